Background: an optimization exercise with open tools, aiming at small area, a short achievable clock period and few clock cycles. Do not read the settings as production practice.
Only simulation tests tie the RTL to the original design; equivalence was not proved.
The runs stand in the order in which they began. Some may have run side by side, so a run need not build on the results above it, and the first need not be the original design.
Some runs may be left out. An edit can pass the tests and still lose a function that they never use.
Power is estimated from default activity; no workload was simulated.

==> design.v <==
module Reg 
#(
  parameter WIDTH = 1, 
  parameter RESET_VAL = 0
)
(
  input clk,
  input rst,
  input [WIDTH-1:0] din,
  output reg [WIDTH-1:0] dout,
  input wen
);
  always @(posedge clk) begin
    if (!rst) begin
      dout <= RESET_VAL;
    end else if (wen) begin
      dout <= din;
    end
  end
endmodule
module CLA_4Bits(PP,GP,S,A,B,CI);
  output          PP,GP;                   
  output [3:0]    S;                       
  input  [3:0]    A,B;                     
  input           CI;                      
  wire [3:0] P =  A | B;
  wire [3:0] G =  A & B;
  wire  C1 =  G[0] | P[0]&CI;
  wire  C2 =  G[1] | P[1]&C1;
  wire  C3 =  G[2] | P[2]&C2;
  wire [3:0] C = { C3, C2, C1, CI };
  assign PP = & P[3:0];
  assign GP = G[3] | P[3]&G[2] | P[3]&P[2]&G[1] | P[3]&P[2]&P[1]&G[0];
  assign S  =  A ^ B ^ C ;
endmodule
module CLA_Gen_2Bits(PPP,GPP,C4,PP,GP,CI);
  output          PPP, GPP, C4;
  input  [1:0]    PP, GP;
  input           CI;
  assign C4=GP[0] | PP[0]&CI,
         GPP=GP[1] | PP[1]&GP[0],
         PPP=PP[1]&PP[0];
endmodule
module CLA_Gen_4Bits(PPP,GPP,C4,C8,C12,PP,GP,CI);
  output          PPP, GPP, C4, C8, C12;
  input  [3:0]    PP, GP;
  input           CI;
      assign C4=GP[0] | PP[0]&CI,
             C8=GP[1] | PP[1]&GP[0] | PP[1]&PP[0]&CI,
             C12=GP[2] | PP[2]&GP[1] | PP[2]&PP[1]&GP[0] | PP[2]&PP[1]&PP[0]&CI,
             GPP=GP[3] | PP[3]&GP[2] | PP[3]&PP[2]&GP[1] | PP[3]&PP[2]&PP[1]&GP[0],
             PPP = & PP[3:0];
endmodule
module CLA_16Bits(PPP,GPP,S,A,B,CI);
  output          GPP, PPP;
  output [15:0]   S;
  input  [15:0]   A,B;
  input           CI;
  wire   [3:0]    PP, GP;
  wire            C4, C8, C12;
  CLA_4Bits  BITS30(PP[0],GP[0],S[3:0],A[3:0],B[3:0],CI),
             BITS74(PP[1],GP[1],S[7:4],A[7:4],B[7:4],C4),
             BITS118(PP[2],GP[2],S[11:8],A[11:8],B[11:8],C8),
             BITS1512(PP[3],GP[3],S[15:12],A[15:12],B[15:12],C12);
  CLA_Gen_4Bits GEN150(PPP,GPP,C4,C8,C12,PP[3:0],GP[3:0],CI);
endmodule
module CLA_64Bits(PPP,GPP,S,A,B,CI);
  output          GPP, PPP;
  output [63:0]   S;
  input  [63:0]   A,B;
  input           CI;
  wire   [3:0]    PP, GP;
  wire            C16, C32, C48;
  CLA_16Bits     BITS15_0(PP[0],GP[0],S[15:0],A[15:0],B[15:0],CI),
                 BITS31_16(PP[1],GP[1],S[31:16],A[31:16],B[31:16],C16),
                 BITS47_32(PP[2],GP[2],S[47:32],A[47:32],B[47:32],C32),
                 BITS63_48(PP[3],GP[3],S[63:48],A[63:48],B[63:48],C48);
  CLA_Gen_4Bits  GEN63_0(PPP,GPP,C16,C32,C48,PP[3:0],GP[3:0],1'b0);
endmodule
module CLA_32Bit_Adder(CO,S,A,B,CI);
  output          CO;
  output [31:0]   S;
  input  [31:0]   A,B;
  input           CI;
  wire            GPP, PPP;
  wire   [1:0]    PP, GP;
  wire            C16, C32, C48;
  CLA_16Bits     BITS15_0(PP[0],GP[0],S[15:0],A[15:0],B[15:0],CI),
                 BITS31_16(PP[1],GP[1],S[31:16],A[31:16],B[31:16],C16);
  CLA_Gen_2Bits  GEN31_0(PPP,GPP,C16,PP[1:0],GP[1:0],CI);
  assign         CO =  GPP | PPP&CI;
endmodule
module CLA_64Bit_Adder(CO,S,A,B,CI);
  output          CO;
  output [63:0]   S;
  input  [63:0]   A,B;
  input           CI;
  wire            GPP, PPP;
  wire   [3:0]    PP, GP;
  wire            C16, C32, C48;
  CLA_16Bits     BITS15_0(PP[0],GP[0],S[15:0],A[15:0],B[15:0],CI),
                 BITS31_16(PP[1],GP[1],S[31:16],A[31:16],B[31:16],C16),
                 BITS47_32(PP[2],GP[2],S[47:32],A[47:32],B[47:32],C32),
                 BITS63_48(PP[3],GP[3],S[63:48],A[63:48],B[63:48],C48);
  CLA_Gen_4Bits  GEN63_0(PPP,GPP,C16,C32,C48,PP[3:0],GP[3:0],CI);
  assign         CO =  GPP | PPP&CI;
endmodule
module CLA_128Bit_Adder_CLK(Clk, Rst, S, A, B);
  input Clk;
  input Rst;
  output reg [127:0]   S;
  input  [127:0]   A,B;
  wire            GPP, PPP;
  wire   [1:0]    PP, GP;
  wire            C64;
  reg [127:0] SInside;
  CLA_64Bits     BITS63_0(PP[0],GP[0],SInside[63:0],A[63:0],B[63:0],1'b0),
                 BITS128_64(PP[1],GP[1],SInside[127:64],A[127:64],B[127:64],C64);
  CLA_Gen_2Bits  GEN63_0(PPP,GPP,C64,PP[1:0],GP[1:0],1'b0);
  always @ (posedge Clk) begin
    if(!Rst) begin
      S <= 128'h0;
    end else begin
      S <= SInside;
    end
  end
endmodule
module CLA_128Bit_Adder(S, A, B);
  output reg [127:0]   S;
  input  [127:0]   A,B;
  wire            GPP, PPP;
  wire   [1:0]    PP, GP;
  wire            C64;
  CLA_64Bits     BITS63_0(PP[0],GP[0],S[63:0],A[63:0],B[63:0],1'b0),
                 BITS128_64(PP[1],GP[1],S[127:64],A[127:64],B[127:64],C64);
  CLA_Gen_2Bits  GEN63_0(PPP,GPP,C64,PP[1:0],GP[1:0],1'b0);
endmodule
module CasAdder3_2
#(parameter DataWidth = 128)
(
  input [DataWidth - 1 : 0] Addend0,
  input [DataWidth - 1 : 0] Addend1,
  input [DataWidth - 1 : 0] Addend2,
  output [DataWidth - 1 : 0] Sum,
  output [DataWidth - 1 : 0] Carry 
);
  assign Sum = Addend0 ^ Addend1 ^ Addend2;
  wire [DataWidth : 0] CarryMore = {(Addend0 & Addend2) | (Addend1 & Addend2) | (Addend0 & Addend1), 1'b0};
  assign Carry = CarryMore[DataWidth - 1 : 0];
  wire [DataWidth - 1 : 0] testsum0 = Addend0 + Addend1 + Addend2;
  wire [DataWidth - 1 : 0] testsum1 = Sum + Carry;
endmodule
module CasAdder4_2
#(parameter DataWidth = 128)
(
  input [DataWidth - 1 : 0] Addend0,
  input [DataWidth - 1 : 0] Addend1,
  input [DataWidth - 1 : 0] Addend2,
  input [DataWidth - 1 : 0] Addend3,
  output [DataWidth - 1 : 0] Sum,
  output [DataWidth - 1 : 0] Carry 
);
  wire [DataWidth - 1 : 0] Addend1AndAddend0 = Addend1 & Addend0;
  wire [DataWidth - 1 : 0] Addend2AndAddend0 = Addend2 & Addend0;
  wire [DataWidth - 1 : 0] Addend2AndAddend1 = Addend2 & Addend1;
  wire [DataWidth - 1 : 0] Sum1 = Addend0 ^ Addend1 ^ Addend2;
  wire [DataWidth : 0] Carry1 = {(Addend1AndAddend0 | Addend2AndAddend0 | Addend2AndAddend1), 1'b0};
  wire [DataWidth - 1 : 0] Carry2 = Carry1[DataWidth - 1 : 0];
  assign Sum = Sum1 ^ Addend3 ^ Carry2;
  wire [DataWidth : 0] Carry3 = {((Sum1 & Addend3) | (Sum1 & Carry2) | (Addend3 & Carry2)), 1'b0};
  assign Carry[DataWidth - 1 : 0] = Carry3[DataWidth - 1 : 0];
endmodule
module GenPP(
  input [63:0] Mulitiplicand,
  input [63:0] Mulitiplier,
  output [64 : 0] PartialProduct0,
  output [64 : 0] PartialProduct1,
  output [64 : 0] PartialProduct2,
  output [64 : 0] PartialProduct3,
  output [64 : 0] PartialProduct4,
  output [64 : 0] PartialProduct5,
  output [64 : 0] PartialProduct6,
  output [64 : 0] PartialProduct7,
  output [64 : 0] PartialProduct8,
  output [64 : 0] PartialProduct9,
  output [64 : 0] PartialProduct10,
  output [64 : 0] PartialProduct11,
  output [64 : 0] PartialProduct12,
  output [64 : 0] PartialProduct13,
  output [64 : 0] PartialProduct14,
  output [64 : 0] PartialProduct15,
  output [64 : 0] PartialProduct16,
  output [64 : 0] PartialProduct17,
  output [64 : 0] PartialProduct18,
  output [64 : 0] PartialProduct19,
  output [64 : 0] PartialProduct20,
  output [64 : 0] PartialProduct21,
  output [64 : 0] PartialProduct22,
  output [64 : 0] PartialProduct23,
  output [64 : 0] PartialProduct24,
  output [64 : 0] PartialProduct25,
  output [64 : 0] PartialProduct26,
  output [64 : 0] PartialProduct27,
  output [64 : 0] PartialProduct28,
  output [64 : 0] PartialProduct29,
  output [64 : 0] PartialProduct30,
  output [64 : 0] PartialProduct31
);
  wire [2:0] Segment0 = {Mulitiplier[1:0], 1'b0};
  wire [2:0] Segment1 = Mulitiplier[3:1];
  wire [2:0] Segment2 = Mulitiplier[5:3];
  wire [2:0] Segment3 = Mulitiplier[7:5];
  wire [2:0] Segment4 = Mulitiplier[9:7];
  wire [2:0] Segment5 = Mulitiplier[11:9];
  wire [2:0] Segment6 = Mulitiplier[13:11];
  wire [2:0] Segment7 = Mulitiplier[15:13];
  wire [2:0] Segment8 = Mulitiplier[17:15];
  wire [2:0] Segment9 = Mulitiplier[19:17];
  wire [2:0] Segment10 = Mulitiplier[21:19];
  wire [2:0] Segment11 = Mulitiplier[23:21];
  wire [2:0] Segment12 = Mulitiplier[25:23];
  wire [2:0] Segment13 = Mulitiplier[27:25];
  wire [2:0] Segment14 = Mulitiplier[29:27];
  wire [2:0] Segment15 = Mulitiplier[31:29];
  wire [2:0] Segment16 = Mulitiplier[33:31];
  wire [2:0] Segment17 = Mulitiplier[35:33];
  wire [2:0] Segment18 = Mulitiplier[37:35];
  wire [2:0] Segment19 = Mulitiplier[39:37];
  wire [2:0] Segment20 = Mulitiplier[41:39];
  wire [2:0] Segment21 = Mulitiplier[43:41];
  wire [2:0] Segment22 = Mulitiplier[45:43];
  wire [2:0] Segment23 = Mulitiplier[47:45];
  wire [2:0] Segment24 = Mulitiplier[49:47];
  wire [2:0] Segment25 = Mulitiplier[51:49];
  wire [2:0] Segment26 = Mulitiplier[53:51];
  wire [2:0] Segment27 = Mulitiplier[55:53];
  wire [2:0] Segment28 = Mulitiplier[57:55];
  wire [2:0] Segment29 = Mulitiplier[59:57];
  wire [2:0] Segment30 = Mulitiplier[61:59];
  wire [2:0] Segment31 = Mulitiplier[63:61];
  assign PartialProduct0 = BoothDecode(Segment0, Mulitiplicand);
  assign PartialProduct1 = BoothDecode(Segment1, Mulitiplicand);
  assign PartialProduct2 = BoothDecode(Segment2, Mulitiplicand);
  assign PartialProduct3 = BoothDecode(Segment3, Mulitiplicand);
  assign PartialProduct4 = BoothDecode(Segment4, Mulitiplicand);
  assign PartialProduct5 = BoothDecode(Segment5, Mulitiplicand);
  assign PartialProduct6 = BoothDecode(Segment6, Mulitiplicand);
  assign PartialProduct7 = BoothDecode(Segment7, Mulitiplicand);
  assign PartialProduct8 = BoothDecode(Segment8, Mulitiplicand);
  assign PartialProduct9 = BoothDecode(Segment9, Mulitiplicand);
  assign PartialProduct10 = BoothDecode(Segment10, Mulitiplicand);
  assign PartialProduct11 = BoothDecode(Segment11, Mulitiplicand);
  assign PartialProduct12 = BoothDecode(Segment12, Mulitiplicand);
  assign PartialProduct13 = BoothDecode(Segment13, Mulitiplicand);
  assign PartialProduct14 = BoothDecode(Segment14, Mulitiplicand);
  assign PartialProduct15 = BoothDecode(Segment15, Mulitiplicand);
  assign PartialProduct16 = BoothDecode(Segment16, Mulitiplicand);
  assign PartialProduct17 = BoothDecode(Segment17, Mulitiplicand);
  assign PartialProduct18 = BoothDecode(Segment18, Mulitiplicand);
  assign PartialProduct19 = BoothDecode(Segment19, Mulitiplicand);
  assign PartialProduct20 = BoothDecode(Segment20, Mulitiplicand);
  assign PartialProduct21 = BoothDecode(Segment21, Mulitiplicand);
  assign PartialProduct22 = BoothDecode(Segment22, Mulitiplicand);
  assign PartialProduct23 = BoothDecode(Segment23, Mulitiplicand);
  assign PartialProduct24 = BoothDecode(Segment24, Mulitiplicand);
  assign PartialProduct25 = BoothDecode(Segment25, Mulitiplicand);
  assign PartialProduct26 = BoothDecode(Segment26, Mulitiplicand);
  assign PartialProduct27 = BoothDecode(Segment27, Mulitiplicand);
  assign PartialProduct28 = BoothDecode(Segment28, Mulitiplicand);
  assign PartialProduct29 = BoothDecode(Segment29, Mulitiplicand);
  assign PartialProduct30 = BoothDecode(Segment30, Mulitiplicand);
  assign PartialProduct31 = BoothDecode(Segment31, Mulitiplicand);
  function [64 : 0] BoothDecode;
    input [2:0] Segment;
    input [64 - 1 : 0] Mulitiplicand;
    case ( Segment[2:0] )
         3'b000  :  BoothDecode = 65'h0_0000_0000_0000_0000;                                          
         3'b001,
         3'b010  :  BoothDecode = { Mulitiplicand[64-1], Mulitiplicand[64-1:0] }  ;  
         3'b011  :  BoothDecode = { Mulitiplicand[64-1:0], 1'b0 }  ;                        
         3'b100  :  BoothDecode = { ~Mulitiplicand[64-1:0], 1'b1 }  ;                       
         3'b101,
         3'b110  :  BoothDecode = { ~Mulitiplicand[64-1], ~Mulitiplicand[64-1:0] } ; 
         3'b111  :  BoothDecode = 65'h1FFFFFFFF_FFFFFFFF;                                            
    endcase
  endfunction
endmodule
module AddPP_FinL(
  input Clk,
  input Rst,
  input [1:0] MulHoldFlagFromEx,
  input [128 - 1 : 0] SumPP_CSA50,
  input [128 - 1 : 0] CarryPP_CSA50,
  output reg [(64 * 2) - 1 : 0] Sum,
  output reg MulHoldEndToEx
);
  wire [(64 * 2) - 1 : 0] SumInside;
  CLA_128Bit_Adder_CLK CLA(Clk, Rst, Sum, SumPP_CSA50, CarryPP_CSA50);
  always @ (posedge Clk) begin
    if(!Rst) begin
      MulHoldEndToEx <= 1'b0;
    end else if(MulHoldFlagFromEx == 2'b01) begin
      MulHoldEndToEx <= 1'b1;
    end else begin
      MulHoldEndToEx <= 1'b0;
    end
  end
endmodule
module AddPP_FivL(
  input Clk,
  input Rst,
  input [1:0] MulHoldFlagFromEx,
  input [126 - 1 : 0] SumPP_CSA40,
  input [126 - 1 : 0] CarryPP_CSA40,
  input Mulitiplier_63,
  output [(64 * 2) - 1 : 0] Sum,
  output reg MulHoldEndToEx
);
  reg [128 - 1 : 0] SumPP_CSA50Inside;
  reg [128 - 1 : 0] CarryPP_CSA50Inside;  
  reg [1:0] MulHoldFlagFromExInside;
  wire [128 - 1 : 0] SumPP_CSA50;
  wire [128 - 1 : 0] CarryPP_CSA50;
  CasAdder3_2 #(128) CSA_50({2'h0, SumPP_CSA40}, {2'h0, CarryPP_CSA40}, {65'h0_0000_0000_0000_0000, Mulitiplier_63, 62'h0000_0000_0000_0000}, SumPP_CSA50, CarryPP_CSA50);
  AddPP_FinL u_AddPP_FinL(Clk, Rst, MulHoldFlagFromExInside, SumPP_CSA50Inside, CarryPP_CSA50Inside, Sum, MulHoldEndToEx);
  Reg #(2, 2'b0) Reg_MulHoldFlagFromExInside (Clk, Rst, MulHoldFlagFromEx, MulHoldFlagFromExInside, 1'b1);
  always @ (posedge Clk) begin
    if(!Rst) begin
      SumPP_CSA50Inside <= 128'h0;
      CarryPP_CSA50Inside <= 128'h0;
    end else begin
      SumPP_CSA50Inside <= SumPP_CSA50;
      CarryPP_CSA50Inside <= CarryPP_CSA50;
    end
  end
endmodule
module AddPP_ForL(
  input Clk,
  input Rst,
  input [1:0] MulHoldFlagFromEx,
  input [94 - 1 : 0] SumPP_CSA30,
  input [96 - 1 : 0] SumPP_CSA31,
  input [94 - 1 : 0] CarryPP_CSA30,
  input [96 - 1 : 0] CarryPP_CSA31,
  input Mulitiplier_63,
  output [(64 * 2) - 1 : 0] Sum,
  output reg MulHoldEndToEx
);
  reg [126 - 1 : 0] SumPP_CSA40Inside;
  reg [126 - 1 : 0] CarryPP_CSA40Inside;
  reg Mulitiplier_63Inside;
  reg [1:0] MulHoldFlagFromExInside;
  wire [126 - 1 : 0] SumPP_CSA40;
  wire [126 - 1 : 0] CarryPP_CSA40;
  CasAdder4_2 #(.DataWidth(126)) CSA_40({32'h0000_0000, SumPP_CSA30}, {SumPP_CSA31, 30'h0000_0000}, {32'h0000_0000, CarryPP_CSA30}, {CarryPP_CSA31, 30'h0000_0000}, SumPP_CSA40, CarryPP_CSA40);
  AddPP_FivL u_AddPP_FivL(Clk, Rst, MulHoldFlagFromExInside, SumPP_CSA40Inside, CarryPP_CSA40Inside, Mulitiplier_63Inside, Sum, MulHoldEndToEx);
  Reg #(2, 2'b0) Reg_MulHoldFlagFromExInside (Clk, Rst, MulHoldFlagFromEx, MulHoldFlagFromExInside, 1'b1);
  always @ (posedge Clk) begin
    if(!Rst) begin
      SumPP_CSA40Inside <= 126'h0;
      CarryPP_CSA40Inside <= 126'h0;
    end else begin
      SumPP_CSA40Inside <= SumPP_CSA40;
      CarryPP_CSA40Inside <= CarryPP_CSA40;
    end
  end
  Reg #(1, 1'b0) Reg_Mulitiplier_63Inside (Clk, Rst, Mulitiplier_63, Mulitiplier_63Inside, 1'b1);
endmodule
module AddPP_ThiL(
  input Clk,
  input Rst,
  input [1:0] MulHoldFlagFromEx,
  input [78 - 1 : 0] SumPP_CSA20,
  input [80 - 1 : 0] SumPP_CSA21,
  input [80 - 1 : 0] SumPP_CSA22,
  input [80 - 1 : 0] SumPP_CSA23,
  input [78 - 1 : 0] CarryPP_CSA20,
  input [80 - 1 : 0] CarryPP_CSA21,
  input [80 - 1 : 0] CarryPP_CSA22,
  input [80 - 1 : 0] CarryPP_CSA23,
  input Mulitiplier_63,
  output [(64 * 2) - 1 : 0] Sum,
  output MulHoldEndToEx
);
  reg [94 - 1 : 0] SumPP_CSA30Inside;
  reg [96 - 1 : 0] SumPP_CSA31Inside;
  reg [94 - 1 : 0] CarryPP_CSA30Inside;
  reg [96 - 1 : 0] CarryPP_CSA31Inside;
  reg Mulitiplier_63Inside;
  reg [1:0] MulHoldFlagFromExInside;
  wire [94 - 1 : 0] SumPP_CSA30;
  wire [94 - 1 : 0] CarryPP_CSA30;
  CasAdder4_2 #(.DataWidth(94)) CSA_30({16'h0000, SumPP_CSA20}, {SumPP_CSA21, 14'h0000}, {16'h0000, CarryPP_CSA20}, {CarryPP_CSA21, 14'h0000}, SumPP_CSA30, CarryPP_CSA30);
  wire [96 - 1 : 0] SumPP_CSA31;
  wire [96 - 1 : 0] CarryPP_CSA31;
  CasAdder4_2 #(.DataWidth(96)) CSA_31({16'h0000, SumPP_CSA22}, {SumPP_CSA23, 16'h0000}, {16'h0000, CarryPP_CSA22}, {CarryPP_CSA23, 16'h0000}, SumPP_CSA31, CarryPP_CSA31);  
  AddPP_ForL u_AddPP_ForL(Clk, Rst, MulHoldFlagFromExInside, SumPP_CSA30Inside, SumPP_CSA31Inside, CarryPP_CSA30Inside, CarryPP_CSA31Inside, Mulitiplier_63Inside, Sum, MulHoldEndToEx);
  Reg #(2, 2'b0) Reg_MulHoldFlagFromExInside (Clk, Rst, MulHoldFlagFromEx, MulHoldFlagFromExInside, 1'b1);
  always @ (posedge Clk) begin
    if(!Rst) begin
      SumPP_CSA30Inside <= 94'h0;
      SumPP_CSA31Inside <= 96'h0;
      CarryPP_CSA30Inside <= 94'h0;
      CarryPP_CSA31Inside <= 96'h0;
    end else begin
      SumPP_CSA30Inside <= SumPP_CSA30;
      SumPP_CSA31Inside <= SumPP_CSA31;
      CarryPP_CSA30Inside <= CarryPP_CSA30;
      CarryPP_CSA31Inside <= CarryPP_CSA31;
    end
  end
  Reg #(1, 1'b0) Reg_Mulitiplier_63Inside (Clk, Rst, Mulitiplier_63, Mulitiplier_63Inside, 1'b1);
endmodule
module AddPP_SecL(
  input Clk,
  input Rst,
  input [1:0] MulHoldFlagFromEx,
  input [70 - 1 : 0] SumPP_CSA10,
  input [72 - 1 : 0] SumPP_CSA11,
  input [72 - 1 : 0] SumPP_CSA12,
  input [72 - 1 : 0] SumPP_CSA13,
  input [72 - 1 : 0] SumPP_CSA14,
  input [72 - 1 : 0] SumPP_CSA15,
  input [72 - 1 : 0] SumPP_CSA16,
  input [72 - 1 : 0] SumPP_CSA17,
  input [70 - 1 : 0] CarryPP_CSA10,
  input [72 - 1 : 0] CarryPP_CSA11,
  input [72 - 1 : 0] CarryPP_CSA12,
  input [72 - 1 : 0] CarryPP_CSA13,
  input [72 - 1 : 0] CarryPP_CSA14,
  input [72 - 1 : 0] CarryPP_CSA15,
  input [72 - 1 : 0] CarryPP_CSA16,
  input [72 - 1 : 0] CarryPP_CSA17,
  input Mulitiplier_63,
  output [(64 * 2) - 1 : 0] Sum,
  output MulHoldEndToEx
);
  reg [78 - 1 : 0] SumPP_CSA20Inside;
  reg [80 - 1 : 0] SumPP_CSA21Inside;
  reg [80 - 1 : 0] SumPP_CSA22Inside;
  reg [80 - 1 : 0] SumPP_CSA23Inside;
  reg [78 - 1 : 0] CarryPP_CSA20Inside;
  reg [80 - 1 : 0] CarryPP_CSA21Inside;
  reg [80 - 1 : 0] CarryPP_CSA22Inside;
  reg [80 - 1 : 0] CarryPP_CSA23Inside;
  reg Mulitiplier_63Inside;
  reg [1:0] MulHoldFlagFromExInside;
  wire [78 - 1 : 0] SumPP_CSA20;
  wire [78 - 1 : 0] CarryPP_CSA20;
  CasAdder4_2 #(.DataWidth(78)) CSA_20({8'h00, SumPP_CSA10}, {SumPP_CSA11, 6'h00}, {8'h00, CarryPP_CSA10}, {CarryPP_CSA11, 6'h00}, SumPP_CSA20, CarryPP_CSA20);
  wire [80 - 1 : 0] SumPP_CSA21;
  wire [80 - 1 : 0] CarryPP_CSA21;
  CasAdder4_2 #(.DataWidth(80)) CSA_21({8'h00, SumPP_CSA12}, {SumPP_CSA13, 8'h00}, {8'h00, CarryPP_CSA12}, {CarryPP_CSA13, 8'h00}, SumPP_CSA21, CarryPP_CSA21);
  wire [80 - 1 : 0] SumPP_CSA22;
  wire [80 - 1 : 0] CarryPP_CSA22;
  CasAdder4_2 #(.DataWidth(80)) CSA_22({8'h00, SumPP_CSA14}, {SumPP_CSA15, 8'h00}, {8'h00, CarryPP_CSA14}, {CarryPP_CSA15, 8'h00}, SumPP_CSA22, CarryPP_CSA22);
  wire [80 - 1 : 0] SumPP_CSA23;
  wire [80 - 1 : 0] CarryPP_CSA23;
  CasAdder4_2 #(.DataWidth(80)) CSA_23({8'h00, SumPP_CSA16}, {SumPP_CSA17, 8'h00}, {8'h00, CarryPP_CSA16}, {CarryPP_CSA17, 8'h00}, SumPP_CSA23, CarryPP_CSA23);
  AddPP_ThiL u_AddPP_ThiL(Clk, Rst, MulHoldFlagFromExInside, SumPP_CSA20Inside, SumPP_CSA21Inside, SumPP_CSA22Inside, SumPP_CSA23Inside, CarryPP_CSA20Inside, CarryPP_CSA21Inside, CarryPP_CSA22Inside, CarryPP_CSA23Inside, Mulitiplier_63Inside, Sum, MulHoldEndToEx);
  Reg #(2, 2'b0) Reg_MulHoldFlagFromExInside (Clk, Rst, MulHoldFlagFromEx, MulHoldFlagFromExInside, 1'b1);
  always @ (posedge Clk) begin
    if(!Rst) begin
      SumPP_CSA20Inside <= 78'h0;
      SumPP_CSA21Inside <= 80'h0;
      SumPP_CSA22Inside <= 80'h0;
      SumPP_CSA23Inside <= 80'h0;
      CarryPP_CSA20Inside <= 78'h0;
      CarryPP_CSA21Inside <= 80'h0;
      CarryPP_CSA22Inside <= 80'h0;
      CarryPP_CSA23Inside <= 80'h0;
    end else begin
      SumPP_CSA20Inside <= SumPP_CSA20;
      SumPP_CSA21Inside <= SumPP_CSA21;
      SumPP_CSA22Inside <= SumPP_CSA22;
      SumPP_CSA23Inside <= SumPP_CSA23;
      CarryPP_CSA20Inside <= CarryPP_CSA20;
      CarryPP_CSA21Inside <= CarryPP_CSA21;
      CarryPP_CSA22Inside <= CarryPP_CSA22;
      CarryPP_CSA23Inside <= CarryPP_CSA23;
    end
  end
  Reg #(1, 1'b0) Reg_Mulitiplier_63Inside (Clk, Rst, Mulitiplier_63, Mulitiplier_63Inside, 1'b1);
endmodule
module AddPP(
  input Clk,
  input Rst,
  input [63:0] Mulitiplier,
  input [1:0] MulHoldFlagFromEx,
  input [64 : 0] PartialProduct0,
  input [64 : 0] PartialProduct1,
  input [64 : 0] PartialProduct2,
  input [64 : 0] PartialProduct3,
  input [64 : 0] PartialProduct4,
  input [64 : 0] PartialProduct5,
  input [64 : 0] PartialProduct6,
  input [64 : 0] PartialProduct7,
  input [64 : 0] PartialProduct8,
  input [64 : 0] PartialProduct9,
  input [64 : 0] PartialProduct10,
  input [64 : 0] PartialProduct11,
  input [64 : 0] PartialProduct12,
  input [64 : 0] PartialProduct13,
  input [64 : 0] PartialProduct14,
  input [64 : 0] PartialProduct15,
  input [64 : 0] PartialProduct16,
  input [64 : 0] PartialProduct17,
  input [64 : 0] PartialProduct18,
  input [64 : 0] PartialProduct19,
  input [64 : 0] PartialProduct20,
  input [64 : 0] PartialProduct21,
  input [64 : 0] PartialProduct22,
  input [64 : 0] PartialProduct23,
  input [64 : 0] PartialProduct24,
  input [64 : 0] PartialProduct25,
  input [64 : 0] PartialProduct26,
  input [64 : 0] PartialProduct27,
  input [64 : 0] PartialProduct28,
  input [64 : 0] PartialProduct29,
  input [64 : 0] PartialProduct30,
  input [64 : 0] PartialProduct31,
  output [(64 * 2) - 1 : 0] Sum,
  output MulHoldEndToEx
);
  reg [70 - 1 : 0] SumPP_CSA10Inside;
  reg [72 - 1 : 0] SumPP_CSA11Inside;
  reg [72 - 1 : 0] SumPP_CSA12Inside;
  reg [72 - 1 : 0] SumPP_CSA13Inside;
  reg [72 - 1 : 0] SumPP_CSA14Inside;
  reg [72 - 1 : 0] SumPP_CSA15Inside;
  reg [72 - 1 : 0] SumPP_CSA16Inside;
  reg [72 - 1 : 0] SumPP_CSA17Inside;
  reg [70 - 1 : 0] CarryPP_CSA10Inside;
  reg [72 - 1 : 0] CarryPP_CSA11Inside;
  reg [72 - 1 : 0] CarryPP_CSA12Inside;
  reg [72 - 1 : 0] CarryPP_CSA13Inside;
  reg [72 - 1 : 0] CarryPP_CSA14Inside;
  reg [72 - 1 : 0] CarryPP_CSA15Inside;
  reg [72 - 1 : 0] CarryPP_CSA16Inside;
  reg [72 - 1 : 0] CarryPP_CSA17Inside;
  reg Mulitiplier_63Inside;
  reg [1:0] MulHoldFlagFromExInside;
  wire [70 - 1 : 0] AddPP0_CSA10 = {{6{1'b0}}, PartialProduct0[64 - 1 : 0]};
  wire [70 - 1 : 0] AddPP1_CSA10 = {{4{1'b0}}, PartialProduct1[64 - 1 : 0], 1'b0, Mulitiplier[1]};
  wire [70 - 1 : 0] AddPP2_CSA10 = {{2{1'b0}}, PartialProduct2[64 - 1 : 0], 1'b0, Mulitiplier[3], 2'h0};
  wire [70 - 1 : 0] AddPP3_CSA10 = {PartialProduct3[64 - 1 : 0], 1'b0, Mulitiplier[5], 4'h0};
  wire [70 - 1 : 0] SumPP_CSA10;
  wire [70 - 1 : 0] CarryPP_CSA10;
  CasAdder4_2 #(.DataWidth(70 )) CSA_10(AddPP0_CSA10, AddPP1_CSA10, AddPP2_CSA10, AddPP3_CSA10, SumPP_CSA10, CarryPP_CSA10);
  wire [72 - 1 : 0] AddPP0_CSA11 = {{6{1'b0}}, PartialProduct4[64 - 1 : 0], 1'b0, Mulitiplier[7]};
  wire [72 - 1 : 0] AddPP1_CSA11 = {{4{1'b0}}, PartialProduct5[64 - 1 : 0], 1'b0, Mulitiplier[9], 2'h0};
  wire [72 - 1 : 0] AddPP2_CSA11 = {{2{1'b0}}, PartialProduct6[64 - 1 : 0], 1'b0, Mulitiplier[11], 4'h0};
  wire [72 - 1 : 0] AddPP3_CSA11 = {PartialProduct7[64 - 1 : 0], 1'b0, Mulitiplier[13], 6'h00};
  wire [72 - 1 : 0] SumPP_CSA11;
  wire [72 - 1 : 0] CarryPP_CSA11;
  CasAdder4_2 #(.DataWidth(72)) CSA_11(AddPP0_CSA11, AddPP1_CSA11, AddPP2_CSA11, AddPP3_CSA11, SumPP_CSA11, CarryPP_CSA11);
  wire [72 - 1 : 0] AddPP0_CSA12 = {{6{1'b0}}, PartialProduct8[64 - 1 : 0], 1'b0, Mulitiplier[15]};
  wire [72 - 1 : 0] AddPP1_CSA12 = {{4{1'b0}}, PartialProduct9[64 - 1 : 0], 1'b0, Mulitiplier[17], 2'h0};
  wire [72 - 1 : 0] AddPP2_CSA12 = {{2{1'b0}}, PartialProduct10[64 - 1 : 0], 1'b0, Mulitiplier[19], 4'h0};
  wire [72 - 1 : 0] AddPP3_CSA12 = {PartialProduct11[64 - 1 : 0], 1'b0, Mulitiplier[21], 6'h00};
  wire [72 - 1 : 0] SumPP_CSA12;
  wire [72 - 1 : 0] CarryPP_CSA12;
  CasAdder4_2 #(.DataWidth(72)) CSA_12(AddPP0_CSA12, AddPP1_CSA12, AddPP2_CSA12, AddPP3_CSA12, SumPP_CSA12, CarryPP_CSA12);
  wire [72 - 1 : 0] AddPP0_CSA13 = {{6{1'b0}}, PartialProduct12[64 - 1 : 0], 1'b0, Mulitiplier[23]};
  wire [72 - 1 : 0] AddPP1_CSA13 = {{4{1'b0}}, PartialProduct13[64 - 1 : 0], 1'b0, Mulitiplier[25], 2'h0};
  wire [72 - 1 : 0] AddPP2_CSA13 = {{2{1'b0}}, PartialProduct14[64 - 1 : 0], 1'b0, Mulitiplier[27], 4'h0};
  wire [72 - 1 : 0] AddPP3_CSA13 = {PartialProduct15[64 - 1 : 0], 1'b0, Mulitiplier[29], 6'h00};
  wire [72 - 1 : 0] SumPP_CSA13;
  wire [72 - 1 : 0] CarryPP_CSA13;
  CasAdder4_2 #(.DataWidth(72)) CSA_13(AddPP0_CSA13, AddPP1_CSA13, AddPP2_CSA13, AddPP3_CSA13, SumPP_CSA13, CarryPP_CSA13);
  wire [72 - 1 : 0] AddPP0_CSA14 = {{6{1'b0}}, PartialProduct16[64 - 1 : 0], 1'b0, Mulitiplier[31]};
  wire [72 - 1 : 0] AddPP1_CSA14 = {{4{1'b0}}, PartialProduct17[64 - 1 : 0], 1'b0, Mulitiplier[33], 2'h0};
  wire [72 - 1 : 0] AddPP2_CSA14 = {{2{1'b0}}, PartialProduct18[64 - 1 : 0], 1'b0, Mulitiplier[35], 4'h0};
  wire [72 - 1 : 0] AddPP3_CSA14 = {PartialProduct19[64 - 1 : 0], 1'b0, Mulitiplier[37], 6'h00};
  wire [72 - 1 : 0] SumPP_CSA14;
  wire [72 - 1 : 0] CarryPP_CSA14;
  CasAdder4_2 #(.DataWidth(72)) CSA_14(AddPP0_CSA14, AddPP1_CSA14, AddPP2_CSA14, AddPP3_CSA14, SumPP_CSA14, CarryPP_CSA14);
  wire [72 - 1 : 0] AddPP0_CSA15 = {{6{1'b0}}, PartialProduct20[64 - 1 : 0], 1'b0, Mulitiplier[39]};
  wire [72 - 1 : 0] AddPP1_CSA15 = {{4{1'b0}}, PartialProduct21[64 - 1 : 0], 1'b0, Mulitiplier[41], 2'h0};
  wire [72 - 1 : 0] AddPP2_CSA15 = {{2{1'b0}}, PartialProduct22[64 - 1 : 0], 1'b0, Mulitiplier[43], 4'h0};
  wire [72 - 1 : 0] AddPP3_CSA15 = {PartialProduct23[64 - 1 : 0], 1'b0, Mulitiplier[45], 6'h00};
  wire [72 - 1 : 0] SumPP_CSA15;
  wire [72 - 1 : 0] CarryPP_CSA15;
  CasAdder4_2 #(.DataWidth(72)) CSA_15(AddPP0_CSA15, AddPP1_CSA15, AddPP2_CSA15, AddPP3_CSA15, SumPP_CSA15, CarryPP_CSA15);
  wire [72 - 1 : 0] AddPP0_CSA16 = {{6{1'b0}}, PartialProduct24[64 - 1 : 0], 1'b0, Mulitiplier[47]};
  wire [72 - 1 : 0] AddPP1_CSA16 = {{4{1'b0}}, PartialProduct25[64 - 1 : 0], 1'b0, Mulitiplier[49], 2'h0};
  wire [72 - 1 : 0] AddPP2_CSA16 = {{2{1'b0}}, PartialProduct26[64 - 1 : 0], 1'b0, Mulitiplier[51], 4'h0};
  wire [72 - 1 : 0] AddPP3_CSA16 = {PartialProduct27[64 - 1 : 0], 1'b0, Mulitiplier[53], 6'h00};
  wire [72 - 1 : 0] SumPP_CSA16;
  wire [72 - 1 : 0] CarryPP_CSA16;
  CasAdder4_2 #(.DataWidth(72)) CSA_16(AddPP0_CSA16, AddPP1_CSA16, AddPP2_CSA16, AddPP3_CSA16, SumPP_CSA16, CarryPP_CSA16);
  wire [72 - 1 : 0] AddPP0_CSA17 = {{6{1'b0}}, PartialProduct28[64 - 1 : 0], 1'b0, Mulitiplier[55]};
  wire [72 - 1 : 0] AddPP1_CSA17 = {{4{1'b0}}, PartialProduct29[64 - 1 : 0], 1'b0, Mulitiplier[57], 2'h0};
  wire [72 - 1 : 0] AddPP2_CSA17 = {{2{1'b0}}, PartialProduct30[64 - 1 : 0], 1'b0, Mulitiplier[59], 4'h0};
  wire [72 - 1 : 0] AddPP3_CSA17 = {PartialProduct31[64 - 1 : 0], 1'b0, Mulitiplier[61], 6'h00};
  wire [72 - 1 : 0] SumPP_CSA17;
  wire [72 - 1 : 0] CarryPP_CSA17;
  CasAdder4_2 #(.DataWidth(72)) CSA_17(AddPP0_CSA17, AddPP1_CSA17, AddPP2_CSA17, AddPP3_CSA17, SumPP_CSA17, CarryPP_CSA17);
  AddPP_SecL u_AddPP_SecL(Clk, Rst, MulHoldFlagFromExInside, SumPP_CSA10Inside, SumPP_CSA11Inside, SumPP_CSA12Inside, SumPP_CSA13Inside, SumPP_CSA14Inside, SumPP_CSA15Inside, SumPP_CSA16Inside, SumPP_CSA17Inside, CarryPP_CSA10Inside, CarryPP_CSA11Inside, CarryPP_CSA12Inside, CarryPP_CSA13Inside, CarryPP_CSA14Inside, CarryPP_CSA15Inside, CarryPP_CSA16Inside, CarryPP_CSA17Inside, Mulitiplier_63Inside, Sum, MulHoldEndToEx);
  always @ (posedge Clk) begin
    if(!Rst) begin
      MulHoldFlagFromExInside <= 2'b0;
    end else begin
      MulHoldFlagFromExInside <= MulHoldFlagFromEx;
    end
  end
  always @ (posedge Clk) begin
    if(!Rst) begin
      SumPP_CSA10Inside <= 70'h0;
      SumPP_CSA11Inside <= 72'h0;
      SumPP_CSA12Inside <= 72'h0;
      SumPP_CSA13Inside <= 72'h0;
      SumPP_CSA14Inside <= 72'h0;
      SumPP_CSA15Inside <= 72'h0;
      SumPP_CSA16Inside <= 72'h0;
      SumPP_CSA17Inside <= 72'h0;
      CarryPP_CSA10Inside <= 70'h0;
      CarryPP_CSA11Inside <= 72'h0;
      CarryPP_CSA12Inside <= 72'h0;
      CarryPP_CSA13Inside <= 72'h0;
      CarryPP_CSA14Inside <= 72'h0;
      CarryPP_CSA15Inside <= 72'h0;
      CarryPP_CSA16Inside <= 72'h0;
      CarryPP_CSA17Inside <= 72'h0;
    end else begin
      SumPP_CSA10Inside <= SumPP_CSA10;
      SumPP_CSA11Inside <= SumPP_CSA11;
      SumPP_CSA12Inside <= SumPP_CSA12;
      SumPP_CSA13Inside <= SumPP_CSA13;
      SumPP_CSA14Inside <= SumPP_CSA14;
      SumPP_CSA15Inside <= SumPP_CSA15;
      SumPP_CSA16Inside <= SumPP_CSA16;
      SumPP_CSA17Inside <= SumPP_CSA17;
      CarryPP_CSA10Inside <= CarryPP_CSA10;
      CarryPP_CSA11Inside <= CarryPP_CSA11;
      CarryPP_CSA12Inside <= CarryPP_CSA12;
      CarryPP_CSA13Inside <= CarryPP_CSA13;
      CarryPP_CSA14Inside <= CarryPP_CSA14;
      CarryPP_CSA15Inside <= CarryPP_CSA15;
      CarryPP_CSA16Inside <= CarryPP_CSA16;
      CarryPP_CSA17Inside <= CarryPP_CSA17;
    end
  end
  Reg #(1, 1'b0) Reg_Mulitiplier_63Inside (Clk, Rst, Mulitiplier[63], Mulitiplier_63Inside, 1'b1);
endmodule
module DivCore (
  input Clk,
  input Rst,
  input [63:0] Divisor,
  input [63:0] Dividend, 
  input [1:0] DivHoldFlagFromEx,
  input [4:0] DivWriteAddrToDiv,
  input [6:0] DivOpCodeFromEx,
  input [2:0] DivFunct3FromEx,
  input [6:0] DivFunct7FromEx,
  output reg [63:0] Quotient,
  output reg [63:0] Remainder,
  output reg DivHoldEndToEx,                                           
  output [6:0] DivOpCodeToEx,
  output [2:0] DivFunct3ToEx,
  output [6:0] DivFunct7ToEx,
  output [4:0] DivWriteAddrToEx
);
  parameter DivIdel = 4'b0001;
  parameter DivStart = 4'b0010;
  parameter DivRun = 4'b0100;
  parameter DivEnd = 4'b1000;
  reg [3:0] CurrentState;
  reg [3:0] NextState;
  reg [6:0] DivCounter;
  reg [128:0] RemainderInside;
  reg [63:0] DivisorInside;
  reg [63:0] DividendInside;
  reg [6:0] DivOpocdeInside;
  reg [2:0] DivFunct3Inside;
  reg [6:0] DivFunct7Inside;
  reg [4:0] DivWriteAddrInside;
  always @ (posedge Clk) begin
    if(!Rst) begin
      DivisorInside <= 64'h0;
      DividendInside <= 64'h0;
      DivOpocdeInside <= 7'h00;
      DivFunct3Inside <= 3'h0;
      DivFunct7Inside <= 7'h00;
      DivWriteAddrInside <= 5'h00;
    end else if(DivHoldFlagFromEx == 2'b10) begin
      DivisorInside <= Divisor;
      DividendInside <= Dividend;
      DivOpocdeInside <= DivOpCodeFromEx;
      DivFunct3Inside <= DivFunct3FromEx;
      DivFunct7Inside <= DivFunct7FromEx;
      DivWriteAddrInside <= DivWriteAddrToDiv;
    end
  end
  assign DivOpCodeToEx = DivHoldEndToEx ? DivOpocdeInside : 7'h00;
  assign DivFunct3ToEx = DivHoldEndToEx ? DivFunct3Inside : 3'h0;
  assign DivFunct7ToEx = DivHoldEndToEx ? DivFunct7Inside : 7'h00;
  assign DivWriteAddrToEx = DivHoldEndToEx ? DivWriteAddrInside : 5'h00;
  wire [63:0] ans;
  wire [63:0] InvDivisorInside = ~DivisorInside + 1;
  wire CarryOut;
  CLA_64Bit_Adder CLA_64Bit_Adder_Div(CarryOut, ans, RemainderInside[127:64], InvDivisorInside, 1'b0);
  always @ (posedge Clk) begin
    if(!Rst) begin
      CurrentState <= DivIdel;
    end else begin
      CurrentState <= NextState;
    end
  end
  always @ ( * ) begin
    case (CurrentState) 
      DivIdel : begin
        if(DivHoldFlagFromEx == 2'b10) begin
          NextState = DivStart;
        end else begin
          NextState = DivIdel;
        end
      end
      DivStart : begin
        NextState = DivRun;
      end
      DivRun : begin
        if(DivCounter == 7'h40) begin
          NextState = DivEnd;
        end else begin
          NextState = DivRun;
        end
      end
      DivEnd : begin
        NextState = DivIdel;
      end
      default : begin
        NextState = DivIdel;
      end
    endcase
  end
  always @ ( * ) begin
    case (CurrentState)
      DivIdel : begin
        Remainder = 64'b0;
        DivHoldEndToEx = 1'b0;
        Quotient = 64'b0;
      end
      DivStart : begin
        Remainder = 64'b0;
        DivHoldEndToEx = 1'b0;
        Quotient = 64'b0;
      end
      DivEnd : begin
        DivHoldEndToEx = 1'b1;
        Remainder = RemainderInside[128:65];
        Quotient = RemainderInside[63:0];
      end
      default : begin
        Remainder = 64'b0;
        DivHoldEndToEx = 1'b0;
        Quotient = 64'b0;
      end
    endcase
  end
  always @ (posedge Clk) begin
    if(!Rst) begin
      DivCounter <= 7'h00;
      RemainderInside <= 129'h0;
    end else begin
      case (CurrentState)
        DivStart : begin
          DivCounter <= 7'h00;
          RemainderInside <= {65'h0, DividendInside};
        end
        DivRun : begin
          RemainderInside <= (CarryOut | RemainderInside[128]) ? {ans[63:0], RemainderInside[63:0], 1'b1} : {RemainderInside[127:0], 1'b0};
          if(DivCounter == 7'h40) begin
            DivCounter <= 7'h00;
          end else begin
            DivCounter <= DivCounter + 1;
          end
        end
        default : begin
          DivCounter <= 7'h00;
          RemainderInside <= 129'h0;
        end
      endcase
    end
  end
endmodule
module BalotelliMulDiv (
  input Clk,
  input Rst,
  input InValid,
  input [3:0] InOp,
  input [63:0] InA,
  input [63:0] InB,
  output InReady,
  output OutValid,
  output [63:0] OutResult
);
  reg Busy;
  wire Fire = InValid & ~Busy;
  assign InReady = ~Busy;
  wire Word = InOp[3];
  wire IsDiv = InOp[2];
  wire DivSigned = IsDiv & ~InOp[0];
  wire [63:0] ExtA = Word ? (DivSigned ? {{32{InA[31]}}, InA[31:0]} : {32'h0, InA[31:0]}) : InA;
  wire [63:0] ExtB = Word ? (DivSigned ? {{32{InB[31]}}, InB[31:0]} : {32'h0, InB[31:0]}) : InB;
  wire NegA = DivSigned & ExtA[63];
  wire NegB = DivSigned & ExtB[63];
  wire [63:0] AbsA = NegA ? (~ExtA + 64'h1) : ExtA;
  wire [63:0] AbsB = NegB ? (~ExtB + 64'h1) : ExtB;
  reg [3:0] OpR;
  reg [63:0] AR;
  reg [63:0] BR;
  reg NegAR;
  reg NegBR;
  wire MulDone;
  wire DivDone;
  wire Done = MulDone | DivDone;
  always @(posedge Clk) begin
    if (!Rst) begin
      Busy <= 1'b0;
      OpR <= 4'h0;
      AR <= 64'h0;
      BR <= 64'h0;
      NegAR <= 1'b0;
      NegBR <= 1'b0;
    end else begin
      if (Fire) begin
        Busy <= 1'b1;
        OpR <= InOp;
        AR <= ExtA;
        BR <= ExtB;
        NegAR <= NegA;
        NegBR <= NegB;
      end else if (Done) begin
        Busy <= 1'b0;
      end
    end
  end
  wire [1:0] MulHoldFlag = (Fire & ~IsDiv) ? 2'b01 : 2'b00;
  wire [127:0] Product;
  wire [64 : 0] PartialProduct0;
  wire [64 : 0] PartialProduct1;
  wire [64 : 0] PartialProduct2;
  wire [64 : 0] PartialProduct3;
  wire [64 : 0] PartialProduct4;
  wire [64 : 0] PartialProduct5;
  wire [64 : 0] PartialProduct6;
  wire [64 : 0] PartialProduct7;
  wire [64 : 0] PartialProduct8;
  wire [64 : 0] PartialProduct9;
  wire [64 : 0] PartialProduct10;
  wire [64 : 0] PartialProduct11;
  wire [64 : 0] PartialProduct12;
  wire [64 : 0] PartialProduct13;
  wire [64 : 0] PartialProduct14;
  wire [64 : 0] PartialProduct15;
  wire [64 : 0] PartialProduct16;
  wire [64 : 0] PartialProduct17;
  wire [64 : 0] PartialProduct18;
  wire [64 : 0] PartialProduct19;
  wire [64 : 0] PartialProduct20;
  wire [64 : 0] PartialProduct21;
  wire [64 : 0] PartialProduct22;
  wire [64 : 0] PartialProduct23;
  wire [64 : 0] PartialProduct24;
  wire [64 : 0] PartialProduct25;
  wire [64 : 0] PartialProduct26;
  wire [64 : 0] PartialProduct27;
  wire [64 : 0] PartialProduct28;
  wire [64 : 0] PartialProduct29;
  wire [64 : 0] PartialProduct30;
  wire [64 : 0] PartialProduct31;
  GenPP GenPP_64(InA, InB, PartialProduct0, PartialProduct1, PartialProduct2,
                PartialProduct3, PartialProduct4, PartialProduct5, PartialProduct6, PartialProduct7, PartialProduct8,
                PartialProduct9, PartialProduct10, PartialProduct11, PartialProduct12, PartialProduct13, PartialProduct14,
                PartialProduct15, PartialProduct16, PartialProduct17, PartialProduct18, PartialProduct19, PartialProduct20,
                PartialProduct21, PartialProduct22, PartialProduct23, PartialProduct24, PartialProduct25, PartialProduct26,
                PartialProduct27, PartialProduct28, PartialProduct29, PartialProduct30, PartialProduct31);
  AddPP AddPP_64(Clk, Rst, InB, MulHoldFlag, PartialProduct0, PartialProduct1, PartialProduct2,
                PartialProduct3, PartialProduct4, PartialProduct5, PartialProduct6, PartialProduct7, PartialProduct8,
                PartialProduct9, PartialProduct10, PartialProduct11, PartialProduct12, PartialProduct13, PartialProduct14,
                PartialProduct15, PartialProduct16, PartialProduct17, PartialProduct18, PartialProduct19, PartialProduct20,
                PartialProduct21, PartialProduct22, PartialProduct23, PartialProduct24, PartialProduct25, PartialProduct26,
                PartialProduct27, PartialProduct28, PartialProduct29, PartialProduct30, PartialProduct31, Product, MulDone);
  wire [63:0] MulResult = OpR[3] ? {{32{Product[31]}}, Product[31:0]} : Product[63:0];
  wire [1:0] DivHoldFlag = (Fire & IsDiv) ? 2'b10 : 2'b00;
  wire [63:0] Quotient;
  wire [63:0] Remainder;
  DivCore DivCore_RISCV (Clk, Rst, AbsB, AbsA, DivHoldFlag,
                         5'h00, 7'h00, 3'h0, 7'h00,
                         Quotient, Remainder, DivDone,
                         , , , );
  wire DivByZero = (BR == 64'h0);
  wire [63:0] SQuotient = (NegAR ^ NegBR) ? (~Quotient + 64'h1) : Quotient;
  wire [63:0] SRemainder = NegAR ? (~Remainder + 64'h1) : Remainder;
  wire [63:0] DivFull = OpR[1] ? (DivByZero ? AR : SRemainder)
                                   : (DivByZero ? 64'hffff_ffff_ffff_ffff : SQuotient);
  wire [63:0] DivResult = OpR[3] ? {{32{DivFull[31]}}, DivFull[31:0]} : DivFull;
  assign OutValid = Done;
  assign OutResult = DivDone ? DivResult : (MulDone ? MulResult : 64'h0);
endmodule
==> run.sh <==
#!/bin/bash
# synth_recipe.tcl (not shown) runs the flow's synth.tcl, then flattens the netlist and writes it again
# the make line also repeats each setting of config.mk as NAME=value (left out here)
make -C /OpenROAD-flow-scripts/flow DESIGN_CONFIG=/design/flow/config.mk WORK_HOME=/design/flow/orfs CLKGATE_MAP_FILE= SYNTH_SCRIPT=/design/flow/synth_recipe.tcl finish
==> config.mk <==
export PLATFORM = sky130hd
export DESIGN_NAME = BalotelliMulDiv
export DESIGN_NICKNAME = BalotelliMulDiv
export VERILOG_FILES = /design/flow/design.v
export SDC_FILE = /design/flow/constraint.sdc
export NUM_CORES = 4
export LEC_CHECK = 0
export CAP_MARGIN = 20
export CORE_MARGIN = 2
export CORE_UTILIZATION = 40
export SLEW_MARGIN = 20
==> constraint.sdc <==
create_clock -name core_clock -period 8.0 [get_ports {Clk}]
set_input_delay 1.6000 -clock core_clock [delete_from_list [all_inputs] [get_ports {Clk}]]
set_output_delay 1.6000 -clock core_clock [all_outputs]
set_load 0.01 [all_outputs]
==> results of run 1 <==
==> how the worst min path moves through the flow <==
stage                                         from                                    endpoint  slack [ns]
3_3_place_gp         AddPP_64.SumPP_CSA14Inside[2]  AddPP_64.u_AddPP_SecL.SumPP_CSA22Inside[2]        0.41
4_1_cts                                  flip-flop                                   flip-flop        0.43
5_1_grt                                  flip-flop                                   flip-flop        0.43
2_1_floorplan  AddPP_64.MulHoldFlagFromExInside[0]                                   flip-flop        0.41
3_5_place_dp         AddPP_64.SumPP_CSA16Inside[2]  AddPP_64.u_AddPP_SecL.SumPP_CSA23Inside[2]        0.42
6_report                                 flip-flop                                   flip-flop        0.42
==> through the flow <==
step	worst slack [ns]	area, um^2	hold slack (ns)	cells
after CTS	0.7674	134800	0.4252	18930
after global routing	0.5162	134900	0.4308	18941
after detailed placement	1.444	128000	0.4169	18577
after global placement	1.330	128000	0.4137	18576
after floorplan	2.228	124800	0.4119	15651
final	0.6901	134900	0.4221	18957
==> power by group <==
group	internal, mW	switching [mW]
combinational	4.17	6.01
sequential	10.4	1.10
clock	5.71	3.96
total	20.3	11.1
==> cell type report <==
cell class                 instances  share of cell area (%)
clock buffer                     269                   4.224
tap                             4140                   3.840
inverter                         429                   1.201
antenna                           27                 0.05009
multi-input combinational      11771                   60.81
sequential                      1753                   26.02
clock inverter                    84                  0.8376
timing repair buffer             484                   3.016
==> worst max-delay path, stage by stage (launching register included) <==
cell and delay, ns:
dfxtp_1 0.32, nor4_1 0.42, nand4_1 0.29, nor4_2 1.02
buf_4 0.36, nor2_2 0.04, buf_4 0.27, o21ai_0 0.21
nand4_1 0.37, o21ai_1 0.66, a221o_1 0.28, clkdlybuf4s50_1 0.55
==> cell usage after synthesis, drive strengths merged, types with 38 or more instances <==
cell type and n:
a211oi 330, a21o 79, a21oi 1275, a221oi 103, a22o 64, a22oi 642, a31oi 38, and2 919
buf 261, clkbuf 1437, dfxtp 1753, fa 995, ha 479, inv 426, maj3 55, mux2i 65
nand2 1811, nand2b 74, nand3 94, nor2 1893, nor3 128, nor4 89, o211ai 266, o21ai 1444
o31ai 69, or3 51, or4 53, xnor2 267, xor2 152
==> routing by layer <==
layer | GRT usage (%) | wire (um)
met4 | 16.32 | 30190
met3 | 7.198 | 50540
met5 | 0 | 145
met1 | 39.29 | 196700
met2 | 43.58 | 201900
==> kinds of logic after synthesis <==
logic type / synth area share [%]
compound gates: 21.90
xor+xnor: 2.940
fa+ha+maj: 21.20
buf+inv: 6.400
flops: 28.12
mux: 0.5483
simple gates: 18.90
==> results by group, run 1 <==
Drt
  – Wire per inst: 25.29 um
  – Routed wire length: 479500 um
  – Drt via density: a little under 6
  – DRC viols: 0
  – DRT iter0 DRCs: 13885
  – Routed Antenna Nets: 0
  – 1st-pass router iterations: 10
  – Vias: 111450

Timing
  – F_max: 0.1368 GHz
  – Tmin final: 7.310 ns
  – # setup viols final: 0
  – Final worst-path cycle share: 91.37%
  – TNS Setup: 0 ns
  – Slew Limit Fails: 0
  – Max-Slew Margin vs Limit: between 10% and 20%
  – Least-Margin Pin Slew: 1.279 ns
  – Setup Skew: 0.06880 ns
  – Final hold vios: 0
  – RSZ-0062 raised after global routing: false

Clock tree
  – Total CTS buffers: 200
  – Setup repair bufs after CTS: 0
  – Clk Latency, worst-skew pair: 0.91 ns
  – Worst-path clk slew: approximately 0.070 ns
  – Post-CTS Resized: 0
  – H-tree depth: 4
  – CTS tree: built
  – CTS root buf: clkbuf_16
  – Max Buffers Root-to-Sink: 4
  – TritonCTS Sinks: 1753
  – CTS Hold Buffers Added: 0

Flow run
  – Max Cap Viol: 0

Finish
  – Storage cell area: 35090 um^2
  – Share of cells above drive strength 1: approximately 5.5%
  – Most frequent cells in the layout: 1866 x nor2_1, 1807 x nand2_1, 1752 x dfxtp_1
  – Fillers: 30831
  – Fin nets: around 16000
  – Commonest non-fill, non-tap cell in the layout: nor2_1
  – Area occupied by multi-input gates: 82040 um^2
  – Area Growth Syn to Fin: 8.076%
  – Util after Layout: 43.36%

Worst setup path
  – Data required time of the worst path: 6.40 ns
  – Crit path capture: OutResult[38]
  – Worst r2r src: DivCore_RISCV.DivisorInside[12]
  – CP startpoint kind: flip-flop
  – Setup CP Type: flip-flop to primary output
  – Peak fanout along the critical path: 32
  – CP endpoint kind: primary output
  – Worst Setup SP: BR[58]
  – R2R setup slack: 1.41 ns
  – WP data arrival: around 5.7 ns
  – R2R Path End: DivCore_RISCV.RemainderInside[127]
  – Worst r2r path cells: 22

Synthesis
  – Post-synth EDFFs: 0
  – Main synth FF type: dfxtp_1
  – Synthesized area: 124800 um^2
  – Synth area leaders: dfxtp_1 28%, fa_1 16%, o21ai_0 5.8%
  – Seq/Total Area, Yosys: approximately 28%
  – Syn Area/Cell: 7.975 um^2
  – Asr flop ratio synth: 0%
  – Count of different cell masters after synthesis: between 80 and 90
  – Post-synthesis net count: 17260
  – Synth Register Bits: 1753
  – Synth Warn #: 12
  – Share of the synthesized area in the top cell type: about 28%
  – Synth Instances: 15651
  – Largest area contributor in the netlist: dfxtp_1

Power and ir drop
  – Total leakage power: 53.63 nW
  – VDD IR-drop max: between 200 and 250 uV
  – Power density over cell area: approximately 230 nW/um^2
  – Pwr Total: 31.33 mW

Global route
  – Total Routing Usage GR: 29.46%
  – GRT overflow: 0
  – Antenna violations before repair: between 50 and 60
  – Vias in the first global route: roughly 100k
  – Pin count of the biggest net entering global routing: 241
  – First-pass GRT wire length: roughly 700000 um

Placed design
  – Gpl congestion: between 1 and 1.5
  – Port Buffers: 200
  – DP HPWL: 336400 um

Floorplan
  – IO Count: about 200
  – Core Region: between 300000 and 400000 um^2
  – DIE HEIGHT: approximately 560 um
  – Placement row count: 205
  – DIE AREA: approximately 320000 um^2
  – Starting Density: about two fifths
  – Die X: 562.6 um

Outcome
  – Outcome: no timing/DRC/antenna violations

Worst hold path
  – Hold Path Depth: 1
  – Worst hold-check path type: flip-flop to flip-flop
==> inputs of run 2 (changes only) <==
==> design.v (replaced) <==
module BalotelliMulDiv (
  input Clk,
  input Rst,
  input InValid,
  input [3:0] InOp,
  input [63:0] InA,
  input [63:0] InB,
  output InReady,
  output OutValid,
  output [63:0] OutResult
);
  localparam IDLE = 2'd0, MUL = 2'd1, DPRE = 2'd2, DDIV = 2'd3;
  reg [1:0] Mode;
  reg DShift;        
  reg Rdy;           
  reg First;         
  reg QPrev;         
  reg OpW, OpSg, OpRem;
  reg NegA, NegB, Dz;
  reg [6:0] Cnt;
  reg TV;            
  reg TMul, TW, TNeg, TQ, TOnes;
  reg OV;
  reg [63:0] X1, X2, S, C, Out;
  assign InReady = Rdy;
  assign OutValid = OV;
  assign OutResult = Out;
  function [6:0] clz64(input [63:0] v);
    reg [1:0] c1 [0:31];
    reg z1 [0:31];
    reg [2:0] c2 [0:15];
    reg z2 [0:15];
    reg [3:0] c3 [0:7];
    reg z3 [0:7];
    reg [4:0] c4 [0:3];
    reg z4 [0:3];
    reg [5:0] c5 [0:1];
    reg z5 [0:1];
    integer i;
    begin
      for (i = 0; i < 32; i = i + 1) begin
        z1[i] = ~(v[2*i+1] | v[2*i]);
        c1[i] = {1'b0, ~v[2*i+1]};
      end
      for (i = 0; i < 16; i = i + 1) begin
        z2[i] = z1[2*i+1] & z1[2*i];
        c2[i] = z1[2*i+1] ? {1'b1, c1[2*i][0]} : {1'b0, c1[2*i+1][0]};
      end
      for (i = 0; i < 8; i = i + 1) begin
        z3[i] = z2[2*i+1] & z2[2*i];
        c3[i] = z2[2*i+1] ? {1'b1, c2[2*i][1:0]} : {1'b0, c2[2*i+1][1:0]};
      end
      for (i = 0; i < 4; i = i + 1) begin
        z4[i] = z3[2*i+1] & z3[2*i];
        c4[i] = z3[2*i+1] ? {1'b1, c3[2*i][2:0]} : {1'b0, c3[2*i+1][2:0]};
      end
      for (i = 0; i < 2; i = i + 1) begin
        z5[i] = z4[2*i+1] & z4[2*i];
        c5[i] = z4[2*i+1] ? {1'b1, c4[2*i][3:0]} : {1'b0, c4[2*i+1][3:0]};
      end
      if (z5[1] & z5[0]) clz64 = 7'd64;
      else clz64 = z5[1] ? {2'b01, c5[0][4:0]} : {2'b00, c5[1][4:0]};
    end
  endfunction
  reg [63:0] AddA, AddB;
  reg AddCin;
  wire [64:0] AddSum = {1'b0, AddA} + {1'b0, AddB} + {64'h0, AddCin};
  wire Cond = AddSum[64];
  wire Busy = Mode != IDLE;
  wire InMul = Mode == MUL;
  wire InDPre = Mode == DPRE;
  wire InDShift = (Mode == DDIV) & DShift;
  wire InDIter = (Mode == DDIV) & ~DShift;
  always @(*) begin
    if (TV) begin
      if (TMul) begin
        AddA = S;
        AddB = C;
        AddCin = 1'b0;
      end else begin
        AddA = (TQ ? C : S) ^ {64{TNeg}};
        AddB = 64'h0;
        AddCin = TNeg;
      end
    end else if (InDShift) begin
      AddA = X1;
      AddB = 64'h0;
      AddCin = NegA;
    end else begin
      AddA = S;
      AddB = ~X2;
      AddCin = ~NegB;
    end
  end
  wire [63:0] Qm = (First & OpW) ? {{32{X2[31]}}, X2[31:0]} : X2;
  function [63:0] booth_pp(input [2:0] b, input [63:0] m);
    reg neg, one, two;
    begin
      neg = b[2] & ~(b[1] & b[0]);
      one = b[1] ^ b[0];
      two = (b[2] & ~b[1] & ~b[0]) | (~b[2] & b[1] & b[0]);
      booth_pp = (({64{one}} & m) | ({64{two}} & {m[62:0], 1'b0})) ^ {64{neg}};
    end
  endfunction
  wire [2:0] Bd0 = {Qm[1], Qm[0], QPrev};
  wire [2:0] Bd1 = {Qm[3], Qm[2], Qm[1]};
  wire Neg0 = Bd0[2] & ~(Bd0[1] & Bd0[0]);
  wire Neg1 = Bd1[2] & ~(Bd1[1] & Bd1[0]);
  wire [63:0] PP0 = booth_pp(Bd0, X1);
  wire [63:0] PP1 = booth_pp(Bd1, {X1[61:0], 2'b00});
  wire [63:0] S0 = First ? 64'h0 : S;
  wire [63:0] C0 = First ? 64'h0 : C;
  wire [63:0] S1 = S0 ^ C0 ^ PP0;
  wire [63:0] M1 = (S0 & C0) | (S0 & PP0) | (C0 & PP0);
  wire [63:0] C1 = {M1[62:0], Neg0};
  wire [63:0] S2 = S1 ^ C1 ^ PP1;
  wire [63:0] M2 = (S1 & C1) | (S1 & PP1) | (C1 & PP1);
  wire [63:0] C2 = {M2[62:0], Neg1};
  wire MulLastNext = (&Qm[63:7]) | ~(|Qm[63:7]);
  wire [63:0] QmNext = {{4{Qm[63]}}, Qm[63:4]};
  wire MulLastIn = (&InB[63:3]) | ~(|InB[63:3]) |
                   (InOp[3] & ((&InB[31:3]) | ~(|InB[31:3])));
  wire [63:0] AExt = OpW ? {{32{OpSg & X1[31]}}, X1[31:0]} : X1;
  wire [63:0] BExt = OpW ? {{32{OpSg & X2[31]}}, X2[31:0]} : X2;
  wire PNegA = OpSg & AExt[63];
  wire PNegB = OpSg & BExt[63];
  wire [63:0] PV = AExt ^ {64{PNegA}};
  wire [63:0] PVLen = PNegA ? {PV[62:0], 1'b1} : PV;
  wire [63:0] PY = BExt ^ {64{PNegB}};
  wire PDz = ~(|BExt);
  wire [7:0] PJ = {1'b0, clz64(PY)} - {1'b0, clz64(PVLen)};
  wire PSkip = PJ[7] | PDz;
  reg [63:0] Sh;
  always @(*) begin
    Sh = X2;
    if (Cnt[0]) Sh = {Sh[62:0], NegB};
    if (Cnt[1]) Sh = {Sh[61:0], {2{NegB}}};
    if (Cnt[2]) Sh = {Sh[59:0], {4{NegB}}};
    if (Cnt[3]) Sh = {Sh[55:0], {8{NegB}}};
    if (Cnt[4]) Sh = {Sh[47:0], {16{NegB}}};
    if (Cnt[5]) Sh = {Sh[31:0], {32{NegB}}};
    if (Cnt[6]) Sh = {64{NegB}};
  end
  wire [63:0] Res = TW ? {{32{AddSum[31]}}, AddSum[31:0]} : AddSum[63:0];
  always @(posedge Clk) begin
    if (Rdy) begin
      X1 <= InA;
      X2 <= InB;
      OpW <= InOp[3];
      OpSg <= ~InOp[0];
      OpRem <= InOp[1];
    end else if (InMul) begin
      X1 <= {X1[59:0], 4'h0};
      X2 <= QmNext;
    end else if (InDPre) begin
      X1 <= PV;
      X2 <= PY;
    end else if (InDShift) begin
      X2 <= Sh;
    end else begin
      X2 <= {1'b0, X2[63:1]};
    end
    if (InMul) begin
      S <= S2;
      C <= C2;
    end else begin
      if (InDShift | Cond) S <= AddSum[63:0];
      C <= InDShift ? 64'h0 : {C[62:0], Cond};
    end
    Out <= TOnes ? 64'hffff_ffff_ffff_ffff : Res;
    QPrev <= Rdy ? 1'b0 : Qm[3];
    First <= Rdy;
    if (InDPre) begin
      NegA <= PNegA;
      NegB <= PNegB;
      Dz <= PDz;
      Cnt <= PJ[6:0];
    end else if (InDIter) begin
      Cnt <= Cnt - 7'd1;
    end
    TMul <= InMul;
    TW <= OpW;
    TQ <= ~OpRem;
    TNeg <= OpRem ? NegA : (NegA ^ NegB);
    TOnes <= ~InMul & ~OpRem & Dz;
    if (!Rst) begin
      Mode <= IDLE;
      DShift <= 1'b0;
      Rdy <= 1'b1;
      TV <= 1'b0;
      OV <= 1'b0;
    end else begin
      TV <= Rdy & Busy;
      OV <= TV;
      if (Rdy) begin
        if (InValid) begin
          Mode <= InOp[2] ? DPRE : MUL;
          Rdy <= ~InOp[2] & MulLastIn;
        end else begin
          Mode <= IDLE;
          Rdy <= 1'b1;
        end
      end else begin
        case (Mode)
          MUL: Rdy <= MulLastNext;
          DPRE: begin
            Mode <= DDIV;
            DShift <= 1'b1;
            Rdy <= PSkip;
          end
          default: begin
            DShift <= 1'b0;
            Rdy <= DShift ? (Cnt == 7'd0) : (Cnt == 7'd1);
          end
        endcase
      end
    end
  end
endmodule
==> run 2 against run 1 <==
- synthesized cell count is 69% lower
- non-clock buffer count is 166 lower
- flip-flop and latch count is 1407 lower
- sequential power is 68% lower
- register-to-register slack better by 0.41 ns
- routed wire length is 68% lower
- critical path type is now flip-flop to flip-flop
==> results by group, run 2 <==
Finish
  – Commonest non-fill, non-tap cell in the layout: nand2_1
  – Fillers: about 9200
  – Fin nets: roughly 5000
  – Util after Layout: 44.92%
  – Area Growth Syn to Fin: 11.22%
  – Share of cells above drive strength 1: 7.643%
  – Most frequent cells in the layout: 668 x nand2_1, 449 x o21ai_0, 417 x a21oi_1

Power and ir drop
  – Sw Ratio: between 40% and 50%
  – Internal: between 7 and 8 mW
  – Switching pwr: 6.933 mW
  – Logic gate share of total power: ~59%
  – Clock share of power: 15.8%
  – Power density over cell area: 350.1 nW/um^2
  – VDD IR-drop max: 221.4 uV
  – Flop pwr share: 25.3%
  – Total leakage power: roughly 15 nW

Timing
  – F_max: between 0.15 and 0.2 GHz
  – Max-Slew Margin vs Limit: around 24%
  – Least-Margin Pin Slew: 1.138 ns
  – TNS Setup: 0 ns
  – Final hold vios: 0
  – Setup Skew: roughly 0.024 ns
  – Tmin final: a little over 6 ns
  – # setup viols final: 0
  – Slew Limit Fails: 0
  – Final worst-path cycle share: 77.24%
  – RSZ-0062 raised after global routing: false
  – Post-route setup slack: 1.821 ns

Global route
  – Antenna violations before repair: 11
  – First-pass GRT wire length: 226300 um
  – Pin count of the biggest net entering global routing: 109
  – Total Routing Usage GR: a little under a third
  – GRT overflow: 0
  – Vias in the first global route: 35628

Synthesis
  – Synth top cells by count: 669 x nand2_1, 449 x o21ai_0, 429 x clkbuf_1
  – Synth Instances: roughly 4800
  – Main synth FF type: dfxtp_1
  – Top-count cell post-synth: nand2_1
  – Post-synth EDFFs: 143
  – Synth Warn #: 21
  – Seq/Total Area, Yosys: 22.58%
  – Synthesized area: between 30000 and 40000 um^2
  – Synth Register Bits: around 350
  – Count of different cell masters after synthesis: 91
  – Synth area leaders: edfxtp_1 12%, dfxtp_1 11%, fa_1 7.0%
  – Asr flop ratio synth: 0%
  – Share of the synthesized area in the top cell type: 11.60%
  – Syn Area/Cell: 7.678 um^2
  – Post-synthesis net count: 5165
  – Largest area contributor in the netlist: edfxtp_1

Worst setup path
  – Worst r2r src: TMul
  – R2R Path End: S[52]
  – Setup CP Type: flip-flop to flip-flop
  – R2R setup slack: 1.82 ns
  – Peak fanout along the critical path: 41
  – Worst r2r path cells: 14
  – WP data arrival: 6.52 ns
  – Data required time of the worst path: 8.34 ns
  – CP endpoint kind: flip-flop
  – CP startpoint kind: flip-flop

Drt
  – Vias: 37377
  – Drt via density: 6.337
  – Wire per inst: 25.80 um
  – DRC viols: 0
  – DRT iter0 DRCs: around 4000
  – 1st-pass router iterations: 6
  – Routed wire length: 152200 um
  – Routed Antenna Nets: 0

Placed design
  – Pre-CTS setup slack: 1.946 ns
  – Gpl congestion: 1.001
  – Port Buffers: 200
  – DP HPWL: 107700 um

Worst hold path
  – Hold Path Depth: 1
  – Worst hold-check path type: flip-flop to flip-flop
  – Hold path endpoint: TQ
  – Min-Delay Startpoint: OpRem

Clock tree
  – CTS tree: built
  – CTS Hold Buffers Added: 0
  – H-tree depth: 2
  – TritonCTS Sinks: 346
  – CTS root buf: clkbuf_16
  – Max Buffers Root-to-Sink: 3
  – Clk Latency, worst-skew pair: 0.65 ns
  – Worst-path clk slew: 0.07 ns
  – Setup repair bufs after CTS: 0
  – Post-CTS Resized: 0
  – Total CTS buffers: 47

Floorplan
  – DIE HEIGHT: about 300 um
  – Die X: between 300 and 400 um
  – Placement row count: roughly 110
  – IO Count: 201
  – Core Region: about 90000 um^2
  – DIE AREA: 95000 um^2
  – Starting Density: 40.39%

Outcome
  – Outcome: no timing/DRC/antenna violations

Flow run
  – Max Cap Viol: 0
==> run 2: cell types whose count changed in the layout (fill, tap and decap cells not counted), sizes merged, moves of 866 or more <==
cell / before / now
nand2: 1811 / 669
dfxtp: 1753 / 203
nor2: 1893 / 260
and2: 919 / 14
o21ai: 1444 / 455
fa: 995 / 129
==> run 2: power by group through the flow <==
stage               Sequential, mW  Combinational [mW]  Clock (mW)
detailed placement            3.64                8.36           0
floorplan                     3.19                5.93           0
global route                  3.73                9.32        2.37
global placement              3.65                8.30           0
finish                        3.65                8.49        2.28
CTS                           3.62                8.39        2.31
==> run 2: area by class of cell <==
| type | count | area [um^2] | share of cell area [%] |
|---|---|---|---|
| flip-flops and latches | 346 | 8378 | 20.35 |
| clock inverters | 25 | 282.8 | 0.6867 |
| clock buffers | 63 | 1319 | 3.203 |
| diodes | 2 | 5.005 | 0.01215 |
| multi-input cells | 3838 | 26360 | 64.01 |
| inverters | 120 | 451.7 | 1.097 |
| well taps | 1186 | 1484 | 3.604 |
| repair buffers | 318 | 2900 | 7.044 |
==> run 2: layer usage <==
layer | GRT usage [%] | routed length (um) | vias up
met5 | 0 | 11 | -
met4 | 16.23 | 8577 | 2
li1 | - | - | 16984
met1 | 41.48 | 62800 | 18053
met3 | 6.315 | 14300 | 385
met2 | 47.81 | 66470 | 1953
==> run 2: metrics by stage <==
stage	std cells	hold slack [ns]	cell area, um^2	power [mW]
after global placement	5808	0.4066	39570	11.95
after detailed placement	5808	0.4060	39570	11.99
after floorplan	4822	0.3706	37020	9.122
after CTS	5896	0.4165	41170	14.32
final	5898	0.4167	41180	14.41
after global routing	5896	0.4334	41170	15.41
==> run 2: how the worst max path moves through the flow <==
| stage | slack [ns] | to | startpoint |
|---|---|---|---|
| finish | 1.82 | S[52] | TMul |
| global route | 1.54 | S[52] | TMul |
| CTS | 1.90 | S[52] | TMul |
| detailed placement | 1.95 | S[52] | TMul |
| global placement | 2.01 | S[52] | TMul |
| floorplan | 1.76 | S[0] | Mode[0] |
==> run 2: logic make-up (layout without fill, tap and decap cells) <==
| kind of cell | after synthesis | count (layout) | synth area share (%) |
|---|---|---|---|
| AOI/OAI and AO/OA | 1569 | 1569 | 26.27 |
| adders and majority gates | 208 | 208 | 9.645 |
| muxes | 176 | 176 | 7.063 |
| xor gates and xnor gates | 374 | 374 | 8.848 |
| DFF | 346 | 346 | 22.58 |
| buffers and inverters | 638 | 526 | 6.570 |
| and+or+nand+nor | 1511 | 1511 | 19.02 |
| other | 0 | 2 | 0 |
==> run 2: critical path: stages, from the launching register on <==
cell and delay [ns]:
dfxtp_1 0.84, and2_2 0.93, a21oi_1 0.22, fa_1 0.50, fa_1 0.48, nor2b_1 0.19, o2111ai_1 0.19, a211oi_2 0.30
o21ai_1 0.13, a2111oi_0 0.76, a211oi_1 0.16, buf_4 0.22, a2111o_1 0.40, a2111oi_0 0.45, a311oi_1 0.09
Testbench counts for the RTL of run 2, summed over its fixed seeds: cycles 30,454.
==> inputs of run 3 (changes only) <==
--- a/config.mk
+++ b/config.mk
@@ -5,7 +5,9 @@
 export SDC_FILE = /design/flow/constraint.sdc
 export NUM_CORES = 4
 export LEC_CHECK = 0
+export ABC_CLOCK_PERIOD_IN_PS = 2500
 export CAP_MARGIN = 20
 export CORE_MARGIN = 2
 export CORE_UTILIZATION = 40
+export SETUP_SLACK_MARGIN = 5
 export SLEW_MARGIN = 20
==> run 3 against run 2 <==
- count of clock-buffer cells in the layout up 7
- sequential share of layout area down 3.0 points
- fmax up 32%
- hold slack worse by 0.0039 ns
- setup slack better by 1.5 ns
- critical path type unchanged
- largest power group unchanged
==> results by group, run 3 <==
Outcome
  – Outcome: no timing/DRC/antenna violations

Synthesis
  – Synth top cells by count: 669 x nand2_1, 449 x o21ai_0, 429 x clkbuf_1
  – Share of the synthesized area in the top cell type: 11.60%
  – Count of different cell masters after synthesis: approximately 90
  – Seq/Total Area, Yosys: 22.58%
  – Synth Warn #: 21
  – Syn Area/Cell: about 7.7 um^2
  – Synth Register Bits: roughly 350
  – Post-synthesis net count: about 5200
  – Synth area leaders: edfxtp_1 12%, dfxtp_1 11%, fa_1 7.0%
  – Asr flop ratio synth: 0%
  – Post-synth EDFFs: ~140
  – Largest area contributor in the netlist: edfxtp_1
  – Synthesized area: 37020 um^2
  – Main synth FF type: dfxtp_1
  – Top-count cell post-synth: nand2_1
  – Synth Instances: 4822

Power and ir drop
  – Flop pwr share: between 10% and 20%
  – Internal: 9.813 mW
  – Sw Ratio: 46.83%
  – VDD IR-drop max: 185.4 uV
  – Power density over cell area: 381.9 nW/um^2
  – Pwr Total: about 18 mW
  – Switching pwr: 8.642 mW
  – Logic gate share of total power: 68.6%
  – Total leakage power: 18.24 nW
  – Clock share of power: 11.7%

Placed design
  – Placed Area: 39760 um^2
  – Gpl congestion: 0.9807
  – DP HPWL: 106300 um
  – Pre-CTS setup slack: 1.657 ns
  – Port Buffers: 200

Clock tree
  – TritonCTS Sinks: approximately 350
  – Clk Latency, worst-skew pair: 0.66 ns
  – Max Buffers Root-to-Sink: 3
  – CTS tree: built
  – Total CTS buffers: 47
  – Worst-path clk slew: approximately 0.070 ns
  – H-tree depth: 2
  – CTS root buf: clkbuf_16

Worst hold path
  – Worst hold-check path type: flip-flop to flip-flop

Finish
  – Commonest non-fill, non-tap cell in the layout: nand2_1
  – Area Growth Syn to Fin: 30.54%
  – Fin nets: 5355
  – Fillers: ~8500
  – Share of cells above drive strength 1: 21.87%
  – Most frequent cells in the layout: 647 x nand2_1, 370 x a21oi_1, 322 x o21ai_0
  – Post-route cell area: ~48000 um^2

Floorplan
  – Die X: 308.2 um
  – IO Count: 201
  – Starting Density: approximately two fifths
  – DIE AREA: between 90000 and 100000 um^2
  – Core Region: 91660 um^2
  – Placement row count: 111
  – DIE HEIGHT: about 300 um

Flow run
  – Max Cap Viol: 0

Drt
  – DRT iter0 DRCs: 5065
  – Routed Antenna Nets: 0
  – Routed wire length: 173500 um
  – Wire per inst: 27.81 um
  – Drt via density: 6.502
  – DRC viols: 0
  – Vias: 40571
  – 1st-pass router iterations: 8

Global route
  – Met3 usage: under 10%
  – First-pass GRT wire length: 248400 um
  – GRT overflow: 0
  – Met2 Use GR: approximately 53%
  – GR peak layer: met2
  – Vias in the first global route: 37918
  – Pin count of the biggest net entering global routing: 176
  – Met1 Use GR: 44.65%
  – Antenna violations before repair: 13
  – Total Routing Usage GR: 34.71%

Timing
  – TNS Setup: 0 ns
  – Least-Margin Pin Slew: 1.062 ns
  – F_max: around 0.21 GHz
  – Slew Limit Fails: 0
  – Post-route setup slack: 3.303 ns
  – Final worst-path cycle share: between 50% and 60%
  – Tmin final: 4.697 ns
  – Final hold vios: 0
  – RSZ-0062 raised after global routing: true
  – Setup Skew: slightly above 0.03 ns
  – # setup viols final: 0
  – Max-Slew Margin vs Limit: 29.16%

Worst setup path
  – Data required time of the worst path: between 8 and 9 ns
  – Peak fanout along the critical path: 6
  – CP endpoint kind: flip-flop
  – Setup CP Type: flip-flop to flip-flop
  – WP data arrival: 5.10 ns
  – R2R setup slack: roughly 3.3 ns
  – CP startpoint kind: flip-flop
[run 3: cell counts after synthesis]
Identical to the previous run, type by type.
[run 3: final timing paths]
kind / cells past startpoint / end / start
worst min-delay path: 1 / TQ / OpRem
worst min register to register: 1 / TQ / OpRem
worst max-delay path: 18 / S[25] / X1[0]
worst max register to register: 18 / S[25] / X1[0]
[run 3: power by group through the flow]
stage          logic, mW  registers (mW)  clock network (mW)
2_1_floorplan       6.14            3.18                   0
3_3_place_gp        8.46            3.65                   0
3_5_place_dp        8.52            3.64                   0
4_1_cts             11.2            3.58                2.17
5_1_grt             13.5            3.69                2.24
6_report            12.7            3.62                2.17
[run 3: final cells by class]
type                       count  area, um^2  share of cell area, %
inverter                     120       485.5                  1.005
antenna                        5       12.51                0.02589
multi-input combinational   3849       29400                  60.84
timing repair buffer         648        7042                  14.57
tap                         1186        1484                  3.071
sequential                   346        8402                  17.39
clock inverter                16       87.58                 0.1812
clock buffer                  70        1410                  2.918
[run 3: kinds of logic (layout without fill, tap and decap cells)]
group | after synthesis | count (layout) | synth area share (%)
other | 0 | 5 | 0
adder cells (fa/ha/maj) | 208 | 208 | 9.645
buffers and inverters | 638 | 854 | 6.570
AO/OA/AOI/OAI | 1569 | 1570 | 26.27
flip-flops | 346 | 346 | 22.58
multiplexers | 176 | 176 | 7.063
AND/OR/NAND/NOR | 1511 | 1521 | 19.02
XOR/XNOR | 374 | 374 | 8.848
[run 3: timing repair]
item                                   4_1_cts  5_1_grt
pin swaps                                  157      132
hold buffers                                 0        0
setup endpoints to repair                  455      336
cloned                                      39        8
buffers inserted                           217       88
endpoints found under the hold margin        0        0
resized for setup                          564      286
[run 3: routing by layer]
layer / vias to the layer above / wire length, um
li1: 17697 / -
met1: 19624 / 66150
met2: 2618 / 76940
met3: 624 / 19390
met4: 8 / 10970
met5: - / 57
[run 3: critical path, stage by stage (launching register included)]
cell and delay [ns]:
edfxtp_1 0.56, inv_1 0.28, o21ai_0 0.16, o21ai_1 0.24, fa_2 0.29, fa_2 0.25
nor2b_4 0.06, o2111ai_4 0.22, buf_6 0.14, a21oi_4 0.05, or4b_4 0.60, a311oi_4 0.43
nor2_2 0.08, a41oi_2 0.28, o2bb2ai_4 0.17, nand3_4 0.12, buf_12 0.20, buf_8 0.14
buf_16 0.15
[run 3: metrics by stage]
stage | cells | hold WS (ns) | utilization, %
after global routing | 6235 | 0.4360 | 52.71
after detailed placement | 5797 | 0.4010 | 43.38
final | 6240 | 0.4128 | 52.72
after floorplan | 4822 | 0.3706 | -
after CTS | 6139 | 0.4089 | 50.50
after global placement | 5797 | 0.4085 | 43.38
==> inputs of run 4 (changes only) <==
--- a/design.v
+++ b/design.v
@@ -104,22 +104,34 @@
   endfunction
   wire [2:0] Bd0 = {Qm[1], Qm[0], QPrev};
   wire [2:0] Bd1 = {Qm[3], Qm[2], Qm[1]};
+  wire [2:0] Bd2 = {Qm[5], Qm[4], Qm[3]};
+  wire [2:0] Bd3 = {Qm[7], Qm[6], Qm[5]};
   wire Neg0 = Bd0[2] & ~(Bd0[1] & Bd0[0]);
   wire Neg1 = Bd1[2] & ~(Bd1[1] & Bd1[0]);
+  wire Neg2 = Bd2[2] & ~(Bd2[1] & Bd2[0]);
+  wire Neg3 = Bd3[2] & ~(Bd3[1] & Bd3[0]);
   wire [63:0] PP0 = booth_pp(Bd0, X1);
   wire [63:0] PP1 = booth_pp(Bd1, {X1[61:0], 2'b00});
+  wire [63:0] PP2 = booth_pp(Bd2, {X1[59:0], 4'b0000});
+  wire [63:0] PP3 = booth_pp(Bd3, {X1[57:0], 6'b000000});
   wire [63:0] S0 = First ? 64'h0 : S;
   wire [63:0] C0 = First ? 64'h0 : C;
-  wire [63:0] S1 = S0 ^ C0 ^ PP0;
-  wire [63:0] M1 = (S0 & C0) | (S0 & PP0) | (C0 & PP0);
-  wire [63:0] C1 = {M1[62:0], Neg0};
-  wire [63:0] S2 = S1 ^ C1 ^ PP1;
-  wire [63:0] M2 = (S1 & C1) | (S1 & PP1) | (C1 & PP1);
-  wire [63:0] C2 = {M2[62:0], Neg1};
-  wire MulLastNext = (&Qm[63:7]) | ~(|Qm[63:7]);
-  wire [63:0] QmNext = {{4{Qm[63]}}, Qm[63:4]};
-  wire MulLastIn = (&InB[63:3]) | ~(|InB[63:3]) |
-                   (InOp[3] & ((&InB[31:3]) | ~(|InB[31:3])));
+  wire [63:0] Sa = S0 ^ C0 ^ PP0;
+  wire [63:0] Ma = (S0 & C0) | (S0 & PP0) | (C0 & PP0);
+  wire [63:0] Ca = {Ma[62:0], Neg0};
+  wire [63:0] Sb = PP1 ^ PP2 ^ PP3;
+  wire [63:0] Mb = (PP1 & PP2) | (PP1 & PP3) | (PP2 & PP3);
+  wire [63:0] Cb = {Mb[62:0], Neg1};
+  wire [63:0] Sc = Sa ^ Ca ^ Sb;
+  wire [63:0] Mc = (Sa & Ca) | (Sa & Sb) | (Ca & Sb);
+  wire [63:0] Cc = {Mc[62:0], Neg2};
+  wire [63:0] S2 = Sc ^ Cc ^ Cb;
+  wire [63:0] M2 = (Sc & Cc) | (Sc & Cb) | (Cc & Cb);
+  wire [63:0] C2 = {M2[62:0], Neg3};
+  wire MulLastNext = (&Qm[63:15]) | ~(|Qm[63:15]);
+  wire [63:0] QmNext = {{8{Qm[63]}}, Qm[63:8]};
+  wire MulLastIn = (&InB[63:7]) | ~(|InB[63:7]) |
+                   (InOp[3] & ((&InB[31:7]) | ~(|InB[31:7])));
   wire [63:0] AExt = OpW ? {{32{OpSg & X1[31]}}, X1[31:0]} : X1;
   wire [63:0] BExt = OpW ? {{32{OpSg & X2[31]}}, X2[31:0]} : X2;
   wire PNegA = OpSg & AExt[63];
@@ -150,7 +162,7 @@
       OpSg <= ~InOp[0];
       OpRem <= InOp[1];
     end else if (InMul) begin
-      X1 <= {X1[59:0], 4'h0};
+      X1 <= {X1[55:0], 8'h00};
       X2 <= QmNext;
     end else if (InDPre) begin
       X1 <= PV;
@@ -168,7 +180,7 @@
       C <= InDShift ? 64'h0 : {C[62:0], Cond};
     end
     Out <= TOnes ? 64'hffff_ffff_ffff_ffff : Res;
-    QPrev <= Rdy ? 1'b0 : Qm[3];
+    QPrev <= Rdy ? 1'b0 : Qm[7];
     First <= Rdy;
     if (InDPre) begin
       NegA <= PNegA;
==> run 4 against run 3 <==
- still clean
- final cell count grew 18%
- via count rose by 21%
- first-iteration DRC count grew 40%
- critical path depth increased by 2
- final area up 25%
- routed wire length is 36% higher
- sequential power increased by 4%
- sequential share of layout area decreased by 3.4 points
- count of clock-buffer cells in the layout decreased by 9
- core utilization grew 3.9 points
==> results by group, run 4 <==
Power and ir drop
  – Total leakage power: 23.79 nW
  – Power density over cell area: 469.1 nW/um^2
  – VDD IR-drop max: 247.8 uV

Synthesis
  – Main synth FF type: dfxtp_1
  – Count of different cell masters after synthesis: 92
  – Synth Register Bits: 346
  – Synth Warn #: 21
  – Synth top cells by count: 574 x nand2_1, 472 x o21ai_0, 433 x inv_1
  – Syn Area/Cell: between 7 and 8 um^2
  – Post-synth EDFFs: 143
  – Post-synthesis net count: 5928
  – Share of the synthesized area in the top cell type: 11.85%
  – Largest area contributor in the netlist: fa_1
  – Synthesized area: 42900 um^2
  – Seq/Total Area, Yosys: 19.48%
  – Synth Instances: between 5000 and 6000
  – Asr flop ratio synth: 0%
  – Synth area leaders: fa_1 12%, edfxtp_1 10%, dfxtp_1 9.5%
  – Top-count cell post-synth: nand2_1

Drt
  – Vias: 49074
  – 1st-pass router iterations: 9
  – Wire per inst: 32.24 um
  – Routed wire length: 236600 um
  – Drt via density: around 6.7
  – DRC viols: 0
  – DRT iter0 DRCs: 7100
  – Routed Antenna Nets: 0

Finish
  – Storage cell area: 8462 um^2
  – Commonest non-fill, non-tap cell in the layout: nand2_1
  – Area Growth Syn to Fin: 40.82%
  – Most frequent cells in the layout: 512 x nand2_1, 393 x buf_4, 370 x inv_1
  – Fin nets: between 6000 and 7000
  – Area occupied by multi-input gates: 35860 um^2
  – Share of cells above drive strength 1: 31.66%
  – Fillers: 9290
  – Util after Layout: 56.59%

Clock tree
  – CTS root buf: clkbuf_16
  – CTS Hold Buffers Added: 0
  – H-tree depth: 2
  – CTS tree: built
  – Max Buffers Root-to-Sink: 3
  – Total CTS buffers: 49
  – Clk Latency, worst-skew pair: 0.68 ns
  – TritonCTS Sinks: 346
  – Worst-path clk slew: 0.07 ns

Worst setup path
  – CP bufs+invs: 4
  – Worst Setup SP: Mode[0]
  – CP startpoint kind: flip-flop
  – WP data arrival: 4.78 ns
  – CP delay by family, top: compound AO/OA/AOI/OAI gates
  – Worst r2r src: Mode[0]
  – Peak fanout along the critical path: 8
  – Data required time of the worst path: approximately 8.4 ns
  – CP endpoint kind: flip-flop
  – Setup CP Type: flip-flop to flip-flop
  – CP peak stage delay: 0.47 ns
  – Slowest CP cell: fa_2
  – CP cell instances: ha_4, nand2_8, buf_16, nor2_4, a211oi_4, a31oi_2, fa_2, fa_2, nor2b_4, o31a_1, a21oi_2, a21oi_2, o21ai_4, nor4b_4, o2111ai_1, a31oi_1, nand2b_4, buf_12, buf_12, buf_16

Global route
  – Antenna violations before repair: 24
  – GRT overflow: 0
  – Vias in the first global route: about 46000
  – First-pass GRT wire length: approximately 330000 um
  – Total Routing Usage GR: ~40%
  – Pin count of the biggest net entering global routing: between 100 and 150

Timing
  – Final worst-path cycle share: 54.95%
  – Setup Skew: 0.04104 ns
  – # setup viols final: 0
  – F_max: 0.2275 GHz
  – Slew Limit Fails: 0
  – Post-route setup slack: 3.604 ns
  – TNS Setup: 0 ns
  – Hold_ws: just under 0.5 ns
  – Final hold vios: 0
  – Max-Slew Margin vs Limit: between 30 and 40%
  – Least-Margin Pin Slew: 1.036 ns
  – Tmin final: 4.396 ns
  – RSZ-0062 raised after global routing: true

Floorplan
  – Die X: 331.5 um
  – Core Region: 106800 um^2
  – DIE AREA: 109900 um^2
  – DIE HEIGHT: between 300 and 400 um
  – Placement row count: between 100 and 150
  – IO Count: around 200
  – Starting Density: 40.19%

Placed design
  – Port Buffers: 200
  – DP HPWL: 128500 um
  – Gpl congestion: roughly 1
  – Pre-CTS setup slack: 2.312 ns

Worst hold path
  – Min-Delay Startpoint: C[61]
  – Worst hold-check path type: flip-flop to flip-flop

Flow run
  – Max Cap Viol: 0

Outcome
  – Outcome: no timing/DRC/antenna violations
==> run 4: path summary, 6_finish.rpt <==
| check | to | slack [ns] | depth (start not counted) |
|---|---|---|---|
| min | C[62] | 0.49 | 2 |
| max | S[2] | 3.60 | 20 |
| max reg2reg | S[2] | 3.60 | 20 |
| min reg2reg | C[62] | 0.49 | 2 |
==> run 4: worst register-to-register path, cell delays in order (launching register included) <==
cell,delay [ns]
dfxtp_4,0.35
ha_4,0.19
nand2_8,0.16
buf_16,0.17
nor2_4,0.05
a211oi_4,0.17
a31oi_2,0.07
fa_2,0.47
fa_2,0.42
nor2b_4,0.12
o31a_1,0.15
a21oi_2,0.09
a21oi_2,0.24
o21ai_4,0.14
nor4b_4,0.29
o2111ai_1,0.14
a31oi_1,0.26
nand2b_4,0.20
buf_12,0.16
buf_12,0.12
buf_16,0.15
==> run 4: per-stage QoR <==
| step | area [um^2] | total power [mW] | std cells |
|---|---|---|---|
| floorplan | 44250 | 14.16 | 5458 |
| global placement | 46180 | 18.68 | 6622 |
| detailed placement | 46200 | 18.80 | 6623 |
| CTS | 56490 | 25.47 | 7146 |
| global route | 60400 | 29.78 | 7333 |
| finish | 60410 | 28.34 | 7339 |
==> run 4: per-layer routing <==
metal	GRT usage (%)	vias up	share of wire (%)
met5	0	-	0.063
met4	30.24	16	10
met3	13.80	1249	14
met2	59.92	4065	42
met1	48.19	23643	34
li1	-	20101	-
==> run 4: power by group <==
| group | switching, mW | leakage, nW | internal (mW) |
|---|---|---|---|
| combinational | 12.3 | 19.8 | 9.92 |
| clock | 1.03 | 0.807 | 1.36 |
| sequential | 0.972 | 3.15 | 2.80 |
| total | 14.3 | 23.8 | 14.1 |
==> run 4: cell families (layout without fill, tap and decap cells) <==
family	after synthesis	count (layout)	synth area share (%)
other	0	8	0
buffers and inverters	1001	1451	9.120
AOI/OAI and AO/OA	1693	1695	25.10
muxes	207	207	6.895
xor gates and xnor gates	492	492	10.04
adders and majority gates	335	335	14.22
and+or+nand+nor	1384	1402	15.14
DFF	346	346	19.48
==> run 4: cell type report <==
| type | instances | area share, % |
|---|---|---|
| timing repair buffer | 914 | 17.99 |
| multi-input combinational | 4131 | 59.36 |
| sequential | 346 | 14.01 |
| antenna | 8 | 0.03314 |
| clock buffer | 61 | 2.224 |
| inverter | 440 | 2.873 |
| timing repair inverter | 5 | 0.08284 |
| tap | 1403 | 2.906 |
| clock inverter | 31 | 0.5281 |
==> run 4: timing repair <==
action / CTS / global route
cloned: 79 / 17
setup endpoints to repair: 459 / 306
gates resized for setup: 975 / 522
setup buffers: 352 / 168
pin swaps: 493 / 358
Testbench counts for the RTL of run 4, summed over its fixed seeds: cycles 24,179.
==> inputs of run 5 (changes only) <==
--- a/design.v
+++ b/design.v
@@ -9,9 +9,10 @@
   output OutValid,
   output [63:0] OutResult
 );
-  localparam IDLE = 2'd0, MUL = 2'd1, DPRE = 2'd2, DDIV = 2'd3;
-  reg [1:0] Mode;
-  reg DShift;        
+  reg SMul;          
+  reg SPre;          
+  reg SShift;        
+  reg SIter;         
   reg Rdy;           
   reg First;         
   reg QPrev;         
@@ -19,8 +20,9 @@
   reg NegA, NegB, Dz;
   reg [6:0] Cnt;
   reg TV;            
-  reg TMul, TW, TNeg, TQ, TOnes;
+  reg TW, TOnes;
   reg OV;
+  reg ASelS, ASelC, ASelX1, AInv, BSelC, BSelD, ACin;
   reg [63:0] X1, X2, S, C, Out;
   assign InReady = Rdy;
   assign OutValid = OV;
@@ -62,36 +64,11 @@
       else clz64 = z5[1] ? {2'b01, c5[0][4:0]} : {2'b00, c5[1][4:0]};
     end
   endfunction
-  reg [63:0] AddA, AddB;
-  reg AddCin;
-  wire [64:0] AddSum = {1'b0, AddA} + {1'b0, AddB} + {64'h0, AddCin};
+  wire [63:0] AddA = ((S & {64{ASelS}}) | (C & {64{ASelC}}) | (X1 & {64{ASelX1}})) ^ {64{AInv}};
+  wire [63:0] AddB = (C & {64{BSelC}}) | (~X2 & {64{BSelD}});
+  wire [65:0] AddWide = {1'b0, AddA, ACin} + {1'b0, AddB, ACin};
+  wire [64:0] AddSum = AddWide[65:1];
   wire Cond = AddSum[64];
-  wire Busy = Mode != IDLE;
-  wire InMul = Mode == MUL;
-  wire InDPre = Mode == DPRE;
-  wire InDShift = (Mode == DDIV) & DShift;
-  wire InDIter = (Mode == DDIV) & ~DShift;
-  always @(*) begin
-    if (TV) begin
-      if (TMul) begin
-        AddA = S;
-        AddB = C;
-        AddCin = 1'b0;
-      end else begin
-        AddA = (TQ ? C : S) ^ {64{TNeg}};
-        AddB = 64'h0;
-        AddCin = TNeg;
-      end
-    end else if (InDShift) begin
-      AddA = X1;
-      AddB = 64'h0;
-      AddCin = NegA;
-    end else begin
-      AddA = S;
-      AddB = ~X2;
-      AddCin = ~NegB;
-    end
-  end
   wire [63:0] Qm = (First & OpW) ? {{32{X2[31]}}, X2[31:0]} : X2;
   function [63:0] booth_pp(input [2:0] b, input [63:0] m);
     reg neg, one, two;
@@ -154,6 +131,10 @@
     if (Cnt[6]) Sh = {64{NegB}};
   end
   wire [63:0] Res = TW ? {{32{AddSum[31]}}, AddSum[31:0]} : AddSum[63:0];
+  wire Busy = SMul | SShift | SIter;
+  wire TVNext = Rst & Rdy & Busy;
+  wire ShNext = ~Rdy & SPre;
+  wire TNegNext = OpRem ? NegA : (NegA ^ NegB);
   always @(posedge Clk) begin
     if (Rdy) begin
       X1 <= InA;
@@ -161,70 +142,69 @@
       OpW <= InOp[3];
       OpSg <= ~InOp[0];
       OpRem <= InOp[1];
-    end else if (InMul) begin
+    end else if (SMul) begin
       X1 <= {X1[55:0], 8'h00};
       X2 <= QmNext;
-    end else if (InDPre) begin
+    end else if (SPre) begin
       X1 <= PV;
       X2 <= PY;
-    end else if (InDShift) begin
+    end else if (SShift) begin
       X2 <= Sh;
     end else begin
       X2 <= {1'b0, X2[63:1]};
     end
-    if (InMul) begin
+    if (SMul) begin
       S <= S2;
       C <= C2;
     end else begin
-      if (InDShift | Cond) S <= AddSum[63:0];
-      C <= InDShift ? 64'h0 : {C[62:0], Cond};
+      if (SShift | Cond) S <= AddSum[63:0];
+      C <= SShift ? 64'h0 : {C[62:0], Cond};
     end
     Out <= TOnes ? 64'hffff_ffff_ffff_ffff : Res;
     QPrev <= Rdy ? 1'b0 : Qm[7];
     First <= Rdy;
-    if (InDPre) begin
+    if (SPre) begin
       NegA <= PNegA;
       NegB <= PNegB;
       Dz <= PDz;
       Cnt <= PJ[6:0];
-    end else if (InDIter) begin
+    end else if (SIter) begin
       Cnt <= Cnt - 7'd1;
     end
-    TMul <= InMul;
     TW <= OpW;
-    TQ <= ~OpRem;
-    TNeg <= OpRem ? NegA : (NegA ^ NegB);
-    TOnes <= ~InMul & ~OpRem & Dz;
+    TOnes <= ~SMul & ~OpRem & Dz;
+    ASelS <= TVNext ? (SMul | OpRem) : ~ShNext;
+    ASelC <= TVNext & ~SMul & ~OpRem;
+    ASelX1 <= ShNext;
+    AInv <= TVNext & ~SMul & TNegNext;
+    BSelC <= TVNext & SMul;
+    BSelD <= ~TVNext & ~ShNext;
+    ACin <= TVNext ? (~SMul & TNegNext) : (SPre ? PNegA : ~NegB);
     if (!Rst) begin
-      Mode <= IDLE;
-      DShift <= 1'b0;
+      SMul <= 1'b0;
+      SPre <= 1'b0;
+      SShift <= 1'b0;
+      SIter <= 1'b0;
       Rdy <= 1'b1;
       TV <= 1'b0;
       OV <= 1'b0;
     end else begin
-      TV <= Rdy & Busy;
+      TV <= TVNext;
       OV <= TV;
       if (Rdy) begin
-        if (InValid) begin
-          Mode <= InOp[2] ? DPRE : MUL;
-          Rdy <= ~InOp[2] & MulLastIn;
-        end else begin
-          Mode <= IDLE;
-          Rdy <= 1'b1;
-        end
+        SMul <= InValid & ~InOp[2];
+        SPre <= InValid & InOp[2];
+        SShift <= 1'b0;
+        SIter <= 1'b0;
+        Rdy <= ~InValid | (~InOp[2] & MulLastIn);
       end else begin
-        case (Mode)
-          MUL: Rdy <= MulLastNext;
-          DPRE: begin
-            Mode <= DDIV;
-            DShift <= 1'b1;
-            Rdy <= PSkip;
-          end
-          default: begin
-            DShift <= 1'b0;
-            Rdy <= DShift ? (Cnt == 7'd0) : (Cnt == 7'd1);
-          end
-        endcase
+        SPre <= 1'b0;
+        SShift <= SPre;
+        SIter <= SShift | SIter;
+        if (SMul) Rdy <= MulLastNext;
+        else if (SPre) Rdy <= PSkip;
+        else if (SShift) Rdy <= Cnt == 7'd0;
+        else Rdy <= Cnt == 7'd1;
       end
     end
   end
==> run 5 against run 4 <==
- fmax decreased by 1.0%
- highest routed layer unchanged
- hold slack improved by 0.015 ns
- global-route usage decreased by 1.6 points
- sequential share of layout area increased by 0.73 points
- still clean
- flip-flop and latch count increased by 5
==> results by group, run 5 <==
Timing
  – Max-Slew Margin vs Limit: 17.12%
  – RSZ-0062 raised after global routing: true
  – Setup Skew: 0.02158 ns
  – F_max: 0.2252 GHz
  – Least-Margin Pin Slew: 1.239 ns
  – Post-route setup slack: 3.559 ns
  – Final hold vios: 0
  – Tmin final: between 4 and 5 ns
  – TNS Setup: 0 ns
  – Final worst-path cycle share: about 56%
  – Slew Limit Fails: 0
  – # setup viols final: 0

Worst setup path
  – Setup CP Type: flip-flop to flip-flop
  – R2R Path End: S[6]
  – CP peak stage delay: 0.54 ns
  – Data required time of the worst path: 8.39 ns
  – CP delay by family, top: compound AO/OA/AOI/OAI gates
  – CP bufs+invs: 5
  – WP data arrival: 4.83 ns
  – Worst r2r path cells: 17
  – Slowest CP cell: o32ai_4
  – R2R setup slack: roughly 3.6 ns
  – Peak fanout along the critical path: 7
  – CP startpoint kind: flip-flop
  – Worst r2r src: ASelS
  – CP endpoint kind: flip-flop
  – CP cell instances: buf_6, a222oi_1, xnor2_1, ha_2, buf_6, buf_4, nand2_1, o21ai_0, a21oi_1, o32ai_4, o211ai_2, nand2_2, a41oi_4, o221a_4, o21bai_4, buf_12, buf_12

Global route
  – Antenna violations before repair: 18
  – Total Routing Usage GR: 38.77%
  – GRT overflow: 0
  – Vias in the first global route: ~43000
  – First-pass GRT wire length: approximately 300000 um
  – Pin count of the biggest net entering global routing: 170

Synthesis
  – Top-count cell post-synth: nand2_1
  – Main synth FF type: dfxtp_1
  – Post-Synth Simple-Gate Area: 14.95%
  – Count of different cell masters after synthesis: 93
  – Multiplexer share of the synthesized area: 6.681%
  – Share of the synthesized area in the top cell type: approximately an eighth
  – Synth area leaders: fa_1 12%, edfxtp_1 10%, dfxtp_1 10%
  – Synthesized area: 41000 um^2
  – Adder-Cell Fraction of Synth Area: approximately 15%
  – Synth Instances: between 5000 and 6000
  – Synth Warn #: 21
  – Post-synth EDFFs: about 140
  – Syn Area/Cell: slightly above 8 um^2
  – Synth Area in Compound Gates: around a quarter
  – Seq/Total Area, Yosys: between 20% and 30%
  – Post-Synth XOR/XNOR Area: 10.70%
  – Post-synthesis net count: roughly 5500
  – Asr flop ratio synth: 0%
  – Largest family of logic cells by synthesized area: compound AO/OA/AOI/OAI gates
  – Synth Register Bits: roughly 350
  – Largest area contributor in the netlist: fa_1
  – Synth top cells by count: 515 x nand2_1, 466 x xnor2_1, 428 x o21ai_0

Finish
  – Fin nets: 6002
  – Share of cells above drive strength 1: 31.79%
  – Area Growth Syn to Fin: 41.68%
  – Most frequent cells in the layout: 485 x nand2_1, 399 x buf_4, 375 x inv_1
  – Commonest non-fill, non-tap cell in the layout: nand2_1
  – Non-Filler Instances: 6951

Floorplan
  – IO Count: 201
  – DIE AREA: 105100 um^2
  – DIE HEIGHT: 324.1 um
  – Core Region: roughly 100000 um^2
  – Die X: between 300 and 400 um
  – Starting Density: between 40% and 50%
  – Placement row count: 117

Drt
  – Wire per inst: between 30 and 40 um
  – Routed wire length: roughly 220000 um
  – Drt via density: 6.671
  – DRC viols: 0
  – DRT iter0 DRCs: 7493
  – 1st-pass router iterations: 14
  – Vias: 46371
  – Routed Antenna Nets: 0

Placed design
  – Gpl congestion: 0.9919
  – Port Buffers: 200
  – DP HPWL: 121000 um
  – Pre-CTS setup slack: 2.391 ns
  – Dpl cells: about 6200

Clock tree
  – TritonCTS Sinks: 351
  – Clk Latency, worst-skew pair: roughly 0.69 ns
  – CTS root buf: clkbuf_16
  – Worst-path clk slew: about 0.060 ns
  – Total CTS buffers: 49
  – H-tree depth: 2
  – Max Buffers Root-to-Sink: 3
  – CTS tree: built

Worst hold path
  – Hold Path Depth: 2
  – Hold path endpoint: C[44]
  – Worst hold-check path type: flip-flop to flip-flop
  – Min-Delay Startpoint: C[43]

Flow run
  – Max Cap Viol: 0

Outcome
  – Outcome: no timing/DRC/antenna violations
run 5: cell types whose count changed after synthesis, sizes merged, moves of 38 or more:
cell and delta:
a211oi -59, a21oi -104, xnor2 +64, a222oi +70, o21ai -38, and3 -41
a22oi -63, xor2 -55, nand2 -58
run 5: cell type report:
class | instances | area (um^2)
Sequential cell | 351 | 8561
Fill cell | 8568 | 43660
Antenna cell | 9 | 22.52
Inverter | 428 | 1652
Tap cell | 1368 | 1712
Clock buffer | 72 | 1465
Timing Repair inverter | 1 | 8.758
Clock inverter | 18 | 148.9
Timing Repair Buffer | 920 | 10840
Multi-Input combinational cell | 3784 | 33680
run 5: worst register-to-register path: cells and delay by family, from the launching register on:
kind	cells	cell delay, ns
buf+inv	5	0.76
flops	1	0.43
fa+ha+maj	1	0.37
compound gates	8	2.26
simple gates	2	0.16
xor+xnor	1	0.15
run 5: routing by layer:
layer | vias to the layer above | routed length [um] | global-route usage (%)
li1 | 18798 | - | -
met1 | 22246 | 73170 | 46.72
met2 | 4034 | 90530 | 57.59
met3 | 1281 | 32350 | 11.58
met4 | 12 | 23090 | 30.63
met5 | - | 78 | 0.09259
run 5: through the flow:
stage / util [%] / instance area, um^2 / hold slack (ns)
floorplan: - / 42400 / 0.3493
global placement: 43.65 / 44410 / 0.4922
detailed placement: 43.65 / 44410 / 0.4995
CTS: 53.65 / 54580 / 0.4964
global route: 57.07 / 58060 / 0.5253
finish: 57.09 / 58080 / 0.5063
run 5: kinds of logic after synthesis:
kind of cell / count (synthesis)
AOI/OAI and AO/OA: 1465
xor gates and xnor gates: 501
adders and majority gates: 332
buffers and inverters: 952
DFF: 351
muxes: 186
and+or+nand+nor: 1293
run 5: worst max-delay path by stage:
| stage | startpoint | end | slack, ns | depth (start not counted) |
|---|---|---|---|---|
| 2_1_floorplan | ASelC | S[0] | 3.41 | 15 |
| 3_3_place_gp | ASelX1 | S[16] | 2.50 | 14 |
| 3_5_place_dp | ASelX1 | S[16] | 2.39 | 14 |
| 4_1_cts | ASelC | S[4] | 3.91 | 17 |
| 5_1_grt | ASelC | S[38] | 3.54 | 17 |
| 6_report | ASelS | S[6] | 3.56 | 17 |
run 5: repair_timing:
item                       4_1_cts  5_1_grt
setup buffers                  351      176
cloned                          67       13
pin swaps                      405      293
hold buffers                     0        0
setup endpoints to repair      424      302
gates resized for setup        952      419
Testbench counts for the RTL of run 5, summed over its fixed seeds: cycles 24,179.
Power of run 5 is not shown: the default activity estimate is doubtful for this run.
==> inputs of run 6 (changes only) <==
--- a/config.mk
+++ b/config.mk
@@ -5,7 +5,7 @@
 export SDC_FILE = /design/flow/constraint.sdc
 export NUM_CORES = 4
 export LEC_CHECK = 0
-export ABC_CLOCK_PERIOD_IN_PS = 2500
+export ABC_CLOCK_PERIOD_IN_PS = 1500
 export CAP_MARGIN = 20
 export CORE_MARGIN = 2
 export CORE_UTILIZATION = 40
==> run 6 against run 5 <==
- still clean on timing, DRC and antenna
- synthesized area did not move
- count of clock-buffer cells in the layout did not move
- final area unchanged
- routed wire length unchanged
- setup slack did not move
- global-route usage unchanged
- non-clock buffer count unchanged
- via count unchanged
- flip-flop and latch count stayed put
- synthesized cell count did not move
- final cell count is the same
- critical endpoint unchanged
==> results by group, run 6 <==
Global route
  – Vias in the first global route: 43318
  – Antenna violations before repair: 18
  – First-pass GRT wire length: 297600 um
  – Pin count of the biggest net entering global routing: 170
  – Total Routing Usage GR: 38.77%
  – GRT overflow: 0

Synthesis
  – Post-Synth XOR/XNOR Area: 10.70%
  – Seq/Total Area, Yosys: 20.63%
  – Synthesized area: 41000 um^2
  – Synth Warn #: 21
  – Synth Instances: 5080
  – Asr flop ratio synth: 0%
  – Synth Register Bits: 351
  – Main synth FF type: dfxtp_1
  – Post-Synth Simple-Gate Area: 14.95%
  – Synth Area in Compound Gates: 23.38%
  – Largest family of logic cells by synthesized area: compound AO/OA/AOI/OAI gates
  – Share of the synthesized area in the top cell type: 12.35%
  – Post-synth EDFFs: 143
  – Multiplexer share of the synthesized area: 6.681%
  – Count of different cell masters after synthesis: 93
  – Largest area contributor in the netlist: fa_1
  – Top-count cell post-synth: nand2_1
  – Synth top cells by count: 515 x nand2_1, 466 x xnor2_1, 428 x o21ai_0
  – Post-synthesis net count: 5547
  – Synth area leaders: fa_1 12%, edfxtp_1 10%, dfxtp_1 10%
  – Adder-Cell Fraction of Synth Area: approximately 15%
  – Syn Area/Cell: 8.070 um^2

Timing
  – Post-route setup slack: 3.559 ns
  – Least-Margin Pin Slew: 1.239 ns
  – Setup Skew: about 0.022 ns
  – Final hold vios: 0
  – Tmin final: 4.441 ns
  – Max-Slew Margin vs Limit: 17.12%
  – TNS Setup: 0 ns
  – # setup viols final: 0
  – RSZ-0062 raised after global routing: true
  – Slew Limit Fails: 0
  – F_max: 0.2252 GHz
  – Final worst-path cycle share: between 50% and 60%

Clock tree
  – CTS Hold Buffers Added: 0
  – CTS tree: built
  – H-tree depth: 2
  – Worst-path clk slew: about 0.060 ns
  – Clk Latency, worst-skew pair: 0.69 ns
  – TritonCTS Sinks: 351
  – CTS root buf: clkbuf_16
  – Total CTS buffers: 49
  – Max Buffers Root-to-Sink: 3

Floorplan
  – IO Count: ~200
  – Die X: 324.1 um
  – Placement row count: 117
  – DIE HEIGHT: between 300 and 400 um
  – Starting Density: 40.29%
  – DIE AREA: 105100 um^2
  – Core Region: 101700 um^2

Worst setup path
  – Worst r2r path cells: 17
  – Peak fanout along the critical path: 7
  – Slowest CP cell: o32ai_4
  – R2R setup slack: 3.56 ns
  – CP startpoint kind: flip-flop
  – CP bufs+invs: 5
  – CP peak stage delay: 0.54 ns
  – R2R Path End: S[6]
  – Worst r2r src: ASelS
  – Setup CP Type: flip-flop to flip-flop
  – Data required time of the worst path: 8.39 ns
  – CP endpoint kind: flip-flop
  – CP delay by family, top: compound AO/OA/AOI/OAI gates
  – WP data arrival: between 4 and 5 ns
  – CP cell instances: buf_6, a222oi_1, xnor2_1, ha_2, buf_6, buf_4, nand2_1, o21ai_0, a21oi_1, o32ai_4, o211ai_2, nand2_2, a41oi_4, o221a_4, o21bai_4, buf_12, buf_12

Placed design
  – DP HPWL: roughly 120000 um
  – Pre-CTS setup slack: about 2.4 ns
  – Gpl congestion: 0.9919
  – Port Buffers: 200

Worst hold path
  – Hold path endpoint: C[44]
  – Worst hold-check path type: flip-flop to flip-flop
  – Hold Path Depth: 2
  – Min-Delay Startpoint: C[43]

Finish
  – Commonest non-fill, non-tap cell in the layout: nand2_1
  – Area Growth Syn to Fin: 41.68%
  – Fin nets: 6002
  – Util after Layout: around 57%
  – Most frequent cells in the layout: 485 x nand2_1, 399 x buf_4, 375 x inv_1
  – Share of cells above drive strength 1: 31.79%

Drt
  – Routed wire length: 219200 um
  – Drt via density: 6.671
  – 1st-pass router iterations: 14
  – Routed Antenna Nets: 0
  – DRC viols: 0
  – DRT iter0 DRCs: 7493
  – Vias: 46371
  – Wire per inst: 31.54 um

Flow run
  – Max Cap Viol: 0

Outcome
  – Outcome: no timing/DRC/antenna violations
run 6: cell counts after synthesis:
No cell type changed its count.
run 6: metal layers:
| metal | track usage [%] | wire (um) | up-vias |
|---|---|---|---|
| li1 | - | - | 18798 |
| met1 | 46.72 | 73170 | 22246 |
| met2 | 57.59 | 90530 | 4034 |
| met3 | 11.58 | 32350 | 1281 |
| met4 | 30.63 | 23090 | 12 |
| met5 | 0.09259 | 78 | - |
run 6: worst max path at each step:
stage                start     to  slack [ns]  depth (start not counted)
detailed placement  ASelX1  S[16]        2.39                         14
global placement    ASelX1  S[16]        2.50                         14
global route         ASelC  S[38]        3.54                         17
finish               ASelS   S[6]        3.56                         17
CTS                  ASelC   S[4]        3.91                         17
floorplan            ASelC   S[0]        3.41                         15
run 6: kinds of logic (layout without fill, tap and decap cells):
group,after synthesis,in the layout
adder cells (fa/ha/maj),332,332
AND/OR/NAND/NOR,1293,1298
XOR/XNOR,501,501
AO/OA/AOI/OAI,1465,1467
buffers and inverters,952,1439
flip-flops,351,351
other,0,9
multiplexers,186,186
run 6: layout make-up:
cell class	count	area [um^2]
fill	8568	43660
multi-input combinational	3784	33680
timing repair buffer	920	10840
sequential	351	8561
tap	1368	1712
inverter	428	1652
clock buffer	72	1465
clock inverter	18	148.9
antenna	9	22.52
timing repair inverter	1	8.758
run 6: metrics by stage:
step / instances / cell area (um^2) / hold WS [ns]
finish: 6951 / 58080 / 0.5063
global route: 6943 / 58060 / 0.5253
CTS: 6753 / 54580 / 0.4964
detailed placement: 6245 / 44410 / 0.4995
global placement: 6245 / 44410 / 0.4922
floorplan: 5080 / 42400 / 0.3493
run 6: what timing repair did:
item                                    CTS  global route
buffers inserted                        351           176
endpoints found under the setup margin  424           302
resized for setup                       952           419
cloned                                   67            13
endpoints found under the hold margin     0             0
pin swaps                               405           293
run 6: worst register-to-register path, stage by stage (launching register included):
cell,delay [ns]
dfxtp_4,0.43
buf_6,0.17
a222oi_1,0.39
xnor2_1,0.15
ha_2,0.37
buf_6,0.13
buf_4,0.10
nand2_1,0.04
o21ai_0,0.37
a21oi_1,0.22
o32ai_4,0.54
o211ai_2,0.16
nand2_2,0.12
a41oi_4,0.11
o221a_4,0.27
o21bai_4,0.20
buf_12,0.20
buf_12,0.16
Power of run 6 is not shown: the default activity estimate is doubtful for this run.
==> inputs of run 7 (changes only) <==
--- a/design.v
+++ b/design.v
@@ -12,18 +12,20 @@
   reg SMul;          
   reg SPre;          
   reg SShift;        
-  reg SIter;         
+  reg SStep1;        
+  reg SStep4;        
   reg Rdy;           
   reg First;         
   reg QPrev;         
   reg OpW, OpSg, OpRem;
   reg NegA, NegB, Dz;
-  reg [6:0] Cnt;
+  reg [5:0] Cnt;     
   reg TV;            
   reg TW, TOnes;
   reg OV;
   reg ASelS, ASelC, ASelX1, AInv, BSelC, BSelD, ACin;
-  reg [63:0] X1, X2, S, C, Out;
+  reg [63:0] X1, S, C, Out;
+  reg [64:0] X2, X3;
   assign InReady = Rdy;
   assign OutValid = OV;
   assign OutResult = Out;
@@ -65,11 +67,22 @@
     end
   endfunction
   wire [63:0] AddA = ((S & {64{ASelS}}) | (C & {64{ASelC}}) | (X1 & {64{ASelX1}})) ^ {64{AInv}};
-  wire [63:0] AddB = (C & {64{BSelC}}) | (~X2 & {64{BSelD}});
+  wire [63:0] AddB = (C & {64{BSelC}}) | (~X2[63:0] & {64{BSelD}});
   wire [65:0] AddWide = {1'b0, AddA, ACin} + {1'b0, AddB, ACin};
   wire [64:0] AddSum = AddWide[65:1];
-  wire Cond = AddSum[64];
-  wire [63:0] Qm = (First & OpW) ? {{32{X2[31]}}, X2[31:0]} : X2;
+  wire [66:0] Sub2Wide = {2'b00, S, ~NegB} + {1'b0, ~{X2[63:0], NegB}, ~NegB};
+  wire [65:0] Sub2 = Sub2Wide[66:1];
+  wire [64:0] A3 = SStep1 ? {2'b00, X2[64:2]} : {1'b0, S};
+  wire [64:0] B3 = SStep1 ? {1'b0, X2[64:2], NegB} : ~X3;
+  wire C3In = SStep1 ? NegB : ~NegB;
+  wire [66:0] Add3Wide = {1'b0, A3, C3In} + {1'b0, B3, C3In};
+  wire [65:0] Add3 = Add3Wide[66:1];
+  wire Ge1 = AddSum[64] & ~X2[64];
+  wire Ge2 = Sub2[65];
+  wire Ge3 = Add3[65];
+  wire Q1 = SStep4 & (Ge3 | Ge2);
+  wire Q0 = SStep4 ? (Ge3 | (Ge1 & ~Ge2)) : Ge1;
+  wire [63:0] Qm = (First & OpW) ? {{32{X2[31]}}, X2[31:0]} : X2[63:0];
   function [63:0] booth_pp(input [2:0] b, input [63:0] m);
     reg neg, one, two;
     begin
@@ -110,7 +123,7 @@
   wire MulLastIn = (&InB[63:7]) | ~(|InB[63:7]) |
                    (InOp[3] & ((&InB[31:7]) | ~(|InB[31:7])));
   wire [63:0] AExt = OpW ? {{32{OpSg & X1[31]}}, X1[31:0]} : X1;
-  wire [63:0] BExt = OpW ? {{32{OpSg & X2[31]}}, X2[31:0]} : X2;
+  wire [63:0] BExt = OpW ? {{32{OpSg & X2[31]}}, X2[31:0]} : X2[63:0];
   wire PNegA = OpSg & AExt[63];
   wire PNegB = OpSg & BExt[63];
   wire [63:0] PV = AExt ^ {64{PNegA}};
@@ -118,47 +131,52 @@
   wire [63:0] PY = BExt ^ {64{PNegB}};
   wire PDz = ~(|BExt);
   wire [7:0] PJ = {1'b0, clz64(PY)} - {1'b0, clz64(PVLen)};
+  wire [5:0] PHalf = PJ[6:1] + {5'b0, PJ[0]};
   wire PSkip = PJ[7] | PDz;
-  reg [63:0] Sh;
+  reg [64:0] Sh;
   always @(*) begin
     Sh = X2;
-    if (Cnt[0]) Sh = {Sh[62:0], NegB};
-    if (Cnt[1]) Sh = {Sh[61:0], {2{NegB}}};
-    if (Cnt[2]) Sh = {Sh[59:0], {4{NegB}}};
-    if (Cnt[3]) Sh = {Sh[55:0], {8{NegB}}};
-    if (Cnt[4]) Sh = {Sh[47:0], {16{NegB}}};
-    if (Cnt[5]) Sh = {Sh[31:0], {32{NegB}}};
-    if (Cnt[6]) Sh = {64{NegB}};
+    if (Cnt[0]) Sh = {Sh[62:0], {2{NegB}}};
+    if (Cnt[1]) Sh = {Sh[60:0], {4{NegB}}};
+    if (Cnt[2]) Sh = {Sh[56:0], {8{NegB}}};
+    if (Cnt[3]) Sh = {Sh[48:0], {16{NegB}}};
+    if (Cnt[4]) Sh = {Sh[32:0], {32{NegB}}};
+    if (Cnt[5]) Sh = {Sh[0], {64{NegB}}};
   end
   wire [63:0] Res = TW ? {{32{AddSum[31]}}, AddSum[31:0]} : AddSum[63:0];
-  wire Busy = SMul | SShift | SIter;
+  wire Busy = SMul | SShift | SStep1 | SStep4;
   wire TVNext = Rst & Rdy & Busy;
   wire ShNext = ~Rdy & SPre;
   wire TNegNext = OpRem ? NegA : (NegA ^ NegB);
   always @(posedge Clk) begin
     if (Rdy) begin
       X1 <= InA;
-      X2 <= InB;
+      X2 <= {1'b0, InB};
       OpW <= InOp[3];
       OpSg <= ~InOp[0];
       OpRem <= InOp[1];
     end else if (SMul) begin
       X1 <= {X1[55:0], 8'h00};
-      X2 <= QmNext;
+      X2 <= {1'b0, QmNext};
     end else if (SPre) begin
       X1 <= PV;
-      X2 <= PY;
+      X2 <= {1'b0, PY};
     end else if (SShift) begin
       X2 <= Sh;
     end else begin
-      X2 <= {1'b0, X2[63:1]};
-    end
+      X2 <= {2'b00, X2[64:2]};
+    end
+    X3 <= SStep1 ? Add3[64:0] : {2'b00, X3[64:2]};
     if (SMul) begin
       S <= S2;
       C <= C2;
     end else begin
-      if (SShift | Cond) S <= AddSum[63:0];
-      C <= SShift ? 64'h0 : {C[62:0], Cond};
+      if (SShift | (Q1 & Q0)) S <= SShift ? AddSum[63:0] : Add3[63:0];
+      else if (Q1) S <= Sub2[63:0];
+      else if (Q0) S <= AddSum[63:0];
+      if (SShift) C <= 64'h0;
+      else if (SStep4) C <= {C[61:0], Q1, Q0};
+      else C <= {C[62:0], Q0};
     end
     Out <= TOnes ? 64'hffff_ffff_ffff_ffff : Res;
     QPrev <= Rdy ? 1'b0 : Qm[7];
@@ -167,9 +185,9 @@
       NegA <= PNegA;
       NegB <= PNegB;
       Dz <= PDz;
-      Cnt <= PJ[6:0];
-    end else if (SIter) begin
-      Cnt <= Cnt - 7'd1;
+      Cnt <= PHalf;
+    end else if (SStep4) begin
+      Cnt <= Cnt - 6'd1;
     end
     TW <= OpW;
     TOnes <= ~SMul & ~OpRem & Dz;
@@ -184,7 +202,8 @@
       SMul <= 1'b0;
       SPre <= 1'b0;
       SShift <= 1'b0;
-      SIter <= 1'b0;
+      SStep1 <= 1'b0;
+      SStep4 <= 1'b0;
       Rdy <= 1'b1;
       TV <= 1'b0;
       OV <= 1'b0;
@@ -195,16 +214,19 @@
         SMul <= InValid & ~InOp[2];
         SPre <= InValid & InOp[2];
         SShift <= 1'b0;
-        SIter <= 1'b0;
+        SStep1 <= 1'b0;
+        SStep4 <= 1'b0;
         Rdy <= ~InValid | (~InOp[2] & MulLastIn);
       end else begin
         SPre <= 1'b0;
         SShift <= SPre;
-        SIter <= SShift | SIter;
+        SStep1 <= SShift;
+        SStep4 <= SStep1 | SStep4;
         if (SMul) Rdy <= MulLastNext;
         else if (SPre) Rdy <= PSkip;
-        else if (SShift) Rdy <= Cnt == 7'd0;
-        else Rdy <= Cnt == 7'd1;
+        else if (SShift) Rdy <= Cnt == 6'd0;
+        else if (SStep1) Rdy <= Cnt == 6'd1;
+        else Rdy <= Cnt == 6'd2;
       end
     end
   end
--- a/config.mk
+++ b/config.mk
@@ -5,7 +5,6 @@
 export SDC_FILE = /design/flow/constraint.sdc
 export NUM_CORES = 4
 export LEC_CHECK = 0
-export ABC_CLOCK_PERIOD_IN_PS = 1500
 export CAP_MARGIN = 20
 export CORE_MARGIN = 2
 export CORE_UTILIZATION = 40
==> run 7 against run 6 <==
- non-clock buffer count rose by 203
- critical path type unchanged
- via count rose by 37%
- core utilization rose by 1.0 points
- synthesized cell count rose by 35%
- final cell count rose by 33%
- die area rose by 29%
- routed wire length rose by 47%
==> results by group, run 7 <==
Synthesis
  – Synth Register Bits: 417
  – Syn Area/Cell: 7.732 um^2
  – Synthesized area: 53100 um^2
  – Synth Warn #: 21
  – Count of different cell masters after synthesis: 92
  – Share of the synthesized area in the top cell type: 10.33%
  – Multiplexer share of the synthesized area: under 10%
  – Post-Synth XOR/XNOR Area: approximately a tenth
  – Post-Synth Simple-Gate Area: 15.05%
  – Post-synthesis net count: between 7000 and 8000
  – Seq/Total Area, Yosys: 18.42%
  – Synth area leaders: dfxtp_1 10%, fa_1 9.6%, xnor2_1 8.8%
  – Asr flop ratio synth: 0%
  – Main synth FF type: dfxtp_1
  – Synth Instances: 6868
  – Adder-Cell Fraction of Synth Area: approximately 15%
  – Synth Area in Compound Gates: 27.01%
  – Largest area contributor in the netlist: dfxtp_1
  – Synth top cells by count: 636 x nand2_1, 560 x clkbuf_1, 536 x a21oi_1
  – Top-count cell post-synth: nand2_1
  – Largest family of logic cells by synthesized area: compound AO/OA/AOI/OAI gates
  – Post-synth EDFFs: 143

Finish
  – Fin nets: around 8000
  – Area Growth Syn to Fin: 44.09%
  – Most frequent cells in the layout: 571 x nand2_1, 567 x buf_4, 449 x inv_1
  – Commonest non-fill, non-tap cell in the layout: nand2_1
  – Regs by FF count: X2 (65), X3 (65)
  – Share of cells above drive strength 1: 32.97%

Timing
  – # setup viols final: 0
  – Final worst-path cycle share: 60.83%
  – TNS Setup: 0 ns
  – Final hold vios: 0
  – F_max: 0.2055 GHz
  – Max-Slew Margin vs Limit: around a fifth
  – Least-Margin Pin Slew: roughly 1.2 ns
  – Setup Skew: 0.04715 ns
  – Tmin final: 4.866 ns
  – RSZ-0062 raised after global routing: true
  – Slew Limit Fails: 0

Worst setup path
  – CP peak stage delay: 0.54 ns
  – Worst r2r src: X2[10]
  – Most used cell, CP: a21o_1
  – R2R Path End: Rdy
  – Peak fanout along the critical path: 7
  – R2R setup slack: 3.13 ns
  – WP data arrival: 5.48 ns
  – CP endpoint kind: flip-flop
  – CP cell instances: inv_1, nand3_1, or3_1, o31a_1, nor2_1, nand2b_1, or2_2, nand2b_4, nor2_2, a31o_2, ha_1, nor2b_1, o21ai_1, nand2b_1, a21o_1, a21o_1, a21o_1, a21oi_2, o21ai_2, o21ai_1, o21ai_2, a311oi_1
  – CP startpoint kind: flip-flop
  – Slowest CP cell: inv_1
  – Setup CP Type: flip-flop to flip-flop
  – Data required time of the worst path: 8.61 ns
  – Worst r2r path cells: 22

Clock tree
  – TritonCTS Sinks: 417
  – Max Buffers Root-to-Sink: 3
  – CTS tree: built
  – CTS root buf: clkbuf_16
  – H-tree depth: 2
  – Worst-path clk slew: 0.06 ns
  – Total CTS buffers: 57
  – Clk Latency, worst-skew pair: 0.74 ns

Drt
  – Drt via density: 6.877
  – DRC viols: 0
  – Routed wire length: 322800 um
  – Routed Antenna Nets: 0
  – Wire per inst: 34.89 um
  – Vias: 63637
  – DRT iter0 DRCs: slightly above 10000
  – 1st-pass router iterations: 10

Floorplan
  – Core Region: 131600 um^2
  – DIE AREA: 135700 um^2
  – Die X: around 370 um
  – IO Count: 201
  – Starting Density: 40.34%
  – Placement row count: about 130
  – DIE HEIGHT: between 300 and 400 um

Global route
  – Vias in the first global route: 58694
  – First-pass GRT wire length: 439000 um
  – GRT overflow: 0
  – Pin count of the biggest net entering global routing: 106
  – Total Routing Usage GR: between 40% and 50%
  – Antenna violations before repair: 36

Placed design
  – DP HPWL: 202700 um
  – Gpl congestion: 1.026
  – Port Buffers: 200

Worst hold path
  – Min-Delay Startpoint: X3[60]
  – Worst hold-check path type: flip-flop to flip-flop
  – Hold path endpoint: X3[58]
  – Hold Path Depth: 2

Outcome
  – Outcome: no timing/DRC/antenna violations

Flow run
  – Max Cap Viol: 0
-- run 7: cells by family (layout without fill, tap and decap cells) --
logic type,Yosys count,in the layout
xor+xnor,623,623
buf+inv,1171,1752
fa+ha+maj,465,465
other cells,0,21
compound gates,2200,2203
mux,267,267
simple gates,1725,1750
flops,417,417
-- run 7: per-stage QoR --
stage	setup slack, ns	cell area, um^2	cells	utilization [%]	hold WS, ns
2_1_floorplan	4.008	55330	6868	-	0.3642
3_3_place_gp	1.548	57550	8348	43.72	0.4627
3_5_place_dp	1.536	57550	8348	43.72	0.4671
4_1_cts	3.386	71900	9006	54.62	0.4762
5_1_grt	3.108	76460	9233	58.09	0.4902
6_report	3.134	76510	9253	58.13	0.4633
-- run 7: critical path, delay by kind of cell, from the launching register on --
kind	cells	cell delay [ns]
flip-flops	1	0.31
buffers and inverters	1	0.54
AO/OA/AOI/OAI	11	1.91
AND/OR/NAND/NOR	9	1.72
adder cells (fa/ha/maj)	1	0.27
-- run 7: worst max-delay path by stage --
stage | end | start | cells past startpoint | slack, ns
3_3_place_gp | Rdy | X1[31] | 19 | 1.55
6_report | Rdy | X2[10] | 22 | 3.13
4_1_cts | Rdy | OpW | 25 | 3.39
5_1_grt | Rdy | X2[63] | 22 | 3.11
2_1_floorplan | S[62] | ASelS | 18 | 4.01
3_5_place_dp | Rdy | X1[31] | 19 | 1.54
-- run 7: area by class of cell --
| cell class | instances | area, um^2 |
|---|---|---|
| repair buffers | 1123 | 12520 |
| fillers | 11174 | 55120 |
| well taps | 1755 | 2196 |
| multi-input cells | 5308 | 47700 |
| clock inverters | 26 | 391.6 |
| diodes | 21 | 52.55 |
| clock buffers | 81 | 1703 |
| flip-flops and latches | 417 | 9857 |
| inverters | 521 | 2083 |
| repair inverters | 1 | 8.758 |
-- run 7: metal layers --
layer | track usage (%) | routed length, um | vias to the layer above
met2 | 61.60 | 125900 | 5763
met4 | 31.90 | 30760 | 25
met5 | 0 | 227 | -
met1 | 56.08 | 114600 | 30582
met3 | 17.65 | 51250 | 1592
li1 | - | - | 25675
-- run 7: repair_timing --
item / CTS / global route
pin swaps: 635 / 508
hold buffers: 0 / 0
buffers inserted: 465 / 218
endpoints found under the setup margin: 556 / 430
gates resized for setup: 1403 / 599
cloned: 86 / 8
Testbench counts for the RTL of run 7, summed over its fixed seeds: cycles 17,360.
Power of run 7 is not shown: the default activity estimate is doubtful for this run.
==> inputs of run 8 (changes only) <==
--- a/config.mk
+++ b/config.mk
@@ -8,5 +8,5 @@
 export CAP_MARGIN = 20
 export CORE_MARGIN = 2
 export CORE_UTILIZATION = 40
-export SETUP_SLACK_MARGIN = 5
+export SETUP_SLACK_MARGIN = 3
 export SLEW_MARGIN = 20
==> run 8 against run 7 <==
- hold slack worse by 0.0038 ns
- synthesized area did not move
- setup slack worse by 0.16 ns
- flip-flop and latch count stayed put
- first-iteration DRC count shrank 21%
- routed wire length fell by 22%
- synthesized cell count did not move
- count of clock-buffer cells in the layout is 4 higher
- critical path type unchanged
- die area stayed put
- clock skew rose by 0.013 ns
==> results by group, run 8 <==
Outcome
  – Outcome: no timing/DRC/antenna violations

Worst setup path
  – CP peak stage delay: 0.45 ns
  – Slowest CP cell: nor3b_2
  – CP cell instances: buf_4, inv_1, ha_1, a21oi_1, nor3b_1, a211oi_2, nor3b_2, a31oi_1, a21oi_2, o41a_1, o21ai_1, a2111oi_0, nor2_1, xnor2_1, o31ai_1
  – CP startpoint kind: flip-flop
  – Data required time of the worst path: 8.44 ns
  – CP endpoint kind: flip-flop
  – WP data arrival: 5.47 ns
  – Setup CP Type: flip-flop to flip-flop
  – Peak fanout along the critical path: 13

Clock tree
  – Worst-path clk slew: around 0.06 ns
  – Max Buffers Root-to-Sink: 3
  – CTS root buf: clkbuf_16
  – TritonCTS Sinks: 417
  – CTS tree: built
  – H-tree depth: 2
  – Clk Latency, worst-skew pair: 0.75 ns
  – Total CTS buffers: ~60

Global route
  – Vias in the first global route: just over 50000
  – Antenna violations before repair: 34
  – GRT overflow: 0
  – Pin count of the biggest net entering global routing: between 100 and 150
  – Total Routing Usage GR: 35.58%
  – First-pass GRT wire length: around 360000 um

Synthesis
  – Synthesized area: 53100 um^2
  – Share of the synthesized area in the top cell type: 10.33%
  – Syn Area/Cell: between 7 and 8 um^2
  – Largest area contributor in the netlist: dfxtp_1
  – Post-synthesis net count: 7468
  – Synth top cells by count: 636 x nand2_1, 560 x clkbuf_1, 536 x a21oi_1
  – Top-count cell post-synth: nand2_1
  – Synth Register Bits: 417
  – Synth Instances: 6868
  – Asr flop ratio synth: 0%
  – Seq/Total Area, Yosys: 18.42%
  – Synth area leaders: dfxtp_1 10%, fa_1 9.6%, xnor2_1 8.8%
  – Synth Warn #: 21
  – Main synth FF type: dfxtp_1
  – Post-synth EDFFs: 143
  – Count of different cell masters after synthesis: 92

Drt
  – Routed wire length: 253200 um
  – 1st-pass router iterations: 12
  – DRC viols: 0
  – DRT iter0 DRCs: approximately 8000
  – Vias: 55131
  – Wire per inst: 29.68 um
  – Drt via density: around 6.5
  – Routed Antenna Nets: 0

Timing
  – TNS Setup: 0 ns
  – Setup Skew: 0.06024 ns
  – Tmin final: approximately 5 ns
  – RSZ-0062 raised after global routing: true
  – Slew Limit Fails: 0
  – Least-Margin Pin Slew: 1.139 ns
  – Final worst-path cycle share: 62.82%
  – Max-Slew Margin vs Limit: a little under a quarter
  – F_max: ~0.20 GHz
  – # setup viols final: 0
  – Final hold vios: 0
  – Post-route setup slack: 2.974 ns

Floorplan
  – Core Region: 131600 um^2
  – DIE AREA: approximately 140000 um^2
  – Starting Density: 40.34%
  – Placement row count: 133
  – Die X: 368.4 um
  – IO Count: about 200
  – DIE HEIGHT: 368.4 um

Placed design
  – Placed Area: 56200 um^2
  – DP HPWL: approximately 190000 um
  – Port Buffers: 200
  – Gpl congestion: a little over 1
  – Pre-CTS setup slack: 1.702 ns

Worst hold path
  – Worst hold-check path type: flip-flop to flip-flop

Finish
  – Most frequent cells in the layout: 623 x nand2_1, 534 x xnor2_1, 524 x a21oi_1
  – Share of cells above drive strength 1: between 10% and 20%
  – Fillers: 13102
  – Storage cell area: 9879 um^2
  – Post-route cell area: 60050 um^2
  – Fin nets: 7323
  – Regs by FF count: X2 (65), X3 (65)
  – Commonest non-fill, non-tap cell in the layout: nand2_1
  – Area Growth Syn to Fin: 13.08%
  – Area occupied by multi-input gates: 39740 um^2

Flow run
  – Max Cap Viol: 0
## run 8: cell counts after synthesis
No cell type changed its count.
## run 8: final timing paths
path | from | to | slack (ns) | cells past startpoint
worst min register to register | X3[45] | X3[43] | 0.46 | 2
worst max register to register | X2[2] | S[60] | 2.97 | 15
worst max-delay path | X2[2] | S[60] | 2.97 | 15
worst min-delay path | X3[45] | X3[43] | 0.46 | 2
## run 8: per-layer routing
layer / vias to the layer above / share of wire [%] / global-route usage [%]
met2: 3531 / 41 / 50.72
met3: 545 / 12 / 8.212
li1: 24146 / - / -
met5: - / 0.0087 / 0
met1: 26905 / 43 / 51.22
met4: 4 / 4.7 / 14.42
## run 8: repair_timing
action | CTS | global route
endpoints found under the setup margin | 185 | 136
setup buffers | 37 | 30
pin swaps | 15 | 27
hold buffers | 0 | 0
cloned | 9 | 7
gates resized for setup | 145 | 102
## run 8: logic make-up after synthesis
kind of cell / count (synthesis) / share of synthesized area [%]
compound gates: 2200 / 27.01
xor+xnor: 623 / 10.29
mux: 267 / 6.305
simple gates: 1725 / 15.05
flops: 417 / 18.42
fa+ha+maj: 465 / 14.55
buf+inv: 1171 / 8.381
## run 8: per-stage QoR
step                hold WS [ns]  util, %  std cells
finish                    0.4596    45.62       8531
global route              0.5050    45.61       8528
CTS                       0.4630    44.99       8491
detailed placement        0.4413    42.69       8334
global placement          0.4450    42.69       8334
floorplan                 0.3462        -       6868
## run 8: critical path, delay by kind of cell (launching register included)
kind	cells	cell delay (ns)
flops	1	0.31
simple gates	3	0.98
xor+xnor	1	0.28
buf+inv	2	0.56
compound gates	8	2.17
fa+ha+maj	1	0.42
## run 8: cell type report
| type | instances | share of cell area, % |
|---|---|---|
| Antenna cell | 3 | 0.01250 |
| Clock buffer | 85 | 2.826 |
| Clock inverter | 26 | 0.5209 |
| Inverter | 521 | 3.290 |
| Multi-Input combinational cell | 5284 | 66.17 |
| Sequential cell | 417 | 16.45 |
| Tap cell | 1755 | 3.657 |
| Timing Repair Buffer | 439 | 7.053 |
| Timing Repair inverter | 1 | 0.01250 |
Power of run 8 is not shown: the default activity estimate is doubtful for this run.
==> inputs of run 9 (changes only) <==
--- a/design.v
+++ b/design.v
@@ -19,11 +19,11 @@
   reg QPrev;         
   reg OpW, OpSg, OpRem;
   reg NegA, NegB, Dz;
-  reg [5:0] Cnt;     
+  reg [6:0] Cnt;     
   reg TV;            
-  reg TW, TOnes;
+  reg TW, TQ, TNeg;
   reg OV;
-  reg ASelS, ASelC, ASelX1, AInv, BSelC, BSelD, ACin;
+  reg ASelAlt, ASelX1, BSelC, BSelD, ACin;
   reg [63:0] X1, S, C, Out;
   reg [64:0] X2, X3;
   assign InReady = Rdy;
@@ -66,7 +66,8 @@
       else clz64 = z5[1] ? {2'b01, c5[0][4:0]} : {2'b00, c5[1][4:0]};
     end
   endfunction
-  wire [63:0] AddA = ((S & {64{ASelS}}) | (C & {64{ASelC}}) | (X1 & {64{ASelX1}})) ^ {64{AInv}};
+  wire [63:0] AddAlt = ASelX1 ? X1 : ((TQ ? C : S) ^ {64{TNeg}});
+  wire [63:0] AddA = ASelAlt ? AddAlt : S;
   wire [63:0] AddB = (C & {64{BSelC}}) | (~X2[63:0] & {64{BSelD}});
   wire [65:0] AddWide = {1'b0, AddA, ACin} + {1'b0, AddB, ACin};
   wire [64:0] AddSum = AddWide[65:1];
@@ -131,17 +132,17 @@
   wire [63:0] PY = BExt ^ {64{PNegB}};
   wire PDz = ~(|BExt);
   wire [7:0] PJ = {1'b0, clz64(PY)} - {1'b0, clz64(PVLen)};
-  wire [5:0] PHalf = PJ[6:1] + {5'b0, PJ[0]};
   wire PSkip = PJ[7] | PDz;
+  wire [5:0] Half = Cnt[6:1] + {5'b0, Cnt[0]};
   reg [64:0] Sh;
   always @(*) begin
     Sh = X2;
-    if (Cnt[0]) Sh = {Sh[62:0], {2{NegB}}};
-    if (Cnt[1]) Sh = {Sh[60:0], {4{NegB}}};
-    if (Cnt[2]) Sh = {Sh[56:0], {8{NegB}}};
-    if (Cnt[3]) Sh = {Sh[48:0], {16{NegB}}};
-    if (Cnt[4]) Sh = {Sh[32:0], {32{NegB}}};
-    if (Cnt[5]) Sh = {Sh[0], {64{NegB}}};
+    if (Half[0]) Sh = {Sh[62:0], {2{NegB}}};
+    if (Half[1]) Sh = {Sh[60:0], {4{NegB}}};
+    if (Half[2]) Sh = {Sh[56:0], {8{NegB}}};
+    if (Half[3]) Sh = {Sh[48:0], {16{NegB}}};
+    if (Half[4]) Sh = {Sh[32:0], {32{NegB}}};
+    if (Half[5]) Sh = {Sh[0], {64{NegB}}};
   end
   wire [63:0] Res = TW ? {{32{AddSum[31]}}, AddSum[31:0]} : AddSum[63:0];
   wire Busy = SMul | SShift | SStep1 | SStep4;
@@ -178,26 +179,27 @@
       else if (SStep4) C <= {C[61:0], Q1, Q0};
       else C <= {C[62:0], Q0};
     end
-    Out <= TOnes ? 64'hffff_ffff_ffff_ffff : Res;
+    Out <= Res;
     QPrev <= Rdy ? 1'b0 : Qm[7];
     First <= Rdy;
     if (SPre) begin
       NegA <= PNegA;
       NegB <= PNegB;
       Dz <= PDz;
-      Cnt <= PHalf;
+      Cnt <= PJ[6:0];
+    end else if (SShift) begin
+      Cnt <= {1'b0, Half};
     end else if (SStep4) begin
-      Cnt <= Cnt - 6'd1;
+      Cnt <= Cnt - 7'd1;
     end
     TW <= OpW;
-    TOnes <= ~SMul & ~OpRem & Dz;
-    ASelS <= TVNext ? (SMul | OpRem) : ~ShNext;
-    ASelC <= TVNext & ~SMul & ~OpRem;
+    TQ <= ~OpRem;
+    TNeg <= TNegNext | (~OpRem & Dz);
+    ASelAlt <= (TVNext & ~SMul) | ShNext;
     ASelX1 <= ShNext;
-    AInv <= TVNext & ~SMul & TNegNext;
     BSelC <= TVNext & SMul;
     BSelD <= ~TVNext & ~ShNext;
-    ACin <= TVNext ? (~SMul & TNegNext) : (SPre ? PNegA : ~NegB);
+    ACin <= TVNext ? (~SMul & TNegNext & ~(~OpRem & Dz)) : (SPre ? PNegA : ~NegB);
     if (!Rst) begin
       SMul <= 1'b0;
       SPre <= 1'b0;
@@ -224,9 +226,9 @@
         SStep4 <= SStep1 | SStep4;
         if (SMul) Rdy <= MulLastNext;
         else if (SPre) Rdy <= PSkip;
-        else if (SShift) Rdy <= Cnt == 6'd0;
-        else if (SStep1) Rdy <= Cnt == 6'd1;
-        else Rdy <= Cnt == 6'd2;
+        else if (SShift) Rdy <= Cnt == 7'd0;
+        else if (SStep1) Rdy <= Cnt == 7'd1;
+        else Rdy <= Cnt == 7'd2;
       end
     end
   end
--- a/config.mk
+++ b/config.mk
@@ -8,5 +8,5 @@
 export CAP_MARGIN = 20
 export CORE_MARGIN = 2
 export CORE_UTILIZATION = 40
-export SETUP_SLACK_MARGIN = 3
+export SETUP_SLACK_MARGIN = 2
 export SLEW_MARGIN = 20
==> run 9 against run 8 <==
- flip-flop and latch count did not move
- die area rose by 1.8%
- hold slack got worse by 0.024 ns
- highest routed layer unchanged
- critical path type unchanged
- final cell count rose by 2.3%
- via count rose by 0.29%
- still clean
- count of clock-buffer cells in the layout fell by 6
- register-to-register slack got worse by 0.79 ns
==> results by group, run 9 <==
Timing
  – Final hold vios: 0
  – Final worst-path cycle share: 72.68%
  – Tmin final: 5.814 ns
  – Slew Limit Fails: 0
  – F_max: roughly 0.17 GHz
  – TNS Setup: 0 ns
  – # setup viols final: 0
  – Setup Skew: 0.04593 ns
  – Least-Margin Pin Slew: 1.151 ns
  – Max-Slew Margin vs Limit: 23.29%
  – RSZ-0062 raised after global routing: false

Drt
  – DRT iter0 DRCs: 7635
  – Routed Antenna Nets: 0
  – Vias: 55291
  – Wire per inst: 28.55 um
  – DRC viols: 0
  – 1st-pass router iterations: 8
  – Routed wire length: 249200 um
  – Drt via density: between 6 and 7

Synthesis
  – Top-count cell post-synth: nand2_1
  – Synthesized area: 54060 um^2
  – Synth Instances: about 7000
  – Asr flop ratio synth: 0%
  – Seq/Total Area, Yosys: a little under a fifth
  – Count of different cell masters after synthesis: 104
  – Share of the synthesized area in the top cell type: approximately a tenth
  – Synth Warn #: 21
  – Post-synth EDFFs: 144
  – Synth top cells by count: 736 x nand2_1, 624 x o21ai_0, 595 x a21oi_1
  – Largest area contributor in the netlist: dfxtp_1
  – Post-synthesis net count: 7723
  – Main synth FF type: dfxtp_1
  – Synth area leaders: dfxtp_1 10%, fa_1 9.4%, edfxtp_1 8.0%
  – Syn Area/Cell: 7.590 um^2
  – Synth Register Bits: 417

Floorplan
  – Placement row count: roughly 130
  – Starting Density: 40.41%
  – Die X: 371.6 um
  – DIE HEIGHT: ~370 um
  – Core Region: 133800 um^2
  – IO Count: between 200 and 250
  – DIE AREA: 138100 um^2

Worst setup path
  – R2R setup slack: 2.19 ns
  – CP delay by family, top: compound AO/OA/AOI/OAI gates
  – Setup CP Type: flip-flop to flip-flop
  – Slowest CP cell: o32a_2
  – CP endpoint kind: flip-flop
  – Peak fanout along the critical path: 64
  – CP cell instances: clkbuf_8, inv_1, o221ai_1, a21bo_2, or2_2, nor2_1, nand3_1, inv_1, nand2b_4, o32a_2, ha_1, nor2b_1, o21ai_0, nand2b_1, and2_1, o21ai_0, nand2b_1, a21o_1, a21oi_1, o21ai_0, a2111oi_0
  – CP bufs+invs: 3
  – Worst r2r src: OpW
  – Worst r2r path cells: 21
  – Data required time of the worst path: 8.55 ns
  – R2R Path End: Rdy
  – WP data arrival: 6.36 ns
  – CP startpoint kind: flip-flop
  – Most used cell, CP: o21ai_0
  – CP peak stage delay: 0.53 ns

Clock tree
  – CTS tree: built
  – Worst-path clk slew: 0.07 ns
  – CTS root buf: clkbuf_16
  – TritonCTS Sinks: 417
  – Max Buffers Root-to-Sink: 3
  – Total CTS buffers: 60
  – Clk Latency, worst-skew pair: approximately 0.73 ns
  – H-tree depth: 2
  – Setup repair bufs after CTS: 0
  – CTS Hold Buffers Added: 0

Worst hold path
  – Worst hold-check path type: flip-flop to flip-flop
  – Hold path endpoint: OV
  – Min-Delay Startpoint: TV
  – Hold Path Depth: 1

Finish
  – Area Growth Syn to Fin: 10.40%
  – Share of cells above drive strength 1: a little over 7%
  – Fin nets: approximately 7500
  – Most frequent cells in the layout: 736 x nand2_1, 622 x o21ai_0, 592 x a21oi_1
  – Regs by FF count: X2 (65), X3 (65)
  – Commonest non-fill, non-tap cell in the layout: nand2_1

Global route
  – GRT overflow: 0
  – Vias in the first global route: 52011
  – Pin count of the biggest net entering global routing: 145
  – Total Routing Usage GR: 34.82%
  – Antenna violations before repair: 24
  – First-pass GRT wire length: about 360000 um

Outcome
  – Outcome: no timing/DRC/antenna violations

Placed design
  – Gpl congestion: 1.043
  – DP HPWL: 190100 um
  – Port Buffers: 200

Flow run
  – Max Cap Viol: 0
## run 9: changes by cell type in the layout (fill, tap and decap cells not counted), moves of 43 or more
cell / previous run / this run
a21oi_1: 524 / 592
nand2_1: 623 / 736
buf_4: 206 / 157
xor2_1: 86 / 139
a211oi_1: 115 / 47
o21ai_0: 498 / 622
xnor2_1: 534 / 491
mux2i_1: 123 / 201
a222oi_1: 70 / 6
## run 9: worst max path at each step
stage / cells past startpoint / startpoint / slack (ns) / endpoint
after floorplan: 19 / TQ / 2.64 / S[0]
after global placement: 18 / OpW / 2.12 / Cnt[6]
after detailed placement: 21 / X1[63] / 1.97 / Rdy
after CTS: 23 / X1[63] / 2.03 / Rdy
after global routing: 21 / OpW / 1.96 / Rdy
final: 21 / OpW / 2.19 / Rdy
## run 9: area by class of cell
cell class	instances	area [um^2]
clock inverters	35	508.0
clock buffers	79	1759
repair buffers	367	3359
multi-input cells	5514	39960
fillers	13665	74110
flip-flops and latches	417	9832
well taps	1768	2212
diodes	6	15.01
inverters	545	2046
## run 9: per-layer routing
metal	wire length, um	up-vias	track usage, %	share of wire, %
li1	-	24676	-	-
met1	109500	27045	50.48	44
met2	103100	3116	50.65	41
met3	27070	450	7.168	11
met4	9580	4	12.29	3.8
met5	27	-	0	0.011
## run 9: repair_timing
action,4_1_cts,5_1_grt
gates resized for setup,3,10
setup endpoints to repair,1,1
hold endpoints to repair,0,0
## run 9: cells by family (layout without fill, tap and decap cells)
family / Yosys count / after routing / synth area share, %
DFF: 417 / 417 / 18.11
adders and majority gates: 465 / 465 / 14.29
xor gates and xnor gates: 635 / 635 / 10.30
and+or+nand+nor: 1834 / 1834 / 15.56
muxes: 313 / 313 / 6.790
buffers and inverters: 1192 / 1026 / 8.440
AOI/OAI and AO/OA: 2267 / 2267 / 26.52
other: 0 / 6 / 0
## run 9: metrics by stage
stage / instance area, um^2 / hold slack (ns) / instances / util, % / setup slack (ns)
2_1_floorplan: 54070 / 0.3427 / 7123 / - / 2.638
3_3_place_gp: 57350 / 0.4236 / 8611 / 42.86 / 2.123
4_1_cts: 59630 / 0.4356 / 8725 / 44.57 / 2.032
6_report: 59690 / 0.4356 / 8731 / 44.61 / 2.186
5_1_grt: 59670 / 0.4665 / 8725 / 44.60 / 1.964
3_5_place_dp: 57350 / 0.4215 / 8611 / 42.87 / 1.970
Testbench counts for the RTL of run 9, summed over its fixed seeds: cycles 17,360.
Power of run 9 is left out: the tool's default activity adds up to more than one toggle a clock period on the data nets, which glitch-free logic cannot reach.
==> inputs of run 10 (changes only) <==
--- a/config.mk
+++ b/config.mk
@@ -8,5 +8,5 @@
 export CAP_MARGIN = 20
 export CORE_MARGIN = 2
 export CORE_UTILIZATION = 40
-export SETUP_SLACK_MARGIN = 2
+export SETUP_SLACK_MARGIN = 3
 export SLEW_MARGIN = 20
==> run 10 against run 9 <==
- clock skew up 0.0030 ns
- critical endpoint is now Cnt[6]
- routed wire length up 1.9%
- core utilization up 0.79 points
==> results by group, run 10 <==
Outcome
  – Outcome: no timing/DRC/antenna violations

Floorplan
  – IO Count: 201
  – Core Region: ~130000 um^2
  – DIE AREA: 138100 um^2
  – Placement row count: 134
  – Die X: 371.6 um
  – DIE HEIGHT: 371.6 um
  – Starting Density: about two fifths

Worst setup path
  – Worst r2r src: OpSg
  – CP bufs+invs: 3
  – CP peak stage delay: 0.75 ns
  – CP cell instances: buf_6, and2_4, or3_1, o31ai_1, a21oi_1, or2_2, nor2_2, nand3_2, inv_4, nand2b_4, buf_4, o32ai_2, fa_1, nor2b_1, o21ai_0, nand2b_1, a21o_1, a21oi_1, xnor2_1, nand2_1, o21ai_0
  – R2R Path End: Cnt[6]
  – Worst r2r path cells: 21
  – Data required time of the worst path: approximately 8.4 ns
  – CP startpoint kind: flip-flop
  – Peak fanout along the critical path: 19
  – R2R setup slack: 2.97 ns
  – CP delay by family, top: compound AO/OA/AOI/OAI gates
  – Setup CP Type: flip-flop to flip-flop
  – WP data arrival: 5.42 ns
  – CP endpoint kind: flip-flop
  – Slowest CP cell: o32ai_2

Clock tree
  – CTS tree: built
  – Worst-path clk slew: 0.07 ns
  – Total CTS buffers: 58
  – Max Buffers Root-to-Sink: 3
  – CTS Hold Buffers Added: 0
  – Clk Latency, worst-skew pair: 0.71 ns
  – H-tree depth: 2
  – CTS root buf: clkbuf_16
  – TritonCTS Sinks: 417

Finish
  – Commonest non-fill, non-tap cell in the layout: nand2_1
  – Post-route cell area: 60750 um^2
  – Share of cells above drive strength 1: 9.230%
  – Area Growth Syn to Fin: 12.37%
  – Util after Layout: 45.41%
  – Regs by FF count: X2 (65), X3 (65)
  – Fillers: 13569
  – Fin nets: 7594
  – Most frequent cells in the layout: 732 x nand2_1, 616 x o21ai_0, 586 x a21oi_1

Worst hold path
  – Hold path endpoint: X3[33]
  – Hold Path Depth: 1
  – Worst hold-check path type: flip-flop to flip-flop
  – Min-Delay Startpoint: X3[35]

Synthesis
  – Synthesized area: 54060 um^2
  – Syn Area/Cell: 7.590 um^2
  – Synth top cells by count: 736 x nand2_1, 624 x o21ai_0, 595 x a21oi_1
  – Seq/Total Area, Yosys: 18.11%
  – Top-count cell post-synth: nand2_1
  – Synth Instances: roughly 7100
  – Synth Register Bits: 417
  – Post-synthesis net count: 7723
  – Main synth FF type: dfxtp_1
  – Synth area leaders: dfxtp_1 10%, fa_1 9.4%, edfxtp_1 8.0%
  – Synth Warn #: 21
  – Largest area contributor in the netlist: dfxtp_1
  – Count of different cell masters after synthesis: 104
  – Post-synth EDFFs: 144
  – Asr flop ratio synth: 0%
  – Share of the synthesized area in the top cell type: between 10% and 20%

Drt
  – Wire per inst: 28.80 um
  – DRC viols: 0
  – Drt via density: 6.380
  – 1st-pass router iterations: 7
  – Routed wire length: 253900 um
  – Vias: 56239
  – Routed Antenna Nets: 0
  – DRT iter0 DRCs: 7813

Timing
  – Setup Skew: between 0.04 and 0.05 ns
  – Least-Margin Pin Slew: 1.188 ns
  – Final hold vios: 0
  – RSZ-0062 raised after global routing: true
  – Tmin final: 5.025 ns
  – F_max: 0.1990 GHz
  – Slew Limit Fails: 0
  – TNS Setup: 0 ns
  – Final worst-path cycle share: 62.82%
  – Max-Slew Margin vs Limit: approximately a fifth
  – Post-route setup slack: 2.975 ns
  – # setup viols final: 0

Flow run
  – Max Cap Viol: 0

Placed design
  – Placed Area: 57410 um^2
  – DP HPWL: about 190000 um
  – Pre-CTS setup slack: 1.470 ns
  – Gpl congestion: 1.016
  – Port Buffers: 200

Global route
  – Pin count of the biggest net entering global routing: 82
  – Antenna violations before repair: 29
  – First-pass GRT wire length: 360600 um
  – Total Routing Usage GR: 35.08%
  – Vias in the first global route: 52443
  – GRT overflow: 0
==> run 10: final cells by class <==
class                      instances  area (um^2)  area share (%)
clock inverter                    42        440.4          0.7250
tap                             1768         2212           3.641
clock buffer                      66         1513           2.490
timing repair buffer             451         4245           6.988
antenna                            5        12.51         0.02060
inverter                         545         2074           3.415
multi-input combinational       5521        40410           66.51
sequential                       417         9846           16.21
==> run 10: kinds of logic after synthesis <==
logic type / Yosys count / synth area share [%]
AO/OA/AOI/OAI: 2267 / 26.52
AND/OR/NAND/NOR: 1834 / 15.56
buffers and inverters: 1192 / 8.440
XOR/XNOR: 635 / 10.30
adder cells (fa/ha/maj): 465 / 14.29
flip-flops: 417 / 18.11
multiplexers: 313 / 6.790
==> run 10: what timing repair did <==
action / CTS / global route
gates cloned: 4 / 7
endpoints found under the setup margin: 182 / 110
pin swaps: 4 / 16
buffers inserted: 21 / 44
resized for setup: 54 / 92
==> run 10: worst max-delay path by stage <==
stage / start / to / depth (start not counted)
3_3_place_gp: X1[63] / Rdy / 23
5_1_grt: OpW / Rdy / 22
6_report: OpSg / Cnt[6] / 21
4_1_cts: X1[31] / Rdy / 24
2_1_floorplan: TQ / S[0] / 19
3_5_place_dp: X1[63] / Rdy / 23
==> run 10: per-layer routing <==
layer	routed length, um	global-route usage, %
met4	11210	13.51
met3	30630	7.985
met1	107600	50.37
met2	104200	50.53
met5	253	0
==> run 10: metrics by stage <==
step / hold WS (ns) / instances
2_1_floorplan: 0.3427 / 7123
3_3_place_gp: 0.4448 / 8626
3_5_place_dp: 0.4491 / 8626
4_1_cts: 0.4650 / 8759
5_1_grt: 0.4765 / 8810
6_report: 0.4563 / 8815
Power of run 10 is not shown: the default activity estimate is doubtful for this run.
==> inputs of run 11 (changes only) <==
--- a/design.v
+++ b/design.v
@@ -17,7 +17,7 @@
   reg Rdy;           
   reg First;         
   reg QPrev;         
-  reg OpW, OpSg, OpRem;
+  reg OpW, OpRem;
   reg NegA, NegB, Dz;
   reg [6:0] Cnt;     
   reg TV;            
@@ -83,7 +83,7 @@
   wire Ge3 = Add3[65];
   wire Q1 = SStep4 & (Ge3 | Ge2);
   wire Q0 = SStep4 ? (Ge3 | (Ge1 & ~Ge2)) : Ge1;
-  wire [63:0] Qm = (First & OpW) ? {{32{X2[31]}}, X2[31:0]} : X2[63:0];
+  wire [63:0] Qm = X2[63:0];
   function [63:0] booth_pp(input [2:0] b, input [63:0] m);
     reg neg, one, two;
     begin
@@ -123,14 +123,14 @@
   wire [63:0] QmNext = {{8{Qm[63]}}, Qm[63:8]};
   wire MulLastIn = (&InB[63:7]) | ~(|InB[63:7]) |
                    (InOp[3] & ((&InB[31:7]) | ~(|InB[31:7])));
-  wire [63:0] AExt = OpW ? {{32{OpSg & X1[31]}}, X1[31:0]} : X1;
-  wire [63:0] BExt = OpW ? {{32{OpSg & X2[31]}}, X2[31:0]} : X2[63:0];
-  wire PNegA = OpSg & AExt[63];
-  wire PNegB = OpSg & BExt[63];
-  wire [63:0] PV = AExt ^ {64{PNegA}};
-  wire [63:0] PVLen = PNegA ? {PV[62:0], 1'b1} : PV;
-  wire [63:0] PY = BExt ^ {64{PNegB}};
-  wire PDz = ~(|BExt);
+  wire InSg = ~InOp[0] | ~InOp[2];
+  wire [63:0] InAExt = InOp[3] ? {{32{InSg & InA[31]}}, InA[31:0]} : InA;
+  wire [63:0] InBExt = InOp[3] ? {{32{InSg & InB[31]}}, InB[31:0]} : InB;
+  wire InNegA = InOp[2] & ~InOp[0] & (InOp[3] ? InA[31] : InA[63]);
+  wire InNegB = InOp[2] & ~InOp[0] & (InOp[3] ? InB[31] : InB[63]);
+  wire [63:0] PVLen = NegA ? {X1[62:0], 1'b1} : X1;
+  wire [63:0] PY = X2[63:0];
+  wire PDz = ~(|X2[63:0]) & ~NegB;
   wire [7:0] PJ = {1'b0, clz64(PY)} - {1'b0, clz64(PVLen)};
   wire PSkip = PJ[7] | PDz;
   wire [5:0] Half = Cnt[6:1] + {5'b0, Cnt[0]};
@@ -151,17 +151,17 @@
   wire TNegNext = OpRem ? NegA : (NegA ^ NegB);
   always @(posedge Clk) begin
     if (Rdy) begin
-      X1 <= InA;
-      X2 <= {1'b0, InB};
+      X1 <= InAExt ^ {64{InNegA}};
+      X2 <= {1'b0, InBExt ^ {64{InNegB}}};
+      NegA <= InNegA;
+      NegB <= InNegB;
       OpW <= InOp[3];
-      OpSg <= ~InOp[0];
       OpRem <= InOp[1];
     end else if (SMul) begin
       X1 <= {X1[55:0], 8'h00};
       X2 <= {1'b0, QmNext};
     end else if (SPre) begin
-      X1 <= PV;
-      X2 <= {1'b0, PY};
+      X2 <= X2;
     end else if (SShift) begin
       X2 <= Sh;
     end else begin
@@ -183,8 +183,6 @@
     QPrev <= Rdy ? 1'b0 : Qm[7];
     First <= Rdy;
     if (SPre) begin
-      NegA <= PNegA;
-      NegB <= PNegB;
       Dz <= PDz;
       Cnt <= PJ[6:0];
     end else if (SShift) begin
@@ -199,7 +197,7 @@
     ASelX1 <= ShNext;
     BSelC <= TVNext & SMul;
     BSelD <= ~TVNext & ~ShNext;
-    ACin <= TVNext ? (~SMul & TNegNext & ~(~OpRem & Dz)) : (SPre ? PNegA : ~NegB);
+    ACin <= TVNext ? (~SMul & TNegNext & ~(~OpRem & Dz)) : (SPre ? NegA : ~NegB);
     if (!Rst) begin
       SMul <= 1'b0;
       SPre <= 1'b0;
--- a/config.mk
+++ b/config.mk
@@ -8,5 +8,5 @@
 export CAP_MARGIN = 20
 export CORE_MARGIN = 2
 export CORE_UTILIZATION = 40
-export SETUP_SLACK_MARGIN = 3
+export SETUP_SLACK_MARGIN = 3.5
 export SLEW_MARGIN = 20
==> run 11 against run 10 <==
- synthesized area fell by 1.7%
- hold slack got worse by 0.12 ns
- routed wire length rose by 3.9%
- clock skew fell by 0.017 ns
- final cell count fell by 0.83%
- highest routed layer unchanged
- final area rose by 3.5%
- flip-flop and latch count fell by 1
- die area fell by 1.7%
==> results by group, run 11 <==
Floorplan
  – Core Region: approximately 130000 um^2
  – Placement row count: 133
  – IO Count: 201
  – Die X: 368.4 um
  – DIE AREA: 135700 um^2
  – Starting Density: 40.36%
  – DIE HEIGHT: about 370 um

Worst hold path
  – Min-Delay Startpoint: OpW
  – Hold Path Depth: 0
  – Worst hold-check path type: flip-flop to flip-flop

Worst setup path
  – Worst r2r path cells: 21
  – Setup CP Type: flip-flop to flip-flop
  – Worst r2r src: TQ
  – CP startpoint kind: flip-flop
  – Peak fanout along the critical path: 12
  – CP endpoint kind: flip-flop
  – Data required time of the worst path: 8.44 ns
  – WP data arrival: 5.13 ns
  – Worst Setup SP: TQ

Clock tree
  – CTS root buf: clkbuf_16
  – CTS tree: built
  – Clk Latency, worst-skew pair: 0.70 ns
  – H-tree depth: 2
  – Total CTS buffers: between 50 and 60
  – Max Buffers Root-to-Sink: 3
  – Worst-path clk slew: ~0.06 ns
  – CTS Hold Buffers Added: 0
  – TritonCTS Sinks: 416

Timing
  – Final hold vios: 0
  – RSZ-0062 raised after global routing: true
  – TNS Setup: 0 ns
  – F_max: 0.2131 GHz
  – Setup Skew: 0.03200 ns
  – Post-route setup slack: 3.307 ns
  – Slew Limit Fails: 0
  – Max-Slew Margin vs Limit: 5.294%
  – # setup viols final: 0
  – Final worst-path cycle share: 58.66%
  – Least-Margin Pin Slew: 1.411 ns
  – Hold_ws: around 0.34 ns
  – Tmin final: about 4.7 ns

Finish
  – Most frequent cells in the layout: 599 x nand2_1, 584 x a21oi_1, 526 x o21ai_0
  – Fin nets: 7525
  – Area Growth Syn to Fin: 18.42%
  – Fillers: ~13000
  – Commonest non-fill, non-tap cell in the layout: nand2_1
  – Regs by FF count: X2 (65), X3 (65)
  – Share of cells above drive strength 1: 13.38%
  – Util after Layout: a little under half

Global route
  – GRT overflow: 0
  – Antenna violations before repair: 20
  – Vias in the first global route: 50355
  – First-pass GRT wire length: 362900 um
  – Pin count of the biggest net entering global routing: 136
  – Total Routing Usage GR: a little over a third

Outcome
  – Outcome: no timing/DRC/antenna violations

Synthesis
  – Count of different cell masters after synthesis: 114
  – Largest area contributor in the netlist: edfxtp_1
  – Post-synth EDFFs: 204
  – Syn Area/Cell: 7.767 um^2
  – Synth Warn #: 21
  – Main synth FF type: dfxtp_1
  – Post-synthesis net count: ~7400
  – Share of the synthesized area in the top cell type: 11.53%
  – Synth top cells by count: 615 x nand2_1, 606 x a21oi_1, 559 x o21ai_0
  – Top-count cell post-synth: nand2_1
  – Synth Register Bits: approximately 420
  – Synth area leaders: edfxtp_1 12%, fa_1 9.6%, dfxtp_1 8.0%
  – Synthesized area: 53120 um^2
  – Synth Instances: 6839
  – Seq/Total Area, Yosys: roughly a fifth
  – Asr flop ratio synth: 0%

Drt
  – DRT iter0 DRCs: 8712
  – Vias: 55964
  – Routed Antenna Nets: 0
  – DRC viols: 0
  – 1st-pass router iterations: 10
  – Drt via density: 6.402
  – Routed wire length: 263800 um
  – Wire per inst: 30.18 um

Placed design
  – Pre-CTS setup slack: 1.767 ns
  – Gpl congestion: 1.111
  – Port Buffers: 200
  – DP HPWL: 188100 um

Flow run
  – Max Cap Viol: 0
## run 11: path summary, 6_finish.rpt
| kind | endpoint | slack [ns] |
|---|---|---|
| setup / recovery | S[33] | 3.31 |
| hold / removal | TW | 0.34 |
| setup reg to reg | S[33] | 3.31 |
| hold reg to reg | TW | 0.34 |
## run 11: layout make-up
| type | instances | area (um^2) | share of cell area [%] |
|---|---|---|---|
| diodes | 15 | 37.54 | 0.05967 |
| clock buffers | 67 | 1535 | 2.441 |
| clock inverters | 37 | 405.4 | 0.6445 |
| inverters | 519 | 2003 | 3.184 |
| multi-input cells | 5326 | 40140 | 63.82 |
| flip-flops and latches | 416 | 10410 | 16.55 |
| well taps | 1755 | 2196 | 3.491 |
| repair buffers | 607 | 6175 | 9.816 |
## run 11: cells by family after synthesis
kind of cell / after synthesis / share of synthesized area [%]
simple gates: 1699 / 14.74
mux: 323 / 6.614
buf+inv: 1104 / 7.999
flops: 416 / 19.52
fa+ha+maj: 464 / 14.52
compound gates: 2200 / 26.17
xor+xnor: 633 / 10.44
## run 11: routing by layer
layer  vias up  routed length, um  GRT usage (%)
met5         -                348         0.7479
met4        12              16150          17.69
met3       650              41320          15.73
met2      4047              99590          47.53
met1     27017             106400          50.51
li1      24238                  -              -
## run 11: worst max-delay path: stages (launching register included)
cell and delay [ns]:
dfxtp_4 0.36, buf_12 0.13, buf_12 0.13, mux2i_1 0.21
xor2_1 0.16, o21ai_0 0.09, nand2_1 0.10, o21ai_1 0.08
ha_1 0.38, and4_4 0.23, a21o_4 0.22, a311oi_4 0.29
o31a_4 0.20, a31o_4 0.19, o211ai_4 0.12, a221oi_4 0.34
nor4_2 0.08, o31ai_2 0.38, nand4_1 0.19, buf_6 0.23
buf_4 0.17, buf_16 0.15
## run 11: timing repair
action | CTS | global route
resized for setup | 158 | 243
pin swaps | 38 | 72
gates cloned | 9 | 15
endpoints found under the setup margin | 214 | 190
buffers inserted | 112 | 108
## run 11: per-stage QoR
step | area (um^2) | instances
6_report | 62900 | 8742
5_1_grt | 62870 | 8727
4_1_cts | 60600 | 8604
3_5_place_dp | 56640 | 8379
3_3_place_gp | 56630 | 8379
2_1_floorplan | 53200 | 6839
Testbench counts for the RTL of run 11, summed over its fixed seeds: cycles 17,360.
Power of run 11 is not shown: the default activity estimate is doubtful for this run.
==> inputs of run 12 (changes only) <==
--- a/config.mk
+++ b/config.mk
@@ -8,5 +8,5 @@
 export CAP_MARGIN = 20
 export CORE_MARGIN = 2
 export CORE_UTILIZATION = 40
-export SETUP_SLACK_MARGIN = 3.5
+export SETUP_SLACK_MARGIN = 4
 export SLEW_MARGIN = 20
==> run 12 against run 11 <==
- flip-flop and latch count unchanged
- global-route usage increased by 4.0 points
- register-to-register slack improved by 0.03 ns
- core utilization increased by 4.8 points
- count of clock-buffer cells in the layout increased by 6
- non-clock buffer count increased by 309
- hold slack improved by 0.012 ns
- routed wire length increased by 11%
- synthesized area unchanged
- still clean
- critical endpoint is now S[57]
- fmax increased by 0.61%
==> results by group, run 12 <==
Synthesis
  – Adder-Cell Fraction of Synth Area: between 10% and 20%
  – Synthesized area: 53120 um^2
  – Top-count cell post-synth: nand2_1
  – Synth area leaders: edfxtp_1 12%, fa_1 9.6%, dfxtp_1 8.0%
  – Share of the synthesized area in the top cell type: ~12%
  – Main synth FF type: dfxtp_1
  – Largest area contributor in the netlist: edfxtp_1
  – Seq/Total Area, Yosys: ~20%
  – Syn Area/Cell: just under 8 um^2
  – Synth Instances: 6839
  – Synth Warn #: 21
  – Multiplexer share of the synthesized area: 6.614%
  – Largest family of logic cells by synthesized area: compound AO/OA/AOI/OAI gates
  – Post-synth EDFFs: 204
  – Count of different cell masters after synthesis: between 100 and 150
  – Post-synthesis net count: 7438
  – Synth top cells by count: 615 x nand2_1, 606 x a21oi_1, 559 x o21ai_0
  – Asr flop ratio synth: 0%
  – Synth Register Bits: 416
  – Post-Synth XOR/XNOR Area: 10.44%
  – Post-Synth Simple-Gate Area: 14.74%
  – Synth Area in Compound Gates: 26.17%

Drt
  – 1st-pass router iterations: 13
  – Top routing layer in use: met5
  – Drt via density: roughly 6.6
  – Routed Antenna Nets: 0
  – DR WL met2: 109100 um
  – Wire per inst: 32.18 um
  – DRC viols: 0
  – DRT iter0 DRCs: 10824
  – Met1 Wirelength: 112000 um
  – Vias: 59501
  – Routed wire length: about 300000 um
  – Met3 wire len: 48090 um

Worst setup path
  – CP bufs+invs: 5
  – Worst r2r path cells: 22
  – CP delay by family, top: compound AO/OA/AOI/OAI gates
  – Slowest CP cell: dfxtp_4
  – CP endpoint kind: flip-flop
  – R2R setup slack: 3.34 ns
  – Setup CP Type: flip-flop to flip-flop
  – Peak fanout along the critical path: 6
  – CP startpoint kind: flip-flop
  – CP peak stage delay: 0.41 ns
  – Worst r2r src: TQ
  – Data required time of the worst path: 8.45 ns
  – CP cell instances: buf_12, buf_12, mux2i_4, xor2_1, o21ai_1, nand2_1, o21ai_1, ha_1, buf_4, nand3_1, a21boi_2, buf_4, buf_4, and4bb_2, o21ai_4, o311a_4, o21a_4, o21ai_4, a21oi_2, xor2_2, a222oi_1, a21oi_1
  – Most used cell, CP: buf_4
  – WP data arrival: about 5.1 ns
  – R2R Path End: S[57]

Worst hold path
  – Min-Delay Startpoint: OpW
  – Hold path endpoint: TW
  – Hold Path Depth: 0
  – Worst hold-check path type: flip-flop to flip-flop

Global route
  – Antenna violations before repair: 16
  – Pin count of the biggest net entering global routing: 102
  – GRT overflow: 0
  – First-pass GRT wire length: 399700 um
  – Total Routing Usage GR: between 40% and 50%
  – Vias in the first global route: roughly 54000

Finish
  – Fillers: 12181
  – Most frequent cells in the layout: 569 x nand2_1, 548 x a21oi_1, 484 x buf_4
  – Regs by FF count: X2 (65), X3 (65)
  – Share of cells above drive strength 1: 22.10%
  – Fin nets: 7840
  – Area Growth Syn to Fin: 30.32%
  – Commonest non-fill, non-tap cell in the layout: nand2_1

Timing
  – F_max: 0.2144 GHz
  – TNS Setup: 0 ns
  – Final worst-path cycle share: 58.31%
  – RSZ-0062 raised after global routing: true
  – Tmin final: 4.665 ns
  – Final hold vios: 0
  – # setup viols final: 0
  – Slew Limit Fails: 0
  – Least-Margin Pin Slew: 1.398 ns
  – Max-Slew Margin vs Limit: 5.833%
  – Setup Skew: 0.05153 ns

Floorplan
  – IO Count: 201
  – Core Region: 131600 um^2
  – DIE AREA: 135700 um^2
  – Placement row count: around 130
  – Die X: 368.4 um
  – DIE HEIGHT: 368.4 um
  – Starting Density: about 40%

Clock tree
  – CTS root buf: clkbuf_16
  – TritonCTS Sinks: 416
  – CTS tree: built
  – Total CTS buffers: 56
  – Worst-path clk slew: 0.07 ns
  – Clk Latency, worst-skew pair: 0.72 ns
  – Max Buffers Root-to-Sink: 3
  – H-tree depth: 2

Outcome
  – Outcome: no timing/DRC/antenna violations

Placed design
  – DP HPWL: 195800 um
  – Port Buffers: 200
  – Gpl congestion: 1.139

Flow run
  – Max Cap Viol: 0
[run 12: repair_timing]
action	4_1_cts	5_1_grt
hold buffers	0	0
setup buffers	375	153
setup endpoints to repair	326	245
resized for setup	678	421
cloned	43	17
pin swaps	214	197
[run 12: metrics by stage]
stage	instances	hold slack [ns]	util (%)	cell area, um^2	worst slack (ns)
final	9067	0.3505	52.59	69230	3.335
after detailed placement	8350	0.3357	42.86	56410	1.898
after global placement	8350	0.3330	42.86	56410	1.884
after floorplan	6839	0.3233	-	53240	1.834
after global routing	9045	0.3715	52.55	69170	3.293
after CTS	8874	0.3523	49.97	65770	3.594
[run 12: worst max path at each step]
| stage | cells after the start | to | from | slack [ns] |
|---|---|---|---|---|
| floorplan | 18 | S[0] | TQ | 1.83 |
| finish | 22 | S[57] | TQ | 3.34 |
| global placement | 18 | S[3] | TQ | 1.88 |
| CTS | 21 | S[30] | TQ | 3.59 |
| detailed placement | 18 | S[3] | TQ | 1.90 |
| global route | 21 | S[15] | TQ | 3.29 |
[run 12: kinds of logic after synthesis]
| family | Yosys count |
|---|---|
| XOR/XNOR | 633 |
| AND/OR/NAND/NOR | 1699 |
| adder cells (fa/ha/maj) | 464 |
| multiplexers | 323 |
| flip-flops | 416 |
| buffers and inverters | 1104 |
| AO/OA/AOI/OAI | 2200 |
[run 12: final cells by class]
class / count / area [um^2] / share of cell area (%)
multi-input cells: 5330 / 42530 / 61.44
diodes: 23 / 57.56 / 0.08314
repair buffers: 916 / 10040 / 14.51
clock buffers: 73 / 1568 / 2.265
flip-flops and latches: 416 / 10410 / 15.04
repair inverters: 2 / 17.52 / 0.02530
clock inverters: 33 / 350.3 / 0.5061
inverters: 519 / 2048 / 2.959
well taps: 1755 / 2196 / 3.172
[run 12: per-layer routing]
metal | track usage (%) | vias up
met5 | 0.9972 | -
met4 | 22.16 | 30
met2 | 52.88 | 4722
met3 | 18.76 | 993
met1 | 54.16 | 28856
li1 | - | 24900
Power of run 12 is not shown: the default activity estimate is doubtful for this run.
==> inputs of run 13 (changes only) <==
==> design.v (replaced) <==
module BalotelliMulDiv (
  input Clk,
  input Rst,
  input InValid,
  input [3:0] InOp,
  input [63:0] InA,
  input [63:0] InB,
  output InReady,
  output OutValid,
  output [63:0] OutResult
);
  reg SMul;          
  reg SShift;        
  reg SStep1;        
  reg SStep4;        
  reg Rdy;           
  reg First;         
  reg QPrev;         
  reg OpW, OpRem;
  reg NegA, NegB, Dz;
  reg [6:0] Cnt;     
  reg TV;            
  reg TW, TQ, TNeg;
  reg OV;
  reg ASelAlt, BSelC, BSelD, ACin;
  reg A3SelAlt;
  reg [63:0] X1, S, C, Out;
  reg [64:0] X2, X3;
  assign InReady = Rdy;
  assign OutValid = OV;
  assign OutResult = Out;
  function [6:0] clz64(input [63:0] v);
    reg [1:0] c1 [0:31];
    reg z1 [0:31];
    reg [2:0] c2 [0:15];
    reg z2 [0:15];
    reg [3:0] c3 [0:7];
    reg z3 [0:7];
    reg [4:0] c4 [0:3];
    reg z4 [0:3];
    reg [5:0] c5 [0:1];
    reg z5 [0:1];
    integer i;
    begin
      for (i = 0; i < 32; i = i + 1) begin
        z1[i] = ~(v[2*i+1] | v[2*i]);
        c1[i] = {1'b0, ~v[2*i+1]};
      end
      for (i = 0; i < 16; i = i + 1) begin
        z2[i] = z1[2*i+1] & z1[2*i];
        c2[i] = z1[2*i+1] ? {1'b1, c1[2*i][0]} : {1'b0, c1[2*i+1][0]};
      end
      for (i = 0; i < 8; i = i + 1) begin
        z3[i] = z2[2*i+1] & z2[2*i];
        c3[i] = z2[2*i+1] ? {1'b1, c2[2*i][1:0]} : {1'b0, c2[2*i+1][1:0]};
      end
      for (i = 0; i < 4; i = i + 1) begin
        z4[i] = z3[2*i+1] & z3[2*i];
        c4[i] = z3[2*i+1] ? {1'b1, c3[2*i][2:0]} : {1'b0, c3[2*i+1][2:0]};
      end
      for (i = 0; i < 2; i = i + 1) begin
        z5[i] = z4[2*i+1] & z4[2*i];
        c5[i] = z4[2*i+1] ? {1'b1, c4[2*i][3:0]} : {1'b0, c4[2*i+1][3:0]};
      end
      if (z5[1] & z5[0]) clz64 = 7'd64;
      else clz64 = z5[1] ? {2'b01, c5[0][4:0]} : {2'b00, c5[1][4:0]};
    end
  endfunction
  wire [63:0] AddAlt = (TQ ? C : S) ^ {64{TNeg}};
  wire [63:0] AddA = ASelAlt ? AddAlt : S;
  wire [63:0] AddB = (C & {64{BSelC}}) | (~X2[63:0] & {64{BSelD}});
  wire [65:0] AddWide = {1'b0, AddA, ACin} + {1'b0, AddB, ACin};
  wire [64:0] AddSum = AddWide[65:1];
  wire [66:0] Sub2Wide = {2'b00, S, ~NegB} + {1'b0, ~{X2[63:0], NegB}, ~NegB};
  wire [65:0] Sub2 = Sub2Wide[66:1];
  wire [64:0] A3 = A3SelAlt ? (SStep1 ? {2'b00, X2[64:2]} : {1'b0, X1}) : {1'b0, S};
  wire [64:0] B3 = SStep1 ? {1'b0, X2[64:2], NegB} : (~X3 & {65{~SShift}});
  wire C3In = SStep1 ? NegB : (SShift ? NegA : ~NegB);
  wire [66:0] Add3Wide = {1'b0, A3, C3In} + {1'b0, B3, C3In};
  wire [65:0] Add3 = Add3Wide[66:1];
  wire Ge1 = AddSum[64] & ~X2[64];
  wire Ge2 = Sub2[65];
  wire Ge3 = Add3[65];
  wire Q1 = SStep4 & (Ge3 | Ge2);
  wire Q0 = SStep4 ? (Ge3 | (Ge1 & ~Ge2)) : Ge1;
  wire [63:0] Qm = X2[63:0];
  function [63:0] booth_pp(input [2:0] b, input [63:0] m);
    reg neg, one, two;
    begin
      neg = b[2] & ~(b[1] & b[0]);
      one = b[1] ^ b[0];
      two = (b[2] & ~b[1] & ~b[0]) | (~b[2] & b[1] & b[0]);
      booth_pp = (({64{one}} & m) | ({64{two}} & {m[62:0], 1'b0})) ^ {64{neg}};
    end
  endfunction
  wire [16:0] Qx = {Qm[15:0], QPrev};
  wire [7:0] Ng;
  wire [63:0] PP [0:7];
  genvar k;
  generate
    for (k = 0; k < 8; k = k + 1) begin : g_pp
      wire [2:0] bd = Qx[2*k+2:2*k];
      assign Ng[k] = bd[2] & ~(bd[1] & bd[0]);
      assign PP[k] = booth_pp(bd, X1 << (2*k));
    end
  endgenerate
  wire [63:0] S0 = First ? 64'h0 : S;
  wire [63:0] C0 = First ? 64'h0 : C;
  function [127:0] csa(input [63:0] x, input [63:0] y, input [63:0] z, input n);
    reg [63:0] m;
    begin
      m = (x & y) | (x & z) | (y & z);
      csa = {x ^ y ^ z, m[62:0], n};
    end
  endfunction
  wire [127:0] Ra = csa(PP[0], PP[1], PP[2], Ng[0]);
  wire [127:0] Rb = csa(PP[3], PP[4], PP[5], Ng[1]);
  wire [127:0] Rc = csa(PP[6], PP[7], S0, Ng[2]);
  wire [127:0] Rd = csa(Ra[127:64], Ra[63:0], Rb[127:64], Ng[3]);
  wire [127:0] Re = csa(Rb[63:0], Rc[127:64], Rc[63:0], Ng[4]);
  wire [127:0] Rf = csa(Rd[127:64], Rd[63:0], Re[127:64], Ng[5]);
  wire [127:0] Rg = csa(Rf[127:64], Rf[63:0], Re[63:0], Ng[6]);
  wire [127:0] Rh = csa(Rg[127:64], Rg[63:0], C0, Ng[7]);
  wire [63:0] S2 = Rh[127:64];
  wire [63:0] C2 = Rh[63:0];
  wire MulLastNext = (&Qm[63:31]) | ~(|Qm[63:31]);
  wire [63:0] QmNext = {{16{Qm[63]}}, Qm[63:16]};
  wire MulLastIn = (&InB[63:15]) | ~(|InB[63:15]) |
                   (InOp[3] & ((&InB[31:15]) | ~(|InB[31:15])));
  wire InSg = ~InOp[0] | ~InOp[2];
  wire [63:0] InAExt = InOp[3] ? {{32{InSg & InA[31]}}, InA[31:0]} : InA;
  wire [63:0] InBExt = InOp[3] ? {{32{InSg & InB[31]}}, InB[31:0]} : InB;
  wire InNegA = InOp[2] & ~InOp[0] & (InOp[3] ? InA[31] : InA[63]);
  wire InNegB = InOp[2] & ~InOp[0] & (InOp[3] ? InB[31] : InB[63]);
  wire [63:0] InV = InAExt ^ {64{InNegA}};
  wire [63:0] InY = InBExt ^ {64{InNegB}};
  wire [63:0] PVLen = InNegA ? {InV[62:0], 1'b1} : InV;
  wire [63:0] PY = InY;
  wire PDz = ~(|InY) & ~InNegB;
  wire [7:0] PJ = {1'b0, clz64(PY)} - {1'b0, clz64(PVLen)};
  wire PSkip = PJ[7] | PDz;
  wire [5:0] Half = Cnt[6:1] + {5'b0, Cnt[0]};
  reg [64:0] Sh;
  always @(*) begin
    Sh = X2;
    if (Half[0]) Sh = {Sh[62:0], {2{NegB}}};
    if (Half[1]) Sh = {Sh[60:0], {4{NegB}}};
    if (Half[2]) Sh = {Sh[56:0], {8{NegB}}};
    if (Half[3]) Sh = {Sh[48:0], {16{NegB}}};
    if (Half[4]) Sh = {Sh[32:0], {32{NegB}}};
    if (Half[5]) Sh = {Sh[0], {64{NegB}}};
  end
  wire [63:0] Res = TW ? {{32{AddSum[31]}}, AddSum[31:0]} : AddSum[63:0];
  wire Busy = SMul | SShift | SStep1 | SStep4;
  wire TVNext = Rst & Rdy & Busy;
  wire ShNext = Rdy & InValid & InOp[2];
  wire TNegNext = OpRem ? NegA : (NegA ^ NegB);
  always @(posedge Clk) begin
    if (Rdy) begin
      X1 <= InV;
      X2 <= {1'b0, InY};
      NegA <= InNegA;
      NegB <= InNegB;
      Dz <= PDz;
      OpW <= InOp[3];
      OpRem <= InOp[1];
    end else if (SMul) begin
      X1 <= {X1[47:0], 16'h0000};
      X2 <= {1'b0, QmNext};
    end else if (SShift) begin
      X2 <= Sh;
    end else begin
      X2 <= {2'b00, X2[64:2]};
    end
    X3 <= SStep1 ? Add3[64:0] : {2'b00, X3[64:2]};
    if (SMul) begin
      S <= S2;
      C <= C2;
    end else begin
      if (SShift | (Q1 & Q0)) S <= Add3[63:0];
      else if (Q1) S <= Sub2[63:0];
      else if (Q0) S <= AddSum[63:0];
      if (SShift) C <= 64'h0;
      else if (SStep4) C <= {C[61:0], Q1, Q0};
      else C <= {C[62:0], Q0};
    end
    Out <= Res;
    QPrev <= Rdy ? 1'b0 : Qm[15];
    First <= Rdy;
    if (Rdy) begin
      Cnt <= PJ[6:0];
    end else if (SShift) begin
      Cnt <= {1'b0, Half};
    end else if (SStep4) begin
      Cnt <= Cnt - 7'd1;
    end
    TW <= OpW;
    TQ <= ~OpRem;
    TNeg <= TNegNext | (~OpRem & Dz);
    ASelAlt <= TVNext & ~SMul;
    BSelC <= TVNext & SMul;
    BSelD <= ~TVNext;
    ACin <= TVNext ? (~SMul & TNegNext & ~(~OpRem & Dz)) : ~NegB;
    A3SelAlt <= ShNext | (~Rdy & SShift);
    if (!Rst) begin
      SMul <= 1'b0;
      SShift <= 1'b0;
      SStep1 <= 1'b0;
      SStep4 <= 1'b0;
      Rdy <= 1'b1;
      TV <= 1'b0;
      OV <= 1'b0;
    end else begin
      TV <= TVNext;
      OV <= TV;
      if (Rdy) begin
        SMul <= InValid & ~InOp[2];
        SShift <= InValid & InOp[2];
        SStep1 <= 1'b0;
        SStep4 <= 1'b0;
        Rdy <= ~InValid | (InOp[2] ? PSkip : MulLastIn);
      end else begin
        SShift <= 1'b0;
        SStep1 <= SShift;
        SStep4 <= SStep1 | SStep4;
        if (SMul) Rdy <= MulLastNext;
        else if (SShift) Rdy <= Cnt == 7'd0;
        else if (SStep1) Rdy <= Cnt == 7'd1;
        else Rdy <= Cnt == 7'd2;
      end
    end
  end
endmodule
--- a/config.mk
+++ b/config.mk
@@ -8,5 +8,5 @@
 export CAP_MARGIN = 20
 export CORE_MARGIN = 2
 export CORE_UTILIZATION = 40
-export SETUP_SLACK_MARGIN = 4
+export SETUP_SLACK_MARGIN = 3.5
 export SLEW_MARGIN = 20
==> run 13 against run 12 <==
- still clean on timing, DRC and antenna
- core utilization shrank 1.8 points
- clock skew down 0.011 ns
- register-to-register slack got worse by 0.40 ns
- setup slack lost 0.40 ns
- final area is 15% higher
- routed wire length up 22%
- final cell count grew 14%
- flip-flop and latch count decreased by 1
- count of clock-buffer cells in the layout decreased by 5
- critical path depth fell by 4
==> results by group, run 13 <==
Outcome
  – Outcome: no timing/DRC/antenna violations

Global route
  – GRT overflow: 0
  – Total Routing Usage GR: 42.14%
  – Antenna violations before repair: 26
  – First-pass GRT wire length: 490900 um
  – Vias in the first global route: 66230
  – Pin count of the biggest net entering global routing: 91

Floorplan
  – DIE HEIGHT: 401.3 um
  – Placement row count: ~150
  – DIE AREA: 161000 um^2
  – Core Region: 156400 um^2
  – Starting Density: 40.36%
  – Die X: 401.3 um
  – IO Count: 201

Worst setup path
  – Setup CP Type: flip-flop to flip-flop
  – WP data arrival: 5.52 ns
  – Worst Setup SP: X2[10]
  – CP peak stage delay: roughly 0.56 ns
  – CP startpoint kind: flip-flop
  – CP cell instances: clkinvlp_4, nand2_2, o22ai_4, buf_12, buf_4, buf_16, buf_12, a22oi_2, xnor2_2, fa_2, inv_1, fa_2, fa_2, fa_2, fa_1, inv_2, a222oi_1, o21ai_1
  – CP endpoint kind: flip-flop
  – Peak fanout along the critical path: 13
  – Worst r2r src: X2[10]
  – Most used cell, CP: fa_2
  – Data required time of the worst path: 8.46 ns
  – Slowest CP cell: fa_2

Finish
  – Fillers: 14640
  – Most frequent cells in the layout: 671 x xnor2_1, 594 x nand2_1, 563 x a21oi_1
  – Share of cells above drive strength 1: 20.72%
  – Regs by FF count: X2 (65), X3 (65)
  – Area Growth Syn to Fin: 25.89%
  – Fin nets: ~9100
  – Commonest non-fill, non-tap cell in the layout: xnor2_1

Timing
  – Final worst-path cycle share: 63.31%
  – RSZ-0062 raised after global routing: true
  – Final hold vios: 0
  – F_max: 0.1975 GHz
  – # setup viols final: 0
  – TNS Setup: 0 ns
  – Least-Margin Pin Slew: 1.254 ns
  – Tmin final: approximately 5.1 ns
  – Setup Skew: approximately 0.041 ns
  – Max-Slew Margin vs Limit: 15.92%
  – Slew Limit Fails: 0

Drt
  – DRT iter0 DRCs: 10028
  – Wire per inst: 34.55 um
  – Drt via density: 6.692
  – 1st-pass router iterations: 10
  – DRC viols: 0
  – Routed wire length: around 360000 um
  – Vias: between 60000 and 70000
  – Routed Antenna Nets: 0

Clock tree
  – H-tree depth: 2
  – Worst-path clk slew: 0.06 ns
  – CTS root buf: clkbuf_16
  – Clk Latency, worst-skew pair: 0.74 ns
  – CTS tree: built
  – TritonCTS Sinks: 415
  – Total CTS buffers: 55
  – Max Buffers Root-to-Sink: 3

Flow run
  – Max Cap Viol: 0

Worst hold path
  – Min-Delay Startpoint: OpW
  – Worst hold-check path type: flip-flop to flip-flop

Synthesis
  – Seq/Total Area, Yosys: between 15 and 20%
  – Synth Warn #: 21
  – Post-synthesis net count: 8798
  – Count of different cell masters after synthesis: about 100
  – Syn Area/Cell: 7.944 um^2
  – Synth top cells by count: 711 x xnor2_1, 613 x a21oi_1, 613 x nand2_1
  – Largest area contributor in the netlist: fa_1
  – Synth area leaders: fa_1 16%, xnor2_1 9.9%, dfxtp_1 8.6%
  – Post-synth EDFFs: 143
  – Synthesized area: 63120 um^2
  – Main synth FF type: dfxtp_1
  – Top-count cell post-synth: xnor2_1
  – Share of the synthesized area in the top cell type: between 10% and 20%
  – Synth Instances: 7946
  – Asr flop ratio synth: 0%
  – Synth Register Bits: approximately 420

Placed design
  – Gpl congestion: roughly 1.1
  – Port Buffers: 200
  – DP HPWL: 244300 um
## run 13: cell types whose count changed in the layout (fill, tap and decap cells not counted), moves of 71 or more
| cell | change |
|---|---|
| nor2b_1 | -86 |
| o22ai_1 | +127 |
| fa_1 | +128 |
| o21ai_0 | -71 |
| a22oi_2 | +92 |
| fa_2 | +120 |
| nand2b_1 | +87 |
| inv_1 | +77 |
| a22oi_1 | +120 |
| xnor2_1 | +288 |
## run 13: final cells by class
class	count	area [um^2]	area share, %
diodes	17	42.54	0.05353
clock buffers	68	1506	1.896
clock inverters	35	478.0	0.6015
inverters	603	2431	3.059
multi-input cells	6206	51960	65.38
flip-flops and latches	415	9841	12.38
well taps	2058	2575	3.240
repair buffers	912	10550	13.27
repair inverters	9	88.84	0.1118
## run 13: metrics by stage
stage	std cells	instance area (um^2)	setup slack, ns	utilization, %	hold slack (ns)
after detailed placement	9697	67070	1.111	42.89	0.3741
final	10323	79470	2.935	50.81	0.4067
after global routing	10311	79440	2.862	50.80	0.4000
after floorplan	7946	63880	2.693	-	0.3233
after CTS	10204	76730	3.062	49.06	0.3879
after global placement	9697	67070	1.000	42.89	0.3862
## run 13: cells by family (layout without fill, tap and decap cells)
group           count (synthesis)  count (layout)  synth area share, %
compound gates               2458            2463                25.08
xor+xnor                      846             846                11.74
fa+ha+maj                     717             717                20.18
buf+inv                      1338            1627                8.113
flops                         415             415                15.43
mux                           328             328                5.929
other cells                     0              17                    0
simple gates                 1844            1852                13.53
## run 13: critical path, delay by kind of cell, from the launching register on
kind | cells | cell delay (ns)
buffers and inverters | 7 | 0.92
flip-flops | 1 | 0.45
AND/OR/NAND/NOR | 1 | 0.12
XOR/XNOR | 1 | 0.11
AO/OA/AOI/OAI | 4 | 0.72
adder cells (fa/ha/maj) | 5 | 2.47
## run 13: worst paths after layout
path	to	slack [ns]	cells after the start
max reg2reg	S[56]	2.94	18
min reg2reg	TW	0.41	0
min	TW	0.41	0
max	S[56]	2.94	18
## run 13: what timing repair did
action	4_1_cts	5_1_grt
hold buffers	0	0
setup buffers	347	92
resized for setup	766	437
cloned	57	10
setup endpoints to repair	267	206
pin swaps	234	264
## run 13: per-layer routing
metal | up-vias | part of all wire (%) | GRT usage (%)
met2 | 5243 | 42 | 63.33
met5 | - | 0.26 | 3.598
met4 | 32 | 10 | 33.55
li1 | 28540 | - | -
met1 | 33503 | 34 | 48.03
met3 | 1763 | 13 | 15.33
Testbench counts for the RTL of run 13, summed over its fixed seeds: cycles 12,975.
Power of run 13 is left out: the tool's default activity adds up to more than one toggle a clock period on the data nets, which glitch-free logic cannot reach.
==> inputs of run 14 (changes only) <==
--- a/design.v
+++ b/design.v
@@ -18,11 +18,12 @@
   reg QPrev;         
   reg OpW, OpRem;
   reg NegA, NegB, Dz;
-  reg [6:0] Cnt;     
+  reg [5:0] Cnt;     
+  reg [6:0] LzA, LzB;  
   reg TV;            
-  reg TW, TQ, TNeg;
+  reg TW;
   reg OV;
-  reg ASelAlt, BSelC, BSelD, ACin;
+  reg AInv, AZero, BInv, BSelC, BSelD, ACin;
   reg A3SelAlt;
   reg [63:0] X1, S, C, Out;
   reg [64:0] X2, X3;
@@ -66,9 +67,8 @@
       else clz64 = z5[1] ? {2'b01, c5[0][4:0]} : {2'b00, c5[1][4:0]};
     end
   endfunction
-  wire [63:0] AddAlt = (TQ ? C : S) ^ {64{TNeg}};
-  wire [63:0] AddA = ASelAlt ? AddAlt : S;
-  wire [63:0] AddB = (C & {64{BSelC}}) | (~X2[63:0] & {64{BSelD}});
+  wire [63:0] AddA = (S ^ {64{AInv}}) & {64{~AZero}};
+  wire [63:0] AddB = ((C ^ {64{BInv}}) & {64{BSelC}}) | (~X2[63:0] & {64{BSelD}});
   wire [65:0] AddWide = {1'b0, AddA, ACin} + {1'b0, AddB, ACin};
   wire [64:0] AddSum = AddWide[65:1];
   wire [66:0] Sub2Wide = {2'b00, S, ~NegB} + {1'b0, ~{X2[63:0], NegB}, ~NegB};
@@ -93,12 +93,12 @@
       booth_pp = (({64{one}} & m) | ({64{two}} & {m[62:0], 1'b0})) ^ {64{neg}};
     end
   endfunction
-  wire [16:0] Qx = {Qm[15:0], QPrev};
-  wire [7:0] Ng;
-  wire [63:0] PP [0:7];
+  wire [12:0] Qx = {Qm[11:0], QPrev};
+  wire [5:0] Ng;
+  wire [63:0] PP [0:5];
   genvar k;
   generate
-    for (k = 0; k < 8; k = k + 1) begin : g_pp
+    for (k = 0; k < 6; k = k + 1) begin : g_pp
       wire [2:0] bd = Qx[2*k+2:2*k];
       assign Ng[k] = bd[2] & ~(bd[1] & bd[0]);
       assign PP[k] = booth_pp(bd, X1 << (2*k));
@@ -115,18 +115,16 @@
   endfunction
   wire [127:0] Ra = csa(PP[0], PP[1], PP[2], Ng[0]);
   wire [127:0] Rb = csa(PP[3], PP[4], PP[5], Ng[1]);
-  wire [127:0] Rc = csa(PP[6], PP[7], S0, Ng[2]);
-  wire [127:0] Rd = csa(Ra[127:64], Ra[63:0], Rb[127:64], Ng[3]);
-  wire [127:0] Re = csa(Rb[63:0], Rc[127:64], Rc[63:0], Ng[4]);
-  wire [127:0] Rf = csa(Rd[127:64], Rd[63:0], Re[127:64], Ng[5]);
-  wire [127:0] Rg = csa(Rf[127:64], Rf[63:0], Re[63:0], Ng[6]);
-  wire [127:0] Rh = csa(Rg[127:64], Rg[63:0], C0, Ng[7]);
+  wire [127:0] Rd = csa(Ra[127:64], Ra[63:0], Rb[127:64], Ng[2]);
+  wire [127:0] Re = csa(Rb[63:0], S0, C0, Ng[3]);
+  wire [127:0] Rf = csa(Rd[127:64], Rd[63:0], Re[127:64], Ng[4]);
+  wire [127:0] Rh = csa(Rf[127:64], Rf[63:0], Re[63:0], Ng[5]);
   wire [63:0] S2 = Rh[127:64];
   wire [63:0] C2 = Rh[63:0];
-  wire MulLastNext = (&Qm[63:31]) | ~(|Qm[63:31]);
-  wire [63:0] QmNext = {{16{Qm[63]}}, Qm[63:16]};
-  wire MulLastIn = (&InB[63:15]) | ~(|InB[63:15]) |
-                   (InOp[3] & ((&InB[31:15]) | ~(|InB[31:15])));
+  wire MulLastNext = (&Qm[63:23]) | ~(|Qm[63:23]);
+  wire [63:0] QmNext = {{12{Qm[63]}}, Qm[63:12]};
+  wire MulLastIn = (&InB[63:11]) | ~(|InB[63:11]) |
+                   (InOp[3] & ((&InB[31:11]) | ~(|InB[31:11])));
   wire InSg = ~InOp[0] | ~InOp[2];
   wire [63:0] InAExt = InOp[3] ? {{32{InSg & InA[31]}}, InA[31:0]} : InA;
   wire [63:0] InBExt = InOp[3] ? {{32{InSg & InB[31]}}, InB[31:0]} : InB;
@@ -137,18 +135,20 @@
   wire [63:0] PVLen = InNegA ? {InV[62:0], 1'b1} : InV;
   wire [63:0] PY = InY;
   wire PDz = ~(|InY) & ~InNegB;
-  wire [7:0] PJ = {1'b0, clz64(PY)} - {1'b0, clz64(PVLen)};
-  wire PSkip = PJ[7] | PDz;
-  wire [5:0] Half = Cnt[6:1] + {5'b0, Cnt[0]};
+  wire [7:0] PJ = {1'b0, LzB} - {1'b0, LzA};
+  wire PSkip = PJ[7] | Dz;
+  wire [5:0] Half = PJ[6:1] + {5'b0, PJ[0]};
   reg [64:0] Sh;
   always @(*) begin
     Sh = X2;
-    if (Half[0]) Sh = {Sh[62:0], {2{NegB}}};
-    if (Half[1]) Sh = {Sh[60:0], {4{NegB}}};
-    if (Half[2]) Sh = {Sh[56:0], {8{NegB}}};
-    if (Half[3]) Sh = {Sh[48:0], {16{NegB}}};
-    if (Half[4]) Sh = {Sh[32:0], {32{NegB}}};
-    if (Half[5]) Sh = {Sh[0], {64{NegB}}};
+    if (PJ[0]) Sh = {Sh[62:0], {2{NegB}}};
+    if (PJ[1]) Sh = {Sh[62:0], {2{NegB}}};
+    if (PJ[2]) Sh = {Sh[60:0], {4{NegB}}};
+    if (PJ[3]) Sh = {Sh[56:0], {8{NegB}}};
+    if (PJ[4]) Sh = {Sh[48:0], {16{NegB}}};
+    if (PJ[5]) Sh = {Sh[32:0], {32{NegB}}};
+    if (PJ[6]) Sh = {Sh[0], {64{NegB}}};
+    if (PSkip) Sh = {65{1'b1}};
   end
   wire [63:0] Res = TW ? {{32{AddSum[31]}}, AddSum[31:0]} : AddSum[63:0];
   wire Busy = SMul | SShift | SStep1 | SStep4;
@@ -165,7 +165,7 @@
       OpW <= InOp[3];
       OpRem <= InOp[1];
     end else if (SMul) begin
-      X1 <= {X1[47:0], 16'h0000};
+      X1 <= {X1[51:0], 12'h0};
       X2 <= {1'b0, QmNext};
     end else if (SShift) begin
       X2 <= Sh;
@@ -185,20 +185,22 @@
       else C <= {C[62:0], Q0};
     end
     Out <= Res;
-    QPrev <= Rdy ? 1'b0 : Qm[15];
+    QPrev <= Rdy ? 1'b0 : Qm[11];
     First <= Rdy;
     if (Rdy) begin
-      Cnt <= PJ[6:0];
-    end else if (SShift) begin
-      Cnt <= {1'b0, Half};
+      LzA <= clz64(PVLen);
+      LzB <= clz64(PY);
+    end
+    if (SShift) begin
+      Cnt <= Half;
     end else if (SStep4) begin
-      Cnt <= Cnt - 7'd1;
+      Cnt <= Cnt - 6'd1;
     end
     TW <= OpW;
-    TQ <= ~OpRem;
-    TNeg <= TNegNext | (~OpRem & Dz);
-    ASelAlt <= TVNext & ~SMul;
-    BSelC <= TVNext & SMul;
+    AInv <= TVNext & ~SMul & OpRem & TNegNext;
+    AZero <= TVNext & ~SMul & ~OpRem;
+    BInv <= TVNext & ~SMul & (TNegNext | Dz);
+    BSelC <= TVNext & (SMul | ~OpRem);
     BSelD <= ~TVNext;
     ACin <= TVNext ? (~SMul & TNegNext & ~(~OpRem & Dz)) : ~NegB;
     A3SelAlt <= ShNext | (~Rdy & SShift);
@@ -218,15 +220,15 @@
         SShift <= InValid & InOp[2];
         SStep1 <= 1'b0;
         SStep4 <= 1'b0;
-        Rdy <= ~InValid | (InOp[2] ? PSkip : MulLastIn);
+        Rdy <= ~InValid | (~InOp[2] & MulLastIn);
       end else begin
         SShift <= 1'b0;
         SStep1 <= SShift;
         SStep4 <= SStep1 | SStep4;
         if (SMul) Rdy <= MulLastNext;
-        else if (SShift) Rdy <= Cnt == 7'd0;
-        else if (SStep1) Rdy <= Cnt == 7'd1;
-        else Rdy <= Cnt == 7'd2;
+        else if (SShift) Rdy <= PSkip | (Half == 6'd0);
+        else if (SStep1) Rdy <= Cnt == 6'd1;
+        else Rdy <= Cnt == 6'd2;
       end
     end
   end
==> run 14 against run 13 <==
- hold slack gained 0.034 ns
- register-to-register slack gained 0.11 ns
- non-clock buffer count shrank 329
- fmax grew 2.3%
- first-iteration DRC count shrank 9.2%
- setup slack gained 0.11 ns
- critical path type unchanged
==> results by group, run 14 <==
Clock tree
  – Worst-path clk slew: approximately 0.07 ns
  – CTS root buf: clkbuf_16
  – CTS tree: built
  – CTS Hold Buffers Added: 0
  – H-tree depth: 2
  – Clk Latency, worst-skew pair: 0.71 ns
  – Total CTS buffers: 56
  – Max Buffers Root-to-Sink: 3
  – TritonCTS Sinks: 428

Floorplan
  – Starting Density: between 40% and 50%
  – DIE HEIGHT: roughly 380 um
  – Core Region: 141900 um^2
  – Die X: 382.6 um
  – DIE AREA: 146400 um^2
  – Placement row count: 138
  – IO Count: 201

Timing
  – # setup viols final: 0
  – Slew Limit Fails: 0
  – Max-Slew Margin vs Limit: approximately 26%
  – TNS Setup: 0 ns
  – F_max: 0.2020 GHz
  – Final worst-path cycle share: 61.88%
  – RSZ-0062 raised after global routing: true
  – Final hold vios: 0
  – Setup Skew: 0.03912 ns
  – Tmin final: 4.951 ns
  – Least-Margin Pin Slew: 1.113 ns

Outcome
  – Outcome: no timing/DRC/antenna violations

Finish
  – Regs by FF count: X2 (65), X3 (65)
  – Share of cells above drive strength 1: 12.81%
  – Area Growth Syn to Fin: 18.05%
  – Most frequent cells in the layout: 654 x xnor2_1, 580 x nand2_1, 567 x nor2_1
  – Fillers: 13889
  – Fin nets: 8110
  – Commonest non-fill, non-tap cell in the layout: xnor2_1

Placed design
  – DP HPWL: just over 200000 um
  – Gpl congestion: 1.060
  – Port Buffers: 200

Synthesis
  – Post-synth EDFFs: 154
  – Top-count cell post-synth: xnor2_1
  – Share of the synthesized area in the top cell type: between 10% and 20%
  – Post-synthesis net count: roughly 8100
  – Synth top cells by count: 668 x xnor2_1, 603 x nand2_1, 584 x nor2_1
  – Synth Register Bits: approximately 430
  – Main synth FF type: dfxtp_1
  – Synthesized area: 57330 um^2
  – Syn Area/Cell: 7.766 um^2
  – Largest area contributor in the netlist: fa_1
  – Synth area leaders: fa_1 13%, xnor2_1 10%, dfxtp_1 9.6%
  – Seq/Total Area, Yosys: around 18%
  – Count of different cell masters after synthesis: 89
  – Synth Warn #: 21
  – Asr flop ratio synth: 0%
  – Synth Instances: 7382

Worst setup path
  – CP startpoint kind: flip-flop
  – Setup CP Type: flip-flop to flip-flop
  – WP data arrival: 5.40 ns
  – CP peak stage delay: 0.61 ns
  – CP endpoint kind: flip-flop
  – CP bufs+invs: 5
  – CP delay by family, top: adder cells
  – CP cell instances: clkinvlp_4, buf_6, nand3_2, o21ai_4, clkbuf_16, a22oi_2, xnor2_2, fa_1, inv_1, fa_2, fa_1, inv_2, fa_2, o21ai_4, nor2_1, a222oi_1, nand2_1
  – Worst r2r src: X2[1]
  – Slowest CP cell: fa_2
  – Peak fanout along the critical path: 61
  – Worst Setup SP: X2[1]
  – Data required time of the worst path: between 8 and 9 ns

Drt
  – Routed Antenna Nets: 0
  – 1st-pass router iterations: 7
  – DRC viols: 0
  – Drt via density: between 6 and 7
  – Vias: roughly 60000
  – DRT iter0 DRCs: 9106
  – Wire per inst: 30.61 um
  – Routed wire length: 285600 um

Global route
  – GRT overflow: 0
  – Vias in the first global route: 55965
  – First-pass GRT wire length: 400500 um
  – Total Routing Usage GR: between 30 and 40%
  – Pin count of the biggest net entering global routing: 172
  – Antenna violations before repair: 15

Flow run
  – Max Cap Viol: 0

Worst hold path
  – Worst hold-check path type: flip-flop to flip-flop
  – Min-Delay Startpoint: TV
-- run 14: final timing paths --
check / depth (start not counted) / endpoint / slack [ns]
setup / recovery: 17 / S[61] / 3.05
hold / removal: 1 / OV / 0.44
setup reg to reg: 17 / S[61] / 3.05
hold reg to reg: 1 / OV / 0.44
-- run 14: cell families after synthesis --
group / Yosys count / synth area share, %
xor+xnor: 813 / 12.42
flops: 428 / 17.63
simple gates: 1900 / 15.31
fa+ha+maj: 589 / 17.78
compound gates: 2300 / 25.35
buf+inv: 1142 / 7.619
mux: 210 / 3.883
-- run 14: per-stage QoR --
stage               hold slack, ns  util [%]  area (um^2)  cells  worst slack (ns)
floorplan                   0.3233         -        57440   7382             3.504
global placement            0.4234     42.80        60740   8982             1.513
detailed placement          0.4229     42.80        60750   8982             1.450
CTS                         0.4451     46.60        66140   9259             3.221
global route                0.4709     47.67        67650   9324             3.067
finish                      0.4407     47.68        67670   9333             3.049
-- run 14: what timing repair did --
action                                  in CTS  in global routing
buffers inserted                           143                 50
endpoints found under the setup margin     351                222
pin swaps                                   70                 74
cloned                                      28                 15
gates resized for setup                    406                216
-- run 14: final cells by class --
| cell class | instances | area, um^2 | area share, % |
|---|---|---|---|
| antenna | 9 | 22.52 | 0.03328 |
| clock buffer | 71 | 1556 | 2.300 |
| clock inverter | 35 | 414.1 | 0.6120 |
| inverter | 491 | 1947 | 2.877 |
| multi-input combinational | 5825 | 44800 | 66.20 |
| sequential | 428 | 10200 | 15.07 |
| tap | 1890 | 2365 | 3.494 |
| timing repair buffer | 583 | 6365 | 9.405 |
| timing repair inverter | 1 | 8.758 | 0.01294 |
-- run 14: metal layers --
layer  vias to the layer above  part of all wire, %  GRT usage [%]
met5                         -                0.049              0
met4                        22                  6.1          17.95
met3                       806                   15          13.61
met2                      4469                   39          49.90
met1                     29137                   40          51.14
li1                      25854                    -              -
Testbench counts for the RTL of run 14, summed over its fixed seeds: cycles 14,539.
Power of run 14 is left out for the same reason.
==> inputs of run 15 (changes only) <==
--- a/design.v
+++ b/design.v
@@ -93,12 +93,12 @@
       booth_pp = (({64{one}} & m) | ({64{two}} & {m[62:0], 1'b0})) ^ {64{neg}};
     end
   endfunction
-  wire [12:0] Qx = {Qm[11:0], QPrev};
-  wire [5:0] Ng;
-  wire [63:0] PP [0:5];
+  wire [8:0] Qx = {Qm[7:0], QPrev};
+  wire [3:0] Ng;
+  wire [63:0] PP [0:3];
   genvar k;
   generate
-    for (k = 0; k < 6; k = k + 1) begin : g_pp
+    for (k = 0; k < 4; k = k + 1) begin : g_pp
       wire [2:0] bd = Qx[2*k+2:2*k];
       assign Ng[k] = bd[2] & ~(bd[1] & bd[0]);
       assign PP[k] = booth_pp(bd, X1 << (2*k));
@@ -114,17 +114,15 @@
     end
   endfunction
   wire [127:0] Ra = csa(PP[0], PP[1], PP[2], Ng[0]);
-  wire [127:0] Rb = csa(PP[3], PP[4], PP[5], Ng[1]);
+  wire [127:0] Rb = csa(PP[3], S0, C0, Ng[1]);
   wire [127:0] Rd = csa(Ra[127:64], Ra[63:0], Rb[127:64], Ng[2]);
-  wire [127:0] Re = csa(Rb[63:0], S0, C0, Ng[3]);
-  wire [127:0] Rf = csa(Rd[127:64], Rd[63:0], Re[127:64], Ng[4]);
-  wire [127:0] Rh = csa(Rf[127:64], Rf[63:0], Re[63:0], Ng[5]);
+  wire [127:0] Rh = csa(Rd[127:64], Rd[63:0], Rb[63:0], Ng[3]);
   wire [63:0] S2 = Rh[127:64];
   wire [63:0] C2 = Rh[63:0];
-  wire MulLastNext = (&Qm[63:23]) | ~(|Qm[63:23]);
-  wire [63:0] QmNext = {{12{Qm[63]}}, Qm[63:12]};
-  wire MulLastIn = (&InB[63:11]) | ~(|InB[63:11]) |
-                   (InOp[3] & ((&InB[31:11]) | ~(|InB[31:11])));
+  wire MulLastNext = (&Qm[63:15]) | ~(|Qm[63:15]);
+  wire [63:0] QmNext = {{8{Qm[63]}}, Qm[63:8]};
+  wire MulLastIn = (&InB[63:7]) | ~(|InB[63:7]) |
+                   (InOp[3] & ((&InB[31:7]) | ~(|InB[31:7])));
   wire InSg = ~InOp[0] | ~InOp[2];
   wire [63:0] InAExt = InOp[3] ? {{32{InSg & InA[31]}}, InA[31:0]} : InA;
   wire [63:0] InBExt = InOp[3] ? {{32{InSg & InB[31]}}, InB[31:0]} : InB;
@@ -165,7 +163,7 @@
       OpW <= InOp[3];
       OpRem <= InOp[1];
     end else if (SMul) begin
-      X1 <= {X1[51:0], 12'h0};
+      X1 <= {X1[55:0], 8'h0};
       X2 <= {1'b0, QmNext};
     end else if (SShift) begin
       X2 <= Sh;
@@ -185,7 +183,7 @@
       else C <= {C[62:0], Q0};
     end
     Out <= Res;
-    QPrev <= Rdy ? 1'b0 : Qm[11];
+    QPrev <= Rdy ? 1'b0 : Qm[7];
     First <= Rdy;
     if (Rdy) begin
       LzA <= clz64(PVLen);
==> run 15 against run 14 <==
- global-route usage fell by 0.79 points
- hold slack got worse by 0.010 ns
- critical path depth fell by 2
- critical endpoint is now S[4]
- core utilization decreased by 0.84 points
- non-clock buffer count is 92 lower
- routed wire length down 10%
- die area down 6.9%
- clock skew rose by 0.0067 ns
- register-to-register slack improved by 0.45 ns
- highest routed layer unchanged
- synthesized cell count is 5.3% lower
- still clean
- final cell count shrank 6.0%
==> results by group, run 15 <==
Finish
  – Share of cells above drive strength 1: 11.46%
  – Area Growth Syn to Fin: 15.88%
  – Regs by FF count: X2 (65), X3 (65)
  – Non-Filler Instances: 8773
  – Most frequent cells in the layout: 579 x nor2_1, 573 x nand2_1, 479 x a21oi_1
  – Commonest non-fill, non-tap cell in the layout: nor2_1
  – Fin nets: approximately 7600

Drt
  – DRC viols: 0
  – Wire per inst: 29.32 um
  – DRT iter0 DRCs: 7508
  – Routed wire length: 257200 um
  – Drt via density: roughly 6.3
  – Vias: 55701
  – Routed Antenna Nets: 0
  – 1st-pass router iterations: 8

Clock tree
  – Total CTS buffers: 57
  – CTS root buf: clkbuf_16
  – TritonCTS Sinks: 428
  – Clk Latency, worst-skew pair: 0.71 ns
  – Worst-path clk slew: 0.07 ns
  – H-tree depth: 2
  – CTS tree: built
  – Max Buffers Root-to-Sink: 3
  – CTS Hold Buffers Added: 0

Worst setup path
  – R2R Path End: S[4]
  – Crit path capture: S[4]
  – Worst Setup SP: X2[43]
  – CP startpoint kind: flip-flop
  – Data required time of the worst path: 8.43 ns
  – Worst r2r path cells: 15
  – Worst r2r src: X2[43]
  – CP endpoint kind: flip-flop
  – WP data arrival: between 4 and 5 ns
  – Peak fanout along the critical path: 8
  – Setup CP Type: flip-flop to flip-flop
  – R2R setup slack: ~3.5 ns

Floorplan
  – Core Region: 132000 um^2
  – Starting Density: 40.42%
  – DIE AREA: 136300 um^2
  – Placement row count: 133
  – DIE HEIGHT: 369.2 um
  – Die X: 369.2 um
  – IO Count: 201

Synthesis
  – Synth area leaders: dfxtp_1 10%, fa_1 9.6%, edfxtp_1 8.7%
  – Synth Warn #: 21
  – Synth Register Bits: ~430
  – Share of the synthesized area in the top cell type: 10.28%
  – Syn Area/Cell: 7.633 um^2
  – Largest area contributor in the netlist: dfxtp_1
  – Seq/Total Area, Yosys: a little under a fifth
  – Post-synth EDFFs: 154
  – Post-synthesis net count: ~7600
  – Asr flop ratio synth: 0%
  – Synth Instances: 6989
  – Synthesized area: 53340 um^2
  – Top-count cell post-synth: nor2_1
  – Synth top cells by count: 590 x nor2_1, 583 x nand2_1, 514 x o21ai_0
  – Count of different cell masters after synthesis: 92
  – Main synth FF type: dfxtp_1

Timing
  – # setup viols final: 0
  – Final worst-path cycle share: 56.29%
  – Setup Skew: 0.04579 ns
  – Max-Slew Margin vs Limit: 15.72%
  – F_max: 0.2220 GHz
  – Final hold vios: 0
  – RSZ-0062 raised after global routing: true
  – Slew Limit Fails: 0
  – Hold_ws: 0.4305 ns
  – TNS Setup: 0 ns
  – Least-Margin Pin Slew: 1.251 ns
  – Tmin final: about 4.5 ns

Placed design
  – Gpl congestion: approximately 1.0
  – Dpl cells: 8508
  – DP HPWL: 192300 um
  – Port Buffers: 200

Global route
  – Met3 usage: 12.14%
  – GR peak layer: met1
  – Met2 Use GR: 49.87%
  – Pin count of the biggest net entering global routing: 118
  – First-pass GRT wire length: 368100 um
  – Antenna violations before repair: 9
  – GRT overflow: 0
  – Met1 Use GR: 50.57%
  – Vias in the first global route: 52702
  – Total Routing Usage GR: between 30% and 40%

Flow run
  – Max Cap Viol: 0

Outcome
  – Outcome: no timing/DRC/antenna violations

Worst hold path
  – Worst hold-check path type: flip-flop to flip-flop
run 15: changes by cell type after synthesis, moves of 28 or more:
cell	before	now
o211ai_1	63	35
o21ai_0	555	514
xnor2_1	668	473
clkbuf_1	536	467
mux2i_1	120	171
fa_1	376	255
a22oi_1	359	263
xor2_1	145	210
run 15: area by class of cell:
class / instances / area [um^2]
Timing Repair Buffer: 491 / 4916
Sequential cell: 428 / 10180
Clock inverter: 34 / 342.8
Fill cell: 13206 / 70150
Antenna cell: 11 / 27.53
Clock buffer: 73 / 1580
Inverter: 477 / 1821
Tap cell: 1755 / 2196
Multi-Input combinational cell: 5504 / 40750
run 15: routing by layer:
| layer | up-vias | wire, um |
|---|---|---|
| met5 | - | 68 |
| met4 | 10 | 13270 |
| met3 | 604 | 33930 |
| met2 | 3514 | 102500 |
| met1 | 27042 | 107400 |
| li1 | 24531 | - |
run 15: through the flow:
stage | area (um^2) | worst slack [ns] | utilization, %
after global routing | 61790 | 3.411 | 46.82
after CTS | 60190 | 3.395 | 45.61
after global placement | 56730 | 1.752 | 42.99
final | 61810 | 3.497 | 46.84
after floorplan | 53370 | 3.582 | -
after detailed placement | 56730 | 1.688 | 42.99
run 15: cells by family after synthesis:
kind of cell | count (synthesis) | share of synthesized area, %
mux | 272 | 5.383
compound gates | 2138 | 25.36
xor+xnor | 683 | 11.21
buf+inv | 1067 | 7.686
simple gates | 1935 | 16.89
fa+ha+maj | 466 | 14.52
flops | 428 | 18.95
run 15: worst max-delay path: stages, from the launching register on:
cell and delay, ns:
dfxtp_1 0.69, buf_4 0.33, inv_1 0.25, ha_1 0.47
a21boi_1 0.32, nor2_1 0.09, a21boi_0 0.41, nor2_1 0.10
o21ai_0 0.35, a21oi_4 0.13, nor2_4 0.14, buf_12 0.17
buf_4 0.16, mux2_2 0.33, a21oi_1 0.17, o21ai_0 0.10
run 15: timing repair:
action                     CTS  global route
buffers inserted            55            71
gates resized for setup    209           207
gates cloned                10            11
pin swaps                   24            55
setup endpoints to repair  273           202
run 15: how the worst min path moves through the flow:
stage               from  endpoint  slack, ns  depth (start not counted)
floorplan            OpW        TW       0.32                          0
global placement      TV        OV       0.42                          1
detailed placement    TV        OV       0.42                          1
CTS                   TV        OV       0.43                          1
global route          TV        OV       0.46                          1
finish                TV        OV       0.43                          1
Testbench counts for the RTL of run 15, summed over its fixed seeds: cycles 16,307.
Power of run 15 is not shown: the default activity estimate is doubtful for this run.
==> inputs of run 16 (changes only) <==
--- a/design.v
+++ b/design.v
@@ -15,7 +15,7 @@
   reg SStep4;        
   reg Rdy;           
   reg First;         
-  reg QPrev;         
+  reg [5:0] BNeg, BOne, BTwo;  
   reg OpW, OpRem;
   reg NegA, NegB, Dz;
   reg [5:0] Cnt;     
@@ -84,24 +84,20 @@
   wire Q1 = SStep4 & (Ge3 | Ge2);
   wire Q0 = SStep4 ? (Ge3 | (Ge1 & ~Ge2)) : Ge1;
   wire [63:0] Qm = X2[63:0];
-  function [63:0] booth_pp(input [2:0] b, input [63:0] m);
-    reg neg, one, two;
-    begin
-      neg = b[2] & ~(b[1] & b[0]);
-      one = b[1] ^ b[0];
-      two = (b[2] & ~b[1] & ~b[0]) | (~b[2] & b[1] & b[0]);
-      booth_pp = (({64{one}} & m) | ({64{two}} & {m[62:0], 1'b0})) ^ {64{neg}};
-    end
-  endfunction
-  wire [8:0] Qx = {Qm[7:0], QPrev};
-  wire [3:0] Ng;
-  wire [63:0] PP [0:3];
+  wire [12:0] BNextBits = Rdy ? {InBExt[11:0], 1'b0} : {Qm[23:11]};
+  wire [5:0] Ng = BNeg;
+  wire [63:0] PP [0:5];
   genvar k;
   generate
-    for (k = 0; k < 4; k = k + 1) begin : g_pp
-      wire [2:0] bd = Qx[2*k+2:2*k];
-      assign Ng[k] = bd[2] & ~(bd[1] & bd[0]);
-      assign PP[k] = booth_pp(bd, X1 << (2*k));
+    for (k = 0; k < 6; k = k + 1) begin : g_pp
+      wire [2:0] bd = BNextBits[2*k+2:2*k];
+      wire [63:0] m = X1 << (2*k);
+      always @(posedge Clk) begin
+        BNeg[k] <= bd[2] & ~(bd[1] & bd[0]);
+        BOne[k] <= bd[1] ^ bd[0];
+        BTwo[k] <= (bd[2] & ~bd[1] & ~bd[0]) | (~bd[2] & bd[1] & bd[0]);
+      end
+      assign PP[k] = (({64{BOne[k]}} & m) | ({64{BTwo[k]}} & {m[62:0], 1'b0})) ^ {64{BNeg[k]}};
     end
   endgenerate
   wire [63:0] S0 = First ? 64'h0 : S;
@@ -114,15 +110,17 @@
     end
   endfunction
   wire [127:0] Ra = csa(PP[0], PP[1], PP[2], Ng[0]);
-  wire [127:0] Rb = csa(PP[3], S0, C0, Ng[1]);
+  wire [127:0] Rb = csa(PP[3], PP[4], PP[5], Ng[1]);
   wire [127:0] Rd = csa(Ra[127:64], Ra[63:0], Rb[127:64], Ng[2]);
-  wire [127:0] Rh = csa(Rd[127:64], Rd[63:0], Rb[63:0], Ng[3]);
+  wire [127:0] Re = csa(Rb[63:0], S0, C0, Ng[3]);
+  wire [127:0] Rf = csa(Rd[127:64], Rd[63:0], Re[127:64], Ng[4]);
+  wire [127:0] Rh = csa(Rf[127:64], Rf[63:0], Re[63:0], Ng[5]);
   wire [63:0] S2 = Rh[127:64];
   wire [63:0] C2 = Rh[63:0];
-  wire MulLastNext = (&Qm[63:15]) | ~(|Qm[63:15]);
-  wire [63:0] QmNext = {{8{Qm[63]}}, Qm[63:8]};
-  wire MulLastIn = (&InB[63:7]) | ~(|InB[63:7]) |
-                   (InOp[3] & ((&InB[31:7]) | ~(|InB[31:7])));
+  wire MulLastNext = (&Qm[63:23]) | ~(|Qm[63:23]);
+  wire [63:0] QmNext = {{12{Qm[63]}}, Qm[63:12]};
+  wire MulLastIn = (&InB[63:11]) | ~(|InB[63:11]) |
+                   (InOp[3] & ((&InB[31:11]) | ~(|InB[31:11])));
   wire InSg = ~InOp[0] | ~InOp[2];
   wire [63:0] InAExt = InOp[3] ? {{32{InSg & InA[31]}}, InA[31:0]} : InA;
   wire [63:0] InBExt = InOp[3] ? {{32{InSg & InB[31]}}, InB[31:0]} : InB;
@@ -163,7 +161,7 @@
       OpW <= InOp[3];
       OpRem <= InOp[1];
     end else if (SMul) begin
-      X1 <= {X1[55:0], 8'h0};
+      X1 <= {X1[51:0], 12'h0};
       X2 <= {1'b0, QmNext};
     end else if (SShift) begin
       X2 <= Sh;
@@ -183,7 +181,6 @@
       else C <= {C[62:0], Q0};
     end
     Out <= Res;
-    QPrev <= Rdy ? 1'b0 : Qm[7];
     First <= Rdy;
     if (Rdy) begin
       LzA <= clz64(PVLen);
==> run 16 against run 15 <==
- still clean
- global-route usage up 1.2 points
- critical path depth stayed put
- sequential share of layout area down 0.81 points
- setup slack worse by 0.057 ns
- largest cell class unchanged
==> results by group, run 16 <==
Outcome
  – Outcome: no timing/DRC/antenna violations

Clock tree
  – Clk Latency, worst-skew pair: between 0.7 and 0.8 ns
  – H-tree depth: 2
  – CTS tree: built
  – Worst-path clk slew: 0.07 ns
  – Total CTS buffers: 59
  – Max Buffers Root-to-Sink: 3
  – TritonCTS Sinks: 445
  – CTS root buf: clkbuf_16

Worst setup path
  – Worst r2r path cells: 15
  – CP endpoint kind: flip-flop
  – Data required time of the worst path: 8.44 ns
  – Setup CP Type: flip-flop to flip-flop
  – CP startpoint kind: flip-flop
  – WP data arrival: 5.00 ns
  – Peak fanout along the critical path: 11

Global route
  – First-pass GRT wire length: 406000 um
  – Pin count of the biggest net entering global routing: 117
  – Total Routing Usage GR: 37.39%
  – Antenna violations before repair: 11
  – GRT overflow: 0
  – Vias in the first global route: ~56000

Flow run
  – Max Cap Viol: 0

Floorplan
  – Placement row count: 140
  – IO Count: about 200
  – Starting Density: about two fifths
  – Die X: approximately 390 um
  – Core Region: around 150000 um^2
  – DIE AREA: 148700 um^2
  – DIE HEIGHT: around 390 um

Synthesis
  – Top-count cell post-synth: xnor2_1
  – Synthesized area: 58270 um^2
  – Largest area contributor in the netlist: fa_1
  – Syn Area/Cell: 7.891 um^2
  – Count of different cell masters after synthesis: 96
  – Seq/Total Area, Yosys: approximately 18%
  – Synth top cells by count: 658 x xnor2_1, 623 x nand2_1, 556 x a21oi_1
  – Synth Instances: 7384
  – Share of the synthesized area in the top cell type: 12.92%
  – Post-synthesis net count: ~8100
  – Synth Register Bits: 445
  – Synth Warn #: 21
  – Asr flop ratio synth: 0%
  – Synth area leaders: fa_1 13%, dfxtp_1 10%, xnor2_1 9.9%
  – Post-synth EDFFs: 154
  – Main synth FF type: dfxtp_1

Drt
  – Routed wire length: 294100 um
  – Routed Antenna Nets: 0
  – DRT iter0 DRCs: 9462
  – Drt via density: ~6.5
  – 1st-pass router iterations: 10
  – Vias: 60745
  – DRC viols: 0
  – Wire per inst: 31.56 um

Worst hold path
  – Worst hold-check path type: flip-flop to flip-flop
  – Hold Path Depth: 0

Placed design
  – Gpl congestion: 1.084
  – Port Buffers: 200
  – DP HPWL: ~220000 um

Timing
  – Final worst-path cycle share: 57.00%
  – Setup Skew: 0.03749 ns
  – Final hold vios: 0
  – Max-Slew Margin vs Limit: 14.00%
  – Least-Margin Pin Slew: 1.282 ns
  – RSZ-0062 raised after global routing: true
  – TNS Setup: 0 ns
  – Slew Limit Fails: 0
  – F_max: roughly 0.22 GHz
  – Tmin final: 4.560 ns
  – Hold_ws: ~0.36 ns
  – # setup viols final: 0

Finish
  – Fillers: ~14000
  – Regs by FF count: X2 (65), X3 (65)
  – Fin nets: around 8100
  – Most frequent cells in the layout: 643 x xnor2_1, 606 x nand2_1, 534 x a21oi_1
  – Share of cells above drive strength 1: a little under an eighth
  – Area Growth Syn to Fin: 15.87%
  – Commonest non-fill, non-tap cell in the layout: xnor2_1
## run 16: kinds of logic after synthesis
logic type / Yosys count / synth area share (%)
XOR/XNOR: 805 / 12.11
flip-flops: 445 / 17.93
AND/OR/NAND/NOR: 1805 / 14.49
AO/OA/AOI/OAI: 2321 / 25.44
buffers and inverters: 1149 / 7.638
multiplexers: 270 / 4.898
adder cells (fa/ha/maj): 589 / 17.49
## run 16: final timing paths
path	from	to	slack, ns
worst max register to register	X2[44]	S[26]	3.44
worst min register to register	OpW	TW	0.36
worst max-delay path	X2[44]	S[26]	3.44
worst min-delay path	OpW	TW	0.36
## run 16: layout make-up
cell class / instances / area [um^2] / share of cell area [%]
antenna: 9 / 22.52 / 0.03336
timing repair inverter: 1 / 8.758 / 0.01297
sequential: 445 / 10570 / 15.66
inverter: 509 / 2006 / 2.971
timing repair buffer: 522 / 5495 / 8.139
clock inverter: 31 / 340.3 / 0.5041
clock buffer: 79 / 1702 / 2.520
multi-input combinational: 5805 / 44970 / 66.61
tap: 1917 / 2399 / 3.553
## run 16: per-stage QoR
stage	std cells	utilization, %	area (um^2)	worst slack [ns]
floorplan	7384	-	58290	3.503
global placement	9020	42.38	61550	1.750
detailed placement	9020	42.38	61550	1.721
CTS	9203	44.89	65180	3.465
global route	9309	46.48	67490	3.394
finish	9318	46.49	67510	3.440
## run 16: critical path, cell delays in order, from the launching register on
cell and delay, ns:
dfxtp_1 0.32, buf_4 0.25, clkinvlp_4 0.38, ha_2 0.46, nand4_1 0.17, nor2_1 0.12, a32o_1 0.22, a211o_1 0.35
nor4_4 0.48, nor2_1 0.20, a31oi_4 0.25, buf_12 0.18, and2_4 0.32, nor2_1 0.08, a211oi_1 0.32, o21ai_0 0.15
## run 16: per-layer routing
| metal | up-vias | global-route usage [%] | wire length, um |
|---|---|---|---|
| li1 | 25918 | - | - |
| met1 | 29622 | 53.45 | 121500 |
| met2 | 4489 | 49.38 | 111800 |
| met3 | 704 | 14.84 | 44830 |
| met4 | 12 | 14.58 | 15590 |
| met5 | - | 0 | 274 |
## run 16: repair_timing
item / in CTS / in global routing
gates cloned: 16 / 15
resized for setup: 209 / 279
pin swaps: 22 / 78
setup buffers: 57 / 91
hold buffers: 0 / 0
endpoints found under the setup margin: 273 / 208
Testbench counts for the RTL of run 16, summed over its fixed seeds: cycles 14,539.
Power of run 16 is left out: the tool's default activity adds up to more than one toggle a clock period on the data nets, which glitch-free logic cannot reach.
==> inputs of run 17 (changes only) <==
--- a/design.v
+++ b/design.v
@@ -15,7 +15,7 @@
   reg SStep4;        
   reg Rdy;           
   reg First;         
-  reg [5:0] BNeg, BOne, BTwo;  
+  reg QPrev;         
   reg OpW, OpRem;
   reg NegA, NegB, Dz;
   reg [5:0] Cnt;     
@@ -81,23 +81,30 @@
   wire Ge1 = AddSum[64] & ~X2[64];
   wire Ge2 = Sub2[65];
   wire Ge3 = Add3[65];
-  wire Q1 = SStep4 & (Ge3 | Ge2);
+  wire Q1 = SStep4 & Ge2;
   wire Q0 = SStep4 ? (Ge3 | (Ge1 & ~Ge2)) : Ge1;
+  wire T3 = SShift | (SStep4 & Ge3);
+  wire T2 = SStep4 & Ge2;
+  wire [63:0] DivS = T3 ? Add3[63:0] : T2 ? Sub2[63:0] : Ge1 ? AddSum[63:0] : S;
   wire [63:0] Qm = X2[63:0];
-  wire [12:0] BNextBits = Rdy ? {InBExt[11:0], 1'b0} : {Qm[23:11]};
-  wire [5:0] Ng = BNeg;
-  wire [63:0] PP [0:5];
+  function [63:0] booth_pp(input [2:0] b, input [63:0] m);
+    reg neg, one, two;
+    begin
+      neg = b[2] & ~(b[1] & b[0]);
+      one = b[1] ^ b[0];
+      two = (b[2] & ~b[1] & ~b[0]) | (~b[2] & b[1] & b[0]);
+      booth_pp = (({64{one}} & m) | ({64{two}} & {m[62:0], 1'b0})) ^ {64{neg}};
+    end
+  endfunction
+  wire [8:0] Qx = {Qm[7:0], QPrev};
+  wire [3:0] Ng;
+  wire [63:0] PP [0:3];
   genvar k;
   generate
-    for (k = 0; k < 6; k = k + 1) begin : g_pp
-      wire [2:0] bd = BNextBits[2*k+2:2*k];
-      wire [63:0] m = X1 << (2*k);
-      always @(posedge Clk) begin
-        BNeg[k] <= bd[2] & ~(bd[1] & bd[0]);
-        BOne[k] <= bd[1] ^ bd[0];
-        BTwo[k] <= (bd[2] & ~bd[1] & ~bd[0]) | (~bd[2] & bd[1] & bd[0]);
-      end
-      assign PP[k] = (({64{BOne[k]}} & m) | ({64{BTwo[k]}} & {m[62:0], 1'b0})) ^ {64{BNeg[k]}};
+    for (k = 0; k < 4; k = k + 1) begin : g_pp
+      wire [2:0] bd = Qx[2*k+2:2*k];
+      assign Ng[k] = bd[2] & ~(bd[1] & bd[0]);
+      assign PP[k] = booth_pp(bd, X1 << (2*k));
     end
   endgenerate
   wire [63:0] S0 = First ? 64'h0 : S;
@@ -110,17 +117,15 @@
     end
   endfunction
   wire [127:0] Ra = csa(PP[0], PP[1], PP[2], Ng[0]);
-  wire [127:0] Rb = csa(PP[3], PP[4], PP[5], Ng[1]);
+  wire [127:0] Rb = csa(PP[3], S0, C0, Ng[1]);
   wire [127:0] Rd = csa(Ra[127:64], Ra[63:0], Rb[127:64], Ng[2]);
-  wire [127:0] Re = csa(Rb[63:0], S0, C0, Ng[3]);
-  wire [127:0] Rf = csa(Rd[127:64], Rd[63:0], Re[127:64], Ng[4]);
-  wire [127:0] Rh = csa(Rf[127:64], Rf[63:0], Re[63:0], Ng[5]);
+  wire [127:0] Rh = csa(Rd[127:64], Rd[63:0], Rb[63:0], Ng[3]);
   wire [63:0] S2 = Rh[127:64];
   wire [63:0] C2 = Rh[63:0];
-  wire MulLastNext = (&Qm[63:23]) | ~(|Qm[63:23]);
-  wire [63:0] QmNext = {{12{Qm[63]}}, Qm[63:12]};
-  wire MulLastIn = (&InB[63:11]) | ~(|InB[63:11]) |
-                   (InOp[3] & ((&InB[31:11]) | ~(|InB[31:11])));
+  wire MulLastNext = (&Qm[63:15]) | ~(|Qm[63:15]);
+  wire [63:0] QmNext = {{8{Qm[63]}}, Qm[63:8]};
+  wire MulLastIn = (&InB[63:7]) | ~(|InB[63:7]) |
+                   (InOp[3] & ((&InB[31:7]) | ~(|InB[31:7])));
   wire InSg = ~InOp[0] | ~InOp[2];
   wire [63:0] InAExt = InOp[3] ? {{32{InSg & InA[31]}}, InA[31:0]} : InA;
   wire [63:0] InBExt = InOp[3] ? {{32{InSg & InB[31]}}, InB[31:0]} : InB;
@@ -161,7 +166,7 @@
       OpW <= InOp[3];
       OpRem <= InOp[1];
     end else if (SMul) begin
-      X1 <= {X1[51:0], 12'h0};
+      X1 <= {X1[55:0], 8'h0};
       X2 <= {1'b0, QmNext};
     end else if (SShift) begin
       X2 <= Sh;
@@ -169,18 +174,16 @@
       X2 <= {2'b00, X2[64:2]};
     end
     X3 <= SStep1 ? Add3[64:0] : {2'b00, X3[64:2]};
+    S <= SMul ? S2 : DivS;
     if (SMul) begin
-      S <= S2;
       C <= C2;
     end else begin
-      if (SShift | (Q1 & Q0)) S <= Add3[63:0];
-      else if (Q1) S <= Sub2[63:0];
-      else if (Q0) S <= AddSum[63:0];
       if (SShift) C <= 64'h0;
       else if (SStep4) C <= {C[61:0], Q1, Q0};
       else C <= {C[62:0], Q0};
     end
     Out <= Res;
+    QPrev <= Rdy ? 1'b0 : Qm[7];
     First <= Rdy;
     if (Rdy) begin
       LzA <= clz64(PVLen);
==> run 17 against run 16 <==
- fmax decreased by 2.0%
- die area shrank 5.9%
- flip-flop and latch count fell by 17
- core utilization fell by 0.33 points
- non-clock buffer count fell by 51
- register-to-register slack worse by 0.09 ns
- clock skew rose by 0.019 ns
- critical path depth shrank 2
- routed wire length decreased by 11%
- setup slack lost 0.094 ns
==> results by group, run 17 <==
Timing
  – Final hold vios: 0
  – Setup Skew: 0.05668 ns
  – Post-route setup slack: 3.345 ns
  – # setup viols final: 0
  – F_max: 0.2148 GHz
  – TNS Setup: 0 ns
  – Final worst-path cycle share: between 50% and 60%
  – Slew Limit Fails: 0
  – Max-Slew Margin vs Limit: between 10 and 15%
  – Least-Margin Pin Slew: 1.290 ns
  – RSZ-0062 raised after global routing: true
  – Tmin final: between 4 and 5 ns

Worst setup path
  – Setup CP Type: flip-flop to flip-flop
  – Peak fanout along the critical path: 8
  – R2R Path End: S[60]
  – Worst r2r path cells: 13
  – R2R setup slack: 3.35 ns
  – Data required time of the worst path: between 8 and 9 ns
  – WP data arrival: 5.06 ns
  – CP startpoint kind: flip-flop
  – CP endpoint kind: flip-flop
  – Worst r2r src: X2[20]

Drt
  – 1st-pass router iterations: 8
  – Routed Antenna Nets: 0
  – Wire per inst: 29.64 um
  – Vias: 57442
  – Routed wire length: 262400 um
  – DRC viols: 0
  – Drt via density: 6.490
  – DRT iter0 DRCs: 7910

Synthesis
  – Post-synth EDFFs: 154
  – Synth area leaders: dfxtp_1 10%, fa_1 9.3%, edfxtp_1 8.4%
  – Synth Register Bits: around 430
  – Multiplexer share of the synthesized area: between 7 and 8%
  – Synth Area in Compound Gates: 25.61%
  – Largest family of logic cells by synthesized area: compound AO/OA/AOI/OAI gates
  – Post-Synth Simple-Gate Area: 15.71%
  – Post-Synth XOR/XNOR Area: between 10% and 20%
  – Synth Instances: 7082
  – Share of the synthesized area in the top cell type: 10.01%
  – Seq/Total Area, Yosys: between 10% and 20%
  – Synth top cells by count: 593 x nand2_1, 589 x a21oi_1, 549 x nor2_1
  – Synth Warn #: 21
  – Count of different cell masters after synthesis: a little over 100
  – Largest area contributor in the netlist: dfxtp_1
  – Syn Area/Cell: a little under 8 um^2
  – Post-synthesis net count: 7683
  – Asr flop ratio synth: 0%
  – Main synth FF type: dfxtp_1
  – Top-count cell post-synth: nand2_1
  – Synthesized area: 54770 um^2
  – Adder-Cell Fraction of Synth Area: 14.14%

Global route
  – Antenna violations before repair: 16
  – Vias in the first global route: 53338
  – Total Routing Usage GR: 35.28%
  – Pin count of the biggest net entering global routing: 93
  – GRT overflow: 0
  – First-pass GRT wire length: 370500 um

Placed design
  – DP HPWL: just under 200000 um
  – Gpl congestion: 1.035
  – Pre-CTS setup slack: 1.681 ns
  – Port Buffers: 200
  – Placed Area: ~58000 um^2

Floorplan
  – Core Region: 135600 um^2
  – DIE HEIGHT: around 370 um
  – Placement row count: 135
  – Die X: 374.0 um
  – IO Count: 201
  – Starting Density: about two fifths
  – DIE AREA: about 140000 um^2

Clock tree
  – CTS tree: built
  – H-tree depth: 2
  – Clk Latency, worst-skew pair: 0.73 ns
  – Max Buffers Root-to-Sink: 3
  – CTS Hold Buffers Added: 0
  – CTS root buf: clkbuf_16
  – Worst-path clk slew: 0.07 ns
  – TritonCTS Sinks: 428
  – Total CTS buffers: 58

Worst hold path
  – Min-Delay Startpoint: TV
  – Worst hold-check path type: flip-flop to flip-flop
  – Hold path endpoint: OV
  – Hold Path Depth: 1

Flow run
  – Max Cap Viol: 0

Finish
  – Fin nets: 7608
  – Post-route cell area: 62620 um^2
  – Util after Layout: about 46%
  – Commonest non-fill, non-tap cell in the layout: nand2_1
  – Most frequent cells in the layout: 583 x nand2_1, 570 x a21oi_1, 537 x nor2_1
  – Area Growth Syn to Fin: 14.32%
  – Regs by FF count: X2 (65), X3 (65)
  – Fillers: between 10000 and 15000
  – Share of cells above drive strength 1: 11.25%

Outcome
  – Outcome: no timing/DRC/antenna violations
-- run 17: cell count changes in the layout (fill, tap and decap cells not counted), moves of 50 or more --
cell,delta
a22oi_1,-75
xor2_1,+62
a31oi_1,-50
fa_1,-120
nor2_1,+80
mux2i_1,+67
xnor2_1,-199
-- run 17: cell families (layout without fill, tap and decap cells) --
family,Yosys count,count (layout)
DFF,428,428
and+or+nand+nor,1850,1852
other,0,13
adders and majority gates,466,466
muxes,399,399
xor gates and xnor gates,653,653
buffers and inverters,1093,1065
AOI/OAI and AO/OA,2193,2194
-- run 17: layer usage --
layer,vias to the layer above,global-route usage (%),share of wire (%)
li1,25002,-,-
met1,27842,47.69,40
met2,3883,50.17,41
met3,695,11.36,13
met4,20,17.39,5.9
met5,-,0,0.055
-- run 17: through the flow --
stage	hold slack, ns	instances
final	0.4214	8851
after global routing	0.4615	8838
after CTS	0.4458	8767
after detailed placement	0.4296	8609
after global placement	0.4274	8609
after floorplan	0.3233	7082
-- run 17: worst max-delay path by stage --
stage,end,cells past startpoint,start
global route,S[63],19,BInv
floorplan,S[0],16,SStep1
global placement,S[61],14,SStep1
CTS,LzA[2],12,InOp[2]
detailed placement,S[61],14,SStep1
finish,S[60],13,X2[20]
-- run 17: final cells by class --
| class | instances | area, um^2 | area share, % |
|---|---|---|---|
| Multi-Input combinational cell | 5564 | 41580 | 66.40 |
| Sequential cell | 428 | 10200 | 16.29 |
| Timing Repair Buffer | 471 | 4768 | 7.615 |
| Tap cell | 1781 | 2228 | 3.559 |
| Inverter | 482 | 1866 | 2.979 |
| Clock buffer | 76 | 1592 | 2.542 |
| Clock inverter | 34 | 337.8 | 0.5395 |
| Antenna cell | 13 | 32.53 | 0.05195 |
| Timing Repair inverter | 2 | 13.76 | 0.02198 |
-- run 17: critical path, stage by stage (launching register included) --
cell	delay, ns
dfxtp_2	0.48
buf_4	0.27
inv_1	0.26
ha_1	0.55
nand2_1	0.20
nor4_4	0.49
o2111ai_2	0.35
o2111ai_1	0.21
o21ai_1	0.23
o211ai_1	0.43
nand2_1	0.17
or2_2	0.31
a41oi_1	0.24
o211ai_1	0.14
-- run 17: what timing repair did --
| item | 4_1_cts | 5_1_grt |
|---|---|---|
| setup endpoints to repair | 262 | 200 |
| cloned | 4 | 11 |
| pin swaps | 18 | 27 |
| setup buffers | 44 | 60 |
| resized for setup | 167 | 179 |
Testbench counts for the RTL of run 17, summed over its fixed seeds: cycles 16,307.
Power of run 17 is not shown: the default activity estimate is doubtful for this run.
==> inputs of run 18 (changes only) <==
--- a/design.v
+++ b/design.v
@@ -15,7 +15,7 @@
   reg SStep4;        
   reg Rdy;           
   reg First;         
-  reg QPrev;         
+  reg [5:0] BNeg, BOne, BTwo;  
   reg OpW, OpRem;
   reg NegA, NegB, Dz;
   reg [5:0] Cnt;     
@@ -87,24 +87,20 @@
   wire T2 = SStep4 & Ge2;
   wire [63:0] DivS = T3 ? Add3[63:0] : T2 ? Sub2[63:0] : Ge1 ? AddSum[63:0] : S;
   wire [63:0] Qm = X2[63:0];
-  function [63:0] booth_pp(input [2:0] b, input [63:0] m);
-    reg neg, one, two;
-    begin
-      neg = b[2] & ~(b[1] & b[0]);
-      one = b[1] ^ b[0];
-      two = (b[2] & ~b[1] & ~b[0]) | (~b[2] & b[1] & b[0]);
-      booth_pp = (({64{one}} & m) | ({64{two}} & {m[62:0], 1'b0})) ^ {64{neg}};
-    end
-  endfunction
-  wire [8:0] Qx = {Qm[7:0], QPrev};
-  wire [3:0] Ng;
-  wire [63:0] PP [0:3];
+  wire [12:0] BNextBits = Rdy ? {InBExt[11:0], 1'b0} : {Qm[23:11]};
+  wire [5:0] Ng = BNeg;
+  wire [63:0] PP [0:5];
   genvar k;
   generate
-    for (k = 0; k < 4; k = k + 1) begin : g_pp
-      wire [2:0] bd = Qx[2*k+2:2*k];
-      assign Ng[k] = bd[2] & ~(bd[1] & bd[0]);
-      assign PP[k] = booth_pp(bd, X1 << (2*k));
+    for (k = 0; k < 6; k = k + 1) begin : g_pp
+      wire [2:0] bd = BNextBits[2*k+2:2*k];
+      wire [63:0] m = X1 << (2*k);
+      always @(posedge Clk) begin
+        BNeg[k] <= bd[2] & ~(bd[1] & bd[0]);
+        BOne[k] <= bd[1] ^ bd[0];
+        BTwo[k] <= (bd[2] & ~bd[1] & ~bd[0]) | (~bd[2] & bd[1] & bd[0]);
+      end
+      assign PP[k] = (({64{BOne[k]}} & m) | ({64{BTwo[k]}} & {m[62:0], 1'b0})) ^ {64{BNeg[k]}};
     end
   endgenerate
   wire [63:0] S0 = First ? 64'h0 : S;
@@ -117,15 +113,17 @@
     end
   endfunction
   wire [127:0] Ra = csa(PP[0], PP[1], PP[2], Ng[0]);
-  wire [127:0] Rb = csa(PP[3], S0, C0, Ng[1]);
+  wire [127:0] Rb = csa(PP[3], PP[4], PP[5], Ng[1]);
   wire [127:0] Rd = csa(Ra[127:64], Ra[63:0], Rb[127:64], Ng[2]);
-  wire [127:0] Rh = csa(Rd[127:64], Rd[63:0], Rb[63:0], Ng[3]);
+  wire [127:0] Re = csa(Rb[63:0], S0, C0, Ng[3]);
+  wire [127:0] Rf = csa(Rd[127:64], Rd[63:0], Re[127:64], Ng[4]);
+  wire [127:0] Rh = csa(Rf[127:64], Rf[63:0], Re[63:0], Ng[5]);
   wire [63:0] S2 = Rh[127:64];
   wire [63:0] C2 = Rh[63:0];
-  wire MulLastNext = (&Qm[63:15]) | ~(|Qm[63:15]);
-  wire [63:0] QmNext = {{8{Qm[63]}}, Qm[63:8]};
-  wire MulLastIn = (&InB[63:7]) | ~(|InB[63:7]) |
-                   (InOp[3] & ((&InB[31:7]) | ~(|InB[31:7])));
+  wire MulLastNext = (&Qm[63:23]) | ~(|Qm[63:23]);
+  wire [63:0] QmNext = {{12{Qm[63]}}, Qm[63:12]};
+  wire MulLastIn = (&InB[63:11]) | ~(|InB[63:11]) |
+                   (InOp[3] & ((&InB[31:11]) | ~(|InB[31:11])));
   wire InSg = ~InOp[0] | ~InOp[2];
   wire [63:0] InAExt = InOp[3] ? {{32{InSg & InA[31]}}, InA[31:0]} : InA;
   wire [63:0] InBExt = InOp[3] ? {{32{InSg & InB[31]}}, InB[31:0]} : InB;
@@ -166,7 +164,7 @@
       OpW <= InOp[3];
       OpRem <= InOp[1];
     end else if (SMul) begin
-      X1 <= {X1[55:0], 8'h0};
+      X1 <= {X1[51:0], 12'h0};
       X2 <= {1'b0, QmNext};
     end else if (SShift) begin
       X2 <= Sh;
@@ -183,7 +181,6 @@
       else C <= {C[62:0], Q0};
     end
     Out <= Res;
-    QPrev <= Rdy ? 1'b0 : Qm[7];
     First <= Rdy;
     if (Rdy) begin
       LzA <= clz64(PVLen);
==> run 18 against run 17 <==
- core utilization decreased by 0.33 points
- die area up 6.8%
- synthesized area up 6.9%
- global-route usage grew 2.2 points
- hold slack got worse by 0.066 ns
- count of clock-buffer cells in the layout increased by 1
- critical endpoint is now S[43]
- via count grew 5.1%
- routed wire length is 12% higher
- first-iteration DRC count rose by 16%
==> results by group, run 18 <==
Floorplan
  – Core Region: 145400 um^2
  – DIE HEIGHT: 386.5 um
  – IO Count: 201
  – Placement row count: 140
  – Starting Density: between 40 and 50%
  – Die X: 386.5 um
  – DIE AREA: 149400 um^2

Global route
  – Vias in the first global route: 55212
  – GRT overflow: 0
  – Pin count of the biggest net entering global routing: 88
  – Antenna violations before repair: 21
  – First-pass GRT wire length: 412400 um
  – Total Routing Usage GR: 37.53%

Worst setup path
  – CP endpoint kind: flip-flop
  – Worst r2r path cells: 16
  – Slowest CP cell: o21ai_1
  – R2R setup slack: about 3.4 ns
  – CP peak stage delay: 0.57 ns
  – Setup CP Type: flip-flop to flip-flop
  – CP bufs+invs: 4
  – CP cell instances: clkinv_1, buf_12, o21ai_1, ha_1, a21oi_1, o21ai_0, nor2_1, nand3_1, o21ai_4, o21ai_2, a41oi_1, o21bai_1, a21oi_4, o21ai_4, buf_12, buf_16
  – CP delay by family, top: compound AO/OA/AOI/OAI gates
  – Data required time of the worst path: around 8.5 ns
  – WP data arrival: 5.05 ns
  – CP startpoint kind: flip-flop
  – Worst Setup SP: BSelD
  – R2R Path End: S[43]
  – Worst r2r src: BSelD
  – Peak fanout along the critical path: 43

Timing
  – RSZ-0062 raised after global routing: true
  – # setup viols final: 0
  – F_max: 0.2172 GHz
  – Post-route setup slack: 3.397 ns
  – Final hold vios: 0
  – Final worst-path cycle share: 57.54%
  – Setup Skew: 0.05466 ns
  – Max-Slew Margin vs Limit: 18.55%
  – Tmin final: 4.603 ns
  – Least-Margin Pin Slew: roughly 1.2 ns
  – Slew Limit Fails: 0
  – TNS Setup: 0 ns

Synthesis
  – Synth Register Bits: 445
  – Synth area leaders: fa_1 13%, xnor2_1 10%, dfxtp_1 10%
  – Share of the synthesized area in the top cell type: 12.86%
  – Asr flop ratio synth: 0%
  – Largest area contributor in the netlist: fa_1
  – Synthesized area: between 50000 and 60000 um^2
  – Post-synthesis net count: approximately 8200
  – Synth Area in Compound Gates: 24.92%
  – Post-Synth Simple-Gate Area: 15.08%
  – Multiplexer share of the synthesized area: under 10%
  – Synth Warn #: 21
  – Count of different cell masters after synthesis: slightly above 100
  – Main synth FF type: dfxtp_1
  – Synth top cells by count: 667 x xnor2_1, 617 x nand2_1, 577 x nor2_1
  – Post-Synth XOR/XNOR Area: roughly 12%
  – Top-count cell post-synth: xnor2_1
  – Adder-Cell Fraction of Synth Area: 17.41%
  – Seq/Total Area, Yosys: 17.85%
  – Largest family of logic cells by synthesized area: compound AO/OA/AOI/OAI gates
  – Syn Area/Cell: 7.865 um^2
  – Post-synth EDFFs: 154
  – Synth Instances: roughly 7400

Clock tree
  – Worst-path clk slew: 0.06 ns
  – Clk Latency, worst-skew pair: about 0.74 ns
  – H-tree depth: 2
  – TritonCTS Sinks: 445
  – CTS root buf: clkbuf_16
  – CTS tree: built
  – Total CTS buffers: about 60
  – CTS Hold Buffers Added: 0
  – Max Buffers Root-to-Sink: 3

Finish
  – Fin nets: roughly 8100
  – Most frequent cells in the layout: 656 x xnor2_1, 601 x nand2_1, 567 x nor2_1
  – Regs by FF count: X2 (65), X3 (65)
  – Commonest non-fill, non-tap cell in the layout: xnor2_1
  – Util after Layout: 45.83%
  – Share of cells above drive strength 1: a little over a tenth
  – Area Growth Syn to Fin: 13.85%

Placed design
  – Pre-CTS setup slack: 1.880 ns
  – DP HPWL: 221600 um
  – Port Buffers: 200
  – Gpl congestion: 1.055

Worst hold path
  – Worst hold-check path type: flip-flop to flip-flop
  – Hold Path Depth: 0
  – Min-Delay Startpoint: OpW
  – Hold path endpoint: TW

Drt
  – DRC viols: 0
  – Wire per inst: 31.60 um
  – Vias: ~60000
  – Routed Antenna Nets: 0
  – Drt via density: 6.469
  – Routed wire length: roughly 290000 um
  – 1st-pass router iterations: 8
  – DRT iter0 DRCs: 9154

Flow run
  – Max Cap Viol: 0

Outcome
  – Outcome: no timing/DRC/antenna violations
-- run 18: cell count changes after synthesis, sizes merged, moves of 63 or more --
cell	before	now
a21oi	590	507
a22oi	291	373
fa	255	376
mux2i	245	166
nand2b	161	224
o21ai	467	549
xnor2	449	667
-- run 18: layer usage --
| metal | share of wire [%] | global-route usage [%] | wire [um] |
|---|---|---|---|
| met1 | 43 | 54.72 | 126100 |
| met5 | 0.037 | 0 | 108 |
| met3 | 15 | 14.27 | 44300 |
| met4 | 4.6 | 12.43 | 13430 |
| met2 | 38 | 49.67 | 111000 |
-- run 18: through the flow --
step	instance area (um^2)	instances	hold slack, ns
6_report	66630	9333	0.3556
5_1_grt	66620	9327	0.3855
3_5_place_dp	61950	9088	0.3428
2_1_floorplan	58610	7442	0.3233
4_1_cts	65170	9255	0.3551
3_3_place_gp	61940	9088	0.3255
-- run 18: worst max path at each step --
stage | end | slack, ns | depth (start not counted)
finish | S[43] | 3.40 | 16
global route | S[63] | 3.36 | 16
CTS | X2[31] | 3.41 | 14
detailed placement | LzB[2] | 1.88 | 11
global placement | LzB[2] | 2.05 | 11
floorplan | S[0] | 3.50 | 18
-- run 18: kinds of logic (layout without fill, tap and decap cells) --
family / Yosys count / count (layout)
AO/OA/AOI/OAI: 2257 / 2257
AND/OR/NAND/NOR: 1908 / 1912
buffers and inverters: 1158 / 1122
XOR/XNOR: 811 / 811
adder cells (fa/ha/maj): 589 / 589
flip-flops: 445 / 445
multiplexers: 274 / 274
other: 0 / 6
-- run 18: cell type report --
| type | count | area (um^2) |
|---|---|---|
| antenna | 6 | 15.01 |
| clock buffer | 77 | 1709 |
| clock inverter | 35 | 340.3 |
| fill | 14697 | 78760 |
| inverter | 521 | 1988 |
| multi-input combinational | 5843 | 44810 |
| sequential | 445 | 10560 |
| tap | 1917 | 2399 |
| timing repair buffer | 488 | 4801 |
| timing repair inverter | 1 | 8.758 |
-- run 18: repair_timing --
action / in CTS / in global routing
pin swaps: 23 / 20
gates cloned: 7 / 6
resized for setup: 161 / 195
endpoints found under the setup margin: 226 / 211
setup buffers: 48 / 66
Testbench counts for the RTL of run 18, summed over its fixed seeds: cycles 14,539.
Power of run 18 is not shown: default switching activity piles up to over one toggle a cycle in this logic, so the estimate is an artifact.
==> inputs of run 19 (changes only) <==
--- a/design.v
+++ b/design.v
@@ -81,11 +81,8 @@
   wire Ge1 = AddSum[64] & ~X2[64];
   wire Ge2 = Sub2[65];
   wire Ge3 = Add3[65];
-  wire Q1 = SStep4 & Ge2;
+  wire Q1 = SStep4 & (Ge3 | Ge2);
   wire Q0 = SStep4 ? (Ge3 | (Ge1 & ~Ge2)) : Ge1;
-  wire T3 = SShift | (SStep4 & Ge3);
-  wire T2 = SStep4 & Ge2;
-  wire [63:0] DivS = T3 ? Add3[63:0] : T2 ? Sub2[63:0] : Ge1 ? AddSum[63:0] : S;
   wire [63:0] Qm = X2[63:0];
   wire [12:0] BNextBits = Rdy ? {InBExt[11:0], 1'b0} : {Qm[23:11]};
   wire [5:0] Ng = BNeg;
@@ -172,10 +169,13 @@
       X2 <= {2'b00, X2[64:2]};
     end
     X3 <= SStep1 ? Add3[64:0] : {2'b00, X3[64:2]};
-    S <= SMul ? S2 : DivS;
     if (SMul) begin
+      S <= S2;
       C <= C2;
     end else begin
+      if (SShift | (Q1 & Q0)) S <= Add3[63:0];
+      else if (Q1) S <= Sub2[63:0];
+      else if (Q0) S <= AddSum[63:0];
       if (SShift) C <= 64'h0;
       else if (SStep4) C <= {C[61:0], Q1, Q0};
       else C <= {C[62:0], Q0};
--- a/config.mk
+++ b/config.mk
@@ -7,6 +7,7 @@
 export LEC_CHECK = 0
 export CAP_MARGIN = 20
 export CORE_MARGIN = 2
-export CORE_UTILIZATION = 40
+export CORE_UTILIZATION = 55
+export PLACE_DENSITY = 0.72
 export SETUP_SLACK_MARGIN = 3.5
 export SLEW_MARGIN = 20
==> run 19 against run 18 <==
- largest cell class unchanged
- non-clock buffer count up 34
- hold slack better by 0.099 ns
- first-iteration DRC count up 23%
- still clean on timing, DRC and antenna
- die area down 27%
- flip-flop and latch count unchanged
- synthesized cell count down 0.78%
- highest routed layer unchanged
==> results by group, run 19 <==
Synthesis
  – Asr flop ratio synth: 0%
  – Top-count cell post-synth: xnor2_1
  – Post-synthesis net count: ~8000
  – Count of different cell masters after synthesis: 96
  – Main synth FF type: dfxtp_1
  – Synth Instances: 7384
  – Share of the synthesized area in the top cell type: 12.92%
  – Synth Register Bits: roughly 450
  – Synth Warn #: 21
  – Syn Area/Cell: 7.891 um^2
  – Largest area contributor in the netlist: fa_1
  – Post-synth EDFFs: 154
  – Synth area leaders: fa_1 13%, dfxtp_1 10%, xnor2_1 9.9%
  – Synthesized area: 58270 um^2
  – Synth top cells by count: 658 x xnor2_1, 623 x nand2_1, 556 x a21oi_1
  – Seq/Total Area, Yosys: 17.93%

Drt
  – Wire per inst: ~35 um
  – DRT iter0 DRCs: ~11000
  – DRC viols: 0
  – 1st-pass router iterations: 10
  – Drt via density: 7.321
  – Vias: 64597
  – Routed Antenna Nets: 0
  – Routed wire length: 309600 um

Global route
  – Total Routing Usage GR: approximately 54%
  – First-pass GRT wire length: 421600 um
  – GRT overflow: 0
  – Vias in the first global route: 58817
  – Pin count of the biggest net entering global routing: 128
  – Antenna violations before repair: between 40 and 50

Worst setup path
  – CP peak stage delay: between 0.4 and 0.5 ns
  – CP startpoint kind: flip-flop
  – CP bufs+invs: 1
  – Setup CP Type: flip-flop to flip-flop
  – WP data arrival: 5.12 ns
  – CP delay by family, top: compound AO/OA/AOI/OAI gates
  – Peak fanout along the critical path: 13
  – CP endpoint kind: flip-flop
  – CP cell instances: buf_8, xor2_1, nand2_1, o21ai_0, ha_1, a211o_1, a21oi_1, o21ai_0, a21oi_1, a21boi_2, nor2_1, o21ai_0, xnor2_2, nor2_1, a211oi_1, o31ai_1
  – Slowest CP cell: xnor2_2
  – Most used cell, CP: o21ai_0
  – Data required time of the worst path: between 8 and 9 ns

Timing
  – RSZ-0062 raised after global routing: true
  – TNS Setup: 0 ns
  – Setup Skew: 0.03393 ns
  – Least-Margin Pin Slew: 1.205 ns
  – Slew Limit Fails: 0
  – Max-Slew Margin vs Limit: 19.08%
  – Final worst-path cycle share: between 50% and 60%
  – Final hold vios: 0
  – Hold_ws: 0.4543 ns
  – F_max: 0.2136 GHz
  – Tmin final: 4.681 ns
  – # setup viols final: 0

Placed design
  – Port Buffers: 200
  – Placed Area: about 61000 um^2
  – DP HPWL: 219500 um
  – Gpl congestion: 1.166

Outcome
  – Outcome: no timing/DRC/antenna violations

Finish
  – Most frequent cells in the layout: 633 x xnor2_1, 599 x nand2_1, 538 x a21oi_1
  – Area Growth Syn to Fin: 14.33%
  – Fillers: 9245
  – Util after Layout: 63.38%
  – Share of cells above drive strength 1: 11.33%
  – Post-route cell area: approximately 67000 um^2
  – Fin nets: 8062
  – Regs by FF count: X2 (65), X3 (65)
  – Commonest non-fill, non-tap cell in the layout: xnor2_1

Floorplan
  – Starting Density: 55.43%
  – DIE HEIGHT: 329.5 um
  – Placement row count: 119
  – IO Count: ~200
  – Die X: 329.5 um
  – DIE AREA: 108600 um^2
  – Core Region: ~110000 um^2

Worst hold path
  – Worst hold-check path type: flip-flop to flip-flop

Clock tree
  – Worst-path clk slew: 0.06 ns
  – Clk Latency, worst-skew pair: around 0.73 ns
  – Max Buffers Root-to-Sink: 3
  – Total CTS buffers: 56
  – H-tree depth: 2
  – CTS tree: built
  – CTS root buf: clkbuf_16
  – CTS Hold Buffers Added: 0
  – TritonCTS Sinks: between 400 and 500

Flow run
  – Max Cap Viol: 0
[run 19: per-stage QoR]
step | setup WS, ns | std cells
2_1_floorplan | 3.503 | 7384
3_3_place_gp | 1.933 | 8499
3_5_place_dp | 1.888 | 8500
4_1_cts | 3.441 | 8671
5_1_grt | 3.392 | 8778
6_report | 3.319 | 8824
[run 19: layout make-up]
cell class | count | area (um^2) | area share [%]
Clock inverter | 31 | 359.1 | 0.5390
Timing Repair inverter | 1 | 8.758 | 0.01315
Multi-Input combinational cell | 5803 | 44810 | 67.26
Sequential cell | 445 | 10580 | 15.88
Timing Repair Buffer | 522 | 5559 | 8.345
Antenna cell | 48 | 120.1 | 0.1803
Inverter | 509 | 1938 | 2.909
Clock buffer | 74 | 1510 | 2.267
Tap cell | 1391 | 1740 | 2.613
[run 19: worst register-to-register path, cell delays in order (launching register included)]
cell,delay [ns]
dfxtp_4,0.41
buf_8,0.20
xor2_1,0.28
nand2_1,0.27
o21ai_0,0.26
ha_1,0.40
a211o_1,0.29
a21oi_1,0.21
o21ai_0,0.15
a21oi_1,0.21
a21boi_2,0.14
nor2_1,0.39
o21ai_0,0.25
xnor2_2,0.43
nor2_1,0.08
a211oi_1,0.29
o31ai_1,0.12
[run 19: path summary, 6_finish.rpt]
check	start	end	slack, ns	cells past startpoint
max	BInv	S[41]	3.32	16
min reg2reg	TV	OV	0.45	1
max reg2reg	BInv	S[41]	3.32	16
min	TV	OV	0.45	1
[run 19: routing by layer]
layer	wire [um]	share of wire [%]	track usage [%]	vias to the layer above
li1	-	-	-	25937
met1	100300	32	61.51	30505
met2	124500	40	76.36	6235
met3	47840	15	22.07	1896
met4	36770	12	48.69	24
met5	175	0.057	0	-
[run 19: logic make-up after synthesis]
kind of cell	count (synthesis)	share of synthesized area (%)
fa+ha+maj	589	17.49
simple gates	1805	14.49
flops	445	17.93
buf+inv	1149	7.638
compound gates	2321	25.44
xor+xnor	805	12.11
mux	270	4.898
[run 19: repair_timing]
item	4_1_cts	5_1_grt
gates resized for setup	204	251
setup endpoints to repair	226	211
buffers inserted	48	84
cloned	18	20
pin swaps	23	33
Testbench counts for the RTL of run 19, summed over its fixed seeds: cycles 14,539.
Power of run 19 is left out for the same reason.
==> inputs of run 20 (changes only) <==
--- a/design.v
+++ b/design.v
@@ -68,17 +68,17 @@
     end
   endfunction
   wire [63:0] AddA = (S ^ {64{AInv}}) & {64{~AZero}};
-  wire [63:0] AddB = ((C ^ {64{BInv}}) & {64{BSelC}}) | (~X2[63:0] & {64{BSelD}});
+  wire [63:0] AddB = ((C ^ {64{BInv}}) & {64{BSelC}}) | (X2[63:0] & {64{BSelD}});
   wire [65:0] AddWide = {1'b0, AddA, ACin} + {1'b0, AddB, ACin};
   wire [64:0] AddSum = AddWide[65:1];
-  wire [66:0] Sub2Wide = {2'b00, S, ~NegB} + {1'b0, ~{X2[63:0], NegB}, ~NegB};
+  wire [66:0] Sub2Wide = {2'b00, S, ~NegB} + {1'b0, X2[63:0], ~NegB, ~NegB};
   wire [65:0] Sub2 = Sub2Wide[66:1];
-  wire [64:0] A3 = A3SelAlt ? (SStep1 ? {2'b00, X2[64:2]} : {1'b0, X1}) : {1'b0, S};
-  wire [64:0] B3 = SStep1 ? {1'b0, X2[64:2], NegB} : (~X3 & {65{~SShift}});
-  wire C3In = SStep1 ? NegB : (SShift ? NegA : ~NegB);
+  wire [64:0] A3 = A3SelAlt ? (SStep1 ? {2'b11, X2[64:2]} : {1'b0, X1}) : {1'b0, S};
+  wire [64:0] B3 = SStep1 ? {1'b1, X2[64:2], ~NegB} : (X3 & {65{~SShift}});
+  wire C3In = SShift ? NegA : ~NegB;
   wire [66:0] Add3Wide = {1'b0, A3, C3In} + {1'b0, B3, C3In};
   wire [65:0] Add3 = Add3Wide[66:1];
-  wire Ge1 = AddSum[64] & ~X2[64];
+  wire Ge1 = AddSum[64] & X2[64];
   wire Ge2 = Sub2[65];
   wire Ge3 = Add3[65];
   wire Q1 = SStep4 & (Ge3 | Ge2);
@@ -127,24 +127,25 @@
   wire InNegA = InOp[2] & ~InOp[0] & (InOp[3] ? InA[31] : InA[63]);
   wire InNegB = InOp[2] & ~InOp[0] & (InOp[3] ? InB[31] : InB[63]);
   wire [63:0] InV = InAExt ^ {64{InNegA}};
-  wire [63:0] InY = InBExt ^ {64{InNegB}};
   wire [63:0] PVLen = InNegA ? {InV[62:0], 1'b1} : InV;
-  wire [63:0] PY = InY;
-  wire PDz = ~(|InY) & ~InNegB;
+  wire [63:0] InX2 = InBExt ^ {64{InNegB ^ InOp[2]}};
+  wire [63:0] PY = ~InX2;
+  wire PDz = ~(|PY) & ~InNegB;
   wire [7:0] PJ = {1'b0, LzB} - {1'b0, LzA};
   wire PSkip = PJ[7] | Dz;
   wire [5:0] Half = PJ[6:1] + {5'b0, PJ[0]};
+  wire NB = ~NegB;
   reg [64:0] Sh;
   always @(*) begin
     Sh = X2;
-    if (PJ[0]) Sh = {Sh[62:0], {2{NegB}}};
-    if (PJ[1]) Sh = {Sh[62:0], {2{NegB}}};
-    if (PJ[2]) Sh = {Sh[60:0], {4{NegB}}};
-    if (PJ[3]) Sh = {Sh[56:0], {8{NegB}}};
-    if (PJ[4]) Sh = {Sh[48:0], {16{NegB}}};
-    if (PJ[5]) Sh = {Sh[32:0], {32{NegB}}};
-    if (PJ[6]) Sh = {Sh[0], {64{NegB}}};
-    if (PSkip) Sh = {65{1'b1}};
+    if (PJ[0]) Sh = {Sh[62:0], {2{NB}}};
+    if (PJ[1]) Sh = {Sh[62:0], {2{NB}}};
+    if (PJ[2]) Sh = {Sh[60:0], {4{NB}}};
+    if (PJ[3]) Sh = {Sh[56:0], {8{NB}}};
+    if (PJ[4]) Sh = {Sh[48:0], {16{NB}}};
+    if (PJ[5]) Sh = {Sh[32:0], {32{NB}}};
+    if (PJ[6]) Sh = {Sh[0], {64{NB}}};
+    if (PSkip) Sh = {65{1'b0}};
   end
   wire [63:0] Res = TW ? {{32{AddSum[31]}}, AddSum[31:0]} : AddSum[63:0];
   wire Busy = SMul | SShift | SStep1 | SStep4;
@@ -154,7 +155,7 @@
   always @(posedge Clk) begin
     if (Rdy) begin
       X1 <= InV;
-      X2 <= {1'b0, InY};
+      X2 <= {InOp[2], InX2};
       NegA <= InNegA;
       NegB <= InNegB;
       Dz <= PDz;
@@ -166,9 +167,9 @@
     end else if (SShift) begin
       X2 <= Sh;
     end else begin
-      X2 <= {2'b00, X2[64:2]};
-    end
-    X3 <= SStep1 ? Add3[64:0] : {2'b00, X3[64:2]};
+      X2 <= {2'b11, X2[64:2]};
+    end
+    X3 <= SStep1 ? Add3[64:0] : {2'b11, X3[64:2]};
     if (SMul) begin
       S <= S2;
       C <= C2;
--- a/config.mk
+++ b/config.mk
@@ -7,7 +7,6 @@
 export LEC_CHECK = 0
 export CAP_MARGIN = 20
 export CORE_MARGIN = 2
-export CORE_UTILIZATION = 55
-export PLACE_DENSITY = 0.72
+export CORE_UTILIZATION = 40
 export SETUP_SLACK_MARGIN = 3.5
 export SLEW_MARGIN = 20
==> run 20 against run 19 <==
- still clean
- clock skew increased by 0.0087 ns
- count of clock-buffer cells in the layout decreased by 1
- hold slack got worse by 0.10 ns
==> results by group, run 20 <==
Global route
  – GRT overflow: 0
  – Pin count of the biggest net entering global routing: 160
  – Total Routing Usage GR: 35.93%
  – Antenna violations before repair: 9
  – Vias in the first global route: 56746
  – First-pass GRT wire length: 396000 um

Timing
  – Max-Slew Margin vs Limit: 26.71%
  – Least-Margin Pin Slew: 1.091 ns
  – Tmin final: 4.614 ns
  – Post-route setup slack: 3.386 ns
  – RSZ-0062 raised after global routing: true
  – Slew Limit Fails: 0
  – TNS Setup: 0 ns
  – # setup viols final: 0
  – F_max: roughly 0.22 GHz
  – Setup Skew: 0.04259 ns
  – Final worst-path cycle share: 57.67%
  – Final hold vios: 0

Worst setup path
  – Data required time of the worst path: around 8.4 ns
  – WP data arrival: 5.02 ns
  – CP startpoint kind: flip-flop
  – Worst r2r path cells: 18
  – CP cell instances: buf_16, buf_12, buf_4, mux2i_1, a21oi_1, ha_1, nand2_2, o21bai_2, o311ai_4, a211o_4, a31o_4, nor4b_4, or2_4, a21oi_4, a21oi_4, buf_8, buf_12, or3_4
  – CP endpoint kind: flip-flop
  – R2R Path End: S[6]
  – Setup CP Type: flip-flop to flip-flop
  – R2R setup slack: 3.39 ns
  – Slowest CP cell: or3_4
  – Worst r2r src: SStep1
  – Peak fanout along the critical path: 8
  – CP bufs+invs: 5
  – CP delay by family, top: compound AO/OA/AOI/OAI gates
  – CP peak stage delay: 0.51 ns

Worst hold path
  – Hold path endpoint: TW
  – Worst hold-check path type: flip-flop to flip-flop
  – Hold Path Depth: 0
  – Min-Delay Startpoint: OpW

Floorplan
  – Placement row count: 140
  – Starting Density: roughly two fifths
  – Core Region: around 150000 um^2
  – DIE HEIGHT: 386 um
  – DIE AREA: roughly 150000 um^2
  – IO Count: 201
  – Die X: 386 um

Placed design
  – Port Buffers: 200
  – Pre-CTS setup slack: approximately 2.0 ns
  – Gpl congestion: approximately 1.0
  – DP HPWL: roughly 200000 um

Finish
  – Share of cells above drive strength 1: 11.01%
  – Area Growth Syn to Fin: 15.06%
  – Fin nets: 7951
  – Commonest non-fill, non-tap cell in the layout: xnor2_1
  – Regs by FF count: X2 (65), X3 (65)
  – Most frequent cells in the layout: 630 x xnor2_1, 605 x nor2_1, 542 x a21oi_1

Drt
  – DRT iter0 DRCs: 8260
  – DRC viols: 0
  – Routed Antenna Nets: 0
  – Drt via density: 6.479
  – Routed wire length: 278000 um
  – Vias: 59594
  – Wire per inst: 30.23 um
  – 1st-pass router iterations: 11

Clock tree
  – CTS tree: built
  – Worst-path clk slew: 0.07 ns
  – CTS Hold Buffers Added: 0
  – Max Buffers Root-to-Sink: 3
  – TritonCTS Sinks: about 450
  – CTS root buf: clkbuf_16
  – Clk Latency, worst-skew pair: approximately 0.7 ns
  – H-tree depth: 2
  – Total CTS buffers: 58

Synthesis
  – Count of different cell masters after synthesis: 105
  – Synthesized area: between 50000 and 60000 um^2
  – Seq/Total Area, Yosys: 17.92%
  – Share of the synthesized area in the top cell type: between 10% and 20%
  – Main synth FF type: dfxtp_1
  – Top-count cell post-synth: xnor2_1
  – Post-synthesis net count: 8029
  – Syn Area/Cell: ~8.0 um^2
  – Largest area contributor in the netlist: fa_1
  – Post-synth EDFFs: approximately 160
  – Synth area leaders: fa_1 13%, dfxtp_1 9.9%, xnor2_1 9.6%
  – Synth Instances: about 7300
  – Synth top cells by count: 640 x xnor2_1, 613 x nor2_1, 568 x a21oi_1
  – Synth Warn #: 21
  – Asr flop ratio synth: 0%
  – Synth Register Bits: between 400 and 500

Outcome
  – Outcome: no timing/DRC/antenna violations

Flow run
  – Max Cap Viol: 0
[run 20: logic make-up (layout without fill, tap and decap cells)]
logic type	count (synthesis)	count (layout)	share of synthesized area, %
muxes	306	306	5.421
DFF	445	445	17.92
adders and majority gates	589	589	17.46
and+or+nand+nor	1833	1841	14.63
buffers and inverters	1095	1053	7.147
other	0	4	0
xor gates and xnor gates	786	787	11.79
AOI/OAI and AO/OA	2251	2256	25.63
[run 20: cell type report]
type | instances | area [um^2]
Sequential cell | 445 | 10590
Clock inverter | 37 | 362.8
Antenna cell | 4 | 10.01
Clock buffer | 73 | 1653
Fill cell | 14319 | 78050
Multi-Input combinational cell | 5779 | 45130
Inverter | 445 | 1725
Tap cell | 1917 | 2399
Timing Repair inverter | 1 | 5.005
Timing Repair Buffer | 497 | 5281
[run 20: worst reg2reg max path, cell delays in order, from the launching register on]
cell and delay, ns:
dfxtp_4 0.47, buf_16 0.17, buf_12 0.14, buf_4 0.12, mux2i_1 0.20, a21oi_1 0.11, ha_1 0.36, nand2_2 0.11
o21bai_2 0.14, o311ai_4 0.14, a211o_4 0.38, a31o_4 0.25, nor4b_4 0.14, or2_4 0.30, a21oi_4 0.29, a21oi_4 0.12
buf_8 0.18, buf_12 0.16, or3_4 0.51
[run 20: timing repair]
item,4_1_cts,5_1_grt
setup buffers,78,52
gates cloned,22,7
pin swaps,31,47
setup endpoints to repair,218,211
resized for setup,200,208
[run 20: per-stage QoR]
| stage | hold slack (ns) | std cells | area (um^2) | utilization [%] |
|---|---|---|---|---|
| 3_5_place_dp | 0.3380 | 8925 | 61700 | 42.49 |
| 2_1_floorplan | 0.3233 | 7305 | 58420 | - |
| 5_1_grt | 0.3591 | 9194 | 67150 | 46.24 |
| 3_3_place_gp | 0.3278 | 8925 | 61700 | 42.49 |
| 4_1_cts | 0.3524 | 9135 | 65680 | 45.23 |
| 6_report | 0.3511 | 9198 | 67160 | 46.25 |
[run 20: how the worst max path moves through the flow]
stage          startpoint     end  depth (start not counted)  slack, ns
2_1_floorplan     InA[31]  LzA[3]                         14       3.50
3_3_place_gp       SStep1   S[56]                         14       2.09
3_5_place_dp       SStep1   S[54]                         14       2.01
4_1_cts           InOp[0]  LzA[2]                         13       3.46
5_1_grt            SStep1    S[0]                         20       3.34
6_report           SStep1    S[6]                         18       3.39
[run 20: metal layers]
layer  share of wire, %  wire, um  up-vias  global-route usage (%)
li1                   -         -    25739                       -
met1                 40    112400    29058                   48.55
met2                 41    115200     4058                   52.61
met3                 12     34030      729                   10.06
met4                5.9     16280       10                   16.96
met5              0.024        68        -                       0
Testbench counts for the RTL of run 20, summed over its fixed seeds: cycles 14,539.
Power of run 20 is left out for the same reason.
==> inputs of run 21 (changes only) <==
--- a/design.v
+++ b/design.v
@@ -81,8 +81,11 @@
   wire Ge1 = AddSum[64] & X2[64];
   wire Ge2 = Sub2[65];
   wire Ge3 = Add3[65];
-  wire Q1 = SStep4 & (Ge3 | Ge2);
+  wire Q1 = SStep4 & Ge2;
   wire Q0 = SStep4 ? (Ge3 | (Ge1 & ~Ge2)) : Ge1;
+  wire T3 = SShift | (SStep4 & Ge3);
+  wire T2 = SStep4 & Ge2;
+  wire [63:0] DivS = T3 ? Add3[63:0] : T2 ? Sub2[63:0] : Ge1 ? AddSum[63:0] : S;
   wire [63:0] Qm = X2[63:0];
   wire [12:0] BNextBits = Rdy ? {InBExt[11:0], 1'b0} : {Qm[23:11]};
   wire [5:0] Ng = BNeg;
@@ -170,13 +173,10 @@
       X2 <= {2'b11, X2[64:2]};
     end
     X3 <= SStep1 ? Add3[64:0] : {2'b11, X3[64:2]};
+    S <= SMul ? S2 : DivS;
     if (SMul) begin
-      S <= S2;
       C <= C2;
     end else begin
-      if (SShift | (Q1 & Q0)) S <= Add3[63:0];
-      else if (Q1) S <= Sub2[63:0];
-      else if (Q0) S <= AddSum[63:0];
       if (SShift) C <= 64'h0;
       else if (SStep4) C <= {C[61:0], Q1, Q0};
       else C <= {C[62:0], Q0};
==> run 21 against run 20 <==
- still clean on timing, DRC and antenna
- routed wire length down 5.8%
- setup slack better by 0.14 ns
- core utilization down 0.99 points
- via count down 3.1%
- fmax up 3.1%
- sequential share of layout area up 0.44 points
- synthesized area down 0.37%
==> results by group, run 21 <==
Outcome
  – Outcome: no timing/DRC/antenna violations

Synthesis
  – Largest area contributor in the netlist: fa_1
  – Seq/Total Area, Yosys: 17.99%
  – Post-synthesis net count: approximately 8000
  – Largest family of logic cells by synthesized area: compound AO/OA/AOI/OAI gates
  – Count of different cell masters after synthesis: 100
  – Post-synth EDFFs: between 150 and 200
  – Synth Instances: 7280
  – Synth Area in Compound Gates: 24.88%
  – Share of the synthesized area in the top cell type: 12.94%
  – Synth Register Bits: 445
  – Syn Area/Cell: 7.988 um^2
  – Asr flop ratio synth: 0%
  – Multiplexer share of the synthesized area: 6.343%
  – Main synth FF type: dfxtp_1
  – Post-Synth XOR/XNOR Area: 11.93%
  – Synthesized area: around 58000 um^2
  – Synth top cells by count: 636 x a21oi_1, 626 x xnor2_1, 599 x nor2_1
  – Synth area leaders: fa_1 13%, dfxtp_1 10%, xnor2_1 9.4%
  – Top-count cell post-synth: a21oi_1
  – Post-Synth Simple-Gate Area: between 10 and 15%
  – Synth Warn #: 21
  – Adder-Cell Fraction of Synth Area: roughly 18%

Clock tree
  – CTS root buf: clkbuf_16
  – Max Buffers Root-to-Sink: 3
  – Worst-path clk slew: 0.07 ns
  – Total CTS buffers: 59
  – H-tree depth: 2
  – Clk Latency, worst-skew pair: 0.72 ns
  – TritonCTS Sinks: 445
  – CTS tree: built
  – CTS Hold Buffers Added: 0

Global route
  – Met1 Use GR: roughly 48%
  – GR peak layer: met2
  – Met2 Use GR: 49.11%
  – First-pass GRT wire length: around 380000 um
  – Total Routing Usage GR: 33.95%
  – GRT overflow: 0
  – Pin count of the biggest net entering global routing: 74
  – Antenna violations before repair: 13
  – Met3 usage: about 8.8%
  – Vias in the first global route: 54511

Timing
  – Slew Limit Fails: 0
  – Setup Skew: slightly above 0.04 ns
  – TNS Setup: 0 ns
  – # setup viols final: 0
  – Hold_ws: 0.3466 ns
  – Final worst-path cycle share: 55.91%
  – Post-route setup slack: 3.527 ns
  – Max-Slew Margin vs Limit: 17.48%
  – RSZ-0062 raised after global routing: true
  – Least-Margin Pin Slew: 1.229 ns
  – F_max: 0.2236 GHz
  – Final hold vios: 0
  – Tmin final: between 4 and 5 ns

Finish
  – Fin nets: 7850
  – Share of cells above drive strength 1: 9.349%
  – Regs by FF count: X2 (65), X3 (65)
  – Area Growth Syn to Fin: 12.07%
  – Fillers: 14453
  – Most frequent cells in the layout: 620 x a21oi_1, 618 x xnor2_1, 594 x nor2_1
  – Commonest non-fill, non-tap cell in the layout: a21oi_1

Worst setup path
  – CP startpoint kind: flip-flop
  – CP delay by family, top: compound AO/OA/AOI/OAI gates
  – CP endpoint kind: flip-flop
  – Setup CP Type: flip-flop to flip-flop
  – Data required time of the worst path: 8.45 ns
  – CP cell instances: buf_12, buf_16, mux2i_1, a21oi_1, ha_1, a21oi_1, o21ai_0, a211oi_1, o211ai_1, o211ai_1, o31ai_1, a31oi_2, o21a_1, a21oi_1, xnor2_2, o211ai_1
  – WP data arrival: approximately 5 ns
  – CP bufs+invs: 2
  – CP peak stage delay: 0.46 ns
  – Peak fanout along the critical path: 33
  – Slowest CP cell: ha_1

Placed design
  – Port Buffers: 200
  – Gpl congestion: 1.000
  – Pre-CTS setup slack: 1.980 ns
  – DP HPWL: about 200000 um

Drt
  – DRT iter0 DRCs: 7475
  – Routed wire length: 261900 um
  – Drt via density: 6.357
  – 1st-pass router iterations: 7
  – DRC viols: 0
  – Vias: 57753
  – Wire per inst: 28.83 um
  – Routed Antenna Nets: 0

Floorplan
  – Core Region: 144000 um^2
  – Starting Density: approximately 40%
  – IO Count: 201
  – DIE HEIGHT: 385.3 um
  – Die X: 385.3 um
  – Placement row count: 139
  – DIE AREA: 148400 um^2

Flow run
  – Max Cap Viol: 0

Worst hold path
  – Worst hold-check path type: flip-flop to flip-flop
-- run 21: changes by cell type after synthesis, sizes merged, moves of 20 or more --
cell | before | now
a21oi | 574 | 638
clkbuf | 546 | 497
o22ai | 64 | 19
mux2 | 81 | 124
buf | 104 | 137
o21ai | 435 | 468
nand3 | 111 | 91
xor2 | 146 | 166
-- run 21: kinds of logic after synthesis --
| group | count (synthesis) |
|---|---|
| flops | 445 |
| xor+xnor | 792 |
| buf+inv | 1062 |
| simple gates | 1797 |
| compound gates | 2242 |
| fa+ha+maj | 589 |
| mux | 353 |
-- run 21: layer usage --
layer  share of wire (%)  up-vias
met2                  41     3667
met5               0.061        -
met3                  12      547
li1                    -    25371
met4                 4.8        6
met1                  42    28162
-- run 21: final cells by class --
type,instances,area [um^2],area share (%)
multi-input cells,5775,44390,68.11
flip-flops and latches,445,10570,16.21
repair buffers,417,4240,6.506
well taps,1903,2381,3.653
inverters,428,1632,2.503
clock buffers,77,1627,2.496
clock inverters,35,329.1,0.5049
diodes,5,12.51,0.01920
-- run 21: path summary, 6_finish.rpt --
kind / start / to / slack [ns] / cells past startpoint
max: SStep1 / S[62] / 3.53 / 16
min: OpW / TW / 0.35 / 0
max reg2reg: SStep1 / S[62] / 3.53 / 16
min reg2reg: OpW / TW / 0.35 / 0
-- run 21: metrics by stage --
step / utilization, % / instances / instance area, um^2
after floorplan: - / 7280 / 58200
after global placement: 42.63 / 8884 / 61380
after detailed placement: 42.63 / 8884 / 61380
after CTS: 44.61 / 9038 / 64240
after global routing: 45.25 / 9081 / 65170
final: 45.26 / 9085 / 65180
-- run 21: repair_timing --
action                                  in CTS  in global routing
cloned                                       5                  6
pin swaps                                    9                 19
buffers inserted                            37                 36
endpoints found under the setup margin     218                214
resized for setup                          110                165
-- run 21: worst register-to-register path, cell delays in order, from the launching register on --
cell	delay [ns]
dfxtp_4	0.36
buf_12	0.17
buf_16	0.26
mux2i_1	0.13
a21oi_1	0.38
ha_1	0.46
a21oi_1	0.24
o21ai_0	0.18
a211oi_1	0.40
o211ai_1	0.18
o211ai_1	0.19
o31ai_1	0.13
a31oi_2	0.32
o21a_1	0.28
a21oi_1	0.14
xnor2_2	0.28
o211ai_1	0.12
Testbench counts for the RTL of run 21, summed over its fixed seeds: cycles 14,539.
Power of run 21 is left out for the same reason.
==> inputs of run 22 (changes only) <==
--- a/design.v
+++ b/design.v
@@ -81,11 +81,8 @@
   wire Ge1 = AddSum[64] & X2[64];
   wire Ge2 = Sub2[65];
   wire Ge3 = Add3[65];
-  wire Q1 = SStep4 & Ge2;
+  wire Q1 = SStep4 & (Ge3 | Ge2);
   wire Q0 = SStep4 ? (Ge3 | (Ge1 & ~Ge2)) : Ge1;
-  wire T3 = SShift | (SStep4 & Ge3);
-  wire T2 = SStep4 & Ge2;
-  wire [63:0] DivS = T3 ? Add3[63:0] : T2 ? Sub2[63:0] : Ge1 ? AddSum[63:0] : S;
   wire [63:0] Qm = X2[63:0];
   wire [12:0] BNextBits = Rdy ? {InBExt[11:0], 1'b0} : {Qm[23:11]};
   wire [5:0] Ng = BNeg;
@@ -173,10 +170,13 @@
       X2 <= {2'b11, X2[64:2]};
     end
     X3 <= SStep1 ? Add3[64:0] : {2'b11, X3[64:2]};
-    S <= SMul ? S2 : DivS;
     if (SMul) begin
+      S <= S2;
       C <= C2;
     end else begin
+      if (SShift | (Q1 & Q0)) S <= Add3[63:0];
+      else if (Q1) S <= Sub2[63:0];
+      else if (Q0) S <= AddSum[63:0];
       if (SShift) C <= 64'h0;
       else if (SStep4) C <= {C[61:0], Q1, Q0};
       else C <= {C[62:0], Q0};
--- a/config.mk
+++ b/config.mk
@@ -8,5 +8,5 @@
 export CAP_MARGIN = 20
 export CORE_MARGIN = 2
 export CORE_UTILIZATION = 40
-export SETUP_SLACK_MARGIN = 3.5
+export SETUP_SLACK_MARGIN = 3.25
 export SLEW_MARGIN = 20
==> run 22 against run 21 <==
- clock skew decreased by 0.00096 ns
- sequential share of layout area about the same
- still clean
- fmax decreased by 6.5%
- non-clock buffer count decreased by 4
- final area about the same
- synthesized cell count increased by 0.34%
- register-to-register slack got worse by 0.31 ns
- core utilization decreased by 0.42 points
- routed wire length increased by 4.0%
- critical path depth unchanged
- global-route usage increased by 1.0 points
==> results by group, run 22 <==
Outcome
  – Outcome: no timing/DRC/antenna violations

Synthesis
  – Synth Register Bits: 445
  – Synth Instances: 7305
  – Synth top cells by count: 640 x xnor2_1, 613 x nor2_1, 568 x a21oi_1
  – Synth Area in Compound Gates: 25.63%
  – Synthesized area: 58370 um^2
  – Post-Synth Simple-Gate Area: 14.63%
  – Largest family of logic cells by synthesized area: compound AO/OA/AOI/OAI gates
  – Post-synthesis net count: 8029
  – Largest area contributor in the netlist: fa_1
  – Adder-Cell Fraction of Synth Area: 17.46%
  – Multiplexer share of the synthesized area: 5.421%
  – Synth area leaders: fa_1 13%, dfxtp_1 9.9%, xnor2_1 9.6%
  – Main synth FF type: dfxtp_1
  – Syn Area/Cell: 7.990 um^2
  – Count of different cell masters after synthesis: 105
  – Asr flop ratio synth: 0%
  – Share of the synthesized area in the top cell type: about an eighth
  – Post-Synth XOR/XNOR Area: 11.79%
  – Synth Warn #: 21
  – Post-synth EDFFs: between 150 and 200
  – Top-count cell post-synth: xnor2_1
  – Seq/Total Area, Yosys: roughly 18%

Floorplan
  – Starting Density: 40.20%
  – DIE AREA: 149000 um^2
  – Placement row count: 140
  – DIE HEIGHT: between 300 and 400 um
  – Core Region: approximately 150000 um^2
  – IO Count: 201
  – Die X: 386 um

Finish
  – Commonest non-fill, non-tap cell in the layout: xnor2_1
  – Util after Layout: between 40% and 50%
  – Area Growth Syn to Fin: 11.56%
  – Regs by FF count: X2 (65), X3 (65)
  – Fin nets: 7864
  – Share of cells above drive strength 1: 8.206%
  – Most frequent cells in the layout: 633 x xnor2_1, 610 x nor2_1, 559 x a21oi_1

Timing
  – Least-Margin Pin Slew: 1.116 ns
  – TNS Setup: 0 ns
  – Tmin final: ~4.8 ns
  – Final worst-path cycle share: between 50 and 60%
  – # setup viols final: 0
  – Setup Skew: 0.04008 ns
  – Final hold vios: 0
  – F_max: 0.2090 GHz
  – RSZ-0062 raised after global routing: true
  – Max-Slew Margin vs Limit: 25.04%
  – Slew Limit Fails: 0

Worst setup path
  – Data required time of the worst path: 8.43 ns
  – CP startpoint kind: flip-flop
  – Worst r2r src: BInv
  – Peak fanout along the critical path: 22
  – WP data arrival: roughly 5.2 ns
  – CP endpoint kind: flip-flop
  – R2R setup slack: 3.22 ns
  – Worst r2r path cells: 16
  – Setup CP Type: flip-flop to flip-flop
  – R2R Path End: S[61]

Global route
  – Vias in the first global route: around 56000
  – First-pass GRT wire length: slightly below 400000 um
  – Total Routing Usage GR: 34.97%
  – GRT overflow: 0
  – Pin count of the biggest net entering global routing: between 90 and 100
  – Antenna violations before repair: 7

Worst hold path
  – Min-Delay Startpoint: OpW
  – Hold path endpoint: TW
  – Worst hold-check path type: flip-flop to flip-flop
  – Hold Path Depth: 0

Flow run
  – Max Cap Viol: 0

Clock tree
  – Max Buffers Root-to-Sink: 3
  – H-tree depth: 2
  – Worst-path clk slew: 0.06 ns
  – Total CTS buffers: 60
  – Clk Latency, worst-skew pair: ~0.7 ns
  – TritonCTS Sinks: 445
  – CTS tree: built
  – CTS root buf: clkbuf_16
  – CTS Hold Buffers Added: 0

Drt
  – Routed wire length: ~270000 um
  – DRC viols: 0
  – DRT iter0 DRCs: 7941
  – Routed Antenna Nets: 0
  – Wire per inst: ~30 um
  – Drt via density: between 6 and 7
  – 1st-pass router iterations: 6
  – Vias: approximately 59000

Placed design
  – Port Buffers: 200
  – DP HPWL: about 200000 um
  – Gpl congestion: between 1 and 1.5
## run 22: cell types whose count changed after synthesis, sizes merged, moves of 33 or more
cell | previous run | this run
buf | 137 | 104
clkbuf | 497 | 546
a21oi | 638 | 574
mux2 | 124 | 81
o21ai | 468 | 435
o22ai | 19 | 64
## run 22: worst max path at each step
stage	depth (start not counted)	endpoint	startpoint	slack, ns
after floorplan	17	S[0]	SStep1	3.31
after global placement	16	S[13]	SStep1	1.73
after detailed placement	16	S[11]	SStep1	1.95
after CTS	13	LzB[1]	InOp[3]	3.22
after global routing	16	S[61]	BInv	3.18
final	16	S[61]	BInv	3.22
## run 22: worst max-delay path: stages, from the launching register on
cell and delay, ns:
dfxtp_4 0.37, buf_12 0.12, buf_6 0.31, xor2_1 0.45, a22o_1 0.25, ha_1 0.32
a21o_1 0.21, a21o_1 0.18, a21o_1 0.19, a2111oi_0 0.40, nor3_1 0.12, a2111o_1 0.41
a31oi_1 0.21, o21ai_0 0.13, a21oi_1 0.19, xor2_1 0.46, a211oi_1 0.14
## run 22: final cells by class
type,count,area (um^2)
Clock inverter,39,402.9
Inverter,445,1699
Timing Repair inverter,1,5.005
Tap cell,1917,2399
Multi-Input combinational cell,5774,44380
Sequential cell,445,10550
Timing Repair Buffer,413,4083
Fill cell,14448,80100
Antenna cell,1,2.502
Clock buffer,73,1592
## run 22: kinds of logic after synthesis
family	Yosys count
buffers and inverters	1095
muxes	306
and+or+nand+nor	1833
adders and majority gates	589
AOI/OAI and AO/OA	2251
xor gates and xnor gates	786
DFF	445
## run 22: stage by stage
step | setup WS, ns | instance area [um^2] | hold slack, ns | instances
3_3_place_gp | 1.727 | 61790 | 0.3307 | 8938
4_1_cts | 3.219 | 64350 | 0.3453 | 9077
6_report | 3.216 | 65120 | 0.3441 | 9108
5_1_grt | 3.182 | 65110 | 0.3547 | 9107
3_5_place_dp | 1.948 | 61810 | 0.3311 | 8938
2_1_floorplan | 3.305 | 58390 | 0.3233 | 7305
## run 22: what timing repair did
action,4_1_cts,5_1_grt
endpoints found under the hold margin,0,0
pin swaps,5,11
setup buffers,20,23
gates cloned,7,7
gates resized for setup,61,100
setup endpoints to repair,225,212
## run 22: routing by layer
layer  share of wire [%]  up-vias  track usage (%)
met5               0.030        -                0
met4                 5.8       10            15.93
met3                  12      642            8.514
met2                  41     3971            50.73
met1                  41    28546            48.67
li1                    -    25569                -
Testbench counts for the RTL of run 22, summed over its fixed seeds: cycles 14,539.
Power of run 22 is left out for the same reason.
==> inputs of run 23 (changes only) <==
--- a/design.v
+++ b/design.v
@@ -81,8 +81,11 @@
   wire Ge1 = AddSum[64] & X2[64];
   wire Ge2 = Sub2[65];
   wire Ge3 = Add3[65];
-  wire Q1 = SStep4 & (Ge3 | Ge2);
+  wire Q1 = SStep4 & Ge2;
   wire Q0 = SStep4 ? (Ge3 | (Ge1 & ~Ge2)) : Ge1;
+  wire T3 = SShift | (SStep4 & Ge3);
+  wire T2 = SStep4 & Ge2;
+  wire [63:0] DivS = T3 ? Add3[63:0] : T2 ? Sub2[63:0] : Ge1 ? AddSum[63:0] : S;
   wire [63:0] Qm = X2[63:0];
   wire [12:0] BNextBits = Rdy ? {InBExt[11:0], 1'b0} : {Qm[23:11]};
   wire [5:0] Ng = BNeg;
@@ -170,13 +173,10 @@
       X2 <= {2'b11, X2[64:2]};
     end
     X3 <= SStep1 ? Add3[64:0] : {2'b11, X3[64:2]};
+    S <= SMul ? S2 : DivS;
     if (SMul) begin
-      S <= S2;
       C <= C2;
     end else begin
-      if (SShift | (Q1 & Q0)) S <= Add3[63:0];
-      else if (Q1) S <= Sub2[63:0];
-      else if (Q0) S <= AddSum[63:0];
       if (SShift) C <= 64'h0;
       else if (SStep4) C <= {C[61:0], Q1, Q0};
       else C <= {C[62:0], Q0};
--- a/config.mk
+++ b/config.mk
@@ -8,5 +8,6 @@
 export CAP_MARGIN = 20
 export CORE_MARGIN = 2
 export CORE_UTILIZATION = 40
-export SETUP_SLACK_MARGIN = 3.25
+export SETUP_SLACK_MARGIN = 3.5
 export SLEW_MARGIN = 20
+export TNS_END_PERCENT = 30
==> run 23 against run 22 <==
- still clean on timing, DRC and antenna
- via count fell by 2.1%
- clock skew fell by 0.0091 ns
- final area fell by 0.61%
- hold slack improved by 0.0035 ns
==> results by group, run 23 <==
Outcome
  – Outcome: no timing/DRC/antenna violations

Placed design
  – Pre-CTS setup slack: about 2.0 ns
  – Gpl congestion: about 1
  – Port Buffers: 200
  – Placed Area: 61380 um^2
  – DP HPWL: 197900 um

Synthesis
  – Top-count cell post-synth: a21oi_1
  – Count of different cell masters after synthesis: 100
  – Synth Register Bits: around 450
  – Post-synthesis net count: 8004
  – Syn Area/Cell: 7.988 um^2
  – Largest area contributor in the netlist: fa_1
  – Post-synth EDFFs: 155
  – Share of the synthesized area in the top cell type: 12.94%
  – Main synth FF type: dfxtp_1
  – Synthesized area: 58150 um^2
  – Synth top cells by count: 636 x a21oi_1, 626 x xnor2_1, 599 x nor2_1
  – Synth Instances: 7280
  – Seq/Total Area, Yosys: between 15 and 20%
  – Synth area leaders: fa_1 13%, dfxtp_1 10%, xnor2_1 9.4%
  – Synth Warn #: 21
  – Asr flop ratio synth: 0%

Timing
  – TNS Setup: 0 ns
  – Least-Margin Pin Slew: roughly 1.3 ns
  – Slew Limit Fails: 0
  – Max-Slew Margin vs Limit: 16.20%
  – Setup Skew: 0.03098 ns
  – RSZ-0062 raised after global routing: true
  – Tmin final: 4.587 ns
  – F_max: 0.2180 GHz
  – Final worst-path cycle share: 57.34%
  – Post-route setup slack: 3.413 ns
  – # setup viols final: 0
  – Final hold vios: 0

Global route
  – Antenna violations before repair: 14
  – First-pass GRT wire length: about 380000 um
  – GRT overflow: 0
  – Total Routing Usage GR: 33.92%
  – Vias in the first global route: 54495
  – Pin count of the biggest net entering global routing: 74

Drt
  – Routed Antenna Nets: 0
  – DRT iter0 DRCs: between 7000 and 8000
  – 1st-pass router iterations: 8
  – Drt via density: between 6 and 7
  – DRC viols: 0
  – Routed wire length: between 200000 and 300000 um
  – Wire per inst: 28.78 um
  – Vias: between 50000 and 60000

Floorplan
  – Placement row count: about 140
  – Starting Density: 40.38%
  – DIE HEIGHT: 385.3 um
  – Core Region: ~140000 um^2
  – IO Count: 201
  – Die X: 385.3 um
  – DIE AREA: roughly 150000 um^2

Worst hold path
  – Hold path endpoint: TW
  – Worst hold-check path type: flip-flop to flip-flop
  – Hold Path Depth: 0
  – Min-Delay Startpoint: OpW

Clock tree
  – Clk Latency, worst-skew pair: ~0.72 ns
  – CTS tree: built
  – Worst-path clk slew: 0.06 ns
  – CTS root buf: clkbuf_16
  – TritonCTS Sinks: roughly 450
  – Total CTS buffers: 59
  – H-tree depth: 2
  – Max Buffers Root-to-Sink: 3
  – CTS Hold Buffers Added: 0

Flow run
  – Max Cap Viol: 0

Finish
  – Area Growth Syn to Fin: 11.28%
  – Util after Layout: roughly 45%
  – Most frequent cells in the layout: 620 x xnor2_1, 619 x a21oi_1, 596 x nor2_1
  – Post-route cell area: 64720 um^2
  – Commonest non-fill, non-tap cell in the layout: xnor2_1
  – Fillers: 14481
  – Fin nets: 7822
  – Share of cells above drive strength 1: 8.519%
  – Regs by FF count: X2 (65), X3 (65)

Worst setup path
  – CP peak stage delay: a little over 0.4 ns
  – CP startpoint kind: flip-flop
  – R2R Path End: S[60]
  – R2R setup slack: 3.41 ns
  – CP bufs+invs: 3
  – Worst r2r src: SStep1
  – Slowest CP cell: ha_1
  – Peak fanout along the critical path: 33
  – Data required time of the worst path: 8.44 ns
  – Crit path depth: 17
  – Most used cell, CP: a21oi_1
  – CP endpoint kind: flip-flop
  – WP data arrival: between 5 and 6 ns
  – Setup CP Type: flip-flop to flip-flop
  – CP cell instances: buf_4, buf_4, bufbuf_16, mux2i_1, a21oi_1, ha_1, a21oi_1, o21ai_1, o21ai_0, o211ai_1, o211ai_1, o31ai_1, a31oi_2, o21a_1, xnor2_1, a221o_1, a21oi_1
  – CP delay by family, top: compound AO/OA/AOI/OAI gates
  – Worst r2r path cells: 17
-- run 23: changes by cell type after synthesis, moves of 20 or more --
cell / change
o22ai_1: -45
o21ai_0: -32
clkbuf_1: -53
xor2_1: +20
a21oi_1: +68
buf_1: +26
o21ai_1: +66
mux2_2: +42
-- run 23: worst max-delay path by stage --
stage | end | from | slack [ns]
2_1_floorplan | S[0] | BInv | 3.50
3_3_place_gp | LzA[2] | InOp[2] | 1.91
3_5_place_dp | LzA[2] | InOp[2] | 1.98
4_1_cts | LzB[2] | InOp[0] | 3.12
5_1_grt | S[0] | SStep1 | 3.33
6_report | S[60] | SStep1 | 3.41
-- run 23: metrics by stage --
step,hold WS [ns],cells
after detailed placement,0.3407,8884
after CTS,0.3517,9036
after global placement,0.3297,8884
after global routing,0.3661,9053
final,0.3476,9058
after floorplan,0.3233,7280
-- run 23: area by class of cell --
type | instances | area [um^2] | share of cell area (%)
Multi-Input combinational cell | 5774 | 44220 | 68.33
Sequential cell | 445 | 10560 | 16.32
Timing Repair Buffer | 390 | 3950 | 6.104
Tap cell | 1903 | 2381 | 3.679
Inverter | 428 | 1632 | 2.521
Clock buffer | 77 | 1627 | 2.513
Clock inverter | 35 | 329.1 | 0.5085
Antenna cell | 6 | 15.01 | 0.02320
-- run 23: logic make-up after synthesis --
kind of cell | Yosys count | synth area share, %
xor+xnor | 792 | 11.93
mux | 353 | 6.343
buf+inv | 1062 | 6.975
simple gates | 1797 | 14.36
flops | 445 | 17.99
compound gates | 2242 | 24.88
fa+ha+maj | 589 | 17.53
-- run 23: repair_timing --
item	in CTS	in global routing
resized for setup	93	131
endpoints found under the setup margin	218	218
pin swaps	8	8
gates cloned	5	1
buffers inserted	35	15
-- run 23: routing by layer --
| layer | vias up | part of all wire [%] | GRT usage (%) |
|---|---|---|---|
| met5 | - | 0.014 | 0 |
| met4 | 6 | 4.8 | 13.96 |
| met3 | 548 | 12 | 8.705 |
| met2 | 3571 | 41 | 48.94 |
| met1 | 28089 | 42 | 47.77 |
| li1 | 25308 | - | - |
Testbench counts for the RTL of run 23, summed over its fixed seeds: cycles 14,539.
Power of run 23 is left out for the same reason.
==> inputs of run 24 (changes only) <==
--- a/design.v
+++ b/design.v
@@ -24,7 +24,7 @@
   reg TW;
   reg OV;
   reg AInv, AZero, BInv, BSelC, BSelD, ACin;
-  reg A3SelAlt;
+  reg A3SelS, A3SelX1, A3SelX2;  
   reg [63:0] X1, S, C, Out;
   reg [64:0] X2, X3;
   assign InReady = Rdy;
@@ -73,8 +73,9 @@
   wire [64:0] AddSum = AddWide[65:1];
   wire [66:0] Sub2Wide = {2'b00, S, ~NegB} + {1'b0, X2[63:0], ~NegB, ~NegB};
   wire [65:0] Sub2 = Sub2Wide[66:1];
-  wire [64:0] A3 = A3SelAlt ? (SStep1 ? {2'b11, X2[64:2]} : {1'b0, X1}) : {1'b0, S};
-  wire [64:0] B3 = SStep1 ? {1'b1, X2[64:2], ~NegB} : (X3 & {65{~SShift}});
+  wire [64:0] A3 = ({1'b0, S} & {65{A3SelS}}) | ({1'b0, X1} & {65{A3SelX1}}) |
+                   ({2'b11, X2[64:2]} & {65{A3SelX2}});
+  wire [64:0] B3 = ({1'b1, X2[64:2], ~NegB} & {65{A3SelX2}}) | (X3 & {65{A3SelS}});
   wire C3In = SShift ? NegA : ~NegB;
   wire [66:0] Add3Wide = {1'b0, A3, C3In} + {1'b0, B3, C3In};
   wire [65:0] Add3 = Add3Wide[66:1];
@@ -199,7 +200,9 @@
     BSelC <= TVNext & (SMul | ~OpRem);
     BSelD <= ~TVNext;
     ACin <= TVNext ? (~SMul & TNegNext & ~(~OpRem & Dz)) : ~NegB;
-    A3SelAlt <= ShNext | (~Rdy & SShift);
+    A3SelS <= ~ShNext & ~(~Rdy & SShift);
+    A3SelX1 <= ShNext;
+    A3SelX2 <= ~Rdy & SShift;
     if (!Rst) begin
       SMul <= 1'b0;
       SShift <= 1'b0;
--- a/config.mk
+++ b/config.mk
@@ -10,4 +10,3 @@
 export CORE_UTILIZATION = 40
 export SETUP_SLACK_MARGIN = 3.5
 export SLEW_MARGIN = 20
-export TNS_END_PERCENT = 30
==> run 24 against run 23 <==
- still clean on timing, DRC and antenna
- via count is 5.6% higher
- global-route usage rose by 7.3 points
- register-to-register slack better by 0.03 ns
- final cell count increased by 0.89%
- fmax is 0.74% higher
- largest cell class unchanged
==> results by group, run 24 <==
Global route
  – Pin count of the biggest net entering global routing: approximately 150
  – Vias in the first global route: 57838
  – Total Routing Usage GR: between 40% and 50%
  – Antenna violations before repair: between 40 and 50
  – First-pass GRT wire length: ~440000 um
  – GRT overflow: 0

Finish
  – Share of cells above drive strength 1: between 10% and 20%
  – Fillers: 14224
  – Area Growth Syn to Fin: 16.52%
  – Most frequent cells in the layout: 630 x xnor2_1, 533 x a21oi_1, 515 x nor2_1
  – Non-Filler Instances: 9139
  – Regs by FF count: X2 (65), X3 (65)
  – Commonest non-fill, non-tap cell in the layout: xnor2_1
  – Post-route cell area: 67450 um^2
  – Util after Layout: 46.96%
  – Fin nets: 7892

Floorplan
  – IO Count: 201
  – DIE HEIGHT: 384.4 um
  – Starting Density: between 40% and 50%
  – Placement row count: 139
  – Die X: 384.4 um
  – DIE AREA: about 150000 um^2
  – Core Region: about 140000 um^2

Timing
  – Tmin final: 4.553 ns
  – Setup Skew: 0.03766 ns
  – Final worst-path cycle share: between 50% and 60%
  – RSZ-0062 raised after global routing: true
  – # setup viols final: 0
  – Least-Margin Pin Slew: 1.231 ns
  – F_max: 0.2196 GHz
  – Final hold vios: 0
  – TNS Setup: 0 ns
  – Max-Slew Margin vs Limit: 17.61%
  – Slew Limit Fails: 0

Synthesis
  – Synthesized area: ~58000 um^2
  – Post-Synth XOR/XNOR Area: between 10% and 20%
  – Synth Register Bits: 447
  – Largest area contributor in the netlist: fa_1
  – Count of different cell masters after synthesis: 100
  – Post-synthesis net count: just under 8000
  – Multiplexer share of the synthesized area: 5.553%
  – Synth Area in Compound Gates: roughly 26%
  – Synth top cells by count: 649 x xnor2_1, 574 x a21oi_1, 533 x nor2_1
  – Main synth FF type: dfxtp_1
  – Synth Instances: 7175
  – Syn Area/Cell: 8.068 um^2
  – Top-count cell post-synth: xnor2_1
  – Share of the synthesized area in the top cell type: a little over an eighth
  – Synth Warn #: 21
  – Asr flop ratio synth: 0%
  – Synth area leaders: fa_1 13%, dfxtp_1 10%, xnor2_1 9.8%
  – Post-Synth Simple-Gate Area: 13.68%
  – Post-synth EDFFs: about 160
  – Adder-Cell Fraction of Synth Area: 17.61%
  – Largest family of logic cells by synthesized area: compound AO/OA/AOI/OAI gates
  – Seq/Total Area, Yosys: 18.14%

Placed design
  – Gpl congestion: 1.076
  – Port Buffers: 200
  – Dpl cells: 8830
  – Placed Area: 61450 um^2
  – DP HPWL: between 200000 and 250000 um

Clock tree
  – Total CTS buffers: 60
  – TritonCTS Sinks: roughly 450
  – CTS Hold Buffers Added: 0
  – CTS root buf: clkbuf_16
  – Clk Latency, worst-skew pair: between 0.7 and 0.8 ns
  – Worst-path clk slew: roughly 0.060 ns
  – H-tree depth: 2
  – Max Buffers Root-to-Sink: 3
  – CTS tree: built

Drt
  – 1st-pass router iterations: 28
  – Wire per inst: between 30 and 40 um
  – DRC viols: 0
  – Routed Antenna Nets: 0
  – Routed wire length: 318500 um
  – Drt via density: 6.648
  – Vias: 60757
  – DRT iter0 DRCs: 8861

Worst setup path
  – Data required time of the worst path: 8.40 ns
  – CP startpoint kind: flip-flop
  – Setup CP Type: flip-flop to flip-flop
  – CP cell instances: buf_4, nor2_1, ha_4, nand3_1, o211ai_1, a311oi_4, o22ai_4, a41oi_4, buf_6, o21ai_4, a21oi_4, nor3_4, o221ai_2, o21ai_1, o211ai_1, buf_4, buf_6, nand2_8
  – Slowest CP cell: buf_4
  – CP peak stage delay: 0.41 ns
  – WP data arrival: 4.95 ns
  – CP endpoint kind: flip-flop
  – Peak fanout along the critical path: 35

Flow run
  – Max Cap Viol: 0

Outcome
  – Outcome: no timing/DRC/antenna violations

Worst hold path
  – Worst hold-check path type: flip-flop to flip-flop
==> run 24: cell count changes in the layout (fill, tap and decap cells not counted), sizes merged, moves of 29 or more <==
cell     previous run  this run
inv               433       479
a2111oi            38         9
a21oi             638       576
nor2              602       535
mux2i             229       194
buf               184       352
and3               84        50
a222oi              3        66
==> run 24: path summary, 6_finish.rpt <==
| path | start | endpoint | slack (ns) | cells past startpoint |
|---|---|---|---|---|
| hold reg to reg | OpW | TW | 0.35 | 0 |
| setup reg to reg | AZero | S[14] | 3.45 | 18 |
| hold / removal | OpW | TW | 0.35 | 0 |
| setup / recovery | AZero | S[14] | 3.45 | 18 |
==> run 24: metrics by stage <==
step / worst slack [ns] / hold WS (ns)
6_report: 3.447 / 0.3489
5_1_grt: 3.374 / 0.3751
4_1_cts: 3.396 / 0.3527
3_5_place_dp: 1.764 / 0.3286
3_3_place_gp: 1.779 / 0.3271
2_1_floorplan: 3.532 / 0.3233
==> run 24: logic make-up (layout without fill, tap and decap cells) <==
kind of cell	Yosys count	after routing
AOI/OAI and AO/OA	2229	2230
and+or+nand+nor	1701	1707
buffers and inverters	1110	1148
xor gates and xnor gates	797	797
adders and majority gates	589	589
DFF	447	447
muxes	302	302
other	0	16
==> run 24: critical path: cells and delay by family, from the launching register on <==
kind	cells	cell delay (ns)
AOI/OAI and AO/OA	9	1.93
DFF	1	0.35
buffers and inverters	4	0.96
adders and majority gates	1	0.33
and+or+nand+nor	4	0.65
==> run 24: cell type report <==
type / count / area [um^2] / area share [%]
repair inverters: 1 / 8.758 / 0.01298
well taps: 1903 / 2381 / 3.530
diodes: 16 / 40.04 / 0.05936
flip-flops and latches: 447 / 10630 / 15.76
repair buffers: 556 / 5539 / 8.212
inverters: 477 / 1819 / 2.697
clock buffers: 87 / 1748 / 2.591
clock inverters: 27 / 282.8 / 0.4192
multi-input cells: 5625 / 45010 / 66.72
==> run 24: what timing repair did <==
action | in CTS | in global routing
buffers inserted | 100 | 67
gates resized for setup | 248 | 241
pin swaps | 44 | 80
endpoints found under the setup margin | 240 | 205
gates cloned | 5 | 7
==> run 24: per-layer routing <==
layer,up-vias,GRT usage [%],part of all wire [%]
met1,29907,49.39,36
met2,4166,62.65,43
li1,25446,-,-
met3,1228,9.222,11
met5,-,0,0.020
met4,10,34.74,11
Testbench counts for the RTL of run 24, summed over its fixed seeds: cycles 14,539.
Power of run 24 is left out for the same reason.
==> inputs of run 25 (changes only) <==
--- a/design.v
+++ b/design.v
@@ -24,7 +24,7 @@
   reg TW;
   reg OV;
   reg AInv, AZero, BInv, BSelC, BSelD, ACin;
-  reg A3SelS, A3SelX1, A3SelX2;  
+  reg A3SelAlt;
   reg [63:0] X1, S, C, Out;
   reg [64:0] X2, X3;
   assign InReady = Rdy;
@@ -73,9 +73,8 @@
   wire [64:0] AddSum = AddWide[65:1];
   wire [66:0] Sub2Wide = {2'b00, S, ~NegB} + {1'b0, X2[63:0], ~NegB, ~NegB};
   wire [65:0] Sub2 = Sub2Wide[66:1];
-  wire [64:0] A3 = ({1'b0, S} & {65{A3SelS}}) | ({1'b0, X1} & {65{A3SelX1}}) |
-                   ({2'b11, X2[64:2]} & {65{A3SelX2}});
-  wire [64:0] B3 = ({1'b1, X2[64:2], ~NegB} & {65{A3SelX2}}) | (X3 & {65{A3SelS}});
+  wire [64:0] A3 = A3SelAlt ? (SStep1 ? {2'b11, X2[64:2]} : {1'b0, X1}) : {1'b0, S};
+  wire [64:0] B3 = SStep1 ? {1'b1, X2[64:2], ~NegB} : (X3 & {65{~SShift}});
   wire C3In = SShift ? NegA : ~NegB;
   wire [66:0] Add3Wide = {1'b0, A3, C3In} + {1'b0, B3, C3In};
   wire [65:0] Add3 = Add3Wide[66:1];
@@ -200,9 +199,7 @@
     BSelC <= TVNext & (SMul | ~OpRem);
     BSelD <= ~TVNext;
     ACin <= TVNext ? (~SMul & TNegNext & ~(~OpRem & Dz)) : ~NegB;
-    A3SelS <= ~ShNext & ~(~Rdy & SShift);
-    A3SelX1 <= ShNext;
-    A3SelX2 <= ~Rdy & SShift;
+    A3SelAlt <= ShNext | (~Rdy & SShift);
     if (!Rst) begin
       SMul <= 1'b0;
       SShift <= 1'b0;
--- a/config.mk
+++ b/config.mk
@@ -8,5 +8,6 @@
 export CAP_MARGIN = 20
 export CORE_MARGIN = 2
 export CORE_UTILIZATION = 40
+export GPL_ROUTABILITY_DRIVEN = 0
 export SETUP_SLACK_MARGIN = 3.5
 export SLEW_MARGIN = 20
==> run 25 against run 24 <==
- critical path type unchanged
- critical endpoint is now S[60]
- via count decreased by 4.9%
- synthesized area is 0.46% higher
- largest cell class unchanged
- routed wire length shrank 22%
==> results by group, run 25 <==
Timing
  – Max-Slew Margin vs Limit: 11.69%
  – Least-Margin Pin Slew: 1.315 ns
  – Hold_ws: ~0.34 ns
  – TNS Setup: 0 ns
  – RSZ-0062 raised after global routing: true
  – F_max: 0.2228 GHz
  – Final hold vios: 0
  – Slew Limit Fails: 0
  – # setup viols final: 0
  – Final worst-path cycle share: 56.10%
  – Post-route setup slack: 3.512 ns
  – Setup Skew: 0.04750 ns
  – Tmin final: 4.488 ns

Worst setup path
  – Peak fanout along the critical path: 6
  – Slowest CP cell: a2111o_1
  – CP peak stage delay: 0.48 ns
  – R2R Path End: S[60]
  – CP bufs+invs: 4
  – CP delay by family, top: compound AO/OA/AOI/OAI gates
  – Worst r2r src: BInv
  – R2R setup slack: 3.51 ns
  – CP startpoint kind: flip-flop
  – WP data arrival: 4.93 ns
  – Worst r2r path cells: 18
  – Setup CP Type: flip-flop to flip-flop
  – CP endpoint kind: flip-flop
  – Data required time of the worst path: 8.44 ns
  – Worst Setup SP: BInv
  – CP cell instances: buf_12, buf_8, buf_16, xor2_1, a22o_1, ha_4, a21oi_4, o21ai_2, a211oi_2, nor2_2, or3_1, o21a_4, a2111o_1, a311oi_4, buf_4, xor2_2, a221o_1, a21oi_1

Finish
  – Share of cells above drive strength 1: 9.116%
  – Commonest non-fill, non-tap cell in the layout: a21oi_1
  – Most frequent cells in the layout: 621 x a21oi_1, 620 x xnor2_1, 595 x nor2_1
  – Non-Filler Instances: 9082
  – Area Growth Syn to Fin: 12.30%
  – Regs by FF count: X2 (65), X3 (65)
  – Fillers: 14175
  – Fin nets: 7849

Floorplan
  – Starting Density: roughly two fifths
  – Die X: 385.3 um
  – DIE AREA: between 100000 and 150000 um^2
  – DIE HEIGHT: slightly below 400 um
  – Placement row count: 139
  – IO Count: ~200
  – Core Region: 144000 um^2

Worst hold path
  – Hold Path Depth: 0
  – Worst hold-check path type: flip-flop to flip-flop
  – Hold path endpoint: TW
  – Min-Delay Startpoint: OpW

Synthesis
  – Synth area leaders: fa_1 13%, dfxtp_1 10%, xnor2_1 9.4%
  – Top-count cell post-synth: a21oi_1
  – Asr flop ratio synth: 0%
  – Share of the synthesized area in the top cell type: between 10% and 20%
  – Post-synth EDFFs: approximately 160
  – Syn Area/Cell: 7.988 um^2
  – Synth top cells by count: 636 x a21oi_1, 626 x xnor2_1, 599 x nor2_1
  – Main synth FF type: dfxtp_1
  – Synthesized area: 58150 um^2
  – Synth Warn #: 21
  – Count of different cell masters after synthesis: 100
  – Synth Instances: approximately 7300
  – Synth Register Bits: about 450
  – Largest area contributor in the netlist: fa_1
  – Seq/Total Area, Yosys: 17.99%
  – Post-synthesis net count: 8004

Clock tree
  – H-tree depth: 2
  – Max Buffers Root-to-Sink: 3
  – Total CTS buffers: 57
  – Clk Latency, worst-skew pair: 0.72 ns
  – CTS tree: built
  – Worst-path clk slew: 0.06 ns
  – CTS root buf: clkbuf_16
  – TritonCTS Sinks: 445

Drt
  – Wire per inst: ~27 um
  – Routed Antenna Nets: 0
  – DRC viols: 0
  – Vias: 57798
  – DRT iter0 DRCs: 9085
  – Routed wire length: around 250000 um
  – 1st-pass router iterations: 7
  – Drt via density: around 6.4

Placed design
  – DP HPWL: 185100 um
  – Dpl cells: 8875
  – Pre-CTS setup slack: between 1.5 and 2 ns
  – Port Buffers: 200

Global route
  – Total Routing Usage GR: 32.08%
  – Vias in the first global route: 53893
  – Pin count of the biggest net entering global routing: 128
  – GRT overflow: 0
  – First-pass GRT wire length: between 300000 and 400000 um
  – Antenna violations before repair: 7

Flow run
  – Max Cap Viol: 0

Outcome
  – Outcome: no timing/DRC/antenna violations
run 25: per-stage QoR:
stage               instance area (um^2)  util [%]
global placement                   61270     42.55
CTS                                64080     44.50
global route                       65290     45.34
finish                             65300     45.35
detailed placement                 61270     42.55
floorplan                          58200         -
run 25: layout make-up:
| cell class | instances | area, um^2 | share of cell area [%] |
|---|---|---|---|
| timing repair buffer | 416 | 4200 | 6.432 |
| clock buffer | 71 | 1519 | 2.326 |
| tap | 1903 | 2381 | 3.646 |
| sequential | 445 | 10560 | 16.17 |
| inverter | 428 | 1625 | 2.489 |
| clock inverter | 37 | 452.9 | 0.6936 |
| antenna | 5 | 12.51 | 0.01916 |
| multi-input combinational | 5777 | 44550 | 68.22 |
run 25: cells by family (layout without fill, tap and decap cells):
logic type | after synthesis | after routing | synth area share, %
AND/OR/NAND/NOR | 1797 | 1801 | 14.36
multiplexers | 353 | 353 | 6.343
flip-flops | 445 | 445 | 17.99
AO/OA/AOI/OAI | 2242 | 2242 | 24.88
adder cells (fa/ha/maj) | 589 | 589 | 17.53
other | 0 | 5 | 0
buffers and inverters | 1062 | 952 | 6.975
XOR/XNOR | 792 | 792 | 11.93
run 25: how the worst max path moves through the flow:
stage	cells past startpoint	slack (ns)	to
2_1_floorplan	15	3.50	S[0]
6_report	18	3.51	S[60]
5_1_grt	16	3.40	S[51]
4_1_cts	13	3.39	LzB[2]
3_5_place_dp	14	1.94	S[3]
3_3_place_gp	14	2.00	S[0]
run 25: routing by layer:
layer / share of wire, % / track usage, % / up-vias
li1: - / - / 25358
met5: 0.018 / 0 / -
met2: 41 / 46.17 / 3939
met4: 5.3 / 14.36 / 6
met3: 14 / 10.52 / 617
met1: 40 / 43.40 / 27878
run 25: worst reg2reg max path, stage by stage, from the launching register on:
cell	delay [ns]
dfxtp_4	0.36
buf_12	0.15
buf_8	0.14
buf_16	0.14
xor2_1	0.17
a22o_1	0.27
ha_4	0.27
a21oi_4	0.18
o21ai_2	0.07
a211oi_2	0.22
nor2_2	0.08
or3_1	0.39
o21a_4	0.26
a2111o_1	0.48
a311oi_4	0.35
buf_4	0.17
xor2_2	0.28
a221o_1	0.21
a21oi_1	0.04
run 25: timing repair:
action                                  CTS  global route
setup buffers                            33            46
pin swaps                                10            32
gates resized for setup                  89           177
gates cloned                              6             9
endpoints found under the setup margin  238           178
hold buffers                              0             0
endpoints found under the hold margin     0             0
Testbench counts for the RTL of run 25, summed over its fixed seeds: cycles 14,539.
Power of run 25 is left out for the same reason.
==> inputs of run 26 (changes only) <==
--- a/design.v
+++ b/design.v
@@ -24,7 +24,7 @@
   reg TW;
   reg OV;
   reg AInv, AZero, BInv, BSelC, BSelD, ACin;
-  reg A3SelAlt;
+  reg A3SelS, A3SelX1, A3SelX2;  
   reg [63:0] X1, S, C, Out;
   reg [64:0] X2, X3;
   assign InReady = Rdy;
@@ -73,8 +73,9 @@
   wire [64:0] AddSum = AddWide[65:1];
   wire [66:0] Sub2Wide = {2'b00, S, ~NegB} + {1'b0, X2[63:0], ~NegB, ~NegB};
   wire [65:0] Sub2 = Sub2Wide[66:1];
-  wire [64:0] A3 = A3SelAlt ? (SStep1 ? {2'b11, X2[64:2]} : {1'b0, X1}) : {1'b0, S};
-  wire [64:0] B3 = SStep1 ? {1'b1, X2[64:2], ~NegB} : (X3 & {65{~SShift}});
+  wire [64:0] A3 = ({1'b0, S} & {65{A3SelS}}) | ({1'b0, X1} & {65{A3SelX1}}) |
+                   ({2'b11, X2[64:2]} & {65{A3SelX2}});
+  wire [64:0] B3 = ({1'b1, X2[64:2], ~NegB} & {65{A3SelX2}}) | (X3 & {65{A3SelS}});
   wire C3In = SShift ? NegA : ~NegB;
   wire [66:0] Add3Wide = {1'b0, A3, C3In} + {1'b0, B3, C3In};
   wire [65:0] Add3 = Add3Wide[66:1];
@@ -199,7 +200,9 @@
     BSelC <= TVNext & (SMul | ~OpRem);
     BSelD <= ~TVNext;
     ACin <= TVNext ? (~SMul & TNegNext & ~(~OpRem & Dz)) : ~NegB;
-    A3SelAlt <= ShNext | (~Rdy & SShift);
+    A3SelS <= ~ShNext & ~(~Rdy & SShift);
+    A3SelX1 <= ShNext;
+    A3SelX2 <= ~Rdy & SShift;
     if (!Rst) begin
       SMul <= 1'b0;
       SShift <= 1'b0;
==> run 26 against run 25 <==
- sequential share of layout area is essentially flat
- final cell count fell by 0.44%
- fmax decreased by 4.1%
- final area up 0.69%
- hold slack better by 0.0025 ns
- clock skew grew 0.0074 ns
- synthesized area fell by 0.45%
- register-to-register slack got worse by 0.19 ns
- routed wire length grew 11%
- first-iteration DRC count is 6.0% higher
- critical endpoint is now S[20]
- highest routed layer unchanged
==> results by group, run 26 <==
Synthesis
  – Synth area leaders: fa_1 13%, dfxtp_1 10%, xnor2_1 9.8%
  – Adder-Cell Fraction of Synth Area: 17.61%
  – Post-Synth Simple-Gate Area: 13.68%
  – Main synth FF type: dfxtp_1
  – Count of different cell masters after synthesis: 100
  – Share of the synthesized area in the top cell type: 13.00%
  – Post-synth EDFFs: 155
  – Post-synthesis net count: 7899
  – Synthesized area: 57890 um^2
  – Syn Area/Cell: 8.068 um^2
  – Synth Area in Compound Gates: 25.59%
  – Seq/Total Area, Yosys: 18.14%
  – Top-count cell post-synth: xnor2_1
  – Synth top cells by count: 649 x xnor2_1, 574 x a21oi_1, 533 x nor2_1
  – Largest area contributor in the netlist: fa_1
  – Synth Instances: 7175
  – Largest family of logic cells by synthesized area: compound AO/OA/AOI/OAI gates
  – Synth Register Bits: 447
  – Post-Synth XOR/XNOR Area: 12.06%
  – Multiplexer share of the synthesized area: approximately 5.6%
  – Asr flop ratio synth: 0%
  – Synth Warn #: 21

Worst setup path
  – CP startpoint kind: flip-flop
  – CP endpoint kind: flip-flop
  – Data required time of the worst path: 8.42 ns
  – Setup CP Type: flip-flop to flip-flop
  – Peak fanout along the critical path: 11
  – WP data arrival: approximately 5 ns

Drt
  – Drt via density: 6.635
  – DRT iter0 DRCs: 9630
  – Wire per inst: 30.45 um
  – 1st-pass router iterations: 31
  – DRC viols: 0
  – Routed Antenna Nets: 0
  – Vias: ~60000
  – Routed wire length: 275400 um

Floorplan
  – Starting Density: 40.30%
  – Placement row count: 139
  – DIE HEIGHT: 384.4 um
  – DIE AREA: 147800 um^2
  – IO Count: between 200 and 250
  – Core Region: 143700 um^2
  – Die X: 384.4 um

Timing
  – # setup viols final: 0
  – Slew Limit Fails: 0
  – Least-Margin Pin Slew: 1.231 ns
  – Post-route setup slack: 3.318 ns
  – Final worst-path cycle share: 58.52%
  – Final hold vios: 0
  – F_max: 0.2136 GHz
  – Setup Skew: 0.05493 ns
  – RSZ-0062 raised after global routing: true
  – Tmin final: 4.682 ns
  – TNS Setup: 0 ns
  – Max-Slew Margin vs Limit: 17.28%

Placed design
  – DP HPWL: between 150000 and 200000 um
  – Port Buffers: 200
  – Pre-CTS setup slack: 1.818 ns

Finish
  – Area Growth Syn to Fin: 13.59%
  – Fin nets: a little under 8000
  – Regs by FF count: X2 (65), X3 (65)
  – Most frequent cells in the layout: 633 x xnor2_1, 548 x a21oi_1, 525 x nor2_1
  – Commonest non-fill, non-tap cell in the layout: xnor2_1
  – Share of cells above drive strength 1: just over 10%
  – Fillers: 14256

Global route
  – Antenna violations before repair: 27
  – Vias in the first global route: 55301
  – Total Routing Usage GR: 35.06%
  – Pin count of the biggest net entering global routing: about 150
  – GRT overflow: 0
  – First-pass GRT wire length: roughly 380000 um

Worst hold path
  – Worst hold-check path type: flip-flop to flip-flop

Clock tree
  – Max Buffers Root-to-Sink: 3
  – H-tree depth: 2
  – Clk Latency, worst-skew pair: about 0.73 ns
  – CTS tree: built
  – CTS Hold Buffers Added: 0
  – CTS root buf: clkbuf_16
  – Total CTS buffers: 54
  – TritonCTS Sinks: 447
  – Worst-path clk slew: 0.08 ns

Flow run
  – Max Cap Viol: 0

Outcome
  – Outcome: no timing/DRC/antenna violations
## run 26: changes by cell type in the layout (fill, tap and decap cells not counted), moves of 17 or more
cell	previous run	this run
a2111oi_0	32	3
mux2_2	123	103
inv_1	417	465
xor2_1	159	142
and3_1	82	50
buf_4	158	198
nor2_1	595	525
a21oi_1	621	548
mux2i_1	228	189
o21ai_1	71	54
a222oi_1	3	66
a221o_1	8	34
## run 26: kinds of logic after synthesis
group                    Yosys count
flip-flops                       447
multiplexers                     302
buffers and inverters           1110
AO/OA/AOI/OAI                   2229
AND/OR/NAND/NOR                 1701
XOR/XNOR                         797
adder cells (fa/ha/maj)          589
## run 26: worst paths after layout
check | from | end | slack (ns) | cells after the start
worst max-delay path | X2[12] | S[20] | 3.32 | 14
worst min-delay path | OpW | TW | 0.35 | 0
worst max register to register | X2[12] | S[20] | 3.32 | 14
worst min register to register | OpW | TW | 0.35 | 0
## run 26: layout make-up
| type | instances | area, um^2 | area share (%) |
|---|---|---|---|
| antenna | 17 | 42.54 | 0.06470 |
| clock buffer | 78 | 1565 | 2.380 |
| sequential | 447 | 10610 | 16.13 |
| tap | 1903 | 2381 | 3.621 |
| inverter | 477 | 1819 | 2.767 |
| multi-input combinational | 5628 | 44410 | 67.53 |
| timing repair buffer | 468 | 4668 | 7.099 |
| clock inverter | 24 | 266.5 | 0.4053 |
## run 26: per-layer routing
layer	global-route usage, %	routed length [um]
met4	25.22	25620
met2	51.68	114700
met1	42.32	96760
met3	12.30	38110
met5	0	161
## run 26: what timing repair did
action                     in CTS  in global routing
setup buffers                  47                 70
resized for setup             139                198
gates cloned                    5                 11
setup endpoints to repair     234                217
pin swaps                      19                 48
## run 26: metrics by stage
step	area, um^2	hold WS [ns]	instances	utilization, %
6_report	65760	0.3472	9042	45.77
5_1_grt	65720	0.3613	9027	45.75
4_1_cts	64090	0.3489	8943	44.61
3_5_place_dp	61130	0.3329	8789	42.56
3_3_place_gp	61120	0.3246	8789	42.55
2_1_floorplan	57910	0.3233	7175	-
## run 26: worst max-delay path, stage by stage, from the launching register on
cell and delay, ns:
dfxtp_1 0.73, buf_4 0.39, a22o_1 0.25, ha_4 0.16, nand2_1 0.10, or3_4 0.41
or4_4 0.51, nor3_4 0.23, nor2_4 0.09, o41ai_4 0.40, nor3_4 0.10, buf_6 0.16
buf_4 0.21, o21ai_0 0.47, o21ai_0 0.14
Testbench counts for the RTL of run 26, summed over its fixed seeds: cycles 14,539.
Power of run 26 is left out for the same reason.

-- port drivers added, routing unchanged --
No port has a modelled driver above. Below, the same layouts with a new extraction and two added sets of constraints.
Step 1 sets driving cells, clkbuf_16 on the clock port and buf_2 on the other inputs (assumed; they add their load-dependent delay and slew).
Step 2 moves the port delays by t, midway between the first and last clock arrival at a register: inputs arrive t later, outputs are due t later. That takes back most of the time a late clock gives input paths.
Three values: no drivers, after step 1, after step 2; two values: the first two.
run	t, ns	slack for setup (ns)	latest minus earliest clock arrival (ns)	worst slew at a driven data input, ns
run 1	0.990	0.690 / 0.580 / 1.412	0.072 / 0.073	0.32
run 2	0.707	1.821 / 1.821 / 1.821	0.024 / 0.024	0.05
run 3	0.718	3.303 / 3.303 / 3.303	0.031 / 0.031	0.08
run 4	0.736	3.604 / 3.604 / 3.604	0.041 / 0.041	0.08
run 5	0.752	3.559 / 3.559 / 3.559	0.023 / 0.023	0.06
run 6	0.752	3.559 / 3.559 / 3.559	0.023 / 0.023	0.06
run 7	0.793	3.134 / 3.134 / 2.799	0.048 / 0.047	0.13
run 8	0.798	2.974 / 2.974 / 2.974	0.060 / 0.060	0.05
run 9	0.793	2.186 / 2.186 / 2.186	0.047 / 0.048	0.07
run 10	0.770	2.975 / 2.975 / 2.975	0.049 / 0.049	0.05
run 11	0.761	3.307 / 3.307 / 3.307	0.032 / 0.032	0.07
run 12	0.767	3.335 / 3.335 / 3.335	0.052 / 0.052	0.07
run 13	0.810	2.935 / 2.935 / 2.137	0.041 / 0.041	0.24
run 14	0.783	3.049 / 3.049 / 2.893	0.039 / 0.040	0.08
run 15	0.777	3.496 / 3.496 / 2.854	0.046 / 0.046	0.05
run 16	0.790	3.440 / 3.440 / 2.892	0.038 / 0.038	0.05
run 17	0.777	3.345 / 3.345 / 2.822	0.057 / 0.058	0.09
run 18	0.794	3.397 / 3.397 / 2.902	0.058 / 0.057	0.09
run 19	0.794	3.319 / 3.319 / 2.878	0.035 / 0.035	0.06
run 20	0.780	3.386 / 3.386 / 2.837	0.043 / 0.043	0.06
run 21	0.786	3.527 / 3.527 / 2.889	0.041 / 0.041	0.19
run 22	0.779	3.216 / 3.216 / 2.637	0.040 / 0.040	0.07
run 23	0.790	3.413 / 3.413 / 2.827	0.031 / 0.031	0.19
run 24	0.792	3.447 / 3.447 / 2.887	0.037 / 0.038	0.11
run 25	0.778	3.512 / 3.512 / 2.952	0.048 / 0.047	0.06
run 26	0.790	3.318 / 3.318 / 2.831	0.055 / 0.055	0.09
After both steps every run listed still meets setup and hold. For run 13, which loses most, drivers alone change the setup slack by 0.000 ns; drivers and shift together by -0.798 ns.
